Source: an optimization exercise on an open RTL-to-GDS flow (aim: small area, a short achievable clock period and few clock cycles). Production flows keep margins and buffers that such runs may drop.
RTL that was checked went through simulation tests only; none was proved equivalent to the original.
The runs stand in the order in which they began. Some may have run side by side, so a run need not build on the results above it, and the first need not be the original design.
Not every run is shown, and edits may drop behaviour that the tests do not exercise.
Only the layout flow was run in runs 2 to 6, 8, 9, 12 to 16 and 18 to 22; the RTL was not checked for function there.

[flow/design.v]
module MUL_DIV_top (
    input           clk,
    input           rst_n,
    input  [31:0]   data1,
    input  [31:0]   data2,
    input           MUL_DIV_start,
    input  [2:0]    MUL_DIV_ctrl,
    output [31:0]   MUL_DIV_out,
    output          MUL_DIV_done 
);
wire is_MUL = ~MUL_DIV_ctrl[2];
wire is_DIV =  MUL_DIV_ctrl[2];
wire MUL_done, DIV_done;
wire [31:0] MUL_out, DIV_out;
assign MUL_DIV_out = MUL_done ? MUL_out : DIV_done ? DIV_out : 0;
assign MUL_DIV_done = MUL_done | DIV_done;
WallaceMultiplier m_WallaceMultiplier(
    .clk(clk),
    .rst_n(rst_n),
    .start(MUL_DIV_start & is_MUL),
    .multiplicand(data1), 
    .multiplier(data2),
    .MUL_DIV_ctrl(MUL_DIV_ctrl),
    .MUL_out(MUL_out),
    .MUL_done(MUL_done)
);
SRTDivider m_SRTDivider(
    .clk(clk),
    .rst_n(rst_n),
    .start(MUL_DIV_start & is_DIV),
    .remainder(data1), 
    .divisor(data2),
    .MUL_DIV_ctrl(MUL_DIV_ctrl),
    .DIV_out(DIV_out),
    .DIV_done(DIV_done)
);
endmodule
module WallaceMultiplier (
    input           clk,
    input           rst_n,
    input           start,
    input  [31:0]   multiplicand, 
    input  [31:0]   multiplier,
    input  [2:0]    MUL_DIV_ctrl,
    output [31:0]   MUL_out,
    output          MUL_done
);
wire higher;
wire [1:0] sign;
assign higher = ~(MUL_DIV_ctrl == 3'b000);
assign sign = MUL_DIV_ctrl[1:0];
wire [63:0] partial_0_temp [2:0];
wire [63:0] partial_0 [15:0];
wire [33:0] booth [16:0];
wire [63:0] partial_1 [7:0];
wire [63:0] partial_2 [3:0];
wire [63:0] partial_3 [1:0];
wire [((64 * 8) - 1):0] partial_1_flat;
wire [((64 * 2) - 1):0] partial_3_flat;
wire [((64 * 8) - 1):0] partial_1_flat_o;
wire [((64 * 2) - 1):0] partial_3_flat_o;
wire [63:0] partial_1_o [7:0];
wire [63:0] partial_3_o [1:0];
wire [1:0] r_sign_o [1:0];
wire r_higher_o [1:0];
wire r_start_o [1:0];
wire [63:0] partial_sum;
assign partial_sum = partial_3_o[0] + partial_3_o[1];
assign MUL_out = r_higher_o[1] ? partial_sum[63:32] : partial_sum[31:0];
assign MUL_done = r_start_o[1];
Booth4Decode m_booth_decoder_0 (
    .multiplicand(multiplicand),  
    .code({multiplier[1:0], 1'b0}),  
    .unsign(&sign[1:0]),
    .booth_out(booth[0])
);
assign partial_0[0] = {{30{booth[0][33]}}, booth[0]};  
genvar g_i;
generate
    for (g_i = 1; g_i < 14; g_i = g_i + 1) begin: m_booth_decoders_1_13
        Booth4Decode m_booth_decoder (
            .multiplicand(multiplicand),  
            .code(multiplier[(2 * g_i) + 1: (2 * g_i) - 1]),  
            .unsign(&sign[1:0]),
            .booth_out(booth[g_i])
        );
        assign partial_0[g_i] = {{(30 - (g_i * 2)){booth[g_i][33]}}, {booth[g_i]}, {(g_i * 2){1'b0}}};
    end
    for (g_i = 14; g_i < 16; g_i = g_i + 1) begin: m_booth_decoders_14_15
        Booth4Decode m_booth_decoder (
            .multiplicand(multiplicand),  
            .code(multiplier[(2 * g_i) + 1: (2 * g_i) - 1]),  
            .unsign(&sign[1:0]),
            .booth_out(booth[g_i])
        );
        assign partial_0_temp[g_i - 14] = {{(30 - (g_i * 2)){booth[g_i][33]}}, {booth[g_i]}, {(g_i * 2){1'b0}}};
    end
endgenerate
Booth4Decode m_booth_decoder_16 (
    .multiplicand(multiplicand),  
    .code({{2{~sign[1] & multiplier[31]}}, multiplier[31]}),  
    .unsign(&sign[1:0]),
    .booth_out(booth[16])
);
assign partial_0_temp[2] = {{booth[16][31:0]}, {32{1'b0}}};  
Compressor32 m_compressor_l0(
    .in1(partial_0_temp[0]),
    .in2(partial_0_temp[1]),
    .in3(partial_0_temp[2]),
    .out1(partial_0[14]),
    .out2(partial_0[15])
);
generate
    for (g_i = 0; g_i < 4; g_i = g_i + 1) begin: m_compressors_l1
        Compressor42 m_compressor (
            .in1(partial_0[((g_i * 4) + 0)]),
            .in2(partial_0[((g_i * 4) + 1)]),
            .in3(partial_0[((g_i * 4) + 2)]),
            .in4(partial_0[((g_i * 4) + 3)]),
            .out1(partial_1[((g_i * 2) + 0)]),
            .out2(partial_1[((g_i * 2) + 1)])
        );
    end
endgenerate
generate
    for (g_i = 0; g_i < 8; g_i = g_i + 1) begin: partial_1_flatten
        assign partial_1_flat[(64 * (g_i + 1) - 1):(64 * g_i)] = partial_1[g_i];
    end
endgenerate
MUL_Reg #(.SIZE(8)) m_MUL_0_Reg(
    .clk(clk),
    .rst_n(rst_n),
    .partial_i(partial_1_flat),
    .sign_i(sign),
    .higher_i(higher),
    .start_i(start),
    .partial_o(partial_1_flat_o),
    .sign_o(r_sign_o[0]),
    .higher_o(r_higher_o[0]),
    .start_o(r_start_o[0])
);
generate
    for (g_i = 0; g_i < 8; g_i = g_i + 1) begin: partial_1_o_unflatten
        assign partial_1_o[g_i] = partial_1_flat_o[(64 * (g_i + 1) - 1):(64 * g_i)];
    end
endgenerate
generate
    for (g_i = 0; g_i < 2; g_i = g_i + 1) begin: m_compressors_l2
        Compressor42 m_compressor (
            .in1(partial_1_o[((g_i * 4) + 0)]),
            .in2(partial_1_o[((g_i * 4) + 1)]),
            .in3(partial_1_o[((g_i * 4) + 2)]),
            .in4(partial_1_o[((g_i * 4) + 3)]),
            .out1(partial_2[((g_i * 2) + 0)]),
            .out2(partial_2[((g_i * 2) + 1)])
        );
    end
endgenerate
generate
    for (g_i = 0; g_i < 1; g_i = g_i + 1) begin: m_compressors_l3
        Compressor42 m_compressor (
            .in1(partial_2[((g_i * 4) + 0)]),
            .in2(partial_2[((g_i * 4) + 1)]),
            .in3(partial_2[((g_i * 4) + 2)]),
            .in4(partial_2[((g_i * 4) + 3)]),
            .out1(partial_3[((g_i * 2) + 0)]),
            .out2(partial_3[((g_i * 2) + 1)])
        );
    end
endgenerate
generate
    for (g_i = 0; g_i < 2; g_i = g_i + 1) begin: partial_3_flatten
        assign partial_3_flat[(64 * (g_i + 1) - 1):(64 * g_i)] = partial_3[g_i];
    end
endgenerate
MUL_Reg #(.SIZE(2)) m_MUL_3_Reg(
    .clk(clk),
    .rst_n(rst_n),
    .partial_i(partial_3_flat),
    .sign_i(r_sign_o[0]),
    .higher_i(r_higher_o[0]),
    .start_i(r_start_o[0]),
    .partial_o(partial_3_flat_o),
    .sign_o(r_sign_o[1]),
    .higher_o(r_higher_o[1]),
    .start_o(r_start_o[1])
);
generate
    for (g_i = 0; g_i < 2; g_i = g_i + 1) begin: partial_3_o_unflatten
        assign partial_3_o[g_i] = partial_3_flat_o[(64 * (g_i + 1) - 1):(64 * g_i)];
    end
endgenerate
endmodule
module Booth4Decode (
    input  [2:0]        code,
    input  [31:0]       multiplicand,
    input               unsign,
    output reg [33:0]   booth_out  
);
wire [32:0] pos_multiplicand;
wire [32:0] neg_multiplicand;
assign pos_multiplicand = {(unsign ? 1'b0 : multiplicand[31]), multiplicand};    
assign neg_multiplicand = -pos_multiplicand;                                     
always @(*) begin
    case(code)
        3'b000: booth_out = 34'b0;
        3'b001: booth_out = {pos_multiplicand[32], pos_multiplicand};  
        3'b010: booth_out = {pos_multiplicand[32], pos_multiplicand};
        3'b011: booth_out = {pos_multiplicand, 1'b0};  
        3'b100: booth_out = {neg_multiplicand, 1'b0};  
        3'b101: booth_out = {neg_multiplicand[32], neg_multiplicand};  
        3'b110: booth_out = {neg_multiplicand[32], neg_multiplicand};
        3'b111: booth_out = 34'b0;
        default: booth_out = 34'bx;
    endcase
end
endmodule
module Compressor32 #(
    parameter WIDTH = 64
)  
(
    input  [(WIDTH-1):0]    in1, in2, in3,
    output [(WIDTH-1):0]    out1, out2
);
assign out1 = in1 ^ in2 ^ in3;
assign out2 = ((in1 & in2) | (in1 & in3) | (in2 & in3)) << 1;
endmodule  
module Compressor42 #(
    parameter WIDTH = 64
) 
(
    input  [(WIDTH-1):0]    in1, in2, in3, in4,
    output [(WIDTH-1):0]    out1, out2
);
wire [(WIDTH-1):0] w1, w2, w3;
assign w1 = in1 ^ in2 ^ in3 ^ in4;
assign w2 = (in1 & in2) | (in3 & in4);
assign w3 = (in1 | in2) & (in3 | in4);
assign out1 = {w1} ^ {w3[(WIDTH-2):0], 1'b0};
assign out2 = ((w1 & {w3[(WIDTH-2):0], 1'b0}) | ((~w1) & w2)) << 1;
endmodule  
module MUL_Reg #(
    parameter SIZE = 16
)
(
    input                           clk,
    input                           rst_n,
    input                           start_i,
    input  [((64 * SIZE) - 1):0]    partial_i,
    input  [1:0]                    sign_i,
    input                           higher_i,
    output                          start_o,
    output [((64 * SIZE) - 1):0]    partial_o,
    output [1:0]                    sign_o,
    output                          higher_o
);
genvar g_i;
generate
    for (g_i = 0; g_i < SIZE; g_i = g_i + 1) begin: reg_partial_products
        PipelineRegister #(.WIDTH(64)) reg_partial (.clk(clk), .rst_n(rst_n), .clear(1'b0), .en(1'b1), .data_i(partial_i[(64 * (g_i + 1) - 1):(64 * g_i)]), .data_o(partial_o[(64 * (g_i + 1) - 1):(64 * g_i)]));
    end
endgenerate
PipelineRegister #(.WIDTH( 1)) reg_start    (.clk(clk), .rst_n(rst_n), .clear(1'b0), .en(1'b1), .data_i(start_i),    .data_o(start_o));
PipelineRegister #(.WIDTH( 2)) reg_sign     (.clk(clk), .rst_n(rst_n), .clear(1'b0), .en(1'b1), .data_i(sign_i),     .data_o(sign_o));
PipelineRegister #(.WIDTH( 1)) reg_higher   (.clk(clk), .rst_n(rst_n), .clear(1'b0), .en(1'b1), .data_i(higher_i),   .data_o(higher_o));
endmodule
module PipelineRegister #(
    parameter WIDTH = 32
)
(
    input                   clk,
    input                   rst_n,
    input                   clear,
    input                   en,
    input  [WIDTH-1:0]      data_i,
    output reg [WIDTH-1:0]  data_o
);
always @(posedge clk or negedge rst_n) begin
    if (~rst_n) data_o <= {WIDTH{1'b0}};
    else if (en) begin
        if (clear) data_o <= {WIDTH{1'b0}};
        else data_o <= data_i;
    end
end
endmodule
module SRTDivider (
    input           clk,
    input           rst_n,
    input           start,
    input  [31:0]   remainder,
    input  [31:0]   divisor,
    input  [2:0]    MUL_DIV_ctrl,
    output [31:0]   DIV_out,
    output          DIV_done
);
wire unsign;
wire rem;
assign unsign = MUL_DIV_ctrl[0];
assign rem = MUL_DIV_ctrl[1];
wire remainder_sign;
wire divisor_sign;
assign remainder_sign = remainder[31];
assign divisor_sign = divisor[31];
wire [31:0] abs_remainder;
wire [31:0] abs_divisor;
assign abs_remainder = remainder_sign & (~unsign) ? -remainder : remainder;
assign abs_divisor = divisor_sign & (~unsign) ? -divisor : divisor;
reg         s_start  [17:0];
reg  [31:0] s_r      [17:0];  
reg  [31:0] s_d      [17:0];  
reg  [31:0] s_a      [17:0];  
reg  [33:0] s_p      [17:0];  
reg  [31:0] s_q      [17:0];  
reg         s_r_sign [17:0];
reg         s_d_sign [17:0];
reg         s_unsign [17:0];
reg         s_rem    [17:0];
wire [33:0] t    [15:0];
wire [33:0] d1   [15:0];
wire [33:0] d2   [15:0];
wire [33:0] d3   [15:0];
wire [34:0] t_d1 [15:0];
wire [34:0] t_d2 [15:0];
wire [34:0] t_d3 [15:0];
wire [33:0] p_n  [15:0];
wire [1:0]  q_n  [15:0];
genvar g_i;
generate
    for (g_i = 0; g_i < 16; g_i = g_i + 1) begin: m_div_steps
        assign t[g_i]    = {s_p[g_i][31:0], s_a[g_i][31:30]};
        assign d1[g_i]   = {2'b0, s_d[g_i]};
        assign d2[g_i]   = {1'b0, s_d[g_i], 1'b0};
        assign d3[g_i]   = d1[g_i] + d2[g_i];
        assign t_d1[g_i] = {1'b0, t[g_i]} - {1'b0, d1[g_i]};
        assign t_d2[g_i] = {1'b0, t[g_i]} - {1'b0, d2[g_i]};
        assign t_d3[g_i] = {1'b0, t[g_i]} - {1'b0, d3[g_i]};
        assign q_n[g_i]  = !t_d3[g_i][34] ? 2'd3 : !t_d2[g_i][34] ? 2'd2 : !t_d1[g_i][34] ? 2'd1 : 2'd0;
        assign p_n[g_i]  = !t_d3[g_i][34] ? t_d3[g_i][33:0] : !t_d2[g_i][34] ? t_d2[g_i][33:0] :
                           !t_d1[g_i][34] ? t_d1[g_i][33:0] : t[g_i];
    end
endgenerate
integer i;
always @(posedge clk or negedge rst_n) begin
    if (!rst_n) begin
        for (i = 0; i < 18; i = i + 1) begin
            s_start[i]  <= 1'b0;
            s_r[i]      <= 32'b0;
            s_d[i]      <= 32'b0;
            s_a[i]      <= 32'b0;
            s_p[i]      <= 34'b0;
            s_q[i]      <= 32'b0;
            s_r_sign[i] <= 1'b0;
            s_d_sign[i] <= 1'b0;
            s_unsign[i] <= 1'b0;
            s_rem[i]    <= 1'b0;
        end
    end
    else begin
        s_start[0]  <= start;
        s_r[0]      <= remainder;
        s_d[0]      <= abs_divisor;
        s_a[0]      <= abs_remainder;
        s_p[0]      <= 34'b0;
        s_q[0]      <= 32'b0;
        s_r_sign[0] <= remainder_sign;
        s_d_sign[0] <= divisor_sign;
        s_unsign[0] <= unsign;
        s_rem[0]    <= rem;
        for (i = 1; i < 18; i = i + 1) begin
            s_start[i]  <= s_start[i-1];
            s_r[i]      <= s_r[i-1];
            s_d[i]      <= s_d[i-1];
            s_r_sign[i] <= s_r_sign[i-1];
            s_d_sign[i] <= s_d_sign[i-1];
            s_unsign[i] <= s_unsign[i-1];
            s_rem[i]    <= s_rem[i-1];
        end
        for (i = 1; i < 17; i = i + 1) begin
            s_a[i] <= {s_a[i-1][29:0], 2'b00};
            s_p[i] <= p_n[i-1];
            s_q[i] <= {s_q[i-1][29:0], q_n[i-1]};
        end
        s_a[17] <= s_a[16];
        s_p[17] <= s_p[16];
        s_q[17] <= s_q[16];
    end
end
wire d_zero = ~(|s_d[17]);
wire [31:0] quotient;
wire [31:0] remain;
assign quotient = d_zero ? 32'hffffffff : (s_r_sign[17] ^ s_d_sign[17]) & (~s_unsign[17]) ? -s_q[17] : s_q[17];  
assign remain = d_zero ? s_r[17] : s_r_sign[17] & (~s_unsign[17]) ? -s_p[17][31:0] : s_p[17][31:0];  
assign DIV_out = s_rem[17] ? remain : quotient;
assign DIV_done = s_start[17];
endmodule
[flow/run.sh]
#!/bin/bash
# synth_recipe.tcl (not shown) runs the flow's synth.tcl, then flattens the netlist and writes it again
# the make line also repeats each setting of config.mk as NAME=value (left out here)
make -C /OpenROAD-flow-scripts/flow DESIGN_CONFIG=/design/flow/config.mk WORK_HOME=/design/flow/orfs CLKGATE_MAP_FILE= SYNTH_SCRIPT=/design/flow/synth_recipe.tcl finish
[flow/config.mk]
export PLATFORM = sky130hd
export DESIGN_NAME = MUL_DIV_top
export DESIGN_NICKNAME = MUL_DIV_top
export VERILOG_FILES = /design/flow/design.v
export SDC_FILE = /design/flow/constraint.sdc
export NUM_CORES = 8
export LEC_CHECK = 0
export CAP_MARGIN = 20
export CORE_MARGIN = 2
export CORE_UTILIZATION = 40
export SLEW_MARGIN = 20
[flow/constraint.sdc]
create_clock -name core_clock -period 9.0 [get_ports {clk}]
set_input_delay 1.8000 -clock core_clock [delete_from_list [all_inputs] [get_ports {clk}]]
set_output_delay 1.8000 -clock core_clock [all_outputs]
set_load 0.01 [all_outputs]
==> results.cfg, run 1 <==
[final_layout]
drive_gt1_frac = 0.0673
nets = 27900
final_cells = 33000
area_delta_synth_final_pct = 9.85
fin_util = 0.440

[drt]
drc = 0
drtAntennaViolNets = 0
wl_per_cell_microns = 27.0
via_per_inst = 6.06
wl_microns = 890000
dr.pass1.iters = 11
dr.first_iter.drc_count = 23200
vias = 200000

[global_route]
grt_pass1_wl_microns = 1290000
grt_start_max_net_pins = 170
grt_usage = 0.304
antenna_found_initial = 104
grt_pass1_vias = 190000
grt-ovfl-total = 0

[worst_setup_path]
end_kind = output port
criticalPathCategory = reg -> out
cp_num_cells = 15
r2r-end = m_SRTDivider.s_p[16][25]$_DFF_PN0_
path_max_fanout = 5
r2r-start = m_SRTDivider.s_d[15][2]$_DFF_PN0_
reg2regPathDepth = 16
cp.required_ns = 7.20
critPathLaunchType = flip-flop
path_cells = ha_1, a21o_1, a21o_1, a31oi_1, a31oi_1, o211a_1, o31a_1, a41o_1, a221oi_1, o221ai_1, buf_4, a2111oi_0, xor2_1, o21ai_1, clkdlybuf4s50_1
regToRegSetupSlack_ns = 2.85
slowest_delay_ns = 0.82
cp_slowest_cell = o21ai_1
cp_num_buf_inv = 2
arrival_ns = 6.62
cpLargestDelayFamily = compound AO/OA/AOI/OAI gates

[yosys]
synth_edf_count = 0
syn_inst = 25400
synth_flop_cell = dfrtp_1
yosysUniqueCellTypes = 106
syn_area_per_cell_sq_um = 8.83
yosys_warnings = 16
synth.ff_latch_count = 2772
synth_area_sq_um = 224000
syn_nets = 28200
seq_area_frac_synth = 0.309
async_flop_share = 1.00

[clocking]
cts.sinks = 2772
cts_tree = done
htree_num_levels = 5
clock_latency_ns = 1.02
clk_pin_slew_ns = 0.06
clk_path_buf_depth = 4
cts_resized = 0
cts.hold.buffers_added = 0
postCtsSetupBuffers = 0
root_buffer = clkbuf_16
numCtsBuffers = 315

[min_path]
hp-class = reg -> reg
worstHoldStart = m_SRTDivider.s_r[9][7]$_DFF_PN0_
min_to = m_SRTDivider.s_r[10][7]$_DFF_PN0_
whs_path_depth = 0

[placement]
gp_congestion = 1.10
placed_cells = 32300
hpwl_microns = 672000
portBuffers = 102

[sta]
timing.setup.tns_ns = 0
slew_headroom = 0.0702
finalCritPeriodShare = 0.936
fmax_mhz = 119
setup_viol = 0
worst_slew_pin_slew_ns = 1.38
final_max_slew_viol_count = 0
fin_crit_ns = 8.42
hold_violations = 0
rsz0062_at_grt = false
finClkSkew_ns = 0.119

[die]
rows = 275
initial_core_util = 0.401
die_x_microns = 753
io_pins = 103
dieArea_sq_um = 567000
core_sq_um = 560000
dieHeight_microns = 753

[flow_run]
maxCapViolCount = 0

[outcome]
status = finished clean
-- cells in the mapped netlist, types with 214 or more instances --
cell / count / share of area
xnor2_1: 1441 / 0.056
inv_1: 1570 / 0.026
nor2b_1: 230 / 0.0064
a21oi_1: 2388 / 0.053
mux2i_1: 348 / 0.016
a211oi_1: 534 / 0.018
clkbuf_1: 1049 / 0.018
nand3_1: 416 / 0.0093
a221oi_1: 255 / 0.010
o211ai_1: 317 / 0.011
a21o_1: 741 / 0.025
nor3_1: 343 / 0.0077
nand2_1: 1714 / 0.029
o21ai_0: 2003 / 0.045
nand2b_1: 287 / 0.0080
fa_1: 528 / 0.047
nor2_1: 1925 / 0.032
dfrtp_1: 2772 / 0.31
xor2_1: 838 / 0.033
ha_1: 2145 / 0.12
o21a_1: 258 / 0.0086
o22ai_1: 214 / 0.0060
-- cell usage in the layout, fill, tap and decap left out, drive strengths merged, types with 256 or more instances in the layout --
master | Yosys | layout
dfrtp | 2772 | 2772
a21oi | 2389 | 2389
ha | 2145 | 2145
o21ai | 2023 | 2023
nor2 | 1926 | 1926
nand2 | 1714 | 1714
inv | 1573 | 1593
xnor2 | 1443 | 1443
xor2 | 838 | 838
a21o | 741 | 741
buf | 143 | 585
a211oi | 537 | 537
fa | 528 | 528
clkbuf | 1050 | 430
nand3 | 416 | 416
mux2i | 348 | 348
nor3 | 346 | 346
o211ai | 317 | 317
nand2b | 287 | 287
o21a | 258 | 258
a221oi | 256 | 256
-- through the flow --
step / setup WS [ns] / cell area [sq um] / hold slack [ns]
2_1_floorplan: 2.04 / 224000 / 0.331
3_3_place_gp: 1.08 / 235000 / 0.331
3_5_place_dp: 1.13 / 235000 / 0.335
4_1_cts: 0.509 / 246000 / 0.196
5_1_grt: 0.354 / 246000 / 0.212
6_report: 0.580 / 246000 / 0.257
-- per-layer routing --
metal | up-vias | wire (microns) | GRT usage
met1 | 96300 | 367000 | 0.393
li1 | 90900 | - | -
met5 | - | 1510 | 0.00976
met2 | 9735 | 361000 | 0.440
met4 | 57 | 70000 | 0.191
met3 | 3020 | 89500 | 0.0928
-- kinds of logic (layout without fill, tap and decap cells) --
logic type / Yosys count / in the layout / synth area share
and+or+nand+nor: 5912 / 5912 / 0.122
buffers and inverters: 2781 / 2794 / 0.0467
xor gates and xnor gates: 2286 / 2286 / 0.0896
muxes: 467 / 467 / 0.0215
AOI/OAI and AO/OA: 8497 / 8497 / 0.243
DFF: 2772 / 2772 / 0.309
adders and majority gates: 2699 / 2699 / 0.168
other: 0 / 78 / 0
-- area by class of cell --
| class | instances | area, sq um |
|---|---|---|
| repair buffers | 629 | 5080 |
| clock inverters | 148 | 2140 |
| flip-flops and latches | 2772 | 69400 |
| well taps | 7479 | 9360 |
| fillers | 54600 | 313000 |
| inverters | 1588 | 5960 |
| clock buffers | 429 | 8970 |
| diodes | 78 | 195 |
| multi-input cells | 19900 | 145000 |
-- worst max-delay path by stage --
stage          slack (ns)              end
6_report             0.58  MUL_DIV_out[30]
5_1_grt              0.35  MUL_DIV_out[25]
3_5_place_dp         1.13        flip-flop
2_1_floorplan        2.04        flip-flop
3_3_place_gp         1.08        flip-flop
4_1_cts              0.51  MUL_DIV_out[25]
Testbench counts, summed over its fixed seeds: cycles 79,680.
Power of run 1 is not shown: the default activity estimate is doubtful for this run.
==> run 2, diff against run 1 <==
==> flow/design.v (replaced) <==
module MUL_DIV_top (
    input           clk,
    input           rst_n,
    input  [31:0]   data1,
    input  [31:0]   data2,
    input           MUL_DIV_start,
    input  [2:0]    MUL_DIV_ctrl,
    output [31:0]   MUL_DIV_out,
    output          MUL_DIV_done
);
localparam [2:0] S_IDLE = 3'd0, S_MUL1 = 3'd1, S_MUL = 3'd2, S_TAIL = 3'd3,
                 S_CORR = 3'd4, S_DPREP = 3'd5, S_DIV = 3'd6, S_FIX = 3'd7;
reg  [2:0]  state;
reg         done_r;
reg  [2:0]  op;
reg         osel;       
reg  [3:0]  cnt;
reg  [4:0]  dcnt;
reg  [1:0]  tcnt;
reg         corr;
reg         rneg, qneg, dz;
reg  [34:0] X;
reg  [31:0] Y;
reg  [33:0] M;
reg         yb;         
function [5:0] clz32;
    input [31:0] v;
    integer i;
    reg found;
    begin
        clz32 = 6'd32;
        found = 1'b0;
        for (i = 31; i >= 0; i = i - 1)
            if (!found && v[i]) begin
                clz32 = 31 - i;
                found = 1'b1;
            end
    end
endfunction
wire op_div   = op[2];
wire op_rem   = op[2] & op[1];
wire a_signed = op[2] ? ~op[0] : (op[1:0] != 2'd3);
wire b_signed = op[2] ? ~op[0] : (op[1:0] == 2'd0 || op[1:0] == 2'd1);
reg         b_one, b_two, b_neg, b_y, cin;
wire [34:0] Mx = {M[33], M};
reg  [34:0] mag;
always @* begin
    mag = 35'd0;
    if (b_one) mag = Mx;
    if (b_two) mag = {M, 1'b0};
    if (b_y)   mag = {3'b000, Y};
end
wire [34:0] Bop = b_neg ? ~mag : mag;
wire [34:0] S   = X + Bop + {34'd0, cin};
wire [2:0] bd = {Y[1], Y[0], yb};
wire bd_one = (bd == 3'b001) | (bd == 3'b010) | (bd == 3'b101) | (bd == 3'b110);
wire bd_two = (bd == 3'b011) | (bd == 3'b100);
wire bd_neg = Y[1] & ~(Y[0] & yb);
wire        ysgn   = Y[31] & b_signed;
wire [5:0]  clz_y  = clz32(Y ^ {32{ysgn}});
wire [5:0]  sbits  = 6'd33 - clz_y;                
wire [4:0]  jd     = (sbits + 6'd1) >> 1;          
wire [4:0]  j16    = (jd > 5'd16) ? 5'd16 : jd;
wire [2:0]  jgrp   = (j16 + 5'd3) >> 2;            
wire        asgn   = M[31] & a_signed;
wire [5:0]  clz_a  = clz32(M[31:0] ^ {32{asgn}});
wire [6:0]  k_raw  = {1'b0, clz_y} - {1'b0, clz_a} + {6'd0, asgn};  
wire        k_neg  = k_raw[6];
wire [4:0]  k      = (k_raw[5]) ? 5'd31 : k_raw[4:0];
wire        b_zero = (Y == 32'd0);
wire [33:0] Msh    = {{2{ysgn}}, Y} << k;
always @* begin
    b_one = 1'b0; b_two = 1'b0; b_neg = 1'b0; b_y = 1'b0; cin = 1'b0;
    case (state)
        S_MUL1, S_MUL: begin b_one = bd_one; b_two = bd_two; b_neg = bd_neg; cin = bd_neg; end
        S_CORR:        begin b_one = 1'b1; end
        S_DPREP:       begin b_one = 1'b1; b_neg = asgn; cin = asgn; end    
        S_DIV:         begin b_one = 1'b1; b_neg = ~M[33]; cin = ~M[33]; end
        S_FIX: begin
            if (op_rem) begin b_neg = 1'b1; end                   
            else begin b_y = 1'b1; b_neg = 1'b1; cin = ~dz; end   
        end
        default: ;
    endcase
end
wire fix_needed_rem = rneg;
wire fix_needed_q   = qneg | dz;
always @(posedge clk or negedge rst_n) begin
    if (!rst_n) begin
        state  <= S_IDLE;
        done_r <= 1'b0;
    end else begin
        done_r <= 1'b0;
        case (state)
            S_IDLE: if (MUL_DIV_start) state <= MUL_DIV_ctrl[2] ? S_DPREP : S_MUL1;
            S_MUL1: state <= S_MUL;
            S_MUL: if (cnt == 4'd1) begin
                if (tcnt != 2'd0) state <= S_TAIL;
                else if (corr) state <= S_CORR;
                else begin state <= S_IDLE; done_r <= 1'b1; end
            end
            S_TAIL: if (tcnt == 2'd1) begin state <= S_IDLE; done_r <= 1'b1; end
            S_CORR: begin state <= S_IDLE; done_r <= 1'b1; end
            S_DPREP: begin
                if (!k_neg && !b_zero) state <= S_DIV;
                else if ((op_rem && asgn) || (!op_rem && b_zero)) state <= S_FIX;
                else begin state <= S_IDLE; done_r <= 1'b1; end
            end
            S_DIV: if (dcnt == 5'd0) begin
                if (op_rem ? rneg : qneg) state <= S_FIX;
                else begin state <= S_IDLE; done_r <= 1'b1; end
            end
            S_FIX: begin state <= S_IDLE; done_r <= 1'b1; end
            default: state <= S_IDLE;
        endcase
    end
end
wire q_bit = ~S[34];
always @(posedge clk) begin
    case (state)
        S_IDLE: if (MUL_DIV_start) begin
            op   <= MUL_DIV_ctrl;
            X    <= 35'd0;
            Y    <= data2;
            yb   <= 1'b0;
            M    <= {{2{data1[31] & (MUL_DIV_ctrl[2] ? ~MUL_DIV_ctrl[0] : (MUL_DIV_ctrl[1:0] != 2'd3))}}, data1};
            osel <= ~MUL_DIV_ctrl[2] & (MUL_DIV_ctrl[1:0] != 2'd0);
        end
        S_MUL1, S_MUL: begin
            X  <= {S[34], S[34], S[34:2]};
            Y  <= {S[1:0], Y[31:2]};
            yb <= Y[1];
            if (state == S_MUL1) begin
                cnt  <= {jgrp[2:0], 2'b00} - 4'd1;    
                tcnt <= 3'd4 - jgrp;
                corr <= (jd == 5'd17);
            end else
                cnt <= cnt - 4'd1;
        end
        S_TAIL: begin
            X    <= {{8{X[34]}}, X[34:8]};
            Y    <= {X[7:0], Y[31:8]};
            tcnt <= tcnt - 2'd1;
        end
        S_CORR: X <= S;
        S_DPREP: begin
            X    <= (op_rem | ~b_zero) ? S : 35'd0;   
            M    <= Msh;
            Y    <= 32'd0;
            dcnt <= k;
            dz   <= b_zero;
            rneg <= asgn;
            qneg <= (asgn ^ ysgn) & ~b_zero;
            osel <= op_rem & ~asgn;
        end
        S_DIV: begin
            if (q_bit) X <= (dcnt == 5'd0 && !op_rem) ? 35'd0 : S;
            else if (dcnt == 5'd0 && !op_rem) X <= 35'd0;
            Y    <= {Y[30:0], q_bit};
            M    <= {M[33], M[33:1]};
            dcnt <= dcnt - 5'd1;
        end
        S_FIX: begin
            Y    <= op_rem ? ~S[31:0] : S[31:0];
            osel <= 1'b0;
        end
        default: ;
    endcase
end
assign MUL_DIV_out  = osel ? X[31:0] : Y;
assign MUL_DIV_done = done_r;
endmodule
==> run 2 against run 1 <==
Compared with the run above: setup slack gained 0.27 ns; non-clock buffer count decreased by 481; flip-flop and latch count decreased by 2647; critical endpoint is now M[33]$_DFFE_PP_; still clean; clock-buffer cell count shrank 411; sequential share of layout area is 5.6 points lower; register-to-register slack got worse by 2.0 ns; critical path type is now reg -> reg; via count is 92% lower; utilization up 2.4 points; hold slack improved by 0.36 ns; clock skew fell by 0.11 ns; synthesized area shrank 94%; fmax rose by 3.4%.
==> results.cfg, run 2 <==
[worst_setup_path]
arrival_ns = 8.32
cp.required_ns = 9.17
r2r-start = op[2]$_DFFE_PP_
critPathLaunchType = flip-flop
cp_slowest_cell = a2111oi_0
cpLargestDelayFamily = compound AO/OA/AOI/OAI gates
path_max_fanout = 35
criticalPathCategory = reg -> reg
end_kind = flip-flop
startpoint = op[2]$_DFFE_PP_
slowest_delay_ns = 1.08
cp_num_buf_inv = 2
path_cells = o21ai_0, nand2_1, clkinv_1, buf_4, nor2_1, a2bb2oi_1, or3_1, nor3_1, nand2_1, a21oi_1, a2111oi_0, ha_1, ha_1, nor2b_1, a211oi_2, nand4_4, mux4_2, mux2i_1, o22ai_1, or4_1

[drt]
vias = 15800
met1Wirelength_microns = 26300
top_layer_used = met4
wl_per_cell_microns = 28.3
wl_met3_microns = 8500
via_per_inst = 6.93
drtAntennaViolNets = 0
wl_met2_microns = 26700
drc = 0
wl_microns = 64400
dr.first_iter.drc_count = 2487
dr.pass1.iters = 9

[clocking]
cts_tree = done
numCtsBuffers = 17
clk_pin_slew_ns = 0.07
postCtsSetupBuffers = 0
cts.sinks = 125
cts_resized = 0
clk_path_buf_depth = 2
cts.hold.buffers_added = 0
clock_latency_ns = 0.44
root_buffer = clkbuf_16
htree_num_levels = 4

[global_route]
grt_pass1_vias = 14200
grt_usage = 0.330
grt_start_max_net_pins = 60
grt-ovfl-total = 0
antenna_found_initial = 3
grt_pass1_wl_microns = 93700

[yosys]
yosys.area_share.simple = 0.185
async_flop_share = 0.0320
yosys.area.top_type = edfxtp_1
synth_compound_area_frac = 0.283
synth_fa_ha_area_frac = 0.0480
synth_top_family_by_area = compound AO/OA/AOI/OAI gates
syn_nets = 1917
synth_area_leaders = edfxtp_1 (25%), mux2i_1 (5.1%), a21oi_1 (5.0%)
synth_flop_cell = edfxtp_1
yosysUniqueCellTypes = 93
synth.most_common_cell = nand2_1
netlist_top_cells_count = nand2_1 (183), nor2_1 (179), a21oi_1 (145), edfxtp_1 (121), clkbuf_1 (113)
seq_area_frac_synth = 0.257
synth.ff_latch_count = 125
syn_area_per_cell_sq_um = 8.11
synth_top_area_frac = 0.250
synth_edf_count = 121
muxShareOfSynthArea = 0.104
synth_xor_area_frac = 0.0632
synth_area_sq_um = 14500
yosys_warnings = 1
syn_inst = 1793

[sta]
rsz0062_at_grt = false
fmax_mhz = 123
final_max_slew_viol_count = 0
setup_viol = 0
timing.setup.tns_ns = 0
fin_crit_ns = 8.15
hold_violations = 0
worst_slew_pin_slew_ns = 1.29
slew_headroom = 0.116
finClkSkew_ns = 0.00908
finalCritPeriodShare = 0.905

[die]
io_pins = 103
core_sq_um = 35700
dieArea_sq_um = 37900
initial_core_util = 0.408
die_x_microns = 195
rows = 69
dieHeight_microns = 195

[placement]
hpwl_microns = 46700
portBuffers = 102
gp_congestion = 0.940

[outcome]
status = finished clean

[final_layout]
fillCellCount = 3500
largest_register_ffs = 35
drive_gt1_frac = 0.0949
area_delta_synth_final_pct = 13.8
largestRegisters = X x35, M x34, Y x32
final_common_cell = nand2_1
regMostFlops = X
nets = 1924
layout_common_cells = nand2_1 (183), nor2_1 (172), a21oi_1 (145)
register_area_sq_um = 3740
multiInputGateArea_sq_um = 10000

[min_path]
hp-class = reg -> reg
worstHoldStart = dcnt[0]$_DFFE_PN_

[flow_run]
maxCapViolCount = 0
==> run 2: through the flow <==
| step | hold slack, ns | setup slack [ns] | util | instance area (sq um) | std cells |
|---|---|---|---|---|---|
| floorplan | 0.555 | 1.58 | - | 14500 | 1793 |
| global placement | 0.596 | 1.49 | 0.445 | 15900 | 2242 |
| detailed placement | 0.604 | 1.27 | 0.445 | 15900 | 2242 |
| CTS | 0.613 | 1.24 | 0.463 | 16500 | 2274 |
| global route | 0.636 | 0.680 | 0.464 | 16500 | 2274 |
| finish | 0.616 | 0.854 | 0.464 | 16500 | 2276 |
==> run 2: path summary, 6_finish.rpt <==
check,end,cells past startpoint,slack [ns]
max in group asynchronous,state[2]$_DFFE_PN0P_,1,7.14
worst min register to register,dcnt[0]$_DFFE_PN_,1,0.62
worst min-delay path,dcnt[0]$_DFFE_PN_,1,0.62
worst max register to register,M[33]$_DFFE_PP_,20,0.85
worst max-delay path,M[33]$_DFFE_PP_,20,0.85
min in group asynchronous,state[1]$_DFFE_PN0P_,1,1.61
==> run 2: area by class of cell <==
class                           count  area share
Antenna cell                        2    0.000303
Inverter                           61      0.0139
Sequential cell                   125       0.226
Clock buffer                       18      0.0259
Timing Repair Buffer              148      0.0826
Clock inverter                     14      0.0123
Multi-Input combinational cell   1447       0.604
Tap cell                          461      0.0349
==> run 2: logic make-up (layout without fill, tap and decap cells) <==
kind of cell,Yosys count,after routing
AO/OA/AOI/OAI,591,591
AND/OR/NAND/NOR,577,577
buffers and inverters,221,241
multiplexers,128,128
flip-flops,125,125
XOR/XNOR,97,97
adder cells (fa/ha/maj),54,54
other,0,2
==> run 2: layer usage <==
layer | GRT usage | vias up
li1 | - | 6884
met5 | 0 | -
met2 | 0.470 | 1177
met4 | 0.141 | 0
met1 | 0.470 | 7545
met3 | 0.0843 | 161
Power of run 2 is not shown: default switching activity piles up to over one toggle a cycle in this logic, so the estimate is an artifact.
==> run 3, diff against run 2 <==
==> flow/design.v (replaced) <==
module MUL_DIV_top (
    input           clk,
    input           rst_n,
    input  [31:0]   data1,
    input  [31:0]   data2,
    input           MUL_DIV_start,
    input  [2:0]    MUL_DIV_ctrl,
    output [31:0]   MUL_DIV_out,
    output          MUL_DIV_done
);
localparam [2:0] S_IDLE = 3'd0, S_MUL1 = 3'd1, S_MUL = 3'd2, S_TAIL = 3'd3,
                 S_CORR = 3'd4, S_DPREP = 3'd5, S_DIV = 3'd6, S_FIX = 3'd7;
function [5:0] clz32;
    input [31:0] v;
    reg   [15:0] z1;  reg [15:0] c1;
    reg   [7:0]  z2;  reg [15:0] c2;
    reg   [3:0]  z3;  reg [11:0] c3;
    reg   [1:0]  z4;  reg [7:0]  c4;
    reg          z5;  reg [4:0]  c5;
    integer i;
    begin
        for (i = 0; i < 16; i = i + 1) begin
            z1[i] = ~(v[2*i+1] | v[2*i]);
            c1[i] = ~v[2*i+1];
        end
        for (i = 0; i < 8; i = i + 1) begin
            z2[i] = z1[2*i+1] & z1[2*i];
            c2[2*i+1 -: 2] = z1[2*i+1] ? {1'b1, c1[2*i]} : {1'b0, c1[2*i+1]};
        end
        for (i = 0; i < 4; i = i + 1) begin
            z3[i] = z2[2*i+1] & z2[2*i];
            c3[3*i+2 -: 3] = z2[2*i+1] ? {1'b1, c2[4*i+1 -: 2]} : {1'b0, c2[4*i+3 -: 2]};
        end
        for (i = 0; i < 2; i = i + 1) begin
            z4[i] = z3[2*i+1] & z3[2*i];
            c4[4*i+3 -: 4] = z3[2*i+1] ? {1'b1, c3[6*i+2 -: 3]} : {1'b0, c3[6*i+5 -: 3]};
        end
        z5 = z4[1] & z4[0];
        c5 = z4[1] ? {1'b1, c4[3:0]} : {1'b0, c4[7:4]};
        clz32 = z5 ? 6'd32 : {1'b0, c5};
    end
endfunction
function [2:0] booth;
    input [2:0] b;
    begin
        booth[2] = b[1] ^ b[0];                                    
        booth[1] = (b == 3'b011) | (b == 3'b100);                  
        booth[0] = b[2] & ~(b[1] & b[0]);                          
    end
endfunction
reg  [2:0]  state;
reg         done_r;
reg  [2:0]  op;
reg         osel;            
reg  [2:0]  cnt;             
reg  [1:0]  tcnt;            
reg  [4:0]  dcnt;            
reg         corr;
reg         rneg, qneg, dz;
reg  [5:0]  clza_r, clzb_r;  
reg  [34:0] X;
reg  [31:0] Y;
reg  [33:0] M;
reg         one0, two0, neg0, one1, two1, neg1, magy, cin;
wire op_rem   = op[2] & op[1];
wire a_signed = op[2] ? ~op[0] : (op[1:0] != 2'd3);
wire b_signed = op[2] ? ~op[0] : ~op[1];
localparam W = 38;
wire [W-1:0] Mx   = {{(W-34){M[33]}}, M};
wire [W-1:0] mag0 = (one0 ? Mx : {W{1'b0}}) | (two0 ? {Mx[W-2:0], 1'b0} : {W{1'b0}})
                  | (magy ? {{(W-32){1'b0}}, Y} : {W{1'b0}});
wire [W-1:0] mag1 = (one1 ? {Mx[W-3:0], 2'b00} : {W{1'b0}}) | (two1 ? {Mx[W-4:0], 3'b000} : {W{1'b0}});
wire [W-1:0] A    = {{(W-35){X[34]}}, X};
wire [W-1:0] B    = mag0 ^ {W{neg0}};
wire [W-1:0] C    = mag1 ^ {W{neg1}};
wire [W-1:0] cs_s = A ^ B ^ C;
wire [W-1:0] cs_c = {(A[W-2:0] & B[W-2:0]) | (A[W-2:0] & C[W-2:0]) | (B[W-2:0] & C[W-2:0]), neg1};
wire [W-1:0] S    = cs_s + cs_c + {{(W-1){1'b0}}, cin};
wire        asgn  = M[31] & a_signed;
wire        bsgn  = Y[31] & b_signed;
wire [5:0]  clz_a = (M[31] & ~a_signed) ? 6'd0 : clza_r;
wire [5:0]  clz_b = (Y[31] & ~b_signed) ? 6'd0 : clzb_r;
wire [5:0]  jd    = (6'd34 - clz_b) >> 1;                   
wire [4:0]  j16   = (jd > 6'd16) ? 5'd16 : jd[4:0];
wire [2:0]  jg    = (j16 + 5'd3) >> 2;                      
wire [6:0]  k_raw = {1'b0, clz_b} - {1'b0, clz_a} + {6'd0, asgn};
wire        k_neg = k_raw[6];
wire [4:0]  k     = k_raw[5] ? 5'd31 : k_raw[4:0];
wire        b_zero = (clzb_r == 6'd32) & ~Y[31];
wire [33:0] Msh   = {{2{bsgn}}, Y} << k;
reg [2:0] nstate;
reg       ndone;
always @* begin
    nstate = state;
    ndone  = 1'b0;
    case (state)
        S_IDLE:  if (MUL_DIV_start) nstate = MUL_DIV_ctrl[2] ? S_DPREP : S_MUL1;
        S_MUL1:  nstate = S_MUL;
        S_MUL:   if (cnt == 3'd1) begin
                     if (tcnt != 2'd0) nstate = S_TAIL;
                     else if (corr) nstate = S_CORR;
                     else begin nstate = S_IDLE; ndone = 1'b1; end
                 end
        S_TAIL:  if (tcnt == 2'd1) begin nstate = S_IDLE; ndone = 1'b1; end
        S_CORR:  begin nstate = S_IDLE; ndone = 1'b1; end
        S_DPREP: if (!k_neg && !b_zero) nstate = S_DIV;
                 else if (op_rem ? asgn : b_zero) nstate = S_FIX;
                 else begin nstate = S_IDLE; ndone = 1'b1; end
        S_DIV:   if (dcnt == 5'd0) begin
                     if (op_rem ? rneg : qneg) nstate = S_FIX;
                     else begin nstate = S_IDLE; ndone = 1'b1; end
                 end
        S_FIX:   begin nstate = S_IDLE; ndone = 1'b1; end
        default: nstate = S_IDLE;
    endcase
end
always @(posedge clk or negedge rst_n) begin
    if (!rst_n) begin
        state  <= S_IDLE;
        done_r <= 1'b0;
    end else begin
        state  <= nstate;
        done_r <= ndone;
    end
end
wire       in_asgn = data1[31] & (MUL_DIV_ctrl[2] ? ~MUL_DIV_ctrl[0] : (MUL_DIV_ctrl[1:0] != 2'd3));
wire [2:0] bd0_in  = booth({data2[1:0], 1'b0});
wire [2:0] bd1_in  = booth(data2[3:1]);
wire [2:0] bd0_y   = booth(Y[5:3]);
wire [2:0] bd1_y   = booth(Y[7:5]);
wire       fix_rem = op_rem;
wire       dsgn    = (state == S_DPREP) ? bsgn : M[33];    
reg  [7:0] nctl;    
always @* begin
    nctl = 8'd0;
    case (nstate)
        S_MUL1:  nctl = {bd0_in, bd1_in, 1'b0, bd0_in[0]};
        S_MUL:   nctl = {bd0_y, bd1_y, 1'b0, bd0_y[0]};
        S_CORR:  nctl = {3'b100, 3'b000, 1'b0, 1'b0};
        S_DPREP: nctl = {2'b10, in_asgn, 3'b000, 1'b0, in_asgn};
        S_DIV:   nctl = {2'b10, ~dsgn, 3'b000, 1'b0, ~dsgn};
        S_FIX:   nctl = fix_rem ? {3'b001, 3'b000, 1'b0, 1'b0}
                                : {3'b001, 3'b000, 1'b1, (state == S_DPREP) ? ~b_zero : ~dz};
        default: nctl = 8'd0;
    endcase
end
always @(posedge clk) {one0, two0, neg0, one1, two1, neg1, magy, cin} <= nctl;
wire q_bit = ~S[W-1];
always @(posedge clk) begin
    case (state)
        S_IDLE: if (MUL_DIV_start) begin
            op     <= MUL_DIV_ctrl;
            X      <= 35'd0;
            Y      <= data2;
            M      <= {{2{in_asgn}}, data1};
            osel   <= ~MUL_DIV_ctrl[2] & (MUL_DIV_ctrl[1:0] != 2'd0);
            clza_r <= clz32(data1 ^ {32{data1[31]}});
            clzb_r <= clz32(data2 ^ {32{data2[31]}});
        end
        S_MUL1, S_MUL: begin
            X <= {S[W-1], S[W-1:4]};
            Y <= {S[3:0], Y[31:4]};
            if (state == S_MUL1) begin
                cnt  <= {jg, 1'b0} - 3'd1;     
                tcnt <= 3'd4 - jg;
                corr <= jd[4] & jd[0];         
            end else
                cnt <= cnt - 3'd1;
        end
        S_TAIL: begin
            X    <= {{8{X[34]}}, X[34:8]};
            Y    <= {X[7:0], Y[31:8]};
            tcnt <= tcnt - 2'd1;
        end
        S_CORR: X <= S[34:0];
        S_DPREP: begin
            X    <= (op_rem | ~b_zero) ? S[34:0] : 35'd0;    
            M    <= Msh;
            Y    <= 32'd0;
            dcnt <= k;
            dz   <= b_zero;
            rneg <= asgn;
            qneg <= (asgn ^ bsgn) & ~b_zero;
            osel <= op_rem & ~asgn;
        end
        S_DIV: begin
            if (dcnt == 5'd0 && !op_rem) X <= 35'd0;
            else if (q_bit) X <= S[34:0];
            Y    <= {Y[30:0], q_bit};
            M    <= {M[33], M[33:1]};
            dcnt <= dcnt - 5'd1;
        end
        S_FIX: begin
            Y    <= fix_rem ? ~S[31:0] : S[31:0];
            osel <= 1'b0;
        end
        default: ;
    endcase
end
assign MUL_DIV_out  = osel ? X[31:0] : Y;
assign MUL_DIV_done = done_r;
endmodule
==> run 3 against run 2 <==
Compared with the run above: still clean on timing, DRC and antenna; die area grew 12%; global-route usage shrank 2.2 points; register-to-register slack gained 2.6 ns; non-clock buffer count shrank 13; flip-flop and latch count grew 18; clock-buffer cell count grew 1; hold slack gained 0.014 ns; critical path type unchanged; highest routed layer unchanged.
==> results.cfg, run 3 <==
[yosys]
syn_inst = 1976
yosys.area_share.simple = 0.163
synth_fa_ha_area_frac = 0.0935
synth_area_sq_um = 16400
netlist_top_cells_count = nor2_1 (172), nand2_1 (168), inv_1 (134), edfxtp_1 (131), o21ai_0 (130)
synth_top_family_by_area = compound AO/OA/AOI/OAI gates
muxShareOfSynthArea = 0.0875
async_flop_share = 0.0280
synth.most_common_cell = nor2_1
synth_flop_cell = edfxtp_1
seq_area_frac_synth = 0.256
syn_nets = 2145
syn_area_per_cell_sq_um = 8.29
yosys_warnings = 1
synth_area_leaders = edfxtp_1 (24%), xnor2_1 (5.3%), mux2i_1 (5.1%)
synth_xor_area_frac = 0.0785
synth.ff_latch_count = 143
yosysUniqueCellTypes = 85
synth_top_area_frac = 0.240
synth_edf_count = 131
synth_compound_area_frac = 0.257
yosys.area.top_type = edfxtp_1

[placement]
portBuffers = 102
hpwl_microns = 49500
place_ws_ns = 3.60
gp_congestion = 0.965
place_area_sq_um = 17800

[die]
dieHeight_microns = 206
io_pins = 103
rows = 74
die_x_microns = 206
initial_core_util = 0.403
core_sq_um = 40600
dieArea_sq_um = 42600

[sta]
fmax_mhz = 180
slew_headroom = 0.278
hold_violations = 0
fin_crit_ns = 5.55
finClkSkew_ns = 0.0160
rsz0062_at_grt = false
worst_slew_pin_slew_ns = 1.08
fin_ws_ns = 3.45
timing.setup.tns_ns = 0
finalCritPeriodShare = 0.617
setup_viol = 0
final_max_slew_viol_count = 0

[final_layout]
regMostFlops = X
fin_util = 0.453
layout_common_cells = nor2_1 (170), nand2_1 (168), inv_1 (134)
drive_gt1_frac = 0.0722
design_area_sq_um = 18400
area_delta_synth_final_pct = 12.5
largest_register_ffs = 35
final_common_cell = nor2_1
fillCellCount = 4049
nets = 2165
largestRegisters = X x35, M x34, Y x32

[clocking]
cts_resized = 0
root_buffer = clkbuf_16
clk_pin_slew_ns = 0.08
clock_latency_ns = 0.47
numCtsBuffers = 17
postCtsSetupBuffers = 0
htree_num_levels = 4
cts.hold.buffers_added = 0
cts.sinks = 143
cts_tree = done
clk_path_buf_depth = 2

[drt]
dr.pass1.iters = 17
vias = 16600
wl_per_cell_microns = 26.2
met1Wirelength_microns = 27500
via_per_inst = 6.54
drtAntennaViolNets = 0
wl_met3_microns = 7040
dr.first_iter.drc_count = 2508
top_layer_used = met4
wl_met2_microns = 29000
wl_microns = 66500
drc = 0

[worst_setup_path]
cp_slowest_cell = dfxtp_1
cp.required_ns = 9.11
path_max_fanout = 34
cpMostUsedCell = a21oi_1
arrival_ns = 5.66
cpLargestDelayFamily = compound AO/OA/AOI/OAI gates
cp_num_buf_inv = 3
critPathLaunchType = flip-flop
path_cells = inv_2, xnor2_1, fa_1, inv_1, ha_1, a211oi_1, nor2_1, or3_1, a41oi_1, or4b_1, a21oi_1, o21ai_0, a21oi_1, nor3_2, buf_4
end_kind = flip-flop
slowest_delay_ns = 0.82
criticalPathCategory = reg -> reg

[global_route]
grt_usage = 0.309
grt_pass1_vias = 15500
grt_pass1_wl_microns = 97500
antenna_found_initial = 3
grt_start_max_net_pins = 63
grt-ovfl-total = 0

[outcome]
status = finished clean

[min_path]
hp-class = reg -> reg

[flow_run]
maxCapViolCount = 0
run 3: kinds of logic after synthesis:
| family | Yosys count |
|---|---|
| DFF | 143 |
| buffers and inverters | 272 |
| AOI/OAI and AO/OA | 613 |
| muxes | 134 |
| and+or+nand+nor | 573 |
| xor gates and xnor gates | 142 |
| adders and majority gates | 99 |
run 3: final cells by class:
type / count / area [sq um] / share of cell area
multi-input cells: 1561 / 11200 / 0.606
flip-flops and latches: 143 / 4200 / 0.228
repair buffers: 135 / 1270 / 0.0691
well taps: 532 / 666 / 0.0362
inverters: 138 / 518 / 0.0281
clock buffers: 19 / 443 / 0.0241
clock inverters: 13 / 154 / 0.00836
diodes: 1 / 2.50 / 0.000136
run 3: metal layers:
metal | global-route usage | vias up
met1 | 0.419 | 8028
li1 | - | 7393
met4 | 0.139 | 0
met5 | 0 | -
met3 | 0.0640 | 164
met2 | 0.471 | 1050
run 3: path summary, 6_finish.rpt:
path | startpoint | endpoint | slack (ns) | cells past startpoint
min in group asynchronous | rst_n | done_r$_DFF_PN0_ | 1.54 | 1
max in group asynchronous | rst_n | state[0]$_DFF_PN0_ | 7.27 | 1
worst min register to register | dcnt[0]$_DFFE_PN_ | dcnt[0]$_DFFE_PN_ | 0.63 | 1
worst min-delay path | dcnt[0]$_DFFE_PN_ | dcnt[0]$_DFFE_PN_ | 0.63 | 1
worst max-delay path | neg1$_SDFF_PN0_ | X[0]$_SDFFCE_PN0P_ | 3.45 | 15
worst max register to register | neg1$_SDFF_PN0_ | X[0]$_SDFFCE_PN0P_ | 3.45 | 15
run 3: per-stage QoR:
step / instances / hold WS [ns]
after floorplan: 1976 / 0.524
after global placement: 2508 / 0.594
after detailed placement: 2508 / 0.608
after CTS: 2540 / 0.629
after global routing: 2541 / 0.642
final: 2542 / 0.630
Power of run 3 is left out for the same reason.
==> run 4, diff against run 3 <==
--- a/flow/config.mk
+++ b/flow/config.mk
@@ -5,7 +5,9 @@
 export SDC_FILE = /design/flow/constraint.sdc
 export NUM_CORES = 8
 export LEC_CHECK = 0
+export ABC_CLOCK_PERIOD_IN_PS = 3000
 export CAP_MARGIN = 20
 export CORE_MARGIN = 2
 export CORE_UTILIZATION = 40
+export SETUP_SLACK_MARGIN = 5
 export SLEW_MARGIN = 20
==> run 4 against run 3 <==
Compared with the run above: still clean; global-route usage is 3.7 points higher; fmax is 21% higher; setup slack better by 0.98 ns; die area stayed put; utilization is 10 points higher; register-to-register slack better by 0.98 ns; first-iteration DRC count is 10% higher; synthesized area stayed put; non-clock buffer count is 203 higher; critical endpoint is now X[10]$_SDFFCE_PN0P_.
==> results.cfg, run 4 <==
[final_layout]
multiInputGateArea_sq_um = 13200
register_area_sq_um = 4210
layout_common_cells = buf_4 (172), nor2_1 (159), nand2_1 (153)
regMostFlops = X
n_antenna_cell = 0
drive_gt1_frac = 0.277
area_delta_synth_final_pct = 37.6
final_common_cell = buf_4
largestRegisters = X x35, M x34, Y x32
nets = 2372
fillCellCount = 3518
largest_register_ffs = 35

[sta]
finClkSkew_ns = 0.0191
slew_headroom = 0.174
whs_ns = 0.611
fin_crit_ns = 4.57
timing.setup.tns_ns = 0
worst_slew_pin_slew_ns = 1.24
rsz0062_at_grt = true
hold_violations = 0
fmax_mhz = 219
finalCritPeriodShare = 0.508
setup_viol = 0
final_max_slew_viol_count = 0

[clocking]
clk_pin_slew_ns = 0.08
numCtsBuffers = 17
cts.sinks = 143
clock_latency_ns = 0.48
clk_path_buf_depth = 2
cts_tree = done
root_buffer = clkbuf_16
cts.hold.buffers_added = 0
htree_num_levels = 4

[yosys]
seq_area_frac_synth = 0.256
syn_inst = 1976
yosysUniqueCellTypes = 85
synth_edf_count = 131
synth.ff_latch_count = 143
synth_area_leaders = edfxtp_1 (24%), xnor2_1 (5.3%), mux2i_1 (5.1%)
synth_area_sq_um = 16400
netlist_top_cells_count = nor2_1 (172), nand2_1 (168), inv_1 (134), edfxtp_1 (131), o21ai_0 (130)
syn_nets = 2145
synth_top_area_frac = 0.240
synth.most_common_cell = nor2_1
yosys_warnings = 1
syn_area_per_cell_sq_um = 8.29
synth_flop_cell = edfxtp_1
yosys.area.top_type = edfxtp_1
async_flop_share = 0.0280

[die]
die_x_microns = 206
initial_core_util = 0.403
dieArea_sq_um = 42600
rows = 74
dieHeight_microns = 206
io_pins = 103
core_sq_um = 40600

[global_route]
antenna_found_initial = 1
grt_pass1_wl_microns = 109000
grt_start_max_net_pins = 66
grt_usage = 0.346
grt-ovfl-total = 0
grt_pass1_vias = 16800

[drt]
wl_microns = 76600
drtAntennaViolNets = 0
via_per_inst = 6.59
wl_per_cell_microns = 27.9
vias = 18100
dr.first_iter.drc_count = 2764
drc = 0
dr.pass1.iters = 12

[placement]
portBuffers = 102
gp_congestion = 0.967
hpwl_microns = 50600

[worst_setup_path]
startpoint = M[19]$_DFFE_PP_
path_max_fanout = 9
cp.required_ns = 9.18
regToRegSetupSlack_ns = 4.43
r2r-start = M[19]$_DFFE_PP_
criticalPathCategory = reg -> reg
arrival_ns = 4.75
end_kind = flip-flop
critPathLaunchType = flip-flop

[min_path]
worstHoldStart = cnt[0]$_SDFFCE_PP1N_
hp-class = reg -> reg

[flow_run]
maxCapViolCount = 0

[outcome]
status = finished clean
[run 4: cell count changes in the layout (fill, tap and decap cells not counted), sizes merged]
cell,delta
buf,+195
clkbuf,+4
or4,+4
bufbuf,+3
clkinv,-3
clkinvlp,+3
clkdlybuf4s50,-2
clkdlybuf4s15,+1
diode,-1
dlygate4sd2,+1
dlymetal6s2s,+1
[run 4: worst paths after layout]
check                                  endpoint  cells past startpoint
hold reg to reg            cnt[0]$_SDFFCE_PP1N_                      1
hold / removal             cnt[0]$_SDFFCE_PP1N_                      1
max in group asynchronous    state[1]$_DFF_PN0_                      1
min in group asynchronous      done_r$_DFF_PN0_                      1
setup / recovery            X[10]$_SDFFCE_PN0P_                     16
setup reg to reg            X[10]$_SDFFCE_PN0P_                     16
[run 4: stage by stage]
stage / area [sq um] / worst slack (ns) / cells / utilization
floorplan: 16700 / 4.36 / 1976 / -
global placement: 18000 / 3.71 / 2512 / 0.444
detailed placement: 18000 / 3.61 / 2512 / 0.444
CTS: 20900 / 4.58 / 2664 / 0.515
global route: 22500 / 4.37 / 2748 / 0.554
finish: 22500 / 4.43 / 2748 / 0.554
[run 4: logic make-up (layout without fill, tap and decap cells)]
logic type	Yosys count	in the layout	synth area share
compound gates	613	613	0.257
xor+xnor	142	142	0.0785
buf+inv	272	508	0.0643
fa+ha+maj	99	99	0.0935
simple gates	573	577	0.163
mux	134	134	0.0875
flops	143	143	0.256
[run 4: repair_timing]
action                     CTS  global route
setup endpoints to repair  143           159
pin swaps                  104           129
buffers inserted           112            80
cloned                       8             4
gates resized for setup    253           190
[run 4: critical path, cell delays in order (launching register included)]
cell	delay (ns)
edfxtp_1	0.57
a222oi_1	0.45
xor2_1	0.16
fa_1	0.51
inv_1	0.04
ha_1	0.35
nand2_1	0.14
o21ai_4	0.25
nor4bb_2	0.08
o21a_2	0.16
or4b_4	0.53
a21oi_4	0.21
or3_4	0.19
a21oi_4	0.07
nor3_4	0.21
buf_12	0.17
buf_16	0.16
[run 4: final cells by class]
class / instances / share of cell area
Clock inverter: 13 / 0.00672
Timing Repair Buffer: 338 / 0.146
Tap cell: 532 / 0.0295
Multi-Input combinational cell: 1565 / 0.588
Clock buffer: 19 / 0.0197
Sequential cell: 143 / 0.187
Inverter: 138 / 0.0233
[run 4: routing by layer]
metal  track usage  vias up  wire, microns
li1              -     7812              -
met3        0.0793      277           9190
met5             0        -              0
met2         0.533     1317          33500
met4         0.178        0           4760
met1         0.453     8715          29100
Power of run 4 is left out for the same reason.
==> run 5, diff against run 4 <==
--- a/flow/config.mk
+++ b/flow/config.mk
@@ -9,5 +9,4 @@
 export CAP_MARGIN = 20
 export CORE_MARGIN = 2
 export CORE_UTILIZATION = 40
-export SETUP_SLACK_MARGIN = 5
 export SLEW_MARGIN = 20
==> run 5 against run 4 <==
Compared with the run above: still clean; non-clock buffer count fell by 203; final cell count fell by 7.5%; fmax fell by 18%; clock-buffer cell count did not move; cell area fell by 18%; highest routed layer unchanged.
==> results.cfg, run 5 <==
[worst_setup_path]
criticalPathCategory = reg -> reg
cp.required_ns = 9.11
path_cells = inv_2, xnor2_1, fa_1, inv_1, ha_1, a211oi_1, nor2_1, or3_1, a41oi_1, or4b_1, a21oi_1, o21ai_0, a21oi_1, nor3_2, buf_4
arrival_ns = 5.66
critPathLaunchType = flip-flop
cp_slowest_cell = dfxtp_1
path_max_fanout = 34
slowest_delay_ns = 0.82
end_kind = flip-flop
cpMostUsedCell = a21oi_1

[yosys]
synth_flop_cell = edfxtp_1
syn_inst = 1976
yosys.area.top_type = edfxtp_1
synth_edf_count = 131
async_flop_share = 0.0280
synth_area_leaders = edfxtp_1 (24%), xnor2_1 (5.3%), mux2i_1 (5.1%)
seq_area_frac_synth = 0.256
synth_area_sq_um = 16400
syn_nets = 2145
synth_top_area_frac = 0.240
synth.most_common_cell = nor2_1
yosys_warnings = 1
netlist_top_cells_count = nor2_1 (172), nand2_1 (168), inv_1 (134), edfxtp_1 (131), o21ai_0 (130)
yosysUniqueCellTypes = 85
syn_area_per_cell_sq_um = 8.29
synth.ff_latch_count = 143

[final_layout]
fin_util = 0.453
largest_register_ffs = 35
design_area_sq_um = 18400
drive_gt1_frac = 0.0722
final_common_cell = nor2_1
area_delta_synth_final_pct = 12.5
largestRegisters = X x35, M x34, Y x32
layout_common_cells = nor2_1 (170), nand2_1 (168), inv_1 (134)
regMostFlops = X
nets = 2165

[die]
rows = 74
core_sq_um = 40600
dieHeight_microns = 206
io_pins = 103
dieArea_sq_um = 42600
initial_core_util = 0.403
die_x_microns = 206

[sta]
finalCritPeriodShare = 0.617
rsz0062_at_grt = false
hold_violations = 0
finClkSkew_ns = 0.0160
setup_viol = 0
worst_slew_pin_slew_ns = 1.08
fmax_mhz = 180
timing.setup.tns_ns = 0
final_max_slew_viol_count = 0
slew_headroom = 0.278
fin_crit_ns = 5.55

[clocking]
htree_num_levels = 4
clk_path_buf_depth = 2
numCtsBuffers = 17
postCtsSetupBuffers = 0
cts_resized = 0
root_buffer = clkbuf_16
cts.hold.buffers_added = 0
cts_tree = done
clock_latency_ns = 0.47
cts.sinks = 143
clk_pin_slew_ns = 0.08

[drt]
via_per_inst = 6.54
dr.first_iter.drc_count = 2508
drtAntennaViolNets = 0
vias = 16600
drc = 0
wl_microns = 66500
dr.pass1.iters = 17
wl_per_cell_microns = 26.2

[global_route]
grt-ovfl-total = 0
grt_start_max_net_pins = 63
grt_pass1_wl_microns = 97500
antenna_found_initial = 3
grt_usage = 0.309
grt_pass1_vias = 15500

[placement]
place_area_sq_um = 17800
gp_congestion = 0.965
portBuffers = 102
hpwl_microns = 49500

[flow_run]
maxCapViolCount = 0

[min_path]
hp-class = reg -> reg

[outcome]
status = finished clean
-- run 5: cell type report --
cell class,count,area (sq um)
antenna,1,2.50
timing repair buffer,135,1270
inverter,138,518
clock inverter,13,154
fill,4049,22200
multi-input combinational,1561,11200
tap,532,666
clock buffer,19,443
sequential,143,4200
-- run 5: worst paths after layout --
| path | startpoint | end | slack, ns | cells after the start |
|---|---|---|---|---|
| max | neg1$_SDFF_PN0_ | X[0]$_SDFFCE_PN0P_ | 3.45 | 15 |
| min | dcnt[0]$_DFFE_PN_ | dcnt[0]$_DFFE_PN_ | 0.63 | 1 |
| min in group asynchronous | rst_n | done_r$_DFF_PN0_ | 1.54 | 1 |
| max reg2reg | neg1$_SDFF_PN0_ | X[0]$_SDFFCE_PN0P_ | 3.45 | 15 |
| min reg2reg | dcnt[0]$_DFFE_PN_ | dcnt[0]$_DFFE_PN_ | 0.63 | 1 |
| max in group asynchronous | rst_n | state[0]$_DFF_PN0_ | 7.27 | 1 |
-- run 5: layer usage --
| metal | up-vias | GRT usage | wire length, microns |
|---|---|---|---|
| met4 | 0 | 0.139 | 2940 |
| met5 | - | 0 | 0 |
| met2 | 1050 | 0.471 | 29000 |
| met1 | 8028 | 0.419 | 27500 |
| met3 | 164 | 0.0640 | 7040 |
| li1 | 7393 | - | - |
-- run 5: stage by stage --
step / std cells / worst slack, ns / hold WS [ns]
4_1_cts: 2540 / 3.56 / 0.629
2_1_floorplan: 1976 / 2.57 / 0.524
5_1_grt: 2541 / 3.25 / 0.642
3_3_place_gp: 2508 / 3.67 / 0.594
3_5_place_dp: 2508 / 3.60 / 0.608
6_report: 2542 / 3.45 / 0.630
-- run 5: logic make-up after synthesis --
| family | Yosys count | synth area share |
|---|---|---|
| AO/OA/AOI/OAI | 613 | 0.257 |
| XOR/XNOR | 142 | 0.0785 |
| adder cells (fa/ha/maj) | 99 | 0.0935 |
| buffers and inverters | 272 | 0.0643 |
| flip-flops | 143 | 0.256 |
| multiplexers | 134 | 0.0875 |
| AND/OR/NAND/NOR | 573 | 0.163 |
-- run 5: worst max-delay path, delay by kind of cell (launching register included) --
kind	cells	cell delay (ns)
flip-flops	1	0.82
adder cells (fa/ha/maj)	2	0.93
AND/OR/NAND/NOR	4	0.84
AO/OA/AOI/OAI	5	1.18
XOR/XNOR	1	0.30
buffers and inverters	3	1.03
Power of run 5 is left out for the same reason.
==> run 6, diff against run 5 <==
--- a/flow/config.mk
+++ b/flow/config.mk
@@ -5,7 +5,7 @@
 export SDC_FILE = /design/flow/constraint.sdc
 export NUM_CORES = 8
 export LEC_CHECK = 0
-export ABC_CLOCK_PERIOD_IN_PS = 3000
+export ABC_CLOCK_PERIOD_IN_PS = 4500
 export CAP_MARGIN = 20
 export CORE_MARGIN = 2
 export CORE_UTILIZATION = 40
==> run 6 against run 5 <==
Compared with the run above: sequential share of layout area did not move; first-iteration DRC count did not move; register-to-register slack barely moved; via count did not move; routed wire length did not move; fmax did not move; critical path type unchanged; highest routed layer unchanged.
==> results.cfg, run 6 <==
[yosys]
synth_area_leaders = edfxtp_1 (24%), xnor2_1 (5.3%), mux2i_1 (5.1%)
synth_top_area_frac = 0.240
seq_area_frac_synth = 0.256
synth_area_sq_um = 16400
netlist_top_cells_count = nor2_1 (172), nand2_1 (168), inv_1 (134), edfxtp_1 (131), o21ai_0 (130)
yosys_warnings = 1
syn_inst = 1976
synth.most_common_cell = nor2_1
synth.ff_latch_count = 143
yosysUniqueCellTypes = 85
syn_area_per_cell_sq_um = 8.29
yosys.area.top_type = edfxtp_1
synth_flop_cell = edfxtp_1
synth_edf_count = 131
async_flop_share = 0.0280
syn_nets = 2145

[clocking]
cts.sinks = 143
htree_num_levels = 4
cts_resized = 0
clk_path_buf_depth = 2
postCtsSetupBuffers = 0
clock_latency_ns = 0.47
clk_pin_slew_ns = 0.08
cts_tree = done
root_buffer = clkbuf_16
numCtsBuffers = 17
cts.hold.buffers_added = 0

[worst_setup_path]
criticalPathCategory = reg -> reg
reg2regPathDepth = 15
r2r-start = neg1$_SDFF_PN0_
cp.required_ns = 9.11
regToRegSetupSlack_ns = 3.45
end_kind = flip-flop
critPathLaunchType = flip-flop
arrival_ns = 5.66
path_max_fanout = 34
r2r-end = X[0]$_SDFFCE_PN0P_

[sta]
fin_ws_ns = 3.45
setup_viol = 0
finClkSkew_ns = 0.0160
hold_violations = 0
fmax_mhz = 180
final_max_slew_viol_count = 0
fin_crit_ns = 5.55
worst_slew_pin_slew_ns = 1.08
rsz0062_at_grt = false
slew_headroom = 0.278
timing.setup.tns_ns = 0
finalCritPeriodShare = 0.617

[final_layout]
design_area_sq_um = 18400
area_delta_synth_final_pct = 12.5
final_common_cell = nor2_1
drive_gt1_frac = 0.0722
fin_util = 0.453
regMostFlops = X
largest_register_ffs = 35
nets = 2165
largestRegisters = X x35, M x34, Y x32
layout_common_cells = nor2_1 (170), nand2_1 (168), inv_1 (134)

[min_path]
worstHoldStart = dcnt[0]$_DFFE_PN_
hp-class = reg -> reg
whs_path_depth = 1
min_to = dcnt[0]$_DFFE_PN_

[drt]
dr.first_iter.drc_count = 2508
wl_microns = 66500
dr.pass1.iters = 17
vias = 16600
via_per_inst = 6.54
drtAntennaViolNets = 0
wl_per_cell_microns = 26.2
drc = 0

[global_route]
grt_pass1_vias = 15500
grt-ovfl-total = 0
grt_start_max_net_pins = 63
grt_pass1_wl_microns = 97500
antenna_found_initial = 3
grt_usage = 0.309

[placement]
hpwl_microns = 49500
portBuffers = 102
place_area_sq_um = 17800
gp_congestion = 0.965
place_ws_ns = 3.60

[die]
die_x_microns = 206
dieHeight_microns = 206
initial_core_util = 0.403
dieArea_sq_um = 42600
io_pins = 103
rows = 74
core_sq_um = 40600

[outcome]
status = finished clean

[flow_run]
maxCapViolCount = 0
run 6: worst max-delay path by stage:
stage	depth (start not counted)	startpoint	endpoint	slack, ns
after floorplan	16	neg0$_SDFF_PN0_	X[0]$_SDFFCE_PN0P_	2.57
after global placement	14	two1$_SDFF_PN0_	X[3]$_SDFFCE_PN0P_	3.67
after detailed placement	15	neg1$_SDFF_PN0_	X[2]$_SDFFCE_PN0P_	3.60
after CTS	15	neg1$_SDFF_PN0_	X[2]$_SDFFCE_PN0P_	3.56
after global routing	15	neg1$_SDFF_PN0_	X[14]$_SDFFCE_PN0P_	3.25
final	15	neg1$_SDFF_PN0_	X[0]$_SDFFCE_PN0P_	3.45
run 6: layout make-up:
class	count	area [sq um]
fill	4049	22200
sequential	143	4200
timing repair buffer	135	1270
tap	532	666
clock buffer	19	443
antenna	1	2.50
multi-input combinational	1561	11200
clock inverter	13	154
inverter	138	518
run 6: cells by family (layout without fill, tap and decap cells):
family                     after synthesis  after routing  synth area share
AOI/OAI and AO/OA                      613            613             0.257
and+or+nand+nor                        573            573             0.163
buffers and inverters                  272            305            0.0643
DFF                                    143            143             0.256
xor gates and xnor gates               142            142            0.0785
muxes                                  134            134            0.0875
adders and majority gates               99             99            0.0935
other                                    0              1                 0
run 6: stage by stage:
step,hold WS (ns),instances
floorplan,0.524,1976
global placement,0.594,2508
detailed placement,0.608,2508
CTS,0.629,2540
global route,0.642,2541
finish,0.630,2542
run 6: critical path, cell delays in order, from the launching register on:
cell and delay, ns:
dfxtp_1 0.82, inv_2 0.52, xnor2_1 0.30, fa_1 0.54, inv_1 0.05, ha_1 0.39
a211oi_1 0.25, nor2_1 0.12, or3_1 0.37, a41oi_1 0.36, or4b_1 0.22, a21oi_1 0.09
o21ai_0 0.33, a21oi_1 0.15, nor3_2 0.13, buf_4 0.46
run 6: routing by layer:
metal | up-vias | routed length, microns | global-route usage
li1 | 7393 | - | -
met5 | - | 0 | 0
met2 | 1050 | 29000 | 0.471
met4 | 0 | 2940 | 0.139
met1 | 8028 | 27500 | 0.419
met3 | 164 | 7040 | 0.0640
Power of run 6 is left out for the same reason.
==> run 7, diff against run 6 <==
--- a/flow/design.v
+++ b/flow/design.v
@@ -8,8 +8,9 @@
     output [31:0]   MUL_DIV_out,
     output          MUL_DIV_done
 );
-localparam [2:0] S_IDLE = 3'd0, S_MUL1 = 3'd1, S_MUL = 3'd2, S_TAIL = 3'd3,
-                 S_CORR = 3'd4, S_DPREP = 3'd5, S_DIV = 3'd6, S_FIX = 3'd7;
+localparam [3:0] S_IDLE = 4'd0, S_MUL1 = 4'd1, S_MUL = 4'd2, S_TAIL = 4'd3,
+                 S_CORR = 4'd4, S_DPREP = 4'd5, S_DIV = 4'd6, S_FIX = 4'd7,
+                 S_RCOR = 4'd8;
 function [5:0] clz32;
     input [31:0] v;
     reg   [15:0] z1;  reg [15:0] c1;
@@ -48,7 +49,7 @@
         booth[0] = b[2] & ~(b[1] & b[0]);                          
     end
 endfunction
-reg  [2:0]  state;
+reg  [3:0]  state;
 reg         done_r;
 reg  [2:0]  op;
 reg         osel;            
@@ -61,7 +62,9 @@
 reg  [34:0] X;
 reg  [31:0] Y;
 reg  [33:0] M;
-reg         one0, two0, neg0, one1, two1, neg1, magy, cin;
+reg         one0, two0, neg0r, one1, two1, neg1, magy, cinr, dmode;
+wire        neg0 = neg0r ^ (dmode & X[34]);
+wire        cin  = cinr  ^ (dmode & X[34]);
 wire op_rem   = op[2] & op[1];
 wire a_signed = op[2] ? ~op[0] : (op[1:0] != 2'd3);
 wire b_signed = op[2] ? ~op[0] : ~op[1];
@@ -88,7 +91,7 @@
 wire [4:0]  k     = k_raw[5] ? 5'd31 : k_raw[4:0];
 wire        b_zero = (clzb_r == 6'd32) & ~Y[31];
 wire [33:0] Msh   = {{2{bsgn}}, Y} << k;
-reg [2:0] nstate;
+reg [3:0] nstate;
 reg       ndone;
 always @* begin
     nstate = state;
@@ -107,9 +110,12 @@
                  else if (op_rem ? asgn : b_zero) nstate = S_FIX;
                  else begin nstate = S_IDLE; ndone = 1'b1; end
         S_DIV:   if (dcnt == 5'd0) begin
-                     if (op_rem ? rneg : qneg) nstate = S_FIX;
+                     if (op_rem ? S[W-1] : qneg) nstate = op_rem ? S_RCOR : S_FIX;
+                     else if (op_rem & rneg) nstate = S_FIX;
                      else begin nstate = S_IDLE; ndone = 1'b1; end
                  end
+        S_RCOR:  if (rneg) nstate = S_FIX;
+                 else begin nstate = S_IDLE; ndone = 1'b1; end
         S_FIX:   begin nstate = S_IDLE; ndone = 1'b1; end
         default: nstate = S_IDLE;
     endcase
@@ -137,6 +143,7 @@
         S_MUL1:  nctl = {bd0_in, bd1_in, 1'b0, bd0_in[0]};
         S_MUL:   nctl = {bd0_y, bd1_y, 1'b0, bd0_y[0]};
         S_CORR:  nctl = {3'b100, 3'b000, 1'b0, 1'b0};
+        S_RCOR:  nctl = {2'b10, M[33], 3'b000, 1'b0, M[33]};           
         S_DPREP: nctl = {2'b10, in_asgn, 3'b000, 1'b0, in_asgn};
         S_DIV:   nctl = {2'b10, ~dsgn, 3'b000, 1'b0, ~dsgn};
         S_FIX:   nctl = fix_rem ? {3'b001, 3'b000, 1'b0, 1'b0}
@@ -144,7 +151,10 @@
         default: nctl = 8'd0;
     endcase
 end
-always @(posedge clk) {one0, two0, neg0, one1, two1, neg1, magy, cin} <= nctl;
+always @(posedge clk) begin
+    {one0, two0, neg0r, one1, two1, neg1, magy, cinr} <= nctl;
+    dmode <= (nstate == S_DIV);
+end
 wire q_bit = ~S[W-1];
 always @(posedge clk) begin
     case (state)
@@ -184,12 +194,12 @@
             osel <= op_rem & ~asgn;
         end
         S_DIV: begin
-            if (dcnt == 5'd0 && !op_rem) X <= 35'd0;
-            else if (q_bit) X <= S[34:0];
+            X    <= (dcnt == 5'd0 && !op_rem) ? 35'd0 : S[34:0];
             Y    <= {Y[30:0], q_bit};
-            M    <= {M[33], M[33:1]};
+            if (dcnt != 5'd0) M <= {M[33], M[33:1]};
             dcnt <= dcnt - 5'd1;
         end
+        S_RCOR: X <= S[34:0];
         S_FIX: begin
             Y    <= fix_rem ? ~S[31:0] : S[31:0];
             osel <= 1'b0;
--- a/flow/config.mk
+++ b/flow/config.mk
@@ -5,7 +5,6 @@
 export SDC_FILE = /design/flow/constraint.sdc
 export NUM_CORES = 8
 export LEC_CHECK = 0
-export ABC_CLOCK_PERIOD_IN_PS = 4500
 export CAP_MARGIN = 20
 export CORE_MARGIN = 2
 export CORE_UTILIZATION = 40
==> run 7 against run 6 <==
Compared with the run above: die area fell by 2.2%; synthesized area fell by 2.2%; hold slack got worse by 0.014 ns; final cell count fell by 3.5%; first-iteration DRC count fell by 14%; register-to-register slack got worse by 0.37 ns; non-clock buffer count fell by 5; critical endpoint is now Y[29]$_DFFE_PP_; setup slack got worse by 0.37 ns; clock-buffer cell count rose by 2; largest cell class unchanged; flip-flop and latch count rose by 2.
==> results.cfg, run 7 <==
[yosys]
syn_nets = 2054
seq_area_frac_synth = 0.265
synth_top_area_frac = 0.246
syn_inst = 1884
muxShareOfSynthArea = 0.0830
synth.most_common_cell = nand2_1
yosys.area_share.simple = 0.170
synth_top_family_by_area = compound AO/OA/AOI/OAI gates
synth_flop_cell = edfxtp_1
synth_compound_area_frac = 0.251
syn_area_per_cell_sq_um = 8.50
yosys.area.top_type = edfxtp_1
synth_xor_area_frac = 0.0744
synth_fa_ha_area_frac = 0.0964
synth_area_leaders = edfxtp_1 (25%), xnor2_1 (5.8%), mux2i_1 (5.1%)
synth_edf_count = 131
synth_area_sq_um = 16000
netlist_top_cells_count = nand2_1 (200), nor2_1 (142), edfxtp_1 (131), inv_1 (131), xnor2_1 (106)
synth.ff_latch_count = 145
async_flop_share = 0.0345
yosys_warnings = 1
yosysUniqueCellTypes = 89

[final_layout]
area_delta_synth_final_pct = 13.3
multiInputGateArea_sq_um = 10900
final_cells = 2454
final_common_cell = nand2_1
largestRegisters = X x35, M x34, Y x32
design_area_sq_um = 18100
fillCellCount = 3911
drive_gt1_frac = 0.0659
register_area_sq_um = 4240
largest_register_ffs = 35
nets = 2086
layout_common_cells = nand2_1 (200), nor2_1 (140), edfxtp_1 (131), inv_1 (131), xnor2_1 (106)
regMostFlops = X

[worst_setup_path]
arrival_ns = 6.09
path_cells = inv_2, xnor2_1, fa_1, inv_1, ha_1, nand2_1, a2111oi_2, o211ai_2, nand2_1, a31oi_1, o31ai_1, xnor2_1, mux2i_1, a221oi_1
critPathLaunchType = flip-flop
cp.required_ns = 9.17
path_max_fanout = 24
slowest_delay_ns = 0.94
criticalPathCategory = reg -> reg
cp_slowest_cell = dfxtp_1
end_kind = flip-flop

[clocking]
htree_num_levels = 4
cts.sinks = 145
postCtsSetupBuffers = 0
root_buffer = clkbuf_16
clock_latency_ns = 0.45
clk_pin_slew_ns = 0.07
cts_resized = 0
cts.hold.buffers_added = 0
clk_path_buf_depth = 2
cts_tree = done
numCtsBuffers = 17

[die]
die_x_microns = 204
rows = 73
initial_core_util = 0.404
core_sq_um = 39600
dieArea_sq_um = 41600
io_pins = 103
dieHeight_microns = 204

[outcome]
status = finished clean

[drt]
vias = 16000
via_per_inst = 6.53
wl_per_cell_microns = 26.5
drtAntennaViolNets = 0
dr.first_iter.drc_count = 2158
wl_microns = 65000
drc = 0
dr.pass1.iters = 10

[placement]
place_area_sq_um = 17500
portBuffers = 102
placed_cells = 2422
hpwl_microns = 49500
gp_congestion = 0.997

[sta]
fin_crit_ns = 5.92
slew_headroom = 0.228
whs_ns = 0.616
setup_viol = 0
finalCritPeriodShare = 0.658
worst_slew_pin_slew_ns = 1.15
rsz0062_at_grt = false
finClkSkew_ns = 0.0135
hold_violations = 0
timing.setup.tns_ns = 0
fmax_mhz = 169
final_max_slew_viol_count = 0

[min_path]
hp-class = reg -> reg

[global_route]
grt_usage = 0.307
grt_start_max_net_pins = 73
grt_pass1_vias = 15400
grt-ovfl-total = 0
grt_pass1_wl_microns = 95600
antenna_found_initial = 2

[flow_run]
maxCapViolCount = 0
-- run 7: cell count changes in the layout (fill, tap and decap cells not counted), moves of 10 or more --
cell      change
nand3_1      -11
a221oi_1     +12
xor2_1       -10
a21o_1       -15
o21ai_0      -33
nand2_1      +32
nor2_1       -30
a21oi_1      -29
a222oi_1     +21
a22oi_1      -25
a31oi_1      +12
-- run 7: cell families after synthesis --
kind of cell               after synthesis
and+or+nand+nor                        576
buffers and inverters                  251
AOI/OAI and AO/OA                      554
muxes                                  122
DFF                                    145
adders and majority gates              100
xor gates and xnor gates               136
-- run 7: critical path, delay by kind of cell (launching register included) --
kind | cells | cell delay [ns]
AO/OA/AOI/OAI | 5 | 1.83
adder cells (fa/ha/maj) | 2 | 0.98
flip-flops | 1 | 0.94
XOR/XNOR | 2 | 0.68
buffers and inverters | 2 | 0.63
AND/OR/NAND/NOR | 2 | 0.41
multiplexers | 1 | 0.15
-- run 7: final timing paths --
path / startpoint / endpoint / slack (ns) / depth (start not counted)
setup / recovery: neg1$_SDFF_PN0_ / Y[29]$_DFFE_PP_ / 3.08 / 14
hold / removal: X[13]$_SDFFCE_PN0P_ / X[5]$_SDFFCE_PN0P_ / 0.62 / 2
setup reg to reg: neg1$_SDFF_PN0_ / Y[29]$_DFFE_PP_ / 3.08 / 14
hold reg to reg: X[13]$_SDFFCE_PN0P_ / X[5]$_SDFFCE_PN0P_ / 0.62 / 2
max in group asynchronous: rst_n / state[3]$_DFF_PN0_ / 7.17 / 1
min in group asynchronous: rst_n / done_r$_DFF_PN0_ / 1.61 / 1
-- run 7: layout make-up --
type                    instances  area share
diodes                          2    0.000276
clock buffers                  21      0.0243
clock inverters                 9      0.0101
inverters                     134      0.0277
multi-input cells            1488       0.599
flip-flops and latches        145       0.234
well taps                     525      0.0362
repair buffers                130      0.0690
-- run 7: metal layers --
| metal | vias to the layer above | GRT usage | wire length (microns) |
|---|---|---|---|
| met5 | - | 0 | 0 |
| met4 | 0 | 0.123 | 2890 |
| met3 | 168 | 0.105 | 7860 |
| met2 | 955 | 0.476 | 28700 |
| met1 | 7719 | 0.392 | 25500 |
| li1 | 7173 | - | - |
-- run 7: through the flow --
step	util	setup WS [ns]
4_1_cts	0.457	3.28
3_3_place_gp	0.441	3.35
3_5_place_dp	0.442	3.31
5_1_grt	0.457	2.92
6_report	0.458	3.08
2_1_floorplan	-	4.16
Testbench counts for the RTL of run 7, summed over its fixed seeds: cycles 64,181.
Power of run 7 is left out for the same reason.
==> run 8, diff against run 7 <==
--- a/flow/design.v
+++ b/flow/design.v
@@ -65,9 +65,11 @@
 reg         one0, two0, neg0r, one1, two1, neg1, magy, cinr, dmode;
 wire        neg0 = neg0r ^ (dmode & X[34]);
 wire        cin  = cinr  ^ (dmode & X[34]);
+reg  a_signed, b_signed;       
+reg  fz_a, fz_b;               
 wire op_rem   = op[2] & op[1];
-wire a_signed = op[2] ? ~op[0] : (op[1:0] != 2'd3);
-wire b_signed = op[2] ? ~op[0] : ~op[1];
+wire in_as    = MUL_DIV_ctrl[2] ? ~MUL_DIV_ctrl[0] : (MUL_DIV_ctrl[1:0] != 2'd3);
+wire in_bs    = MUL_DIV_ctrl[2] ? ~MUL_DIV_ctrl[0] : ~MUL_DIV_ctrl[1];
 localparam W = 38;
 wire [W-1:0] Mx   = {{(W-34){M[33]}}, M};
 wire [W-1:0] mag0 = (one0 ? Mx : {W{1'b0}}) | (two0 ? {Mx[W-2:0], 1'b0} : {W{1'b0}})
@@ -81,8 +83,8 @@
 wire [W-1:0] S    = cs_s + cs_c + {{(W-1){1'b0}}, cin};
 wire        asgn  = M[31] & a_signed;
 wire        bsgn  = Y[31] & b_signed;
-wire [5:0]  clz_a = (M[31] & ~a_signed) ? 6'd0 : clza_r;
-wire [5:0]  clz_b = (Y[31] & ~b_signed) ? 6'd0 : clzb_r;
+wire [5:0]  clz_a = fz_a ? 6'd0 : clza_r;
+wire [5:0]  clz_b = fz_b ? 6'd0 : clzb_r;
 wire [5:0]  jd    = (6'd34 - clz_b) >> 1;                   
 wire [4:0]  j16   = (jd > 6'd16) ? 5'd16 : jd[4:0];
 wire [2:0]  jg    = (j16 + 5'd3) >> 2;                      
@@ -110,8 +112,8 @@
                  else if (op_rem ? asgn : b_zero) nstate = S_FIX;
                  else begin nstate = S_IDLE; ndone = 1'b1; end
         S_DIV:   if (dcnt == 5'd0) begin
-                     if (op_rem ? S[W-1] : qneg) nstate = op_rem ? S_RCOR : S_FIX;
-                     else if (op_rem & rneg) nstate = S_FIX;
+                     if (op_rem) nstate = S_RCOR;
+                     else if (qneg) nstate = S_FIX;
                      else begin nstate = S_IDLE; ndone = 1'b1; end
                  end
         S_RCOR:  if (rneg) nstate = S_FIX;
@@ -129,7 +131,7 @@
         done_r <= ndone;
     end
 end
-wire       in_asgn = data1[31] & (MUL_DIV_ctrl[2] ? ~MUL_DIV_ctrl[0] : (MUL_DIV_ctrl[1:0] != 2'd3));
+wire       in_asgn = data1[31] & in_as;
 wire [2:0] bd0_in  = booth({data2[1:0], 1'b0});
 wire [2:0] bd1_in  = booth(data2[3:1]);
 wire [2:0] bd0_y   = booth(Y[5:3]);
@@ -143,7 +145,7 @@
         S_MUL1:  nctl = {bd0_in, bd1_in, 1'b0, bd0_in[0]};
         S_MUL:   nctl = {bd0_y, bd1_y, 1'b0, bd0_y[0]};
         S_CORR:  nctl = {3'b100, 3'b000, 1'b0, 1'b0};
-        S_RCOR:  nctl = {2'b10, M[33], 3'b000, 1'b0, M[33]};           
+        S_RCOR:  nctl = {2'b10, ~M[33], 3'b000, 1'b0, ~M[33]};         
         S_DPREP: nctl = {2'b10, in_asgn, 3'b000, 1'b0, in_asgn};
         S_DIV:   nctl = {2'b10, ~dsgn, 3'b000, 1'b0, ~dsgn};
         S_FIX:   nctl = fix_rem ? {3'b001, 3'b000, 1'b0, 1'b0}
@@ -153,7 +155,7 @@
 end
 always @(posedge clk) begin
     {one0, two0, neg0r, one1, two1, neg1, magy, cinr} <= nctl;
-    dmode <= (nstate == S_DIV);
+    dmode <= (nstate == S_DIV) | (nstate == S_RCOR);
 end
 wire q_bit = ~S[W-1];
 always @(posedge clk) begin
@@ -165,6 +167,10 @@
             M      <= {{2{in_asgn}}, data1};
             osel   <= ~MUL_DIV_ctrl[2] & (MUL_DIV_ctrl[1:0] != 2'd0);
             clza_r <= clz32(data1 ^ {32{data1[31]}});
+            a_signed <= in_as;
+            b_signed <= in_bs;
+            fz_a   <= data1[31] & ~in_as;
+            fz_b   <= data2[31] & ~in_bs;
             clzb_r <= clz32(data2 ^ {32{data2[31]}});
         end
         S_MUL1, S_MUL: begin
@@ -199,7 +205,7 @@
             if (dcnt != 5'd0) M <= {M[33], M[33:1]};
             dcnt <= dcnt - 5'd1;
         end
-        S_RCOR: X <= S[34:0];
+        S_RCOR: if (X[34]) X <= S[34:0];
         S_FIX: begin
             Y    <= fix_rem ? ~S[31:0] : S[31:0];
             osel <= 1'b0;
--- a/flow/config.mk
+++ b/flow/config.mk
@@ -8,4 +8,5 @@
 export CAP_MARGIN = 20
 export CORE_MARGIN = 2
 export CORE_UTILIZATION = 40
+export SETUP_SLACK_MARGIN = 5
 export SLEW_MARGIN = 20
==> run 8 against run 7 <==
Compared with the run above: still clean; clock-buffer cell count grew 3; via count increased by 10%; routed wire length increased by 13%; flip-flop and latch count rose by 3; utilization up 7.0 points; critical path type unchanged; critical endpoint is now X[32]$_SDFFCE_PN0P_; largest cell class unchanged.
==> results.cfg, run 8 <==
[yosys]
seq_area_frac_synth = 0.260
netlist_top_cells_count = nand2_1 (187), edfxtp_1 (134), o21ai_0 (132), nor2_1 (128), inv_1 (125)
syn_nets = 2159
synth_area_sq_um = 16600
synth_edf_count = 134
synth_area_leaders = edfxtp_1 (24%), xnor2_1 (6.2%), fa_1 (4.7%)
yosysUniqueCellTypes = 87
synth.most_common_cell = nand2_1
syn_area_per_cell_sq_um = 8.37
async_flop_share = 0.0338
yosys.area.top_type = edfxtp_1
yosys_warnings = 1
synth.ff_latch_count = 148
synth_flop_cell = edfxtp_1
synth_top_area_frac = 0.242
syn_inst = 1989

[sta]
worst_slew_pin_slew_ns = 1.11
setup_viol = 0
finClkSkew_ns = 0.0137
fin_crit_ns = 4.31
fmax_mhz = 232
timing.setup.tns_ns = 0
rsz0062_at_grt = true
fin_ws_ns = 4.69
finalCritPeriodShare = 0.479
final_max_slew_viol_count = 0
slew_headroom = 0.260
hold_violations = 0

[final_layout]
final_common_cell = nand2_1
area_delta_synth_final_pct = 29.7
fillCellCount = 3747
n_antenna_cell = 0
drive_gt1_frac = 0.238
register_area_sq_um = 4330
nets = 2283
largestRegisters = X x35, M x34, Y x32
largest_register_ffs = 35
layout_common_cells = nand2_1 (180), edfxtp_1 (134), buf_4 (123)
final_cells = 2658
regMostFlops = X
multiInputGateArea_sq_um = 13000

[clocking]
numCtsBuffers = 17
clk_pin_slew_ns = 0.07
root_buffer = clkbuf_16
cts_tree = done
htree_num_levels = 4
clock_latency_ns = 0.46
cts.sinks = 148
clk_path_buf_depth = 2
cts.hold.buffers_added = 0

[die]
dieArea_sq_um = 43200
io_pins = 103
dieHeight_microns = 208
die_x_microns = 208
rows = 74
initial_core_util = 0.407
core_sq_um = 40900

[placement]
placed_cells = 2517
place_ws_ns = 3.93
portBuffers = 102
gp_congestion = 0.995
hpwl_microns = 50300

[flow_run]
maxCapViolCount = 0

[global_route]
antenna_found_initial = 0
grt_usage = 0.321
grt_pass1_vias = 16100
grt_pass1_wl_microns = 105000
grt_start_max_net_pins = 75
grt-ovfl-total = 0

[drt]
wl_per_cell_microns = 27.5
via_per_inst = 6.63
vias = 17600
wl_microns = 73100
dr.pass1.iters = 10
dr.first_iter.drc_count = 2671
drtAntennaViolNets = 0
drc = 0

[worst_setup_path]
cp_slowest_cell = fa_1
cpMostUsedCell = buf_12
path_max_fanout = 7
reg2regPathDepth = 17
r2r-end = X[32]$_SDFFCE_PN0P_
end_kind = flip-flop
arrival_ns = 4.52
startpoint = X[34]$_SDFFCE_PN0P_
cp.required_ns = 9.21
slowest_delay_ns = 0.56
path_cells = nand2_2, xor2_4, buf_12, buf_12, xnor2_1, fa_1, inv_1, ha_4, nand2_1, o21ai_2, a31o_2, a31oi_4, o21ai_4, a311oi_2, o31ai_1, xor2_1, a221o_1
criticalPathCategory = reg -> reg
regToRegSetupSlack_ns = 4.69
r2r-start = X[34]$_SDFFCE_PN0P_
critPathLaunchType = flip-flop

[min_path]
hp-class = reg -> reg
worstHoldStart = dz$_DFFE_PP_
whs_path_depth = 3
min_to = cinr$_SDFF_PN0_

[outcome]
status = finished clean
==> run 8: how the worst max path moves through the flow <==
stage / slack, ns / endpoint / cells past startpoint
global placement: 3.98 / Y[20]$_DFFE_PP_ / 17
detailed placement: 3.93 / Y[20]$_DFFE_PP_ / 17
CTS: 4.84 / X[32]$_SDFFCE_PN0P_ / 14
finish: 4.69 / X[32]$_SDFFCE_PN0P_ / 17
global route: 4.62 / Y[0]$_DFFE_PP_ / 20
floorplan: 4.84 / X[32]$_SDFFCE_PN0P_ / 17
==> run 8: through the flow <==
step | area [sq um] | hold slack (ns) | util
2_1_floorplan | 16900 | 0.535 | -
3_3_place_gp | 18300 | 0.590 | 0.447
3_5_place_dp | 18300 | 0.576 | 0.447
4_1_cts | 20300 | 0.596 | 0.497
5_1_grt | 21600 | 0.621 | 0.527
6_report | 21600 | 0.599 | 0.527
==> run 8: area by class of cell <==
cell class / instances / share of cell area
Inverter: 127 / 0.0225
Clock inverter: 8 / 0.00464
Tap cell: 532 / 0.0308
Clock buffer: 24 / 0.0223
Sequential cell: 148 / 0.201
Timing Repair Buffer: 259 / 0.117
Multi-Input combinational cell: 1560 / 0.602
==> run 8: cell families after synthesis <==
logic type	share of synthesized area
simple gates	0.165
fa+ha+maj	0.0928
compound gates	0.266
mux	0.0681
flops	0.260
xor+xnor	0.0776
buf+inv	0.0701
==> run 8: what timing repair did <==
action,4_1_cts,5_1_grt
endpoints found under the setup margin,103,120
buffers inserted,45,56
resized for setup,177,167
gates cloned,7,1
pin swaps,55,76
==> run 8: worst max-delay path: cells and delay by family, from the launching register on <==
family / cells / cell delay [ns]
simple gates: 2 / 0.29
fa+ha+maj: 2 / 0.87
buf+inv: 3 / 0.38
flops: 1 / 0.48
xor+xnor: 3 / 0.50
compound gates: 7 / 1.53
==> run 8: routing by layer <==
metal,vias up,wire length [microns],global-route usage
met1,8549,29200,0.442
li1,7659,-,-
met2,1192,31700,0.477
met5,-,0,0
met4,0,3740,0.136
met3,210,8430,0.0832
Power of run 8 is left out for the same reason.
==> run 9, diff against run 8 <==
--- a/flow/config.mk
+++ b/flow/config.mk
@@ -8,5 +8,5 @@
 export CAP_MARGIN = 20
 export CORE_MARGIN = 2
 export CORE_UTILIZATION = 40
-export SETUP_SLACK_MARGIN = 5
+export SETUP_SLACK_MARGIN = 4
 export SLEW_MARGIN = 20
==> run 9 against run 8 <==
Compared with the run above: still clean on timing, DRC and antenna; non-clock buffer count decreased by 111; clock-buffer cell count increased by 2; synthesized cell count unchanged; first-iteration DRC count decreased by 1.2%; largest cell class unchanged; highest routed layer unchanged.
==> results.cfg, run 9 <==
[yosys]
synth_area_leaders = edfxtp_1 (24%), xnor2_1 (6.2%), fa_1 (4.7%)
yosysUniqueCellTypes = 87
synth.ff_latch_count = 148
netlist_top_cells_count = nand2_1 (187), edfxtp_1 (134), o21ai_0 (132), nor2_1 (128), inv_1 (125)
synth_top_area_frac = 0.242
yosys_warnings = 1
syn_inst = 1989
synth_edf_count = 134
yosys.area.top_type = edfxtp_1
seq_area_frac_synth = 0.260
async_flop_share = 0.0338
synth_area_sq_um = 16600
syn_nets = 2159
synth.most_common_cell = nand2_1
syn_area_per_cell_sq_um = 8.37
synth_flop_cell = edfxtp_1

[drt]
via_per_inst = 6.56
dr.pass1.iters = 8
drtAntennaViolNets = 0
dr.first_iter.drc_count = 2638
drc = 0
wl_per_cell_microns = 27.0
vias = 16700
wl_microns = 68700

[die]
dieArea_sq_um = 43200
io_pins = 103
rows = 74
core_sq_um = 40900
initial_core_util = 0.407
die_x_microns = 208
dieHeight_microns = 208

[worst_setup_path]
path_cells = a222oi_1, xnor2_1, fa_1, inv_1, ha_1, a211o_1, o211ai_2, a21oi_1, a31oi_1, o21ai_0, a21oi_1, xnor2_1, a22oi_1, nand2_1
cpLargestDelayFamily = compound AO/OA/AOI/OAI gates
slowest_delay_ns = 0.70
path_max_fanout = 8
cp_num_buf_inv = 1
arrival_ns = 5.19
criticalPathCategory = reg -> reg
cp_slowest_cell = edfxtp_1
cp.required_ns = 9.30
end_kind = flip-flop
critPathLaunchType = flip-flop

[global_route]
grt_use_met3 = 0.0818
grt_pass1_wl_microns = 100000
use_met1 = 0.419
antenna_found_initial = 1
grt-ovfl-total = 0
grt_usage = 0.308
grt_start_max_net_pins = 75
grt_pass1_vias = 15300
top_usage_layer = met2
gr-usage-met2 = 0.456

[final_layout]
layout_common_cells = nand2_1 (187), edfxtp_1 (134), o21ai_0 (131)
final_common_cell = nand2_1
fillCellCount = 4050
nets = 2171
area_delta_synth_final_pct = 12.6
largestRegisters = X x35, M x34, Y x32
drive_gt1_frac = 0.0889
largest_register_ffs = 35
regMostFlops = X

[min_path]
hp-class = reg -> reg

[sta]
rsz0062_at_grt = true
fin_crit_ns = 4.89
setup_viol = 0
worst_slew_pin_slew_ns = 1.07
finalCritPeriodShare = 0.543
final_max_slew_viol_count = 0
fmax_mhz = 205
hold_violations = 0
slew_headroom = 0.288
timing.setup.tns_ns = 0
finClkSkew_ns = 0.0164

[clocking]
htree_num_levels = 4
clk_path_buf_depth = 2
root_buffer = clkbuf_16
clock_latency_ns = 0.47
clk_pin_slew_ns = 0.07
cts.sinks = 148
numCtsBuffers = 17
cts_tree = done

[placement]
hpwl_microns = 51100
portBuffers = 102
gp_congestion = 0.997

[flow_run]
maxCapViolCount = 0

[outcome]
status = finished clean
-- run 9: logic make-up (layout without fill, tap and decap cells) --
kind of cell	count (synthesis)	count (layout)	synth area share
AND/OR/NAND/NOR	574	574	0.165
AO/OA/AOI/OAI	634	634	0.266
XOR/XNOR	145	145	0.0776
flip-flops	148	148	0.260
adder cells (fa/ha/maj)	100	100	0.0928
multiplexers	106	106	0.0681
buffers and inverters	282	307	0.0701
other	0	1	0
-- run 9: what timing repair did --
action / 4_1_cts / 5_1_grt
buffers inserted: 1 / 0
resized for setup: 4 / 6
hold buffers: 0 / 0
setup endpoints to repair: 12 / 28
pin swaps: 0 / 1
-- run 9: final timing paths --
| kind | start | end | slack, ns | depth (start not counted) |
|---|---|---|---|---|
| setup / recovery | Y[2]$_DFFE_PP_ | X[24]$_SDFFCE_PN0P_ | 4.11 | 14 |
| hold / removal | dz$_DFFE_PP_ | cinr$_SDFF_PN0_ | 0.60 | 3 |
| setup reg to reg | Y[2]$_DFFE_PP_ | X[24]$_SDFFCE_PN0P_ | 4.11 | 14 |
| hold reg to reg | dz$_DFFE_PP_ | cinr$_SDFF_PN0_ | 0.60 | 3 |
| max in group asynchronous | rst_n | state[2]$_DFF_PN0_ | 7.24 | 1 |
| min in group asynchronous | rst_n | state[3]$_DFF_PN0_ | 1.56 | 1 |
-- run 9: per-layer routing --
metal	part of all wire	vias up
met5	0	-
met4	0.043	0
met3	0.11	164
met2	0.43	1053
met1	0.41	8071
li1	-	7420
-- run 9: cell type report --
class	instances	area, sq um	area share
Tap cell	532	666	0.0355
Multi-Input combinational cell	1559	11300	0.600
Timing Repair Buffer	148	1390	0.0742
Clock buffer	26	564	0.0301
Inverter	127	479	0.0256
Clock inverter	6	50.0	0.00267
Antenna cell	1	2.50	0.000134
Sequential cell	148	4340	0.231
-- run 9: metrics by stage --
step / util / hold slack (ns) / setup WS, ns / instance area (sq um) / cells
after floorplan: - / 0.535 / 4.07 / 16600 / 1989
after global placement: 0.441 / 0.582 / 3.83 / 18100 / 2512
after detailed placement: 0.442 / 0.574 / 3.87 / 18100 / 2513
after CTS: 0.457 / 0.599 / 3.98 / 18700 / 2546
after global routing: 0.458 / 0.626 / 4.00 / 18700 / 2546
final: 0.458 / 0.596 / 4.11 / 18700 / 2547
-- run 9: tightest hold or removal path: stages, from the launching register on --
cell      delay, ns
edfxtp_1       0.33
nand2_1        0.05
nand3_1        0.08
o211ai_1       0.09
Power of run 9 is left out for the same reason.
==> run 10, diff against run 9 <==
==> flow/design.v: back to that of run 7 <==
==> run 10 against run 9 <==
Compared with the run above: first-iteration DRC count shrank 12%; flip-flop and latch count shrank 3; critical path depth grew 3; hold slack gained 0.021 ns; register-to-register slack is essentially flat; fmax grew 0.16%; utilization grew 0.80 points; highest routed layer is now met5.
==> results.cfg, run 10 <==
[drt]
wl_microns = 65300
drtAntennaViolNets = 0
via_per_inst = 6.51
vias = 16000
wl_per_cell_microns = 26.5
dr.pass1.iters = 10
drc = 0
dr.first_iter.drc_count = 2329

[global_route]
grt_usage = 0.307
grt_pass1_wl_microns = 95800
grt_start_max_net_pins = 73
grt-ovfl-total = 0
grt_pass1_vias = 15400
antenna_found_initial = 1

[final_layout]
drive_gt1_frac = 0.0846
fillCellCount = 3864
n_antenna_cell = 0
regMostFlops = X
nets = 2098
final_common_cell = nand2_1
largest_register_ffs = 35
area_delta_synth_final_pct = 15.3
largestRegisters = X x35, M x34, Y x32
layout_common_cells = nand2_1 (198), nor2_1 (140), edfxtp_1 (131), inv_1 (131)

[worst_setup_path]
path_max_fanout = 17
critPathLaunchType = flip-flop
criticalPathCategory = reg -> reg
arrival_ns = 5.20
cp.required_ns = 9.32
end_kind = flip-flop

[yosys]
synth.most_common_cell = nand2_1
syn_area_per_cell_sq_um = 8.50
yosys.area.top_type = edfxtp_1
synth_flop_cell = edfxtp_1
netlist_top_cells_count = nand2_1 (200), nor2_1 (142), edfxtp_1 (131), inv_1 (131), xnor2_1 (106)
seq_area_frac_synth = 0.265
syn_inst = 1884
syn_nets = 2054
synth_top_area_frac = 0.246
synth.ff_latch_count = 145
synth_edf_count = 131
synth_area_leaders = edfxtp_1 (25%), xnor2_1 (5.8%), mux2i_1 (5.1%)
yosys_warnings = 1
async_flop_share = 0.0345
yosysUniqueCellTypes = 89
synth_area_sq_um = 16000

[sta]
slew_headroom = 0.390
rsz0062_at_grt = true
finClkSkew_ns = 0.0153
fmax_mhz = 205
fin_crit_ns = 4.88
timing.setup.tns_ns = 0
final_max_slew_viol_count = 0
setup_viol = 0
hold_violations = 0
finalCritPeriodShare = 0.542
worst_slew_pin_slew_ns = 0.912

[clocking]
clock_latency_ns = 0.45
cts.sinks = 145
clk_pin_slew_ns = 0.07
clk_path_buf_depth = 2
htree_num_levels = 4
cts_tree = done
root_buffer = clkbuf_16
numCtsBuffers = 17

[flow_run]
maxCapViolCount = 0

[die]
core_sq_um = 39600
rows = 73
dieArea_sq_um = 41600
io_pins = 103
dieHeight_microns = 204
die_x_microns = 204
initial_core_util = 0.404

[placement]
gp_congestion = 0.997
hpwl_microns = 49500
portBuffers = 102

[min_path]
hp-class = reg -> reg

[outcome]
status = finished clean
## run 10: through the flow
step           cell area (sq um)  instances  setup slack, ns   util  hold WS (ns)
2_1_floorplan              16000       1884             4.16      -         0.548
3_5_place_dp               17500       2422             3.31  0.442         0.608
6_report                   18500       2464             4.12  0.466         0.617
4_1_cts                    18200       2454             4.04  0.460         0.618
5_1_grt                    18500       2464             3.97  0.466         0.623
3_3_place_gp               17500       2421             3.35  0.441         0.595
## run 10: critical path, cell delays in order (launching register included)
cell,delay [ns]
edfxtp_1,0.54
nand2_2,0.18
xor2_4,0.22
buf_12,0.14
clkbuf_16,0.20
xnor2_1,0.15
fa_1,0.50
inv_1,0.04
ha_1,0.41
nand4_1,0.25
nor4_4,0.44
nand2_1,0.12
a311oi_2,0.43
or4_4,0.22
a21oi_1,0.11
o31ai_4,0.45
or2_1,0.24
o22ai_1,0.10
## run 10: what timing repair did
action,CTS,global route
buffers inserted,2,9
setup endpoints to repair,57,59
pin swaps,1,5
endpoints found under the hold margin,0,0
gates cloned,0,1
hold buffers,0,0
resized for setup,14,30
## run 10: metal layers
metal,routed length (microns),track usage,part of all wire
met4,3040,0.123,0.047
met2,28700,0.477,0.44
met3,7790,0.104,0.12
met1,25700,0.393,0.39
met5,18,0,0.00028
## run 10: path summary, 6_finish.rpt
check | from | end | slack [ns] | cells after the start
max | X[34]$_SDFFCE_PN0P_ | two0$_SDFF_PN0_ | 4.12 | 17
min | dcnt[0]$_DFFE_PN_ | dcnt[0]$_DFFE_PN_ | 0.62 | 1
max reg2reg | X[34]$_SDFFCE_PN0P_ | two0$_SDFF_PN0_ | 4.12 | 17
min reg2reg | dcnt[0]$_DFFE_PN_ | dcnt[0]$_DFFE_PN_ | 0.62 | 1
max in group asynchronous | rst_n | state[3]$_DFF_PN0_ | 7.17 | 1
min in group asynchronous | rst_n | done_r$_DFF_PN0_ | 1.61 | 1
## run 10: layout make-up
| class | instances | area (sq um) | share of cell area |
|---|---|---|---|
| repair buffers | 142 | 1400 | 0.0757 |
| clock buffers | 21 | 440 | 0.0238 |
| well taps | 525 | 657 | 0.0356 |
| clock inverters | 9 | 184 | 0.00996 |
| inverters | 134 | 505 | 0.0274 |
| multi-input cells | 1488 | 11000 | 0.598 |
| flip-flops and latches | 145 | 4240 | 0.230 |
## run 10: kinds of logic (layout without fill, tap and decap cells)
group | after synthesis | count (layout) | share of synthesized area
AND/OR/NAND/NOR | 576 | 576 | 0.170
AO/OA/AOI/OAI | 554 | 554 | 0.251
buffers and inverters | 251 | 306 | 0.0612
flip-flops | 145 | 145 | 0.265
XOR/XNOR | 136 | 136 | 0.0744
multiplexers | 122 | 122 | 0.0830
adder cells (fa/ha/maj) | 100 | 100 | 0.0964
Testbench counts for the RTL of run 10, summed over its fixed seeds: cycles 64,181.
Power of run 10 is left out for the same reason.
==> run 11, diff against run 10 <==
--- a/flow/config.mk
+++ b/flow/config.mk
@@ -8,5 +8,5 @@
 export CAP_MARGIN = 20
 export CORE_MARGIN = 2
 export CORE_UTILIZATION = 40
-export SETUP_SLACK_MARGIN = 4
+export SETUP_SLACK_MARGIN = 4.5
 export SLEW_MARGIN = 20
==> run 11 against run 10 <==
Compared with the run above: still clean; fmax is 7.7% higher; synthesized cell count stayed put; setup slack better by 0.35 ns; first-iteration DRC count is 15% higher; critical path depth is 1 lower; die area stayed put; synthesized area stayed put; routed wire length is 4.8% higher; global-route usage is 0.87 points higher; flip-flop and latch count stayed put; sequential share of layout area is 1.2 points lower; cell area is 5.6% higher; critical endpoint is now cinr$_SDFF_PN0_; largest cell class unchanged.
==> results.cfg, run 11 <==
[worst_setup_path]
path_cells = a222oi_1, xnor2_2, fa_1, inv_1, ha_4, a21o_1, or3_4, o211ai_4, a21oi_4, or4_4, a21oi_2, nor2_2, nor3_4, inv_2, a221oi_2, o21ai_1
path_max_fanout = 9
arrival_ns = 4.85
cpLargestDelayFamily = compound AO/OA/AOI/OAI gates
reg2regPathDepth = 16
critPathLaunchType = flip-flop
slowest_delay_ns = 0.59
criticalPathCategory = reg -> reg
regToRegSetupSlack_ns = 4.47
r2r-start = Y[4]$_DFFE_PP_
cp_num_buf_inv = 2
cp_slowest_cell = edfxtp_1
end_kind = flip-flop
cp.required_ns = 9.32
r2r-end = cinr$_SDFF_PN0_

[sta]
timing.setup.tns_ns = 0
final_max_slew_viol_count = 0
fin_crit_ns = 4.53
rsz0062_at_grt = true
setup_viol = 0
finalCritPeriodShare = 0.503
hold_violations = 0
fmax_mhz = 221
slew_headroom = 0.393
finClkSkew_ns = 0.0173
worst_slew_pin_slew_ns = 0.910

[clocking]
cts_tree = done
root_buffer = clkbuf_16
clk_pin_slew_ns = 0.07
cts.hold.buffers_added = 0
numCtsBuffers = 17
clock_latency_ns = 0.45
htree_num_levels = 4
cts.sinks = 145
clk_path_buf_depth = 2

[global_route]
grt_usage = 0.316
grt_start_max_net_pins = 73
antenna_found_initial = 0
grt_pass1_vias = 15600
grt-ovfl-total = 0
grt_pass1_wl_microns = 98500

[final_layout]
area_delta_synth_final_pct = 21.8
largest_register_ffs = 35
drive_gt1_frac = 0.158
final_common_cell = nand2_1
nets = 2144
layout_common_cells = nand2_1 (190), nor2_1 (136), edfxtp_1 (131), inv_1 (131), clkdlybuf4s50_1 (102)
regMostFlops = X
largestRegisters = X x35, M x34, Y x32

[yosys]
syn_area_per_cell_sq_um = 8.50
synth_area_sq_um = 16000
yosysUniqueCellTypes = 89
seq_area_frac_synth = 0.265
syn_inst = 1884
synth.ff_latch_count = 145
synth_flop_cell = edfxtp_1
synth.most_common_cell = nand2_1
netlist_top_cells_count = nand2_1 (200), nor2_1 (142), edfxtp_1 (131), inv_1 (131), xnor2_1 (106)
synth_area_leaders = edfxtp_1 (25%), xnor2_1 (5.8%), mux2i_1 (5.1%)
yosys_warnings = 1
synth_edf_count = 131
async_flop_share = 0.0345
synth_top_area_frac = 0.246
yosys.area.top_type = edfxtp_1
syn_nets = 2054

[drt]
wl_per_cell_microns = 27.2
drtAntennaViolNets = 0
wl_microns = 68400
dr.first_iter.drc_count = 2680
vias = 16600
dr.pass1.iters = 11
via_per_inst = 6.61
drc = 0

[min_path]
hp-class = reg -> reg
whs_path_depth = 2
worstHoldStart = X[13]$_SDFFCE_PN0P_
min_to = X[5]$_SDFFCE_PN0P_

[die]
initial_core_util = 0.404
die_x_microns = 204
dieHeight_microns = 204
rows = 73
core_sq_um = 39600
io_pins = 103
dieArea_sq_um = 41600

[placement]
gp_congestion = 1.02
portBuffers = 102
hpwl_microns = 50100

[outcome]
status = finished clean

[flow_run]
maxCapViolCount = 0
==> run 11: logic make-up after synthesis <==
family	share of synthesized area
multiplexers	0.0830
AO/OA/AOI/OAI	0.251
flip-flops	0.265
XOR/XNOR	0.0744
AND/OR/NAND/NOR	0.170
buffers and inverters	0.0612
adder cells (fa/ha/maj)	0.0964
==> run 11: worst min-delay path, delay by kind of cell (launching register included) <==
family / cells / cell delay (ns)
flops: 1 / 0.38
simple gates: 1 / 0.06
compound gates: 1 / 0.06
==> run 11: per-stage QoR <==
step / utilization / std cells / hold slack (ns) / area, sq um / worst slack (ns)
2_1_floorplan: - / 1884 / 0.548 / 16000 / 4.55
3_3_place_gp: 0.442 / 2424 / 0.580 / 17500 / 3.56
3_5_place_dp: 0.442 / 2424 / 0.595 / 17500 / 3.52
4_1_cts: 0.466 / 2471 / 0.612 / 18500 / 4.43
5_1_grt: 0.492 / 2512 / 0.648 / 19500 / 4.40
6_report: 0.492 / 2513 / 0.616 / 19500 / 4.47
==> run 11: layout make-up <==
cell class                 instances  area, sq um
antenna                            1         2.50
clock buffer                      18          429
clock inverter                    14          141
fill                            3835        20100
inverter                         134          505
multi-input combinational       1488        11700
sequential                       145         4240
tap                              525          657
timing repair buffer             188         1840
==> run 11: how the worst max path moves through the flow <==
| stage | start | endpoint | depth (start not counted) |
|---|---|---|---|
| 2_1_floorplan | X[34]$_SDFFCE_PN0P_ | cinr$_SDFF_PN0_ | 15 |
| 3_3_place_gp | neg1$_SDFF_PN0_ | Y[23]$_DFFE_PP_ | 14 |
| 3_5_place_dp | neg1$_SDFF_PN0_ | Y[23]$_DFFE_PP_ | 14 |
| 4_1_cts | X[34]$_SDFFCE_PN0P_ | X[29]$_SDFFCE_PN0P_ | 16 |
| 5_1_grt | M[5]$_DFFE_PP_ | cinr$_SDFF_PN0_ | 17 |
| 6_report | Y[4]$_DFFE_PP_ | cinr$_SDFF_PN0_ | 16 |
==> run 11: what timing repair did <==
item / in CTS / in global routing
gates resized for setup: 48 / 128
cloned: 2 / 3
pin swaps: 9 / 49
buffers inserted: 13 / 38
endpoints found under the setup margin: 98 / 90
==> run 11: routing by layer <==
metal	global-route usage	wire (microns)
met1	0.416	26900
met4	0.137	3290
met2	0.482	30200
met3	0.0918	8100
met5	0	0
Power of run 11 is left out for the same reason.
==> run 12, diff against run 11 <==
==> flow/design.v (replaced) <==
module MUL_DIV_top (
    input           clk,
    input           rst_n,
    input  [31:0]   data1,
    input  [31:0]   data2,
    input           MUL_DIV_start,
    input  [2:0]    MUL_DIV_ctrl,
    output [31:0]   MUL_DIV_out,
    output          MUL_DIV_done
);
localparam [3:0] S_IDLE = 4'd0, S_MUL = 4'd1, S_TAIL = 4'd2, S_CORR = 4'd3,
                 S_DPREP = 4'd4, S_ZCHK = 4'd5, S_UP = 4'd6, S_DOWN = 4'd7,
                 S_RCOR = 4'd8, S_FIX = 4'd9;
function [2:0] booth;
    input [2:0] b;
    begin
        booth[2] = b[1] ^ b[0];
        booth[1] = (b == 3'b011) | (b == 3'b100);
        booth[0] = b[2] & ~(b[1] & b[0]);
    end
endfunction
reg  [3:0]  state;
reg         done_r;
reg         op_rem;          
reg         osel;            
reg  [2:0]  cnt;             
reg  [1:0]  tcnt;            
reg  [5:0]  dcnt;            
reg  [1:0]  dph;             
reg         corr;
reg         asgn, qneg;
reg  [34:0] X;
reg  [31:0] Y;
reg  [33:0] M;
reg         one0, two0, neg0r, one1, two1, neg1r, magy, cinr, dmode;
wire        neg0 = neg0r ^ (dmode & X[34]);
wire        neg1 = neg1r ^ (dmode & X[34]);
wire        cin  = cinr  ^ (dmode & X[34]);
localparam W = 38;
wire [W-1:0] Mx   = {{(W-34){M[33]}}, M};
wire [W-1:0] mag0 = (one0 ? Mx : {W{1'b0}}) | (two0 ? {Mx[W-2:0], 1'b0} : {W{1'b0}})
                  | (magy ? {{(W-32){1'b0}}, Y} : {W{1'b0}});
wire [W-1:0] mag1 = (one1 ? {Mx[W-3:0], 2'b00} : {W{1'b0}}) | (two1 ? {Mx[W-4:0], 3'b000} : {W{1'b0}});
wire [W-1:0] A    = {{(W-35){X[34]}}, X};
wire [W-1:0] B    = mag0 ^ {W{neg0}};
wire [W-1:0] C    = mag1 ^ {W{neg1}};
wire [W-1:0] cs_s = A ^ B ^ C;
wire [W-1:0] cs_c = {(A[W-2:0] & B[W-2:0]) | (A[W-2:0] & C[W-2:0]) | (B[W-2:0] & C[W-2:0]), neg1};
wire [W-1:0] S    = cs_s + cs_c + {{(W-1){1'b0}}, cin};
wire         s_neg = S[W-1];
wire        in_div  = MUL_DIV_ctrl[2];
wire        in_as   = in_div ? ~MUL_DIV_ctrl[0] : (MUL_DIV_ctrl[1:0] != 2'd3);  
wire        in_bs   = in_div ? ~MUL_DIV_ctrl[0] : ~MUL_DIV_ctrl[1];             
wire        in_asgn = data1[31] & in_as;
wire        in_bsgn = data2[31] & in_bs;
wire        in_dz   = (data2 == 32'd0);
wire [31:0] in_ae   = data1 ^ {32{in_asgn}};
wire        in_g1   = ~|in_ae[31:7];
wire        in_g2   = ~|in_ae[31:15];
wire        in_g3   = ~|in_ae[31:23];
wire [2:0]  in_jg   = in_g1 ? 3'd1 : in_g2 ? 3'd2 : in_g3 ? 3'd3 : 3'd4;
reg [3:0] nstate;
reg       ndone;
always @* begin
    nstate = state;
    ndone  = 1'b0;
    case (state)
        S_IDLE:  if (MUL_DIV_start) begin
                     if (!in_div) nstate = S_MUL;
                     else if (in_dz) begin nstate = S_IDLE; ndone = 1'b1; end
                     else nstate = in_asgn ? S_DPREP : S_ZCHK;
                 end
        S_MUL:   if (cnt == 3'd1) begin
                     if (tcnt != 2'd0) nstate = S_TAIL;
                     else if (corr) nstate = S_CORR;
                     else begin nstate = S_IDLE; ndone = 1'b1; end
                 end
        S_TAIL:  if (tcnt == 2'd1) begin nstate = S_IDLE; ndone = 1'b1; end
        S_CORR:  begin nstate = S_IDLE; ndone = 1'b1; end
        S_DPREP: nstate = S_ZCHK;
        S_ZCHK:  if (s_neg) begin nstate = S_IDLE; ndone = 1'b1; end    
                 else nstate = S_UP;
        S_UP:    if (s_neg) nstate = S_DOWN;
        S_DOWN:  if (dcnt == 6'd0) begin
                     if (op_rem) nstate = S_RCOR;
                     else if (qneg) nstate = S_FIX;
                     else begin nstate = S_IDLE; ndone = 1'b1; end
                 end
        S_RCOR:  if (asgn) nstate = S_FIX;
                 else begin nstate = S_IDLE; ndone = 1'b1; end
        S_FIX:   begin nstate = S_IDLE; ndone = 1'b1; end
        default: nstate = S_IDLE;
    endcase
end
always @(posedge clk or negedge rst_n) begin
    if (!rst_n) begin
        state  <= S_IDLE;
        done_r <= 1'b0;
    end else begin
        state  <= nstate;
        done_r <= ndone;
    end
end
wire [2:0] bd0_in  = booth({data1[1:0], 1'b0});
wire [2:0] bd1_in  = booth(data1[3:1]);
wire [2:0] bd0_y   = booth(Y[5:3]);
wire [2:0] bd1_y   = booth(Y[7:5]);
wire       msgn    = M[33];
reg  [8:0] nctl;    
always @* begin
    nctl = 9'd0;
    case (nstate)
        S_MUL:   nctl = (state == S_IDLE) ? {bd0_in, bd1_in, 1'b0, bd0_in[0], 1'b0}
                                          : {bd0_y,  bd1_y,  1'b0, bd0_y[0],  1'b0};
        S_CORR:  nctl = {3'b100, 3'b000, 3'b000};                           
        S_DPREP: nctl = {3'b001, 3'b000, 3'b110};                           
        S_ZCHK:  nctl = (state == S_IDLE) ? {2'b10, ~in_bsgn, 3'b000, 1'b0, ~in_bsgn, 1'b0}
                                          : {2'b10, ~msgn,    3'b000, 1'b0, ~msgn,    1'b0};
        S_UP:    nctl = {3'b000, 2'b01, ~msgn, 3'b000};                     
        S_DOWN:  if (state == S_UP)   nctl = {3'b000, 2'b10, ~msgn, 3'b001};    
                 else if (dph == 2'd0) nctl = {2'b01, ~msgn, 3'b000, 1'b0, ~msgn, 1'b1};  
                 else                  nctl = {2'b10, ~msgn, 3'b000, 1'b0, ~msgn, 1'b1};  
        S_RCOR:  nctl = {2'b10, ~msgn, 3'b000, 1'b0, ~msgn, 1'b1};          
        S_FIX:   nctl = op_rem ? {3'b001, 3'b000, 3'b000}                   
                               : {3'b001, 3'b000, 3'b110};                  
        default: nctl = 9'd0;
    endcase
end
always @(posedge clk) {one0, two0, neg0r, one1, two1, neg1r, magy, cinr, dmode} <= nctl;
always @(posedge clk) begin
    case (state)
        S_IDLE: if (MUL_DIV_start) begin
            op_rem <= MUL_DIV_ctrl[2] & MUL_DIV_ctrl[1];
            X      <= (in_div & ~in_asgn) ? {3'b000, data1} : 35'd0;
            Y      <= data1 | {32{in_div & ~MUL_DIV_ctrl[1] & in_dz}};   
            M      <= {{2{in_bsgn}}, data2};
            osel   <= ~in_div & (MUL_DIV_ctrl[1:0] != 2'd0);
            cnt    <= {in_jg, 1'b0};
            tcnt   <= 3'd4 - in_jg;
            corr   <= data1[31] & ~in_as;
            asgn   <= in_asgn;
            qneg   <= in_asgn ^ in_bsgn;
            dcnt   <= 6'd2;
        end
        S_MUL: begin
            X   <= {S[W-1], S[W-1:4]};
            Y   <= {S[3:0], Y[31:4]};
            cnt <= cnt - 3'd1;
        end
        S_TAIL: begin
            X    <= {{8{X[34]}}, X[34:8]};
            Y    <= {X[7:0], Y[31:8]};
            tcnt <= tcnt - 2'd1;
        end
        S_CORR: X <= S[34:0];
        S_DPREP: X <= {3'b000, S[31:0]};                   
        S_ZCHK: begin
            if (!op_rem) Y <= 32'd0;                       
            osel <= op_rem & ~s_neg & ~asgn;
        end
        S_UP: if (!s_neg) begin
            M    <= {M[30:0], 3'b000};
            dcnt <= dcnt + 6'd3;
        end else
            dph  <= 2'd0;
        S_DOWN: begin
            X    <= (dcnt == 6'd0 && !op_rem) ? 35'd0 : S[34:0];
            Y    <= {Y[30:0], ~s_neg};
            if (dph == 2'd2 && dcnt != 6'd0) M <= {M[33], M[33:1]};
            if (dph != 2'd2) dph <= dph + 2'd1;
            dcnt <= dcnt - 6'd1;
        end
        S_RCOR: if (X[34]) X <= S[34:0];
        S_FIX: begin
            Y    <= op_rem ? ~S[31:0] : S[31:0];
            osel <= 1'b0;
        end
        default: ;
    endcase
end
assign MUL_DIV_out  = osel ? X[31:0] : Y;
assign MUL_DIV_done = done_r;
endmodule
--- a/flow/config.mk
+++ b/flow/config.mk
@@ -8,5 +8,5 @@
 export CAP_MARGIN = 20
 export CORE_MARGIN = 2
 export CORE_UTILIZATION = 40
-export SETUP_SLACK_MARGIN = 4.5
+export SETUP_SLACK_MARGIN = 4
 export SLEW_MARGIN = 20
==> run 12 against run 11 <==
Compared with the run above: die area fell by 20%; hold slack got worse by 0.060 ns; via count fell by 25%; cell area fell by 21%; synthesized area fell by 20%; global-route usage fell by 2.6 points; highest routed layer unchanged; flip-flop and latch count fell by 12; setup slack got worse by 0.34 ns; final cell count fell by 24%; utilization fell by 0.24 points; clock skew fell by 0.0038 ns; non-clock buffer count fell by 38.
==> results.cfg, run 12 <==
[die]
dieHeight_microns = 182
dieArea_sq_um = 33300
core_sq_um = 31500
initial_core_util = 0.405
rows = 65
io_pins = 103
die_x_microns = 182

[drt]
wl_per_cell_microns = 26.0
drc = 0
vias = 12400
dr.first_iter.drc_count = 2214
drtAntennaViolNets = 0
dr.pass1.iters = 9
via_per_inst = 6.51
wl_microns = 49500

[worst_setup_path]
r2r-end = X[32]$_DFFE_PP_
end_kind = flip-flop
cp.required_ns = 9.14
criticalPathCategory = reg -> reg
startpoint = X[34]$_DFFE_PP_
critPathLaunchType = flip-flop
regToRegSetupSlack_ns = 4.13
reg2regPathDepth = 19
cp_slowest_cell = fa_1
slowest_delay_ns = 0.51
path_max_fanout = 6
path_cells = nand2_4, xor2_4, buf_4, clkbuf_16, xnor2_1, fa_1, inv_1, ha_2, a21o_1, a311oi_2, or3b_4, a2111oi_4, buf_4, o2111ai_4, nand4_1, a31oi_4, nand2b_1, a311oi_2, o221ai_1
cp-endpoint = X[32]$_DFFE_PP_
arrival_ns = 5.01
r2r-start = X[34]$_DFFE_PP_

[min_path]
hp-class = reg -> reg

[global_route]
grt_start_max_net_pins = 77
antenna_found_initial = 0
grt_pass1_wl_microns = 72600
grt_pass1_vias = 11700
grt_usage = 0.290
grt-ovfl-total = 0

[sta]
fmax_mhz = 205
finClkSkew_ns = 0.0135
rsz0062_at_grt = true
hold_violations = 0
timing.setup.tns_ns = 0
setup_viol = 0
slew_headroom = 0.278
fin_crit_ns = 4.87
finalCritPeriodShare = 0.541
worst_slew_pin_slew_ns = 1.07
final_max_slew_viol_count = 0

[clocking]
cts_tree = done
numCtsBuffers = 17
htree_num_levels = 4
clk_path_buf_depth = 2
clk_pin_slew_ns = 0.06
clock_latency_ns = 0.43
root_buffer = clkbuf_16
cts.sinks = 133

[yosys]
syn_area_per_cell_sq_um = 9.00
yosysUniqueCellTypes = 81
seq_area_frac_synth = 0.304
synth_flop_cell = edfxtp_1
synth_edf_count = 119
netlist_top_cells_count = nand2_1 (162), edfxtp_1 (119), inv_1 (119), xnor2_1 (107), o21ai_0 (98)
yosys.area.top_type = edfxtp_1
syn_nets = 1577
syn_inst = 1416
async_flop_share = 0.0376
synth.ff_latch_count = 133
synth.most_common_cell = nand2_1
yosys_warnings = 1
synth_area_leaders = edfxtp_1 (28%), xnor2_1 (7.4%), a222oi_1 (6.1%)
synth_top_area_frac = 0.280
synth_area_sq_um = 12700

[final_layout]
largestRegisters = X x35, M x34, Y x32
n_antenna_cell = 0
area_delta_synth_final_pct = 20.9
drive_gt1_frac = 0.115
nets = 1652
regMostFlops = X
layout_common_cells = nand2_1 (161), edfxtp_1 (119), inv_1 (118)
final_common_cell = nand2_1
largest_register_ffs = 35

[flow_run]
maxCapViolCount = 0

[placement]
gp_congestion = 0.970
portBuffers = 102
hpwl_microns = 34500

[outcome]
status = finished clean
## run 12: per-layer routing
| metal | global-route usage | wire (microns) | part of all wire |
|---|---|---|---|
| met1 | 0.388 | 19300 | 0.39 |
| met2 | 0.448 | 22100 | 0.45 |
| met3 | 0.0607 | 5620 | 0.11 |
| met4 | 0.142 | 2540 | 0.051 |
| met5 | 0 | 0 | 0 |
## run 12: kinds of logic (layout without fill, tap and decap cells)
kind of cell | after synthesis | count (layout) | synth area share
AND/OR/NAND/NOR | 344 | 344 | 0.123
XOR/XNOR | 145 | 145 | 0.0997
flip-flops | 133 | 133 | 0.304
AO/OA/AOI/OAI | 422 | 423 | 0.242
buffers and inverters | 215 | 302 | 0.0644
adder cells (fa/ha/maj) | 92 | 92 | 0.113
multiplexers | 65 | 65 | 0.0538
## run 12: cell type report
type | count | area, sq um
inverter | 120 | 450
tap | 402 | 503
timing repair buffer | 150 | 1500
clock inverter | 11 | 174
sequential | 133 | 3880
fill | 2910 | 16100
multi-input combinational | 1069 | 8440
clock buffer | 21 | 460
## run 12: stage by stage
step	instance area (sq um)	utilization	std cells	setup slack (ns)	hold slack (ns)
floorplan	12800	-	1416	4.02	0.531
global placement	14200	0.451	1845	2.83	0.541
detailed placement	14200	0.451	1845	2.65	0.546
CTS	15000	0.477	1891	3.96	0.555
global route	15400	0.489	1906	3.99	0.598
finish	15400	0.489	1906	4.13	0.557
## run 12: how the worst min path moves through the flow
| stage | cells after the start | end | slack (ns) | from |
|---|---|---|---|---|
| after global placement | 1 | dph[0]$_SDFFCE_PN0P_ | 0.54 | dph[0]$_SDFFCE_PN0P_ |
| after CTS | 1 | dph[0]$_SDFFCE_PN0P_ | 0.55 | dph[0]$_SDFFCE_PN0P_ |
| after global routing | 1 | dph[0]$_SDFFCE_PN0P_ | 0.60 | dph[0]$_SDFFCE_PN0P_ |
| after detailed placement | 1 | dph[0]$_SDFFCE_PN0P_ | 0.55 | dph[0]$_SDFFCE_PN0P_ |
| final | 1 | dph[0]$_SDFFCE_PN0P_ | 0.56 | dph[0]$_SDFFCE_PN0P_ |
| after floorplan | 1 | dph[0]$_SDFFCE_PN0P_ | 0.53 | dph[0]$_SDFFCE_PN0P_ |
## run 12: timing repair
action,in CTS,in global routing
pin swaps,3,12
endpoints found under the setup margin,94,61
cloned,1,3
resized for setup,14,41
buffers inserted,13,12
hold buffers,0,0
## run 12: critical path, delay by kind of cell, from the launching register on
family	cells	cell delay (ns)
buffers and inverters	4	0.57
flip-flops	1	0.43
AO/OA/AOI/OAI	7	1.37
AND/OR/NAND/NOR	4	1.04
XOR/XNOR	2	0.26
adder cells (fa/ha/maj)	2	0.89
Power of run 12 is left out for the same reason.
==> run 13, diff against run 12 <==
--- a/flow/config.mk
+++ b/flow/config.mk
@@ -8,5 +8,5 @@
 export CAP_MARGIN = 20
 export CORE_MARGIN = 2
 export CORE_UTILIZATION = 40
-export SETUP_SLACK_MARGIN = 4
+export SETUP_SLACK_MARGIN = 4.5
 export SLEW_MARGIN = 20
==> run 13 against run 12 <==
Compared with the run above: global-route usage grew 1.5 points; cell area grew 7.5%; first-iteration DRC count grew 3.5%; critical path type unchanged; via count grew 4.0%; routed wire length grew 5.9%; utilization grew 3.7 points; sequential share of layout area shrank 1.7 points; fmax grew 1.3%.
==> results.cfg, run 13 <==
[yosys]
yosysUniqueCellTypes = 81
synth_fa_ha_area_frac = 0.113
synth_top_family_by_area = compound AO/OA/AOI/OAI gates
syn_area_per_cell_sq_um = 9.00
synth.ff_latch_count = 133
synth_flop_cell = edfxtp_1
synth_area_leaders = edfxtp_1 (28%), xnor2_1 (7.4%), a222oi_1 (6.1%)
synth_xor_area_frac = 0.0997
synth_edf_count = 119
async_flop_share = 0.0376
synth.most_common_cell = nand2_1
syn_nets = 1577
yosys.area_share.simple = 0.123
syn_inst = 1416
seq_area_frac_synth = 0.304
yosys_warnings = 1
synth_compound_area_frac = 0.242
netlist_top_cells_count = nand2_1 (162), edfxtp_1 (119), inv_1 (119), xnor2_1 (107), o21ai_0 (98)
synth_area_sq_um = 12700
yosys.area.top_type = edfxtp_1
synth_top_area_frac = 0.280
muxShareOfSynthArea = 0.0538

[sta]
slew_headroom = 0.195
finClkSkew_ns = 0.0248
timing.setup.tns_ns = 0
fin_ws_ns = 4.19
finalCritPeriodShare = 0.534
hold_violations = 0
fmax_mhz = 208
worst_slew_pin_slew_ns = 1.20
final_max_slew_viol_count = 0
setup_viol = 0
fin_crit_ns = 4.81
rsz0062_at_grt = true

[clocking]
root_buffer = clkbuf_16
cts.sinks = 133
clk_path_buf_depth = 2
numCtsBuffers = 17
htree_num_levels = 4
cts.hold.buffers_added = 0
clk_pin_slew_ns = 0.07
cts_tree = done
clock_latency_ns = 0.45

[worst_setup_path]
arrival_ns = 4.99
end_kind = flip-flop
path_max_fanout = 10
cp-endpoint = Y[28]$_DFFE_PP_
startpoint = X[34]$_DFFE_PP_
cp.required_ns = 9.18
r2r-end = Y[28]$_DFFE_PP_
reg2regPathDepth = 20
regToRegSetupSlack_ns = 4.19
critPathLaunchType = flip-flop
r2r-start = X[34]$_DFFE_PP_
criticalPathCategory = reg -> reg

[final_layout]
largest_register_ffs = 35
largestRegisters = X x35, M x34, Y x32
area_delta_synth_final_pct = 30.0
final_common_cell = nand2_1
layout_common_cells = nand2_1 (160), edfxtp_1 (119), inv_1 (119)
regMostFlops = X
nets = 1703
fillCellCount = 2801
drive_gt1_frac = 0.190
n_antenna_cell = 0
design_area_sq_um = 16600
fin_util = 0.526

[min_path]
hp-class = reg -> reg

[die]
initial_core_util = 0.405
core_sq_um = 31500
dieHeight_microns = 182
io_pins = 103
rows = 65
die_x_microns = 182
dieArea_sq_um = 33300

[placement]
hpwl_microns = 34700
gp_congestion = 0.929
place_ws_ns = 3.06
place_area_sq_um = 14300
portBuffers = 102

[global_route]
grt_pass1_vias = 12200
antenna_found_initial = 0
grt-ovfl-total = 0
grt_usage = 0.305
grt_start_max_net_pins = 77
grt_pass1_wl_microns = 76100

[drt]
via_per_inst = 6.59
drc = 0
dr.pass1.iters = 15
vias = 12900
dr.first_iter.drc_count = 2292
wl_microns = 52400
drtAntennaViolNets = 0
wl_per_cell_microns = 26.8

[flow_run]
maxCapViolCount = 0

[outcome]
status = finished clean
-- run 13: cell counts after synthesis --
No cell type changed its count.
-- run 13: how the worst min path moves through the flow --
stage / from / cells after the start / end / slack (ns)
4_1_cts: dph[0]$_SDFFCE_PN0P_ / 1 / dph[0]$_SDFFCE_PN0P_ / 0.57
3_3_place_gp: dph[0]$_SDFFCE_PN0P_ / 1 / dph[0]$_SDFFCE_PN0P_ / 0.54
6_report: dph[0]$_SDFFCE_PN0P_ / 1 / dph[0]$_SDFFCE_PN0P_ / 0.57
5_1_grt: dph[0]$_SDFFCE_PN0P_ / 1 / dph[0]$_SDFFCE_PN0P_ / 0.60
3_5_place_dp: dph[0]$_SDFFCE_PN0P_ / 1 / dph[0]$_SDFFCE_PN0P_ / 0.56
2_1_floorplan: dph[0]$_SDFFCE_PN0P_ / 1 / dph[0]$_SDFFCE_PN0P_ / 0.53
-- run 13: layer usage --
metal / global-route usage / wire, microns
met2: 0.479 / 23400
met5: 0 / 0
met1: 0.399 / 20300
met4: 0.142 / 2730
met3: 0.0702 / 6060
-- run 13: cell families (layout without fill, tap and decap cells) --
group                    after synthesis  after routing
AO/OA/AOI/OAI                        422            424
XOR/XNOR                             145            145
adder cells (fa/ha/maj)               92             92
buffers and inverters                215            352
flip-flops                           133            133
multiplexers                          65             65
AND/OR/NAND/NOR                      344            344
-- run 13: worst max-delay path, cell delays in order (launching register included) --
cell	delay, ns
edfxtp_1	0.45
nand2_4	0.15
xor2_4	0.19
buf_12	0.14
buf_12	0.10
buf_12	0.14
xnor2_1	0.10
fa_1	0.49
inv_1	0.06
ha_4	0.31
nand4_4	0.16
nor2_4	0.19
or3b_4	0.42
a2111oi_4	0.29
buf_4	0.19
o2111ai_4	0.19
a31o_1	0.26
a31oi_4	0.27
xnor2_2	0.11
a221oi_2	0.24
nor2_1	0.08
-- run 13: area by class of cell --
class                           instances  area [sq um]  area share
Timing Repair Buffer                  200          2070       0.125
Multi-Input combinational cell       1070          9070       0.548
Tap cell                              402           503      0.0304
Clock buffer                           19           433      0.0261
Sequential cell                       133          3880       0.234
Inverter                              120           450      0.0272
Clock inverter                         13           146     0.00884
-- run 13: what timing repair did --
action,CTS,global route
endpoints found under the setup margin,110,91
pin swaps,39,25
cloned,6,1
setup buffers,49,23
gates resized for setup,82,67
-- run 13: stage by stage --
step,hold WS [ns],instances
detailed placement,0.562,1846
global route,0.598,1957
CTS,0.572,1933
floorplan,0.531,1416
finish,0.566,1957
global placement,0.542,1845
Power of run 13 is left out for the same reason.
==> run 14, diff against run 13 <==
--- a/flow/config.mk
+++ b/flow/config.mk
@@ -8,5 +8,5 @@
 export CAP_MARGIN = 20
 export CORE_MARGIN = 2
 export CORE_UTILIZATION = 40
-export SETUP_SLACK_MARGIN = 4.5
+export SETUP_SLACK_MARGIN = 5
 export SLEW_MARGIN = 20
==> run 14 against run 13 <==
Compared with the run above: cell area increased by 8.4%; clock skew decreased by 0.012 ns; register-to-register slack improved by 0.04 ns; largest cell class unchanged; still clean on timing, DRC and antenna; final cell count increased by 2.9%; critical path depth decreased by 1; first-iteration DRC count increased by 15%; fmax increased by 0.82%; hold slack got worse by 0.0032 ns.
==> results.cfg, run 14 <==
[outcome]
status = finished clean

[die]
dieHeight_microns = 182
core_sq_um = 31500
dieArea_sq_um = 33300
initial_core_util = 0.405
die_x_microns = 182
rows = 65
io_pins = 103

[min_path]
hp-class = reg -> reg

[placement]
portBuffers = 102
hpwl_microns = 34600
place_ws_ns = 3.25
gp_congestion = 0.926
placed_cells = 1845

[worst_setup_path]
cp_slowest_cell = edfxtp_1
critPathLaunchType = flip-flop
path_max_fanout = 5
path_cells = nand2_4, xor2_4, buf_12, xor2_4, ha_4, mux2i_4, xor2_2, fa_2, a21o_1, a311oi_2, or3b_4, a2111oi_4, buf_6, o2111ai_4, a31oi_4, a31o_2, a21oi_2, xor2_2, o221ai_1
cpLargestDelayFamily = compound AO/OA/AOI/OAI gates
cp_num_buf_inv = 2
criticalPathCategory = reg -> reg
cp.required_ns = 9.17
arrival_ns = 4.94
end_kind = flip-flop
slowest_delay_ns = 0.46

[yosys]
yosys.area.top_type = edfxtp_1
synth_area_leaders = edfxtp_1 (28%), xnor2_1 (7.4%), a222oi_1 (6.1%)
synth_edf_count = 119
syn_inst = 1416
synth.ff_latch_count = 133
synth_flop_cell = edfxtp_1
synth_top_area_frac = 0.280
syn_nets = 1577
netlist_top_cells_count = nand2_1 (162), edfxtp_1 (119), inv_1 (119), xnor2_1 (107), o21ai_0 (98)
yosysUniqueCellTypes = 81
syn_area_per_cell_sq_um = 9.00
yosys_warnings = 1
synth.most_common_cell = nand2_1
async_flop_share = 0.0376
synth_area_sq_um = 12700
seq_area_frac_synth = 0.304

[sta]
hold_violations = 0
finalCritPeriodShare = 0.530
rsz0062_at_grt = true
slew_headroom = 0.304
final_max_slew_viol_count = 0
fmax_mhz = 210
fin_ws_ns = 4.23
finClkSkew_ns = 0.0126
whs_ns = 0.562
fin_crit_ns = 4.77
timing.setup.tns_ns = 0
worst_slew_pin_slew_ns = 1.04
setup_viol = 0

[clocking]
numCtsBuffers = 17
clk_pin_slew_ns = 0.07
htree_num_levels = 4
cts_tree = done
root_buffer = clkbuf_16
clock_latency_ns = 0.45
cts.hold.buffers_added = 0
clk_path_buf_depth = 2
cts.sinks = 133

[global_route]
grt_pass1_wl_microns = 76700
grt-ovfl-total = 0
antenna_found_initial = 0
grt_pass1_vias = 12300
grt_start_max_net_pins = 77
grt_usage = 0.304

[final_layout]
layout_common_cells = nand2_1 (148), edfxtp_1 (119), inv_1 (111)
final_cells = 2013
register_area_sq_um = 3880
multiInputGateArea_sq_um = 9860
largest_register_ffs = 35
nets = 1759
area_delta_synth_final_pct = 40.9
drive_gt1_frac = 0.279
fillCellCount = 2590
final_common_cell = nand2_1
regMostFlops = X
largestRegisters = X x35, M x34, Y x32

[drt]
via_per_inst = 6.67
vias = 13400
wl_per_cell_microns = 26.9
drtAntennaViolNets = 0
wl_microns = 54200
drc = 0
dr.pass1.iters = 10
dr.first_iter.drc_count = 2645

[flow_run]
maxCapViolCount = 0
## run 14: cell counts after synthesis
Identical to the previous run, type by type.
## run 14: final timing paths
check	start	slack, ns	endpoint	cells past startpoint
max	X[34]$_DFFE_PP_	4.23	X[32]$_DFFE_PP_	19
min	dph[0]$_SDFFCE_PN0P_	0.56	dph[0]$_SDFFCE_PN0P_	1
max reg2reg	X[34]$_DFFE_PP_	4.23	X[32]$_DFFE_PP_	19
min reg2reg	dph[0]$_SDFFCE_PN0P_	0.56	dph[0]$_SDFFCE_PN0P_	1
max in group asynchronous	rst_n	7.21	state[0]$_DFF_PN0_	1
min in group asynchronous	rst_n	1.58	done_r$_DFF_PN0_	1
## run 14: metrics by stage
| stage | utilization | area (sq um) |
|---|---|---|
| after floorplan | - | 13300 |
| after global placement | 0.463 | 14600 |
| after detailed placement | 0.463 | 14600 |
| after CTS | 0.528 | 16600 |
| after global routing | 0.571 | 18000 |
| final | 0.571 | 18000 |
## run 14: per-layer routing
| layer | global-route usage | share of wire |
|---|---|---|
| met1 | 0.405 | 0.37 |
| met2 | 0.474 | 0.45 |
| met4 | 0.155 | 0.058 |
| met5 | 0 | 0 |
| met3 | 0.0557 | 0.12 |
## run 14: what timing repair did
| action | 4_1_cts | 5_1_grt |
|---|---|---|
| setup buffers | 65 | 61 |
| resized for setup | 116 | 154 |
| pin swaps | 51 | 102 |
| endpoints found under the setup margin | 123 | 123 |
| cloned | 6 | 4 |
## run 14: final cells by class
cell class,count,share of cell area
clock buffer,17,0.0237
clock inverter,14,0.0117
antenna,1,0.000139
multi-input combinational,1069,0.549
sequential,133,0.216
timing repair buffer,257,0.147
inverter,120,0.0251
tap,402,0.0280
## run 14: logic make-up after synthesis
kind of cell               after synthesis  synth area share
AOI/OAI and AO/OA                      422             0.242
and+or+nand+nor                        344             0.123
buffers and inverters                  215            0.0644
xor gates and xnor gates               145            0.0997
DFF                                    133             0.304
adders and majority gates               92             0.113
muxes                                   65            0.0538
Power of run 14 is left out for the same reason.
==> run 15, diff against run 14 <==
--- a/flow/config.mk
+++ b/flow/config.mk
@@ -5,8 +5,9 @@
 export SDC_FILE = /design/flow/constraint.sdc
 export NUM_CORES = 8
 export LEC_CHECK = 0
+export ABC_AREA = 1
 export CAP_MARGIN = 20
 export CORE_MARGIN = 2
 export CORE_UTILIZATION = 40
-export SETUP_SLACK_MARGIN = 5
+export SETUP_SLACK_MARGIN = 4
 export SLEW_MARGIN = 20
==> run 15 against run 14 <==
Compared with the run above: critical path depth fell by 4; hold slack worse by 0.0024 ns; register-to-register slack worse by 0.06 ns; non-clock buffer count is 134 lower; die area increased by 7.5%; cell area down 11%; sequential share of layout area up 2.6 points; still clean.
==> results.cfg, run 15 <==
[die]
dieArea_sq_um = 35800
dieHeight_microns = 189
initial_core_util = 0.407
core_sq_um = 33700
die_x_microns = 189
io_pins = 103
rows = 67

[clocking]
clk_pin_slew_ns = 0.07
htree_num_levels = 4
clk_path_buf_depth = 2
clock_latency_ns = 0.47
cts_tree = done
root_buffer = clkbuf_16
cts.sinks = 133
numCtsBuffers = 17

[sta]
fin_ws_ns = 4.17
slew_headroom = 0.325
finClkSkew_ns = 0.0158
fmax_mhz = 207
timing.setup.tns_ns = 0
hold_violations = 0
setup_viol = 0
rsz0062_at_grt = false
finalCritPeriodShare = 0.537
final_max_slew_viol_count = 0
fin_crit_ns = 4.83
worst_slew_pin_slew_ns = 1.00

[final_layout]
nets = 2137
layout_common_cells = nand2_1 (427), inv_1 (288), nor2_1 (142)
drive_gt1_frac = 0.0794
largest_register_ffs = 35
fin_util = 0.475
regMostFlops = X
final_common_cell = nand2_1
area_delta_synth_final_pct = 16.7
final_cells = 2438
largestRegisters = X x35, M x34, Y x32

[yosys]
async_flop_share = 0.0376
synth_edf_count = 119
yosys.area.top_type = edfxtp_1
syn_area_per_cell_sq_um = 7.21
netlist_top_cells_count = nand2_1 (428), inv_1 (292), nor2_1 (143), edfxtp_1 (119), nand3_1 (112)
synth_area_leaders = edfxtp_1 (26%), nand2_1 (12%), inv_1 (8.0%)
syn_inst = 1903
syn_nets = 2064
synth.ff_latch_count = 133
yosysUniqueCellTypes = 60
synth_top_area_frac = 0.260
synth.most_common_cell = nand2_1
synth_area_sq_um = 13700
seq_area_frac_synth = 0.283
yosys_warnings = 1
synth_flop_cell = edfxtp_1

[drt]
dr.first_iter.drc_count = 1945
vias = 14900
via_per_inst = 6.11
wl_per_cell_microns = 26.3
wl_microns = 64200
dr.pass1.iters = 9
drtAntennaViolNets = 0
drc = 0

[worst_setup_path]
criticalPathCategory = reg -> reg
end_kind = flip-flop
path_max_fanout = 33
reg2regPathDepth = 15
arrival_ns = 4.99
critPathLaunchType = flip-flop
cp.required_ns = 9.16

[min_path]
hp-class = reg -> reg
whs_path_depth = 1

[global_route]
grt_start_max_net_pins = 65
grt_pass1_vias = 13900
grt_pass1_wl_microns = 91600
grt_usage = 0.351
antenna_found_initial = 1
grt-ovfl-total = 0

[placement]
placed_cells = 2395
place_ws_ns = 3.51
gp_congestion = 1.01
portBuffers = 102
hpwl_microns = 48100

[outcome]
status = finished clean

[flow_run]
maxCapViolCount = 0
-- run 15: stage by stage --
step                cell area (sq um)  hold slack (ns)
floorplan                       13700            0.531
global placement                15200            0.543
detailed placement              15200            0.548
CTS                             15900            0.558
global route                    16000            0.571
finish                          16000            0.560
-- run 15: worst paths after layout --
path	endpoint	startpoint	slack [ns]
worst max register to register	M[10]$_DFFE_PP_	two1$_DFF_P_	4.17
max in group asynchronous	state[2]$_DFF_PN0_	rst_n	7.26
worst max-delay path	M[10]$_DFFE_PP_	two1$_DFF_P_	4.17
worst min-delay path	dph[0]$_SDFFCE_PN0P_	dph[0]$_SDFFCE_PN0P_	0.56
min in group asynchronous	done_r$_DFF_PN0_	rst_n	1.55
worst min register to register	dph[0]$_SDFFCE_PN0P_	dph[0]$_SDFFCE_PN0P_	0.56
-- run 15: timing repair --
item                                    in CTS  in global routing
hold buffers                                 0                  0
endpoints found under the hold margin        0                  0
resized for setup                           18                  6
setup buffers                                0                  5
gates cloned                                 2                  3
endpoints found under the setup margin      62                 55
-- run 15: layout make-up --
cell class	instances	area (sq um)
diodes	1	2.50
well taps	448	561
clock inverters	11	149
inverters	325	1240
flip-flops and latches	133	3880
fillers	3535	17700
multi-input cells	1372	8420
clock buffers	21	460
repair buffers	123	1270
repair inverters	4	30.0
-- run 15: kinds of logic (layout without fill, tap and decap cells) --
group           after synthesis  count (layout)  share of synthesized area
mux                           1               1                   0.000729
flops                       133             133                      0.283
compound gates              410             410                      0.197
xor+xnor                     98              98                     0.0625
other cells                   0               1                          0
simple gates                772             772                      0.244
buf+inv                     398             484                      0.110
fa+ha+maj                    91              91                      0.104
-- run 15: worst max-delay path, cell delays in order, from the launching register on --
cell and delay (ns):
dfxtp_1 0.50, clkinvlp_4 0.47, o22ai_1 0.45, xor2_1 0.16
fa_1 0.53, inv_1 0.04, ha_1 0.38, a21oi_1 0.25
and2_1 0.20, nand2_1 0.13, a21oi_2 0.24, nand4_1 0.18
nand3_4 0.18, o21ai_1 0.18, a311oi_4 0.33, buf_12 0.26
-- run 15: routing by layer --
metal	vias to the layer above	wire length, microns	part of all wire	global-route usage
met3	204	6500	0.10	0.0677
met5	-	112	0.0017	0.00962
met2	971	28500	0.44	0.551
met4	4	3740	0.058	0.185
li1	6588	-	-	-
met1	7138	25300	0.39	0.458
Power of run 15 is left out for the same reason.
==> run 16, diff against run 15 <==
--- a/flow/config.mk
+++ b/flow/config.mk
@@ -5,9 +5,8 @@
 export SDC_FILE = /design/flow/constraint.sdc
 export NUM_CORES = 8
 export LEC_CHECK = 0
-export ABC_AREA = 1
 export CAP_MARGIN = 20
 export CORE_MARGIN = 2
-export CORE_UTILIZATION = 40
+export CORE_UTILIZATION = 60
 export SETUP_SLACK_MARGIN = 4
 export SLEW_MARGIN = 20
==> run 16 against run 15 <==
Compared with the run above: still clean on timing, DRC and antenna; first-iteration DRC count increased by 27%; cell area decreased by 6.3%; hold slack got worse by 0.0020 ns.
==> results.cfg, run 16 <==
[yosys]
synth_area_sq_um = 12700
yosys_warnings = 1
synth.ff_latch_count = 133
async_flop_share = 0.0376
synth_edf_count = 119
yosysUniqueCellTypes = 81
syn_nets = 1577
syn_area_per_cell_sq_um = 9.00
synth_area_leaders = edfxtp_1 (28%), xnor2_1 (7.4%), a222oi_1 (6.1%)
synth.most_common_cell = nand2_1
syn_inst = 1416
yosys.area.top_type = edfxtp_1
synth_top_area_frac = 0.280
netlist_top_cells_count = nand2_1 (162), edfxtp_1 (119), inv_1 (119), xnor2_1 (107), o21ai_0 (98)
synth_flop_cell = edfxtp_1
seq_area_frac_synth = 0.304

[worst_setup_path]
path_cells = nand2_4, xor2_4, buf_12, buf_4, xor2_1, fa_1, ha_1, and2_1, a221o_1, a21oi_1, nor2_1, o41ai_1, o21ai_0, xor2_1, xnor2_1, o211ai_1
cp_num_cells = 16
cpLargestDelayFamily = compound AO/OA/AOI/OAI gates
criticalPathCategory = reg -> reg
regToRegSetupSlack_ns = 4.02
path_max_fanout = 14
critPathLaunchType = flip-flop
cpMostUsedCell = xor2_1
reg2regPathDepth = 16
r2r-end = Y[17]$_DFFE_PP_
cp.required_ns = 9.13
arrival_ns = 5.11
cp_slowest_cell = o41ai_1
r2r-start = X[34]$_DFFE_PP_
slowest_delay_ns = 0.53
end_kind = flip-flop
cp_num_buf_inv = 2

[final_layout]
multiInputGateArea_sq_um = 8330
final_common_cell = nand2_1
register_area_sq_um = 3880
largestRegisters = X x35, M x34, Y x32
layout_common_cells = nand2_1 (161), edfxtp_1 (119), inv_1 (119)
largest_register_ffs = 35
drive_gt1_frac = 0.104
area_delta_synth_final_pct = 17.7
fillCellCount = 1702
nets = 1642
regMostFlops = X

[sta]
finClkSkew_ns = 0.0140
whs_ns = 0.558
timing.setup.tns_ns = 0
rsz0062_at_grt = true
finalCritPeriodShare = 0.553
fmax_mhz = 201
hold_violations = 0
setup_viol = 0
worst_slew_pin_slew_ns = 1.13
final_max_slew_viol_count = 0
fin_crit_ns = 4.98
slew_headroom = 0.244

[global_route]
grt_pass1_vias = 11800
grt_usage = 0.419
grt_start_max_net_pins = 76
grt_pass1_wl_microns = 70100
grt-ovfl-total = 0
antenna_found_initial = 0

[die]
rows = 53
core_sq_um = 21000
dieHeight_microns = 150
initial_core_util = 0.608
io_pins = 103
dieArea_sq_um = 22400
die_x_microns = 150

[drt]
wl_microns = 47700
dr.pass1.iters = 23
dr.first_iter.drc_count = 2468
wl_per_cell_microns = 27.0
drc = 0
via_per_inst = 7.20
vias = 12700
drtAntennaViolNets = 0

[min_path]
worstHoldStart = dph[0]$_SDFFCE_PN0P_
min_to = dph[0]$_SDFFCE_PN0P_
hp-class = reg -> reg
whs_path_depth = 1

[clocking]
clk_path_buf_depth = 2
clock_latency_ns = 0.44
cts.sinks = 133
cts_tree = done
root_buffer = clkbuf_16
htree_num_levels = 4
clk_pin_slew_ns = 0.07
numCtsBuffers = 17

[placement]
gp_congestion = 0.984
portBuffers = 102
hpwl_microns = 32900

[flow_run]
maxCapViolCount = 0

[outcome]
status = finished clean
## run 16: cell type report
type,instances,area share
Multi-Input combinational cell,1069,0.556
Sequential cell,133,0.259
Timing Repair Buffer,140,0.0924
Inverter,120,0.0300
Clock buffer,18,0.0293
Tap cell,275,0.0229
Clock inverter,14,0.0110
Antenna cell,1,0.000167
## run 16: timing repair
item	in CTS	in global routing
buffers inserted	6	13
hold buffers	0	0
gates cloned	2	0
setup endpoints to repair	89	50
pin swaps	6	13
gates resized for setup	11	21
## run 16: worst max path at each step
stage                         start               to  slack (ns)
detailed placement  X[34]$_DFFE_PP_  M[11]$_DFFE_PP_        2.73
global route        X[34]$_DFFE_PP_  X[32]$_DFFE_PP_        3.90
global placement    X[34]$_DFFE_PP_  M[10]$_DFFE_PP_        2.88
finish              X[34]$_DFFE_PP_  Y[17]$_DFFE_PP_        4.02
CTS                 X[34]$_DFFE_PP_  X[30]$_DFFE_PP_        4.01
floorplan           X[34]$_DFFE_PP_   M[0]$_DFFE_PP_        4.02
## run 16: per-stage QoR
step            util  worst slack, ns  cell area, sq um  cells
4_1_cts        0.706             4.01             14800   1756
3_3_place_gp   0.668             2.88             14000   1716
5_1_grt        0.716             3.90             15000   1769
2_1_floorplan      -             4.02             12800   1416
3_5_place_dp   0.668             2.73             14000   1716
6_report       0.716             4.02             15000   1770
## run 16: worst reg2reg max path: cells and delay by family (launching register included)
kind / cells / cell delay, ns
buffers and inverters: 2 / 0.31
AO/OA/AOI/OAI: 5 / 1.61
adder cells (fa/ha/maj): 2 / 0.82
AND/OR/NAND/NOR: 3 / 0.43
flip-flops: 1 / 0.46
XOR/XNOR: 4 / 1.04
## run 16: layer usage
| metal | track usage | wire length [microns] |
|---|---|---|
| met1 | 0.553 | 17000 |
| met2 | 0.625 | 20900 |
| met3 | 0.108 | 6700 |
| met4 | 0.241 | 3110 |
| met5 | 0 | 0 |
## run 16: cells by family (layout without fill, tap and decap cells)
| group | after synthesis | after routing | synth area share |
|---|---|---|---|
| AOI/OAI and AO/OA | 422 | 423 | 0.242 |
| and+or+nand+nor | 344 | 344 | 0.123 |
| muxes | 65 | 65 | 0.0538 |
| other | 0 | 1 | 0 |
| DFF | 133 | 133 | 0.304 |
| buffers and inverters | 215 | 292 | 0.0644 |
| xor gates and xnor gates | 145 | 145 | 0.0997 |
| adders and majority gates | 92 | 92 | 0.113 |
Power of run 16 is left out for the same reason.
==> run 17, diff against run 16 <==
==> flow/design.v (replaced) <==
module MUL_DIV_top (
    input           clk,
    input           rst_n,
    input  [31:0]   data1,
    input  [31:0]   data2,
    input           MUL_DIV_start,
    input  [2:0]    MUL_DIV_ctrl,
    output [31:0]   MUL_DIV_out,
    output          MUL_DIV_done
);
localparam [3:0] S_IDLE = 4'd0, S_MUL = 4'd1, S_TAIL = 4'd2, S_CORR = 4'd3,
                 S_DPREP = 4'd4, S_ZCHK = 4'd5, S_UP = 4'd6, S_DOWN = 4'd7,
                 S_RCOR = 4'd8, S_FIX = 4'd9;
function [2:0] booth;
    input [2:0] b;
    begin
        booth[2] = b[1] ^ b[0];
        booth[1] = (b == 3'b011) | (b == 3'b100);
        booth[0] = b[2] & ~(b[1] & b[0]);
    end
endfunction
reg  [3:0]  state;
reg         done_r;
reg         op_rem;          
reg         osel;            
reg  [5:0]  cnt;             
reg  [1:0]  ph;              
reg         corr;
reg         asgn, qneg;
reg  [34:0] X;
reg  [31:0] Y;
reg  [32:0] M;
reg         one0, two0, neg0, one1, two1, neg1, magy, cin;
localparam W = 37;
wire [W-1:0] Mx   = {{(W-33){M[32]}}, M};
wire [W-1:0] mag0 = (one0 ? Mx : {W{1'b0}}) | (two0 ? {Mx[W-2:0], 1'b0} : {W{1'b0}})
                  | (magy ? {{(W-32){1'b0}}, Y} : {W{1'b0}});
wire [W-1:0] mag1 = (one1 ? {Mx[W-3:0], 2'b00} : {W{1'b0}}) | (two1 ? {Mx[W-4:0], 3'b000} : {W{1'b0}});
wire [W-1:0] A    = {{(W-35){X[34]}}, X};
wire [W-1:0] B    = mag0 ^ {W{neg0}};
wire [W-1:0] C    = mag1 ^ {W{neg1}};
wire [W-1:0] cs_s = A ^ B ^ C;
wire [W-1:0] cs_c = {(A[W-2:0] & B[W-2:0]) | (A[W-2:0] & C[W-2:0]) | (B[W-2:0] & C[W-2:0]), neg1};
wire [W-1:0] S    = cs_s + cs_c + {{(W-1){1'b0}}, cin};
wire         s_neg = S[W-1];
wire        in_div  = MUL_DIV_ctrl[2];
wire        in_as   = in_div ? ~MUL_DIV_ctrl[0] : (MUL_DIV_ctrl[1:0] != 2'd3);  
wire        in_bs   = in_div ? ~MUL_DIV_ctrl[0] : ~MUL_DIV_ctrl[1];             
wire        in_asgn = data1[31] & in_as;
wire        in_bsgn = data2[31] & in_bs;
wire        in_dz   = (data2 == 32'd0);
wire [31:0] in_ae   = data1 ^ {32{in_asgn}};
wire        in_g1   = ~|in_ae[31:7];
wire        in_g2   = ~|in_ae[31:15];
wire        in_g3   = ~|in_ae[31:23];
wire [2:0]  in_jg   = in_g1 ? 3'd1 : in_g2 ? 3'd2 : in_g3 ? 3'd3 : 3'd4;
reg [3:0] nstate;
reg       ndone;
always @* begin
    nstate = state;
    ndone  = 1'b0;
    case (state)
        S_IDLE:  if (MUL_DIV_start) begin
                     if (!in_div) nstate = S_MUL;
                     else if (in_dz) begin nstate = S_IDLE; ndone = 1'b1; end
                     else nstate = in_asgn ? S_DPREP : S_ZCHK;
                 end
        S_MUL:   if (cnt[2:0] == 3'd1) begin
                     if (ph != 2'd0) nstate = S_TAIL;
                     else if (corr) nstate = S_CORR;
                     else begin nstate = S_IDLE; ndone = 1'b1; end
                 end
        S_TAIL:  if (ph == 2'd1) begin nstate = S_IDLE; ndone = 1'b1; end
        S_CORR:  begin nstate = S_IDLE; ndone = 1'b1; end
        S_DPREP: nstate = S_ZCHK;
        S_ZCHK:  if (s_neg) begin nstate = S_IDLE; ndone = 1'b1; end    
                 else nstate = S_UP;
        S_UP:    if (s_neg) nstate = S_DOWN;
        S_DOWN:  if (cnt == 6'd0) begin
                     if (op_rem) nstate = S_RCOR;
                     else if (qneg) nstate = S_FIX;
                     else begin nstate = S_IDLE; ndone = 1'b1; end
                 end
        S_RCOR:  if (asgn) nstate = S_FIX;
                 else begin nstate = S_IDLE; ndone = 1'b1; end
        S_FIX:   begin nstate = S_IDLE; ndone = 1'b1; end
        default: nstate = S_IDLE;
    endcase
end
always @(posedge clk or negedge rst_n) begin
    if (!rst_n) begin
        state  <= S_IDLE;
        done_r <= 1'b0;
    end else begin
        state  <= nstate;
        done_r <= ndone;
    end
end
wire [2:0] bd0_in  = booth({data1[1:0], 1'b0});
wire [2:0] bd1_in  = booth(data1[3:1]);
wire [2:0] bd0_y   = booth(Y[5:3]);
wire [2:0] bd1_y   = booth(Y[7:5]);
wire       msgn    = M[32];
localparam [7:0] C_ZERO  = 8'b000_000_00;
localparam [7:0] C_CORR  = 8'b100_000_00;      
localparam [7:0] C_NEGY  = 8'b001_000_11;      
localparam [7:0] C_DEC   = 8'b001_000_00;      
reg  [7:0] nctl;    
wire [7:0] c_m1  = {2'b10, ~msgn, 3'b000, 1'b0, ~msgn};    
wire [7:0] c_m2  = {2'b01, ~msgn, 3'b000, 1'b0, ~msgn};    
wire [7:0] c_m4  = {3'b000, 2'b10, ~msgn, 2'b00};          
wire [7:0] c_m8  = {3'b000, 2'b01, ~msgn, 2'b00};          
reg        flip;    
always @* begin
    nctl = C_ZERO;
    flip = 1'b0;
    case (state)
        S_IDLE:  if (!in_div) nctl = {bd0_in, bd1_in, 1'b0, bd0_in[0]};
                 else if (in_asgn) nctl = C_NEGY;
                 else nctl = {2'b10, ~in_bsgn, 3'b000, 1'b0, ~in_bsgn};
        S_MUL:   if (cnt[2:0] != 3'd1) nctl = {bd0_y, bd1_y, 1'b0, bd0_y[0]};
                 else if (corr && ph == 2'd0) nctl = C_CORR;
        S_DPREP: nctl = c_m1;
        S_ZCHK:  nctl = c_m8;
        S_UP:    nctl = s_neg ? c_m4 : c_m8;
        S_DOWN:  begin
                     if (cnt != 6'd0) nctl = (ph == 2'd0) ? c_m2 : c_m1;
                     else if (op_rem) nctl = c_m1;
                     else nctl = C_NEGY;
                     flip = (cnt != 6'd0 || op_rem) & s_neg;
                 end
        S_RCOR:  nctl = C_DEC;
        default: nctl = C_ZERO;
    endcase
end
always @(posedge clk) {one0, two0, neg0, one1, two1, neg1, magy, cin} <= nctl ^ {2'b00, flip, 2'b00, flip, 1'b0, flip};
always @(posedge clk) begin
    case (state)
        S_IDLE: if (MUL_DIV_start) begin
            op_rem <= MUL_DIV_ctrl[2] & MUL_DIV_ctrl[1];
            X      <= (in_div & ~in_asgn) ? {3'b000, data1} : 35'd0;
            Y      <= data1 | {32{in_div & ~MUL_DIV_ctrl[1] & in_dz}};   
            M      <= {in_bsgn, data2};
            osel   <= ~in_div & (MUL_DIV_ctrl[1:0] != 2'd0);
            cnt    <= in_div ? 6'd2 : {2'b00, in_jg, 1'b0};
            ph     <= 3'd4 - in_jg;
            corr   <= data1[31] & ~in_as;
            asgn   <= in_asgn;
            qneg   <= in_asgn ^ in_bsgn;
        end
        S_MUL: begin
            X   <= {{2{S[W-1]}}, S[W-1:4]};
            Y   <= {S[3:0], Y[31:4]};
            cnt <= cnt - 6'd1;
        end
        S_TAIL: begin
            X    <= {{8{X[34]}}, X[34:8]};
            Y    <= {X[7:0], Y[31:8]};
            ph   <= ph - 2'd1;
        end
        S_CORR: X <= S[34:0];
        S_DPREP: X <= {3'b000, S[31:0]};                   
        S_ZCHK: begin
            if (!op_rem) Y <= 32'd0;                       
            osel <= op_rem & ~s_neg & ~asgn;
        end
        S_UP: if (!s_neg) begin
            M    <= {M[29:0], 3'b000};
            cnt  <= cnt + 6'd3;
        end else
            ph   <= 2'd0;
        S_DOWN: begin
            X    <= (cnt == 6'd0 && !op_rem) ? 35'd0 : S[34:0];
            Y    <= {Y[30:0], ~s_neg};
            if (ph == 2'd2 && cnt != 6'd0) M <= {M[32], M[32:1]};
            if (ph != 2'd2) ph <= ph + 2'd1;
            cnt  <= cnt - 6'd1;
        end
        S_RCOR: if (X[34]) X <= S[34:0];
        S_FIX: begin
            Y    <= op_rem ? ~S[31:0] : S[31:0];
            osel <= 1'b0;
        end
        default: ;
    endcase
end
assign MUL_DIV_out  = osel ? X[31:0] : Y;
assign MUL_DIV_done = done_r;
endmodule
--- a/flow/config.mk
+++ b/flow/config.mk
@@ -7,6 +7,6 @@
 export LEC_CHECK = 0
 export CAP_MARGIN = 20
 export CORE_MARGIN = 2
-export CORE_UTILIZATION = 60
+export CORE_UTILIZATION = 40
 export SETUP_SLACK_MARGIN = 4
 export SLEW_MARGIN = 20
==> run 17 against run 16 <==
Compared with the run above: global-route usage is 12 points lower; cell area down 3.0%; synthesized area decreased by 1.0%; via count shrank 5.1%; setup slack gained 0.16 ns; register-to-register slack improved by 0.16 ns; die area increased by 47%; critical path type unchanged.
==> results.cfg, run 17 <==
[final_layout]
largestRegisters = X x35, M x33, Y x32
drive_gt1_frac = 0.0781
final_common_cell = nand2_1
multiInputGateArea_sq_um = 8200
register_area_sq_um = 3690
n_antenna_cell = 0
area_delta_synth_final_pct = 15.3
layout_common_cells = nand2_1 (147), edfxtp_1 (113), clkdlybuf4s50_1 (102)
regMostFlops = X
design_area_sq_um = 14500
largest_register_ffs = 35
fillCellCount = 3070
nets = 1605
final_cells = 1862

[die]
initial_core_util = 0.403
core_sq_um = 31300
dieHeight_microns = 182
rows = 65
dieArea_sq_um = 33000
io_pins = 103
die_x_microns = 182

[yosys]
synth_area_sq_um = 12600
syn_area_per_cell_sq_um = 8.96
syn_inst = 1408
netlist_top_cells_count = nand2_1 (148), edfxtp_1 (113), inv_1 (101), nor2_1 (101), xnor2_1 (93)
yosys.area.top_type = edfxtp_1
seq_area_frac_synth = 0.292
synth_edf_count = 113
async_flop_share = 0.0397
synth_top_area_frac = 0.269
synth.most_common_cell = nand2_1
syn_nets = 1566
synth_flop_cell = edfxtp_1
synth.ff_latch_count = 126
synth_area_leaders = edfxtp_1 (27%), xnor2_1 (6.5%), fa_1 (5.9%)
yosysUniqueCellTypes = 78
yosys_warnings = 1

[placement]
place_area_sq_um = 13900
gp_congestion = 0.945
placed_cells = 1828
hpwl_microns = 35700
portBuffers = 102

[global_route]
grt_start_max_net_pins = 66
antenna_found_initial = 0
grt-ovfl-total = 0
grt_pass1_wl_microns = 74900
grt_usage = 0.300
grt_pass1_vias = 11900

[clocking]
cts.sinks = 126
root_buffer = clkbuf_16
numCtsBuffers = 17
clock_latency_ns = 0.45
htree_num_levels = 4
clk_pin_slew_ns = 0.06
clk_path_buf_depth = 2
cts_tree = done
cts.hold.buffers_added = 0

[worst_setup_path]
path_max_fanout = 32
cpLargestDelayFamily = compound AO/OA/AOI/OAI gates
cp_num_buf_inv = 3
path_cells = buf_4, a222oi_1, xor2_1, fa_1, inv_1, ha_1, o21ai_0, a2111o_1, a31oi_2, o21ba_2, o21ai_1, a21oi_1, nor2_2, xnor2_4, a221o_1, clkbuf_8
arrival_ns = 4.93
cp_slowest_cell = fa_1
critPathLaunchType = flip-flop
slowest_delay_ns = 0.50
end_kind = flip-flop
criticalPathCategory = reg -> reg
cp.required_ns = 9.12

[drt]
drtAntennaViolNets = 0
wl_microns = 49300
via_per_inst = 6.49
dr.first_iter.drc_count = 1913
dr.pass1.iters = 10
vias = 12100
drc = 0
wl_per_cell_microns = 26.5

[sta]
rsz0062_at_grt = false
finalCritPeriodShare = 0.535
fmax_mhz = 208
worst_slew_pin_slew_ns = 1.16
timing.setup.tns_ns = 0
finClkSkew_ns = 0.0132
setup_viol = 0
final_max_slew_viol_count = 0
fin_crit_ns = 4.81
hold_violations = 0
slew_headroom = 0.226

[min_path]
hp-class = reg -> reg

[outcome]
status = finished clean

[flow_run]
maxCapViolCount = 0
## run 17: repair_timing
item	CTS	global route
endpoints found under the hold margin	0	0
pin swaps	0	1
buffers inserted	0	2
resized for setup	6	4
setup endpoints to repair	71	46
## run 17: stage by stage
| stage | util | worst slack (ns) | hold WS [ns] |
|---|---|---|---|
| global placement | 0.445 | 3.38 | 0.612 |
| CTS | 0.463 | 4.09 | 0.622 |
| finish | 0.464 | 4.19 | 0.624 |
| detailed placement | 0.445 | 3.26 | 0.613 |
| floorplan | - | 4.06 | 0.554 |
| global route | 0.464 | 4.00 | 0.653 |
## run 17: layer usage
layer  track usage  up-vias  share of wire
met5             0        -              0
met2         0.474      682           0.46
met4         0.119        0          0.037
met1         0.401     5937           0.41
met3        0.0646      103           0.10
li1              -     5362              -
## run 17: final cells by class
| cell class | count | share of cell area |
|---|---|---|
| inverter | 103 | 0.0268 |
| tap | 402 | 0.0346 |
| multi-input combinational | 1073 | 0.564 |
| sequential | 126 | 0.254 |
| clock inverter | 14 | 0.00869 |
| timing repair buffer | 126 | 0.0830 |
| clock buffer | 18 | 0.0295 |
## run 17: logic make-up after synthesis
logic type,count (synthesis),share of synthesized area
buffers and inverters,209,0.0638
AOI/OAI and AO/OA,410,0.245
and+or+nand+nor,371,0.135
DFF,126,0.292
muxes,67,0.0564
adders and majority gates,88,0.109
xor gates and xnor gates,137,0.0990
## run 17: worst paths after layout
| kind | start | end | slack, ns | cells after the start |
|---|---|---|---|---|
| setup / recovery | magy$_DFF_P_ | M[11]$_DFFE_PP_ | 4.19 | 16 |
| max in group asynchronous | rst_n | state[0]$_DFFE_PN0P_ | 7.21 | 1 |
| setup reg to reg | magy$_DFF_P_ | M[11]$_DFFE_PP_ | 4.19 | 16 |
| hold / removal | cnt[0]$_SDFFCE_PP0P_ | cnt[0]$_SDFFCE_PP0P_ | 0.62 | 1 |
| min in group asynchronous | rst_n | state[3]$_DFFE_PN0P_ | 1.58 | 1 |
| hold reg to reg | cnt[0]$_SDFFCE_PP0P_ | cnt[0]$_SDFFCE_PP0P_ | 0.62 | 1 |
Testbench counts for the RTL of run 17, summed over its fixed seeds: cycles 71,321.
Power of run 17 is left out for the same reason.
==> run 18, diff against run 17 <==
--- a/flow/design.v
+++ b/flow/design.v
@@ -10,7 +10,7 @@
 );
 localparam [3:0] S_IDLE = 4'd0, S_MUL = 4'd1, S_TAIL = 4'd2, S_CORR = 4'd3,
                  S_DPREP = 4'd4, S_ZCHK = 4'd5, S_UP = 4'd6, S_DOWN = 4'd7,
-                 S_RCOR = 4'd8, S_FIX = 4'd9;
+                 S_RCOR = 4'd8, S_FIX = 4'd9, S_UPN = 4'd10;
 function [2:0] booth;
     input [2:0] b;
     begin
@@ -30,12 +30,13 @@
 reg  [34:0] X;
 reg  [31:0] Y;
 reg  [32:0] M;
-reg         one0, two0, neg0, one1, two1, neg1, magy, cin;
+reg         one0, two0, neg0, one1, two1, six1, neg1, magy, cin;
 localparam W = 37;
 wire [W-1:0] Mx   = {{(W-33){M[32]}}, M};
 wire [W-1:0] mag0 = (one0 ? Mx : {W{1'b0}}) | (two0 ? {Mx[W-2:0], 1'b0} : {W{1'b0}})
                   | (magy ? {{(W-32){1'b0}}, Y} : {W{1'b0}});
-wire [W-1:0] mag1 = (one1 ? {Mx[W-3:0], 2'b00} : {W{1'b0}}) | (two1 ? {Mx[W-4:0], 3'b000} : {W{1'b0}});
+wire [W-1:0] mag1 = (one1 ? {Mx[W-3:0], 2'b00} : {W{1'b0}}) | (two1 ? {Mx[W-4:0], 3'b000} : {W{1'b0}})
+                  | (six1 ? {Mx[W-7:0], 6'b000000} : {W{1'b0}});
 wire [W-1:0] A    = {{(W-35){X[34]}}, X};
 wire [W-1:0] B    = mag0 ^ {W{neg0}};
 wire [W-1:0] C    = mag1 ^ {W{neg1}};
@@ -75,7 +76,7 @@
         S_DPREP: nstate = S_ZCHK;
         S_ZCHK:  if (s_neg) begin nstate = S_IDLE; ndone = 1'b1; end    
                  else nstate = S_UP;
-        S_UP:    if (s_neg) nstate = S_DOWN;
+        S_UP, S_UPN: nstate = s_neg ? S_DOWN : S_UPN;
         S_DOWN:  if (cnt == 6'd0) begin
                      if (op_rem) nstate = S_RCOR;
                      else if (qneg) nstate = S_FIX;
@@ -101,28 +102,29 @@
 wire [2:0] bd0_y   = booth(Y[5:3]);
 wire [2:0] bd1_y   = booth(Y[7:5]);
 wire       msgn    = M[32];
-localparam [7:0] C_ZERO  = 8'b000_000_00;
-localparam [7:0] C_CORR  = 8'b100_000_00;      
-localparam [7:0] C_NEGY  = 8'b001_000_11;      
-localparam [7:0] C_DEC   = 8'b001_000_00;      
-reg  [7:0] nctl;    
-wire [7:0] c_m1  = {2'b10, ~msgn, 3'b000, 1'b0, ~msgn};    
-wire [7:0] c_m2  = {2'b01, ~msgn, 3'b000, 1'b0, ~msgn};    
-wire [7:0] c_m4  = {3'b000, 2'b10, ~msgn, 2'b00};          
-wire [7:0] c_m8  = {3'b000, 2'b01, ~msgn, 2'b00};          
+localparam [8:0] C_ZERO  = 9'b000_0000_00;
+localparam [8:0] C_CORR  = 9'b100_0000_00;     
+localparam [8:0] C_NEGY  = 9'b001_0000_11;     
+localparam [8:0] C_DEC   = 9'b001_0000_00;     
+reg  [8:0] nctl;    
+wire [8:0] c_m1  = {2'b10, ~msgn, 4'b0000, 1'b0, ~msgn};   
+wire [8:0] c_m2  = {2'b01, ~msgn, 4'b0000, 1'b0, ~msgn};   
+wire [8:0] c_m4  = {3'b000, 3'b100, ~msgn, 2'b00};         
+wire [8:0] c_m8  = {3'b000, 3'b010, ~msgn, 2'b00};         
+wire [8:0] c_m64 = {3'b000, 3'b001, ~msgn, 2'b00};         
 reg        flip;    
 always @* begin
     nctl = C_ZERO;
     flip = 1'b0;
     case (state)
-        S_IDLE:  if (!in_div) nctl = {bd0_in, bd1_in, 1'b0, bd0_in[0]};
+        S_IDLE:  if (!in_div) nctl = {bd0_in, bd1_in[2:1], 1'b0, bd1_in[0], 1'b0, bd0_in[0]};
                  else if (in_asgn) nctl = C_NEGY;
-                 else nctl = {2'b10, ~in_bsgn, 3'b000, 1'b0, ~in_bsgn};
-        S_MUL:   if (cnt[2:0] != 3'd1) nctl = {bd0_y, bd1_y, 1'b0, bd0_y[0]};
+                 else nctl = {2'b10, ~in_bsgn, 4'b0000, 1'b0, ~in_bsgn};
+        S_MUL:   if (cnt[2:0] != 3'd1) nctl = {bd0_y, bd1_y[2:1], 1'b0, bd1_y[0], 1'b0, bd0_y[0]};
                  else if (corr && ph == 2'd0) nctl = C_CORR;
         S_DPREP: nctl = c_m1;
         S_ZCHK:  nctl = c_m8;
-        S_UP:    nctl = s_neg ? c_m4 : c_m8;
+        S_UP, S_UPN: nctl = s_neg ? c_m4 : c_m64;
         S_DOWN:  begin
                      if (cnt != 6'd0) nctl = (ph == 2'd0) ? c_m2 : c_m1;
                      else if (op_rem) nctl = c_m1;
@@ -133,7 +135,7 @@
         default: nctl = C_ZERO;
     endcase
 end
-always @(posedge clk) {one0, two0, neg0, one1, two1, neg1, magy, cin} <= nctl ^ {2'b00, flip, 2'b00, flip, 1'b0, flip};
+always @(posedge clk) {one0, two0, neg0, one1, two1, six1, neg1, magy, cin} <= nctl ^ {2'b00, flip, 3'b000, flip, 1'b0, flip};
 always @(posedge clk) begin
     case (state)
         S_IDLE: if (MUL_DIV_start) begin
@@ -164,11 +166,12 @@
             if (!op_rem) Y <= 32'd0;                       
             osel <= op_rem & ~s_neg & ~asgn;
         end
-        S_UP: if (!s_neg) begin
+        S_UP:  ph <= 2'd0;
+        S_UPN: begin
             M    <= {M[29:0], 3'b000};
             cnt  <= cnt + 6'd3;
-        end else
             ph   <= 2'd0;
+        end
         S_DOWN: begin
             X    <= (cnt == 6'd0 && !op_rem) ? 35'd0 : S[34:0];
             Y    <= {Y[30:0], ~s_neg};
==> run 18 against run 17 <==
Compared with the run above: still clean; via count up 2.4%; sequential share of layout area up 0.40 points; flip-flop and latch count up 1; die area down 1.2%; cell area down 0.94%; global-route usage down 0.37 points; routed wire length up 0.46%; clock-buffer cell count down 1; final cell count down 0.43%; critical path type unchanged.
==> results.cfg, run 18 <==
[final_layout]
final_cells = 1854
drive_gt1_frac = 0.0789
layout_common_cells = nand2_1 (187), edfxtp_1 (113), a222oi_1 (110)
largestRegisters = X x35, M x33, Y x32
regMostFlops = X
fillCellCount = 2981
design_area_sq_um = 14400
nets = 1604
largest_register_ffs = 35
register_area_sq_um = 3710
final_common_cell = nand2_1
n_antenna_cell = 0
area_delta_synth_final_pct = 15.6
multiInputGateArea_sq_um = 8060
fin_util = 0.470

[worst_setup_path]
cp.required_ns = 9.31
criticalPathCategory = reg -> reg
slowest_delay_ns = 0.55
cp_num_buf_inv = 1
cp_slowest_cell = edfxtp_1
arrival_ns = 5.07
cpLargestDelayFamily = compound AO/OA/AOI/OAI gates
path_cells = a222oi_1, xnor2_1, fa_1, ha_1, a21oi_1, nand2_1, a2bb2oi_1, nand3_1, a21o_1, a311oi_1, buf_4, nor2_1, or4_1
critPathLaunchType = flip-flop
end_kind = flip-flop
path_max_fanout = 11

[global_route]
grt-ovfl-total = 0
grt_pass1_vias = 11800
grt_start_max_net_pins = 73
antenna_found_initial = 0
grt_pass1_wl_microns = 73900
grt_usage = 0.296

[sta]
hold_violations = 0
finClkSkew_ns = 0.0227
setup_viol = 0
fin_crit_ns = 4.76
fmax_mhz = 210
final_max_slew_viol_count = 0
worst_slew_pin_slew_ns = 1.12
finalCritPeriodShare = 0.529
slew_headroom = 0.251
timing.setup.tns_ns = 0
rsz0062_at_grt = false

[clocking]
postCtsSetupBuffers = 0
cts_tree = done
numCtsBuffers = 17
clk_pin_slew_ns = 0.08
clk_path_buf_depth = 2
cts.sinks = 127
root_buffer = clkbuf_16
clock_latency_ns = 0.46
htree_num_levels = 4
cts.hold.buffers_added = 0

[yosys]
synth_area_leaders = edfxtp_1 (27%), a222oi_1 (8.8%), xnor2_1 (6.8%)
synth_area_sq_um = 12500
yosys_warnings = 1
syn_inst = 1405
synth_top_area_frac = 0.272
synth.ff_latch_count = 127
synth.most_common_cell = nand2_1
netlist_top_cells_count = nand2_1 (187), edfxtp_1 (113), a222oi_1 (110), inv_1 (100), xnor2_1 (97)
yosys.area.top_type = edfxtp_1
syn_nets = 1564
synth_edf_count = 113
syn_area_per_cell_sq_um = 8.87
yosysUniqueCellTypes = 74
async_flop_share = 0.0394
synth_flop_cell = edfxtp_1
seq_area_frac_synth = 0.297

[drt]
dr.first_iter.drc_count = 2483
drc = 0
wl_per_cell_microns = 26.7
dr.pass1.iters = 14
wl_microns = 49500
drtAntennaViolNets = 0
vias = 12400
via_per_inst = 6.67

[placement]
placed_cells = 1822
hpwl_microns = 35700
place_area_sq_um = 13800
portBuffers = 102
gp_congestion = 0.976

[die]
initial_core_util = 0.406
io_pins = 103
dieHeight_microns = 181
die_x_microns = 181
core_sq_um = 30700
dieArea_sq_um = 32600
rows = 64

[min_path]
hp-class = reg -> reg

[flow_run]
maxCapViolCount = 0

[outcome]
status = finished clean
run 18: cell type report:
| type | instances | share of cell area |
|---|---|---|
| well taps | 396 | 0.0344 |
| inverters | 102 | 0.0268 |
| flip-flops and latches | 127 | 0.258 |
| multi-input cells | 1076 | 0.559 |
| clock buffers | 17 | 0.0295 |
| clock inverters | 15 | 0.0116 |
| repair buffers | 121 | 0.0808 |
run 18: worst paths after layout:
kind,start,endpoint,slack [ns],cells after the start
setup / recovery,M[14]$_DFFE_PP_,neg1$_DFF_P_,4.24,13
hold / removal,cnt[0]$_SDFFCE_PP0P_,cnt[0]$_SDFFCE_PP0P_,0.63,1
setup reg to reg,M[14]$_DFFE_PP_,neg1$_DFF_P_,4.24,13
hold reg to reg,cnt[0]$_SDFFCE_PP0P_,cnt[0]$_SDFFCE_PP0P_,0.63,1
max in group asynchronous,rst_n,state[0]$_DFFE_PN0P_,7.27,1
min in group asynchronous,rst_n,state[3]$_DFFE_PN0P_,1.55,1
run 18: repair_timing:
| action | 4_1_cts | 5_1_grt |
|---|---|---|
| setup endpoints to repair | 20 | 25 |
| pin swaps | 0 | 1 |
| gates resized for setup | 3 | 6 |
run 18: worst reg2reg max path, delay by kind of cell, from the launching register on:
kind / cells / cell delay [ns]
adder cells (fa/ha/maj): 2 / 0.92
XOR/XNOR: 1 / 0.21
flip-flops: 1 / 0.55
AO/OA/AOI/OAI: 5 / 1.61
AND/OR/NAND/NOR: 4 / 1.06
buffers and inverters: 1 / 0.26
run 18: logic make-up after synthesis:
logic type,Yosys count,share of synthesized area
AOI/OAI and AO/OA,409,0.252
muxes,35,0.0311
and+or+nand+nor,407,0.151
adders and majority gates,89,0.112
xor gates and xnor gates,136,0.0956
buffers and inverters,202,0.0622
DFF,127,0.297
run 18: through the flow:
stage | worst slack [ns] | hold WS, ns
2_1_floorplan | 4.24 | 0.568
3_3_place_gp | 3.92 | 0.607
3_5_place_dp | 3.84 | 0.620
4_1_cts | 4.11 | 0.633
5_1_grt | 4.02 | 0.676
6_report | 4.24 | 0.634
run 18: per-layer routing:
| metal | GRT usage | share of wire |
|---|---|---|
| met4 | 0.129 | 0.048 |
| met1 | 0.397 | 0.39 |
| met3 | 0.0598 | 0.11 |
| met2 | 0.465 | 0.45 |
| met5 | 0 | 0 |
Power of run 18 is left out for the same reason.
==> run 19, diff against run 18 <==
--- a/flow/design.v
+++ b/flow/design.v
@@ -8,7 +8,7 @@
     output [31:0]   MUL_DIV_out,
     output          MUL_DIV_done
 );
-localparam [3:0] S_IDLE = 4'd0, S_MUL = 4'd1, S_TAIL = 4'd2, S_CORR = 4'd3,
+localparam [3:0] S_IDLE = 4'd0, S_MUL = 4'd1, S_CORR = 4'd3,
                  S_DPREP = 4'd4, S_ZCHK = 4'd5, S_UP = 4'd6, S_DOWN = 4'd7,
                  S_RCOR = 4'd8, S_FIX = 4'd9, S_UPN = 4'd10;
 function [2:0] booth;
@@ -50,11 +50,6 @@
 wire        in_asgn = data1[31] & in_as;
 wire        in_bsgn = data2[31] & in_bs;
 wire        in_dz   = (data2 == 32'd0);
-wire [31:0] in_ae   = data1 ^ {32{in_asgn}};
-wire        in_g1   = ~|in_ae[31:7];
-wire        in_g2   = ~|in_ae[31:15];
-wire        in_g3   = ~|in_ae[31:23];
-wire [2:0]  in_jg   = in_g1 ? 3'd1 : in_g2 ? 3'd2 : in_g3 ? 3'd3 : 3'd4;
 reg [3:0] nstate;
 reg       ndone;
 always @* begin
@@ -67,11 +62,9 @@
                      else nstate = in_asgn ? S_DPREP : S_ZCHK;
                  end
         S_MUL:   if (cnt[2:0] == 3'd1) begin
-                     if (ph != 2'd0) nstate = S_TAIL;
-                     else if (corr) nstate = S_CORR;
+                     if (corr) nstate = S_CORR;
                      else begin nstate = S_IDLE; ndone = 1'b1; end
                  end
-        S_TAIL:  if (ph == 2'd1) begin nstate = S_IDLE; ndone = 1'b1; end
         S_CORR:  begin nstate = S_IDLE; ndone = 1'b1; end
         S_DPREP: nstate = S_ZCHK;
         S_ZCHK:  if (s_neg) begin nstate = S_IDLE; ndone = 1'b1; end    
@@ -121,7 +114,7 @@
                  else if (in_asgn) nctl = C_NEGY;
                  else nctl = {2'b10, ~in_bsgn, 4'b0000, 1'b0, ~in_bsgn};
         S_MUL:   if (cnt[2:0] != 3'd1) nctl = {bd0_y, bd1_y[2:1], 1'b0, bd1_y[0], 1'b0, bd0_y[0]};
-                 else if (corr && ph == 2'd0) nctl = C_CORR;
+                 else if (corr) nctl = C_CORR;
         S_DPREP: nctl = c_m1;
         S_ZCHK:  nctl = c_m8;
         S_UP, S_UPN: nctl = s_neg ? c_m4 : c_m64;
@@ -144,8 +137,7 @@
             Y      <= data1 | {32{in_div & ~MUL_DIV_ctrl[1] & in_dz}};   
             M      <= {in_bsgn, data2};
             osel   <= ~in_div & (MUL_DIV_ctrl[1:0] != 2'd0);
-            cnt    <= in_div ? 6'd2 : {2'b00, in_jg, 1'b0};
-            ph     <= 3'd4 - in_jg;
+            cnt    <= in_div ? 6'd2 : 6'd8;
             corr   <= data1[31] & ~in_as;
             asgn   <= in_asgn;
             qneg   <= in_asgn ^ in_bsgn;
@@ -154,11 +146,6 @@
             X   <= {{2{S[W-1]}}, S[W-1:4]};
             Y   <= {S[3:0], Y[31:4]};
             cnt <= cnt - 6'd1;
-        end
-        S_TAIL: begin
-            X    <= {{8{X[34]}}, X[34:8]};
-            Y    <= {X[7:0], Y[31:8]};
-            ph   <= ph - 2'd1;
         end
         S_CORR: X <= S[34:0];
         S_DPREP: X <= {3'b000, S[31:0]};                   
==> run 19 against run 18 <==
Compared with the run above: utilization is 0.63 points higher; first-iteration DRC count is 27% lower; non-clock buffer count is 2 lower; global-route usage is 2.3 points lower; via count is 10% lower; fmax is 1.1% lower; synthesized cell count is 7.3% lower; cell area is 4.4% lower; final cell count is 5.8% lower; die area is 5.0% lower; critical path type unchanged.
==> results.cfg, run 19 <==
[outcome]
status = finished clean

[sta]
worst_slew_pin_slew_ns = 1.01
rsz0062_at_grt = false
timing.setup.tns_ns = 0
slew_headroom = 0.328
setup_viol = 0
finClkSkew_ns = 0.0132
final_max_slew_viol_count = 0
hold_violations = 0
fin_crit_ns = 4.82
fin_ws_ns = 4.18
finalCritPeriodShare = 0.535
fmax_mhz = 208

[clocking]
numCtsBuffers = 17
clk_path_buf_depth = 2
cts_tree = done
clk_pin_slew_ns = 0.07
cts.hold.buffers_added = 0
root_buffer = clkbuf_16
cts_resized = 5
postCtsSetupBuffers = 0
clock_latency_ns = 0.44
cts.sinks = 127
htree_num_levels = 4

[final_layout]
multiInputGateArea_sq_um = 7450
regMostFlops = X
register_area_sq_um = 3710
area_delta_synth_final_pct = 16.4
layout_common_cells = nand2_1 (157), edfxtp_1 (113), inv_1 (103)
largest_register_ffs = 35
nets = 1508
final_common_cell = nand2_1
fillCellCount = 2754
final_cells = 1747
n_antenna_cell = 0
largestRegisters = X x35, M x33, Y x32
drive_gt1_frac = 0.0814

[yosys]
yosys.area_share.simple = 0.121
synth.ff_latch_count = 127
syn_nets = 1461
yosysUniqueCellTypes = 75
syn_area_per_cell_sq_um = 9.08
synth_area_sq_um = 11800
synth_top_family_by_area = compound AO/OA/AOI/OAI gates
synth_area_leaders = edfxtp_1 (29%), xnor2_1 (6.8%), fa_1 (6.3%)
async_flop_share = 0.0394
synth_xor_area_frac = 0.103
synth.most_common_cell = nand2_1
yosys.area.top_type = edfxtp_1
syn_inst = 1303
netlist_top_cells_count = nand2_1 (157), edfxtp_1 (113), inv_1 (103), xnor2_1 (92), nor2_1 (74)
seq_area_frac_synth = 0.313
synth_fa_ha_area_frac = 0.117
synth_flop_cell = edfxtp_1
muxShareOfSynthArea = 0.0353
synth_edf_count = 113
synth_top_area_frac = 0.287
synth_compound_area_frac = 0.248
yosys_warnings = 1

[worst_setup_path]
slowest_delay_ns = 0.52
end_kind = flip-flop
path_cells = buf_4, a222oi_1, xnor2_1, fa_1, inv_1, ha_1, and3_1, nand3_1, o211a_2, o31ai_1, a31oi_1, o21ai_0, xnor3_1, a21oi_1, nor2_1
cp.required_ns = 9.19
criticalPathCategory = reg -> reg
path_max_fanout = 34
arrival_ns = 5.01
critPathLaunchType = flip-flop
cp_slowest_cell = a222oi_1

[placement]
hpwl_microns = 30800
gp_congestion = 0.949
placed_cells = 1714
place_ws_ns = 3.82
portBuffers = 102

[global_route]
grt_usage = 0.273
antenna_found_initial = 0
grt-ovfl-total = 0
grt_pass1_wl_microns = 64800
grt_pass1_vias = 10700
grt_start_max_net_pins = 70

[drt]
wl_per_cell_microns = 24.5
drtAntennaViolNets = 0
wl_microns = 42700
drc = 0
dr.first_iter.drc_count = 1816
via_per_inst = 6.34
vias = 11100
dr.pass1.iters = 13

[die]
io_pins = 103
core_sq_um = 28900
die_x_microns = 176
rows = 62
dieArea_sq_um = 31000
initial_core_util = 0.409
dieHeight_microns = 176

[flow_run]
maxCapViolCount = 0

[min_path]
hp-class = reg -> reg
-- run 19: cell types whose count changed in the layout (fill, tap and decap cells not counted), moves of 8 or more --
cell      previous run  this run
a21oi_1             61        69
a221oi_1            10        32
a222oi_1           110        64
a31oi_1             28         7
nand2_1            187       157
nand3_1             19        10
nand4_1             17         8
nor3_1              20         9
o221ai_1             3        15
o31ai_1              4        12
-- run 19: path summary, 6_finish.rpt --
kind / start / to / slack, ns / depth (start not counted)
min in group asynchronous: rst_n / state[0]$_DFFE_PN0P_ / 1.58 / 1
worst min register to register: ph[0]$_SDFFCE_PN0P_ / ph[0]$_SDFFCE_PN0P_ / 0.56 / 1
worst max-delay path: one1$_DFF_P_ / Y[28]$_DFFE_PP_ / 4.18 / 15
worst max register to register: one1$_DFF_P_ / Y[28]$_DFFE_PP_ / 4.18 / 15
worst min-delay path: ph[0]$_SDFFCE_PN0P_ / ph[0]$_SDFFCE_PN0P_ / 0.56 / 1
max in group asynchronous: rst_n / done_r$_DFF_PN0_ / 7.22 / 1
-- run 19: cell type report --
type / count / share of cell area
flip-flops and latches: 127 / 0.270
repair buffers: 119 / 0.0854
well taps: 384 / 0.0349
clock buffers: 18 / 0.0312
multi-input cells: 980 / 0.541
clock inverters: 14 / 0.00909
inverters: 105 / 0.0288
-- run 19: critical path, delay by kind of cell, from the launching register on --
kind / cells / cell delay [ns]
buffers and inverters: 2 / 0.28
XOR/XNOR: 2 / 0.43
AND/OR/NAND/NOR: 3 / 0.33
AO/OA/AOI/OAI: 6 / 2.33
adder cells (fa/ha/maj): 2 / 0.87
flip-flops: 1 / 0.30
-- run 19: metal layers --
layer  global-route usage  wire length, microns  vias up
li1                     -                     -     4945
met1                0.371                 18000     5443
met2                0.448                 20100      607
met3               0.0433                  3470       78
met4               0.0847                  1160        0
met5                    0                     0        -
-- run 19: logic make-up (layout without fill, tap and decap cells) --
| group | Yosys count | after routing |
|---|---|---|
| fa+ha+maj | 88 | 88 |
| compound gates | 395 | 395 |
| simple gates | 321 | 321 |
| flops | 127 | 127 |
| mux | 38 | 38 |
| buf+inv | 196 | 256 |
| xor+xnor | 138 | 138 |
-- run 19: through the flow --
step	cell area (sq um)	utilization	hold WS, ns
after floorplan	11800	-	0.531
after global placement	13200	0.455	0.547
after detailed placement	13200	0.455	0.555
after CTS	13700	0.475	0.565
after global routing	13800	0.476	0.600
final	13800	0.476	0.562
Power of run 19 is left out for the same reason.
==> run 20, diff against run 19 <==
==> flow/design.v: back to that of run 18 <==
--- a/flow/config.mk
+++ b/flow/config.mk
@@ -8,5 +8,5 @@
 export CAP_MARGIN = 20
 export CORE_MARGIN = 2
 export CORE_UTILIZATION = 40
-export SETUP_SLACK_MARGIN = 4
+export SETUP_SLACK_MARGIN = 4.3
 export SLEW_MARGIN = 20
==> run 20 against run 19 <==
Compared with the run above: cell area up 7.2%; highest routed layer unchanged; utilization rose by 0.56 points; via count up 13%.
==> results.cfg, run 20 <==
[clocking]
cts.sinks = 127
clk_path_buf_depth = 2
cts.hold.buffers_added = 0
clock_latency_ns = 0.45
htree_num_levels = 4
clk_pin_slew_ns = 0.08
root_buffer = clkbuf_16
numCtsBuffers = 17
cts_tree = done

[drt]
wl_met3_microns = 5490
top_layer_used = met4
wl_met2_microns = 22500
vias = 12600
drtAntennaViolNets = 0
dr.pass1.iters = 13
wl_per_cell_microns = 26.5
drc = 0
met1Wirelength_microns = 19600
wl_microns = 50000
via_per_inst = 6.66
dr.first_iter.drc_count = 2488

[min_path]
hp-class = reg -> reg

[final_layout]
drive_gt1_frac = 0.111
largest_register_ffs = 35
area_delta_synth_final_pct = 18.5
nets = 1636
multiInputGateArea_sq_um = 8150
largestRegisters = X x35, M x33, Y x32
final_common_cell = nand2_1
fillCellCount = 2945
n_antenna_cell = 0
register_area_sq_um = 3710
layout_common_cells = nand2_1 (187), edfxtp_1 (113), a222oi_1 (110)
regMostFlops = X

[sta]
timing.setup.tns_ns = 0
final_max_slew_viol_count = 0
worst_slew_pin_slew_ns = 1.09
rsz0062_at_grt = true
hold_violations = 0
fin_crit_ns = 4.61
setup_viol = 0
finClkSkew_ns = 0.0184
fmax_mhz = 217
finalCritPeriodShare = 0.512
slew_headroom = 0.272

[global_route]
grt-ovfl-total = 0
grt_start_max_net_pins = 73
grt_usage = 0.296
grt_pass1_wl_microns = 73900
grt_pass1_vias = 11800
antenna_found_initial = 0

[placement]
gp_congestion = 0.976
hpwl_microns = 35700
portBuffers = 102

[yosys]
synth_edf_count = 113
synth_compound_area_frac = 0.252
seq_area_frac_synth = 0.297
yosysUniqueCellTypes = 74
synth_top_family_by_area = compound AO/OA/AOI/OAI gates
synth_xor_area_frac = 0.0956
syn_inst = 1405
synth_flop_cell = edfxtp_1
synth_area_sq_um = 12500
synth_top_area_frac = 0.272
netlist_top_cells_count = nand2_1 (187), edfxtp_1 (113), a222oi_1 (110), inv_1 (100), xnor2_1 (97)
yosys.area_share.simple = 0.151
syn_area_per_cell_sq_um = 8.87
synth.ff_latch_count = 127
muxShareOfSynthArea = 0.0311
syn_nets = 1564
yosys.area.top_type = edfxtp_1
synth.most_common_cell = nand2_1
synth_area_leaders = edfxtp_1 (27%), a222oi_1 (8.8%), xnor2_1 (6.8%)
synth_fa_ha_area_frac = 0.112
yosys_warnings = 1
async_flop_share = 0.0394

[worst_setup_path]
critPathLaunchType = flip-flop
arrival_ns = 4.92
cp.required_ns = 9.31
end_kind = flip-flop
path_max_fanout = 11
criticalPathCategory = reg -> reg
regToRegSetupSlack_ns = 4.39

[die]
initial_core_util = 0.406
die_x_microns = 181
io_pins = 103
dieArea_sq_um = 32600
rows = 64
dieHeight_microns = 181
core_sq_um = 30700

[outcome]
status = finished clean

[flow_run]
maxCapViolCount = 0
==> run 20: worst max-delay path, stage by stage, from the launching register on <==
cell and delay [ns]:
edfxtp_1 0.56, a222oi_1 0.44, xnor2_1 0.21, fa_1 0.47, ha_2 0.39, a21oi_1 0.35, nand2_1 0.16, a2bb2oi_1 0.31
nand3_2 0.20, a21o_1 0.22, a311oi_1 0.27, buf_4 0.26, nor2_1 0.10, or4_1 0.53
==> run 20: cells by family (layout without fill, tap and decap cells) <==
group / after synthesis / count (layout)
AO/OA/AOI/OAI: 409 / 409
XOR/XNOR: 136 / 136
adder cells (fa/ha/maj): 89 / 89
buffers and inverters: 202 / 287
flip-flops: 127 / 127
multiplexers: 35 / 35
AND/OR/NAND/NOR: 407 / 407
==> run 20: layout make-up <==
type	instances	area share
Clock buffer	17	0.0288
Inverter	102	0.0261
Tap cell	396	0.0335
Timing Repair Buffer	153	0.0972
Clock inverter	15	0.0114
Sequential cell	127	0.251
Multi-Input combinational cell	1076	0.552
==> run 20: timing repair <==
| item | CTS | global route |
|---|---|---|
| gates cloned | 0 | 0 |
| buffers inserted | 0 | 32 |
| setup endpoints to repair | 52 | 32 |
| pin swaps | 0 | 16 |
| resized for setup | 6 | 27 |
==> run 20: per-layer routing <==
metal / vias up / track usage
li1: 5486 / -
met1: 5985 / 0.397
met2: 907 / 0.465
met3: 176 / 0.0598
met4: 0 / 0.129
met5: - / 0
==> run 20: final timing paths <==
check | from | endpoint | depth (start not counted)
max in group asynchronous | rst_n | state[0]$_DFFE_PN0P_ | 1
worst max register to register | M[14]$_DFFE_PP_ | neg1$_DFF_P_ | 13
worst max-delay path | M[14]$_DFFE_PP_ | neg1$_DFF_P_ | 13
worst min-delay path | cnt[0]$_SDFFCE_PP0P_ | cnt[0]$_SDFFCE_PP0P_ | 1
min in group asynchronous | rst_n | state[3]$_DFFE_PN0P_ | 1
worst min register to register | cnt[0]$_SDFFCE_PP0P_ | cnt[0]$_SDFFCE_PP0P_ | 1
==> run 20: metrics by stage <==
stage | instances | hold slack (ns) | cell area [sq um] | setup WS, ns | utilization
final | 1886 | 0.636 | 14800 | 4.39 | 0.482
after floorplan | 1405 | 0.568 | 12500 | 4.24 | -
after global routing | 1886 | 0.676 | 14800 | 4.23 | 0.482
after detailed placement | 1822 | 0.620 | 13800 | 3.84 | 0.450
after CTS | 1854 | 0.633 | 14400 | 4.23 | 0.469
after global placement | 1822 | 0.607 | 13800 | 3.92 | 0.450
Power of run 20 is left out for the same reason.
==> run 21, diff against run 20 <==
--- a/flow/config.mk
+++ b/flow/config.mk
@@ -8,5 +8,5 @@
 export CAP_MARGIN = 20
 export CORE_MARGIN = 2
 export CORE_UTILIZATION = 40
-export SETUP_SLACK_MARGIN = 4.3
+export SETUP_SLACK_MARGIN = 3.7
 export SLEW_MARGIN = 20
==> run 21 against run 20 <==
Compared with the run above: still clean; final cell count shrank 1.7%; global-route usage unchanged; flip-flop and latch count is the same; critical path depth increased by 1; largest cell class unchanged; highest routed layer unchanged.
==> results.cfg, run 21 <==
[yosys]
synth_flop_cell = edfxtp_1
syn_inst = 1405
synth.ff_latch_count = 127
seq_area_frac_synth = 0.297
synth_edf_count = 113
yosysUniqueCellTypes = 74
netlist_top_cells_count = nand2_1 (187), edfxtp_1 (113), a222oi_1 (110), inv_1 (100), xnor2_1 (97)
synth.most_common_cell = nand2_1
synth_area_leaders = edfxtp_1 (27%), a222oi_1 (8.8%), xnor2_1 (6.8%)
yosys_warnings = 1
async_flop_share = 0.0394
yosys.area.top_type = edfxtp_1
synth_area_sq_um = 12500
synth_top_area_frac = 0.272
syn_nets = 1564
syn_area_per_cell_sq_um = 8.87

[worst_setup_path]
end_kind = flip-flop
cpLargestDelayFamily = simple AND/OR/NAND/NOR gates
critPathLaunchType = flip-flop
cp_num_cells = 14
path_max_fanout = 34
path_cells = xnor2_1, ha_1, mux2i_1, inv_1, fa_1, a21o_1, a22oi_1, nand2b_1, nand3_1, a21o_1, a311oi_1, buf_4, nor2_1, or4_1
r2r-start = neg0$_DFF_P_
arrival_ns = 5.24
cp_slowest_cell = dfxtp_2
reg2regPathDepth = 14
startpoint = neg0$_DFF_P_
cp.required_ns = 9.31
cpMostUsedCell = a21o_1
cp_num_buf_inv = 2
slowest_delay_ns = 0.95
criticalPathCategory = reg -> reg

[final_layout]
largest_register_ffs = 35
area_delta_synth_final_pct = 15.5
layout_common_cells = nand2_1 (187), edfxtp_1 (113), a222oi_1 (110)
largestRegisters = X x35, M x33, Y x32
fillCellCount = 2984
fin_util = 0.469
regMostFlops = X
nets = 1604
final_common_cell = nand2_1
multiInputGateArea_sq_um = 8050
register_area_sq_um = 3700
drive_gt1_frac = 0.0782
n_antenna_cell = 0

[global_route]
grt_usage = 0.296
grt_start_max_net_pins = 73
antenna_found_initial = 0
grt_pass1_vias = 11800
grt-ovfl-total = 0
grt_pass1_wl_microns = 73900

[sta]
timing.setup.tns_ns = 0
setup_viol = 0
worst_slew_pin_slew_ns = 1.10
fmax_mhz = 203
hold_violations = 0
fin_crit_ns = 4.93
finClkSkew_ns = 0.0161
rsz0062_at_grt = false
finalCritPeriodShare = 0.548
final_max_slew_viol_count = 0
slew_headroom = 0.264

[drt]
wl_microns = 49600
dr.first_iter.drc_count = 2433
drc = 0
dr.pass1.iters = 15
via_per_inst = 6.67
drtAntennaViolNets = 0
wl_per_cell_microns = 26.7
vias = 12400

[flow_run]
maxCapViolCount = 0

[die]
dieArea_sq_um = 32600
core_sq_um = 30700
rows = 64
io_pins = 103
dieHeight_microns = 181
initial_core_util = 0.406
die_x_microns = 181

[min_path]
whs_path_depth = 1
hp-class = reg -> reg
worstHoldStart = cnt[0]$_SDFFCE_PP0P_

[clocking]
clk_pin_slew_ns = 0.07
clock_latency_ns = 0.45
root_buffer = clkbuf_16
clk_path_buf_depth = 2
cts.sinks = 127
cts.hold.buffers_added = 0
numCtsBuffers = 17
cts_tree = done
htree_num_levels = 4

[placement]
hpwl_microns = 35700
gp_congestion = 0.976
portBuffers = 102

[outcome]
status = finished clean
## run 21: cell counts after synthesis
Identical to the previous run, type by type.
## run 21: area by class of cell
type / instances / area share
Clock buffer: 17 / 0.0296
Clock inverter: 15 / 0.0117
Inverter: 102 / 0.0268
Multi-Input combinational cell: 1076 / 0.559
Sequential cell: 127 / 0.257
Tap cell: 396 / 0.0344
Timing Repair Buffer: 121 / 0.0809
## run 21: path summary, 6_finish.rpt
path / endpoint / slack (ns)
min in group asynchronous: state[3]$_DFFE_PN0P_ / 1.56
hold reg to reg: cnt[0]$_SDFFCE_PP0P_ / 0.64
hold / removal: cnt[0]$_SDFFCE_PP0P_ / 0.64
max in group asynchronous: state[0]$_DFFE_PN0P_ / 7.26
setup reg to reg: neg1$_DFF_P_ / 4.07
setup / recovery: neg1$_DFF_P_ / 4.07
## run 21: logic make-up after synthesis
| kind of cell | count (synthesis) | share of synthesized area |
|---|---|---|
| muxes | 35 | 0.0311 |
| AOI/OAI and AO/OA | 409 | 0.252 |
| and+or+nand+nor | 407 | 0.151 |
| DFF | 127 | 0.297 |
| buffers and inverters | 202 | 0.0622 |
| xor gates and xnor gates | 136 | 0.0956 |
| adders and majority gates | 89 | 0.112 |
## run 21: worst register-to-register path: stages (launching register included)
cell and delay, ns:
dfxtp_2 0.95, xnor2_1 0.25, ha_1 0.34, mux2i_1 0.41, inv_1 0.14, fa_1 0.48
a21o_1 0.21, a22oi_1 0.21, nand2b_1 0.19, nand3_1 0.22, a21o_1 0.25, a311oi_1 0.27
buf_4 0.25, nor2_1 0.10, or4_1 0.53
## run 21: metal layers
| metal | GRT usage | vias up | part of all wire |
|---|---|---|---|
| met5 | 0 | - | 0 |
| li1 | - | 5412 | - |
| met4 | 0.129 | 0 | 0.043 |
| met1 | 0.397 | 5877 | 0.39 |
| met2 | 0.465 | 917 | 0.46 |
| met3 | 0.0598 | 163 | 0.11 |
## run 21: metrics by stage
stage / setup WS (ns) / std cells / hold WS, ns / instance area, sq um
after CTS: 3.79 / 1854 / 0.633 / 14400
after detailed placement: 3.84 / 1822 / 0.620 / 13800
after floorplan: 4.24 / 1405 / 0.568 / 12500
after global placement: 3.92 / 1822 / 0.607 / 13800
after global routing: 3.81 / 1854 / 0.676 / 14400
final: 4.07 / 1854 / 0.635 / 14400
## run 21: repair_timing
item,4_1_cts,5_1_grt
setup buffers,0,0
setup endpoints to repair,0,20
gates resized for setup,0,3
Power of run 21 is left out for the same reason.
==> run 22, diff against run 21 <==
==> flow/flow/run.sh (new file) <==
#!/bin/bash
# Own layout flow: the standard ORFS flow, with the smallest buffer
# (sky130_fd_sc_hd__buf_1) as the buffer that ORFS puts on every input and
# output port.  Everything else is the standard flow.
set -euo pipefail
export BUFFER_PORTS_ARGS="-buffer_cell sky130_fd_sc_hd__buf_1"
bash standard.sh > standard.log 2>&1
==> flow/standard.sh (new file) <==
#!/bin/bash
# synth_recipe.tcl (not shown) runs the flow's synth.tcl, then flattens the netlist and writes it again
# the make line also repeats each setting of config.mk as NAME=value (left out here)
make -C /OpenROAD-flow-scripts/flow DESIGN_CONFIG=/design/flow/config.mk WORK_HOME=/design/flow/orfs CLKGATE_MAP_FILE= SYNTH_SCRIPT=/design/flow/synth_recipe.tcl "${@:-finish}"
--- a/flow/config.mk
+++ b/flow/config.mk
@@ -8,5 +8,5 @@
 export CAP_MARGIN = 20
 export CORE_MARGIN = 2
 export CORE_UTILIZATION = 40
-export SETUP_SLACK_MARGIN = 3.7
+export SETUP_SLACK_MARGIN = 4
 export SLEW_MARGIN = 20
removed: flow/run.sh
==> run 22 against run 21 <==
Compared with the run above: routed wire length down 1.1%; largest cell class unchanged; via count up 0.30%; synthesized area unchanged; still clean on timing, DRC and antenna; critical path depth shrank 1.
==> results.cfg, run 22 <==
[flow_run]
maxCapViolCount = 0

[sta]
final_max_slew_viol_count = 0
slew_headroom = 0.258
worst_slew_pin_slew_ns = 1.11
timing.setup.tns_ns = 0
hold_violations = 0
finalCritPeriodShare = 0.521
fin_crit_ns = 4.68
finClkSkew_ns = 0.0206
fmax_mhz = 213
rsz0062_at_grt = false
setup_viol = 0

[yosys]
synth_flop_cell = edfxtp_1
seq_area_frac_synth = 0.297
async_flop_share = 0.0394
yosysUniqueCellTypes = 74
synth_area_leaders = edfxtp_1 (27%), a222oi_1 (8.8%), xnor2_1 (6.8%)
synth_edf_count = 113
syn_inst = 1405
syn_area_per_cell_sq_um = 8.87
yosys.area.top_type = edfxtp_1
syn_nets = 1564
synth.most_common_cell = nand2_1
yosys_warnings = 1
synth_area_sq_um = 12500
synth.ff_latch_count = 127
netlist_top_cells_count = nand2_1 (187), edfxtp_1 (113), a222oi_1 (110), inv_1 (100), xnor2_1 (97)
synth_top_area_frac = 0.272

[global_route]
grt_usage = 0.292
grt_pass1_wl_microns = 72600
grt-ovfl-total = 0
antenna_found_initial = 0
grt_pass1_vias = 11600
grt_start_max_net_pins = 73

[final_layout]
largest_register_ffs = 35
final_common_cell = nand2_1
n_antenna_cell = 0
fin_util = 0.449
nets = 1605
area_delta_synth_final_pct = 10.5
final_cells = 1855
register_area_sq_um = 3710
fillCellCount = 3038
multiInputGateArea_sq_um = 8050
layout_common_cells = nand2_1 (187), edfxtp_1 (113), a222oi_1 (110)
design_area_sq_um = 13800
largestRegisters = X x35, M x33, Y x32
drive_gt1_frac = 0.0788
regMostFlops = X

[drt]
wl_per_cell_microns = 26.4
dr.pass1.iters = 12
via_per_inst = 6.69
drc = 0
dr.first_iter.drc_count = 2797
drtAntennaViolNets = 0
vias = 12400
wl_microns = 49000

[worst_setup_path]
path_max_fanout = 7
critPathLaunchType = flip-flop
end_kind = flip-flop
criticalPathCategory = reg -> reg
cp.required_ns = 9.17
arrival_ns = 4.86

[die]
dieHeight_microns = 181
io_pins = 103
die_x_microns = 181
rows = 64
initial_core_util = 0.406
dieArea_sq_um = 32600
core_sq_um = 30700

[min_path]
hp-class = reg -> reg

[clocking]
numCtsBuffers = 17
clock_latency_ns = 0.44
root_buffer = clkbuf_16
cts.sinks = 127
cts_tree = done
clk_path_buf_depth = 2
clk_pin_slew_ns = 0.08
htree_num_levels = 4

[outcome]
status = finished clean

[placement]
place_area_sq_um = 13200
hpwl_microns = 35500
placed_cells = 1823
portBuffers = 102
gp_congestion = 0.966
==> run 22: area by class of cell <==
class | instances | share of cell area
well taps | 396 | 0.0360
inverters | 102 | 0.0280
multi-input cells | 1076 | 0.585
clock buffers | 17 | 0.0309
repair buffers | 122 | 0.0387
clock inverters | 15 | 0.0120
flip-flops and latches | 127 | 0.269
==> run 22: kinds of logic (layout without fill, tap and decap cells) <==
family                     after synthesis  count (layout)  share of synthesized area
muxes                                   35              35                     0.0311
adders and majority gates               89              89                      0.112
and+or+nand+nor                        407             407                      0.151
xor gates and xnor gates               136             136                     0.0956
buffers and inverters                  202             256                     0.0622
AOI/OAI and AO/OA                      409             409                      0.252
DFF                                    127             127                      0.297
==> run 22: routing by layer <==
layer	wire length (microns)	vias up	GRT usage	part of all wire
met2	22600	880	0.468	0.46
met5	0	-	0	0
met1	19000	5963	0.387	0.39
met4	1930	0	0.111	0.039
li1	-	5417	-	-
met3	5470	146	0.0631	0.11
==> run 22: final timing paths <==
| check | start | endpoint | slack (ns) | depth (start not counted) |
|---|---|---|---|---|
| max in group asynchronous | rst_n | state[0]$_DFFE_PN0P_ | 7.61 | 1 |
| worst min-delay path | cnt[0]$_SDFFCE_PP0P_ | cnt[0]$_SDFFCE_PP0P_ | 0.63 | 1 |
| min in group asynchronous | rst_n | state[3]$_DFFE_PN0P_ | 1.19 | 1 |
| worst max register to register | M[13]$_DFFE_PP_ | Y[28]$_DFFE_PP_ | 4.32 | 13 |
| worst max-delay path | M[13]$_DFFE_PP_ | Y[28]$_DFFE_PP_ | 4.32 | 13 |
| worst min register to register | cnt[0]$_SDFFCE_PP0P_ | cnt[0]$_SDFFCE_PP0P_ | 0.63 | 1 |
==> run 22: stage by stage <==
step           worst slack [ns]  hold WS (ns)
6_report                   4.32         0.625
4_1_cts                    4.04         0.623
3_3_place_gp               3.92         0.611
5_1_grt                    4.03         0.652
2_1_floorplan              4.24         0.568
3_5_place_dp               3.91         0.614
==> run 22: what timing repair did <==
item | 4_1_cts | 5_1_grt
buffers inserted | 0 | 0
gates resized for setup | 2 | 5
hold buffers | 0 | 0
endpoints found under the setup margin | 15 | 25
pin swaps | 0 | 1
==> run 22: critical path, stage by stage, from the launching register on <==
cell       delay [ns]
edfxtp_1         0.55
a222oi_1         0.46
xnor2_1          0.23
fa_1             0.47
ha_1             0.46
nand4_1          0.27
a2111oi_1        0.42
nor3_1           0.16
and3_1           0.30
o211ai_1         0.33
xnor2_1          0.27
xnor2_1          0.12
a221oi_1         0.31
nor2_1           0.08
Power of run 22 is left out for the same reason.
==> run 23, diff against run 22 <==
--- a/flow/design.v
+++ b/flow/design.v
@@ -105,9 +105,9 @@
 localparam [8:0] C_ZERO  = 9'b000_0000_00;
 localparam [8:0] C_CORR  = 9'b100_0000_00;     
 localparam [8:0] C_NEGY  = 9'b001_0000_11;     
-localparam [8:0] C_DEC   = 9'b001_0000_00;     
 reg  [8:0] nctl;    
 wire [8:0] c_m1  = {2'b10, ~msgn, 4'b0000, 1'b0, ~msgn};   
+wire [8:0] c_p1  = {2'b10,  msgn, 4'b0000, 1'b0,  msgn};   
 wire [8:0] c_m2  = {2'b01, ~msgn, 4'b0000, 1'b0, ~msgn};   
 wire [8:0] c_m4  = {3'b000, 3'b100, ~msgn, 2'b00};         
 wire [8:0] c_m8  = {3'b000, 3'b010, ~msgn, 2'b00};         
@@ -127,11 +127,11 @@
         S_UP, S_UPN: nctl = s_neg ? c_m4 : c_m64;
         S_DOWN:  begin
                      if (cnt != 6'd0) nctl = (ph == 2'd0) ? c_m2 : c_m1;
-                     else if (op_rem) nctl = c_m1;
+                     else if (op_rem) nctl = s_neg ? c_p1 : C_ZERO;   
                      else nctl = C_NEGY;
-                     flip = (cnt != 6'd0 || op_rem) & s_neg;
+                     flip = (cnt != 6'd0) & s_neg;
                  end
-        S_RCOR:  nctl = C_DEC;
+        S_RCOR:  nctl = C_NEGY;
         default: nctl = C_ZERO;
     endcase
 end
@@ -164,7 +164,6 @@
         S_DPREP: X <= {3'b000, S[31:0]};                   
         S_ZCHK: begin
             if (!op_rem) Y <= 32'd0;                       
-            osel <= op_rem & ~s_neg & ~asgn;
         end
         S_UP:  ph <= 2'd0;
         S_UPN: begin
@@ -179,11 +178,11 @@
             if (ph != 2'd2) ph <= ph + 2'd1;
             cnt  <= cnt - 6'd1;
         end
-        S_RCOR: if (X[34]) X <= S[34:0];
-        S_FIX: begin
-            Y    <= op_rem ? ~S[31:0] : S[31:0];
-            osel <= 1'b0;
+        S_RCOR: begin
+            X <= 35'd0;
+            Y <= S[31:0];
         end
+        S_FIX: Y <= S[31:0];
         default: ;
     endcase
 end
==> flow/run.sh (new file) <==
#!/bin/bash
# synth_recipe.tcl (not shown) runs the flow's synth.tcl, then flattens the netlist and writes it again
# the make line also repeats each setting of config.mk as NAME=value (left out here)
make -C /OpenROAD-flow-scripts/flow DESIGN_CONFIG=/design/flow/config.mk WORK_HOME=/design/flow/orfs CLKGATE_MAP_FILE= SYNTH_SCRIPT=/design/flow/synth_recipe.tcl finish
--- a/flow/config.mk
+++ b/flow/config.mk
@@ -8,5 +8,5 @@
 export CAP_MARGIN = 20
 export CORE_MARGIN = 2
 export CORE_UTILIZATION = 40
-export SETUP_SLACK_MARGIN = 4
+export SETUP_SLACK_MARGIN = 4.3
 export SLEW_MARGIN = 20
removed: flow/flow/run.sh
removed: flow/standard.sh
==> run 23 against run 22 <==
Compared with the run above: non-clock buffer count decreased by 2; via count decreased by 0.27%; setup slack improved by 0.20 ns; die area decreased by 0.93%; routed wire length increased by 3.5%; fmax increased by 4.5%; global-route usage increased by 1.4 points; final cell count decreased by 0.16%; first-iteration DRC count decreased by 16%; synthesized cell count increased by 0.21%; synthesized area decreased by 0.95%; clock skew increased by 0.0030 ns; critical path type unchanged; critical endpoint is now X[30]$_DFFE_PP_; highest routed layer unchanged.
==> results.cfg, run 23 <==
[outcome]
status = finished clean

[clocking]
htree_num_levels = 4
clk_path_buf_depth = 2
clock_latency_ns = 0.46
cts.hold.buffers_added = 0
clk_pin_slew_ns = 0.08
cts.sinks = 126
numCtsBuffers = 17
root_buffer = clkbuf_16
cts_tree = done

[worst_setup_path]
regToRegSetupSlack_ns = 4.52
path_max_fanout = 32
cp.required_ns = 9.17
criticalPathCategory = reg -> reg
end_kind = flip-flop
critPathLaunchType = flip-flop
arrival_ns = 4.66

[global_route]
grt_pass1_vias = 11800
grt_start_max_net_pins = 68
grt_pass1_wl_microns = 75700
antenna_found_initial = 1
grt_usage = 0.306
grt-ovfl-total = 0

[die]
io_pins = 103
initial_core_util = 0.405
rows = 64
dieHeight_microns = 180
die_x_microns = 180
core_sq_um = 30500
dieArea_sq_um = 32300

[placement]
hpwl_microns = 36900
gp_congestion = 0.919
portBuffers = 102

[drt]
wl_per_cell_microns = 27.4
dr.first_iter.drc_count = 2357
wl_microns = 50700
drtAntennaViolNets = 0
vias = 12400
dr.pass1.iters = 14
via_per_inst = 6.68
drc = 0

[sta]
finClkSkew_ns = 0.0236
rsz0062_at_grt = true
slew_headroom = 0.122
hold_violations = 0
finalCritPeriodShare = 0.498
fmax_mhz = 223
timing.setup.tns_ns = 0
setup_viol = 0
fin_crit_ns = 4.48
worst_slew_pin_slew_ns = 1.30
final_max_slew_viol_count = 0

[flow_run]
maxCapViolCount = 0

[yosys]
syn_area_per_cell_sq_um = 8.77
synth_top_area_frac = 0.275
synth_area_leaders = edfxtp_1 (27%), a222oi_1 (9.2%), nand2_1 (6.2%)
synth_flop_cell = edfxtp_1
yosys_warnings = 1
synth.ff_latch_count = 126
synth.most_common_cell = nand2_1
synth_edf_count = 113
seq_area_frac_synth = 0.298
yosysUniqueCellTypes = 79
syn_inst = 1408
synth_area_sq_um = 12300
yosys.area.top_type = edfxtp_1
async_flop_share = 0.0397
syn_nets = 1567
netlist_top_cells_count = nand2_1 (204), a222oi_1 (114), edfxtp_1 (113), inv_1 (107), nor2_1 (91)

[final_layout]
layout_common_cells = nand2_1 (204), a222oi_1 (114), edfxtp_1 (113)
drive_gt1_frac = 0.0790
nets = 1601
regMostFlops = X
largestRegisters = X x35, M x33, Y x32
largest_register_ffs = 35
area_delta_synth_final_pct = 15.6
final_common_cell = nand2_1

[min_path]
hp-class = reg -> reg
run 23: changes by cell type after synthesis, sizes merged, moves of 9 or more:
cell / before / now
xnor2: 97 / 72
nand2: 187 / 205
nor2: 74 / 91
o21ai: 58 / 46
a31oi: 30 / 39
run 23: path summary, 6_finish.rpt:
kind | depth (start not counted) | from | to
min | 2 | asgn$_DFFE_PP_ | state[3]$_DFFE_PN0P_
max in group asynchronous | 1 | rst_n | state[2]$_DFFE_PN0P_
max reg2reg | 13 | magy$_DFF_P_ | X[30]$_DFFE_PP_
max | 13 | magy$_DFF_P_ | X[30]$_DFFE_PP_
min reg2reg | 2 | asgn$_DFFE_PP_ | state[3]$_DFFE_PN0P_
min in group asynchronous | 1 | rst_n | done_r$_DFF_PN0_
run 23: per-stage QoR:
stage | setup slack [ns] | hold slack, ns | area (sq um) | std cells | utilization
2_1_floorplan | 4.80 | 0.547 | 12300 | 1408 | -
6_report | 4.52 | 0.630 | 14300 | 1852 | 0.468
3_5_place_dp | 4.09 | 0.617 | 13600 | 1817 | 0.446
5_1_grt | 4.29 | 0.655 | 14300 | 1851 | 0.467
4_1_cts | 4.41 | 0.628 | 14200 | 1849 | 0.466
3_3_place_gp | 4.14 | 0.615 | 13600 | 1817 | 0.446
run 23: cell families (layout without fill, tap and decap cells):
logic type / count (synthesis) / count (layout) / synth area share
and+or+nand+nor: 422 / 422 / 0.152
AOI/OAI and AO/OA: 410 / 410 / 0.258
buffers and inverters: 213 / 260 / 0.0665
DFF: 126 / 126 / 0.298
xor gates and xnor gates: 111 / 111 / 0.0788
adders and majority gates: 89 / 89 / 0.113
muxes: 37 / 37 / 0.0334
other: 0 / 1 / 0
run 23: final cells by class:
| class | instances | area (sq um) |
|---|---|---|
| Inverter | 108 | 408 |
| Sequential cell | 126 | 3700 |
| Clock inverter | 13 | 125 |
| Multi-Input combinational cell | 1069 | 7910 |
| Clock buffer | 19 | 464 |
| Timing Repair Buffer | 120 | 1160 |
| Antenna cell | 1 | 2.50 |
| Fill cell | 2981 | 16200 |
| Tap cell | 396 | 495 |
run 23: metal layers:
metal  vias up  wire length [microns]  global-route usage
met5         -                      0                   0
li1       5410                      -                   -
met3       120                   5630              0.0786
met2       836                  22900               0.481
met4         0                   1770               0.112
met1      6007                  20400               0.408
run 23: repair_timing:
| action | CTS | global route |
|---|---|---|
| pin swaps | 0 | 1 |
| resized for setup | 8 | 7 |
| setup endpoints to repair | 20 | 15 |
| buffers inserted | 0 | 2 |
run 23: worst max-delay path: stages, from the launching register on:
cell      delay, ns
dfxtp_2        0.72
a22oi_1        0.17
xnor2_1        0.18
ha_1           0.33
mux2_4         0.34
fa_1           0.47
a21o_1         0.20
a311o_1        0.43
nand3_1        0.20
a32oi_1        0.21
a31oi_1        0.46
mux2i_1        0.14
a211oi_1       0.23
o21ai_0        0.12
Testbench counts for the RTL of run 23, summed over its fixed seeds: cycles 71,321.
Power of run 23 is left out for the same reason.
==> run 24, diff against run 23 <==
==> flow/flow/run.sh (new file) <==
#!/bin/bash
# Own layout flow: the standard ORFS flow, with the smallest buffer
# (sky130_fd_sc_hd__buf_1) as the buffer that ORFS puts on every input and
# output port.  Everything else is the standard flow.
set -euo pipefail
export BUFFER_PORTS_ARGS="-buffer_cell sky130_fd_sc_hd__buf_1"
bash standard.sh > standard.log 2>&1
==> flow/standard.sh (new file) <==
#!/bin/bash
# synth_recipe.tcl (not shown) runs the flow's synth.tcl, then flattens the netlist and writes it again
# the make line also repeats each setting of config.mk as NAME=value (left out here)
make -C /OpenROAD-flow-scripts/flow DESIGN_CONFIG=/design/flow/config.mk WORK_HOME=/design/flow/orfs CLKGATE_MAP_FILE= SYNTH_SCRIPT=/design/flow/synth_recipe.tcl "${@:-finish}"
--- a/flow/config.mk
+++ b/flow/config.mk
@@ -8,5 +8,8 @@
 export CAP_MARGIN = 20
 export CORE_MARGIN = 2
 export CORE_UTILIZATION = 40
+export CTS_BUF_LIST = sky130_fd_sc_hd__clkbuf_8
+export CTS_CLUSTER_DIAMETER = 80
+export CTS_CLUSTER_SIZE = 30
 export SETUP_SLACK_MARGIN = 4.3
 export SLEW_MARGIN = 20
removed: flow/run.sh
==> run 24 against run 23 <==
Compared with the run above: first-iteration DRC count is 0.64% lower; via count is 0.93% lower; still clean; global-route usage is 1.2 points lower; non-clock buffer count is 4 lower; hold slack better by 0.0055 ns; utilization is 2.9 points lower; setup slack worse by 0.018 ns; highest routed layer unchanged; synthesized area stayed put; die area stayed put; flip-flop and latch count stayed put; sequential share of layout area is 1.7 points higher; synthesized cell count stayed put; critical path type unchanged.
==> results.cfg, run 24 <==
[yosys]
synth_edf_count = 113
async_flop_share = 0.0397
yosys.area.top_type = edfxtp_1
seq_area_frac_synth = 0.298
syn_nets = 1567
synth_top_area_frac = 0.275
netlist_top_cells_count = nand2_1 (204), a222oi_1 (114), edfxtp_1 (113), inv_1 (107), nor2_1 (91)
syn_inst = 1408
synth.most_common_cell = nand2_1
synth_flop_cell = edfxtp_1
yosys_warnings = 1
yosysUniqueCellTypes = 79
syn_area_per_cell_sq_um = 8.77
synth_area_sq_um = 12300
synth_area_leaders = edfxtp_1 (27%), a222oi_1 (9.2%), nand2_1 (6.2%)
synth.ff_latch_count = 126

[worst_setup_path]
criticalPathCategory = reg -> reg
critPathLaunchType = flip-flop
arrival_ns = 4.73
end_kind = flip-flop
cp.required_ns = 9.23
path_max_fanout = 36

[clocking]
clock_latency_ns = 0.47
htree_num_levels = 4
clk_path_buf_depth = 2
cts.sinks = 126
cts_tree = done
numCtsBuffers = 17
clk_pin_slew_ns = 0.09
root_buffer = clkbuf_8

[drt]
dr.pass1.iters = 15
via_per_inst = 6.63
dr.first_iter.drc_count = 2342
wl_microns = 49500
drtAntennaViolNets = 0
drc = 0
vias = 12300
wl_per_cell_microns = 26.8

[sta]
timing.setup.tns_ns = 0
finalCritPeriodShare = 0.500
rsz0062_at_grt = true
final_max_slew_viol_count = 0
setup_viol = 0
fin_crit_ns = 4.50
slew_headroom = 0.272
fmax_mhz = 222
hold_violations = 0
worst_slew_pin_slew_ns = 1.08
finClkSkew_ns = 0.0119
whs_ns = 0.636

[global_route]
grt_pass1_wl_microns = 72500
grt_pass1_vias = 11400
grt-ovfl-total = 0
antenna_found_initial = 0
grt_start_max_net_pins = 68
grt_usage = 0.294

[final_layout]
drive_gt1_frac = 0.0744
multiInputGateArea_sq_um = 7920
fillCellCount = 3020
regMostFlops = X
final_common_cell = nand2_1
nets = 1597
largestRegisters = X x35, M x33, Y x32
design_area_sq_um = 13400
largest_register_ffs = 35
register_area_sq_um = 3700
area_delta_synth_final_pct = 8.52
layout_common_cells = nand2_1 (204), a222oi_1 (114), edfxtp_1 (113)

[die]
die_x_microns = 180
dieArea_sq_um = 32300
dieHeight_microns = 180
core_sq_um = 30500
initial_core_util = 0.405
io_pins = 103
rows = 64

[min_path]
hp-class = reg -> reg

[outcome]
status = finished clean

[placement]
gp_congestion = 0.970
place_area_sq_um = 13000
portBuffers = 102
hpwl_microns = 36100

[flow_run]
maxCapViolCount = 0
-- run 24: cell counts after synthesis --
Identical to the previous run, type by type.
-- run 24: worst max-delay path: stages (launching register included) --
cell and delay, ns:
dfxtp_4 0.78, xnor2_1 0.20, ha_1 0.34, mux2_4 0.33, fa_1 0.47, a21o_1 0.22
a311o_1 0.44, nand4_1 0.10, o211ai_1 0.20, a41oi_1 0.52, xnor2_4 0.23, a221o_1 0.39
-- run 24: worst paths after layout --
check | cells after the start | end | slack (ns) | startpoint
min in group asynchronous | 1 | done_r$_DFF_PN0_ | 1.22 | rst_n
max | 11 | X[33]$_DFFE_PP_ | 4.50 | neg0$_DFF_P_
max in group asynchronous | 1 | state[2]$_DFFE_PN0P_ | 7.48 | rst_n
min | 1 | cnt[0]$_SDFFCE_PP0P_ | 0.64 | cnt[0]$_SDFFCE_PP0P_
min reg2reg | 1 | cnt[0]$_SDFFCE_PP0P_ | 0.64 | cnt[0]$_SDFFCE_PP0P_
max reg2reg | 11 | X[33]$_DFFE_PP_ | 4.50 | neg0$_DFF_P_
-- run 24: cell type report --
cell class                      instances  share of cell area
Antenna cell                            1            0.000187
Inverter                              108              0.0305
Multi-Input combinational cell       1069               0.591
Clock inverter                         15              0.0109
Sequential cell                       126               0.276
Clock buffer                           17              0.0175
Timing Repair Buffer                  116              0.0364
Tap cell                              396              0.0370
-- run 24: kinds of logic (layout without fill, tap and decap cells) --
family,Yosys count,after routing,share of synthesized area
and+or+nand+nor,422,422,0.152
AOI/OAI and AO/OA,410,410,0.258
buffers and inverters,213,256,0.0665
DFF,126,126,0.298
xor gates and xnor gates,111,111,0.0788
adders and majority gates,89,89,0.113
muxes,37,37,0.0334
other,0,1,0
-- run 24: through the flow --
step | utilization | std cells | setup slack, ns
2_1_floorplan | - | 1408 | 4.80
3_3_place_gp | 0.425 | 1815 | 3.88
3_5_place_dp | 0.425 | 1815 | 3.78
4_1_cts | 0.438 | 1847 | 4.35
5_1_grt | 0.439 | 1847 | 4.28
6_report | 0.439 | 1848 | 4.50
-- run 24: timing repair --
action / 4_1_cts / 5_1_grt
hold buffers: 0 / 0
buffers inserted: 0 / 0
resized for setup: 9 / 7
endpoints found under the hold margin: 0 / 0
endpoints found under the setup margin: 31 / 25
pin swaps: 0 / 0
-- run 24: metal layers --
layer,routed length (microns),track usage,vias to the layer above
li1,-,-,5404
met1,19700,0.393,5933
met2,22600,0.465,801
met3,5270,0.0640,120
met4,1920,0.115,0
met5,0,0,-
Power of run 24 is left out for the same reason.
==> run 25, diff against run 24 <==
--- a/flow/config.mk
+++ b/flow/config.mk
@@ -8,8 +8,5 @@
 export CAP_MARGIN = 20
 export CORE_MARGIN = 2
 export CORE_UTILIZATION = 40
-export CTS_BUF_LIST = sky130_fd_sc_hd__clkbuf_8
-export CTS_CLUSTER_DIAMETER = 80
-export CTS_CLUSTER_SIZE = 30
 export SETUP_SLACK_MARGIN = 4.3
 export SLEW_MARGIN = 20
==> run 25 against run 24 <==
Compared with the run above: die area did not move; largest cell class unchanged; setup slack got worse by 0.013 ns; fmax fell by 0.28%; clock skew fell by 0.0017 ns; flip-flop and latch count did not move; via count rose by 0.73%.
==> results.cfg, run 25 <==
[die]
rows = 64
core_sq_um = 30500
die_x_microns = 180
dieArea_sq_um = 32300
initial_core_util = 0.405
io_pins = 103
dieHeight_microns = 180

[yosys]
async_flop_share = 0.0397
synth.ff_latch_count = 126
syn_nets = 1567
synth_top_family_by_area = compound AO/OA/AOI/OAI gates
yosys.area_share.simple = 0.152
synth_xor_area_frac = 0.0788
synth.most_common_cell = nand2_1
yosysUniqueCellTypes = 79
seq_area_frac_synth = 0.298
yosys.area.top_type = edfxtp_1
muxShareOfSynthArea = 0.0334
yosys_warnings = 1
synth_fa_ha_area_frac = 0.113
synth_edf_count = 113
netlist_top_cells_count = nand2_1 (204), a222oi_1 (114), edfxtp_1 (113), inv_1 (107), nor2_1 (91)
synth_area_leaders = edfxtp_1 (27%), a222oi_1 (9.2%), nand2_1 (6.2%)
syn_inst = 1408
synth_flop_cell = edfxtp_1
synth_top_area_frac = 0.275
syn_area_per_cell_sq_um = 8.77
synth_area_sq_um = 12300
synth_compound_area_frac = 0.258

[worst_setup_path]
slowest_delay_ns = 0.71
critPathLaunchType = flip-flop
cp_slowest_cell = dfxtp_2
path_cells = a22oi_1, xnor2_1, fa_1, inv_1, ha_1, a21o_1, a311o_1, nand4_1, o211ai_1, a41oi_1, xnor2_4, a221o_1
r2r-end = X[33]$_DFFE_PP_
arrival_ns = 4.70
cp-endpoint = X[33]$_DFFE_PP_
criticalPathCategory = reg -> reg
regToRegSetupSlack_ns = 4.49
startpoint = two1$_DFF_P_
end_kind = flip-flop
path_max_fanout = 33
r2r-start = two1$_DFF_P_
cp.required_ns = 9.19
reg2regPathDepth = 12

[final_layout]
drive_gt1_frac = 0.0744
largestRegisters = X x35, M x33, Y x32
register_area_sq_um = 3700
fillCellCount = 2994
area_delta_synth_final_pct = 10.0
regMostFlops = X
n_antenna_cell = 0
final_common_cell = nand2_1
largest_register_ffs = 35
nets = 1597
multiInputGateArea_sq_um = 7920
layout_common_cells = nand2_1 (204), a222oi_1 (114), edfxtp_1 (113)

[sta]
finalCritPeriodShare = 0.502
hold_violations = 0
setup_viol = 0
worst_slew_pin_slew_ns = 1.09
final_max_slew_viol_count = 0
slew_headroom = 0.268
fmax_mhz = 222
rsz0062_at_grt = true
whs_ns = 0.632
fin_crit_ns = 4.51
finClkSkew_ns = 0.0102
timing.setup.tns_ns = 0

[clocking]
cts.hold.buffers_added = 0
htree_num_levels = 4
root_buffer = clkbuf_16
clock_latency_ns = 0.44
numCtsBuffers = 17
cts_tree = done
postCtsSetupBuffers = 0
cts.sinks = 126
clk_pin_slew_ns = 0.06
clk_path_buf_depth = 2

[outcome]
status = finished clean

[global_route]
grt_pass1_vias = 11400
grt_usage = 0.295
grt-ovfl-total = 0
grt_start_max_net_pins = 68
grt_pass1_wl_microns = 72600
antenna_found_initial = 1

[flow_run]
maxCapViolCount = 0

[placement]
hpwl_microns = 36100
portBuffers = 102
gp_congestion = 0.970

[drt]
wl_per_cell_microns = 26.8
drtAntennaViolNets = 0
dr.first_iter.drc_count = 2310
vias = 12300
via_per_inst = 6.68
dr.pass1.iters = 14
drc = 0
wl_microns = 49500

[min_path]
hp-class = reg -> reg
worstHoldStart = asgn$_DFFE_PP_
run 25: worst max-delay path: cells and delay by family, from the launching register on:
kind	cells	cell delay, ns
buf+inv	1	0.04
compound gates	6	2.02
simple gates	1	0.10
xor+xnor	2	0.45
flops	1	0.71
fa+ha+maj	2	0.92
run 25: repair_timing:
action / in CTS / in global routing
cloned: 0 / 0
resized for setup: 10 / 5
setup endpoints to repair: 31 / 11
run 25: through the flow:
step | worst slack (ns) | util | instance area (sq um) | instances
6_report | 4.49 | 0.445 | 13600 | 1847
5_1_grt | 4.29 | 0.445 | 13600 | 1847
4_1_cts | 4.46 | 0.444 | 13600 | 1847
3_5_place_dp | 3.78 | 0.425 | 13000 | 1815
3_3_place_gp | 3.88 | 0.425 | 13000 | 1815
2_1_floorplan | 4.80 | - | 12300 | 1408
run 25: cells by family after synthesis:
| family | Yosys count |
|---|---|
| AND/OR/NAND/NOR | 422 |
| AO/OA/AOI/OAI | 410 |
| buffers and inverters | 213 |
| flip-flops | 126 |
| XOR/XNOR | 111 |
| adder cells (fa/ha/maj) | 89 |
| multiplexers | 37 |
run 25: area by class of cell:
cell class / instances / share of cell area
clock inverters: 14 / 0.0105
repair buffers: 116 / 0.0359
inverters: 108 / 0.0300
multi-input cells: 1069 / 0.583
clock buffers: 18 / 0.0316
flip-flops and latches: 126 / 0.273
well taps: 396 / 0.0365
run 25: layer usage:
layer  vias to the layer above  track usage  wire length (microns)  part of all wire
li1                       5403            -                      -                 -
met1                      6005        0.393                  19900              0.40
met2                       813        0.464                  22600              0.46
met3                       126       0.0667                   5000              0.10
met4                         0        0.120                   1910             0.039
met5                         -            0                      0                 0
run 25: worst min path at each step:
stage | slack [ns] | cells after the start | endpoint
final | 0.63 | 2 | state[3]$_DFFE_PN0P_
after CTS | 0.64 | 1 | cnt[0]$_SDFFCE_PP0P_
after detailed placement | 0.63 | 1 | cnt[0]$_SDFFCE_PP0P_
after global placement | 0.62 | 1 | cnt[0]$_SDFFCE_PP0P_
after global routing | 0.66 | 2 | state[3]$_DFFE_PN0P_
after floorplan | 0.55 | 1 | one0$_DFF_P_
Power of run 25 is left out for the same reason.
==> run 26, diff against run 25 <==
--- a/flow/design.v
+++ b/flow/design.v
@@ -78,7 +78,8 @@
                  else nstate = S_UP;
         S_UP, S_UPN: nstate = s_neg ? S_DOWN : S_UPN;
         S_DOWN:  if (cnt == 6'd0) begin
-                     if (op_rem) nstate = S_RCOR;
+                     if (op_rem & ~asgn & ~s_neg) begin nstate = S_IDLE; ndone = 1'b1; end   
+                     else if (op_rem) nstate = S_RCOR;
                      else if (qneg) nstate = S_FIX;
                      else begin nstate = S_IDLE; ndone = 1'b1; end
                  end
@@ -175,6 +176,7 @@
             X    <= (cnt == 6'd0 && !op_rem) ? 35'd0 : S[34:0];
             Y    <= {Y[30:0], ~s_neg};
             if (ph == 2'd2 && cnt != 6'd0) M <= {M[32], M[32:1]};
+            if (cnt == 6'd0) osel <= op_rem & ~asgn & ~s_neg;
             if (ph != 2'd2) ph <= ph + 2'd1;
             cnt  <= cnt - 6'd1;
         end
==> flow/flow/run.sh (replaced) <==
#!/bin/bash
# Own layout flow: the standard ORFS flow with two changes in how the
# layout is built:
#  - the buffer ORFS puts on every input and output port is the smallest one,
#    sky130_fd_sc_hd__buf_1;
#  - clock tree synthesis uses clusters of up to 30 sinks, clkbuf_8 buffers and
#    no dummy loads.
set -euo pipefail
export BUFFER_PORTS_ARGS="-buffer_cell sky130_fd_sc_hd__buf_1"
export CTS_ARGS="-sink_clustering_enable -repair_clock_nets -sink_clustering_size 30 -sink_clustering_max_diameter 80 -buf_list sky130_fd_sc_hd__clkbuf_8 -dont_use_dummy_load"
bash standard.sh > standard.log 2>&1
--- a/flow/config.mk
+++ b/flow/config.mk
@@ -5,8 +5,8 @@
 export SDC_FILE = /design/flow/constraint.sdc
 export NUM_CORES = 8
 export LEC_CHECK = 0
-export CAP_MARGIN = 20
+export CAP_MARGIN = 5
 export CORE_MARGIN = 2
 export CORE_UTILIZATION = 40
 export SETUP_SLACK_MARGIN = 4.3
-export SLEW_MARGIN = 20
+export SLEW_MARGIN = 5
==> run 26 against run 25 <==
Compared with the run above: register-to-register slack got worse by 0.07 ns; clock skew increased by 0.019 ns; synthesized cell count decreased by 3.3%; highest routed layer unchanged; still clean; routed wire length decreased by 3.8%; via count decreased by 2.3%; first-iteration DRC count about the same.
==> results.cfg, run 26 <==
[worst_setup_path]
critPathLaunchType = flip-flop
cp.required_ns = 9.24
arrival_ns = 4.82
path_max_fanout = 6
criticalPathCategory = reg -> reg
startpoint = M[3]$_DFFE_PP_
r2r-start = M[3]$_DFFE_PP_
end_kind = flip-flop

[final_layout]
multiInputGateArea_sq_um = 7720
final_cells = 1810
largest_register_ffs = 35
nets = 1581
drive_gt1_frac = 0.0803
n_antenna_cell = 0
fillCellCount = 3031
regMostFlops = X
layout_common_cells = nand2_1 (211), edfxtp_1 (113), a222oi_1 (110)
fin_util = 0.444
register_area_sq_um = 3700
final_common_cell = nand2_1
largestRegisters = X x35, M x33, Y x32
area_delta_synth_final_pct = 9.18

[yosys]
yosysUniqueCellTypes = 70
synth_area_leaders = edfxtp_1 (28%), a222oi_1 (9.1%), nand2_1 (6.6%)
syn_inst = 1361
synth.ff_latch_count = 126
synth_area_sq_um = 12100
syn_area_per_cell_sq_um = 8.86
seq_area_frac_synth = 0.305
synth.most_common_cell = nand2_1
syn_nets = 1520
async_flop_share = 0.0397
netlist_top_cells_count = nand2_1 (211), edfxtp_1 (113), a222oi_1 (110), inv_1 (107), clkbuf_1 (79)
synth_top_area_frac = 0.282
synth_flop_cell = edfxtp_1
yosys_warnings = 1
synth_edf_count = 113
yosys.area.top_type = edfxtp_1

[die]
core_sq_um = 29600
dieArea_sq_um = 31500
rows = 63
dieHeight_microns = 178
die_x_microns = 178
initial_core_util = 0.407
io_pins = 103

[sta]
whs_ns = 0.628
final_max_slew_viol_count = 0
hold_violations = 0
slew_headroom = 0.213
timing.setup.tns_ns = 0
finalCritPeriodShare = 0.509
setup_viol = 0
worst_slew_pin_slew_ns = 1.17
finClkSkew_ns = 0.0292
rsz0062_at_grt = false
fmax_mhz = 218
fin_crit_ns = 4.58

[clocking]
clock_latency_ns = 0.50
root_buffer = clkbuf_8
cts.hold.buffers_added = 0
clk_path_buf_depth = 2
numCtsBuffers = 17
htree_num_levels = 4
cts.sinks = 126
cts_tree = done
clk_pin_slew_ns = 0.08

[drt]
drtAntennaViolNets = 0
vias = 12100
drc = 0
via_per_inst = 6.67
wl_microns = 47600
dr.pass1.iters = 11
dr.first_iter.drc_count = 2311
wl_per_cell_microns = 26.3

[min_path]
hp-class = reg -> reg
worstHoldStart = cnt[0]$_SDFFCE_PP0P_

[outcome]
status = finished clean

[placement]
hpwl_microns = 34200
placed_cells = 1779
portBuffers = 102
gp_congestion = 0.938

[global_route]
grt_pass1_vias = 11200
grt_start_max_net_pins = 71
grt_pass1_wl_microns = 69900
grt_usage = 0.298
antenna_found_initial = 0
grt-ovfl-total = 0

[flow_run]
maxCapViolCount = 0
[run 26: cell families (layout without fill, tap and decap cells)]
group | Yosys count | count (layout) | synth area share
compound gates | 401 | 401 | 0.255
simple gates | 398 | 398 | 0.145
buf+inv | 199 | 257 | 0.0630
flops | 126 | 126 | 0.305
xor+xnor | 110 | 111 | 0.0805
fa+ha+maj | 89 | 89 | 0.115
mux | 38 | 38 | 0.0353
[run 26: per-layer routing]
layer	wire length (microns)	track usage	vias to the layer above	part of all wire
li1	-	-	5261	-
met2	21600	0.463	868	0.45
met3	5480	0.0711	126	0.12
met4	1890	0.126	0	0.040
met1	18600	0.396	5811	0.39
met5	0	0	-	0
[run 26: stage by stage]
| stage | cell area (sq um) | setup slack, ns |
|---|---|---|
| 2_1_floorplan | 12100 | 4.87 |
| 3_3_place_gp | 12700 | 3.77 |
| 3_5_place_dp | 12700 | 3.68 |
| 4_1_cts | 13000 | 4.31 |
| 5_1_grt | 13200 | 4.28 |
| 6_report | 13200 | 4.42 |
[run 26: repair_timing]
item,4_1_cts,5_1_grt
pin swaps,0,2
gates resized for setup,7,12
setup endpoints to repair,33,30
setup buffers,0,13
gates cloned,0,1
[run 26: worst paths after layout]
kind / slack, ns / end / cells past startpoint
min reg2reg: 0.63 / cnt[0]$_SDFFCE_PP0P_ / 1
min in group asynchronous: 1.18 / done_r$_DFF_PN0_ / 1
max reg2reg: 4.42 / X[25]$_DFFE_PP_ / 15
max in group asynchronous: 7.53 / state[2]$_DFFE_PN0P_ / 1
min: 0.63 / cnt[0]$_SDFFCE_PP0P_ / 1
max: 4.42 / X[25]$_DFFE_PP_ / 15
[run 26: area by class of cell]
cell class / count / share of cell area
clock buffer: 17 / 0.0178
sequential: 126 / 0.281
tap: 390 / 0.0371
multi-input combinational: 1037 / 0.586
inverter: 108 / 0.0310
timing repair buffer: 132 / 0.0468
[run 26: critical path, cell delays in order, from the launching register on]
cell,delay [ns]
edfxtp_1,0.49
a222oi_1,0.44
xnor2_1,0.15
fa_1,0.52
inv_1,0.04
ha_1,0.35
o21a_1,0.19
nor2_1,0.05
o21ai_0,0.26
o21ai_2,0.16
o31ai_4,0.43
a21oi_4,0.13
o21ai_2,0.29
a41oi_2,0.16
xnor2_1,0.25
a221o_1,0.39
Testbench counts for the RTL of run 26, summed over its fixed seeds: cycles 70,916.
Power of run 26 is left out for the same reason.
==> run 27, diff against run 26 <==
--- a/flow/config.mk
+++ b/flow/config.mk
@@ -8,5 +8,6 @@
 export CAP_MARGIN = 5
 export CORE_MARGIN = 2
 export CORE_UTILIZATION = 40
+export PLACE_DENSITY = 0.75
 export SETUP_SLACK_MARGIN = 4.3
 export SLEW_MARGIN = 5
==> run 27 against run 26 <==
Compared with the run above: via count increased by 1.9%; highest routed layer unchanged; cell area grew 0.54%; non-clock buffer count grew 3; hold slack improved by 0.00091 ns; flip-flop and latch count is the same; critical endpoint is now X[27]$_DFFE_PP_.
==> results.cfg, run 27 <==
[clocking]
clk_path_buf_depth = 2
root_buffer = clkbuf_8
clock_latency_ns = 0.47
clk_pin_slew_ns = 0.09
numCtsBuffers = 17
htree_num_levels = 4
cts.sinks = 126
cts.hold.buffers_added = 0
cts_tree = done

[worst_setup_path]
reg2regPathDepth = 15
path_cells = a222oi_1, xnor2_1, fa_1, inv_1, ha_1, a21o_1, a21oi_1, nor2b_1, a311oi_2, o31ai_4, a21oi_4, o221ai_2, a221o_1, xnor2_2, o221ai_1
criticalPathCategory = reg -> reg
end_kind = flip-flop
path_max_fanout = 7
regToRegSetupSlack_ns = 4.26
r2r-start = M[11]$_DFFE_PP_
arrival_ns = 4.87
critPathLaunchType = flip-flop
cp_slowest_cell = edfxtp_1
cp-endpoint = X[27]$_DFFE_PP_
slowest_delay_ns = 0.55
r2r-end = X[27]$_DFFE_PP_
cp.required_ns = 9.13
startpoint = M[11]$_DFFE_PP_

[yosys]
netlist_top_cells_count = nand2_1 (211), edfxtp_1 (113), a222oi_1 (110), inv_1 (107), clkbuf_1 (79)
synth.ff_latch_count = 126
synth_flop_cell = edfxtp_1
synth_edf_count = 113
seq_area_frac_synth = 0.305
async_flop_share = 0.0397
synth.most_common_cell = nand2_1
syn_inst = 1361
yosys.area.top_type = edfxtp_1
syn_nets = 1520
synth_area_leaders = edfxtp_1 (28%), a222oi_1 (9.1%), nand2_1 (6.6%)
syn_area_per_cell_sq_um = 8.86
yosysUniqueCellTypes = 70
synth_top_area_frac = 0.282
yosys_warnings = 1
synth_area_sq_um = 12100

[sta]
finClkSkew_ns = 0.0398
fmax_mhz = 211
setup_viol = 0
slew_headroom = 0.381
fin_crit_ns = 4.74
rsz0062_at_grt = true
timing.setup.tns_ns = 0
finalCritPeriodShare = 0.526
worst_slew_pin_slew_ns = 0.919
final_max_slew_viol_count = 0
hold_violations = 0

[final_layout]
register_area_sq_um = 3700
nets = 1584
final_cells = 1813
drive_gt1_frac = 0.0871
layout_common_cells = nand2_1 (211), edfxtp_1 (113), a222oi_1 (110)
n_antenna_cell = 0
regMostFlops = X
area_delta_synth_final_pct = 9.77
largest_register_ffs = 35
multiInputGateArea_sq_um = 7750
fillCellCount = 2924
largestRegisters = X x35, M x33, Y x32
final_common_cell = nand2_1

[placement]
placed_cells = 1775
hpwl_microns = 32500
gp_congestion = 1.00
portBuffers = 102

[global_route]
grt_pass1_vias = 11100
grt_start_max_net_pins = 75
grt-ovfl-total = 0
antenna_found_initial = 0
grt_usage = 0.279
grt_pass1_wl_microns = 66600

[die]
io_pins = 103
core_sq_um = 29600
dieArea_sq_um = 31500
dieHeight_microns = 178
die_x_microns = 178
rows = 63
initial_core_util = 0.407

[drt]
wl_per_cell_microns = 25.3
wl_microns = 45800
drc = 0
drtAntennaViolNets = 0
vias = 12300
dr.first_iter.drc_count = 2361
dr.pass1.iters = 15
via_per_inst = 6.78

[outcome]
status = finished clean

[flow_run]
maxCapViolCount = 0

[min_path]
hp-class = reg -> reg
run 27: cell count changes in the layout (fill, tap and decap cells not counted), moves of 2 or more:
| cell | previous run | this run |
|---|---|---|
| a21oi_1 | 61 | 59 |
| a21oi_2 | 0 | 2 |
| buf_4 | 28 | 31 |
| dfxtp_1 | 2 | 0 |
run 27: cell families after synthesis:
| kind of cell | Yosys count | share of synthesized area |
|---|---|---|
| multiplexers | 38 | 0.0353 |
| adder cells (fa/ha/maj) | 89 | 0.115 |
| XOR/XNOR | 110 | 0.0805 |
| flip-flops | 126 | 0.305 |
| AO/OA/AOI/OAI | 401 | 0.255 |
| buffers and inverters | 199 | 0.0630 |
| AND/OR/NAND/NOR | 398 | 0.145 |
run 27: critical path, delay by kind of cell (launching register included):
kind                     cells  cell delay, ns
AO/OA/AOI/OAI                9            2.41
adder cells (fa/ha/maj)      2            0.89
flip-flops                   1            0.55
XOR/XNOR                     2            0.43
AND/OR/NAND/NOR              1            0.09
buffers and inverters        1            0.04
run 27: layout make-up:
type / count / share of cell area
Clock buffer: 17 / 0.0177
Inverter: 108 / 0.0308
Multi-Input combinational cell: 1037 / 0.586
Sequential cell: 126 / 0.280
Tap cell: 390 / 0.0369
Timing Repair Buffer: 135 / 0.0489
run 27: worst min path at each step:
stage / from / end / slack (ns) / cells after the start
after floorplan: X[8]$_DFFE_PP_ / X[0]$_DFFE_PP_ / 0.57 / 1
after global placement: cnt[0]$_SDFFCE_PP0P_ / cnt[0]$_SDFFCE_PP0P_ / 0.61 / 1
after detailed placement: cnt[0]$_SDFFCE_PP0P_ / cnt[0]$_SDFFCE_PP0P_ / 0.61 / 1
after CTS: cnt[0]$_SDFFCE_PP0P_ / cnt[0]$_SDFFCE_PP0P_ / 0.63 / 1
after global routing: cnt[0]$_SDFFCE_PP0P_ / cnt[0]$_SDFFCE_PP0P_ / 0.67 / 1
final: cnt[0]$_SDFFCE_PP0P_ / cnt[0]$_SDFFCE_PP0P_ / 0.63 / 1
run 27: layer usage:
metal  routed length (microns)  vias to the layer above  global-route usage
li1                          -                     5270                   -
met4                      2670                        0               0.149
met3                      5890                      189              0.0675
met1                     16700                     5841               0.358
met5                         0                        -                   0
met2                     20500                      995               0.432
run 27: metrics by stage:
step	instance area, sq um	hold slack, ns	worst slack [ns]	utilization
3_5_place_dp	12700	0.614	3.51	0.429
3_3_place_gp	12700	0.611	3.56	0.429
6_report	13200	0.629	4.26	0.446
2_1_floorplan	12100	0.570	4.87	-
5_1_grt	13200	0.670	4.21	0.446
4_1_cts	13000	0.630	4.30	0.438
run 27: repair_timing:
action                                 in CTS  in global routing
pin swaps                                   0                  8
cloned                                      0                  1
resized for setup                          13                 14
setup buffers                               0                 20
setup endpoints to repair                  38                 28
endpoints found under the hold margin       0                  0
Power of run 27 is left out for the same reason.
==> run 28, diff against run 27 <==
--- a/flow/config.mk
+++ b/flow/config.mk
@@ -8,6 +8,5 @@
 export CAP_MARGIN = 5
 export CORE_MARGIN = 2
 export CORE_UTILIZATION = 40
-export PLACE_DENSITY = 0.75
-export SETUP_SLACK_MARGIN = 4.3
+export SETUP_SLACK_MARGIN = 4.6
 export SLEW_MARGIN = 5
==> run 28 against run 27 <==
Compared with the run above: sequential share of layout area fell by 0.92 points; register-to-register slack gained 0.36 ns; hold slack got worse by 0.00082 ns; first-iteration DRC count fell by 5.4%; via count shrank 1.4%; flip-flop and latch count did not move; critical path depth unchanged; clock skew shrank 0.012 ns; utilization up 1.5 points; global-route usage up 2.3 points; die area is the same; cell area increased by 3.3%; largest cell class unchanged.
==> results.cfg, run 28 <==
[yosys]
yosysUniqueCellTypes = 70
synth.ff_latch_count = 126
synth_area_sq_um = 12100
seq_area_frac_synth = 0.305
syn_inst = 1361
synth_area_leaders = edfxtp_1 (28%), a222oi_1 (9.1%), nand2_1 (6.6%)
async_flop_share = 0.0397
synth_edf_count = 113
synth.most_common_cell = nand2_1
syn_area_per_cell_sq_um = 8.86
syn_nets = 1520
yosys_warnings = 1
yosys.area.top_type = edfxtp_1
synth_top_area_frac = 0.282
synth_flop_cell = edfxtp_1
netlist_top_cells_count = nand2_1 (211), edfxtp_1 (113), a222oi_1 (110), inv_1 (107), clkbuf_1 (79)

[worst_setup_path]
startpoint = Y[8]$_DFFE_PP_
arrival_ns = 4.57
cp_slowest_cell = edfxtp_1
criticalPathCategory = reg -> reg
cp.required_ns = 9.19
path_cells = a222oi_1, xor2_1, fa_1, inv_1, ha_1, a21oi_2, nand3_2, o21ai_4, o31ai_4, buf_6, a221o_1, a21oi_2, xnor2_2, a222oi_1, o21ai_1
critPathLaunchType = flip-flop
end_kind = flip-flop
r2r-start = Y[8]$_DFFE_PP_
slowest_delay_ns = 0.62
path_max_fanout = 5

[global_route]
grt-ovfl-total = 0
antenna_found_initial = 0
grt_usage = 0.302
grt_start_max_net_pins = 71
grt_pass1_vias = 11400
grt_pass1_wl_microns = 70600

[outcome]
status = finished clean

[drt]
dr.first_iter.drc_count = 2233
via_per_inst = 6.59
dr.pass1.iters = 13
vias = 12100
drc = 0
drtAntennaViolNets = 0
wl_microns = 48400
wl_per_cell_microns = 26.3

[final_layout]
area_delta_synth_final_pct = 13.3
n_antenna_cell = 0
multiInputGateArea_sq_um = 7970
drive_gt1_frac = 0.128
largestRegisters = X x35, M x33, Y x32
fillCellCount = 2970
regMostFlops = X
layout_common_cells = nand2_1 (210), edfxtp_1 (113), a222oi_1 (110)
nets = 1611
final_common_cell = nand2_1
largest_register_ffs = 35
register_area_sq_um = 3700
fin_util = 0.461

[clocking]
root_buffer = clkbuf_8
cts.hold.buffers_added = 0
clock_latency_ns = 0.50
cts.sinks = 126
htree_num_levels = 4
numCtsBuffers = 17
clk_pin_slew_ns = 0.08
cts_tree = done
clk_path_buf_depth = 2

[sta]
setup_viol = 0
finalCritPeriodShare = 0.486
final_max_slew_viol_count = 0
slew_headroom = 0.268
timing.setup.tns_ns = 0
whs_ns = 0.628
rsz0062_at_grt = true
hold_violations = 0
worst_slew_pin_slew_ns = 1.09
fmax_mhz = 228
fin_ws_ns = 4.62
fin_crit_ns = 4.38
finClkSkew_ns = 0.0281

[placement]
place_ws_ns = 3.68
hpwl_microns = 34200
gp_congestion = 0.938
portBuffers = 102

[die]
core_sq_um = 29600
die_x_microns = 178
initial_core_util = 0.407
dieArea_sq_um = 31500
rows = 63
io_pins = 103
dieHeight_microns = 178

[min_path]
worstHoldStart = cnt[0]$_SDFFCE_PP0P_
hp-class = reg -> reg

[flow_run]
maxCapViolCount = 0
[run 28: worst max-delay path, delay by kind of cell, from the launching register on]
kind            cells  cell delay, ns
buf+inv             2            0.20
xor+xnor            2            0.27
fa+ha+maj           2            0.86
simple gates        1            0.17
flops               1            0.62
compound gates      8            1.97
[run 28: layout make-up]
| type | instances | share of cell area |
|---|---|---|
| inverter | 108 | 0.0299 |
| multi-input combinational | 1036 | 0.583 |
| timing repair buffer | 163 | 0.0635 |
| tap | 390 | 0.0357 |
| sequential | 126 | 0.271 |
| clock buffer | 17 | 0.0171 |
[run 28: what timing repair did]
action,in CTS,in global routing
setup endpoints to repair,49,33
hold endpoints to repair,0,0
pin swaps,14,41
resized for setup,29,52
gates cloned,0,0
buffers inserted,23,21
[run 28: stage by stage]
| stage | cells | area (sq um) |
|---|---|---|
| 6_report | 1840 | 13700 |
| 3_5_place_dp | 1779 | 12700 |
| 3_3_place_gp | 1779 | 12700 |
| 4_1_cts | 1819 | 13300 |
| 5_1_grt | 1840 | 13700 |
| 2_1_floorplan | 1361 | 12100 |
[run 28: kinds of logic after synthesis]
group	count (synthesis)	share of synthesized area
fa+ha+maj	89	0.115
mux	38	0.0353
simple gates	398	0.145
buf+inv	199	0.0630
flops	126	0.305
compound gates	401	0.255
xor+xnor	110	0.0805
[run 28: final timing paths]
path                       slack [ns]              endpoint  cells after the start
max reg2reg                      4.62       X[23]$_DFFE_PP_                     15
min reg2reg                      0.63  cnt[0]$_SDFFCE_PP0P_                      1
max in group asynchronous        7.53  state[2]$_DFFE_PN0P_                      1
max                              4.62       X[23]$_DFFE_PP_                     15
min                              0.63  cnt[0]$_SDFFCE_PP0P_                      1
min in group asynchronous        1.17      done_r$_DFF_PN0_                      1
[run 28: routing by layer]
layer | GRT usage | part of all wire | vias up
li1 | - | - | 5321
met1 | 0.385 | 0.38 | 5816
met2 | 0.463 | 0.45 | 829
met3 | 0.0919 | 0.12 | 152
met4 | 0.147 | 0.050 | 0
met5 | 0 | 0 | -
Power of run 28 is left out for the same reason.
==> run 29, diff against run 28 <==
--- a/flow/config.mk
+++ b/flow/config.mk
@@ -8,5 +8,5 @@
 export CAP_MARGIN = 5
 export CORE_MARGIN = 2
 export CORE_UTILIZATION = 40
-export SETUP_SLACK_MARGIN = 4.6
+export SETUP_SLACK_MARGIN = 4.8
 export SLEW_MARGIN = 5
==> run 29 against run 28 <==
Compared with the run above: die area unchanged; via count up 2.8%; still clean on timing, DRC and antenna; clock-buffer cell count unchanged; fmax up 1.4%; largest cell class unchanged.
==> results.cfg, run 29 <==
[die]
rows = 63
die_x_microns = 178
io_pins = 103
initial_core_util = 0.407
core_sq_um = 29600
dieArea_sq_um = 31500
dieHeight_microns = 178

[final_layout]
largestRegisters = X x35, M x33, Y x32
drive_gt1_frac = 0.175
n_antenna_cell = 0
layout_common_cells = nand2_1 (209), edfxtp_1 (113), a222oi_1 (110)
largest_register_ffs = 35
regMostFlops = X
nets = 1633
final_common_cell = nand2_1
fin_util = 0.481
fillCellCount = 2920
area_delta_synth_final_pct = 18.3

[global_route]
grt_start_max_net_pins = 71
top_usage_layer = met2
use_met1 = 0.401
grt_pass1_vias = 11600
grt_use_met3 = 0.0775
gr-usage-met2 = 0.478
grt_pass1_wl_microns = 72000
grt-ovfl-total = 0
antenna_found_initial = 0
grt_usage = 0.307

[sta]
hold_violations = 0
worst_slew_pin_slew_ns = 0.957
rsz0062_at_grt = true
timing.setup.tns_ns = 0
fin_crit_ns = 4.32
finClkSkew_ns = 0.0303
final_max_slew_viol_count = 0
slew_headroom = 0.355
fmax_mhz = 232
finalCritPeriodShare = 0.480
setup_viol = 0

[yosys]
synth_area_leaders = edfxtp_1 (28%), a222oi_1 (9.1%), nand2_1 (6.6%)
netlist_top_cells_count = nand2_1 (211), edfxtp_1 (113), a222oi_1 (110), inv_1 (107), clkbuf_1 (79)
seq_area_frac_synth = 0.305
yosysUniqueCellTypes = 70
synth_flop_cell = edfxtp_1
yosys_warnings = 1
synth_top_area_frac = 0.282
synth.ff_latch_count = 126
syn_nets = 1520
yosys.area.top_type = edfxtp_1
synth_edf_count = 113
syn_inst = 1361
async_flop_share = 0.0397
synth.most_common_cell = nand2_1
syn_area_per_cell_sq_um = 8.86
synth_area_sq_um = 12100

[clocking]
cts.sinks = 126
clock_latency_ns = 0.50
cts.hold.buffers_added = 0
clk_pin_slew_ns = 0.08
cts_tree = done
root_buffer = clkbuf_8
htree_num_levels = 4
numCtsBuffers = 17
clk_path_buf_depth = 2

[worst_setup_path]
arrival_ns = 4.54
cp.required_ns = 9.22
path_max_fanout = 4
regToRegSetupSlack_ns = 4.68
criticalPathCategory = reg -> reg
end_kind = flip-flop
critPathLaunchType = flip-flop

[placement]
gp_congestion = 0.938
hpwl_microns = 34200
portBuffers = 102

[drt]
dr.first_iter.drc_count = 2274
dr.pass1.iters = 11
drc = 0
via_per_inst = 6.69
drtAntennaViolNets = 0
wl_per_cell_microns = 26.6
vias = 12500
wl_microns = 49500

[flow_run]
maxCapViolCount = 0

[outcome]
status = finished clean

[min_path]
hp-class = reg -> reg
run 29: metal layers:
layer / wire length, microns / share of wire
met1: 18600 / 0.37
met2: 22600 / 0.46
met3: 6170 / 0.12
met4: 2150 / 0.043
met5: 0 / 0
run 29: repair_timing:
action	in CTS	in global routing
buffers inserted	42	22
pin swaps	52	73
gates cloned	2	0
gates resized for setup	75	79
endpoints found under the setup margin	60	44
run 29: logic make-up (layout without fill, tap and decap cells):
logic type,after synthesis,in the layout,share of synthesized area
adder cells (fa/ha/maj),89,89,0.115
XOR/XNOR,110,110,0.0805
multiplexers,38,38,0.0353
flip-flops,126,126,0.305
AND/OR/NAND/NOR,398,398,0.145
buffers and inverters,199,310,0.0630
AO/OA/AOI/OAI,401,401,0.255
run 29: stage by stage:
stage          cells  area (sq um)  worst slack [ns]  hold slack (ns)
2_1_floorplan   1361         12100              4.87            0.570
3_3_place_gp    1779         12700              3.77            0.615
3_5_place_dp    1779         12700              3.68            0.624
4_1_cts         1840         13700              4.72            0.636
5_1_grt         1862         14300              4.58            0.666
6_report        1862         14300              4.68            0.628
run 29: final timing paths:
kind                                 startpoint                   end  depth (start not counted)
max                              M[0]$_DFFE_PP_       X[20]$_DFFE_PP_                         16
min                        cnt[0]$_SDFFCE_PP0P_  cnt[0]$_SDFFCE_PP0P_                          1
max reg2reg                      M[0]$_DFFE_PP_       X[20]$_DFFE_PP_                         16
min reg2reg                cnt[0]$_SDFFCE_PP0P_  cnt[0]$_SDFFCE_PP0P_                          1
max in group asynchronous                 rst_n  state[2]$_DFFE_PN0P_                          1
min in group asynchronous                 rst_n      done_r$_DFF_PN0_                          1
run 29: critical path, stage by stage, from the launching register on:
cell,delay [ns]
edfxtp_1,0.46
buf_4,0.18
a22oi_2,0.18
xnor2_1,0.17
ha_1,0.30
mux2_4,0.36
fa_2,0.43
a21oi_4,0.15
o21ai_2,0.10
o211a_4,0.27
o31ai_4,0.37
nand2_1,0.14
nor2_2,0.19
o21ai_2,0.09
xor2_2,0.21
a222oi_1,0.34
nand2_1,0.10
run 29: layout make-up:
type | instances | area (sq um) | area share
multi-input cells | 1036 | 8320 | 0.584
flip-flops and latches | 126 | 3700 | 0.260
well taps | 390 | 488 | 0.0342
inverters | 108 | 408 | 0.0286
repair buffers | 185 | 1100 | 0.0773
clock buffers | 17 | 234 | 0.0164
Power of run 29 is left out for the same reason.
==> run 30, diff against run 29 <==
--- a/flow/design.v
+++ b/flow/design.v
@@ -30,7 +30,8 @@
 reg  [34:0] X;
 reg  [31:0] Y;
 reg  [32:0] M;
-reg         one0, two0, neg0, one1, two1, six1, neg1, magy, cin;
+reg         one0, two0, neg0, one1, two1, six1, neg1, magy;
+wire        cin = neg0;      
 localparam W = 37;
 wire [W-1:0] Mx   = {{(W-33){M[32]}}, M};
 wire [W-1:0] mag0 = (one0 ? Mx : {W{1'b0}}) | (two0 ? {Mx[W-2:0], 1'b0} : {W{1'b0}})
@@ -103,25 +104,25 @@
 wire [2:0] bd0_y   = booth(Y[5:3]);
 wire [2:0] bd1_y   = booth(Y[7:5]);
 wire       msgn    = M[32];
-localparam [8:0] C_ZERO  = 9'b000_0000_00;
-localparam [8:0] C_CORR  = 9'b100_0000_00;     
-localparam [8:0] C_NEGY  = 9'b001_0000_11;     
-reg  [8:0] nctl;    
-wire [8:0] c_m1  = {2'b10, ~msgn, 4'b0000, 1'b0, ~msgn};   
-wire [8:0] c_p1  = {2'b10,  msgn, 4'b0000, 1'b0,  msgn};   
-wire [8:0] c_m2  = {2'b01, ~msgn, 4'b0000, 1'b0, ~msgn};   
-wire [8:0] c_m4  = {3'b000, 3'b100, ~msgn, 2'b00};         
-wire [8:0] c_m8  = {3'b000, 3'b010, ~msgn, 2'b00};         
-wire [8:0] c_m64 = {3'b000, 3'b001, ~msgn, 2'b00};         
+localparam [7:0] C_ZERO  = 8'b000_0000_0;
+localparam [7:0] C_CORR  = 8'b100_0000_0;      
+localparam [7:0] C_NEGY  = 8'b001_0000_1;      
+reg  [7:0] nctl;    
+wire [7:0] c_m1  = {2'b10, ~msgn, 4'b0000, 1'b0};          
+wire [7:0] c_p1  = {2'b10,  msgn, 4'b0000, 1'b0};          
+wire [7:0] c_m2  = {2'b01, ~msgn, 4'b0000, 1'b0};          
+wire [7:0] c_m4  = {3'b000, 3'b100, ~msgn, 1'b0};          
+wire [7:0] c_m8  = {3'b000, 3'b010, ~msgn, 1'b0};          
+wire [7:0] c_m64 = {3'b000, 3'b001, ~msgn, 1'b0};          
 reg        flip;    
 always @* begin
     nctl = C_ZERO;
     flip = 1'b0;
     case (state)
-        S_IDLE:  if (!in_div) nctl = {bd0_in, bd1_in[2:1], 1'b0, bd1_in[0], 1'b0, bd0_in[0]};
+        S_IDLE:  if (!in_div) nctl = {bd0_in, bd1_in[2:1], 1'b0, bd1_in[0], 1'b0};
                  else if (in_asgn) nctl = C_NEGY;
-                 else nctl = {2'b10, ~in_bsgn, 4'b0000, 1'b0, ~in_bsgn};
-        S_MUL:   if (cnt[2:0] != 3'd1) nctl = {bd0_y, bd1_y[2:1], 1'b0, bd1_y[0], 1'b0, bd0_y[0]};
+                 else nctl = {2'b10, ~in_bsgn, 4'b0000, 1'b0};
+        S_MUL:   if (cnt[2:0] != 3'd1) nctl = {bd0_y, bd1_y[2:1], 1'b0, bd1_y[0], 1'b0};
                  else if (corr && ph == 2'd0) nctl = C_CORR;
         S_DPREP: nctl = c_m1;
         S_ZCHK:  nctl = c_m8;
@@ -136,7 +137,7 @@
         default: nctl = C_ZERO;
     endcase
 end
-always @(posedge clk) {one0, two0, neg0, one1, two1, six1, neg1, magy, cin} <= nctl ^ {2'b00, flip, 3'b000, flip, 1'b0, flip};
+always @(posedge clk) {one0, two0, neg0, one1, two1, six1, neg1, magy} <= nctl ^ {2'b00, flip, 3'b000, flip, 1'b0};
 always @(posedge clk) begin
     case (state)
         S_IDLE: if (MUL_DIV_start) begin
--- a/flow/config.mk
+++ b/flow/config.mk
@@ -8,5 +8,5 @@
 export CAP_MARGIN = 5
 export CORE_MARGIN = 2
 export CORE_UTILIZATION = 40
-export SETUP_SLACK_MARGIN = 4.8
+export SETUP_SLACK_MARGIN = 4.6
 export SLEW_MARGIN = 5
==> run 30 against run 29 <==
Compared with the run above: cell area is 5.1% lower; flip-flop and latch count stayed put; fmax fell by 0.36%; hold slack worse by 0.00089 ns; critical endpoint is now X[5]$_DFFE_PP_; highest routed layer unchanged.
==> results.cfg, run 30 <==
[clocking]
clk_pin_slew_ns = 0.07
cts.sinks = 126
htree_num_levels = 4
root_buffer = clkbuf_8
clk_path_buf_depth = 2
numCtsBuffers = 17
clock_latency_ns = 0.49
cts_tree = done

[yosys]
seq_area_frac_synth = 0.297
synth_edf_count = 113
yosys.area.top_type = edfxtp_1
synth.ff_latch_count = 126
synth.most_common_cell = nand2_1
yosysUniqueCellTypes = 82
synth_area_leaders = edfxtp_1 (27%), a222oi_1 (8.7%), fa_1 (6.0%)
synth_area_sq_um = 12400
yosys_warnings = 1
syn_area_per_cell_sq_um = 8.81
syn_nets = 1564
netlist_top_cells_count = nand2_1 (193), edfxtp_1 (113), inv_1 (109), a222oi_1 (108), nor2_1 (91)
async_flop_share = 0.0397
synth_flop_cell = edfxtp_1
synth_top_area_frac = 0.274
syn_inst = 1405

[sta]
setup_viol = 0
timing.setup.tns_ns = 0
finalCritPeriodShare = 0.481
hold_violations = 0
worst_slew_pin_slew_ns = 1.14
slew_headroom = 0.238
final_max_slew_viol_count = 0
finClkSkew_ns = 0.0419
rsz0062_at_grt = true
fmax_mhz = 231
fin_crit_ns = 4.33

[worst_setup_path]
cpLargestDelayFamily = simple AND/OR/NAND/NOR gates
path_max_fanout = 31
criticalPathCategory = in -> reg
cp_num_buf_inv = 1
arrival_ns = 4.61
path_cells = buf_1, o21ai_0, nand2_1, and2_2, a22oi_1, o221ai_1
cp.required_ns = 9.28
end_kind = flip-flop
cp_slowest_cell = and2_2
slowest_delay_ns = 0.87
critPathLaunchType = input pin

[drt]
via_per_inst = 6.62
dr.pass1.iters = 15
wl_per_cell_microns = 26.5
vias = 12200
wl_microns = 48900
dr.first_iter.drc_count = 2309
drc = 0
drtAntennaViolNets = 0

[global_route]
grt_pass1_vias = 11600
grt_start_max_net_pins = 77
grt_pass1_wl_microns = 72600
grt_usage = 0.293
grt-ovfl-total = 0
antenna_found_initial = 0

[die]
dieHeight_microns = 180
rows = 64
initial_core_util = 0.406
dieArea_sq_um = 32400
die_x_microns = 180
core_sq_um = 30500
io_pins = 103

[final_layout]
nets = 1610
area_delta_synth_final_pct = 9.39
layout_common_cells = nand2_1 (193), edfxtp_1 (113), inv_1 (109)
final_common_cell = nand2_1
drive_gt1_frac = 0.0883
largest_register_ffs = 35
largestRegisters = X x35, M x33, Y x32
regMostFlops = X

[placement]
hpwl_microns = 35100
portBuffers = 102
gp_congestion = 0.961

[min_path]
hp-class = reg -> reg

[outcome]
status = finished clean

[flow_run]
maxCapViolCount = 0
[run 30: kinds of logic after synthesis]
| logic type | synth area share |
|---|---|
| buffers and inverters | 0.0668 |
| adders and majority gates | 0.112 |
| DFF | 0.297 |
| muxes | 0.0325 |
| and+or+nand+nor | 0.143 |
| xor gates and xnor gates | 0.0770 |
| AOI/OAI and AO/OA | 0.271 |
[run 30: final timing paths]
path	to	cells past startpoint	slack, ns	startpoint
max in group asynchronous	state[1]$_DFFE_PN0P_	1	7.55	rst_n
min in group asynchronous	done_r$_DFF_PN0_	1	1.21	rst_n
max	X[5]$_DFFE_PP_	6	4.67	MUL_DIV_ctrl[2]
max reg2reg	X[30]$_DFFE_PP_	13	4.72	M[3]$_DFFE_PP_
min	cnt[0]$_SDFFCE_PP0P_	1	0.63	cnt[0]$_SDFFCE_PP0P_
min reg2reg	cnt[0]$_SDFFCE_PP0P_	1	0.63	cnt[0]$_SDFFCE_PP0P_
[run 30: metrics by stage]
stage	utilization	setup WS, ns	instance area, sq um	std cells	hold slack, ns
global placement	0.427	3.86	13000	1818	0.608
floorplan	-	4.83	12400	1405	0.550
CTS	0.436	4.60	13300	1837	0.629
global route	0.444	4.54	13500	1845	0.670
detailed placement	0.427	3.84	13000	1818	0.620
finish	0.444	4.67	13500	1846	0.627
[run 30: cell type report]
class / instances / area (sq um)
Inverter: 112 / 423
Clock buffer: 17 / 234
Multi-Input combinational cell: 1067 / 8090
Fill cell: 3070 / 17000
Timing Repair Buffer: 127 / 594
Tap cell: 396 / 495
Antenna cell: 1 / 2.50
Sequential cell: 126 / 3690
[run 30: repair_timing]
action / in CTS / in global routing
hold buffers: 0 / 0
setup endpoints to repair: 54 / 37
resized for setup: 10 / 33
pin swaps: 3 / 12
buffers inserted: 2 / 8
[run 30: layer usage]
metal  vias to the layer above  wire (microns)  GRT usage
met5                         -               0          0
met4                         0            1930      0.116
met3                       127            5120     0.0673
met2                       775           22600      0.472
met1                      5918           19300      0.381
li1                       5406               -          -
Testbench counts for the RTL of run 30, summed over its fixed seeds: cycles 70,916.
Power of run 30 is left out for the same reason.
==> run 31, diff against run 30 <==
--- a/flow/config.mk
+++ b/flow/config.mk
@@ -8,5 +8,5 @@
 export CAP_MARGIN = 5
 export CORE_MARGIN = 2
 export CORE_UTILIZATION = 40
-export SETUP_SLACK_MARGIN = 4.6
+export SETUP_SLACK_MARGIN = 4.45
 export SLEW_MARGIN = 5
==> run 31 against run 30 <==
Compared with the run above: first-iteration DRC count is 2.8% lower; final cell count is 0.11% lower; critical path type is now reg -> reg; global-route usage hardly changed; critical path depth is 8 higher; via count is 0.58% higher.
==> results.cfg, run 31 <==
[sta]
slew_headroom = 0.234
setup_viol = 0
hold_violations = 0
whs_ns = 0.627
timing.setup.tns_ns = 0
fin_crit_ns = 4.45
finClkSkew_ns = 0.0395
rsz0062_at_grt = false
finalCritPeriodShare = 0.495
fmax_mhz = 224
final_max_slew_viol_count = 0
worst_slew_pin_slew_ns = 1.15

[yosys]
seq_area_frac_synth = 0.297
synth_edf_count = 113
yosys_warnings = 1
synth_flop_cell = edfxtp_1
syn_nets = 1564
yosys.area.top_type = edfxtp_1
syn_inst = 1405
async_flop_share = 0.0397
netlist_top_cells_count = nand2_1 (193), edfxtp_1 (113), inv_1 (109), a222oi_1 (108), nor2_1 (91)
synth.most_common_cell = nand2_1
yosysUniqueCellTypes = 82
syn_area_per_cell_sq_um = 8.81
synth_area_sq_um = 12400
synth_top_area_frac = 0.274
synth_area_leaders = edfxtp_1 (27%), a222oi_1 (8.7%), fa_1 (6.0%)
synth.ff_latch_count = 126

[final_layout]
drive_gt1_frac = 0.0801
final_cells = 1844
register_area_sq_um = 3690
fin_util = 0.440
final_common_cell = nand2_1
multiInputGateArea_sq_um = 8000
n_antenna_cell = 0
area_delta_synth_final_pct = 8.36
largest_register_ffs = 35
largestRegisters = X x35, M x33, Y x32
regMostFlops = X
nets = 1609
fillCellCount = 3093
layout_common_cells = nand2_1 (193), edfxtp_1 (113), inv_1 (109)

[placement]
placed_cells = 1818
hpwl_microns = 35100
gp_congestion = 0.961
portBuffers = 102

[min_path]
hp-class = reg -> reg

[global_route]
grt_usage = 0.293
grt_start_max_net_pins = 77
antenna_found_initial = 0
grt_pass1_vias = 11600
grt-ovfl-total = 0
grt_pass1_wl_microns = 72500

[clocking]
clock_latency_ns = 0.49
root_buffer = clkbuf_8
cts_tree = done
htree_num_levels = 4
numCtsBuffers = 17
cts.hold.buffers_added = 0
clk_pin_slew_ns = 0.08
clk_path_buf_depth = 2
cts.sinks = 126

[drt]
drc = 0
wl_per_cell_microns = 26.5
wl_microns = 48900
dr.pass1.iters = 14
dr.first_iter.drc_count = 2244
via_per_inst = 6.67
drtAntennaViolNets = 0
vias = 12300

[worst_setup_path]
criticalPathCategory = reg -> reg
path_cells = buf_4, xnor2_1, ha_1, mux2_4, fa_1, a21oi_2, o211ai_1, a31oi_4, a31oi_1, a31oi_2, buf_4, xor2_1, o21ai_0, a21o_1
critPathLaunchType = flip-flop
arrival_ns = 4.68
end_kind = flip-flop
cp_slowest_cell = buf_4
slowest_delay_ns = 0.47
cpMostUsedCell = buf_4
path_max_fanout = 36
cp.required_ns = 9.23

[flow_run]
maxCapViolCount = 0

[die]
initial_core_util = 0.406
dieArea_sq_um = 32400
dieHeight_microns = 180
rows = 64
die_x_microns = 180
core_sq_um = 30500
io_pins = 103

[outcome]
status = finished clean
## run 31: cell counts after synthesis
No cell type changed its count.
## run 31: layout make-up
cell class	instances	share of cell area
Tap cell	396	0.0370
Inverter	112	0.0315
Timing Repair Buffer	126	0.0423
Sequential cell	126	0.275
Multi-Input combinational cell	1067	0.597
Clock buffer	17	0.0174
## run 31: per-layer routing
layer,global-route usage,vias up,wire length [microns]
li1,-,5403,-
met1,0.380,5938,19100
met2,0.471,815,22400
met3,0.0673,141,5340
met4,0.116,0,2060
met5,0,-,0
## run 31: per-stage QoR
step                      cell area, sq um  setup WS (ns)
final                                13400           4.55
after global routing                 13400           4.44
after CTS                            13300           4.51
after detailed placement             13000           3.84
after global placement               13000           3.86
after floorplan                      12400           4.83
## run 31: final timing paths
check                      slack [ns]                    to  cells after the start                  from
max                              4.55       X[26]$_DFFE_PP_                     14          neg0$_DFF_P_
min                              0.63  cnt[0]$_SDFFCE_PP0P_                      1  cnt[0]$_SDFFCE_PP0P_
max reg2reg                      4.55       X[26]$_DFFE_PP_                     14          neg0$_DFF_P_
min reg2reg                      0.63  cnt[0]$_SDFFCE_PP0P_                      1  cnt[0]$_SDFFCE_PP0P_
max in group asynchronous        7.56  state[0]$_DFFE_PN0P_                      1                 rst_n
min in group asynchronous        1.20      done_r$_DFF_PN0_                      1                 rst_n
## run 31: kinds of logic (layout without fill, tap and decap cells)
logic type | count (synthesis) | count (layout) | share of synthesized area
AO/OA/AOI/OAI | 440 | 440 | 0.271
multiplexers | 36 | 36 | 0.0325
AND/OR/NAND/NOR | 394 | 394 | 0.143
XOR/XNOR | 108 | 108 | 0.0770
adder cells (fa/ha/maj) | 89 | 89 | 0.112
flip-flops | 126 | 126 | 0.297
buffers and inverters | 212 | 255 | 0.0668
## run 31: timing repair
| action | in CTS | in global routing |
|---|---|---|
| pin swaps | 1 | 7 |
| endpoints found under the setup margin | 42 | 32 |
| setup buffers | 0 | 9 |
| resized for setup | 8 | 12 |
## run 31: critical path, delay by kind of cell (launching register included)
family / cells / cell delay, ns
fa+ha+maj: 2 / 0.80
flops: 1 / 0.31
mux: 1 / 0.34
compound gates: 7 / 1.62
buf+inv: 2 / 0.65
xor+xnor: 2 / 0.44
Power of run 31 is left out for the same reason.
==> run 32, diff against run 31 <==
==> flow/config.mk (replaced) <==
export PLATFORM = sky130hd
export DESIGN_NAME = MUL_DIV_top
export DESIGN_NICKNAME = MUL_DIV_top
export VERILOG_FILES = /design/flow/design.v
export SDC_FILE = /design/flow/constraint.sdc
export NUM_CORES = 8
export LEC_CHECK = 0
export CAP_MARGIN = 0
export CORE_MARGIN = 2
export CORE_UTILIZATION = 40
export SETUP_SLACK_MARGIN = 4.6
export SLEW_MARGIN = 0
==> run 32 against run 31 <==
Compared with the run above: utilization increased by 0.42 points; register-to-register slack improved by 0.17 ns; flip-flop and latch count stayed put; sequential share of layout area down 0.22 points; via count decreased by 0.58%; largest cell class unchanged; non-clock buffer count rose by 1.
==> results.cfg, run 32 <==
[yosys]
synth_area_leaders = edfxtp_1 (27%), a222oi_1 (8.7%), fa_1 (6.0%)
seq_area_frac_synth = 0.297
synth.ff_latch_count = 126
yosys.area.top_type = edfxtp_1
synth_area_sq_um = 12400
synth.most_common_cell = nand2_1
syn_area_per_cell_sq_um = 8.81
synth_edf_count = 113
netlist_top_cells_count = nand2_1 (193), edfxtp_1 (113), inv_1 (109), a222oi_1 (108), nor2_1 (91)
syn_inst = 1405
async_flop_share = 0.0397
synth_flop_cell = edfxtp_1
yosysUniqueCellTypes = 82
yosys_warnings = 1
synth_top_area_frac = 0.274
syn_nets = 1564

[worst_setup_path]
cp.required_ns = 9.28
reg2regPathDepth = 13
cp_num_buf_inv = 1
arrival_ns = 4.61
slowest_delay_ns = 0.87
end_kind = flip-flop
critPathLaunchType = input pin
cp_num_cells = 6
path_max_fanout = 31
path_cells = buf_1, o21ai_0, nand2_1, and2_2, a22oi_1, o221ai_1
cpLargestDelayFamily = simple AND/OR/NAND/NOR gates
cp_slowest_cell = and2_2
criticalPathCategory = in -> reg

[die]
initial_core_util = 0.406
rows = 64
die_x_microns = 180
io_pins = 103
dieHeight_microns = 180
core_sq_um = 30500
dieArea_sq_um = 32400

[drt]
wl_microns = 48900
drtAntennaViolNets = 0
wl_per_cell_microns = 26.5
wl_met3_microns = 5120
drc = 0
wl_met2_microns = 22600
vias = 12200
top_layer_used = met4
dr.first_iter.drc_count = 2309
dr.pass1.iters = 15
met1Wirelength_microns = 19300
via_per_inst = 6.62

[outcome]
status = finished clean

[placement]
gp_congestion = 0.961
portBuffers = 102
hpwl_microns = 35100

[final_layout]
largest_register_ffs = 35
largestRegisters = X x35, M x33, Y x32
nets = 1610
drive_gt1_frac = 0.0883
area_delta_synth_final_pct = 9.39
final_common_cell = nand2_1
fillCellCount = 3070
regMostFlops = X
layout_common_cells = nand2_1 (193), edfxtp_1 (113), inv_1 (109)

[sta]
finClkSkew_ns = 0.0419
final_max_slew_viol_count = 0
worst_slew_pin_slew_ns = 1.14
hold_violations = 0
finalCritPeriodShare = 0.481
timing.setup.tns_ns = 0
setup_viol = 0
slew_headroom = 0.238
fin_crit_ns = 4.33
rsz0062_at_grt = true
fmax_mhz = 231

[clocking]
numCtsBuffers = 17
clock_latency_ns = 0.49
htree_num_levels = 4
clk_path_buf_depth = 2
clk_pin_slew_ns = 0.07
cts.sinks = 126
cts_tree = done
cts.hold.buffers_added = 0
root_buffer = clkbuf_8

[global_route]
grt_pass1_wl_microns = 72600
grt_pass1_vias = 11600
grt-ovfl-total = 0
grt_start_max_net_pins = 77
antenna_found_initial = 0
grt_usage = 0.293

[flow_run]
maxCapViolCount = 0

[min_path]
hp-class = reg -> reg
whs_path_depth = 1
## run 32: worst reg2reg max path, stage by stage, from the launching register on
cell	delay (ns)
edfxtp_1	0.54
a222oi_1	0.43
xor2_1	0.13
fa_1	0.49
inv_1	0.04
ha_1	0.32
nand2_1	0.16
o211ai_1	0.46
a31oi_4	0.23
a31oi_4	0.27
a31oi_4	0.17
o31a_1	0.38
xnor2_1	0.14
a221o_1	0.29
## run 32: layout make-up
type,instances,area (sq um),area share
Multi-Input combinational cell,1067,8090,0.598
Timing Repair Buffer,127,594,0.0439
Inverter,112,423,0.0312
Antenna cell,1,2.50,0.000185
Clock buffer,17,234,0.0173
Sequential cell,126,3690,0.273
Tap cell,396,495,0.0366
## run 32: per-stage QoR
stage | hold WS, ns | util | worst slack, ns | cells | cell area, sq um
global route | 0.670 | 0.444 | 4.54 | 1845 | 13500
detailed placement | 0.620 | 0.427 | 3.84 | 1818 | 13000
CTS | 0.629 | 0.436 | 4.60 | 1837 | 13300
global placement | 0.608 | 0.427 | 3.86 | 1818 | 13000
finish | 0.627 | 0.444 | 4.67 | 1846 | 13500
floorplan | 0.550 | - | 4.83 | 1405 | 12400
## run 32: logic make-up (layout without fill, tap and decap cells)
kind of cell | after synthesis | after routing | share of synthesized area
adder cells (fa/ha/maj) | 89 | 89 | 0.112
XOR/XNOR | 108 | 108 | 0.0770
AO/OA/AOI/OAI | 440 | 440 | 0.271
flip-flops | 126 | 126 | 0.297
buffers and inverters | 212 | 256 | 0.0668
multiplexers | 36 | 36 | 0.0325
other | 0 | 1 | 0
AND/OR/NAND/NOR | 394 | 394 | 0.143
## run 32: per-layer routing
| metal | vias up | track usage |
|---|---|---|
| met1 | 5918 | 0.381 |
| met3 | 127 | 0.0673 |
| met5 | - | 0 |
| li1 | 5406 | - |
| met4 | 0 | 0.116 |
| met2 | 775 | 0.472 |
## run 32: final timing paths
kind | endpoint | slack, ns | startpoint
worst max-delay path | X[5]$_DFFE_PP_ | 4.67 | MUL_DIV_ctrl[2]
worst min-delay path | cnt[0]$_SDFFCE_PP0P_ | 0.63 | cnt[0]$_SDFFCE_PP0P_
worst max register to register | X[30]$_DFFE_PP_ | 4.72 | M[3]$_DFFE_PP_
worst min register to register | cnt[0]$_SDFFCE_PP0P_ | 0.63 | cnt[0]$_SDFFCE_PP0P_
max in group asynchronous | state[1]$_DFFE_PN0P_ | 7.55 | rst_n
min in group asynchronous | done_r$_DFF_PN0_ | 1.21 | rst_n
## run 32: what timing repair did
item,CTS,global route
hold endpoints to repair,0,0
buffers inserted,2,8
resized for setup,10,33
setup endpoints to repair,54,37
pin swaps,3,12
Power of run 32 is left out for the same reason.
==> run 33, diff against run 32 <==
==> flow/config.mk (replaced) <==
export PLATFORM = sky130hd
export DESIGN_NAME = MUL_DIV_top
export DESIGN_NICKNAME = MUL_DIV_top
export VERILOG_FILES = /design/flow/design.v
export SDC_FILE = /design/flow/constraint.sdc
export NUM_CORES = 8
export LEC_CHECK = 0
export CAP_MARGIN = 5
export CORE_MARGIN = 2
export CORE_UTILIZATION = 40
export SETUP_SLACK_MARGIN = 4.7
export SLEW_MARGIN = 5
==> run 33 against run 32 <==
Compared with the run above: die area stayed put; still clean on timing, DRC and antenna; utilization is 0.71 points higher; clock skew is 0.0032 ns lower; routed wire length is 0.66% higher; synthesized cell count stayed put; via count is 1.8% higher; critical path depth is 11 higher; first-iteration DRC count is 0.52% lower; setup slack better by 0.075 ns; sequential share of layout area is 0.43 points lower.
==> results.cfg, run 33 <==
[final_layout]
fillCellCount = 3055
final_common_cell = nand2_1
design_area_sq_um = 13800
layout_common_cells = nand2_1 (192), edfxtp_1 (113), inv_1 (108), a222oi_1 (108), buf_1 (101)
drive_gt1_frac = 0.106
largestRegisters = X x35, M x33, Y x32
largest_register_ffs = 35
area_delta_synth_final_pct = 11.2
nets = 1628
regMostFlops = X
n_antenna_cell = 0

[min_path]
whs_path_depth = 1
hp-class = reg -> reg

[global_route]
grt_pass1_vias = 11600
grt_usage = 0.293
grt_pass1_wl_microns = 72600
grt_start_max_net_pins = 77
grt-ovfl-total = 0
antenna_found_initial = 0

[clocking]
clk_path_buf_depth = 2
clock_latency_ns = 0.49
cts_tree = done
root_buffer = clkbuf_8
htree_num_levels = 4
clk_pin_slew_ns = 0.08
cts.sinks = 126
numCtsBuffers = 17

[worst_setup_path]
path_cells = buf_4, a222oi_1, xnor2_1, fa_1, ha_1, nand2_1, o21ai_2, o31ai_4, buf_12, nor4_4, buf_4, nor4_2, buf_4, nor2_4, xnor2_2, buf_4, o221ai_2
reg2regPathDepth = 17
slowest_delay_ns = 0.54
cp.required_ns = 9.19
cp_slowest_cell = edfxtp_1
cpMostUsedCell = buf_4
criticalPathCategory = reg -> reg
end_kind = flip-flop
path_max_fanout = 6
cp_num_cells = 17
cpLargestDelayFamily = buffers and inverters
cp_num_buf_inv = 5
critPathLaunchType = flip-flop
arrival_ns = 4.45

[drt]
wl_per_cell_microns = 26.4
dr.first_iter.drc_count = 2297
via_per_inst = 6.68
drtAntennaViolNets = 0
drc = 0
dr.pass1.iters = 10
wl_microns = 49300
vias = 12400

[placement]
gp_congestion = 0.961
hpwl_microns = 35100
place_area_sq_um = 13000
portBuffers = 102

[sta]
fin_crit_ns = 4.26
finalCritPeriodShare = 0.473
fmax_mhz = 235
timing.setup.tns_ns = 0
final_max_slew_viol_count = 0
worst_slew_pin_slew_ns = 1.13
slew_headroom = 0.247
finClkSkew_ns = 0.0387
rsz0062_at_grt = true
setup_viol = 0
hold_violations = 0

[die]
dieArea_sq_um = 32400
initial_core_util = 0.406
core_sq_um = 30500
io_pins = 103
rows = 64
die_x_microns = 180
dieHeight_microns = 180

[flow_run]
maxCapViolCount = 0

[yosys]
yosysUniqueCellTypes = 82
synth.most_common_cell = nand2_1
synth_edf_count = 113
yosys_warnings = 1
seq_area_frac_synth = 0.297
async_flop_share = 0.0397
syn_inst = 1405
syn_nets = 1564
synth_area_sq_um = 12400
synth_flop_cell = edfxtp_1
synth_area_leaders = edfxtp_1 (27%), a222oi_1 (8.7%), fa_1 (6.0%)
syn_area_per_cell_sq_um = 8.81
netlist_top_cells_count = nand2_1 (193), edfxtp_1 (113), inv_1 (109), a222oi_1 (108), nor2_1 (91)
yosys.area.top_type = edfxtp_1
synth.ff_latch_count = 126
synth_top_area_frac = 0.274

[outcome]
status = finished clean
## run 33: worst reg2reg max path: stages, from the launching register on
cell      delay (ns)
edfxtp_1        0.54
buf_4           0.21
a222oi_1        0.32
xnor2_1         0.18
fa_1            0.45
ha_1            0.35
nand2_1         0.19
o21ai_2         0.13
o31ai_4         0.31
buf_12          0.17
nor4_4          0.04
buf_4           0.17
nor4_2          0.26
buf_4           0.18
nor2_4          0.04
xnor2_2         0.17
buf_4           0.17
o221ai_2        0.12
## run 33: final cells by class
| cell class | instances | area [sq um] | share of cell area |
|---|---|---|---|
| multi-input combinational | 1067 | 8170 | 0.594 |
| sequential | 126 | 3690 | 0.269 |
| timing repair buffer | 145 | 742 | 0.0539 |
| tap | 396 | 495 | 0.0360 |
| inverter | 112 | 423 | 0.0307 |
| clock buffer | 17 | 234 | 0.0170 |
## run 33: path summary, 6_finish.rpt
kind / start / endpoint / slack, ns
max: M[2]$_DFFE_PP_ / X[31]$_DFFE_PP_ / 4.74
min: cnt[0]$_SDFFCE_PP0P_ / cnt[0]$_SDFFCE_PP0P_ / 0.63
max reg2reg: M[2]$_DFFE_PP_ / X[31]$_DFFE_PP_ / 4.74
min reg2reg: cnt[0]$_SDFFCE_PP0P_ / cnt[0]$_SDFFCE_PP0P_ / 0.63
max in group asynchronous: rst_n / state[0]$_DFFE_PN0P_ / 7.55
min in group asynchronous: rst_n / done_r$_DFF_PN0_ / 1.20
## run 33: timing repair
item                                    CTS  global route
endpoints found under the setup margin   62            39
hold buffers                              0             0
pin swaps                                 5            28
buffers inserted                          5            23
gates resized for setup                  19            46
## run 33: stage by stage
step                       util  setup slack (ns)  std cells  hold slack (ns)
after floorplan               -              4.83       1405            0.550
after global placement    0.427              3.86       1818            0.608
after detailed placement  0.427              3.84       1818            0.620
after CTS                 0.438              4.70       1840            0.629
after global routing      0.451              4.56       1863            0.670
final                     0.451              4.74       1863            0.627
## run 33: metal layers
metal,vias to the layer above,track usage,wire (microns)
met2,801,0.473,22800
met3,138,0.0689,5320
met5,-,0,0
met1,6070,0.378,19300
met4,0,0.117,1840
li1,5435,-,-
## run 33: cell families (layout without fill, tap and decap cells)
group,after synthesis,in the layout,synth area share
AO/OA/AOI/OAI,440,440,0.271
XOR/XNOR,108,108,0.0770
adder cells (fa/ha/maj),89,89,0.112
buffers and inverters,212,274,0.0668
flip-flops,126,126,0.297
multiplexers,36,36,0.0325
AND/OR/NAND/NOR,394,394,0.143
Power of run 33 is left out for the same reason.
==> run 34, diff against run 33 <==
==> flow/run.sh (new file) <==
#!/bin/bash
# synth_recipe.tcl (not shown) runs the flow's synth.tcl, then flattens the netlist and writes it again
# the make line also repeats each setting of config.mk as NAME=value (left out here)
make -C /OpenROAD-flow-scripts/flow DESIGN_CONFIG=/design/flow/config.mk WORK_HOME=/design/flow/orfs CLKGATE_MAP_FILE= SYNTH_SCRIPT=/design/flow/synth_recipe.tcl finish
==> flow/config.mk (replaced) <==
export PLATFORM = sky130hd
export DESIGN_NAME = MUL_DIV_top
export DESIGN_NICKNAME = MUL_DIV_top
export VERILOG_FILES = /design/flow/design.v
export SDC_FILE = /design/flow/constraint.sdc
export NUM_CORES = 8
export LEC_CHECK = 0
export CAP_MARGIN = 20
export CORE_MARGIN = 2
export CORE_UTILIZATION = 40
export CTS_BUF_LIST = sky130_fd_sc_hd__clkbuf_8
export CTS_CLUSTER_DIAMETER = 80
export CTS_CLUSTER_SIZE = 30
export SETUP_SLACK_MARGIN = 4.6
export SLEW_MARGIN = 20
removed: flow/flow/run.sh
removed: flow/standard.sh
==> run 34 against run 33 <==
Compared with the run above: cell area rose by 5.3%; first-iteration DRC count fell by 2.0%; register-to-register slack got worse by 0.03 ns; critical path depth fell by 3; synthesized cell count did not move; hold slack improved by 0.0068 ns; largest cell class unchanged.
==> results.cfg, run 34 <==
[placement]
portBuffers = 102
gp_congestion = 0.946
placed_cells = 1821
hpwl_microns = 35700

[drt]
dr.pass1.iters = 20
vias = 12600
wl_per_cell_microns = 26.7
via_per_inst = 6.71
drc = 0
drtAntennaViolNets = 0
dr.first_iter.drc_count = 2252
wl_microns = 50000

[worst_setup_path]
r2r-start = M[1]$_DFFE_PP_
cp.required_ns = 9.24
critPathLaunchType = flip-flop
path_max_fanout = 7
path_cells = a222oi_1, xor2_1, fa_1, inv_1, fa_1, a21oi_2, o211ai_1, buf_4, a31oi_4, a31oi_2, a31oi_4, mux2i_1, nand2_1, a221o_1
arrival_ns = 4.52
criticalPathCategory = reg -> reg
slowest_delay_ns = 0.54
end_kind = flip-flop
startpoint = M[1]$_DFFE_PP_
cp_slowest_cell = edfxtp_1

[final_layout]
final_common_cell = nand2_1
fillCellCount = 2963
nets = 1622
largestRegisters = X x35, M x33, Y x32
n_antenna_cell = 0
largest_register_ffs = 35
multiInputGateArea_sq_um = 8130
register_area_sq_um = 3700
regMostFlops = X
area_delta_synth_final_pct = 17.1
final_cells = 1872
layout_common_cells = nand2_1 (192), edfxtp_1 (113), inv_1 (109)
drive_gt1_frac = 0.108

[yosys]
syn_nets = 1564
seq_area_frac_synth = 0.297
syn_area_per_cell_sq_um = 8.81
synth_fa_ha_area_frac = 0.112
synth_area_leaders = edfxtp_1 (27%), a222oi_1 (8.7%), fa_1 (6.0%)
synth_area_sq_um = 12400
yosysUniqueCellTypes = 82
async_flop_share = 0.0397
synth_edf_count = 113
synth_flop_cell = edfxtp_1
yosys_warnings = 1
netlist_top_cells_count = nand2_1 (193), edfxtp_1 (113), inv_1 (109), a222oi_1 (108), nor2_1 (91)
yosys.area.top_type = edfxtp_1
yosys.area_share.simple = 0.143
synth.ff_latch_count = 126
synth_compound_area_frac = 0.271
synth_top_family_by_area = compound AO/OA/AOI/OAI gates
synth_top_area_frac = 0.274
muxShareOfSynthArea = 0.0325
synth_xor_area_frac = 0.0770
synth.most_common_cell = nand2_1
syn_inst = 1405

[global_route]
gr-usage-met2 = 0.477
grt-ovfl-total = 0
grt_pass1_wl_microns = 73700
grt_usage = 0.298
grt_start_max_net_pins = 59
antenna_found_initial = 0
grt_pass1_vias = 11700
top_usage_layer = met2
grt_use_met3 = 0.0741
use_met1 = 0.387

[clocking]
cts.sinks = 126
cts_tree = done
htree_num_levels = 4
numCtsBuffers = 17
clock_latency_ns = 0.49
clk_pin_slew_ns = 0.09
root_buffer = clkbuf_8
clk_path_buf_depth = 2

[die]
dieHeight_microns = 180
rows = 64
core_sq_um = 30500
initial_core_util = 0.406
dieArea_sq_um = 32400
die_x_microns = 180
io_pins = 103

[sta]
rsz0062_at_grt = false
fmax_mhz = 233
hold_violations = 0
setup_viol = 0
finClkSkew_ns = 0.0210
worst_slew_pin_slew_ns = 0.983
final_max_slew_viol_count = 0
slew_headroom = 0.344
timing.setup.tns_ns = 0
fin_crit_ns = 4.28
finalCritPeriodShare = 0.476

[min_path]
worstHoldStart = cnt[0]$_SDFFCE_PP0P_
hp-class = reg -> reg

[outcome]
status = finished clean

[flow_run]
maxCapViolCount = 0
[run 34: cell count changes in the layout (fill, tap and decap cells not counted), sizes merged]
| cell | change |
|---|---|
| buf | -107 |
| clkdlybuf4s50 | +102 |
| clkinv | +6 |
| bufinv | +4 |
| inv | +4 |
| clkbuf | -1 |
| clkinvlp | +1 |
[run 34: final cells by class]
| class | count | share of cell area |
|---|---|---|
| Clock inverter | 15 | 0.0145 |
| Inverter | 112 | 0.0292 |
| Timing Repair Buffer | 139 | 0.0901 |
| Clock buffer | 17 | 0.0161 |
| Sequential cell | 126 | 0.255 |
| Multi-Input combinational cell | 1067 | 0.561 |
| Tap cell | 396 | 0.0342 |
[run 34: timing repair]
action / 4_1_cts / 5_1_grt
endpoints found under the setup margin: 58 / 31
setup buffers: 1 / 18
pin swaps: 1 / 9
resized for setup: 19 / 31
hold buffers: 0 / 0
[run 34: critical path, delay by kind of cell (launching register included)]
family | cells | cell delay (ns)
AOI/OAI and AO/OA | 7 | 1.82
adders and majority gates | 2 | 0.95
DFF | 1 | 0.54
muxes | 1 | 0.26
buffers and inverters | 2 | 0.25
xor gates and xnor gates | 1 | 0.13
and+or+nand+nor | 1 | 0.09
[run 34: kinds of logic after synthesis]
logic type,after synthesis
AOI/OAI and AO/OA,440
xor gates and xnor gates,108
adders and majority gates,89
buffers and inverters,212
DFF,126
muxes,36
and+or+nand+nor,394
[run 34: worst paths after layout]
path                                   endpoint  slack [ns]  cells past startpoint
min in group asynchronous  state[0]$_DFFE_PN0P_        1.55                      1
hold / removal             cnt[0]$_SDFFCE_PP0P_        0.63                      1
setup / recovery                X[30]$_DFFE_PP_        4.72                     14
max in group asynchronous  state[2]$_DFFE_PN0P_        7.25                      1
setup reg to reg                X[30]$_DFFE_PP_        4.72                     14
hold reg to reg            cnt[0]$_SDFFCE_PP0P_        0.63                      1
[run 34: metrics by stage]
step           hold WS, ns  instance area (sq um)  utilization  setup slack, ns
2_1_floorplan        0.550                  12400            -             4.83
3_3_place_gp         0.613                  13700        0.448             3.67
3_5_place_dp         0.621                  13700        0.448             3.67
4_1_cts              0.635                  14200        0.465             4.60
5_1_grt              0.659                  14500        0.475             4.59
6_report             0.634                  14500        0.475             4.72
[run 34: per-layer routing]
layer	up-vias	part of all wire	wire length, microns
li1	5455	-	-
met1	6068	0.39	19300
met2	890	0.46	23300
met3	143	0.11	5610
met4	0	0.037	1830
met5	-	0	0
Power of run 34 is left out for the same reason.
==> run 35, diff against run 34 <==
==> flow/flow/run.sh (new file) <==
#!/bin/bash
# Own layout flow: the standard ORFS flow with two changes in how the
# layout is built:
#  - the buffer ORFS puts on every input and output port is the smallest one,
#    sky130_fd_sc_hd__buf_1;
#  - clock tree synthesis uses clusters of up to 30 sinks, clkbuf_8 buffers and
#    no dummy loads.
set -euo pipefail
export BUFFER_PORTS_ARGS="-buffer_cell sky130_fd_sc_hd__buf_1"
export CTS_ARGS="-sink_clustering_enable -repair_clock_nets -sink_clustering_size 30 -sink_clustering_max_diameter 80 -buf_list sky130_fd_sc_hd__clkbuf_8 -dont_use_dummy_load"
bash standard.sh > standard.log 2>&1
==> flow/standard.sh (new file) <==
#!/bin/bash
# synth_recipe.tcl (not shown) runs the flow's synth.tcl, then flattens the netlist and writes it again
# the make line also repeats each setting of config.mk as NAME=value (left out here)
make -C /OpenROAD-flow-scripts/flow DESIGN_CONFIG=/design/flow/config.mk WORK_HOME=/design/flow/orfs CLKGATE_MAP_FILE= SYNTH_SCRIPT=/design/flow/synth_recipe.tcl "${@:-finish}"
==> flow/config.mk (replaced) <==
export PLATFORM = sky130hd
export DESIGN_NAME = MUL_DIV_top
export DESIGN_NICKNAME = MUL_DIV_top
export VERILOG_FILES = /design/flow/design.v
export SDC_FILE = /design/flow/constraint.sdc
export NUM_CORES = 8
export LEC_CHECK = 0
export CAP_MARGIN = 5
export CORE_MARGIN = 2
export CORE_UTILIZATION = 40
export PLACE_DENSITY = 0.5
export SETUP_SLACK_MARGIN = 4.6
export SLEW_MARGIN = 5
removed: flow/run.sh
==> run 35 against run 34 <==
Compared with the run above: cell area down 6.8%; non-clock buffer count down 8; final cell count down 1.2%; still clean on timing, DRC and antenna; setup slack better by 0.024 ns; hold slack worse by 0.00058 ns; global-route usage up 1.0 points; fmax up 0.55%; highest routed layer unchanged; largest cell class unchanged.
==> results.cfg, run 35 <==
[worst_setup_path]
arrival_ns = 4.47
end_kind = flip-flop
criticalPathCategory = reg -> reg
path_cells = a222oi_1, xor2_1, fa_1, inv_1, fa_1, a21oi_2, o211ai_1, a31oi_4, a31oi_4, a21oi_1, xnor2_1, a222oi_1, o21ai_0
cp.required_ns = 9.21
slowest_delay_ns = 0.53
cpLargestDelayFamily = compound AO/OA/AOI/OAI gates
critPathLaunchType = flip-flop
cp_slowest_cell = edfxtp_1
path_max_fanout = 6
cp_num_buf_inv = 1

[final_layout]
largest_register_ffs = 35
fillCellCount = 3120
regMostFlops = X
n_antenna_cell = 0
register_area_sq_um = 3680
nets = 1614
multiInputGateArea_sq_um = 8050
drive_gt1_frac = 0.0867
area_delta_synth_final_pct = 9.08
largestRegisters = X x35, M x33, Y x32
final_common_cell = nand2_1
layout_common_cells = nand2_1 (193), edfxtp_1 (113), inv_1 (109)

[die]
core_sq_um = 30500
io_pins = 103
dieHeight_microns = 180
dieArea_sq_um = 32400
initial_core_util = 0.406
rows = 64
die_x_microns = 180

[yosys]
seq_area_frac_synth = 0.297
syn_inst = 1405
synth_area_sq_um = 12400
netlist_top_cells_count = nand2_1 (193), edfxtp_1 (113), inv_1 (109), a222oi_1 (108), nor2_1 (91)
synth_area_leaders = edfxtp_1 (27%), a222oi_1 (8.7%), fa_1 (6.0%)
async_flop_share = 0.0397
syn_area_per_cell_sq_um = 8.81
yosys_warnings = 1
synth.most_common_cell = nand2_1
synth_edf_count = 113
yosysUniqueCellTypes = 82
synth_top_area_frac = 0.274
synth.ff_latch_count = 126
yosys.area.top_type = edfxtp_1
synth_flop_cell = edfxtp_1
syn_nets = 1564

[drt]
wl_per_cell_microns = 27.6
drc = 0
drtAntennaViolNets = 0
dr.first_iter.drc_count = 2248
vias = 12200
wl_microns = 51100
dr.pass1.iters = 10
via_per_inst = 6.58

[sta]
setup_viol = 0
slew_headroom = 0.263
worst_slew_pin_slew_ns = 1.10
fmax_mhz = 235
hold_violations = 0
finClkSkew_ns = 0.0332
finalCritPeriodShare = 0.473
final_max_slew_viol_count = 0
fin_crit_ns = 4.26
timing.setup.tns_ns = 0
rsz0062_at_grt = true
whs_ns = 0.633

[clocking]
root_buffer = clkbuf_8
cts_tree = done
clk_pin_slew_ns = 0.08
clk_path_buf_depth = 2
cts.hold.buffers_added = 0
cts.sinks = 126
htree_num_levels = 4
clock_latency_ns = 0.50
numCtsBuffers = 17

[global_route]
grt-ovfl-total = 0
grt_start_max_net_pins = 63
grt_pass1_wl_microns = 75100
antenna_found_initial = 1
grt_usage = 0.308
grt_pass1_vias = 11500

[placement]
hpwl_microns = 37100
gp_congestion = 0.895
portBuffers = 102

[outcome]
status = finished clean

[min_path]
hp-class = reg -> reg

[flow_run]
maxCapViolCount = 0
==> run 35: cell counts after synthesis <==
Identical to the previous run, type by type.
==> run 35: routing by layer <==
metal,GRT usage,part of all wire,vias up
met4,0.110,0.034,0
met2,0.493,0.47,722
met5,0,0,-
li1,-,-,5415
met3,0.0691,0.096,99
met1,0.407,0.40,5938
==> run 35: cell type report <==
class | instances | share of cell area
flip-flops and latches | 126 | 0.273
clock buffers | 17 | 0.0173
repair buffers | 131 | 0.0453
multi-input cells | 1067 | 0.596
well taps | 396 | 0.0367
inverters | 112 | 0.0313
==> run 35: final timing paths <==
| path | slack [ns] | endpoint | depth (start not counted) | from |
|---|---|---|---|---|
| hold reg to reg | 0.63 | cnt[0]$_SDFFCE_PP0P_ | 1 | cnt[0]$_SDFFCE_PP0P_ |
| max in group asynchronous | 7.59 | state[3]$_DFFE_PN0P_ | 1 | rst_n |
| setup reg to reg | 4.74 | X[22]$_DFFE_PP_ | 13 | M[0]$_DFFE_PP_ |
| hold / removal | 0.63 | cnt[0]$_SDFFCE_PP0P_ | 1 | cnt[0]$_SDFFCE_PP0P_ |
| setup / recovery | 4.74 | X[22]$_DFFE_PP_ | 13 | M[0]$_DFFE_PP_ |
| min in group asynchronous | 1.16 | state[2]$_DFFE_PN0P_ | 1 | rst_n |
==> run 35: cells by family (layout without fill, tap and decap cells) <==
group / after synthesis / in the layout / share of synthesized area
compound gates: 440 / 440 / 0.271
xor+xnor: 108 / 108 / 0.0770
mux: 36 / 36 / 0.0325
buf+inv: 212 / 260 / 0.0668
fa+ha+maj: 89 / 89 / 0.112
flops: 126 / 126 / 0.297
simple gates: 394 / 394 / 0.143
==> run 35: timing repair <==
item                       in CTS  in global routing
gates resized for setup         8                 23
setup endpoints to repair      51                 31
pin swaps                       1                 12
setup buffers                   1                  8
==> run 35: metrics by stage <==
stage | setup WS, ns | util | cells | area, sq um
global route | 4.56 | 0.442 | 1849 | 13500
floorplan | 4.83 | - | 1405 | 12400
global placement | 4.14 | 0.428 | 1823 | 13100
detailed placement | 4.04 | 0.428 | 1823 | 13100
CTS | 4.63 | 0.437 | 1841 | 13300
finish | 4.74 | 0.442 | 1849 | 13500
Power of run 35 is left out for the same reason.
==> run 36, diff against run 35 <==
==> flow/flow/run.sh (replaced) <==
#!/bin/bash
# Own layout flow: the standard ORFS flow with two changes in how the
# layout is built:
#  - the buffer ORFS puts on every input and output port is a small one,
#    sky130_fd_sc_hd__buf_2;
#  - clock tree synthesis uses clusters of up to 30 sinks, clkbuf_8 buffers and
#    no dummy loads.
set -euo pipefail
export BUFFER_PORTS_ARGS="-buffer_cell sky130_fd_sc_hd__buf_2"
export CTS_ARGS="-sink_clustering_enable -repair_clock_nets -sink_clustering_size 30 -sink_clustering_max_diameter 80 -buf_list sky130_fd_sc_hd__clkbuf_8 -dont_use_dummy_load"
bash standard.sh > standard.log 2>&1
==> run 36 against run 35 <==
Compared with the run above: clock skew shrank 0.0087 ns; critical endpoint is now X[31]$_DFFE_PP_; setup slack got worse by 0.027 ns; critical path type unchanged; register-to-register slack got worse by 0.03 ns.
==> results.cfg, run 36 <==
[drt]
via_per_inst = 6.57
wl_per_cell_microns = 27.6
drtAntennaViolNets = 0
dr.pass1.iters = 10
vias = 12200
drc = 0
wl_microns = 51100
dr.first_iter.drc_count = 2440

[worst_setup_path]
path_cells = a222oi_1, xnor2_1, fa_1, inv_1, ha_1, a211oi_1, nand2_1, o31ai_4, nor4_4, nor4_2, o21ai_0, mux2i_1, o221ai_1
cp.required_ns = 9.19
cp_slowest_cell = edfxtp_1
arrival_ns = 4.47
slowest_delay_ns = 0.53
criticalPathCategory = reg -> reg
end_kind = flip-flop
cp_num_buf_inv = 1
cpLargestDelayFamily = compound AO/OA/AOI/OAI gates
critPathLaunchType = flip-flop
path_max_fanout = 7

[yosys]
syn_nets = 1564
syn_area_per_cell_sq_um = 8.81
yosys_warnings = 1
yosys.area.top_type = edfxtp_1
synth_flop_cell = edfxtp_1
async_flop_share = 0.0397
synth.most_common_cell = nand2_1
synth_area_sq_um = 12400
netlist_top_cells_count = nand2_1 (193), edfxtp_1 (113), inv_1 (109), a222oi_1 (108), nor2_1 (91)
synth_edf_count = 113
synth_area_leaders = edfxtp_1 (27%), a222oi_1 (8.7%), fa_1 (6.0%)
synth_top_area_frac = 0.274
yosysUniqueCellTypes = 82
synth.ff_latch_count = 126
syn_inst = 1405
seq_area_frac_synth = 0.297

[sta]
setup_viol = 0
finClkSkew_ns = 0.0244
final_max_slew_viol_count = 0
hold_violations = 0
rsz0062_at_grt = false
fin_crit_ns = 4.29
timing.setup.tns_ns = 0
finalCritPeriodShare = 0.476
slew_headroom = 0.285
worst_slew_pin_slew_ns = 1.07
fin_ws_ns = 4.71
fmax_mhz = 233

[final_layout]
final_common_cell = nand2_1
drive_gt1_frac = 0.162
fillCellCount = 3033
layout_common_cells = nand2_1 (192), edfxtp_1 (113), inv_1 (109)
register_area_sq_um = 3680
fin_util = 0.448
nets = 1616
regMostFlops = X
n_antenna_cell = 0
multiInputGateArea_sq_um = 8080
area_delta_synth_final_pct = 10.5
largestRegisters = X x35, M x33, Y x32
largest_register_ffs = 35

[placement]
gp_congestion = 0.915
hpwl_microns = 36900
place_ws_ns = 4.04
portBuffers = 102

[die]
rows = 64
io_pins = 103
dieHeight_microns = 180
dieArea_sq_um = 32400
die_x_microns = 180
core_sq_um = 30500
initial_core_util = 0.406

[clocking]
numCtsBuffers = 17
cts.sinks = 126
clk_pin_slew_ns = 0.06
cts_tree = done
clk_path_buf_depth = 2
clock_latency_ns = 0.49
root_buffer = clkbuf_8
htree_num_levels = 4
cts.hold.buffers_added = 0

[global_route]
antenna_found_initial = 1
use_met1 = 0.417
grt_usage = 0.307
top_usage_layer = met2
grt_start_max_net_pins = 63
gr-usage-met2 = 0.487
grt_use_met3 = 0.0667
grt_pass1_vias = 11400
grt_pass1_wl_microns = 74900
grt-ovfl-total = 0

[outcome]
status = finished clean

[min_path]
hp-class = reg -> reg

[flow_run]
maxCapViolCount = 0
## run 36: per-stage QoR
| stage | std cells | hold slack, ns | instance area (sq um) |
|---|---|---|---|
| after global routing | 1851 | 0.646 | 13700 |
| final | 1851 | 0.614 | 13700 |
| after CTS | 1839 | 0.620 | 13400 |
| after floorplan | 1405 | 0.550 | 12400 |
| after global placement | 1821 | 0.614 | 13200 |
| after detailed placement | 1821 | 0.611 | 13200 |
## run 36: logic make-up (layout without fill, tap and decap cells)
family,count (synthesis),count (layout),synth area share
AOI/OAI and AO/OA,440,440,0.271
xor gates and xnor gates,108,108,0.0770
adders and majority gates,89,89,0.112
buffers and inverters,212,262,0.0668
DFF,126,126,0.297
muxes,36,36,0.0325
and+or+nand+nor,394,394,0.143
## run 36: repair_timing
action | 4_1_cts | 5_1_grt
resized for setup | 5 | 36
pin swaps | 1 | 14
setup buffers | 1 | 12
endpoints found under the setup margin | 51 | 43
## run 36: layer usage
| metal | wire length (microns) | share of wire | up-vias |
|---|---|---|---|
| li1 | - | - | 5436 |
| met1 | 20700 | 0.41 | 5907 |
| met2 | 24000 | 0.47 | 739 |
| met3 | 5020 | 0.098 | 81 |
| met4 | 1400 | 0.027 | 0 |
| met5 | 0 | 0 | - |
## run 36: layout make-up
cell class / instances / share of cell area
timing repair buffer: 133 / 0.0557
tap: 396 / 0.0362
multi-input combinational: 1067 / 0.591
sequential: 126 / 0.269
clock buffer: 17 / 0.0171
inverter: 112 / 0.0309
## run 36: worst paths after layout
kind	start	to	slack [ns]	cells past startpoint
setup / recovery	M[5]$_DFFE_PP_	X[31]$_DFFE_PP_	4.71	13
hold / removal	cnt[0]$_SDFFCE_PP0P_	cnt[0]$_SDFFCE_PP0P_	0.61	1
setup reg to reg	M[5]$_DFFE_PP_	X[31]$_DFFE_PP_	4.71	13
hold reg to reg	cnt[0]$_SDFFCE_PP0P_	cnt[0]$_SDFFCE_PP0P_	0.61	1
max in group asynchronous	rst_n	state[2]$_DFFE_PN0P_	7.74	1
min in group asynchronous	rst_n	state[0]$_DFFE_PN0P_	1.12	1
## run 36: worst reg2reg max path, delay by kind of cell (launching register included)
kind	cells	cell delay [ns]
and+or+nand+nor	3	0.69
buffers and inverters	1	0.04
muxes	1	0.20
AOI/OAI and AO/OA	5	1.49
DFF	1	0.53
adders and majority gates	2	0.87
xor gates and xnor gates	1	0.15
Power of run 36 is left out for the same reason.

-- afterwards: timing with drivers on the ports --
The flow's constraints put no driver on any port. The routed layouts listed below were extracted and timed again, unchanged, in two steps.
Step 1, drivers: a clkbuf_16 drives clk and a buf_2 each remaining input, both assumed.
Step 2 adds t to the input delays and takes it off the output delays; t is the mean of the earliest and latest rising clock arrival at the registers after step 1. Input paths then give back, and output paths get back, about the clock's delay inside the block.
Slacks: ideal ports / drivers / drivers and shift; pairs: ideal ports / drivers.
run	t (ns)	setup WS [ns]	worst slew at a driven data input, ns
run 1	1.098	0.580 / 0.442 / 0.644	0.30
run 2	0.481	0.854 / 0.854 / 0.854	0.07
run 3	0.514	3.450 / 3.450 / 3.450	0.06
run 4	0.526	4.426 / 4.426 / 4.426	0.04
run 5	0.514	3.450 / 3.450 / 3.450	0.06
run 6	0.514	3.450 / 3.450 / 3.450	0.06
run 7	0.488	3.081 / 3.081 / 3.081	0.06
run 8	0.512	4.690 / 4.690 / 4.643	0.06
run 9	0.520	4.113 / 4.113 / 4.113	0.05
run 10	0.493	4.121 / 4.121 / 4.121	0.06
run 11	0.494	4.469 / 4.469 / 4.325	0.06
run 12	0.477	4.128 / 4.128 / 3.796	0.04
run 13	0.494	4.191 / 4.191 / 3.949	0.04
run 14	0.494	4.230 / 4.230 / 4.025	0.04
run 15	0.515	4.167 / 4.167 / 3.745	0.05
run 16	0.482	4.025 / 4.025 / 3.850	0.04
run 17	0.494	4.188 / 4.188 / 3.956	0.04
run 18	0.492	4.235 / 4.235 / 4.041	0.05
run 19	0.479	4.184 / 4.184 / 4.184	0.04
run 20	0.487	4.388 / 4.388 / 4.180	0.05
run 21	0.490	4.072 / 4.072 / 4.066	0.05
run 22	0.481	4.315 / 4.315 / 4.315	0.04
run 23	0.497	4.517 / 4.517 / 4.132	0.05
run 24	0.512	4.498 / 4.498 / 4.059	0.04
run 25	0.486	4.486 / 4.486 / 4.073	0.04
run 26	0.538	4.417 / 4.417 / 4.270	0.04
run 27	0.499	4.262 / 4.262 / 4.114	0.04
run 28	0.533	4.623 / 4.623 / 4.348	0.04
run 29	0.538	4.683 / 4.683 / 4.621	0.04
run 30	0.516	4.667 / 4.682 / 4.166	0.05
run 31	0.520	4.545 / 4.545 / 4.168	0.05
run 32	0.516	4.667 / 4.682 / 4.166	0.05
run 33	0.519	4.742 / 4.742 / 4.368	0.05
run 34	0.524	4.716 / 4.716 / 4.273	0.04
run 35	0.528	4.739 / 4.739 / 4.561	0.05
run 36	0.530	4.712 / 4.712 / 4.543	0.05
After both steps every run listed still meets setup and hold.
